What follows belongs to an exercise in optimizing a design on an open flow for small area, a short achievable clock period and few clock cycles; a production flow would make more cautious choices.
RTL that was checked went through simulation tests only; none was proved equivalent to the original.
The runs stand in the order in which they began. Some may have run side by side, so a run need not build on the results above it, and the first need not be the original design.
Some runs may be left out. An edit can pass the tests and still lose a function that they never use.
No functional check of the RTL was part of runs 2 to 4, 16, 17, 19, 20, 22, 29, 30, 32 to 35, 39, 40, 47 and 48.
No activity file was given, so power comes from the tool's default toggle rates.

==> design/flow/design.v <==
module modular_reduction #(
    parameter DATA_WIDTH = 48,   
    parameter Q_WIDTH    = 23    
) (
    input  wire clk,
    input  wire rst_n,
    input  wire start,
    output reg  done,
    input  wire [DATA_WIDTH-1:0] data_in,
    output reg  [Q_WIDTH-1:0]    data_out
);
  localparam [22:0] Q = 23'd8380417;   
  localparam [5:0] K = 6'd24;   
  localparam IDLE = 2'b00;
  localparam COMPUTE = 2'b01;
  localparam FINISH = 2'b10;
  reg [1:0] state;
  reg [1:0] cycle_count;
  reg [DATA_WIDTH-1:0] x_reg;
  reg [49:0] temp1;   
  reg [47:0] temp2;   
  reg [47:0] result;
  function [49:0] mul_mu;
    input [23:0] x;  
    begin
      mul_mu = (x << 25) + (x << 15) + (x << 4) + (x << 3) + (x << 2);
    end
  endfunction
  function [47:0] mul_q;
    input [25:0] x;   
    begin
      mul_q = (x << 23) - (x << 13) + x;
    end
  endfunction
  always @(posedge clk or negedge rst_n) begin
    if (!rst_n) begin
      state <= IDLE;
      cycle_count <= 0;
      done <= 0;
      data_out <= 0;
      x_reg <= 0;
      temp1 <= 0;
      temp2 <= 0;
      result <= 0;
    end else begin
      case (state)
        IDLE: begin
          done <= 0;
          cycle_count <= 0;
          if (start) begin
            x_reg <= data_in;
            state <= COMPUTE;
          end
        end
        COMPUTE: begin
          case (cycle_count)
            2'b00: begin
              temp1 <= mul_mu(x_reg >> K);
              cycle_count <= 2'b01;
            end
            2'b01: begin
              temp2 <= mul_q(temp1 >> K);
              cycle_count <= 2'b10;
            end
            2'b10: begin
              result <= x_reg - temp2;
              cycle_count <= 2'b11;
            end
            2'b11: begin
              if (result >= Q) begin
                result <= result - Q;
              end else begin
                data_out <= result;
                state <= FINISH;
              end
            end
          endcase
        end
        FINISH: begin
          done  <= 1;
          state <= IDLE;
        end
      endcase
    end
  end
endmodule
==> design/flow/run.sh <==
#!/bin/bash
# synth_recipe.tcl (not shown) runs the flow's synth.tcl, then flattens the netlist and writes it again
# the make line also repeats each setting of config.mk as NAME=value (left out here)
make -C /OpenROAD-flow-scripts/flow DESIGN_CONFIG=/design/flow/config.mk WORK_HOME=/design/flow/orfs CLKGATE_MAP_FILE= SYNTH_SCRIPT=/design/flow/synth_recipe.tcl finish
==> design/flow/constraint.sdc <==
create_clock -name core_clock -period 5.0 [get_ports {clk}]
set_input_delay 1.0000 -clock core_clock [delete_from_list [all_inputs] [get_ports {clk}]]
set_output_delay 1.0000 -clock core_clock [all_outputs]
set_load 0.01 [all_outputs]
==> design/flow/config.mk <==
export PLATFORM = sky130hd
export DESIGN_NAME = modular_reduction
export DESIGN_NICKNAME = modular_reduction
export VERILOG_FILES = /design/flow/design.v
export SDC_FILE = /design/flow/constraint.sdc
export NUM_CORES = 4
export LEC_CHECK = 0
export CAP_MARGIN = 20
export CORE_MARGIN = 2
export CORE_UTILIZATION = 40
export SLEW_MARGIN = 20
==> impl_metrics.prom, run 1 <==
# TYPE chip_impl_metric gauge
chip_impl_metric{name="worst_slew_margin_rel",unit="%"} 37.8
chip_impl_metric{name="detailedPlacementHpwl",unit="um"} 40400
chip_impl_metric{name="clock_tree.buffer_depth",unit=""} 2
chip_impl_metric{name="ys_ff_latch",unit=""} 198
chip_impl_metric{name="cts_hold_buffers",unit=""} 0
chip_impl_metric{name="slew_viol_final",unit=""} 0
chip_impl_metric{name="core",unit="um2"} 43100
chip_impl_metric{name="clock_sinks",unit=""} 198
chip_impl_metric{name="yosysWarnings",unit=""} 1
chip_impl_metric{name="period_share",unit="%"} 91.7
chip_impl_metric{name="die_w",unit="um"} 213
chip_impl_metric{name="detail_route.wirelength",unit="um"} 50100
chip_impl_metric{name="n_diodes",unit=""} 0
chip_impl_metric{name="rows",unit=""} 76
chip_impl_metric{name="fillCellCount",unit=""} 4109
chip_impl_metric{name="synthDistinctLibCells",unit=""} 80
chip_impl_metric{name="tightest_slew",unit="ns"} 0.921
chip_impl_metric{name="worst-r2r-cell-count",unit=""} 14
chip_impl_metric{name="async_flop_share",unit="%"} 100
chip_impl_metric{name="clkSlewWorstSetupHoldPaths",unit="ns"} 0.07
chip_impl_metric{name="drc_errors",unit=""} 0
chip_impl_metric{name="initialDrtViolationCount",unit=""} 1091
chip_impl_info{name="crit_path_start_kind",value="register"} 1
chip_impl_metric{name="fmax",unit="GHz"} 0.218
chip_impl_metric{name="vias",unit=""} 14600
chip_impl_info{name="ys.flop_type",value="sky130_fd_sc_hd__dfrtp_1"} 1
chip_impl_metric{name="postSynthCellCount",unit=""} 1992
chip_impl_metric{name="starting_density_of_the_core",unit="%"} 40.5
chip_impl_metric{name="fin_nets",unit=""} 2355
chip_impl_metric{name="cts_resized",unit=""} 0
chip_impl_info{name="clock-root-buffer",value="sky130_fd_sc_hd__clkbuf_16"} 1
chip_impl_metric{name="portbufs",unit=""} 74
chip_impl_metric{name="cts_post_setup_buffers_inserted",unit=""} 0
chip_impl_metric{name="overall_die_height",unit="um"} 213
chip_impl_info{name="hold_path_class",value="register to register"} 1
chip_impl_metric{name="timing_hold_violations_final",unit=""} 0
chip_impl_metric{name="crit_fanout",unit=""} 8
chip_impl_metric{name="grt_pass1_vias",unit=""} 14000
chip_impl_metric{name="max_cap_viols",unit=""} 0
chip_impl_metric{name="critPathArrivalTime",unit="ns"} 4.89
chip_impl_info{name="post-synth-top-area-cell",value="sky130_fd_sc_hd__dfrtp_1"} 1
chip_impl_metric{name="inserted_clock_buffers",unit=""} 17
chip_impl_metric{name="drt-vias-per-instance",unit=""} 5.56
chip_impl_metric{name="clock_tree.htree_level_count",unit=""} 4
chip_impl_info{name="post-synth-top-count-cell",value="sky130_fd_sc_hd__ha_1"} 1
chip_impl_metric{name="wire_per_inst",unit="um"} 19.0
chip_impl_metric{name="grt_max_degree",unit=""} 98
chip_impl_metric{name="setup_viol",unit=""} 0
chip_impl_metric{name="insertion_delay",unit="ns"} 0.46
chip_impl_metric{name="synthToLayoutAreaGrowth",unit="%"} 11.0
chip_impl_metric{name="antenna_found_initial",unit=""} 0
chip_impl_metric{name="cp.required",unit="ns"} 5.30
chip_impl_metric{name="hold-path-cell-count",unit=""} 2
chip_impl_metric{name="synth_edf_count",unit=""} 0
chip_impl_metric{name="post_synth.cell_area_avg",unit="um2"} 8.75
chip_impl_metric{name="die_area",unit="um2"} 45200
chip_impl_metric{name="synth.yosys.seq_area_share",unit="%"} 28.4
chip_impl_metric{name="synth.cell_area",unit="um2"} 17400
chip_impl_metric{name="tns",unit="ns"} 0
chip_impl_metric{name="place.gp.congestion",unit=""} 0.927
chip_impl_metric{name="final.min_clock_period",unit="ns"} 4.58
chip_impl_info{name="worst-setup-path-type",value="register to register"} 1
chip_impl_metric{name="floorplan.io_pins",unit=""} 75
chip_impl_info{name="crit_path_end_kind",value="register"} 1
chip_impl_metric{name="grt_pass1_wl",unit="um"} 79100
chip_impl_metric{name="yosys.area.top_type_share",unit="%"} 28.4
chip_impl_info{name="synthTopCellsByCount",value="sky130_fd_sc_hd__ha_1 (230), sky130_fd_sc_hd__dfrtp_1 (198), sky130_fd_sc_hd__nand2_1 (198), sky130_fd_sc_hd__a21oi_1 (167), sky130_fd_sc_hd__inv_1 (167)"} 1
chip_impl_info{name="run_status",value="complete, no violations"} 1
chip_impl_info{name="synth.top_cells.by_area",value="sky130_fd_sc_hd__dfrtp_1 (28%), sky130_fd_sc_hd__ha_1 (17%), sky130_fd_sc_hd__a21oi_1 (4.8%), sky130_fd_sc_hd__o21ai_0 (4.7%), sky130_fd_sc_hd__fa_1 (4.7%)"} 1
chip_impl_metric{name="final_layout_size_suffix_gt1_share",unit="%"} 7.23
chip_impl_metric{name="first_pass_iters",unit=""} 5
chip_impl_info{name="tritoncts",value="built"} 1
chip_impl_metric{name="clock-skew-final",unit="ns"} 0.00967
chip_impl_metric{name="grt_overflow_total",unit=""} 0
chip_impl_info{name="rsz0062_at_grt",value="false"} 1
chip_impl_metric{name="ant_nets",unit=""} 0
chip_impl_metric{name="globalRouteTotalUtil",unit="%"} 22.7
[worst max-delay path, cell delays in order (launching register included)]
cell and delay (ns):
sky130_fd_sc_hd__dfrtp_1 0.56, sky130_fd_sc_hd__fa_1 0.48, sky130_fd_sc_hd__ha_1 0.31, sky130_fd_sc_hd__ha_1 0.31, sky130_fd_sc_hd__ha_1 0.30, sky130_fd_sc_hd__and4_1 0.18
sky130_fd_sc_hd__a31oi_1 0.11, sky130_fd_sc_hd__nor3_1 0.21, sky130_fd_sc_hd__o221ai_1 0.19, sky130_fd_sc_hd__o211ai_1 0.63, sky130_fd_sc_hd__a21oi_1 0.23, sky130_fd_sc_hd__a211o_1 0.37
sky130_fd_sc_hd__nor3_1 0.31, sky130_fd_sc_hd__xnor2_1 0.15, sky130_fd_sc_hd__o21ai_0 0.08
[placed cells by master (no fill, tap or decap), drive strengths merged, types with 39 or more instances in the layout]
| master | netlist | final |
|---|---|---|
| ha | 230 | 230 |
| nand2 | 201 | 201 |
| dfrtp | 198 | 198 |
| inv | 167 | 171 |
| o21ai | 171 | 171 |
| a21oi | 167 | 167 |
| nor2 | 107 | 107 |
| clkdlybuf4s50 | 0 | 73 |
| mux2 | 68 | 68 |
| xnor2 | 65 | 65 |
| a21o | 63 | 63 |
| fa | 41 | 41 |
| xor2 | 39 | 39 |
[final timing paths]
kind,start,endpoint,slack [ns]
setup / recovery,x_reg[29],temp1[48],0.42
hold reg to reg,data_out[1],data_out[1],0.48
max in group asynchronous,rst_n,temp1[40],3.33
hold / removal,data_out[1],data_out[1],0.48
setup reg to reg,x_reg[29],temp1[48],0.42
min in group asynchronous,rst_n,result[42],0.59
[cell type report]
type,instances,area [um2],share of cell area (%)
sequential,198,4950,25.6
clock inverter,12,118,0.608
clock buffer,20,467,2.41
inverter,168,631,3.26
timing repair buffer,97,917,4.74
tap,585,732,3.78
multi-input combinational,1551,11500,59.6
[through the flow]
step	worst slack, ns	util, %	cell area (um2)	std cells	hold slack [ns]
detailed placement	0.437	43.6	18800	2599	0.472
global route	0.0442	44.9	19300	2631	0.500
global placement	0.543	43.6	18800	2599	0.464
finish	0.416	44.9	19300	2631	0.480
CTS	0.422	44.9	19300	2631	0.489
floorplan	0.928	-	17400	1992	0.450
[cell families (layout without fill, tap and decap cells)]
logic type | Yosys count | count (layout) | share of synthesized area [%]
compound gates | 585 | 585 | 20.8
xor+xnor | 104 | 104 | 5.23
fa+ha+maj | 271 | 271 | 21.2
buf+inv | 243 | 297 | 5.44
flops | 198 | 198 | 28.4
mux | 73 | 73 | 4.68
simple gates | 518 | 518 | 14.2
[per-layer routing]
layer	vias up	routed length [um]	track usage (%)
li1	7189	-	-
met1	7047	23900	32.0
met2	339	22600	35.5
met3	63	2130	3.69
met4	0	1470	7.50
met5	-	0	0
Testbench counts, summed over its fixed seeds: cycles 111,948.
Power of run 1 is left out: the tool's default activity adds up to more than one toggle a clock period on the data nets, which glitch-free logic cannot reach.
==> run 2, diff against run 1 <==
==> design/flow/design.v (replaced) <==
module modular_reduction #(
    parameter DATA_WIDTH = 48,
    parameter Q_WIDTH    = 23
) (
    input  wire clk,
    input  wire rst_n,
    input  wire start,
    output reg  done,
    input  wire [DATA_WIDTH-1:0] data_in,
    output wire [Q_WIDTH-1:0]    data_out
);
  localparam [22:0] Q = 23'd8380417;
  wire [22:0] x0 = data_in[22:0];
  wire [9:0]  A  = data_in[32:23];   
  wire [9:0]  B  = data_in[42:33];   
  wire [2:0]  C  = data_in[45:43];   
  wire [1:0]  D  = data_in[47:46];   
  wire [19:0] M  = data_in[42:23];   
  localparam [25:0] KC = 26'd8314853;
  wire [25:0] y_next = {3'd0, x0} + {3'd0, A, 13'd0} + {3'd0, B, 13'd0}
                     + {10'd0, C, 13'd0} + {8'd0, D, 16'd0} + {24'd0, D}
                     + {6'd0, ~M} + {16'd0, ~B} + {23'd0, ~C}
                     + {13'd0, ~C, 10'd0} + {3'd0, ~C, 20'd0}
                     + {21'd0, ~D, 3'd0} + {10'd0, ~D, 14'd0}
                     + KC;
  reg [25:0] y;
  always @(posedge clk) begin
    y <= y_next;
  end
  always @(posedge clk or negedge rst_n) begin
    if (!rst_n) done <= 1'b0;
    else        done <= start;
  end
  wire [2:0]  yh = y[25:23];
  wire [22:0] yl = y[22:0];
  wire [15:0] c0 = yh * 16'd8191;
  wire [16:0] c1 = c0 + 17'd8191;
  wire [23:0] s0 = {1'b0, yl} + {8'd0, c0};
  wire [23:0] s1 = {1'b0, yl} + {7'd0, c1};   
  assign data_out = s1[23] ? s1[22:0] : s0[22:0];
endmodule
==> run 2 against run 1 <==
  * Now fails the layout checks on negative setup slack
  * Utilization rose by 15 points
  * Via count shrank 61%
  * Cell area decreased by 53%
  * Critical endpoint is now data_out[22]
  * Clock-buffer cell count is 17 lower
  * Sequential share of layout area is 19 points lower
  * Area after synthesis is 65% lower
  * Die area fell by 64%
  * Flip-flop and latch count shrank 171
  * Final cell count fell by 56%
  * Critical path depth grew 5
  * First-iteration DRC count fell by 79%
==> impl_metrics.prom, run 2 <==
# TYPE chip_impl_metric gauge
chip_impl_metric{name="inserted_clock_buffers",unit=""} 3
chip_impl_info{name="ordered_list_of_cells_on_the_worst_path",value="fa_2, ha_4, fa_2, fa_2, fa_1, inv_2, ha_4, inv_2, ha_4, a21o_1, a221oi_2, o2bb2ai_2, a2111oi_4, buf_4, nor2_4, buf_6, a211o_4, o221a_4, buf_6"} 1
chip_impl_metric{name="grt_max_degree",unit=""} 16
chip_impl_info{name="clock-root-buffer",value="sky130_fd_sc_hd__clkbuf_16"} 1
chip_impl_info{name="critical_path.slowest_cell",value="sky130_fd_sc_hd__fa_1"} 1
chip_impl_metric{name="vias",unit=""} 5659
chip_impl_metric{name="cts_hold_buffers",unit=""} 0
chip_impl_metric{name="setup_viol",unit=""} 23
chip_impl_metric{name="detail_route.wirelength",unit="um"} 16400
chip_impl_metric{name="clkSlewWorstSetupHoldPaths",unit="ns"} 0.06
chip_impl_info{name="synthTopCellsByCount",value="sky130_fd_sc_hd__inv_1 (171), sky130_fd_sc_hd__ha_1 (131), sky130_fd_sc_hd__fa_1 (57), sky130_fd_sc_hd__a21oi_1 (39), sky130_fd_sc_hd__nor2_1 (34)"} 1
chip_impl_metric{name="synth_edf_count",unit=""} 0
chip_impl_metric{name="post-route-worst-setup-slack",unit="ns"} -0.964
chip_impl_metric{name="post_synth.cell_area_avg",unit="um2"} 8.58
chip_impl_metric{name="initialDrtViolationCount",unit=""} 233
chip_impl_info{name="crit_path_end_kind",value="output pin"} 1
chip_impl_info{name="run_status",value="failed layout checks"} 1
chip_impl_metric{name="rows",unit=""} 45
chip_impl_metric{name="yosysWarnings",unit=""} 1
chip_impl_metric{name="postSynthCellCount",unit=""} 716
chip_impl_metric{name="drc_errors",unit=""} 0
chip_impl_metric{name="synth.cell_area",unit="um2"} 6150
chip_impl_metric{name="clock_tree.htree_level_count",unit=""} 1
chip_impl_info{name="synth.top_cells.by_area",value="sky130_fd_sc_hd__ha_1 (27%), sky130_fd_sc_hd__fa_1 (19%), sky130_fd_sc_hd__inv_1 (10%), sky130_fd_sc_hd__dfxtp_1 (8.5%), sky130_fd_sc_hd__xnor2_1 (3.7%)"} 1
chip_impl_metric{name="globalRouteTotalUtil",unit="%"} 19.9
chip_impl_info{name="post-synth-top-count-cell",value="sky130_fd_sc_hd__inv_1"} 1
chip_impl_metric{name="wire_per_inst",unit="um"} 14.3
chip_impl_info{name="check.faults",value="negative setup slack"} 1
chip_impl_metric{name="crit_cells",unit=""} 19
chip_impl_info{name="ys.flop_type",value="sky130_fd_sc_hd__dfxtp_1"} 1
chip_impl_metric{name="worst_path_largest_cell_delay",unit="ns"} 0.56
chip_impl_metric{name="pre_cts_ws",unit="ns"} -1.11
chip_impl_metric{name="critPathArrivalTime",unit="ns"} 4.96
chip_impl_metric{name="dp.cells",unit=""} 1126
chip_impl_metric{name="portbufs",unit=""} 74
chip_impl_metric{name="die_area",unit="um2"} 16400
chip_impl_info{name="mostFrequentLayoutCell",value="sky130_fd_sc_hd__buf_4"} 1
chip_impl_metric{name="grt_pass1_vias",unit=""} 6051
chip_impl_metric{name="clock_tree.buffer_depth",unit=""} 2
chip_impl_metric{name="detailedPlacementHpwl",unit="um"} 14300
chip_impl_metric{name="synthDistinctLibCells",unit=""} 67
chip_impl_metric{name="synthToLayoutAreaGrowth",unit="%"} 46.5
chip_impl_metric{name="worst-path-buf-inv",unit=""} 5
chip_impl_metric{name="ant_nets",unit=""} 0
chip_impl_metric{name="async_flop_share",unit="%"} 3.70
chip_impl_metric{name="core",unit="um2"} 15100
chip_impl_metric{name="grt_pass1_wl",unit="um"} 26700
chip_impl_metric{name="die_w",unit="um"} 128
chip_impl_metric{name="fin_nets",unit=""} 1201
-- run 2: changes by cell type after synthesis, sizes merged, moves of 38 or more --
cell / before / now
a21o: 63 / 14
nor2: 107 / 34
ha: 230 / 131
xnor2: 65 / 27
nand2: 201 / 29
mux2: 68 / 1
a21oi: 167 / 41
dfrtp: 198 / 1
o21ai: 171 / 33
clkbuf: 60 / 3
-- run 2: per-layer routing --
layer / share of wire [%] / global-route usage, % / vias to the layer above
li1: - / - / 2861
met1: 41 / 22.2 / 2649
met2: 52 / 39.2 / 114
met3: 2.5 / 0.876 / 35
met4: 3.7 / 7.95 / 0
met5: 0 / 0 / -
-- run 2: how the worst min path moves through the flow --
stage | endpoint | slack, ns | depth (start not counted) | start
finish | done | 0.89 | 1 | rst_n
global route | done | 0.89 | 1 | rst_n
CTS | done | 0.88 | 1 | rst_n
detailed placement | done | 1.16 | 1 | rst_n
global placement | done | 1.15 | 1 | rst_n
floorplan | done | 0.70 | 0 | rst_n
-- run 2: logic make-up (layout without fill, tap and decap cells) --
kind of cell | Yosys count | count (layout) | share of synthesized area (%)
simple gates | 117 | 117 | 9.24
xor+xnor | 46 | 46 | 6.68
flops | 27 | 27 | 8.88
buf+inv | 179 | 424 | 11.5
fa+ha+maj | 188 | 188 | 45.2
mux | 5 | 5 | 0.835
compound gates | 154 | 154 | 17.6
-- run 2: final cells by class --
| type | instances | area (um2) |
|---|---|---|
| Sequential cell | 27 | 552 |
| Fill cell | 1312 | 6080 |
| Multi-Input combinational cell | 510 | 5430 |
| Inverter | 172 | 646 |
| Timing Repair Buffer | 248 | 2060 |
| Tap cell | 188 | 235 |
| Clock inverter | 1 | 5.00 |
| Clock buffer | 3 | 75.1 |
-- run 2: through the flow --
step | setup TNS [ns] | hold WS, ns
floorplan | -9.97 | 0.704
global placement | -25.83 | 1.15
detailed placement | -28.15 | 1.16
CTS | -22.83 | 0.879
global route | -23.77 | 0.888
finish | -19.68 | 0.886
-- run 2: what timing repair did --
action / in CTS / in global routing
gates resized for setup: 135 / 57
pin swaps: 31 / 36
endpoints found under the setup margin: 34 / 31
buffers inserted: 12 / 7
cloned: 0 / 1
Power of run 2 is left out for the same reason.
==> run 3, diff against run 2 <==
==> design/flow/design.v (replaced) <==
module modular_reduction #(
    parameter DATA_WIDTH = 48,
    parameter Q_WIDTH    = 23
) (
    input  wire clk,
    input  wire rst_n,
    input  wire start,
    output reg  done,
    input  wire [DATA_WIDTH-1:0] data_in,
    output wire [Q_WIDTH-1:0]    data_out
);
  wire [22:0] x0 = data_in[22:0];
  wire [9:0]  A  = data_in[32:23];   
  wire [9:0]  B  = data_in[42:33];   
  wire [2:0]  C  = data_in[45:43];   
  wire [1:0]  D  = data_in[47:46];   
  wire [19:0] M  = data_in[42:23];   
  wire [25:0] p0 = {3'd0, x0};
  wire [25:0] p1 = {3'd0, A, 13'd0};
  wire [25:0] p2 = {3'd0, B, 13'd0};
  wire [25:0] p3 = {8'd0, D, C, 11'd0, D};
  wire [25:0] n0 = {6'd0, M};
  wire [25:0] n1 = {16'd0, B};
  wire [25:0] n2 = {3'd0, C, 4'd0, D, 1'd0, C, 5'd0, D, C};
  function [51:0] csa;
    input [25:0] a, b, c;
    begin
      csa[25:0]  = a ^ b ^ c;
      csa[51:26] = {((a & b) | (a & c) | (b & c)), 1'b0};
    end
  endfunction
  wire [51:0] pa = csa(p0, p1, p2);
  wire [51:0] pb = csa(pa[25:0], pa[51:26], p3);
  wire [51:0] na = csa(n0, n1, n2);
  localparam [25:0] KN = 26'd16760836;
  wire [51:0] nb = csa(~na[25:0], ~na[51:26], KN);
  wire [51:0] ya = csa(pb[25:0], pb[51:26], nb[25:0]);
  wire [51:0] yb = csa(ya[25:0], ya[51:26], nb[51:26]);
  wire [25:0] y_next = yb[25:0] + yb[51:26];
  reg [25:0] y;
  always @(posedge clk) begin
    y <= y_next;
  end
  always @(posedge clk or negedge rst_n) begin
    if (!rst_n) done <= 1'b0;
    else        done <= start;
  end
  wire [2:0]  yh = y[25:23];
  wire [22:0] yl = y[22:0];
  reg  [15:0] thr;
  always @(*) begin
    case (yh)
      3'd0: thr = 16'hE001;   
      3'd1: thr = 16'hC002;
      3'd2: thr = 16'hA003;
      3'd3: thr = 16'h8004;
      3'd4: thr = 16'h6005;
      default: thr = 16'h4006;
    endcase
  end
  wire        up = (&yl[22:16]) & (yl[15:0] >= thr);
  wire [3:0]  k  = {1'b0, yh} + {3'd0, up};
  wire [15:0] kq = k * 16'd8191;
  wire [22:0] r  = yl + {7'd0, kq};
  assign data_out = r;
endmodule
==> run 3 against run 2 <==
  * The layout still fails its checks (negative setup slack)
  * Cell area fell by 7.9%
  * Flip-flop and latch count did not move
  * Final cell count fell by 8.5%
  * Area after synthesis fell by 10%
  * First-iteration DRC count fell by 28%
  * Maximum frequency fell by 18%
  * Critical path type unchanged
  * Largest cell class unchanged
==> impl_metrics.prom, run 3 <==
# TYPE chip_impl_metric gauge
chip_impl_info{name="run_status",value="failed layout checks"} 1
chip_impl_info{name="check.faults",value="negative setup slack"} 1
chip_impl_metric{name="first_pass_iters",unit=""} 4
chip_impl_metric{name="synth_edf_count",unit=""} 0
chip_impl_metric{name="die_area",unit="um2"} 14800
chip_impl_metric{name="synthDistinctLibCells",unit=""} 61
chip_impl_metric{name="setup_viol",unit=""} 20
chip_impl_info{name="synthTopCellsByCount",value="sky130_fd_sc_hd__inv_1 (156), sky130_fd_sc_hd__ha_1 (111), sky130_fd_sc_hd__fa_1 (58), sky130_fd_sc_hd__a21oi_1 (43), sky130_fd_sc_hd__o21ai_0 (29)"} 1
chip_impl_metric{name="globalRouteTotalUtil",unit="%"} 19.5
chip_impl_metric{name="critPathArrivalTime",unit="ns"} 6.29
chip_impl_metric{name="clkSlewWorstSetupHoldPaths",unit="ns"} 0.06
chip_impl_info{name="critical_path.slowest_cell",value="sky130_fd_sc_hd__fa_2"} 1
chip_impl_metric{name="final_layout_size_suffix_gt1_share",unit="%"} 33.5
chip_impl_info{name="ys.flop_type",value="sky130_fd_sc_hd__dfxtp_1"} 1
chip_impl_metric{name="portbufs",unit=""} 74
chip_impl_metric{name="detail_route.wirelength",unit="um"} 14000
chip_impl_metric{name="drc_errors",unit=""} 0
chip_impl_metric{name="async_flop_share",unit="%"} 3.70
chip_impl_metric{name="postSynthCellCount",unit=""} 635
chip_impl_metric{name="grt_max_degree",unit=""} 15
chip_impl_metric{name="fmax",unit="GHz"} 0.137
chip_impl_metric{name="die_w",unit="um"} 122
chip_impl_info{name="synth.top_cells.by_area",value="sky130_fd_sc_hd__ha_1 (25%), sky130_fd_sc_hd__fa_1 (21%), sky130_fd_sc_hd__inv_1 (11%), sky130_fd_sc_hd__dfxtp_1 (9.4%), sky130_fd_sc_hd__xnor2_1 (4.4%)"} 1
chip_impl_metric{name="clock_tree.htree_level_count",unit=""} 1
chip_impl_info{name="mostFrequentLayoutCell",value="sky130_fd_sc_hd__buf_4"} 1
chip_impl_metric{name="yosysWarnings",unit=""} 1
chip_impl_metric{name="grt_pass1_wl",unit="um"} 23400
chip_impl_metric{name="fin_nets",unit=""} 1096
chip_impl_metric{name="inserted_clock_buffers",unit=""} 3
chip_impl_metric{name="worst_path_largest_cell_delay",unit="ns"} 0.57
chip_impl_metric{name="ant_nets",unit=""} 0
chip_impl_metric{name="initialDrtViolationCount",unit=""} 168
chip_impl_info{name="clock-root-buffer",value="sky130_fd_sc_hd__clkbuf_16"} 1
chip_impl_metric{name="ys_ff_latch",unit=""} 27
chip_impl_metric{name="detailedPlacementHpwl",unit="um"} 12300
chip_impl_metric{name="clock_tree.buffer_depth",unit=""} 2
chip_impl_metric{name="wire_per_inst",unit="um"} 13.4
chip_impl_metric{name="cp.required",unit="ns"} 4.00
chip_impl_metric{name="synth.cell_area",unit="um2"} 5530
chip_impl_metric{name="grt_overflow_total",unit=""} 0
chip_impl_metric{name="cts_hold_buffers",unit=""} 0
chip_impl_metric{name="grt_pass1_vias",unit=""} 5336
chip_impl_metric{name="rows",unit=""} 42
chip_impl_metric{name="core",unit="um2"} 13400
chip_impl_info{name="post-synth-top-count-cell",value="sky130_fd_sc_hd__inv_1"} 1
chip_impl_metric{name="vias",unit=""} 4998
chip_impl_metric{name="post-route-worst-setup-slack",unit="ns"} -2.29
chip_impl_metric{name="post_synth.cell_area_avg",unit="um2"} 8.71
chip_impl_metric{name="synthToLayoutAreaGrowth",unit="%"} 49.9
==> run 3: cell count changes after synthesis, moves of 5 or more <==
cell	change
sky130_fd_sc_hd__nor2_1	-21
sky130_fd_sc_hd__ha_1	-20
sky130_fd_sc_hd__inv_1	-15
sky130_fd_sc_hd__nand3_1	-11
sky130_fd_sc_hd__nand4_1	+10
sky130_fd_sc_hd__o21a_1	-8
sky130_fd_sc_hd__o31ai_1	-6
sky130_fd_sc_hd__nand2_1	-5
sky130_fd_sc_hd__o21ai_1	-5
==> run 3: cell type report <==
| type | instances | area (um2) |
|---|---|---|
| inverter | 156 | 586 |
| sequential | 27 | 554 |
| multi-input combinational | 443 | 4900 |
| clock buffer | 4 | 78.8 |
| fill | 1171 | 5110 |
| tap | 176 | 220 |
| timing repair buffer | 245 | 1950 |
==> run 3: cell families after synthesis <==
family,synth area share [%]
compound gates,15.3
flops,9.86
buf+inv,11.7
xor+xnor,6.81
simple gates,10.1
mux,0.204
fa+ha+maj,46.1
==> run 3: worst max-delay path by stage <==
stage / cells past startpoint / slack, ns / end
3_5_place_dp: 27 / -2.49 / data_out[13]
5_1_grt: 27 / -2.55 / data_out[11]
6_report: 26 / -2.29 / data_out[11]
4_1_cts: 26 / -2.39 / data_out[11]
2_1_floorplan: 26 / -1.70 / data_out[13]
3_3_place_gp: 28 / -2.21 / data_out[13]
==> run 3: worst max-delay path: cells and delay by family, from the launching register on <==
family                   cells  cell delay, ns
buffers and inverters        2            0.21
flip-flops                   1            0.35
AO/OA/AOI/OAI               13            2.26
adder cells (fa/ha/maj)      8            2.79
XOR/XNOR                     2            0.27
AND/OR/NAND/NOR              1            0.16
==> run 3: per-layer routing <==
layer	vias to the layer above	wire length (um)	part of all wire (%)	global-route usage, %
met4	0	415	3.0	4.96
met2	91	7240	52	38.3
met3	25	338	2.4	0.796
met5	-	0	0	0
li1	2577	-	-	-
met1	2305	6050	43	23.0
==> run 3: per-stage QoR <==
step	setup TNS, ns	util [%]	setup slack, ns	instances	hold WS (ns)
finish	-38.17	61.9	-2.29	1051	0.881
global route	-43.46	61.9	-2.55	1051	0.874
CTS	-38.77	60.4	-2.39	1046	0.876
detailed placement	-46.00	58.0	-2.49	1030	1.15
global placement	-40.72	58.0	-2.21	1030	1.15
floorplan	-24.99	-	-1.70	635	0.704
==> run 3: what timing repair did <==
action / CTS / global route
gates resized for setup: 138 / 41
setup buffers: 13 / 5
setup endpoints to repair: 29 / 25
pin swaps: 61 / 28
Power of run 3 is left out for the same reason.
==> run 4: too many edits to list; what changed since run 3 <==
design/flow/design.v: 66 -> 405 lines; modules unchanged: 0
  modular_reduction: edited, 66 -> 405 lines, not shown
==> run 4 against run 3 <==
  * Flip-flop and latch count unchanged
  * Area after synthesis down 25%
  * Critical endpoint is now data_out[17]
  * Final cell count down 31%
  * The layout still fails its checks (negative setup slack)
  * Critical path depth down 3
  * Sequential share of layout area up 2.7 points
==> impl_metrics.prom, run 4 <==
# TYPE chip_impl_metric gauge
chip_impl_info{name="run_status",value="failed layout checks"} 1
chip_impl_info{name="check.faults",value="negative setup slack"} 1
chip_impl_metric{name="worst_path_largest_cell_delay",unit="ns"} 0.41
chip_impl_metric{name="worst-path-buf-inv",unit=""} 2
chip_impl_info{name="critical_path.top_delay_family",value="simple AND/OR/NAND/NOR gates"} 1
chip_impl_info{name="clock-root-buffer",value="sky130_fd_sc_hd__clkbuf_8"} 1
chip_impl_metric{name="critPathArrivalTime",unit="ns"} 4.37
chip_impl_metric{name="floorplan.io_pins",unit=""} 75
chip_impl_metric{name="synthToLayoutAreaGrowth",unit="%"} 41.1
chip_impl_info{name="synthTopCellsByCount",value="sky130_fd_sc_hd__inv_1 (114), sky130_fd_sc_hd__fa_1 (75), sky130_fd_sc_hd__ha_1 (49), sky130_fd_sc_hd__dfxtp_1 (26), sky130_fd_sc_hd__a21oi_1 (21)"} 1
chip_impl_metric{name="grt_max_degree",unit=""} 18
chip_impl_metric{name="pre_cts_ws",unit="ns"} -0.590
chip_impl_metric{name="tns",unit="ns"} -2.59
chip_impl_metric{name="yosysWarnings",unit=""} 1
chip_impl_metric{name="first_pass_iters",unit=""} 4
chip_impl_metric{name="dp.cells",unit=""} 717
chip_impl_metric{name="regArea",unit="um2"} 553
chip_impl_metric{name="ant_nets",unit=""} 0
chip_impl_metric{name="final-instance-count-excl-fill",unit=""} 729
chip_impl_metric{name="largest_register_ffs",unit=""} 26
chip_impl_info{name="critical_path.slowest_cell",value="sky130_fd_sc_hd__fa_2"} 1
chip_impl_metric{name="drc_errors",unit=""} 0
chip_impl_metric{name="wire_per_inst",unit="um"} 13.5
chip_impl_metric{name="cts_hold_buffers",unit=""} 0
chip_impl_metric{name="vias",unit=""} 3378
chip_impl_metric{name="grt_pass1_vias",unit=""} 3770
chip_impl_metric{name="inserted_clock_buffers",unit=""} 3
chip_impl_metric{name="slew_viol_final",unit=""} 0
chip_impl_metric{name="post_synth.cell_area_avg",unit="um2"} 9.53
chip_impl_metric{name="fin_nets",unit=""} 769
chip_impl_metric{name="setup_viol",unit=""} 9
chip_impl_metric{name="cp.required",unit="ns"} 4.00
chip_impl_metric{name="clkSlewWorstSetupHoldPaths",unit="ns"} 0.09
chip_impl_metric{name="final_layout_size_suffix_gt1_share",unit="%"} 24.1
chip_impl_metric{name="initialDrtViolationCount",unit=""} 70
chip_impl_metric{name="worst_ir_drop_vdd",unit="mV"} 0.214
chip_impl_info{name="mostFrequentLayoutCell",value="sky130_fd_sc_hd__inv_1"} 1
chip_impl_info{name="ys.flop_type",value="sky130_fd_sc_hd__dfxtp_1"} 1
chip_impl_metric{name="die_area",unit="um2"} 11300
chip_impl_metric{name="synth.cell_area",unit="um2"} 4170
chip_impl_metric{name="ys_ff_latch",unit=""} 27
chip_impl_metric{name="clock_tree.htree_level_count",unit=""} 1
chip_impl_metric{name="crit_cells",unit=""} 23
chip_impl_metric{name="grt_pass1_wl",unit="um"} 17000
chip_impl_info{name="synth.top_cells.by_area",value="sky130_fd_sc_hd__fa_1 (36%), sky130_fd_sc_hd__ha_1 (15%), sky130_fd_sc_hd__dfxtp_1 (12%), sky130_fd_sc_hd__inv_1 (10%), sky130_fd_sc_hd__xor2_1 (3.1%)"} 1
chip_impl_metric{name="powerDensity",unit="nW/um2"} 476
chip_impl_metric{name="rows",unit=""} 37
chip_impl_metric{name="synth_edf_count",unit=""} 0
chip_impl_metric{name="die_w",unit="um"} 106
chip_impl_info{name="worst-setup-path-type",value="register to output pin"} 1
chip_impl_metric{name="grt_overflow_total",unit=""} 0
chip_impl_info{name="post-synth-top-count-cell",value="sky130_fd_sc_hd__inv_1"} 1
chip_impl_metric{name="detailedPlacementHpwl",unit="um"} 9220
chip_impl_metric{name="finalCoreUtilization",unit="%"} 57.6
chip_impl_metric{name="post_dp_cell_area",unit="um2"} 5670
chip_impl_metric{name="async_flop_share",unit="%"} 3.70
chip_impl_metric{name="fmax",unit="GHz"} 0.186
chip_impl_info{name="rsz0062_at_grt",value="true"} 1
chip_impl_metric{name="core",unit="um2"} 10200
chip_impl_metric{name="place.gp.congestion",unit=""} 0.889
chip_impl_metric{name="portbufs",unit=""} 74
chip_impl_metric{name="fillCellCount",unit=""} 902
chip_impl_metric{name="postSynthCellCount",unit=""} 438
chip_impl_metric{name="clock_tree.buffer_depth",unit=""} 2
chip_impl_info{name="post-synth-top-area-cell",value="sky130_fd_sc_hd__fa_1"} 1
chip_impl_metric{name="post-route-worst-setup-slack",unit="ns"} -0.374
chip_impl_metric{name="synthDistinctLibCells",unit=""} 53
chip_impl_metric{name="drt-vias-per-instance",unit=""} 4.63
chip_impl_metric{name="globalRouteTotalUtil",unit="%"} 18.9
chip_impl_metric{name="detail_route.wirelength",unit="um"} 9870
chip_impl_metric{name="max_cap_viols",unit=""} 0
## run 4: cell type report
| type | count | area share (%) |
|---|---|---|
| well taps | 136 | 2.89 |
| flip-flops and latches | 27 | 9.39 |
| inverters | 117 | 7.54 |
| repair buffers | 155 | 22.6 |
| multi-input cells | 290 | 56.7 |
| clock inverters | 1 | 0.149 |
| clock buffers | 3 | 0.701 |
## run 4: through the flow
step / hold slack [ns] / power [mW]
floorplan: 0.704 / 1.65
global placement: 1.15 / 2.61
detailed placement: 1.15 / 2.64
CTS: 0.856 / 2.79
global route: 0.853 / 3.12
finish: 0.859 / 2.80
## run 4: repair_timing
item,4_1_cts,5_1_grt
buffers inserted,6,3
gates cloned,0,0
pin swaps,20,15
setup endpoints to repair,11,24
resized for setup,55,33
## run 4: cell families after synthesis
kind of cell | Yosys count | share of synthesized area [%]
buffers and inverters | 121 | 11.4
xor gates and xnor gates | 26 | 5.46
adders and majority gates | 124 | 50.7
AOI/OAI and AO/OA | 62 | 9.35
and+or+nand+nor | 78 | 10.1
DFF | 27 | 13.1
## run 4: power breakdown
part	total (mW)	switching (mW)	internal [mW]
Combinational	2.25	1.11	1.14
Clock	0.124	0.0661	0.0583
Sequential	0.431	0.0835	0.348
## run 4: path summary, 6_finish.rpt
check                       from            to  slack, ns
worst max-delay path       y[23]  data_out[17]      -0.37
worst min-delay path       rst_n          done       0.86
max in group asynchronous  rst_n          done       4.04
min in group core_clock    start          done       1.16
## run 4: metal layers
metal	vias up	global-route usage, %	wire [um]
li1	1675	-	-
met1	1630	22.6	4140
met2	63	36.7	5340
met3	10	0.920	215
met4	0	4.42	177
met5	-	0	0
==> run 5: too many edits to list; what changed since run 4 <==
design/flow/design.v: 405 -> 479 lines; modules unchanged: 0
  modular_reduction: edited, 405 -> 479 lines, not shown
==> run 5 against run 4 <==
  * Sequential power increased by 17%
  * Largest power group unchanged
  * Largest cell class unchanged
  * Global-route usage increased by 0.14 points
  * Wire length up 11%
  * Area after synthesis is 7.8% higher
  * Die area is 7.5% higher
  * First-iteration DRC count up 80%
  * Clock power grew 4%
  * The run now finishes clean
==> impl_metrics.prom, run 5 <==
# TYPE chip_impl_metric gauge
chip_impl_metric{name="critPathArrivalTime",unit="ns"} 4.95
chip_impl_metric{name="clock_tree.buffer_depth",unit=""} 2
chip_impl_metric{name="post-route-worst-setup-slack",unit="ns"} 0.209
chip_impl_metric{name="postSynthCellCount",unit=""} 507
chip_impl_metric{name="cp.required",unit="ns"} 5.16
chip_impl_metric{name="die_w",unit="um"} 110
chip_impl_info{name="ys.flop_type",value="sky130_fd_sc_hd__dfxtp_1"} 1
chip_impl_info{name="synthTopCellsByCount",value="sky130_fd_sc_hd__inv_1 (119), sky130_fd_sc_hd__fa_1 (66), sky130_fd_sc_hd__ha_1 (50), sky130_fd_sc_hd__nor2_1 (30)"} 1
chip_impl_metric{name="detailedPlacementHpwl",unit="um"} 9550
chip_impl_metric{name="ant_nets",unit=""} 0
chip_impl_info{name="post-synth-top-area-cell",value="sky130_fd_sc_hd__fa_1"} 1
chip_impl_info{name="run_status",value="complete, no violations"} 1
chip_impl_metric{name="synthDistinctLibCells",unit=""} 63
chip_impl_metric{name="post_synth.cell_area_avg",unit="um2"} 8.88
chip_impl_metric{name="drc_errors",unit=""} 0
chip_impl_metric{name="drt-vias-per-instance",unit=""} 4.94
chip_impl_metric{name="setup_viol",unit=""} 0
chip_impl_metric{name="final_layout_size_suffix_gt1_share",unit="%"} 9.67
chip_impl_metric{name="globalRouteTotalUtil",unit="%"} 19.0
chip_impl_info{name="critical_path.slowest_cell",value="sky130_fd_sc_hd__clkdlybuf4s50_1"} 1
chip_impl_metric{name="die_area",unit="um2"} 12100
chip_impl_metric{name="finalCoreUtilization",unit="%"} 52.6
chip_impl_metric{name="clock_tree.htree_level_count",unit=""} 1
chip_impl_metric{name="grt_pass1_vias",unit=""} 3821
chip_impl_metric{name="floorplan.io_pins",unit=""} 75
chip_impl_metric{name="fillCellCount",unit=""} 1013
chip_impl_metric{name="grt_max_degree",unit=""} 23
chip_impl_metric{name="worst_path_largest_cell_delay",unit="ns"} 0.50
chip_impl_info{name="synth.top_cells.by_area",value="sky130_fd_sc_hd__fa_1 (29%), sky130_fd_sc_hd__ha_1 (14%), sky130_fd_sc_hd__dfxtp_1 (12%), sky130_fd_sc_hd__inv_1 (9.9%), sky130_fd_sc_hd__xor2_1 (3.7%)"} 1
chip_impl_metric{name="place.gp.congestion",unit=""} 0.830
chip_impl_metric{name="async_flop_share",unit="%"} 3.70
chip_impl_info{name="clock-root-buffer",value="sky130_fd_sc_hd__clkbuf_8"} 1
chip_impl_metric{name="core",unit="um2"} 10900
chip_impl_metric{name="vias",unit=""} 3703
chip_impl_metric{name="clkSlewWorstSetupHoldPaths",unit="ns"} 0.10
chip_impl_metric{name="inserted_clock_buffers",unit=""} 3
chip_impl_metric{name="first_pass_iters",unit=""} 4
chip_impl_metric{name="grt_pass1_wl",unit="um"} 17900
chip_impl_metric{name="post_dp_cell_area",unit="um2"} 5620
chip_impl_metric{name="portbufs",unit=""} 74
chip_impl_metric{name="yosysWarnings",unit=""} 1
chip_impl_metric{name="fin_nets",unit=""} 778
chip_impl_metric{name="initialDrtViolationCount",unit=""} 126
chip_impl_metric{name="worst_ir_drop_vdd",unit="mV"} 0.210
chip_impl_metric{name="slew_viol_final",unit=""} 0
chip_impl_metric{name="powerDensity",unit="nW/um2"} 525
chip_impl_metric{name="largest_register_ffs",unit=""} 26
chip_impl_metric{name="wire_per_inst",unit="um"} 14.5
chip_impl_info{name="mostFrequentLayoutCell",value="sky130_fd_sc_hd__inv_1"} 1
[run 5: timing repair]
action,4_1_cts,5_1_grt
gates resized for setup,0,8
hold buffers,0,0
setup buffers,0,1
endpoints found under the setup margin,0,9
[run 5: worst max-delay path: cells and delay by family]
family	cells	cell delay [ns]
adders and majority gates	4	1.66
and+or+nand+nor	2	0.60
AOI/OAI and AO/OA	6	1.07
buffers and inverters	3	0.61
[run 5: logic make-up after synthesis]
| kind of cell | synth area share [%] |
|---|---|
| xor+xnor | 6.98 |
| fa+ha+maj | 43.5 |
| simple gates | 11.0 |
| compound gates | 14.2 |
| buf+inv | 11.1 |
| mux | 1.20 |
| flops | 12.1 |
[run 5: area by class of cell]
cell class	count	area (um2)	share of cell area, %
Multi-Input combinational cell	350	3500	61.1
Timing Repair Buffer	109	1000	17.5
Inverter	120	450	7.87
Clock inverter	1	7.51	0.131
Clock buffer	3	41.3	0.722
Sequential cell	27	546	9.53
Tap cell	140	175	3.06
[run 5: metal layers]
layer / vias up / global-route usage [%] / wire length (um)
met4: 0 / 3.35 / 78
met1: 1791 / 27.6 / 4940
met2: 76 / 31.6 / 5300
li1: 1832 / - / -
met5: - / 0 / 0
met3: 4 / 1.23 / 595
[run 5: power by group]
group	switching, mW	total, mW	leakage, nW	internal (mW)
logic	1.17	2.37	2.50	1.20
clock network	0.0727	0.129	0.0217	0.0567
registers	0.163	0.506	0.231	0.343
total	1.40	3.00	2.76	1.60
[run 5: worst max-delay path by stage]
stage,from,endpoint,slack (ns)
floorplan,data_in[34],y[23],0.44
finish,data_in[24],y[23],0.21
CTS,data_in[24],y[23],0.07
global placement,data_in[24],y[23],-0.16
detailed placement,data_in[24],y[23],-0.22
global route,y[23],data_out[21],-0.02
[run 5: stage by stage]
stage	cells	setup TNS, ns	hold WS, ns	total power, mW
2_1_floorplan	507	0	0.704	1.96
3_3_place_gp	745	-0.204	1.15	2.77
3_5_place_dp	745	-0.573	1.15	2.82
4_1_cts	749	0	0.842	2.97
5_1_grt	750	-0.0229	0.837	3.32
6_report	750	0	0.849	3.00
Testbench counts for the RTL of run 5, summed over its fixed seeds: cycles 16,000.
==> run 6, diff against run 5 <==
==> design/flow/flow/run.sh (new file) <==
#!/bin/bash
# Own layout flow: the standard flow (standard synthesis included), with
# plain sky130_fd_sc_hd__buf_1 cells as the port buffers instead of the
# buffer that buffer_ports picks by itself (a 0.5 ns clkdlybuf4s50_1).
set -euo pipefail
bash standard.sh "BUFFER_PORTS_ARGS=-buffer_cell sky130_fd_sc_hd__buf_1" finish > standard.log 2>&1
==> design/flow/standard.sh (new file) <==
#!/bin/bash
# synth_recipe.tcl (not shown) runs the flow's synth.tcl, then flattens the netlist and writes it again
# the make line also repeats each setting of config.mk as NAME=value (left out here)
make -C /OpenROAD-flow-scripts/flow DESIGN_CONFIG=/design/flow/config.mk WORK_HOME=/design/flow/orfs CLKGATE_MAP_FILE= SYNTH_SCRIPT=/design/flow/synth_recipe.tcl "${@:-finish}"
removed: design/flow/run.sh
==> run 6 against run 5 <==
  * Setup slack improved by 0.14 ns
  * Via count fell by 3.4%
  * Area after synthesis did not move
  * Sequential power rose by 1%
  * Final cell count fell by 3.2%
  * Synthesized cell count did not move
  * Combinational power fell by 16%
  * Critical path type unchanged
==> impl_metrics.prom, run 6 <==
# TYPE chip_impl_metric gauge
chip_impl_info{name="post-synth-top-area-cell",value="sky130_fd_sc_hd__fa_1"} 1
chip_impl_metric{name="clkSlewWorstSetupHoldPaths",unit="ns"} 0.09
chip_impl_metric{name="clock_tree.htree_level_count",unit=""} 1
chip_impl_metric{name="grt_pass1_wl",unit="um"} 16500
chip_impl_info{name="post-synth-top-count-cell",value="sky130_fd_sc_hd__inv_1"} 1
chip_impl_metric{name="cp.required",unit="ns"} 5.16
chip_impl_metric{name="core",unit="um2"} 10900
chip_impl_metric{name="critPathArrivalTime",unit="ns"} 4.81
chip_impl_metric{name="cts_hold_buffers",unit=""} 0
chip_impl_metric{name="postSynthCellCount",unit=""} 507
chip_impl_metric{name="final_layout_size_suffix_gt1_share",unit="%"} 4.78
chip_impl_metric{name="cts_resized",unit=""} 0
chip_impl_metric{name="die_area",unit="um2"} 12100
chip_impl_metric{name="async_flop_share",unit="%"} 3.70
chip_impl_info{name="most-common-layout-cells",value="sky130_fd_sc_hd__inv_1 (119), sky130_fd_sc_hd__buf_1 (74), sky130_fd_sc_hd__fa_1 (66)"} 1
chip_impl_metric{name="first_pass_iters",unit=""} 4
chip_impl_metric{name="synth.cell_area",unit="um2"} 4500
chip_impl_info{name="ys.flop_type",value="sky130_fd_sc_hd__dfxtp_1"} 1
chip_impl_metric{name="synthToLayoutAreaGrowth",unit="%"} 11.9
chip_impl_metric{name="final-instance-count-excl-fill",unit=""} 726
chip_impl_metric{name="worst_path_largest_cell_delay",unit="ns"} 0.49
chip_impl_metric{name="powerDensity",unit="nW/um2"} 520
chip_impl_metric{name="clock_sinks",unit=""} 27
chip_impl_info{name="tritoncts",value="built"} 1
chip_impl_metric{name="fillCellCount",unit=""} 1106
chip_impl_info{name="crit_path_end_kind",value="register"} 1
chip_impl_metric{name="grt_max_degree",unit=""} 17
chip_impl_metric{name="drt-vias-per-instance",unit=""} 4.93
chip_impl_metric{name="detailedPlacementHpwl",unit="um"} 9080
chip_impl_info{name="clock-root-buffer",value="sky130_fd_sc_hd__clkbuf_8"} 1
chip_impl_metric{name="slew_viol_final",unit=""} 0
chip_impl_metric{name="place.gp.congestion",unit=""} 0.927
chip_impl_metric{name="floorplan.io_pins",unit=""} 75
chip_impl_metric{name="setup_viol",unit=""} 0
chip_impl_metric{name="portbufs",unit=""} 74
chip_impl_metric{name="synthDistinctLibCells",unit=""} 63
chip_impl_metric{name="tns",unit="ns"} 0
chip_impl_metric{name="starting_density_of_the_core",unit="%"} 41.3
chip_impl_metric{name="p_leak",unit="nW"} 2.43
chip_impl_metric{name="grt_pass1_vias",unit=""} 3585
chip_impl_metric{name="ys_ff_latch",unit=""} 27
chip_impl_info{name="largest_register",value="y"} 1
chip_impl_metric{name="wire_per_inst",unit="um"} 14.0
chip_impl_metric{name="clock_tree.buffer_depth",unit=""} 2
chip_impl_metric{name="worst-path-buf-inv",unit=""} 3
chip_impl_info{name="critical_path.top_delay_family",value="adder cells"} 1
chip_impl_metric{name="initialDrtViolationCount",unit=""} 159
chip_impl_metric{name="drc_errors",unit=""} 0
chip_impl_metric{name="post_synth.cell_area_avg",unit="um2"} 8.88
chip_impl_info{name="synthTopCellsByCount",value="sky130_fd_sc_hd__inv_1 (119), sky130_fd_sc_hd__fa_1 (66), sky130_fd_sc_hd__ha_1 (50), sky130_fd_sc_hd__nor2_1 (30)"} 1
chip_impl_info{name="critical_path.slowest_cell",value="sky130_fd_sc_hd__fa_1"} 1
chip_impl_metric{name="overall_die_height",unit="um"} 110
chip_impl_metric{name="crit_fanout",unit=""} 4
chip_impl_metric{name="n_diodes",unit=""} 0
chip_impl_metric{name="pre_cts_ws",unit="ns"} 0.0624
chip_impl_metric{name="vias",unit=""} 3577
chip_impl_metric{name="largest_register_ffs",unit=""} 26
chip_impl_metric{name="worst_ir_drop_vdd",unit="mV"} 0.229
chip_impl_metric{name="globalRouteTotalUtil",unit="%"} 17.4
chip_impl_metric{name="inserted_clock_buffers",unit=""} 3
chip_impl_info{name="run_status",value="complete, no violations"} 1
chip_impl_metric{name="post-route-worst-setup-slack",unit="ns"} 0.348
chip_impl_metric{name="fin_nets",unit=""} 754
chip_impl_metric{name="die_w",unit="um"} 110
chip_impl_metric{name="yosysWarnings",unit=""} 1
chip_impl_metric{name="cts_post_setup_buffers_inserted",unit=""} 0
chip_impl_info{name="synth.top_cells.by_area",value="sky130_fd_sc_hd__fa_1 (29%), sky130_fd_sc_hd__ha_1 (14%), sky130_fd_sc_hd__dfxtp_1 (12%), sky130_fd_sc_hd__inv_1 (9.9%), sky130_fd_sc_hd__xor2_1 (3.7%)"} 1
chip_impl_info{name="mostFrequentLayoutCell",value="sky130_fd_sc_hd__inv_1"} 1
chip_impl_metric{name="ant_nets",unit=""} 0
chip_impl_metric{name="detail_route.wirelength",unit="um"} 10100
chip_impl_metric{name="dp.cells",unit=""} 722
## run 6: worst paths after layout
kind,startpoint,cells past startpoint,slack (ns),to
setup / recovery,data_in[24],15,0.35,y[23]
hold / removal,rst_n,1,0.47,done
max in group asynchronous,rst_n,1,4.44,done
min in group core_clock,start,1,0.82,done
## run 6: through the flow
| stage | hold slack [ns] | utilization [%] | cell area, um2 | total power, mW |
|---|---|---|---|---|
| 4_1_cts | 0.458 | 46.3 | 5040 | 2.64 |
| 2_1_floorplan | 0.704 | - | 4500 | 1.96 |
| 6_report | 0.468 | 46.3 | 5040 | 2.62 |
| 3_5_place_dp | 0.765 | 45.8 | 4990 | 2.50 |
| 3_3_place_gp | 0.762 | 45.8 | 4990 | 2.47 |
| 5_1_grt | 0.459 | 46.3 | 5040 | 2.93 |
## run 6: cell families after synthesis
| kind of cell | after synthesis | share of synthesized area, % |
|---|---|---|
| buffers and inverters | 130 | 11.1 |
| adders and majority gates | 117 | 43.5 |
| and+or+nand+nor | 98 | 11.0 |
| AOI/OAI and AO/OA | 96 | 14.2 |
| xor gates and xnor gates | 35 | 6.98 |
| DFF | 27 | 12.1 |
| muxes | 4 | 1.20 |
## run 6: cell type report
class	instances	area, um2	area share, %
clock buffer	3	41.3	0.820
sequential	27	546	10.8
inverter	120	450	8.94
clock inverter	1	7.51	0.149
tap	140	175	3.48
multi-input combinational	350	3460	68.6
timing repair buffer	85	360	7.15
## run 6: metal layers
layer / vias to the layer above / part of all wire (%) / global-route usage [%]
met5: - / 0 / 0
met4: 0 / 1.0 / 3.44
met3: 10 / 5.7 / 1.59
met2: 89 / 47 / 28.9
met1: 1694 / 46 / 24.8
li1: 1784 / - / -
## run 6: power breakdown
part	internal, mW	switching [mW]
clock network	0.0566	0.0682
registers	0.343	0.167
logic	0.879	1.10
==> run 7, diff against run 6 <==
--- a/design/flow/config.mk
+++ b/design/flow/config.mk
@@ -5,6 +5,7 @@
 export SDC_FILE = /design/flow/constraint.sdc
 export NUM_CORES = 4
 export LEC_CHECK = 0
+export ABC_CLOCK_PERIOD_IN_PS = 2500
 export CAP_MARGIN = 20
 export CORE_MARGIN = 2
 export CORE_UTILIZATION = 40
==> run 7 against run 6 <==
  * Setup slack did not move
  * Non-clock buffer count did not move
  * Final cell count did not move
  * Clock power barely moved
  * Global-route usage did not move
  * Die area did not move
  * Synthesized cell count did not move
  * Area after synthesis did not move
  * Worst hold slack did not move
  * Largest cell class unchanged
  * Critical path type unchanged
==> impl_metrics.prom, run 7 <==
# TYPE chip_impl_metric gauge
chip_impl_metric{name="inserted_clock_buffers",unit=""} 3
chip_impl_metric{name="setup_viol",unit=""} 0
chip_impl_metric{name="powerDensity",unit="nW/um2"} 520
chip_impl_metric{name="fillCellCount",unit=""} 1106
chip_impl_metric{name="cp.required",unit="ns"} 5.16
chip_impl_metric{name="cts_hold_buffers",unit=""} 0
chip_impl_info{name="tritoncts",value="built"} 1
chip_impl_metric{name="async_flop_share",unit="%"} 3.70
chip_impl_metric{name="tns",unit="ns"} 0
chip_impl_metric{name="initialDrtViolationCount",unit=""} 159
chip_impl_metric{name="drc_errors",unit=""} 0
chip_impl_metric{name="met3WireLength",unit="um"} 581
chip_impl_metric{name="clock_tree.buffer_depth",unit=""} 2
chip_impl_metric{name="cts_post_setup_buffers_inserted",unit=""} 0
chip_impl_metric{name="worst_ir_drop_vdd",unit="mV"} 0.229
chip_impl_metric{name="synth.cell_area",unit="um2"} 4500
chip_impl_metric{name="postSynthCellCount",unit=""} 507
chip_impl_metric{name="ant_nets",unit=""} 0
chip_impl_metric{name="clkSlewWorstSetupHoldPaths",unit="ns"} 0.09
chip_impl_metric{name="floorplan.io_pins",unit=""} 75
chip_impl_metric{name="synthToLayoutAreaGrowth",unit="%"} 11.9
chip_impl_info{name="synth.top_cells.by_area",value="sky130_fd_sc_hd__fa_1 (29%), sky130_fd_sc_hd__ha_1 (14%), sky130_fd_sc_hd__dfxtp_1 (12%), sky130_fd_sc_hd__inv_1 (9.9%), sky130_fd_sc_hd__xor2_1 (3.7%)"} 1
chip_impl_metric{name="met2_length",unit="um"} 4790
chip_impl_metric{name="wire_per_inst",unit="um"} 14.0
chip_impl_metric{name="die_w",unit="um"} 110
chip_impl_metric{name="pre_cts_ws",unit="ns"} 0.0624
chip_impl_metric{name="globalRouteTotalUtil",unit="%"} 17.4
chip_impl_metric{name="detail_route.wirelength",unit="um"} 10100
chip_impl_metric{name="core",unit="um2"} 10900
chip_impl_info{name="highest_layer",value="met4"} 1
chip_impl_metric{name="detailedPlacementHpwl",unit="um"} 9080
chip_impl_metric{name="yosysWarnings",unit=""} 1
chip_impl_metric{name="final_layout_size_suffix_gt1_share",unit="%"} 4.78
chip_impl_info{name="ys.flop_type",value="sky130_fd_sc_hd__dfxtp_1"} 1
chip_impl_info{name="mostFrequentLayoutCell",value="sky130_fd_sc_hd__inv_1"} 1
chip_impl_metric{name="cts_resized",unit=""} 0
chip_impl_info{name="post-synth-top-count-cell",value="sky130_fd_sc_hd__inv_1"} 1
chip_impl_info{name="post-synth-top-area-cell",value="sky130_fd_sc_hd__fa_1"} 1
chip_impl_metric{name="detail_route.wirelength.met1",unit="um"} 4660
chip_impl_info{name="synthTopCellsByCount",value="sky130_fd_sc_hd__inv_1 (119), sky130_fd_sc_hd__fa_1 (66), sky130_fd_sc_hd__ha_1 (50), sky130_fd_sc_hd__nor2_1 (30)"} 1
chip_impl_metric{name="largest_register_ffs",unit=""} 26
chip_impl_metric{name="starting_density_of_the_core",unit="%"} 41.3
chip_impl_metric{name="fin_nets",unit=""} 754
chip_impl_info{name="largest_register",value="y"} 1
chip_impl_metric{name="grt_pass1_vias",unit=""} 3585
chip_impl_metric{name="grt_max_degree",unit=""} 17
chip_impl_metric{name="portbufs",unit=""} 74
chip_impl_info{name="run_status",value="complete, no violations"} 1
chip_impl_metric{name="slew_viol_final",unit=""} 0
run 7: per-layer routing:
layer  up-vias  track usage [%]
met5         -                0
met3        10             1.59
met4         0             3.44
met2        89             28.9
li1       1784                -
met1      1694             24.8
run 7: kinds of logic after synthesis:
family | synth area share (%)
DFF | 12.1
xor gates and xnor gates | 6.98
muxes | 1.20
AOI/OAI and AO/OA | 14.2
buffers and inverters | 11.1
and+or+nand+nor | 11.0
adders and majority gates | 43.5
run 7: metrics by stage:
stage,instances,util (%),cell area (um2)
after floorplan,507,-,4500
after global routing,726,46.3,5040
after CTS,726,46.3,5040
after detailed placement,722,45.8,4990
final,726,46.3,5040
after global placement,722,45.8,4990
run 7: worst max-delay path by stage:
stage | startpoint | to | slack, ns | cells past startpoint
finish | data_in[24] | y[23] | 0.35 | 15
global route | data_in[47] | y[23] | 0.007 | 15
CTS | data_in[24] | y[23] | 0.36 | 15
detailed placement | data_in[24] | y[23] | 0.06 | 15
global placement | data_in[24] | y[23] | 0.17 | 15
floorplan | data_in[34] | y[23] | 0.44 | 14
run 7: critical path, cell delays in order:
cell and delay (ns):
sky130_fd_sc_hd__buf_1 0.13, sky130_fd_sc_hd__inv_1 0.06, sky130_fd_sc_hd__ha_1 0.30, sky130_fd_sc_hd__fa_1 0.45, sky130_fd_sc_hd__fa_1 0.49, sky130_fd_sc_hd__inv_1 0.05, sky130_fd_sc_hd__fa_1 0.43, sky130_fd_sc_hd__nor2b_1 0.18
sky130_fd_sc_hd__o2111ai_1 0.15, sky130_fd_sc_hd__a31oi_1 0.28, sky130_fd_sc_hd__a21bo_2 0.23, sky130_fd_sc_hd__a41oi_1 0.16, sky130_fd_sc_hd__a21oi_1 0.33, sky130_fd_sc_hd__a211oi_1 0.12, sky130_fd_sc_hd__or3b_2 0.44
run 7: power breakdown:
| part | total [mW] | switching (mW) | internal, mW | leakage [nW] |
|---|---|---|---|---|
| Sequential | 0.511 | 0.167 | 0.343 | 0.231 |
| Clock | 0.125 | 0.0682 | 0.0566 | 0.0217 |
| Combinational | 1.98 | 1.10 | 0.879 | 2.18 |
run 7: area by class of cell:
cell class                      instances  area (um2)  area share [%]
Multi-Input combinational cell        350        3460            68.6
Sequential cell                        27         546            10.8
Inverter                              120         450            8.94
Timing Repair Buffer                   85         360            7.15
Tap cell                              140         175            3.48
Clock buffer                            3        41.3           0.820
Clock inverter                          1        7.51           0.149
==> run 8, diff against run 7 <==
--- a/design/flow/config.mk
+++ b/design/flow/config.mk
@@ -5,8 +5,8 @@
 export SDC_FILE = /design/flow/constraint.sdc
 export NUM_CORES = 4
 export LEC_CHECK = 0
-export ABC_CLOCK_PERIOD_IN_PS = 2500
 export CAP_MARGIN = 20
 export CORE_MARGIN = 2
 export CORE_UTILIZATION = 40
+export SETUP_SLACK_MARGIN = 0.6
 export SLEW_MARGIN = 20
==> run 8 against run 7 <==
  * Cell area is 5.2% higher
  * Critical endpoint is now data_out[22]
  * Worst hold slack worse by 0.015 ns
  * Highest routed layer unchanged
  * Total power is 9.4% higher
  * Area after synthesis stayed put
  * Critical path type is now register to output pin
  * Sequential power is 2% higher
  * Die area stayed put
  * Maximum frequency is 7.6% higher
  * Clock-buffer cell count stayed put
  * Combinational power is 12% higher
  * Via count is 2.5% higher
==> impl_metrics.prom, run 8 <==
# TYPE chip_impl_metric gauge
chip_impl_metric{name="slew_viol_final",unit=""} 0
chip_impl_metric{name="portbufs",unit=""} 74
chip_impl_info{name="mostFrequentLayoutCell",value="sky130_fd_sc_hd__inv_1"} 1
chip_impl_metric{name="postSynthCellCount",unit=""} 507
chip_impl_metric{name="cp.required",unit="ns"} 4.00
chip_impl_metric{name="inserted_clock_buffers",unit=""} 3
chip_impl_metric{name="detail_route.wirelength",unit="um"} 10900
chip_impl_metric{name="post_dp_cell_area",unit="um2"} 4980
chip_impl_metric{name="fillCellCount",unit=""} 1061
chip_impl_metric{name="async_flop_share",unit="%"} 3.70
chip_impl_info{name="critical_path.slowest_cell",value="sky130_fd_sc_hd__or4_4"} 1
chip_impl_metric{name="largest_register_ffs",unit=""} 26
chip_impl_metric{name="clkSlewWorstSetupHoldPaths",unit="ns"} 0.10
chip_impl_metric{name="worst_path_largest_cell_delay",unit="ns"} 0.57
chip_impl_metric{name="setup_viol",unit=""} 0
chip_impl_metric{name="initialDrtViolationCount",unit=""} 75
chip_impl_metric{name="tns",unit="ns"} 0
chip_impl_metric{name="starting_density_of_the_core",unit="%"} 41.3
chip_impl_metric{name="finish.instance_area",unit="um2"} 5300
chip_impl_metric{name="worst-path-buf-inv",unit=""} 1
chip_impl_metric{name="clock_sinks",unit=""} 27
chip_impl_metric{name="worst_ir_drop_vdd",unit="mV"} 0.204
chip_impl_metric{name="fin_nets",unit=""} 764
chip_impl_metric{name="globalRouteTotalUtil",unit="%"} 18.5
chip_impl_metric{name="clock_tree.buffer_depth",unit=""} 2
chip_impl_metric{name="floorplan.io_pins",unit=""} 75
chip_impl_metric{name="final_layout_size_suffix_gt1_share",unit="%"} 14.8
chip_impl_info{name="largest_register",value="y"} 1
chip_impl_info{name="ys.flop_type",value="sky130_fd_sc_hd__dfxtp_1"} 1
chip_impl_info{name="synth.top_cells.by_area",value="sky130_fd_sc_hd__fa_1 (29%), sky130_fd_sc_hd__ha_1 (14%), sky130_fd_sc_hd__dfxtp_1 (12%), sky130_fd_sc_hd__inv_1 (9.9%), sky130_fd_sc_hd__xor2_1 (3.7%)"} 1
chip_impl_metric{name="grt_pass1_vias",unit=""} 3733
chip_impl_metric{name="drc_errors",unit=""} 0
chip_impl_metric{name="grt_max_degree",unit=""} 17
chip_impl_info{name="ordered_list_of_cells_on_the_worst_path",value="or4_4, nor4_4, nand2_1, fa_2, ha_4, nor2_2, nor2_1, nand2_1, o21ai_2, mux2i_4, nor2_1, xnor2_1, buf_2"} 1
chip_impl_metric{name="yosysWarnings",unit=""} 1
chip_impl_metric{name="core",unit="um2"} 10900
chip_impl_info{name="post-synth-top-area-cell",value="sky130_fd_sc_hd__fa_1"} 1
chip_impl_info{name="critical_path.top_delay_family",value="simple AND/OR/NAND/NOR gates"} 1
chip_impl_info{name="synthTopCellsByCount",value="sky130_fd_sc_hd__inv_1 (119), sky130_fd_sc_hd__fa_1 (66), sky130_fd_sc_hd__ha_1 (50), sky130_fd_sc_hd__nor2_1 (30)"} 1
chip_impl_metric{name="wire_per_inst",unit="um"} 14.8
chip_impl_metric{name="die_w",unit="um"} 110
chip_impl_metric{name="n_diodes",unit=""} 0
chip_impl_info{name="tritoncts",value="built"} 1
chip_impl_metric{name="synthToLayoutAreaGrowth",unit="%"} 17.8
chip_impl_info{name="run_status",value="complete, no violations"} 1
chip_impl_metric{name="ant_nets",unit=""} 0
chip_impl_info{name="post-synth-top-count-cell",value="sky130_fd_sc_hd__inv_1"} 1
chip_impl_metric{name="drt-vias-per-instance",unit=""} 4.98
chip_impl_metric{name="pre_cts_ws",unit="ns"} 0.106
## run 8: cell counts after synthesis
Identical to the previous run, type by type.
## run 8: timing repair
action	CTS	global route
endpoints found under the setup margin	17	17
hold buffers	0	0
setup buffers	3	10
cloned	0	0
pin swaps	4	18
gates resized for setup	16	44
## run 8: metrics by stage
| stage | power [mW] | cells | utilization [%] |
|---|---|---|---|
| 4_1_cts | 2.72 | 726 | 46.9 |
| 6_report | 2.86 | 736 | 48.7 |
| 3_5_place_dp | 2.50 | 719 | 45.7 |
| 5_1_grt | 3.17 | 736 | 48.7 |
| 2_1_floorplan | 1.98 | 507 | - |
| 3_3_place_gp | 2.46 | 719 | 45.7 |
## run 8: cell type report
class                   count  area (um2)  area share [%]
flip-flops and latches     27         552            10.4
well taps                 140         175            3.30
inverters                 120         453            8.54
clock buffers               3        41.3           0.779
repair buffers             95         454            8.57
clock inverters             1        7.51           0.142
multi-input cells         350        3620            68.3
## run 8: path summary, 6_finish.rpt
check | start | endpoint | slack (ns) | depth (start not counted)
worst max-delay path | y[6] | data_out[22] | 0.68 | 13
max in group asynchronous | rst_n | done | 4.45 | 1
min in group core_clock | start | done | 0.81 | 1
worst min-delay path | rst_n | done | 0.45 | 1
## run 8: cell families after synthesis
| group | Yosys count | share of synthesized area [%] |
|---|---|---|
| buffers and inverters | 130 | 11.1 |
| adders and majority gates | 117 | 43.5 |
| and+or+nand+nor | 98 | 11.0 |
| AOI/OAI and AO/OA | 96 | 14.2 |
| xor gates and xnor gates | 35 | 6.98 |
| DFF | 27 | 12.1 |
| muxes | 4 | 1.20 |
## run 8: power breakdown
part / total (mW) / switching [mW] / internal [mW]
clock: 0.130 / 0.0733 / 0.0567
combinational: 2.21 / 1.21 / 1.00
sequential: 0.522 / 0.174 / 0.348
total: 2.86 / 1.46 / 1.41
## run 8: per-layer routing
metal  up-vias  global-route usage (%)  part of all wire [%]  wire length, um
met5         -                       0                     0                0
met4         0                    3.25                  0.73               80
met3         6                    1.29                   3.3              356
met2        61                    31.3                    49             5360
met1      1795                    26.2                    47             5090
li1       1804                       -                     -                -
==> run 9, diff against run 8 <==
--- a/design/flow/config.mk
+++ b/design/flow/config.mk
@@ -8,5 +8,5 @@
 export CAP_MARGIN = 20
 export CORE_MARGIN = 2
 export CORE_UTILIZATION = 40
-export SETUP_SLACK_MARGIN = 0.6
+export SETUP_SLACK_MARGIN = 1.0
 export SLEW_MARGIN = 20
==> run 9 against run 8 <==
  * Total power is 8.8% higher
  * Non-clock buffer count is 16 higher
  * Sequential share of layout area is 0.42 points lower
  * Combinational power is about 10% higher
  * Largest cell class unchanged
  * Utilization is 3.1 points higher
==> impl_metrics.prom, run 9 <==
# TYPE chip_impl_metric gauge
chip_impl_info{name="run_status",value="complete, no violations"} 1
chip_impl_info{name="rsz0062_at_grt",value="true"} 1
chip_impl_metric{name="grt_pass1_vias",unit=""} 3607
chip_impl_metric{name="die_w",unit="um"} 110
chip_impl_metric{name="fillCellCount",unit=""} 1029
chip_impl_metric{name="initialDrtViolationCount",unit=""} 119
chip_impl_metric{name="async_flop_share",unit="%"} 3.70
chip_impl_metric{name="slew_viol_final",unit=""} 0
chip_impl_info{name="synthTopCellsByCount",value="sky130_fd_sc_hd__inv_1 (119), sky130_fd_sc_hd__fa_1 (66), sky130_fd_sc_hd__ha_1 (50), sky130_fd_sc_hd__nor2_1 (30)"} 1
chip_impl_metric{name="totalPowerFinal",unit="mW"} 3.12
chip_impl_metric{name="post_synth_xor_area_fraction",unit="%"} 6.98
chip_impl_metric{name="yosysWarnings",unit=""} 1
chip_impl_metric{name="cts_hold_buffers",unit=""} 0
chip_impl_metric{name="globalRouteTotalUtil",unit="%"} 18.0
chip_impl_info{name="largest_register",value="y"} 1
chip_impl_metric{name="drc_errors",unit=""} 0
chip_impl_metric{name="grt_max_degree",unit=""} 17
chip_impl_metric{name="floorplan.io_pins",unit=""} 75
chip_impl_metric{name="wire_per_inst",unit="um"} 14.4
chip_impl_metric{name="worst-path-buf-inv",unit=""} 2
chip_impl_metric{name="cp.required",unit="ns"} 4.00
chip_impl_metric{name="n_diodes",unit=""} 0
chip_impl_metric{name="post_synth_fa_ha_maj_area_fraction",unit="%"} 43.5
chip_impl_metric{name="postSynthCellCount",unit=""} 507
chip_impl_metric{name="clock_tree.htree_level_count",unit=""} 1
chip_impl_info{name="ordered_list_of_cells_on_the_worst_path",value="or4_4, nor4_4, nand2_1, fa_2, ha_4, nor2_4, nor2_2, nand2_1, o21ai_2, mux2i_4, buf_12, nor2_1, xor2_1, buf_2"} 1
chip_impl_info{name="post-synth-top-count-cell",value="sky130_fd_sc_hd__inv_1"} 1
chip_impl_metric{name="inserted_clock_buffers",unit=""} 3
chip_impl_info{name="tritoncts",value="built"} 1
chip_impl_metric{name="synthMuxAreaShare",unit="%"} 1.20
chip_impl_metric{name="tns",unit="ns"} 0
chip_impl_metric{name="clock_tree.buffer_depth",unit=""} 2
chip_impl_metric{name="setup_viol",unit=""} 0
chip_impl_metric{name="clock_sinks",unit=""} 27
chip_impl_metric{name="yosys.area.top_type_share",unit="%"} 29.4
chip_impl_metric{name="finish.instance_area",unit="um2"} 5640
chip_impl_metric{name="synthToLayoutAreaGrowth",unit="%"} 25.3
chip_impl_metric{name="clkSlewWorstSetupHoldPaths",unit="ns"} 0.10
chip_impl_metric{name="grt_overflow_total",unit=""} 0
chip_impl_metric{name="post_dp_cell_area",unit="um2"} 5000
chip_impl_metric{name="fin_nets",unit=""} 781
chip_impl_metric{name="post_synth_and_or_nand_nor_area_fraction",unit="%"} 11.0
chip_impl_info{name="ys.flop_type",value="sky130_fd_sc_hd__dfxtp_1"} 1
chip_impl_metric{name="core",unit="um2"} 10900
chip_impl_metric{name="drt-vias-per-instance",unit=""} 4.99
chip_impl_metric{name="worst_ir_drop_vdd",unit="mV"} 0.244
chip_impl_info{name="synth.top_cells.by_area",value="sky130_fd_sc_hd__fa_1 (29%), sky130_fd_sc_hd__ha_1 (14%), sky130_fd_sc_hd__dfxtp_1 (12%), sky130_fd_sc_hd__inv_1 (9.9%), sky130_fd_sc_hd__xor2_1 (3.7%)"} 1
chip_impl_metric{name="detail_route.wirelength",unit="um"} 10800
chip_impl_info{name="post-synth-top-area-cell",value="sky130_fd_sc_hd__fa_1"} 1
==> run 9: cell types whose count changed in the layout (fill, tap and decap cells not counted), sizes merged <==
cell	delta
nand2b	+1
clkbuf	-4
clkinvlp	+1
buf	+20
inv	-1
==> run 9: timing repair <==
action                                  in CTS  in global routing
buffers inserted                            16                 14
cloned                                       0                  1
gates resized for setup                     65                 49
pin swaps                                   27                 30
endpoints found under the setup margin      34                 31
==> run 9: final cells by class <==
type / instances / area (um2) / area share (%)
inverters: 120 / 459 / 8.14
clock buffers: 3 / 41.3 / 0.732
clock inverters: 1 / 7.51 / 0.133
flip-flops and latches: 27 / 563 / 9.98
repair buffers: 111 / 642 / 11.4
multi-input cells: 351 / 3750 / 66.5
well taps: 140 / 175 / 3.11
==> run 9: logic make-up (layout without fill, tap and decap cells) <==
kind of cell | after synthesis | count (layout)
buf+inv | 130 | 235
simple gates | 98 | 99
compound gates | 96 | 96
fa+ha+maj | 117 | 117
flops | 27 | 27
mux | 4 | 4
xor+xnor | 35 | 35
==> run 9: metrics by stage <==
stage	util [%]	hold WS, ns	std cells	worst slack [ns]
global placement	46.0	0.764	718	0.108
global route	51.8	0.449	753	0.673
detailed placement	46.0	0.766	718	0.0185
finish	51.8	0.455	753	0.791
floorplan	-	0.704	507	0.636
CTS	49.3	0.456	738	0.799
==> run 9: how the worst max path moves through the flow <==
stage,slack (ns),startpoint,depth (start not counted),end
finish,0.79,y[6],14,data_out[21]
global route,0.67,y[6],14,data_out[21]
CTS,0.80,data_in[35],15,y[23]
detailed placement,0.02,data_in[47],15,y[23]
global placement,0.11,data_in[47],15,y[23]
floorplan,0.64,data_in[47],14,y[23]
==> run 9: per-layer routing <==
layer	wire length [um]	vias up	track usage [%]	share of wire [%]
met5	0	-	0	0
met4	53	0	2.17	0.49
met3	466	4	1.12	4.3
met2	5190	94	29.0	48
met1	5140	1822	27.5	47
li1	-	1836	-	-
==> run 9: where the power goes <==
group	internal [mW]	total [mW]	leakage, nW	switching [mW]
combinational	1.16	2.44	2.42	1.28
sequential	0.357	0.546	0.232	0.188
clock	0.0567	0.132	0.0217	0.0750
total	1.57	3.12	2.67	1.54
==> run 10, diff against run 9 <==
--- a/design/flow/config.mk
+++ b/design/flow/config.mk
@@ -8,5 +8,5 @@
 export CAP_MARGIN = 20
 export CORE_MARGIN = 2
 export CORE_UTILIZATION = 40
-export SETUP_SLACK_MARGIN = 1.0
+export SETUP_SLACK_MARGIN = 1.5
 export SLEW_MARGIN = 20
==> run 10 against run 9 <==
  * Still clean
  * Die area unchanged
  * Area after synthesis unchanged
  * Clock-buffer cell count unchanged
  * Cell area increased by 5.6%
  * Critical path depth increased by 1
  * Clock power decreased by 5%
  * Critical endpoint is now y[23]
==> impl_metrics.prom, run 10 <==
# TYPE chip_impl_metric gauge
chip_impl_info{name="area_dominant_class",value="multi-input combinational cells"} 1
chip_impl_metric{name="clock_tree.htree_level_count",unit=""} 1
chip_impl_metric{name="async_flop_share",unit="%"} 3.70
chip_impl_info{name="post-synth-top-area-cell",value="sky130_fd_sc_hd__fa_1"} 1
chip_impl_metric{name="clock_power_share",unit="%"} 3.7
chip_impl_metric{name="fin_nets",unit=""} 791
chip_impl_metric{name="multi_input_comb_cells",unit=""} 350
chip_impl_metric{name="cts_hold_buffers",unit=""} 0
chip_impl_metric{name="clock_tree.buffer_depth",unit=""} 2
chip_impl_metric{name="slew_viol_final",unit=""} 0
chip_impl_metric{name="intPower",unit="mW"} 1.73
chip_impl_metric{name="worst_ir_drop_vdd",unit="mV"} 0.284
chip_impl_metric{name="area_share_nonclk_buffers",unit="%"} 13.4
chip_impl_metric{name="clkSlewWorstSetupHoldPaths",unit="ns"} 0.10
chip_impl_metric{name="power.share.sequential",unit="%"} 16.6
chip_impl_info{name="rsz0062_at_grt",value="true"} 1
chip_impl_metric{name="n_diodes",unit=""} 0
chip_impl_info{name="synth.top_cells.by_area",value="sky130_fd_sc_hd__fa_1 (29%), sky130_fd_sc_hd__ha_1 (14%), sky130_fd_sc_hd__dfxtp_1 (12%), sky130_fd_sc_hd__inv_1 (9.9%), sky130_fd_sc_hd__xor2_1 (3.7%)"} 1
chip_impl_metric{name="regArea",unit="um2"} 557
chip_impl_metric{name="postSynthCellCount",unit=""} 507
chip_impl_info{name="run_status",value="complete, no violations"} 1
chip_impl_metric{name="grt_overflow_total",unit=""} 0
chip_impl_metric{name="initialDrtViolationCount",unit=""} 227
chip_impl_metric{name="post_synth_and_or_nand_nor_area_fraction",unit="%"} 11.0
chip_impl_metric{name="yosysWarnings",unit=""} 1
chip_impl_info{name="post-synth-top-count-cell",value="sky130_fd_sc_hd__inv_1"} 1
chip_impl_metric{name="finish.instance_area",unit="um2"} 5960
chip_impl_metric{name="fillCellCount",unit=""} 992
chip_impl_metric{name="globalRouteTotalUtil",unit="%"} 18.4
chip_impl_metric{name="cp.required",unit="ns"} 5.16
chip_impl_metric{name="multi_input_gate_share_of_the_layout_cell_area",unit="%"} 65.8
chip_impl_metric{name="totalPowerFinal",unit="mW"} 3.38
chip_impl_metric{name="power.sequential.total",unit="uW"} 559
chip_impl_metric{name="setup_viol",unit=""} 0
chip_impl_metric{name="swShare",unit="%"} 48.9
chip_impl_metric{name="seq-cell-share",unit="%"} 9.35
chip_impl_metric{name="wire_per_inst",unit="um"} 15.1
chip_impl_metric{name="dp.cells",unit=""} 718
chip_impl_info{name="largestPowerGroup",value="combinational logic"} 1
chip_impl_metric{name="post_dp_cell_area",unit="um2"} 5040
chip_impl_metric{name="synthToLayoutAreaGrowth",unit="%"} 32.3
chip_impl_metric{name="clock_sinks",unit=""} 27
chip_impl_metric{name="inserted_clock_buffers",unit=""} 3
chip_impl_info{name="largest_register",value="y"} 1
chip_impl_metric{name="die_w",unit="um"} 110
chip_impl_info{name="tritoncts",value="built"} 1
chip_impl_metric{name="grt_pass1_vias",unit=""} 3756
chip_impl_metric{name="drt-vias-per-instance",unit=""} 5.06
chip_impl_metric{name="post_synth_xor_area_fraction",unit="%"} 6.98
## run 10: cell count changes in the layout (fill, tap and decap cells not counted), moves of 3 or more
cell                      before  now
sky130_fd_sc_hd__o21ai_0      12    9
sky130_fd_sc_hd__buf_6         8   20
sky130_fd_sc_hd__xnor2_1      15   12
sky130_fd_sc_hd__dfxtp_1      16   19
sky130_fd_sc_hd__nor3_4        0    3
sky130_fd_sc_hd__buf_1        53   41
sky130_fd_sc_hd__o21ai_1       5    8
sky130_fd_sc_hd__nor2_4        1    4
sky130_fd_sc_hd__nor3_1        7    4
sky130_fd_sc_hd__nor2_1       26   21
sky130_fd_sc_hd__buf_2        14   24
sky130_fd_sc_hd__xnor2_2       1    4
## run 10: worst max-delay path, stage by stage
cell                         delay [ns]
sky130_fd_sc_hd__buf_8             0.08
sky130_fd_sc_hd__clkinvlp_4        0.10
sky130_fd_sc_hd__fa_2              0.37
sky130_fd_sc_hd__inv_2             0.06
sky130_fd_sc_hd__fa_1              0.42
sky130_fd_sc_hd__fa_1              0.47
sky130_fd_sc_hd__ha_1              0.30
sky130_fd_sc_hd__nor2b_4           0.18
sky130_fd_sc_hd__o2111ai_4         0.15
sky130_fd_sc_hd__a31oi_4           0.22
sky130_fd_sc_hd__a21bo_2           0.20
sky130_fd_sc_hd__a41oi_4           0.12
sky130_fd_sc_hd__a21oi_4           0.27
sky130_fd_sc_hd__a211oi_2          0.11
sky130_fd_sc_hd__or3b_4            0.37
## run 10: path summary, 6_finish.rpt
kind	start	endpoint	slack [ns]	cells after the start
max	data_in[47]	y[23]	0.73	15
min	rst_n	done	0.47	1
max in group asynchronous	rst_n	done	4.44	1
min in group core_clock	start	done	0.82	1
## run 10: layer usage
layer,vias to the layer above,GRT usage [%],part of all wire [%]
li1,1860,-,-
met1,1893,26.5,46
met2,96,30.6,48
met3,10,1.59,4.4
met4,0,2.80,0.97
met5,-,0,0
## run 10: metrics by stage
| step | util [%] | worst slack, ns | hold WS (ns) |
|---|---|---|---|
| 2_1_floorplan | - | 0.650 | 0.704 |
| 3_3_place_gp | 46.3 | 0.117 | 0.762 |
| 3_5_place_dp | 46.3 | 0.00852 | 0.765 |
| 4_1_cts | 51.1 | 0.774 | 0.465 |
| 5_1_grt | 54.7 | 0.608 | 0.469 |
| 6_report | 54.7 | 0.732 | 0.467 |
## run 10: timing repair
item / CTS / global route
buffers inserted: 22 / 18
endpoints found under the setup margin: 45 / 44
pin swaps: 36 / 43
gates resized for setup: 98 / 62
cloned: 0 / 1
## run 10: logic make-up after synthesis
kind of cell,count (synthesis)
buf+inv,130
flops,27
compound gates,96
fa+ha+maj,117
simple gates,98
mux,4
xor+xnor,35
==> run 11, diff against run 10 <==
--- a/design/flow/config.mk
+++ b/design/flow/config.mk
@@ -5,8 +5,9 @@
 export SDC_FILE = /design/flow/constraint.sdc
 export NUM_CORES = 4
 export LEC_CHECK = 0
+export ABC_AREA = 1
 export CAP_MARGIN = 20
 export CORE_MARGIN = 2
 export CORE_UTILIZATION = 40
-export SETUP_SLACK_MARGIN = 1.5
+export SETUP_SLACK_MARGIN = 0.6
 export SLEW_MARGIN = 20
==> run 11 against run 10 <==
  * Setup slack improved by 0.063 ns
  * Utilization fell by 9.1 points
  * Still clean
  * Combinational power is 26% lower
  * Area after synthesis rose by 4.3%
  * Non-clock buffer count shrank 47
  * Critical path depth grew 2
  * Sequential power is 14% lower
  * Critical path type unchanged
  * Synthesized cell count increased by 21%
  * Clock-buffer cell count increased by 1
==> impl_metrics.prom, run 11 <==
# TYPE chip_impl_metric gauge
chip_impl_metric{name="n_diodes",unit=""} 0
chip_impl_info{name="synth.top_cells.by_area",value="sky130_fd_sc_hd__fa_1 (28%), sky130_fd_sc_hd__ha_1 (13%), sky130_fd_sc_hd__inv_1 (13%), sky130_fd_sc_hd__dfxtp_1 (11%), sky130_fd_sc_hd__nand2_1 (8.8%)"} 1
chip_impl_metric{name="synthToLayoutAreaGrowth",unit="%"} 10.9
chip_impl_metric{name="grt_pass1_vias",unit=""} 4038
chip_impl_metric{name="groute.layer.met1.usage",unit="%"} 23.4
chip_impl_info{name="largest_register",value="y"} 1
chip_impl_metric{name="inserted_clock_buffers",unit=""} 3
chip_impl_info{name="globalRoute.busiestLayer",value="met2"} 1
chip_impl_metric{name="first_pass_iters",unit=""} 5
chip_impl_metric{name="floorplan.io_pins",unit=""} 75
chip_impl_metric{name="vias",unit=""} 3968
chip_impl_metric{name="synth_edf_count",unit=""} 0
chip_impl_metric{name="globalRouteMet3Util",unit="%"} 2.92
chip_impl_metric{name="p_leak",unit="nW"} 2.80
chip_impl_metric{name="detail_route.wirelength",unit="um"} 10500
chip_impl_metric{name="regArea",unit="um2"} 547
chip_impl_metric{name="worst_ir_drop_vdd",unit="mV"} 0.307
chip_impl_metric{name="initialDrtViolationCount",unit=""} 241
chip_impl_metric{name="grt_max_degree",unit=""} 15
chip_impl_metric{name="powerDensity",unit="nW/um2"} 506
chip_impl_metric{name="slew_viol_final",unit=""} 0
chip_impl_metric{name="drc_errors",unit=""} 0
chip_impl_info{name="critical_path.slowest_cell",value="sky130_fd_sc_hd__fa_1"} 1
chip_impl_metric{name="fillCellCount",unit=""} 1172
chip_impl_metric{name="largest_register_ffs",unit=""} 26
chip_impl_metric{name="yosysWarnings",unit=""} 1
chip_impl_metric{name="timing_hold_violations_final",unit=""} 0
chip_impl_metric{name="multiInputGateArea",unit="um2"} 3470
chip_impl_info{name="post-synth-top-area-cell",value="sky130_fd_sc_hd__fa_1"} 1
chip_impl_metric{name="drt-vias-per-instance",unit=""} 4.77
chip_impl_metric{name="finalCoreUtilization",unit="%"} 45.6
chip_impl_info{name="post-synth-top-count-cell",value="sky130_fd_sc_hd__inv_1"} 1
chip_impl_metric{name="clkSlewWorstSetupHoldPaths",unit="ns"} 0.06
chip_impl_info{name="cp-startpoint",value="data_in[34]"} 1
chip_impl_metric{name="global_route.usage.met2",unit="%"} 30.2
chip_impl_metric{name="period_share",unit="%"} 84.1
chip_impl_metric{name="grt_overflow_total",unit=""} 0
chip_impl_metric{name="cp.required",unit="ns"} 5.14
chip_impl_metric{name="final-instance-count-excl-fill",unit=""} 832
chip_impl_metric{name="clock_tree.htree_level_count",unit=""} 1
chip_impl_metric{name="grt_pass1_wl",unit="um"} 18400
chip_impl_metric{name="globalRouteTotalUtil",unit="%"} 17.6
chip_impl_metric{name="yosys.area.top_type_share",unit="%"} 28.2
chip_impl_metric{name="die_w",unit="um"} 112
chip_impl_metric{name="max_cap_viols",unit=""} 0
chip_impl_metric{name="die_area",unit="um2"} 12600
chip_impl_metric{name="ys_ff_latch",unit=""} 27
chip_impl_info{name="run_status",value="complete, no violations"} 1
chip_impl_info{name="hold_path_class",value="input port to asynchronous set/reset pin"} 1
chip_impl_metric{name="fin_nets",unit=""} 857
chip_impl_metric{name="synth.cell_area",unit="um2"} 4690
chip_impl_info{name="critical_path.top_delay_family",value="adder cells"} 1
chip_impl_metric{name="setup_viol",unit=""} 0
chip_impl_metric{name="worst-path-buf-inv",unit=""} 4
chip_impl_info{name="rsz0062_at_grt",value="true"} 1
chip_impl_metric{name="dp.cells",unit=""} 827
chip_impl_info{name="tritoncts",value="built"} 1
chip_impl_metric{name="synthDistinctLibCells",unit=""} 36
chip_impl_metric{name="crit_fanout",unit=""} 9
chip_impl_info{name="synthTopCellsByCount",value="sky130_fd_sc_hd__inv_1 (166), sky130_fd_sc_hd__nand2_1 (110), sky130_fd_sc_hd__fa_1 (66), sky130_fd_sc_hd__ha_1 (50), sky130_fd_sc_hd__nor2_1 (44)"} 1
chip_impl_metric{name="wire_per_inst",unit="um"} 12.6
chip_impl_info{name="ordered_list_of_cells_on_the_worst_path",value="buf_1, inv_1, ha_1, fa_1, fa_1, inv_1, fa_1, inv_1, nand3_1, o211ai_1, nand2_1, o211ai_1, nand3_1, nand3_4, nand2_1, o21ai_0, nor2_1"} 1
chip_impl_info{name="ys.flop_type",value="sky130_fd_sc_hd__dfxtp_1"} 1
chip_impl_info{name="clock-root-buffer",value="sky130_fd_sc_hd__clkbuf_16"} 1
chip_impl_metric{name="worst_path_largest_cell_delay",unit="ns"} 0.49
chip_impl_metric{name="async_flop_share",unit="%"} 3.70
chip_impl_metric{name="worst_slew_margin_rel",unit="%"} 69.6
chip_impl_metric{name="clock_tree.buffer_depth",unit=""} 2
chip_impl_metric{name="clock_sinks",unit=""} 27
chip_impl_metric{name="synth.yosys.seq_area_share",unit="%"} 11.6
chip_impl_metric{name="postSynthCellCount",unit=""} 615
[run 11: changes by cell type after synthesis, sizes merged, moves of 6 or more]
cell and delta:
nand2 +91, inv +50, nand3 +36, nor2 +20
nand4 +14, xnor2 -11, xor2 -11, nand2b -9
o21a -8, clkbuf -7, o21ai -6
[run 11: path summary, 6_finish.rpt]
path                       endpoint  slack [ns]  depth (start not counted)
min in group core_clock        done        0.85                          1
worst max-delay path          y[17]        0.80                         17
worst min-delay path           done        0.50                          1
max in group asynchronous      done        4.40                          1
[run 11: cell families after synthesis]
group | synth area share [%]
compound gates | 6.64
xor+xnor | 2.43
buf+inv | 14.7
fa+ha+maj | 41.5
simple gates | 23.1
flops | 11.6
[run 11: area by class of cell]
type | count | area share [%]
sequential | 27 | 10.5
timing repair buffer | 75 | 5.51
multi-input combinational | 413 | 66.7
inverter | 170 | 12.3
clock buffer | 4 | 1.51
tap | 143 | 3.44
[run 11: timing repair]
item,CTS,global route
resized for setup,0,6
setup endpoints to repair,0,12
hold buffers,0,0
setup buffers,0,1
[run 11: per-stage QoR]
stage               power, mW  hold WS [ns]  setup slack (ns)  area, um2
floorplan                1.95         0.704             0.966       4690
global placement         2.43         0.762             0.606       5100
detailed placement       2.44         0.764             0.531       5100
CTS                      2.63         0.495             0.601       5180
global route             2.99         0.497             0.574       5200
finish                   2.63         0.500             0.796       5200
[run 11: power breakdown]
part	leakage, nW	internal [mW]	switching (mW)
clock	0.0382	0.109	0.0636
combinational	2.53	0.748	1.23
sequential	0.231	0.342	0.137
total	2.80	1.20	1.44
[run 11: routing by layer]
metal  up-vias  routed length, um
li1       2014                  -
met1      1851               4690
met2        95               5040
met3         8                594
met4         0                140
met5         -                  0
==> run 12, diff against run 11 <==
--- a/design/flow/config.mk
+++ b/design/flow/config.mk
@@ -9,5 +9,4 @@
 export CAP_MARGIN = 20
 export CORE_MARGIN = 2
 export CORE_UTILIZATION = 40
-export SETUP_SLACK_MARGIN = 0.6
 export SLEW_MARGIN = 20
==> run 12 against run 11 <==
  * Still clean on timing, DRC and antenna
  * Clock power about the same
  * Setup slack worse by 0.19 ns
  * Die area unchanged
  * Largest cell class unchanged
  * Largest power group unchanged
  * Highest routed layer unchanged
==> impl_metrics.prom, run 12 <==
# TYPE chip_impl_metric gauge
chip_impl_info{name="run_status",value="complete, no violations"} 1
chip_impl_metric{name="initialDrtViolationCount",unit=""} 233
chip_impl_metric{name="synthToLayoutAreaGrowth",unit="%"} 10.3
chip_impl_metric{name="vias",unit=""} 3965
chip_impl_metric{name="post_synth_and_or_nand_nor_area_fraction",unit="%"} 23.1
chip_impl_info{name="main_combinational_cell_family_by_area_after_synthesis",value="adder cells"} 1
chip_impl_metric{name="drt-vias-per-instance",unit=""} 4.77
chip_impl_info{name="cp-startpoint",value="y[23]"} 1
chip_impl_info{name="hold_path_class",value="input port to asynchronous set/reset pin"} 1
chip_impl_metric{name="clock_sinks",unit=""} 27
chip_impl_metric{name="clkSlewWorstSetupHoldPaths",unit="ns"} 0.06
chip_impl_metric{name="cts_post_setup_buffers_inserted",unit=""} 0
chip_impl_info{name="synthTopCellsByCount",value="sky130_fd_sc_hd__inv_1 (166), sky130_fd_sc_hd__nand2_1 (110), sky130_fd_sc_hd__fa_1 (66), sky130_fd_sc_hd__ha_1 (50), sky130_fd_sc_hd__nor2_1 (44)"} 1
chip_impl_metric{name="timing_hold_violations_final",unit=""} 0
chip_impl_info{name="ys.flop_type",value="sky130_fd_sc_hd__dfxtp_1"} 1
chip_impl_metric{name="synth.cell_area",unit="um2"} 4690
chip_impl_info{name="post-synth-top-count-cell",value="sky130_fd_sc_hd__inv_1"} 1
chip_impl_metric{name="yosysWarnings",unit=""} 1
chip_impl_metric{name="postSynthCellCount",unit=""} 615
chip_impl_metric{name="worst_ir_drop_vdd",unit="mV"} 0.305
chip_impl_metric{name="grt_pass1_wl",unit="um"} 18400
chip_impl_metric{name="inserted_clock_buffers",unit=""} 3
chip_impl_metric{name="power.share.sequential",unit="%"} 18.3
chip_impl_info{name="rsz0062_at_grt",value="false"} 1
chip_impl_metric{name="clock_tree.htree_level_count",unit=""} 1
chip_impl_metric{name="grt_max_degree",unit=""} 15
chip_impl_metric{name="n_diodes",unit=""} 0
chip_impl_metric{name="cts_hold_buffers",unit=""} 0
chip_impl_metric{name="fillCellCount",unit=""} 1174
chip_impl_metric{name="powerDensity",unit="nW/um2"} 504
chip_impl_metric{name="slew_viol_final",unit=""} 0
chip_impl_metric{name="ys_ff_latch",unit=""} 27
chip_impl_metric{name="clock_tree.buffer_depth",unit=""} 2
chip_impl_metric{name="yosys.area.top_type_share",unit="%"} 28.2
chip_impl_metric{name="totalPowerFinal",unit="mW"} 2.61
chip_impl_metric{name="setup_viol",unit=""} 0
chip_impl_metric{name="crit_fanout",unit=""} 14
chip_impl_metric{name="p_switching",unit="mW"} 1.42
chip_impl_metric{name="power_frac_comb",unit="%"} 75.1
chip_impl_metric{name="cp.required",unit="ns"} 4.00
chip_impl_info{name="largest_register",value="y"} 1
chip_impl_metric{name="floorplan.io_pins",unit=""} 75
chip_impl_metric{name="detail_route.wirelength",unit="um"} 10400
chip_impl_metric{name="max_cap_viols",unit=""} 0
chip_impl_metric{name="die_w",unit="um"} 112
chip_impl_metric{name="clock_power_share",unit="%"} 6.6
chip_impl_metric{name="fin_nets",unit=""} 856
chip_impl_metric{name="synthDistinctLibCells",unit=""} 36
chip_impl_metric{name="post_synthesis_compound_gate_area_fraction",unit="%"} 6.64
-- run 12: cell counts after synthesis --
Identical to the previous run, type by type.
-- run 12: kinds of logic (layout without fill, tap and decap cells) --
family / Yosys count / count (layout)
and+or+nand+nor: 232 / 232
buffers and inverters: 175 / 248
adders and majority gates: 116 / 116
AOI/OAI and AO/OA: 52 / 52
DFF: 27 / 27
xor gates and xnor gates: 13 / 13
-- run 12: power groups by stage --
stage	Sequential (mW)	Combinational, mW	Clock (mW)
final	0.478	1.96	0.172
after CTS	0.479	1.97	0.176
after global placement	0.482	1.95	0
after floorplan	0.427	1.52	0
after global routing	0.496	2.28	0.188
after detailed placement	0.484	1.96	0
-- run 12: critical path, stage by stage (launching register included) --
cell                      delay (ns)
sky130_fd_sc_hd__dfxtp_1        0.47
sky130_fd_sc_hd__inv_1          0.08
sky130_fd_sc_hd__ha_1           0.20
sky130_fd_sc_hd__inv_1          0.06
sky130_fd_sc_hd__ha_1           0.15
sky130_fd_sc_hd__nor2_1         0.05
sky130_fd_sc_hd__o21ai_0        0.28
sky130_fd_sc_hd__nand3_1        0.15
sky130_fd_sc_hd__fa_1           0.40
sky130_fd_sc_hd__ha_1           0.22
sky130_fd_sc_hd__inv_1          0.08
sky130_fd_sc_hd__nand2_1        0.07
sky130_fd_sc_hd__nand3_1        0.08
sky130_fd_sc_hd__nand2_1        0.07
sky130_fd_sc_hd__inv_1          0.07
sky130_fd_sc_hd__nand3_2        0.25
sky130_fd_sc_hd__nand3_1        0.18
sky130_fd_sc_hd__nand2_1        0.06
sky130_fd_sc_hd__nand2_1        0.06
sky130_fd_sc_hd__buf_1          0.15
-- run 12: path summary, 6_finish.rpt --
kind / endpoint / cells past startpoint
min: done / 1
max: data_out[18] / 19
max in group asynchronous: done / 1
min in group core_clock: done / 1
-- run 12: through the flow --
stage / worst slack, ns / instances / cell area [um2] / util [%]
floorplan: 0.966 / 615 / 4690 / -
global placement: 0.606 / 827 / 5100 / 44.6
detailed placement: 0.531 / 827 / 5100 / 44.6
CTS: 0.601 / 831 / 5180 / 45.3
global route: 0.258 / 831 / 5180 / 45.3
finish: 0.604 / 831 / 5180 / 45.3
-- run 12: area by class of cell --
class	count	area, um2	area share, %
timing repair buffer	74	278	5.37
inverter	170	639	12.4
tap	143	179	3.46
sequential	27	546	10.5
clock buffer	4	78.8	1.52
multi-input combinational	413	3460	66.8
-- run 12: per-layer routing --
metal / global-route usage, % / share of wire, %
met1: 23.4 / 44
met2: 30.2 / 48
met3: 2.92 / 6.6
met4: 3.98 / 1.3
met5: 0 / 0
==> run 13, diff against run 12 <==
--- a/design/flow/config.mk
+++ b/design/flow/config.mk
@@ -9,4 +9,5 @@
 export CAP_MARGIN = 20
 export CORE_MARGIN = 2
 export CORE_UTILIZATION = 40
+export SETUP_SLACK_MARGIN = 0.8
 export SLEW_MARGIN = 20
==> run 13 against run 12 <==
  * Area after synthesis unchanged
  * Highest routed layer unchanged
  * Global-route usage grew 0.069 points
  * Worst hold slack about the same
  * Largest cell class unchanged
  * Cell area is 2.6% higher
  * Synthesized cell count unchanged
  * Clock power hardly changed
  * Still clean
  * Critical path depth fell by 3
  * Non-clock buffer count rose by 6
  * Clock-buffer cell count unchanged
  * Critical path type is now input port to register
==> impl_metrics.prom, run 13 <==
# TYPE chip_impl_metric gauge
chip_impl_metric{name="synthDistinctLibCells",unit=""} 36
chip_impl_metric{name="floorplan.io_pins",unit=""} 75
chip_impl_metric{name="initialDrtViolationCount",unit=""} 252
chip_impl_metric{name="powerDensity",unit="nW/um2"} 515
chip_impl_info{name="synthTopCellsByCount",value="sky130_fd_sc_hd__inv_1 (166), sky130_fd_sc_hd__nand2_1 (110), sky130_fd_sc_hd__fa_1 (66), sky130_fd_sc_hd__ha_1 (50), sky130_fd_sc_hd__nor2_1 (44)"} 1
chip_impl_info{name="cp-startpoint",value="data_in[34]"} 1
chip_impl_info{name="rsz0062_at_grt",value="true"} 1
chip_impl_info{name="highest_layer",value="met4"} 1
chip_impl_metric{name="detail_route.wirelength.met1",unit="um"} 4890
chip_impl_metric{name="yosys.area.top_type_share",unit="%"} 28.2
chip_impl_metric{name="clock_sinks",unit=""} 27
chip_impl_metric{name="pre_cts_ws",unit="ns"} 0.531
chip_impl_metric{name="ys_ff_latch",unit=""} 27
chip_impl_info{name="largest_register",value="y"} 1
chip_impl_metric{name="power.share.sequential",unit="%"} 17.6
chip_impl_info{name="timing.critical_path.to",value="y[9]"} 1
chip_impl_metric{name="drt-vias-per-instance",unit=""} 4.81
chip_impl_metric{name="met2_length",unit="um"} 5270
chip_impl_metric{name="postSynthCellCount",unit=""} 615
chip_impl_metric{name="grt_pass1_wl",unit="um"} 18500
chip_impl_metric{name="slew_viol_final",unit=""} 0
chip_impl_metric{name="synth.cell_area",unit="um2"} 4690
chip_impl_metric{name="cp.required",unit="ns"} 5.17
chip_impl_metric{name="timing_hold_violations_final",unit=""} 0
chip_impl_info{name="hold_path_class",value="input port to asynchronous set/reset pin"} 1
chip_impl_metric{name="post-route-worst-setup-slack",unit="ns"} 0.952
chip_impl_metric{name="worst_ir_drop_vdd",unit="mV"} 0.296
chip_impl_info{name="run_status",value="complete, no violations"} 1
chip_impl_metric{name="p_switching",unit="mW"} 1.49
chip_impl_metric{name="max_cap_viols",unit=""} 0
chip_impl_metric{name="power_frac_comb",unit="%"} 76.1
chip_impl_metric{name="crit_fanout",unit=""} 3
chip_impl_metric{name="global_route.usage.met2",unit="%"} 30.4
chip_impl_metric{name="cts_post_setup_buffers_inserted",unit=""} 0
chip_impl_info{name="synth.top_cells.by_area",value="sky130_fd_sc_hd__fa_1 (28%), sky130_fd_sc_hd__ha_1 (13%), sky130_fd_sc_hd__inv_1 (13%), sky130_fd_sc_hd__dfxtp_1 (11%), sky130_fd_sc_hd__nand2_1 (8.8%)"} 1
chip_impl_metric{name="setup_viol",unit=""} 0
chip_impl_metric{name="critPathArrivalTime",unit="ns"} 4.22
chip_impl_metric{name="vias",unit=""} 4028
chip_impl_info{name="post-synth-top-count-cell",value="sky130_fd_sc_hd__inv_1"} 1
chip_impl_metric{name="met3WireLength",unit="um"} 588
chip_impl_metric{name="clkSlewWorstSetupHoldPaths",unit="ns"} 0.06
chip_impl_metric{name="fillCellCount",unit=""} 1161
chip_impl_metric{name="clock_tree.buffer_depth",unit=""} 2
chip_impl_metric{name="clock_power_share",unit="%"} 6.3
chip_impl_metric{name="grt_max_degree",unit=""} 15
chip_impl_metric{name="globalRouteMet3Util",unit="%"} 2.92
chip_impl_metric{name="cts_hold_buffers",unit=""} 0
chip_impl_metric{name="detail_route.wirelength",unit="um"} 10900
chip_impl_metric{name="inserted_clock_buffers",unit=""} 3
[run 13: worst min path at each step]
stage          startpoint  endpoint  slack [ns]  cells past startpoint
6_report            rst_n      done        0.50                      1
5_1_grt             rst_n      done        0.50                      1
4_1_cts             rst_n      done        0.50                      1
3_5_place_dp        rst_n      done        0.76                      1
3_3_place_gp        rst_n      done        0.76                      1
2_1_floorplan       rst_n      done        0.70                      0
[run 13: power groups by stage]
| stage | combinational (mW) | sequential [mW] | clock [mW] |
|---|---|---|---|
| final | 2.08 | 0.482 | 0.172 |
| after CTS | 1.98 | 0.480 | 0.176 |
| after detailed placement | 1.96 | 0.484 | 0 |
| after floorplan | 1.52 | 0.427 | 0 |
| after global placement | 1.95 | 0.482 | 0 |
| after global routing | 2.41 | 0.500 | 0.188 |
[run 13: critical path, cell delays in order]
cell and delay (ns):
sky130_fd_sc_hd__clkbuf_2 0.14, sky130_fd_sc_hd__inv_1 0.08, sky130_fd_sc_hd__ha_1 0.29, sky130_fd_sc_hd__fa_1 0.46, sky130_fd_sc_hd__fa_1 0.49, sky130_fd_sc_hd__inv_1 0.06, sky130_fd_sc_hd__fa_2 0.37, sky130_fd_sc_hd__inv_1 0.08
sky130_fd_sc_hd__nand3_1 0.07, sky130_fd_sc_hd__o211ai_1 0.13, sky130_fd_sc_hd__nand2_1 0.09, sky130_fd_sc_hd__o211ai_1 0.17, sky130_fd_sc_hd__buf_4 0.18, sky130_fd_sc_hd__inv_1 0.04, sky130_fd_sc_hd__fa_1 0.38, sky130_fd_sc_hd__xnor2_1 0.19
[run 13: area by class of cell]
cell class	count	area (um2)	share of cell area (%)
multi-input cells	414	3540	66.6
inverters	170	639	12.0
flip-flops and latches	27	549	10.3
repair buffers	80	329	6.20
well taps	143	179	3.37
clock buffers	4	78.8	1.48
[run 13: cells by family (layout without fill, tap and decap cells)]
group	Yosys count	in the layout	share of synthesized area, %
AO/OA/AOI/OAI	52	52	6.64
XOR/XNOR	13	13	2.43
adder cells (fa/ha/maj)	116	116	41.5
buffers and inverters	175	254	14.7
flip-flops	27	27	11.6
AND/OR/NAND/NOR	232	233	23.1
[run 13: metrics by stage]
| stage | total power, mW | util, % | instances | instance area [um2] |
|---|---|---|---|---|
| 2_1_floorplan | 1.95 | - | 615 | 4690 |
| 3_5_place_dp | 2.44 | 44.6 | 827 | 5100 |
| 3_3_place_gp | 2.43 | 44.6 | 827 | 5100 |
| 6_report | 2.74 | 46.5 | 838 | 5310 |
| 5_1_grt | 3.09 | 46.5 | 838 | 5310 |
| 4_1_cts | 2.64 | 45.5 | 831 | 5190 |
--- run 14: outline of the changes from run 13 ---
design/flow/design.v: 479 -> 428 lines; modules unchanged: 0
  modular_reduction: edited, 479 -> 418 lines, shown in part
  fa3: new, 10 lines
==> module modular_reduction, changes in run 14, first 5 of 236 lines <==
@@ -18,152 +18,91 @@
   assign hc1 = x[16] & x[26];
   assign hs2 = x[0] ^ x[23];
   assign hc2 = x[0] & x[23];
-  assign fs0 = x[1] ^ x[47] ^ nx[23];
==> module fa3 as of run 14 <==
module fa3 (
    input  wire a,
    input  wire b,
    input  wire c,
    output wire s,
    output wire co
);
  assign s  = a ^ b ^ c;
  assign co = (a & b) | (a & c) | (b & c);
endmodule
==> design/flow/flow/run.sh (replaced) <==
#!/bin/bash
# Own layout flow: the standard flow with two changes.
#  - Synthesis: the standard flow's synthesis script, except that Yosys's extract_fa runs
#    only inside module fa3 (the RTL's full adder), which is kept as its own
#    module until the final flatten, so every fa3 becomes one
#    sky130_fd_sc_hd__fa_1 and all other logic is left to abc (no half adders
#    and no inverters forced around extracted adders). Everything else,
#    including the final flatten and renaming, is synth_recipe.tcl as given.
#  - Port buffers: plain sky130_fd_sc_hd__buf_1 instead of the buffer that
#    buffer_ports picks by itself (a 0.5 ns clkdlybuf4s50_1).
set -euo pipefail
W=$PWD
grep -q 'extract_fa {\*}\[dont_use_extract_fa_args\]' "$FLOW_HOME/scripts/synth.tcl"
sed 's/extract_fa {\*}\[dont_use_extract_fa_args\]/extract_fa -fa fa3/' \
  "$FLOW_HOME/scripts/synth.tcl" > "$W/own_synth_body.tcl"
sed "s#source \$::env(SCRIPTS_DIR)/synth.tcl#source $W/own_synth_body.tcl#" \
  "$W/synth_recipe.tcl" > "$W/own_synth.tcl"
grep -q "own_synth_body.tcl" "$W/own_synth.tcl"
bash standard.sh "SYNTH_SCRIPT=$W/own_synth.tcl" "SYNTH_KEEP_MODULES=fa3" \
  "BUFFER_PORTS_ARGS=-buffer_cell sky130_fd_sc_hd__buf_1" finish > standard.log 2>&1
--- a/design/flow/config.mk
+++ b/design/flow/config.mk
@@ -9,5 +9,5 @@
 export CAP_MARGIN = 20
 export CORE_MARGIN = 2
 export CORE_UTILIZATION = 40
-export SETUP_SLACK_MARGIN = 0.8
+export SETUP_SLACK_MARGIN = 0.6
 export SLEW_MARGIN = 20
==> run 14 against run 13 <==
  * Still clean on timing, DRC and antenna
  * Cell area decreased by 9.4%
  * Setup slack got worse by 0.081 ns
  * Wire length fell by 2.8%
  * Area after synthesis shrank 7.0%
  * Clock power is 27% lower
==> impl_metrics.prom, run 14 <==
# TYPE chip_impl_metric gauge
chip_impl_info{name="largest_register",value="y"} 1
chip_impl_metric{name="grt_overflow_total",unit=""} 0
chip_impl_metric{name="grt_max_degree",unit=""} 16
chip_impl_info{name="post-synth-top-count-cell",value="sky130_fd_sc_hd__nand2_1"} 1
chip_impl_metric{name="drt-vias-per-instance",unit=""} 4.77
chip_impl_metric{name="slew_viol_final",unit=""} 0
chip_impl_metric{name="clock_power_share",unit="%"} 5.3
chip_impl_info{name="ys.flop_type",value="sky130_fd_sc_hd__dfxtp_1"} 1
chip_impl_metric{name="worst_slew_margin_rel",unit="%"} 57.8
chip_impl_metric{name="synthDistinctLibCells",unit=""} 32
chip_impl_metric{name="vias",unit=""} 4161
chip_impl_metric{name="floorplan.io_pins",unit=""} 75
chip_impl_metric{name="power_frac_comb",unit="%"} 75.4
chip_impl_metric{name="worst_path_largest_cell_delay",unit="ns"} 0.56
chip_impl_info{name="synthTopCellsByCount",value="sky130_fd_sc_hd__nand2_1 (195), sky130_fd_sc_hd__inv_1 (118), sky130_fd_sc_hd__nor2_1 (88), sky130_fd_sc_hd__fa_1 (61), sky130_fd_sc_hd__nand3_1 (42)"} 1
chip_impl_info{name="ordered_list_of_cells_on_the_worst_path",value="buf_1, fa_1, fa_1, fa_1, nand2_1, inv_1, nor2_1, a21oi_1, o21ai_0, inv_1, o21ai_0, a21boi_0, nand3_1, nand2_1"} 1
chip_impl_metric{name="postSynthCellCount",unit=""} 662
chip_impl_info{name="hold_path_class",value="input port to asynchronous set/reset pin"} 1
chip_impl_info{name="rsz0062_at_grt",value="false"} 1
chip_impl_metric{name="intPower",unit="mW"} 1.03
chip_impl_metric{name="ys_ff_latch",unit=""} 27
chip_impl_metric{name="cts_hold_buffers",unit=""} 0
chip_impl_metric{name="crit_fanout",unit=""} 6
chip_impl_metric{name="clkSlewWorstSetupHoldPaths",unit="ns"} 0.10
chip_impl_info{name="run_status",value="complete, no violations"} 1
chip_impl_metric{name="cp.required",unit="ns"} 5.19
chip_impl_metric{name="detail_route.wirelength",unit="um"} 10600
chip_impl_metric{name="detail_route.wirelength.met1",unit="um"} 5100
chip_impl_metric{name="totalPowerFinal",unit="mW"} 2.38
chip_impl_metric{name="clock_sinks",unit=""} 27
chip_impl_metric{name="powerDensity",unit="nW/um2"} 495
chip_impl_metric{name="synthToLayoutAreaGrowth",unit="%"} 10.3
chip_impl_info{name="synth.top_cells.by_area",value="sky130_fd_sc_hd__fa_1 (28%), sky130_fd_sc_hd__nand2_1 (17%), sky130_fd_sc_hd__dfxtp_1 (12%), sky130_fd_sc_hd__inv_1 (10%), sky130_fd_sc_hd__nor2_1 (7.6%)"} 1
chip_impl_info{name="critical_path.slowest_cell",value="sky130_fd_sc_hd__fa_1"} 1
chip_impl_metric{name="p_switching",unit="mW"} 1.35
chip_impl_metric{name="worst-path-buf-inv",unit=""} 3
chip_impl_metric{name="cts_post_setup_buffers_inserted",unit=""} 0
chip_impl_metric{name="critPathArrivalTime",unit="ns"} 4.32
chip_impl_metric{name="max_cap_viols",unit=""} 0
chip_impl_metric{name="timing_hold_violations_final",unit=""} 0
chip_impl_metric{name="worst_ir_drop_vdd",unit="mV"} 0.165
chip_impl_metric{name="synth.cell_area",unit="um2"} 4360
chip_impl_metric{name="grt_pass1_wl",unit="um"} 18500
chip_impl_metric{name="yosys.area.top_type_share",unit="%"} 28.0
chip_impl_metric{name="n_diodes",unit=""} 0
chip_impl_info{name="path_common_cell",value="sky130_fd_sc_hd__fa_1"} 1
chip_impl_metric{name="clock_tree.buffer_depth",unit=""} 2
chip_impl_metric{name="inserted_clock_buffers",unit=""} 3
chip_impl_metric{name="fillCellCount",unit=""} 1163
==> run 14: layer usage <==
| metal | GRT usage, % | vias to the layer above |
|---|---|---|
| met5 | 0 | - |
| met4 | 4.12 | 0 |
| met3 | 1.69 | 11 |
| met2 | 34.4 | 80 |
| met1 | 26.6 | 1908 |
| li1 | - | 2162 |
==> run 14: cell type report <==
| cell class | instances | area (um2) | share of cell area (%) |
|---|---|---|---|
| Timing Repair Buffer | 74 | 278 | 5.77 |
| Clock inverter | 1 | 5.00 | 0.104 |
| Tap cell | 140 | 175 | 3.64 |
| Sequential cell | 27 | 546 | 11.3 |
| Clock buffer | 3 | 41.3 | 0.858 |
| Inverter | 120 | 450 | 9.36 |
| Multi-Input combinational cell | 508 | 3320 | 68.9 |
==> run 14: final timing paths <==
kind                             start  endpoint  slack, ns  cells after the start
setup / recovery           data_in[37]     y[22]       0.87                     14
hold / removal                   rst_n      done       0.46                      1
max in group asynchronous        rst_n      done       4.44                      1
min in group core_clock          start      done       0.82                      1
==> run 14: power groups by stage <==
stage / Sequential (mW) / Clock (mW) / Combinational [mW]
finish: 0.460 / 0.126 / 1.80
global route: 0.480 / 0.140 / 2.10
CTS: 0.460 / 0.130 / 1.81
detailed placement: 0.465 / 0 / 1.81
global placement: 0.466 / 0 / 1.77
floorplan: 0.406 / 0 / 1.44
==> run 14: logic make-up (layout without fill, tap and decap cells) <==
group | Yosys count | after routing | synth area share, %
AO/OA/AOI/OAI | 48 | 48 | 5.99
buffers and inverters | 127 | 198 | 11.5
adder cells (fa/ha/maj) | 61 | 61 | 28.0
flip-flops | 27 | 27 | 12.5
XOR/XNOR | 26 | 26 | 5.22
AND/OR/NAND/NOR | 373 | 373 | 36.8
==> run 14: per-module statistics from Yosys (local to each module, per instance) <==
| module | cell area [um2] | flip-flops and latches |
|---|---|---|
| modular_reduction | 3140 | 27 |
| fa3 | 20.0 | 0 |
==> run 14: metrics by stage <==
step / worst slack [ns] / instances / hold slack, ns / utilization, % / cell area (um2)
finish: 0.870 / 873 / 0.461 / 44.8 / 4810
global placement: 0.627 / 869 / 0.763 / 44.4 / 4770
CTS: 0.844 / 873 / 0.460 / 44.8 / 4810
detailed placement: 0.530 / 869 / 0.774 / 44.4 / 4770
global route: 0.601 / 873 / 0.456 / 44.8 / 4810
floorplan: 1.17 / 662 / 0.704 / - / 4360
Testbench counts for the RTL of run 14, summed over its fixed seeds: cycles 16,000.
==> run 15, diff against run 14 <==
--- a/design/flow/flow/run.sh
+++ b/design/flow/flow/run.sh
@@ -6,13 +6,17 @@
 #    sky130_fd_sc_hd__fa_1 and all other logic is left to abc (no half adders
 #    and no inverters forced around extracted adders). Everything else,
 #    including the final flatten and renaming, is synth_recipe.tcl as given.
+#  - abc runs flow/abc.script instead of ORFS's abc_area/abc_speed script.
 #  - Port buffers: plain sky130_fd_sc_hd__buf_1 instead of the buffer that
 #    buffer_ports picks by itself (a 0.5 ns clkdlybuf4s50_1).
 set -euo pipefail
 W=$PWD
 grep -q 'extract_fa {\*}\[dont_use_extract_fa_args\]' "$FLOW_HOME/scripts/synth.tcl"
-sed 's/extract_fa {\*}\[dont_use_extract_fa_args\]/extract_fa -fa fa3/' \
+grep -q '^  log_cmd abc {\*}$abc_args$' "$FLOW_HOME/scripts/synth.tcl"
+sed -e 's/extract_fa {\*}\[dont_use_extract_fa_args\]/extract_fa -fa fa3/' \
+  -e "s#^  log_cmd abc {\*}\$abc_args\$#  lset abc_args 1 $W/flow/abc.script\n  log_cmd abc {*}\$abc_args#" \
   "$FLOW_HOME/scripts/synth.tcl" > "$W/own_synth_body.tcl"
+grep -q "flow/abc.script" "$W/own_synth_body.tcl"
 sed "s#source \$::env(SCRIPTS_DIR)/synth.tcl#source $W/own_synth_body.tcl#" \
   "$W/synth_recipe.tcl" > "$W/own_synth.tcl"
 grep -q "own_synth_body.tcl" "$W/own_synth.tcl"
==> design/flow/flow/abc.script (new file) <==
&get -n
&st
&dch
&nf -R 1000
&put
topo
stime -c
buffer -c
upsize -c
dnsize -c
==> run 15 against run 14 <==
  * Combinational power rose by 4%
  * Clock power barely moved
  * Still clean
  * Highest routed layer unchanged
  * First-iteration DRC count fell by 39%
  * Flip-flop and latch count did not move
==> impl_metrics.prom, run 15 <==
# TYPE chip_impl_metric gauge
chip_impl_info{name="synthTopCellsByCount",value="sky130_fd_sc_hd__fa_1 (61), sky130_fd_sc_hd__nand2_1 (43), sky130_fd_sc_hd__xnor2_1 (40), sky130_fd_sc_hd__nor2_1 (39), sky130_fd_sc_hd__inv_1 (33)"} 1
chip_impl_metric{name="synth.cell_area",unit="um2"} 3890
chip_impl_metric{name="vias",unit=""} 3143
chip_impl_metric{name="powerDensity",unit="nW/um2"} 541
chip_impl_info{name="rsz0062_at_grt",value="true"} 1
chip_impl_metric{name="final-instance-count-excl-fill",unit=""} 649
chip_impl_metric{name="postSynthCellCount",unit=""} 429
chip_impl_info{name="run_status",value="complete, no violations"} 1
chip_impl_metric{name="inserted_clock_buffers",unit=""} 3
chip_impl_metric{name="cp.required",unit="ns"} 4.00
chip_impl_metric{name="cts_hold_buffers",unit=""} 0
chip_impl_metric{name="ys_ff_latch",unit=""} 27
chip_impl_metric{name="worst_path_largest_cell_delay",unit="ns"} 0.37
chip_impl_metric{name="critPathArrivalTime",unit="ns"} 3.35
chip_impl_metric{name="slew_viol_final",unit=""} 0
chip_impl_info{name="post-synth-top-count-cell",value="sky130_fd_sc_hd__fa_1"} 1
chip_impl_metric{name="clock_tree.buffer_depth",unit=""} 2
chip_impl_metric{name="yosys.area.top_type_share",unit="%"} 31.4
chip_impl_metric{name="max_cap_viols",unit=""} 0
chip_impl_metric{name="clkSlewWorstSetupHoldPaths",unit="ns"} 0.09
chip_impl_metric{name="synth.yosys.seq_area_share",unit="%"} 14.0
chip_impl_info{name="critical_path.slowest_cell",value="sky130_fd_sc_hd__nor4_4"} 1
chip_impl_metric{name="detail_route.wirelength",unit="um"} 8900
chip_impl_info{name="ys.flop_type",value="sky130_fd_sc_hd__dfxtp_1"} 1
chip_impl_info{name="cp-startpoint",value="y[6]"} 1
chip_impl_metric{name="n_diodes",unit=""} 0
chip_impl_metric{name="overall_die_height",unit="um"} 103
chip_impl_info{name="worst-setup-path-type",value="register to output pin"} 1
chip_impl_metric{name="worst_ir_drop_vdd",unit="mV"} 0.163
chip_impl_metric{name="grt_overflow_total",unit=""} 0
chip_impl_metric{name="drt-vias-per-instance",unit=""} 4.84
chip_impl_metric{name="dp.cells",unit=""} 634
chip_impl_metric{name="synthToLayoutAreaGrowth",unit="%"} 18.2
chip_impl_metric{name="floorplan.io_pins",unit=""} 75
chip_impl_metric{name="final_layout_size_suffix_gt1_share",unit="%"} 16.5
chip_impl_metric{name="post_dp_cell_area",unit="um2"} 4350
chip_impl_info{name="ordered_list_of_cells_on_the_worst_path",value="nor4_4, nand2_1, nor3_4, nand2_2, or2_4, a21oi_2, nor2_2, and2_4, nor2_4, nor2_4, a21oi_2, or3_4, mux2_4, o41ai_4, nand2_1, buf_1"} 1
chip_impl_metric{name="grt_max_degree",unit=""} 17
chip_impl_info{name="hold_path_class",value="input port to asynchronous set/reset pin"} 1
chip_impl_metric{name="synthDistinctLibCells",unit=""} 59
chip_impl_metric{name="worst_slew_margin_rel",unit="%"} 68.3
chip_impl_metric{name="finish.instance_area",unit="um2"} 4600
chip_impl_info{name="synth.top_cells.by_area",value="sky130_fd_sc_hd__fa_1 (31%), sky130_fd_sc_hd__dfxtp_1 (13%), sky130_fd_sc_hd__xnor2_1 (9.0%), sky130_fd_sc_hd__xor2_1 (7.2%), sky130_fd_sc_hd__nand2_1 (4.1%)"} 1
chip_impl_metric{name="grt_pass1_wl",unit="um"} 13900
chip_impl_metric{name="totalPowerFinal",unit="mW"} 2.49
chip_impl_metric{name="timing_hold_violations_final",unit=""} 0
chip_impl_metric{name="clock_sinks",unit=""} 27
chip_impl_metric{name="async_flop_share",unit="%"} 3.70
chip_impl_metric{name="crit_fanout",unit=""} 5
==> run 15: where the power goes <==
part	switching (mW)	internal, mW	leakage, nW	total, mW
logic	1.03	0.837	1.58	1.87
clock network	0.0656	0.0570	0.0228	0.123
registers	0.156	0.349	0.232	0.505
total	1.25	1.24	1.83	2.49
==> run 15: cell families after synthesis <==
family                   share of synthesized area (%)
AO/OA/AOI/OAI                                     10.2
XOR/XNOR                                          16.6
adder cells (fa/ha/maj)                           33.8
buffers and inverters                             4.24
flip-flops                                        14.0
multiplexers                                      1.54
AND/OR/NAND/NOR                                   19.6
==> run 15: per-module statistics from Yosys (local to each module, per instance) <==
| module | cells inside | flip-flops and latches |
|---|---|---|
| fa3 | 1 | 0 |
| modular_reduction | 368 | 27 |
==> run 15: worst max-delay path: cells and delay by family, from the launching register on <==
family	cells	cell delay, ns
simple gates	11	1.74
compound gates	3	0.50
buf+inv	1	0.13
mux	1	0.36
flops	1	0.35
==> run 15: cell type report <==
class,instances,area [um2]
inverter,33,124
timing repair buffer,92,428
multi-input combinational,360,3290
fill,955,4990
tap,133,166
clock buffer,4,45.0
sequential,27,554
==> run 15: what timing repair did <==
action | CTS | global route
pin swaps | 3 | 6
setup buffers | 2 | 9
endpoints found under the hold margin | 0 | 0
setup endpoints to repair | 23 | 28
resized for setup | 10 | 29
==> run 15: layer usage <==
layer / share of wire [%] / global-route usage [%] / vias up
met1: 43 / 20.9 / 1507
met3: 3.3 / 1.56 / 4
met2: 53 / 32.4 / 67
li1: - / - / 1565
met4: 0.66 / 2.77 / 0
met5: 0 / 0 / -
==> run 15: path summary, 6_finish.rpt <==
check | slack, ns | to
max | 0.65 | data_out[6]
min | 0.47 | done
min in group core_clock | 0.83 | done
max in group asynchronous | 4.43 | done
==> run 15: stage by stage <==
step                      setup WS [ns]  hold slack, ns  util (%)
after global placement            0.277           0.763      45.3
after floorplan                   0.658           0.704         -
after CTS                         0.591           0.469      46.4
after detailed placement          0.191           0.767      45.3
after global routing              0.482           0.462      48.0
final                             0.651           0.474      48.0
==> run 16: too many edits to list; what changed since run 15 <==
design/flow/design.v: 428 -> 412 lines; modules unchanged: 1
  modular_reduction: edited, 418 -> 402 lines, shown in part
==> module modular_reduction as of run 16, first 13 of 402 lines <==
module modular_reduction #(
    parameter DATA_WIDTH = 48,
    parameter Q_WIDTH    = 23
) (
    input  wire clk,
    input  wire rst_n,
    input  wire start,
    output reg  done,
    input  wire [DATA_WIDTH-1:0] data_in,
    output wire [Q_WIDTH-1:0]    data_out
);
  wire [47:0] x = data_in;
  wire [47:0] nx = ~data_in;
==> design/flow/flow/run.sh (replaced) <==
#!/bin/bash
# Own layout flow: the standard flow with these changes.
#  - Synthesis: the standard flow's synthesis script, except that Yosys's extract_fa runs
#    only inside module fa3 (the RTL's full adder), which is kept as its own
#    module until the final flatten, so every fa3 becomes one
#    sky130_fd_sc_hd__fa_1 and all other logic is left to abc (no half adders
#    and no inverters forced around extracted adders). Everything else,
#    including the final flatten and renaming, is synth_recipe.tcl as given.
#  - If flow/abc.script exists, abc runs it instead of ORFS's abc script.
#  - Port buffers: plain sky130_fd_sc_hd__buf_1 instead of the buffer that
#    buffer_ports picks by itself (a 0.5 ns clkdlybuf4s50_1).
# Each tool's output goes to standard.log (make) and ORFS's own logs.
set -euo pipefail
W=$PWD
S="$FLOW_HOME/scripts/synth.tcl"
grep -q 'extract_fa {\*}\[dont_use_extract_fa_args\]' "$S"
grep -q '^  log_cmd abc {\*}$abc_args$' "$S"
ABC_SED=()
if [[ -f "$W/flow/abc.script" ]]; then
  ABC_SED=(-e "s#^  log_cmd abc {\*}\$abc_args\$#  lset abc_args 1 $W/flow/abc.script\n  log_cmd abc {*}\$abc_args#")
fi
sed -e 's/extract_fa {\*}\[dont_use_extract_fa_args\]/extract_fa -fa fa3/' "${ABC_SED[@]}" \
  "$S" > "$W/own_synth_body.tcl"
sed "s#source \$::env(SCRIPTS_DIR)/synth.tcl#source $W/own_synth_body.tcl#" \
  "$W/synth_recipe.tcl" > "$W/own_synth.tcl"
grep -q "own_synth_body.tcl" "$W/own_synth.tcl"
bash standard.sh "SYNTH_SCRIPT=$W/own_synth.tcl" "SYNTH_KEEP_MODULES=fa3" \
  "BUFFER_PORTS_ARGS=-buffer_cell sky130_fd_sc_hd__buf_1" finish > standard.log 2>&1
==> run 16 against run 15 <==
  * Now fails the layout checks on negative setup slack
  * Wire length rose by 11%
  * Global-route usage rose by 3.3 points
  * Worst hold slack got worse by 0.013 ns
  * Via count rose by 9.1%
  * Setup slack got worse by 1.3 ns
  * Die area fell by 5.1%
  * Critical path depth rose by 13
  * Sequential share of layout area fell by 2.1 points
  * First-iteration DRC count rose by 13%
  * Combinational power rose by 45%
==> impl_metrics.prom, run 16 <==
# TYPE chip_impl_metric gauge
chip_impl_metric{name="cts_hold_buffers",unit=""} 0
chip_impl_metric{name="power.share.sequential",unit="%"} 13.1
chip_impl_info{name="ys.flop_type",value="sky130_fd_sc_hd__dfxtp_1"} 1
chip_impl_metric{name="worst_ir_drop_vdd",unit="mV"} 0.314
chip_impl_info{name="check.faults",value="negative setup slack"} 1
chip_impl_info{name="timing.critical_path.to",value="data_out[17]"} 1
chip_impl_metric{name="vias",unit=""} 3430
chip_impl_metric{name="fin_worst_hold_slack",unit="ns"} 0.461
chip_impl_metric{name="pre_cts_ws",unit="ns"} -0.718
chip_impl_metric{name="cp.required",unit="ns"} 4.00
chip_impl_info{name="critical_path.slowest_cell",value="sky130_fd_sc_hd__a311o_1"} 1
chip_impl_metric{name="final_layout_size_suffix_gt1_share",unit="%"} 37.8
chip_impl_metric{name="floorplan.io_pins",unit=""} 75
chip_impl_info{name="cp-startpoint",value="y[8]"} 1
chip_impl_metric{name="overall_die_height",unit="um"} 100
chip_impl_metric{name="die_w",unit="um"} 100
chip_impl_metric{name="grt_overflow_total",unit=""} 0
chip_impl_metric{name="timing_hold_violations_final",unit=""} 0
chip_impl_metric{name="post-route-worst-setup-slack",unit="ns"} -0.642
chip_impl_info{name="run_status",value="failed layout checks"} 1
chip_impl_metric{name="worst-path-buf-inv",unit=""} 5
chip_impl_metric{name="synthToLayoutAreaGrowth",unit="%"} 49.9
chip_impl_metric{name="worst_path_largest_cell_delay",unit="ns"} 0.35
chip_impl_metric{name="clock_tree.buffer_depth",unit=""} 2
chip_impl_metric{name="setup_viol",unit=""} 26
chip_impl_info{name="hold_path_class",value="input port to asynchronous set/reset pin"} 1
chip_impl_metric{name="drt-vias-per-instance",unit=""} 4.87
chip_impl_metric{name="intPower",unit="mW"} 1.80
chip_impl_info{name="rsz0062_at_grt",value="true"} 1
chip_impl_metric{name="n_diodes",unit=""} 0
chip_impl_info{name="synth.top_cells.by_area",value="sky130_fd_sc_hd__fa_1 (33%), sky130_fd_sc_hd__dfxtp_1 (14%), sky130_fd_sc_hd__xnor2_1 (10%), sky130_fd_sc_hd__xor2_1 (6.6%), sky130_fd_sc_hd__nor2_1 (4.7%)"} 1
chip_impl_metric{name="crit_fanout",unit=""} 7
chip_impl_metric{name="async_flop_share",unit="%"} 3.70
chip_impl_metric{name="yosys.area.top_type_share",unit="%"} 33.1
chip_impl_metric{name="inserted_clock_buffers",unit=""} 3
chip_impl_metric{name="synth.cell_area",unit="um2"} 3690
chip_impl_metric{name="worst_slew_margin_rel",unit="%"} 63.7
chip_impl_metric{name="critPathArrivalTime",unit="ns"} 4.64
chip_impl_info{name="post-synth-top-count-cell",value="sky130_fd_sc_hd__fa_1"} 1
chip_impl_info{name="synthTopCellsByCount",value="sky130_fd_sc_hd__fa_1 (61), sky130_fd_sc_hd__nor2_1 (46), sky130_fd_sc_hd__xnor2_1 (44), sky130_fd_sc_hd__inv_1 (38), sky130_fd_sc_hd__nand2_1 (38)"} 1
chip_impl_metric{name="grt_max_degree",unit=""} 17
chip_impl_metric{name="ys_ff_latch",unit=""} 27
chip_impl_metric{name="detail_route.wirelength",unit="um"} 9880
chip_impl_metric{name="slew_viol_final",unit=""} 0
chip_impl_metric{name="clock_power_share",unit="%"} 4.0
chip_impl_metric{name="synth.yosys.seq_area_share",unit="%"} 14.8
chip_impl_metric{name="grt_pass1_wl",unit="um"} 16000
chip_impl_metric{name="power_frac_comb",unit="%"} 82.9
chip_impl_metric{name="powerDensity",unit="nW/um2"} 591
-- run 16: what timing repair did --
action                     in CTS  in global routing
pin swaps                      28                 32
buffers inserted               17                 16
gates cloned                    0                  0
setup endpoints to repair      32                 38
gates resized for setup        65                 49
-- run 16: cells by family (layout without fill, tap and decap cells) --
| group | after synthesis | after routing | share of synthesized area, % |
|---|---|---|---|
| and+or+nand+nor | 129 | 129 | 17.2 |
| xor gates and xnor gates | 72 | 72 | 17.1 |
| adders and majority gates | 70 | 70 | 35.6 |
| AOI/OAI and AO/OA | 62 | 62 | 10.5 |
| buffers and inverters | 44 | 232 | 4.55 |
| DFF | 27 | 27 | 14.8 |
| muxes | 1 | 1 | 0.271 |
-- run 16: metrics by stage --
step	std cells	instance area (um2)	power (mW)
after floorplan	405	3830	1.85
final	704	5530	3.27
after global placement	667	4830	2.58
after CTS	688	5240	3.03
after detailed placement	667	4830	2.62
after global routing	704	5530	3.56
-- run 16: per-module statistics from Yosys (local to each module, per instance) --
module / copies in the design / flops+latches / cells inside / cell area, um2
fa3: 61 / 0 / 1 / 20.0
modular_reduction: 1 / 27 / 344 / 2470
-- run 16: layer usage --
layer	routed length (um)	track usage, %
met4	181	5.37
met3	390	2.02
met5	0	0
met1	4390	27.9
met2	4920	34.2
-- run 16: worst min-delay path by stage --
stage	to	start	depth (start not counted)	slack, ns
floorplan	done	rst_n	0	0.70
global placement	done	rst_n	1	0.76
detailed placement	done	rst_n	1	0.76
CTS	done	rst_n	1	0.46
global route	done	rst_n	1	0.47
finish	done	rst_n	1	0.46
-- run 16: final cells by class --
class | count | area, um2
clock buffers | 3 | 41.3
clock inverters | 1 | 7.51
fillers | 753 | 3580
inverters | 40 | 153
multi-input cells | 334 | 3360
flip-flops and latches | 27 | 552
well taps | 111 | 139
repair buffers | 188 | 1270
-- run 16: power groups by stage --
| stage | clock [mW] | combinational, mW | sequential [mW] |
|---|---|---|---|
| 6_report | 0.130 | 2.71 | 0.428 |
| 5_1_grt | 0.144 | 2.97 | 0.442 |
| 4_1_cts | 0.134 | 2.47 | 0.426 |
| 3_5_place_dp | 0 | 2.20 | 0.423 |
| 3_3_place_gp | 0 | 2.16 | 0.421 |
| 2_1_floorplan | 0 | 1.40 | 0.451 |
==> run 17, diff against run 16 <==
==> design/flow/flow/abc.script (replaced) <==
strash
dch
map -a
topo
stime -c
buffer -c
upsize -c
dnsize -c
==> run 17 against run 16 <==
  * The layout still fails its checks (negative setup slack)
  * Worst hold slack better by 0.011 ns
  * Sequential power grew 4.9%
  * Largest cell class unchanged
  * Global-route usage down 0.32 points
  * Sequential share of layout area rose by 0.88 points
  * Flip-flop and latch count is the same
==> impl_metrics.prom, run 17 <==
# TYPE chip_impl_metric gauge
chip_impl_metric{name="synth.cell_area",unit="um2"} 3860
chip_impl_metric{name="global_route.usage.met2",unit="%"} 35.6
chip_impl_metric{name="n_diodes",unit=""} 0
chip_impl_metric{name="post_dp_cell_area",unit="um2"} 4340
chip_impl_metric{name="finish.instance_area",unit="um2"} 5060
chip_impl_metric{name="yosys.area.top_type_share",unit="%"} 31.7
chip_impl_metric{name="timing_hold_violations_final",unit=""} 0
chip_impl_metric{name="cp.required",unit="ns"} 4.00
chip_impl_metric{name="grt_pass1_wl",unit="um"} 16300
chip_impl_metric{name="post-route-worst-setup-slack",unit="ns"} -0.00348
chip_impl_metric{name="worst_path_largest_cell_delay",unit="ns"} 0.34
chip_impl_metric{name="grt_max_degree",unit=""} 16
chip_impl_metric{name="totalPowerFinal",unit="mW"} 2.82
chip_impl_metric{name="fillCellCount",unit=""} 911
chip_impl_info{name="timing.critical_path.to",value="data_out[18]"} 1
chip_impl_metric{name="portbufs",unit=""} 74
chip_impl_info{name="globalRoute.busiestLayer",value="met2"} 1
chip_impl_metric{name="ys_ff_latch",unit=""} 27
chip_impl_info{name="rsz0062_at_grt",value="true"} 1
chip_impl_metric{name="worst_ir_drop_vdd",unit="mV"} 0.199
chip_impl_metric{name="crit_fanout",unit=""} 6
chip_impl_info{name="critical_path.slowest_cell",value="sky130_fd_sc_hd__dfxtp_2"} 1
chip_impl_metric{name="synth.yosys.seq_area_share",unit="%"} 14.1
chip_impl_metric{name="critPathArrivalTime",unit="ns"} 4.00
chip_impl_metric{name="detail_route.wirelength",unit="um"} 9860
chip_impl_metric{name="final_layout_size_suffix_gt1_share",unit="%"} 24.8
chip_impl_metric{name="die_w",unit="um"} 102
chip_impl_metric{name="globalRouteMet3Util",unit="%"} 2.94
chip_impl_metric{name="final-instance-count-excl-fill",unit=""} 761
chip_impl_info{name="cp-startpoint",value="y[6]"} 1
chip_impl_metric{name="grt_overflow_total",unit=""} 0
chip_impl_metric{name="cts_hold_buffers",unit=""} 0
chip_impl_info{name="hold_path_class",value="input port to asynchronous set/reset pin"} 1
chip_impl_info{name="run_status",value="failed layout checks"} 1
chip_impl_info{name="check.faults",value="negative setup slack"} 1
chip_impl_info{name="highest_layer",value="met4"} 1
chip_impl_metric{name="detail_route.wirelength.met1",unit="um"} 4260
chip_impl_metric{name="inserted_clock_buffers",unit=""} 3
chip_impl_metric{name="setup_viol",unit=""} 1
chip_impl_metric{name="worst-path-buf-inv",unit=""} 8
chip_impl_metric{name="groute.layer.met1.usage",unit="%"} 25.0
chip_impl_info{name="synth.top_cells.by_area",value="sky130_fd_sc_hd__fa_1 (32%), sky130_fd_sc_hd__dfxtp_1 (13%), sky130_fd_sc_hd__nor2_1 (11%), sky130_fd_sc_hd__inv_1 (8.4%), sky130_fd_sc_hd__nand2_1 (5.9%)"} 1
chip_impl_metric{name="worst_slew_margin_rel",unit="%"} 72.1
chip_impl_info{name="post-synth-top-count-cell",value="sky130_fd_sc_hd__nor2_1"} 1
chip_impl_info{name="ys.flop_type",value="sky130_fd_sc_hd__dfxtp_1"} 1
chip_impl_metric{name="dp.cells",unit=""} 719
chip_impl_metric{name="fin_worst_hold_slack",unit="ns"} 0.472
chip_impl_metric{name="met2_length",unit="um"} 5020
chip_impl_metric{name="met3WireLength",unit="um"} 362
[run 17: cell types whose count changed in the layout (fill, tap and decap cells not counted), moves of 8 or more]
| cell | previous run | this run |
|---|---|---|
| sky130_fd_sc_hd__buf_4 | 94 | 28 |
| sky130_fd_sc_hd__nor2_1 | 40 | 101 |
| sky130_fd_sc_hd__inv_1 | 37 | 84 |
| sky130_fd_sc_hd__nand2_1 | 35 | 57 |
| sky130_fd_sc_hd__xnor2_1 | 36 | 14 |
| sky130_fd_sc_hd__nor2_2 | 2 | 14 |
| sky130_fd_sc_hd__nor2_4 | 5 | 16 |
| sky130_fd_sc_hd__buf_6 | 24 | 15 |
| sky130_fd_sc_hd__a21oi_2 | 5 | 13 |
| sky130_fd_sc_hd__inv_2 | 2 | 10 |
| sky130_fd_sc_hd__xnor2_2 | 8 | 0 |
[run 17: repair_timing]
| item | in CTS | in global routing |
|---|---|---|
| setup buffers | 19 | 19 |
| pin swaps | 21 | 32 |
| setup endpoints to repair | 23 | 32 |
| gates resized for setup | 55 | 54 |
[run 17: how the worst min path moves through the flow]
stage,cells past startpoint,to,startpoint
after floorplan,0,done,rst_n
after global routing,1,done,rst_n
after detailed placement,1,done,rst_n
after global placement,1,done,rst_n
final,1,done,rst_n
after CTS,1,done,rst_n
[run 17: modules after synthesis (local to each module, per instance)]
| module | flops+latches | cells | copies in the design | area, um2 |
|---|---|---|---|---|
| modular_reduction | 27 | 451 | 1 | 2640 |
| fa3 | 0 | 1 | 61 | 20.0 |
[run 17: logic make-up (layout without fill, tap and decap cells)]
kind of cell	after synthesis	count (layout)	share of synthesized area [%]
AO/OA/AOI/OAI	61	61	9.51
buffers and inverters	98	218	9.67
adder cells (fa/ha/maj)	62	62	31.9
flip-flops	27	27	14.1
XOR/XNOR	35	35	7.95
AND/OR/NAND/NOR	229	229	26.8
[run 17: per-stage QoR]
stage,setup slack (ns),setup TNS (ns)
5_1_grt,-0.360,-2.99
6_report,-0.00348,-0.00348
3_3_place_gp,0.227,0
4_1_cts,0.0372,0
3_5_place_dp,0.0611,0
2_1_floorplan,0.584,0
[run 17: layout make-up]
cell class | count | area [um2] | share of cell area [%]
clock buffer | 3 | 41.3 | 0.816
multi-input combinational | 387 | 3210 | 63.4
clock inverter | 1 | 5.00 | 0.0990
timing repair buffer | 116 | 714 | 14.1
inverter | 98 | 380 | 7.52
sequential | 27 | 549 | 10.9
tap | 129 | 161 | 3.19
[run 17: power breakdown]
part	switching, mW	total, mW	internal, mW
registers	0.107	0.449	0.342
logic	1.25	2.25	1.00
clock network	0.0641	0.120	0.0558
total	1.42	2.82	1.40
==> run 18, diff against run 17 <==
==> design/flow/design.v: back to that of run 14 <==
==> design/flow/flow/run.sh (replaced) <==
#!/bin/bash
# Own layout flow: the standard flow with two changes.
#  - Synthesis: the standard flow's synthesis script, except that Yosys's extract_fa runs
#    only inside module fa3 (the RTL's full adder), which is kept as its own
#    module until the final flatten, so every fa3 becomes one
#    sky130_fd_sc_hd__fa_1 and all other logic is left to abc (no half adders
#    and no inverters forced around extracted adders). Everything else,
#    including the final flatten and renaming, is synth_recipe.tcl as given.
#  - abc runs flow/abc.script instead of ORFS's abc_area/abc_speed script.
#  - Port buffers: plain sky130_fd_sc_hd__buf_1 instead of the buffer that
#    buffer_ports picks by itself (a 0.5 ns clkdlybuf4s50_1).
set -euo pipefail
W=$PWD
grep -q 'extract_fa {\*}\[dont_use_extract_fa_args\]' "$FLOW_HOME/scripts/synth.tcl"
grep -q '^  log_cmd abc {\*}$abc_args$' "$FLOW_HOME/scripts/synth.tcl"
sed -e 's/extract_fa {\*}\[dont_use_extract_fa_args\]/extract_fa -fa fa3/' \
  -e "s#^  log_cmd abc {\*}\$abc_args\$#  lset abc_args 1 $W/flow/abc.script\n  log_cmd abc {*}\$abc_args#" \
  "$FLOW_HOME/scripts/synth.tcl" > "$W/own_synth_body.tcl"
grep -q "flow/abc.script" "$W/own_synth_body.tcl"
sed "s#source \$::env(SCRIPTS_DIR)/synth.tcl#source $W/own_synth_body.tcl#" \
  "$W/synth_recipe.tcl" > "$W/own_synth.tcl"
grep -q "own_synth_body.tcl" "$W/own_synth.tcl"
bash standard.sh "SYNTH_SCRIPT=$W/own_synth.tcl" "SYNTH_KEEP_MODULES=fa3" \
  "BUFFER_PORTS_ARGS=-buffer_cell sky130_fd_sc_hd__buf_1" finish > standard.log 2>&1
==> run 18 against run 17 <==
  * Final cell count down 3.9%
  * Global-route usage is 0.84 points lower
  * Total power down 20%
  * The run now finishes clean
==> impl_metrics.prom, run 18 <==
# TYPE chip_impl_metric gauge
chip_impl_metric{name="postSynthCellCount",unit=""} 521
chip_impl_info{name="cp-startpoint",value="data_in[26]"} 1
chip_impl_info{name="ys.flop_type",value="sky130_fd_sc_hd__dfxtp_1"} 1
chip_impl_metric{name="finish.instance_area",unit="um2"} 4510
chip_impl_metric{name="post_synth_xor_area_fraction",unit="%"} 8.44
chip_impl_metric{name="die_w",unit="um"} 103
chip_impl_metric{name="vias",unit=""} 3515
chip_impl_info{name="hold_path_class",value="input port to asynchronous set/reset pin"} 1
chip_impl_metric{name="setup_viol",unit=""} 0
chip_impl_metric{name="timing_hold_violations_final",unit=""} 0
chip_impl_metric{name="post_synth_fa_ha_maj_area_fraction",unit="%"} 31.5
chip_impl_info{name="rsz0062_at_grt",value="true"} 1
chip_impl_info{name="run_status",value="complete, no violations"} 1
chip_impl_metric{name="fin_worst_hold_slack",unit="ns"} 0.463
chip_impl_metric{name="pre_cts_ws",unit="ns"} 0.282
chip_impl_metric{name="post_synth_and_or_nand_nor_area_fraction",unit="%"} 24.1
chip_impl_metric{name="critPathArrivalTime",unit="ns"} 4.33
chip_impl_metric{name="synthToLayoutAreaGrowth",unit="%"} 14.4
chip_impl_metric{name="tns",unit="ns"} 0
chip_impl_metric{name="worst_ir_drop_vdd",unit="mV"} 0.157
chip_impl_metric{name="post-route-worst-setup-slack",unit="ns"} 0.843
chip_impl_metric{name="inserted_clock_buffers",unit=""} 3
chip_impl_metric{name="fillCellCount",unit=""} 1040
chip_impl_metric{name="synth.yosys.seq_area_share",unit="%"} 13.8
chip_impl_metric{name="totalPowerFinal",unit="mW"} 2.26
chip_impl_info{name="main_combinational_cell_family_by_area_after_synthesis",value="adder cells"} 1
chip_impl_metric{name="synthMuxAreaShare",unit="%"} 0
chip_impl_metric{name="ys_ff_latch",unit=""} 27
chip_impl_metric{name="slew_viol_final",unit=""} 0
chip_impl_metric{name="antenna_found_initial",unit=""} 0
chip_impl_metric{name="worst_slew_margin_rel",unit="%"} 71.7
chip_impl_metric{name="post_dp_cell_area",unit="um2"} 4380
chip_impl_info{name="post-synth-top-count-cell",value="sky130_fd_sc_hd__nor2_1"} 1
chip_impl_metric{name="synth.cell_area",unit="um2"} 3940
chip_impl_metric{name="rows",unit=""} 36
chip_impl_metric{name="grt_max_degree",unit=""} 17
chip_impl_info{name="synth.top_cells.by_area",value="sky130_fd_sc_hd__fa_1 (31%), sky130_fd_sc_hd__dfxtp_1 (13%), sky130_fd_sc_hd__nor2_1 (11%), sky130_fd_sc_hd__inv_1 (8.4%), sky130_fd_sc_hd__xor2_1 (4.9%)"} 1
chip_impl_info{name="critical_path.slowest_cell",value="sky130_fd_sc_hd__fa_1"} 1
chip_impl_metric{name="grt_overflow_total",unit=""} 0
chip_impl_metric{name="yosys.area.top_type_share",unit="%"} 31.0
chip_impl_metric{name="post_synthesis_compound_gate_area_fraction",unit="%"} 12.8
chip_impl_metric{name="clkSlewWorstSetupHoldPaths",unit="ns"} 0.09
chip_impl_metric{name="worst_path_largest_cell_delay",unit="ns"} 0.51
chip_impl_info{name="worst-setup-path-type",value="input port to register"} 1
chip_impl_metric{name="detail_route.wirelength",unit="um"} 9270
chip_impl_metric{name="final.min_clock_period",unit="ns"} 4.16
chip_impl_metric{name="crit_fanout",unit=""} 4
chip_impl_metric{name="grt_pass1_wl",unit="um"} 15900
chip_impl_metric{name="portbufs",unit=""} 74
## run 18: cell types whose count changed in the layout (fill, tap and decap cells not counted), moves of 7 or more
cell,previous run,this run
sky130_fd_sc_hd__o21ai_0,16,23
sky130_fd_sc_hd__buf_1,52,68
sky130_fd_sc_hd__nor2_1,101,113
sky130_fd_sc_hd__nor2_4,16,1
sky130_fd_sc_hd__a21oi_2,13,5
sky130_fd_sc_hd__buf_2,16,0
sky130_fd_sc_hd__a21oi_1,11,20
sky130_fd_sc_hd__and2_1,7,14
sky130_fd_sc_hd__buf_4,28,2
sky130_fd_sc_hd__buf_6,15,0
## run 18: kinds of logic (layout without fill, tap and decap cells)
logic type | after synthesis | after routing
flops | 27 | 27
simple gates | 218 | 218
xor+xnor | 38 | 38
fa+ha+maj | 63 | 63
buf+inv | 97 | 174
compound gates | 78 | 78
## run 18: worst max-delay path: cells and delay by family
kind | cells | cell delay, ns
adders and majority gates | 4 | 1.73
buffers and inverters | 1 | 0.12
and+or+nand+nor | 7 | 0.75
AOI/OAI and AO/OA | 4 | 0.75
## run 18: metal layers
metal | wire length, um | global-route usage [%] | up-vias
li1 | - | - | 1777
met1 | 4110 | 25.7 | 1642
met2 | 4490 | 33.5 | 91
met3 | 612 | 2.42 | 5
met4 | 66 | 3.24 | 0
met5 | 0 | 0 | -
## run 18: modules after synthesis, one instance, submodules excluded
module | flops+latches | cell area [um2] | times used
modular_reduction | 27 | 2720 | 1
fa3 | 0 | 20.0 | 61
## run 18: area by class of cell
type	count	area, um2	share of cell area [%]
Inverter	94	357	7.91
Sequential cell	27	547	12.1
Tap cell	133	166	3.69
Multi-Input combinational cell	397	3090	68.5
Clock inverter	1	7.51	0.166
Timing Repair Buffer	76	300	6.66
Clock buffer	3	41.3	0.915
## run 18: through the flow
| stage | instances | utilization, % |
|---|---|---|
| 4_1_cts | 730 | 45.9 |
| 3_5_place_dp | 726 | 45.2 |
| 6_report | 731 | 46.6 |
| 3_3_place_gp | 726 | 45.2 |
| 5_1_grt | 731 | 46.6 |
| 2_1_floorplan | 521 | - |
## run 18: final timing paths
check	slack [ns]	cells after the start	endpoint
worst min-delay path	0.46	1	done
worst max-delay path	0.84	16	y[25]
max in group asynchronous	4.44	1	done
min in group core_clock	0.82	1	done
## run 18: power breakdown
part	total (mW)	switching [mW]	internal, mW
Sequential	0.459	0.119	0.340
Combinational	1.67	1.03	0.647
Clock	0.128	0.0713	0.0568
Total	2.26	1.22	1.04
## run 18: what timing repair did
action	in CTS	in global routing
resized for setup	3	22
hold endpoints to repair	0	0
endpoints found under the setup margin	6	15
buffers inserted	0	1
hold buffers	0	0
pin swaps	0	3
Testbench counts for the RTL of run 18, summed over its fixed seeds: cycles 16,000.
==> run 19, diff against run 18 <==
--- a/design/flow/design.v
+++ b/design/flow/design.v
@@ -103,6 +103,23 @@
   fa3 u_fs60 (.a(~x[45]), .b(hs12), .c(fc37), .s(fs60), .co(fc60));
   wire [25:0] ra = {1'b0, fc60, fc59, fc58, fc57, fc56, fc55, fc54, fc53, fc52, ~fc51, fc50, fc49, fc48, ~fc47, ~fc46, ~fc45, ~fc44, fc43, fc42, fc41, ~fc40, fc39, fc38, hc13, hs13};
   wire [25:0] rb = {1'b0, hc12, fs60, fs59, fs58, fs57, fs56, fs55, fs54, fs53, fs52, ~fs51, fs50, fs49, fs48, ~fs47, ~fs46, ~fs45, ~fs44, fs43, fs42, fs41, ~fs40, fs39, fs38, hs11};
+  wire [25:0] y_next;
+  cpa u_cpa (.ra(ra), .rb(rb), .y_next(y_next));
+  reg [25:0] y;
+  always @(posedge clk) begin
+    y <= y_next;
+  end
+  always @(posedge clk or negedge rst_n) begin
+    if (!rst_n) done <= 1'b0;
+    else        done <= start;
+  end
+  outside u_out (.y(y), .data_out(data_out));
+endmodule
+module cpa (
+    input  wire [25:0] ra,
+    input  wire [25:0] rb,
+    output wire [25:0] y_next
+);
   wire [25:0] g0 = ra & rb;
   wire [25:0] p0 = ra ^ rb;
   wire G0_1 = g0[1] | (p0[1] & g0[0]);
@@ -195,15 +212,12 @@
   wire G4_24 = G3_24 | (P3_24 & G3_15);
   wire G4_25 = G3_25 | (P3_25 & G3_15);
   wire [25:0] cy = {G4_24, G4_23, G4_22, G4_21, G4_20, G4_19, G4_18, G4_17, G4_16, G3_15, G3_14, G3_13, G3_12, G3_11, G3_10, G3_9, G3_8, G2_7, G2_6, G2_5, G2_4, G1_3, G1_2, G0_1, g0[0], 1'b0};
-  wire [25:0] y_next = p0 ^ cy;
-  reg [25:0] y;
-  always @(posedge clk) begin
-    y <= y_next;
-  end
-  always @(posedge clk or negedge rst_n) begin
-    if (!rst_n) done <= 1'b0;
-    else        done <= start;
-  end
+  assign y_next = p0 ^ cy;
+endmodule
+module outside (
+    input  wire [25:0] y,
+    output wire [22:0]   data_out
+);
   wire [2:0]  yh = y[25:23];
   wire [9:0]  H  = y[22:13];
   wire [12:0] L  = y[12:0];
@@ -392,24 +406,38 @@
   assign c16 = up ? c16_1 : c16_0;
   assign h3 = up ? h3_1 : h3_0;
   wire [9:0]  fl;
+  wire [9:0]  zl;                        
   genvar gi;
+  assign zl[0] = 1'b1;
+  generate
+    for (gi = 1; gi < 10; gi = gi + 1) begin : g_zl
+      assign zl[gi] = zl[gi-1] & ~L[gi+2];
+    end
+  endgenerate
   generate
     for (gi = 0; gi < 10; gi = gi + 1) begin : g_dec
       if (gi == 0) begin : g0
         assign fl[gi] = b3;
       end else begin : gn
-        assign fl[gi] = b3 & ~|L[gi+2:3];
+        assign fl[gi] = b3 & zl[gi];
       end
     end
   endgenerate
   wire [9:0]  mid = L[12:3] ^ fl;
   wire [6:0]  fh;
+  wire [6:0]  ah;                        
+  assign ah[0] = 1'b1;
+  generate
+    for (gi = 1; gi < 7; gi = gi + 1) begin : g_ah
+      assign ah[gi] = ah[gi-1] & H[gi+2];
+    end
+  endgenerate
   generate
     for (gi = 0; gi < 7; gi = gi + 1) begin : g_inc
       if (gi == 0) begin : g0
         assign fh[gi] = c16;
       end else begin : gn
-        assign fh[gi] = c16 & (&H[gi+2:3]);
+        assign fh[gi] = c16 & ah[gi];
       end
     end
   endgenerate
==> design/flow/flow/run.sh (replaced) <==
#!/bin/bash
# Own layout flow: the standard flow with these changes.
#  - Synthesis: the standard flow's synthesis script, except that
#    * Yosys's extract_fa runs only inside module fa3 (the RTL's full adder),
#      so every fa3 becomes one sky130_fd_sc_hd__fa_1 and all other logic is
#      left to abc (no half adders or inverters forced around adders);
#    * the modules named in flow/abc_mods.txt are kept as their own modules
#      until the final flatten, and abc maps each of them with the script
#      named beside it (scripts in flow/).
#    Everything else, including the final flatten and renaming, is
#    synth_recipe.tcl as given.
#  - Port buffers: plain sky130_fd_sc_hd__buf_1 instead of the buffer that
#    buffer_ports picks by itself (a 0.5 ns clkdlybuf4s50_1).
# make's output goes to standard.log; each ORFS step keeps its own log.
set -euo pipefail
W=$PWD
S="$FLOW_HOME/scripts/synth.tcl"
grep -q 'extract_fa {\*}\[dont_use_extract_fa_args\]' "$S"
grep -q '^  log_cmd abc {\*}$abc_args$' "$S"
MODS=""
KEEP="fa3"
ABC_TCL=""
while read -r m s; do
  [[ -z "$m" ]] && continue
  [[ -f "$W/flow/$s" ]]
  ABC_TCL+="  set a \$abc_args\\n  lset a 1 $W/flow/$s\\n  log_cmd abc {*}\$a $m\\n"
  [[ "$m" != "$FLOW_TOP" ]] && KEEP+=" $m"
done < "$W/flow/abc_mods.txt"
sed -e 's/extract_fa {\*}\[dont_use_extract_fa_args\]/extract_fa -fa fa3/' \
  -e "s#^  log_cmd abc {\*}\$abc_args\$#$ABC_TCL#" \
  "$S" > "$W/own_synth_body.tcl"
sed "s#source \$::env(SCRIPTS_DIR)/synth.tcl#source $W/own_synth_body.tcl#" \
  "$W/synth_recipe.tcl" > "$W/own_synth.tcl"
grep -q "own_synth_body.tcl" "$W/own_synth.tcl"
bash standard.sh "SYNTH_SCRIPT=$W/own_synth.tcl" "SYNTH_KEEP_MODULES=$KEEP" \
  "BUFFER_PORTS_ARGS=-buffer_cell sky130_fd_sc_hd__buf_1" finish > standard.log 2>&1
==> design/flow/flow/abc3.script (new file) <==
strash
dch
map -a
topo
stime -c
buffer -c
upsize -c
dnsize -c
==> design/flow/flow/abc8.script (new file) <==
strash
dch
map
topo
stime -c
buffer -c
upsize -c
dnsize -c
==> design/flow/flow/abc_mods.txt (new file) <==
cpa abc8.script
outside abc3.script
modular_reduction abc3.script
--- a/design/flow/config.mk
+++ b/design/flow/config.mk
@@ -5,7 +5,6 @@
 export SDC_FILE = /design/flow/constraint.sdc
 export NUM_CORES = 4
 export LEC_CHECK = 0
-export ABC_AREA = 1
 export CAP_MARGIN = 20
 export CORE_MARGIN = 2
 export CORE_UTILIZATION = 40
removed: design/flow/flow/abc.script
==> run 19 against run 18 <==
  * Still clean on timing, DRC and antenna
  * Worst hold slack improved by 0.010 ns
  * Utilization decreased by 0.90 points
  * Cell area increased by 9.3%
  * Synthesized cell count increased by 18%
  * Non-clock buffer count unchanged
  * Via count increased by 21%
  * First-iteration DRC count increased by 120%
  * Die area increased by 11%
  * Total power increased by 9.4%
  * Flip-flop and latch count unchanged
  * Critical path type unchanged
==> impl_metrics.prom, run 19 <==
# TYPE chip_impl_metric gauge
chip_impl_info{name="run_status",value="complete, no violations"} 1
chip_impl_metric{name="dp.cells",unit=""} 832
chip_impl_metric{name="wire_per_inst",unit="um"} 13.4
chip_impl_metric{name="synthToLayoutAreaGrowth",unit="%"} 11.8
chip_impl_metric{name="final.min_clock_period",unit="ns"} 3.97
chip_impl_metric{name="worst-path-buf-inv",unit=""} 4
chip_impl_metric{name="synth_edf_count",unit=""} 0
chip_impl_metric{name="fmax",unit="GHz"} 0.252
chip_impl_metric{name="postSynthCellCount",unit=""} 616
chip_impl_metric{name="die_area",unit="um2"} 11900
chip_impl_metric{name="swShare",unit="%"} 56.2
chip_impl_metric{name="final-instance-count-excl-fill",unit=""} 836
chip_impl_metric{name="vias",unit=""} 4237
chip_impl_metric{name="yosys.area.top_type_share",unit="%"} 27.7
chip_impl_metric{name="powerDensity",unit="nW/um2"} 502
chip_impl_metric{name="first_pass_iters",unit=""} 5
chip_impl_metric{name="post_synth.cell_area_avg",unit="um2"} 7.16
chip_impl_metric{name="timing_hold_violations_final",unit=""} 0
chip_impl_metric{name="synth.cell_area",unit="um2"} 4410
chip_impl_info{name="critical_path.top_delay_family",value="adder cells"} 1
chip_impl_metric{name="synth.yosys.seq_area_share",unit="%"} 12.4
chip_impl_metric{name="portbufs",unit=""} 74
chip_impl_metric{name="worst_path_largest_cell_delay",unit="ns"} 0.49
chip_impl_metric{name="grt_pass1_vias",unit=""} 4150
chip_impl_info{name="crit_path_start_kind",value="input port"} 1
chip_impl_metric{name="detailedPlacementHpwl",unit="um"} 9910
chip_impl_metric{name="clock_power_share",unit="%"} 4.9
chip_impl_metric{name="power_frac_comb",unit="%"} 77.2
chip_impl_info{name="cp-startpoint",value="data_in[35]"} 1
chip_impl_metric{name="n_diodes",unit=""} 0
chip_impl_info{name="synthTopCellsByCount",value="sky130_fd_sc_hd__inv_1 (108), sky130_fd_sc_hd__nor2_1 (108), sky130_fd_sc_hd__nand2_1 (92), sky130_fd_sc_hd__fa_1 (61), sky130_fd_sc_hd__a21oi_1 (34)"} 1
chip_impl_metric{name="globalRouteTotalUtil",unit="%"} 20.3
chip_impl_info{name="timing.critical_path.to",value="y[18]"} 1
chip_impl_info{name="ys.flop_type",value="sky130_fd_sc_hd__dfxtp_1"} 1
chip_impl_metric{name="ant_nets",unit=""} 0
chip_impl_metric{name="critPathArrivalTime",unit="ns"} 4.13
chip_impl_metric{name="intPower",unit="mW"} 1.08
chip_impl_metric{name="rows",unit=""} 38
chip_impl_metric{name="p_switching",unit="mW"} 1.39
chip_impl_metric{name="yosysWarnings",unit=""} 1
chip_impl_metric{name="grt_overflow_total",unit=""} 0
chip_impl_metric{name="grt_max_degree",unit=""} 15
chip_impl_metric{name="setup_viol",unit=""} 0
chip_impl_metric{name="inserted_clock_buffers",unit=""} 3
chip_impl_metric{name="crit_cells",unit=""} 14
chip_impl_metric{name="overall_die_height",unit="um"} 109
chip_impl_metric{name="tns",unit="ns"} 0
chip_impl_metric{name="clock_tree.htree_level_count",unit=""} 1
chip_impl_metric{name="worst_ir_drop_vdd",unit="mV"} 0.198
chip_impl_metric{name="die_w",unit="um"} 109
chip_impl_metric{name="drc_errors",unit=""} 0
chip_impl_metric{name="clkSlewWorstSetupHoldPaths",unit="ns"} 0.09
chip_impl_info{name="hold_path_class",value="input port to asynchronous set/reset pin"} 1
chip_impl_metric{name="antenna_found_initial",unit=""} 0
chip_impl_metric{name="power.share.sequential",unit="%"} 17.9
chip_impl_info{name="worst-setup-path-type",value="input port to register"} 1
chip_impl_metric{name="crit_fanout",unit=""} 10
chip_impl_metric{name="cp.required",unit="ns"} 5.16
chip_impl_metric{name="slew_viol_final",unit=""} 0
chip_impl_info{name="synth.top_cells.by_area",value="sky130_fd_sc_hd__fa_1 (28%), sky130_fd_sc_hd__dfxtp_1 (12%), sky130_fd_sc_hd__inv_1 (9.2%), sky130_fd_sc_hd__nor2_1 (9.2%), sky130_fd_sc_hd__nand2_1 (7.8%)"} 1
chip_impl_info{name="mostFrequentLayoutCell",value="sky130_fd_sc_hd__inv_1"} 1
chip_impl_metric{name="detail_route.wirelength",unit="um"} 11200
chip_impl_metric{name="cts_post_setup_buffers_inserted",unit=""} 0
chip_impl_metric{name="initialDrtViolationCount",unit=""} 222
chip_impl_metric{name="synthDistinctLibCells",unit=""} 46
chip_impl_info{name="rsz0062_at_grt",value="false"} 1
chip_impl_metric{name="period_share",unit="%"} 79.4
chip_impl_metric{name="grt_pass1_wl",unit="um"} 19100
chip_impl_info{name="critical_path.slowest_cell",value="sky130_fd_sc_hd__fa_1"} 1
chip_impl_info{name="clock-root-buffer",value="sky130_fd_sc_hd__clkbuf_8"} 1
chip_impl_metric{name="ys_ff_latch",unit=""} 27
[run 19: worst min-delay path by stage]
stage	end	slack, ns
after floorplan	done	0.70
after global placement	done	0.76
after detailed placement	done	0.77
after CTS	done	0.46
after global routing	done	0.46
final	done	0.47
[run 19: layer usage]
metal	vias up	share of wire, %	GRT usage (%)
met1	1981	46	28.0
met5	-	0	0
met2	131	48	35.0
met4	0	1.0	4.40
met3	10	4.8	1.49
li1	2115	-	-
[run 19: repair_timing]
item | in CTS | in global routing
hold endpoints to repair | 0 | 0
hold buffers | 0 | 0
gates resized for setup | 0 | 3
endpoints found under the setup margin | 0 | 3
[run 19: Yosys stat by module, one instance, submodules excluded]
module	copies in the design	area [um2]
modular_reduction	1	915
cpa	1	1350
outside	1	921
fa3	61	20.0
[run 19: area by class of cell]
class,instances,area (um2)
repair buffers,76,294
fillers,1104,5860
multi-input cells,474,3440
clock buffers,4,45.0
inverters,115,432
flip-flops and latches,27,546
well taps,140,175
[run 19: kinds of logic after synthesis]
logic type | synth area share (%)
other | 0.0850
DFF | 12.4
AOI/OAI and AO/OA | 17.8
adders and majority gates | 27.7
xor gates and xnor gates | 6.50
buffers and inverters | 10.1
and+or+nand+nor | 25.5
[run 19: metrics by stage]
stage	hold slack, ns	util (%)	cell area, um2	setup WS [ns]	power, mW
detailed placement	0.767	45.2	4880	0.740	2.35
global placement	0.763	45.2	4880	0.809	2.31
finish	0.473	45.7	4930	1.03	2.47
CTS	0.461	45.6	4920	0.937	2.48
floorplan	0.704	-	4420	1.32	1.87
global route	0.457	45.7	4930	0.622	2.79
[run 19: power groups by stage]
stage	logic [mW]	registers (mW)	clock network [mW]
3_3_place_gp	1.86	0.446	0
3_5_place_dp	1.90	0.445	0
4_1_cts	1.91	0.440	0.130
6_report	1.91	0.442	0.122
5_1_grt	2.19	0.460	0.137
2_1_floorplan	1.46	0.413	0
==> run 20, diff against run 19 <==
==> design/flow/flow/abc_mods.txt (replaced) <==
cpa abc8.script
outside abc8.script
modular_reduction abc3.script
==> run 20 against run 19 <==
  * Area after synthesis is 7.0% higher
  * Setup slack worse by 0.012 ns
  * Via count is 6.1% higher
  * Still clean
  * Non-clock buffer count stayed put
  * Sequential power is 8.1% higher
  * Die area is 6.7% higher
  * Total power is 7.6% higher
  * Critical path depth is 4 lower
  * Cell area is 6.0% higher
  * First-iteration DRC count is 38% higher
  * Maximum frequency is 0.31% lower
  * Clock-buffer cell count is 1 lower
==> impl_metrics.prom, run 20 <==
# TYPE chip_impl_metric gauge
chip_impl_metric{name="ys_ff_latch",unit=""} 27
chip_impl_metric{name="die_area",unit="um2"} 12700
chip_impl_metric{name="cp.required",unit="ns"} 4.00
chip_impl_metric{name="dp.cells",unit=""} 864
chip_impl_metric{name="final-instance-count-excl-fill",unit=""} 868
chip_impl_info{name="critical_path.slowest_cell",value="sky130_fd_sc_hd__o22ai_2"} 1
chip_impl_metric{name="critPathArrivalTime",unit="ns"} 2.98
chip_impl_metric{name="timing_hold_violations_final",unit=""} 0
chip_impl_metric{name="first_pass_iters",unit=""} 5
chip_impl_metric{name="grt_overflow_total",unit=""} 0
chip_impl_metric{name="yosysWarnings",unit=""} 1
chip_impl_metric{name="fmax",unit="GHz"} 0.251
chip_impl_metric{name="setup_viol",unit=""} 0
chip_impl_metric{name="slew_viol_final",unit=""} 0
chip_impl_metric{name="synth.yosys.seq_area_share",unit="%"} 11.6
chip_impl_metric{name="vias",unit=""} 4494
chip_impl_metric{name="cts_hold_buffers",unit=""} 0
chip_impl_metric{name="totalPowerFinal",unit="mW"} 2.66
chip_impl_metric{name="drc_errors",unit=""} 0
chip_impl_metric{name="worst_ir_drop_vdd",unit="mV"} 0.281
chip_impl_metric{name="powerDensity",unit="nW/um2"} 509
chip_impl_metric{name="synthToLayoutAreaGrowth",unit="%"} 10.8
chip_impl_metric{name="overall_die_height",unit="um"} 113
chip_impl_metric{name="rows",unit=""} 39
chip_impl_metric{name="tns",unit="ns"} 0
chip_impl_metric{name="antenna_found_initial",unit=""} 0
chip_impl_info{name="ys.flop_type",value="sky130_fd_sc_hd__dfxtp_1"} 1
chip_impl_metric{name="cts_post_setup_buffers_inserted",unit=""} 0
chip_impl_metric{name="p_switching",unit="mW"} 1.50
chip_impl_metric{name="period_share",unit="%"} 79.7
chip_impl_metric{name="wire_per_inst",unit="um"} 14.2
chip_impl_info{name="run_status",value="complete, no violations"} 1
chip_impl_info{name="crit_path_start_kind",value="register"} 1
chip_impl_metric{name="crit_fanout",unit=""} 13
chip_impl_metric{name="cts_resized",unit=""} 0
chip_impl_metric{name="grt_max_degree",unit=""} 24
chip_impl_metric{name="pre_cts_ws",unit="ns"} 0.747
chip_impl_info{name="worst-setup-path-type",value="register to output pin"} 1
chip_impl_metric{name="ant_nets",unit=""} 0
chip_impl_metric{name="detail_route.wirelength",unit="um"} 12300
chip_impl_metric{name="synth.cell_area",unit="um2"} 4720
chip_impl_metric{name="inserted_clock_buffers",unit=""} 3
chip_impl_metric{name="die_w",unit="um"} 113
chip_impl_metric{name="post-route-worst-setup-slack",unit="ns"} 1.02
chip_impl_info{name="hold_path_class",value="input port to asynchronous set/reset pin"} 1
chip_impl_info{name="mostFrequentLayoutCell",value="sky130_fd_sc_hd__nand2_1"} 1
chip_impl_metric{name="yosys.area.top_type_share",unit="%"} 25.9
chip_impl_metric{name="final.min_clock_period",unit="ns"} 3.98
chip_impl_metric{name="n_diodes",unit=""} 0
-- run 20: cell types whose count changed in the layout (fill, tap and decap cells not counted), sizes merged, moves of 4 or more --
| cell | previous run | this run |
|---|---|---|
| nand3 | 14 | 24 |
| nor2 | 120 | 92 |
| nand4 | 7 | 14 |
| nand2 | 92 | 116 |
| inv | 115 | 109 |
| o21bai | 3 | 7 |
| o21ai | 30 | 37 |
| o211ai | 15 | 25 |
-- run 20: per-layer routing --
metal | GRT usage, % | wire (um) | vias to the layer above
met3 | 1.08 | 405 | 15
met1 | 27.4 | 5850 | 2089
met4 | 3.41 | 148 | 0
li1 | - | - | 2276
met5 | 0 | 0 | -
met2 | 35.9 | 5900 | 114
-- run 20: modules after synthesis, one instance, submodules excluded --
| module | flops+latches | times used |
|---|---|---|
| outside | 0 | 1 |
| modular_reduction | 27 | 1 |
| fa3 | 0 | 61 |
| cpa | 0 | 1 |
-- run 20: logic make-up after synthesis --
kind of cell               after synthesis  synth area share, %
AOI/OAI and AO/OA                      146                 21.4
other                                    1               0.0795
buffers and inverters                  117                 9.79
and+or+nand+nor                        273                 26.3
DFF                                     27                 11.6
adders and majority gates               61                 25.9
xor gates and xnor gates                25                 4.96
-- run 20: area by class of cell --
class,instances,area (um2)
inverters,109,409
flip-flops and latches,27,546
multi-input cells,509,3720
clock inverters,1,5.00
fillers,1202,6240
well taps,143,179
repair buffers,76,293
clock buffers,3,75.1
-- run 20: worst max-delay path by stage --
stage	to	cells after the start	slack [ns]	startpoint
final	data_out[17]	10	1.02	y[24]
after global placement	y[25]	13	0.79	data_in[25]
after detailed placement	y[25]	13	0.75	data_in[25]
after global routing	y[25]	13	0.74	data_in[25]
after CTS	y[25]	13	1.01	data_in[25]
after floorplan	y[25]	12	1.32	data_in[15]
-- run 20: per-stage QoR --
| step | hold WS (ns) | cell area, um2 |
|---|---|---|
| 3_3_place_gp | 0.762 | 5150 |
| 4_1_cts | 0.493 | 5230 |
| 6_report | 0.494 | 5230 |
| 3_5_place_dp | 0.767 | 5150 |
| 5_1_grt | 0.490 | 5230 |
| 2_1_floorplan | 0.704 | 4730 |
-- run 20: power by group through the flow --
stage | logic, mW | clock network [mW] | registers, mW
3_5_place_dp | 2.01 | 0 | 0.478
4_1_cts | 2.02 | 0.182 | 0.473
2_1_floorplan | 1.57 | 0 | 0.413
6_report | 2.01 | 0.177 | 0.478
3_3_place_gp | 1.98 | 0 | 0.478
5_1_grt | 2.30 | 0.193 | 0.492
==> run 21, diff against run 20 <==
==> design/flow/design.v: back to that of run 14 <==
==> design/flow/flow/run.sh (replaced) <==
#!/bin/bash
# Own layout flow: the standard flow with two changes.
#  - Synthesis: the standard flow's synthesis script, except that Yosys's extract_fa runs
#    only inside module fa3 (the RTL's full adder), which is kept as its own
#    module until the final flatten, so every fa3 becomes one
#    sky130_fd_sc_hd__fa_1 and all other logic is left to abc (no half adders
#    and no inverters forced around extracted adders). Everything else,
#    including the final flatten and renaming, is synth_recipe.tcl as given.
#  - abc runs flow/abc.script instead of ORFS's abc_area/abc_speed script.
#  - Port buffers: plain sky130_fd_sc_hd__buf_1 instead of the buffer that
#    buffer_ports picks by itself (a 0.5 ns clkdlybuf4s50_1).
set -euo pipefail
W=$PWD
grep -q 'extract_fa {\*}\[dont_use_extract_fa_args\]' "$FLOW_HOME/scripts/synth.tcl"
grep -q '^  log_cmd abc {\*}$abc_args$' "$FLOW_HOME/scripts/synth.tcl"
sed -e 's/extract_fa {\*}\[dont_use_extract_fa_args\]/extract_fa -fa fa3/' \
  -e "s#^  log_cmd abc {\*}\$abc_args\$#  lset abc_args 1 $W/flow/abc.script\n  log_cmd abc {*}\$abc_args#" \
  "$FLOW_HOME/scripts/synth.tcl" > "$W/own_synth_body.tcl"
grep -q "flow/abc.script" "$W/own_synth_body.tcl"
sed "s#source \$::env(SCRIPTS_DIR)/synth.tcl#source $W/own_synth_body.tcl#" \
  "$W/synth_recipe.tcl" > "$W/own_synth.tcl"
grep -q "own_synth_body.tcl" "$W/own_synth.tcl"
bash standard.sh "SYNTH_SCRIPT=$W/own_synth.tcl" "SYNTH_KEEP_MODULES=fa3" \
  "BUFFER_PORTS_ARGS=-buffer_cell sky130_fd_sc_hd__buf_1" finish > standard.log 2>&1
==> design/flow/flow/abc.script (new file) <==
strash
dch
map -a
topo
stime -c
buffer -c
upsize -c
dnsize -c
--- a/design/flow/config.mk
+++ b/design/flow/config.mk
@@ -5,8 +5,9 @@
 export SDC_FILE = /design/flow/constraint.sdc
 export NUM_CORES = 4
 export LEC_CHECK = 0
+export ABC_AREA = 1
 export CAP_MARGIN = 20
 export CORE_MARGIN = 2
 export CORE_UTILIZATION = 40
-export SETUP_SLACK_MARGIN = 0.6
+export SETUP_SLACK_MARGIN = 0.3
 export SLEW_MARGIN = 20
removed: design/flow/flow/abc3.script
removed: design/flow/flow/abc8.script
removed: design/flow/flow/abc_mods.txt
==> run 21 against run 20 <==
  * Sequential power shrank 6.5%
  * Critical path depth grew 8
  * Cell area shrank 15%
  * Flip-flop and latch count is the same
  * Non-clock buffer count shrank 1
  * Global-route usage shrank 1.1 points
  * Synthesized cell count shrank 20%
==> impl_metrics.prom, run 21 <==
# TYPE chip_impl_metric gauge
chip_impl_info{name="run_status",value="complete, no violations"} 1
chip_impl_metric{name="dp.cells",unit=""} 726
chip_impl_metric{name="ys_ff_latch",unit=""} 27
chip_impl_metric{name="tns",unit="ns"} 0
chip_impl_info{name="worst-setup-path-type",value="register to output pin"} 1
chip_impl_info{name="rsz0062_at_grt",value="true"} 1
chip_impl_metric{name="p_switching",unit="mW"} 1.19
chip_impl_metric{name="first_pass_iters",unit=""} 4
chip_impl_metric{name="grt_max_degree",unit=""} 17
chip_impl_info{name="clock-root-buffer",value="sky130_fd_sc_hd__clkbuf_8"} 1
chip_impl_metric{name="overall_die_height",unit="um"} 103
chip_impl_metric{name="detail_route.wirelength",unit="um"} 9230
chip_impl_metric{name="timing_hold_violations_final",unit=""} 0
chip_impl_metric{name="core",unit="um2"} 9680
chip_impl_metric{name="die_area",unit="um2"} 10700
chip_impl_metric{name="n_diodes",unit=""} 0
chip_impl_info{name="hold_path_class",value="input port to asynchronous set/reset pin"} 1
chip_impl_metric{name="powerDensity",unit="nW/um2"} 501
chip_impl_metric{name="rows",unit=""} 36
chip_impl_metric{name="largest_register_ffs",unit=""} 26
chip_impl_info{name="ys.flop_type",value="sky130_fd_sc_hd__dfxtp_1"} 1
chip_impl_metric{name="yosysWarnings",unit=""} 1
chip_impl_info{name="mostFrequentLayoutCell",value="sky130_fd_sc_hd__nor2_1"} 1
chip_impl_metric{name="crit_fanout",unit=""} 7
chip_impl_metric{name="antenna_found_initial",unit=""} 0
chip_impl_metric{name="vias",unit=""} 3517
chip_impl_metric{name="synthToLayoutAreaGrowth",unit="%"} 12.7
chip_impl_metric{name="wire_per_inst",unit="um"} 12.6
chip_impl_metric{name="drc_errors",unit=""} 0
chip_impl_info{name="crit_path_start_kind",value="register"} 1
chip_impl_metric{name="grt_overflow_total",unit=""} 0
chip_impl_metric{name="yosys.area.top_type_share",unit="%"} 31.0
chip_impl_info{name="synth.top_cells.by_area",value="sky130_fd_sc_hd__fa_1 (31%), sky130_fd_sc_hd__dfxtp_1 (13%), sky130_fd_sc_hd__nor2_1 (11%), sky130_fd_sc_hd__inv_1 (8.4%), sky130_fd_sc_hd__xor2_1 (4.9%)"} 1
chip_impl_metric{name="die_w",unit="um"} 103
chip_impl_metric{name="cts_post_setup_buffers_inserted",unit=""} 0
chip_impl_metric{name="final-instance-count-excl-fill",unit=""} 730
chip_impl_metric{name="inserted_clock_buffers",unit=""} 3
chip_impl_metric{name="final.min_clock_period",unit="ns"} 4.37
chip_impl_metric{name="critPathArrivalTime",unit="ns"} 3.37
chip_impl_metric{name="period_share",unit="%"} 87.4
chip_impl_metric{name="synth.cell_area",unit="um2"} 3940
chip_impl_metric{name="worst_path_largest_cell_delay",unit="ns"} 0.34
chip_impl_metric{name="swShare",unit="%"} 53.6
chip_impl_metric{name="slew_viol_final",unit=""} 0
chip_impl_metric{name="ant_nets",unit=""} 0
chip_impl_metric{name="synth.yosys.seq_area_share",unit="%"} 13.8
chip_impl_info{name="critical_path.slowest_cell",value="sky130_fd_sc_hd__dfxtp_1"} 1
chip_impl_metric{name="cp.required",unit="ns"} 4.00
chip_impl_metric{name="setup_viol",unit=""} 0
==> run 21: cell families (layout without fill, tap and decap cells) <==
kind of cell               after synthesis  count (layout)  share of synthesized area, %
xor gates and xnor gates                38              38                          8.44
and+or+nand+nor                        218             218                          24.1
DFF                                     27              27                          13.8
AOI/OAI and AO/OA                       78              78                          12.8
buffers and inverters                   97             173                          9.33
adders and majority gates               63              63                          31.5
==> run 21: path summary, 6_finish.rpt <==
path | start | end | slack [ns] | depth (start not counted)
min | rst_n | done | 0.47 | 1
max in group asynchronous | rst_n | done | 4.44 | 1
min in group core_clock | start | done | 0.82 | 1
max | y[3] | data_out[6] | 0.63 | 18
==> run 21: routing by layer <==
| metal | routed length [um] | track usage [%] | up-vias |
|---|---|---|---|
| met1 | 4160 | 25.7 | 1654 |
| met4 | 65 | 3.24 | 0 |
| met5 | 0 | 0 | - |
| met2 | 4450 | 33.3 | 88 |
| li1 | - | - | 1770 |
| met3 | 554 | 2.42 | 5 |
==> run 21: repair_timing <==
item	4_1_cts	5_1_grt
setup endpoints to repair	0	9
hold buffers	0	0
hold endpoints to repair	0	0
gates resized for setup	0	3
==> run 21: per-module statistics from Yosys, one instance, submodules excluded <==
module / copies in the design / flip-flops and latches
fa3: 61 / 0
modular_reduction: 1 / 27
==> run 21: through the flow <==
step           hold slack, ns  setup slack [ns]  area [um2]  power (mW)
6_report                0.466             0.628        4440        2.22
5_1_grt                 0.457             0.249        4440        2.51
4_1_cts                 0.458             0.482        4430        2.23
3_5_place_dp            0.767             0.282        4380        2.10
3_3_place_gp            0.767             0.387        4380        2.08
2_1_floorplan           0.704             0.761        3940        1.69
==> run 21: final cells by class <==
| cell class | count | area (um2) |
|---|---|---|
| fill | 1042 | 5240 |
| multi-input combinational | 397 | 3040 |
| sequential | 27 | 546 |
| inverter | 94 | 353 |
| timing repair buffer | 75 | 285 |
| tap | 133 | 166 |
| clock buffer | 3 | 41.3 |
| clock inverter | 1 | 7.51 |
==> run 21: power groups by stage <==
stage	registers (mW)	logic, mW	clock network (mW)
2_1_floorplan	0.409	1.28	0
3_3_place_gp	0.447	1.63	0
3_5_place_dp	0.449	1.65	0
4_1_cts	0.443	1.66	0.133
5_1_grt	0.465	1.90	0.140
6_report	0.447	1.65	0.126
Testbench counts for the RTL of run 21, summed over its fixed seeds: cycles 16,000.
## Run 22: large edit since run 21, in outline
design/flow/design.v: 428 -> 283 lines; modules unchanged: 1
  modular_reduction: edited, 418 -> 273 lines, not shown
==> design/flow/flow/run.sh (replaced) <==
#!/bin/bash
# Own layout flow: the standard flow with these changes.
#  - Synthesis: the standard flow's synthesis script, except that Yosys's extract_fa runs
#    only inside module fa3 (the RTL's full adder), which is kept as its own
#    module until the final flatten, so every fa3 becomes one
#    sky130_fd_sc_hd__fa_1 and all other logic is left to abc (no half adders
#    and no inverters forced around extracted adders). Everything else,
#    including the final flatten and renaming, is synth_recipe.tcl as given.
#  - If flow/abc.script exists, abc runs it instead of ORFS's abc script.
#  - Port buffers: plain sky130_fd_sc_hd__buf_1 instead of the buffer that
#    buffer_ports picks by itself (a 0.5 ns clkdlybuf4s50_1).
# Each tool's output goes to standard.log (make) and ORFS's own logs.
set -euo pipefail
W=$PWD
S="$FLOW_HOME/scripts/synth.tcl"
grep -q 'extract_fa {\*}\[dont_use_extract_fa_args\]' "$S"
grep -q '^  log_cmd abc {\*}$abc_args$' "$S"
ABC_SED=()
if [[ -f "$W/flow/abc.script" ]]; then
  ABC_SED=(-e "s#^  log_cmd abc {\*}\$abc_args\$#  lset abc_args 1 $W/flow/abc.script\n  log_cmd abc {*}\$abc_args#")
fi
sed -e 's/extract_fa {\*}\[dont_use_extract_fa_args\]/extract_fa -fa fa3/' "${ABC_SED[@]}" \
  "$S" > "$W/own_synth_body.tcl"
sed "s#source \$::env(SCRIPTS_DIR)/synth.tcl#source $W/own_synth_body.tcl#" \
  "$W/synth_recipe.tcl" > "$W/own_synth.tcl"
grep -q "own_synth_body.tcl" "$W/own_synth.tcl"
bash standard.sh "SYNTH_SCRIPT=$W/own_synth.tcl" "SYNTH_KEEP_MODULES=fa3" \
  "BUFFER_PORTS_ARGS=-buffer_cell sky130_fd_sc_hd__buf_1" finish > standard.log 2>&1
--- a/design/flow/config.mk
+++ b/design/flow/config.mk
@@ -9,5 +9,5 @@
 export CAP_MARGIN = 20
 export CORE_MARGIN = 2
 export CORE_UTILIZATION = 40
-export SETUP_SLACK_MARGIN = 0.3
+export SETUP_SLACK_MARGIN = 0.6
 export SLEW_MARGIN = 20
==> run 22 against run 21 <==
  * Sequential share of layout area rose by 0.33 points
  * Clock power barely moved
  * Critical path type is now input port to register
  * Flip-flop and latch count is the same
  * Via count fell by 13%
  * Utilization is 1.5 points higher
  * Combinational power about the same
  * Area after synthesis is 5.5% lower
  * Final cell count shrank 8.1%
  * Global-route usage shrank 1.8 points
  * Non-clock buffer count is 9 higher
  * Critical endpoint is now y[22]
  * Clock-buffer cell count increased by 1
  * Wire length fell by 11%
==> impl_metrics.prom, run 22 <==
# TYPE chip_impl_metric gauge
chip_impl_info{name="run_status",value="complete, no violations"} 1
chip_impl_metric{name="fillCellCount",unit=""} 906
chip_impl_metric{name="synthToLayoutAreaGrowth",unit="%"} 16.5
chip_impl_metric{name="die_area",unit="um2"} 10100
chip_impl_metric{name="tns",unit="ns"} 0
chip_impl_metric{name="synth.yosys.seq_area_share",unit="%"} 14.6
chip_impl_metric{name="multiInputGateArea",unit="um2"} 2890
chip_impl_metric{name="detail_route.wirelength",unit="um"} 8220
chip_impl_metric{name="yosysWarnings",unit=""} 1
chip_impl_info{name="synth.top_cells.by_area",value="sky130_fd_sc_hd__fa_1 (33%), sky130_fd_sc_hd__dfxtp_1 (14%), sky130_fd_sc_hd__nor2_1 (11%), sky130_fd_sc_hd__inv_1 (9.1%), sky130_fd_sc_hd__xor2_1 (7.3%)"} 1
chip_impl_metric{name="yosys.area.top_type_share",unit="%"} 32.8
chip_impl_metric{name="drt-vias-per-instance",unit=""} 4.58
chip_impl_metric{name="finish.instance_area",unit="um2"} 4340
chip_impl_metric{name="critPathArrivalTime",unit="ns"} 4.40
chip_impl_info{name="crit_path_start_kind",value="input port"} 1
chip_impl_info{name="main_combinational_cell_family_by_area_after_synthesis",value="adder cells"} 1
chip_impl_metric{name="powerDensity",unit="nW/um2"} 510
chip_impl_metric{name="post_dp_cell_area",unit="um2"} 4140
chip_impl_metric{name="rows",unit=""} 35
chip_impl_metric{name="vias",unit=""} 3072
chip_impl_metric{name="timing_hold_violations_final",unit=""} 0
chip_impl_info{name="rsz0062_at_grt",value="true"} 1
chip_impl_metric{name="setup_viol",unit=""} 0
chip_impl_metric{name="slew_viol_final",unit=""} 0
chip_impl_metric{name="grt_max_degree",unit=""} 15
chip_impl_metric{name="n_diodes",unit=""} 0
chip_impl_metric{name="ys_ff_latch",unit=""} 27
chip_impl_metric{name="ant_nets",unit=""} 0
chip_impl_metric{name="post_synthesis_compound_gate_area_fraction",unit="%"} 9.10
chip_impl_metric{name="first_pass_iters",unit=""} 4
chip_impl_metric{name="inserted_clock_buffers",unit=""} 3
chip_impl_metric{name="post_synth_fa_ha_maj_area_fraction",unit="%"} 33.4
chip_impl_metric{name="crit_fanout",unit=""} 8
chip_impl_metric{name="period_share",unit="%"} 84.8
chip_impl_metric{name="die_w",unit="um"} 101
chip_impl_metric{name="final.min_clock_period",unit="ns"} 4.24
chip_impl_metric{name="worst_path_largest_cell_delay",unit="ns"} 0.50
chip_impl_metric{name="post_synth_xor_area_fraction",unit="%"} 10.8
chip_impl_metric{name="antenna_found_initial",unit=""} 0
chip_impl_metric{name="drc_errors",unit=""} 0
chip_impl_metric{name="cp.required",unit="ns"} 5.16
chip_impl_metric{name="core",unit="um2"} 9150
chip_impl_info{name="mostFrequentLayoutCell",value="sky130_fd_sc_hd__nor2_1"} 1
chip_impl_info{name="hold_path_class",value="input port to asynchronous set/reset pin"} 1
chip_impl_metric{name="wire_per_inst",unit="um"} 12.3
chip_impl_metric{name="grt_overflow_total",unit=""} 0
chip_impl_info{name="critical_path.slowest_cell",value="sky130_fd_sc_hd__fa_1"} 1
chip_impl_metric{name="post_synth_and_or_nand_nor_area_fraction",unit="%"} 22.7
chip_impl_metric{name="largest_register_ffs",unit=""} 26
==> run 22: changes by cell type in the layout (fill, tap and decap cells not counted), moves of 3 or more <==
cell	change
sky130_fd_sc_hd__buf_1	-7
sky130_fd_sc_hd__nand3_1	-3
sky130_fd_sc_hd__xor2_1	+9
sky130_fd_sc_hd__nor3_1	-7
sky130_fd_sc_hd__buf_4	+8
sky130_fd_sc_hd__o311ai_0	-3
sky130_fd_sc_hd__o22ai_1	-3
sky130_fd_sc_hd__nand2_1	-6
sky130_fd_sc_hd__nor2_1	-13
sky130_fd_sc_hd__clkbuf_2	+7
sky130_fd_sc_hd__nor2_4	+4
sky130_fd_sc_hd__o21ai_0	-12
==> run 22: modules after synthesis, one instance, submodules excluded <==
module	flops+latches	times used	area, um2
fa3	0	61	20.0
modular_reduction	27	1	2500
==> run 22: what timing repair did <==
action	in CTS	in global routing
hold buffers	0	0
pin swaps	1	9
buffers inserted	1	9
setup endpoints to repair	1	27
resized for setup	0	30
==> run 22: worst max-delay path by stage <==
stage,from,slack (ns),endpoint,depth (start not counted)
3_3_place_gp,data_in[35],0.43,y[22],17
3_5_place_dp,data_in[23],0.33,y[22],17
5_1_grt,y[23],0.54,data_out[10],21
6_report,data_in[35],0.76,y[22],17
2_1_floorplan,data_in[23],0.80,y[20],15
4_1_cts,y[3],0.60,data_out[19],13
==> run 22: cell type report <==
cell class / instances / area share [%]
Sequential cell: 27 / 12.6
Inverter: 93 / 8.05
Clock buffer: 4 / 1.04
Timing Repair Buffer: 84 / 8.42
Tap cell: 111 / 3.20
Multi-Input combinational cell: 352 / 66.7
==> run 22: cell families (layout without fill, tap and decap cells) <==
family                   after synthesis  in the layout
AO/OA/AOI/OAI                         51             51
XOR/XNOR                              46             46
adder cells (fa/ha/maj)               63             63
buffers and inverters                 93            181
flip-flops                            27             27
AND/OR/NAND/NOR                      192            192
==> run 22: through the flow <==
step / hold WS (ns) / cells / setup WS [ns]
6_report: 0.466 / 671 / 0.758
5_1_grt: 0.464 / 671 / 0.537
4_1_cts: 0.462 / 662 / 0.601
3_5_place_dp: 0.765 / 657 / 0.331
3_3_place_gp: 0.766 / 657 / 0.433
2_1_floorplan: 0.704 / 472 / 0.796
==> run 22: power breakdown <==
part / switching, mW / internal [mW] / total, mW
sequential: 0.0739 / 0.339 / 0.413
clock: 0.0678 / 0.0572 / 0.125
combinational: 1.00 / 0.667 / 1.67
total: 1.15 / 1.06 / 2.21
==> run 22: layer usage <==
metal / GRT usage, % / share of wire (%)
met1: 23.2 / 46
met2: 31.1 / 50
met3: 1.32 / 3.1
met4: 2.53 / 0.72
met5: 0 / 0
==> run 23, diff against run 22 <==
--- a/design/flow/design.v
+++ b/design/flow/design.v
@@ -131,71 +131,45 @@
   wire P0_23 = p0[23] & p0[22];
   wire G0_25 = g0[25] | (p0[25] & g0[24]);
   wire P0_25 = p0[25] & p0[24];
-  wire G1_2 = g0[2] | (p0[2] & G0_1);
   wire G1_3 = G0_3 | (P0_3 & G0_1);
-  wire G1_6 = g0[6] | (p0[6] & G0_5);
-  wire P1_6 = p0[6] & P0_5;
   wire G1_7 = G0_7 | (P0_7 & G0_5);
   wire P1_7 = P0_7 & P0_5;
-  wire G1_10 = g0[10] | (p0[10] & G0_9);
-  wire P1_10 = p0[10] & P0_9;
   wire G1_11 = G0_11 | (P0_11 & G0_9);
   wire P1_11 = P0_11 & P0_9;
-  wire G1_14 = g0[14] | (p0[14] & G0_13);
-  wire P1_14 = p0[14] & P0_13;
   wire G1_15 = G0_15 | (P0_15 & G0_13);
   wire P1_15 = P0_15 & P0_13;
-  wire G1_18 = g0[18] | (p0[18] & G0_17);
-  wire P1_18 = p0[18] & P0_17;
   wire G1_19 = G0_19 | (P0_19 & G0_17);
   wire P1_19 = P0_19 & P0_17;
-  wire G1_22 = g0[22] | (p0[22] & G0_21);
-  wire P1_22 = p0[22] & P0_21;
   wire G1_23 = G0_23 | (P0_23 & G0_21);
   wire P1_23 = P0_23 & P0_21;
-  wire G2_4 = g0[4] | (p0[4] & G1_3);
-  wire G2_5 = G0_5 | (P0_5 & G1_3);
-  wire G2_6 = G1_6 | (P1_6 & G1_3);
   wire G2_7 = G1_7 | (P1_7 & G1_3);
-  wire G2_12 = g0[12] | (p0[12] & G1_11);
-  wire P2_12 = p0[12] & P1_11;
-  wire G2_13 = G0_13 | (P0_13 & G1_11);
-  wire P2_13 = P0_13 & P1_11;
-  wire G2_14 = G1_14 | (P1_14 & G1_11);
-  wire P2_14 = P1_14 & P1_11;
   wire G2_15 = G1_15 | (P1_15 & G1_11);
   wire P2_15 = P1_15 & P1_11;
-  wire G2_20 = g0[20] | (p0[20] & G1_19);
-  wire P2_20 = p0[20] & P1_19;
-  wire G2_21 = G0_21 | (P0_21 & G1_19);
-  wire P2_21 = P0_21 & P1_19;
-  wire G2_22 = G1_22 | (P1_22 & G1_19);
-  wire P2_22 = P1_22 & P1_19;
   wire G2_23 = G1_23 | (P1_23 & G1_19);
   wire P2_23 = P1_23 & P1_19;
-  wire G3_8 = g0[8] | (p0[8] & G2_7);
-  wire G3_9 = G0_9 | (P0_9 & G2_7);
-  wire G3_10 = G1_10 | (P1_10 & G2_7);
-  wire G3_11 = G1_11 | (P1_11 & G2_7);
-  wire G3_12 = G2_12 | (P2_12 & G2_7);
-  wire G3_13 = G2_13 | (P2_13 & G2_7);
-  wire G3_14 = G2_14 | (P2_14 & G2_7);
   wire G3_15 = G2_15 | (P2_15 & G2_7);
-  wire G3_24 = g0[24] | (p0[24] & G2_23);
-  wire P3_24 = p0[24] & P2_23;
-  wire G3_25 = G0_25 | (P0_25 & G2_23);
-  wire P3_25 = P0_25 & P2_23;
-  wire G4_16 = g0[16] | (p0[16] & G3_15);
-  wire G4_17 = G0_17 | (P0_17 & G3_15);
-  wire G4_18 = G1_18 | (P1_18 & G3_15);
-  wire G4_19 = G1_19 | (P1_19 & G3_15);
-  wire G4_20 = G2_20 | (P2_20 & G3_15);
-  wire G4_21 = G2_21 | (P2_21 & G3_15);
-  wire G4_22 = G2_22 | (P2_22 & G3_15);
-  wire G4_23 = G2_23 | (P2_23 & G3_15);
-  wire G4_24 = G3_24 | (P3_24 & G3_15);
-  wire G4_25 = G3_25 | (P3_25 & G3_15);
-  wire [25:0] cy = {G4_24, G4_23, G4_22, G4_21, G4_20, G4_19, G4_18, G4_17, G4_16, G3_15, G3_14, G3_13, G3_12, G3_11, G3_10, G3_9, G3_8, G2_7, G2_6, G2_5, G2_4, G1_3, G1_2, G0_1, g0[0], 1'b0};
+  wire G6_23 = G2_23 | (P2_23 & G3_15);
+  wire G7_11 = G1_11 | (P1_11 & G2_7);
+  wire G7_19 = G1_19 | (P1_19 & G3_15);
+  wire G8_5 = G0_5 | (P0_5 & G1_3);
+  wire G8_9 = G0_9 | (P0_9 & G2_7);
+  wire G8_13 = G0_13 | (P0_13 & G7_11);
+  wire G8_17 = G0_17 | (P0_17 & G3_15);
+  wire G8_21 = G0_21 | (P0_21 & G7_19);
+  wire G8_25 = G0_25 | (P0_25 & G6_23);
+  wire G9_2 = g0[2] | (p0[2] & G0_1);
+  wire G9_4 = g0[4] | (p0[4] & G1_3);
+  wire G9_6 = g0[6] | (p0[6] & G8_5);
+  wire G9_8 = g0[8] | (p0[8] & G2_7);
+  wire G9_10 = g0[10] | (p0[10] & G8_9);
+  wire G9_12 = g0[12] | (p0[12] & G7_11);
+  wire G9_14 = g0[14] | (p0[14] & G8_13);
+  wire G9_16 = g0[16] | (p0[16] & G3_15);
+  wire G9_18 = g0[18] | (p0[18] & G8_17);
+  wire G9_20 = g0[20] | (p0[20] & G7_19);
+  wire G9_22 = g0[22] | (p0[22] & G8_21);
+  wire G9_24 = g0[24] | (p0[24] & G6_23);
+  wire [25:0] cy = {G9_24, G6_23, G9_22, G8_21, G9_20, G7_19, G9_18, G8_17, G9_16, G3_15, G9_14, G8_13, G9_12, G7_11, G9_10, G8_9, G9_8, G2_7, G9_6, G8_5, G9_4, G1_3, G9_2, G0_1, g0[0], 1'b0};
   assign y_next = p0 ^ cy;
   reg [25:0] y;
   always @(posedge clk) begin
==> run 23 against run 22 <==
  * Cell area down 2.7%
  * First-iteration DRC count fell by 1.2%
  * Maximum frequency fell by 0.46%
  * Clock power is essentially flat
  * Flip-flop and latch count did not move
  * Synthesized cell count is 2.5% lower
  * Global-route usage about the same
  * Wire length down 1.4%
  * Via count shrank 0.75%
  * Critical endpoint is now y[19]
  * Highest routed layer unchanged
==> impl_metrics.prom, run 23 <==
# TYPE chip_impl_metric gauge
chip_impl_metric{name="setup_viol",unit=""} 0
chip_impl_metric{name="wire_per_inst",unit="um"} 12.4
chip_impl_metric{name="drc_errors",unit=""} 0
chip_impl_metric{name="cp.required",unit="ns"} 5.16
chip_impl_metric{name="ant_nets",unit=""} 0
chip_impl_metric{name="met2_length",unit="um"} 4030
chip_impl_metric{name="synth.yosys.seq_area_share",unit="%"} 15.0
chip_impl_metric{name="cts_hold_buffers",unit=""} 0
chip_impl_info{name="crit_path_start_kind",value="input port"} 1
chip_impl_metric{name="drt-vias-per-instance",unit=""} 4.68
chip_impl_metric{name="first_pass_iters",unit=""} 5
chip_impl_metric{name="die_area",unit="um2"} 9850
chip_impl_info{name="mostFrequentLayoutCell",value="sky130_fd_sc_hd__nor2_1"} 1
chip_impl_metric{name="starting_density_of_the_core",unit="%"} 41.4
chip_impl_metric{name="detail_route.wirelength.met1",unit="um"} 3620
chip_impl_info{name="tritoncts",value="built"} 1
chip_impl_metric{name="postSynthCellCount",unit=""} 460
chip_impl_metric{name="yosysWarnings",unit=""} 1
chip_impl_metric{name="initialDrtViolationCount",unit=""} 80
chip_impl_metric{name="regArea",unit="um2"} 546
chip_impl_metric{name="yosys.area.top_type_share",unit="%"} 33.7
chip_impl_info{name="run_status",value="complete, no violations"} 1
chip_impl_metric{name="powerDensity",unit="nW/um2"} 491
chip_impl_metric{name="final.min_clock_period",unit="ns"} 4.26
chip_impl_info{name="hold_path_class",value="input port to asynchronous set/reset pin"} 1
chip_impl_metric{name="grt_pass1_vias",unit=""} 3013
chip_impl_info{name="critical_path.slowest_cell",value="sky130_fd_sc_hd__fa_1"} 1
chip_impl_metric{name="pre_cts_ws",unit="ns"} 0.243
chip_impl_metric{name="crit_fanout",unit=""} 5
chip_impl_metric{name="met3WireLength",unit="um"} 292
chip_impl_metric{name="critPathArrivalTime",unit="ns"} 4.43
chip_impl_metric{name="fin_worst_hold_slack",unit="ns"} 0.469
chip_impl_info{name="rsz0062_at_grt",value="true"} 1
chip_impl_metric{name="largest_register_ffs",unit=""} 26
chip_impl_metric{name="worst_path_largest_cell_delay",unit="ns"} 0.51
chip_impl_metric{name="fillCellCount",unit=""} 893
chip_impl_info{name="synth.top_cells.by_area",value="sky130_fd_sc_hd__fa_1 (34%), sky130_fd_sc_hd__dfxtp_1 (14%), sky130_fd_sc_hd__nor2_1 (10%), sky130_fd_sc_hd__inv_1 (8.4%), sky130_fd_sc_hd__xor2_1 (7.0%)"} 1
chip_impl_metric{name="tns",unit="ns"} 0
chip_impl_metric{name="die_w",unit="um"} 99.2
chip_impl_metric{name="n_diodes",unit=""} 0
chip_impl_metric{name="post-route-worst-setup-slack",unit="ns"} 0.739
chip_impl_metric{name="post_dp_cell_area",unit="um2"} 4060
chip_impl_metric{name="synthToLayoutAreaGrowth",unit="%"} 16.4
chip_impl_metric{name="timing_hold_violations_final",unit=""} 0
chip_impl_info{name="highest_layer",value="met4"} 1
chip_impl_metric{name="core",unit="um2"} 8760
chip_impl_metric{name="antenna_found_initial",unit=""} 0
chip_impl_metric{name="grt_max_degree",unit=""} 15
chip_impl_info{name="post-synth-top-count-cell",value="sky130_fd_sc_hd__nor2_1"} 1
-- run 23: changes by cell type after synthesis, sizes merged, moves of 3 or more --
cell and change:
nor2 -11, nor3 +3, nand2 +5, a21oi -3
inv -6, xnor2 +3
-- run 23: where the power goes --
part | internal, mW | switching, mW
clock | 0.0571 | 0.0645
sequential | 0.338 | 0.0680
combinational | 0.616 | 0.928
total | 1.01 | 1.06
-- run 23: metrics by stage --
stage / util [%] / total power, mW / cells
2_1_floorplan: - / 1.52 / 460
3_3_place_gp: 46.3 / 1.85 / 644
3_5_place_dp: 46.3 / 1.87 / 644
4_1_cts: 46.9 / 2.00 / 648
5_1_grt: 48.2 / 2.33 / 652
6_report: 48.2 / 2.07 / 652
-- run 23: cells by family after synthesis --
kind of cell    synth area share (%)
compound gates                  7.76
xor+xnor                        11.3
fa+ha+maj                       34.0
buf+inv                         9.07
flops                           15.0
simple gates                    22.8
-- run 23: cell type report --
class | instances | area share (%)
Timing Repair Buffer | 80 | 7.82
Multi-Input combinational cell | 346 | 67.2
Clock buffer | 4 | 1.07
Tap cell | 108 | 3.20
Sequential cell | 27 | 12.9
Inverter | 87 | 7.79
-- run 23: worst max path at each step --
stage,depth (start not counted),to,start
floorplan,17,y[24],data_in[23]
global route,20,data_out[10],y[24]
finish,17,y[19],data_in[29]
global placement,19,y[24],data_in[38]
detailed placement,19,y[24],data_in[38]
CTS,19,y[24],data_in[35]
-- run 23: what timing repair did --
action	CTS	global route
endpoints found under the setup margin	3	10
pin swaps	0	5
gates resized for setup	1	24
cloned	0	0
buffers inserted	0	4
-- run 23: per-module statistics from Yosys, one instance, submodules excluded --
module / times used / cells / cell area, um2
modular_reduction: 1 / 399 / 2410
fa3: 61 / 1 / 20.0
-- run 23: per-layer routing --
layer | track usage, % | vias to the layer above
met5 | 0 | -
met4 | 5.48 | 0
met3 | 1.26 | 13
met2 | 30.2 | 64
met1 | 22.9 | 1415
li1 | - | 1557
Testbench counts for the RTL of run 23, summed over its fixed seeds: cycles 16,000.
==> run 24, diff against run 23 <==
--- a/design/flow/config.mk
+++ b/design/flow/config.mk
@@ -9,5 +9,5 @@
 export CAP_MARGIN = 20
 export CORE_MARGIN = 2
 export CORE_UTILIZATION = 40
-export SETUP_SLACK_MARGIN = 0.6
+export SETUP_SLACK_MARGIN = 0.9
 export SLEW_MARGIN = 20
==> run 24 against run 23 <==
  * Still clean
  * Via count grew 0.72%
  * Setup slack gained 0.16 ns
  * Critical path depth is 2 higher
  * Utilization increased by 2.9 points
  * Clock-buffer cell count unchanged
  * Worst hold slack improved by 0.0014 ns
  * Sequential share of layout area decreased by 0.62 points
==> impl_metrics.prom, run 24 <==
# TYPE chip_impl_metric gauge
chip_impl_info{name="synth.top_cells.by_area",value="sky130_fd_sc_hd__fa_1 (34%), sky130_fd_sc_hd__dfxtp_1 (14%), sky130_fd_sc_hd__nor2_1 (10%), sky130_fd_sc_hd__inv_1 (8.4%), sky130_fd_sc_hd__xor2_1 (7.0%)"} 1
chip_impl_metric{name="clock_tree.buffer_depth",unit=""} 2
chip_impl_metric{name="ant_nets",unit=""} 0
chip_impl_metric{name="die_w",unit="um"} 99.2
chip_impl_metric{name="grt_pass1_vias",unit=""} 3081
chip_impl_metric{name="critPathArrivalTime",unit="ns"} 4.30
chip_impl_metric{name="post_dp_cell_area",unit="um2"} 4080
chip_impl_metric{name="synth.yosys.seq_area_share",unit="%"} 15.0
chip_impl_metric{name="die_area",unit="um2"} 9850
chip_impl_metric{name="powerDensity",unit="nW/um2"} 501
chip_impl_info{name="post-synth-top-count-cell",value="sky130_fd_sc_hd__nor2_1"} 1
chip_impl_metric{name="setup_viol",unit=""} 0
chip_impl_metric{name="starting_density_of_the_core",unit="%"} 41.4
chip_impl_metric{name="synthToLayoutAreaGrowth",unit="%"} 23.4
chip_impl_metric{name="globalRouteTotalUtil",unit="%"} 17.2
chip_impl_info{name="critical_path.slowest_cell",value="sky130_fd_sc_hd__fa_1"} 1
chip_impl_metric{name="inserted_clock_buffers",unit=""} 3
chip_impl_metric{name="fillCellCount",unit=""} 843
chip_impl_metric{name="postSynthCellCount",unit=""} 460
chip_impl_info{name="main_combinational_cell_family_by_area_after_synthesis",value="adder cells"} 1
chip_impl_info{name="hold_path_class",value="input port to asynchronous set/reset pin"} 1
chip_impl_metric{name="crit_fanout",unit=""} 3
chip_impl_metric{name="core",unit="um2"} 8760
chip_impl_metric{name="drc_errors",unit=""} 0
chip_impl_metric{name="synthDistinctLibCells",unit=""} 38
chip_impl_metric{name="post_synth_and_or_nand_nor_area_fraction",unit="%"} 22.8
chip_impl_metric{name="tns",unit="ns"} 0
chip_impl_metric{name="post_synth_xor_area_fraction",unit="%"} 11.3
chip_impl_metric{name="worst_path_largest_cell_delay",unit="ns"} 0.56
chip_impl_metric{name="largest_register_ffs",unit=""} 26
chip_impl_info{name="run_status",value="complete, no violations"} 1
chip_impl_metric{name="cts_hold_buffers",unit=""} 0
chip_impl_info{name="mostFrequentLayoutCell",value="sky130_fd_sc_hd__nor2_1"} 1
chip_impl_metric{name="antenna_found_initial",unit=""} 0
chip_impl_info{name="cp-startpoint",value="data_in[45]"} 1
chip_impl_metric{name="wire_per_inst",unit="um"} 12.5
chip_impl_metric{name="n_diodes",unit=""} 0
chip_impl_metric{name="post_synthesis_compound_gate_area_fraction",unit="%"} 7.76
chip_impl_metric{name="yosys.area.top_type_share",unit="%"} 33.7
chip_impl_metric{name="initialDrtViolationCount",unit=""} 115
chip_impl_metric{name="totalPowerFinal",unit="mW"} 2.24
chip_impl_metric{name="grt_max_degree",unit=""} 15
chip_impl_metric{name="drt-vias-per-instance",unit=""} 4.63
chip_impl_metric{name="yosysWarnings",unit=""} 1
chip_impl_metric{name="synthMuxAreaShare",unit="%"} 0
chip_impl_metric{name="cp.required",unit="ns"} 5.20
chip_impl_info{name="rsz0062_at_grt",value="true"} 1
chip_impl_info{name="tritoncts",value="built"} 1
chip_impl_info{name="crit_path_start_kind",value="input port"} 1
run 24: report_power, final:
group          internal (mW)  switching, mW
logic                  0.700           1.00
clock network         0.0570         0.0651
registers              0.342         0.0745
run 24: logic make-up (layout without fill, tap and decap cells):
kind of cell | after synthesis | in the layout
adder cells (fa/ha/maj) | 62 | 62
flip-flops | 27 | 27
XOR/XNOR | 47 | 47
AO/OA/AOI/OAI | 44 | 44
buffers and inverters | 87 | 182
AND/OR/NAND/NOR | 193 | 193
run 24: path summary, 6_finish.rpt:
kind / end / slack (ns) / cells past startpoint
min in group core_clock: done / 0.82 / 1
max: y[24] / 0.90 / 19
min: done / 0.47 / 1
max in group asynchronous: done / 4.43 / 1
run 24: repair_timing:
item | CTS | global route
pin swaps | 6 | 19
endpoints found under the hold margin | 0 | 0
gates resized for setup | 18 | 75
setup buffers | 4 | 11
endpoints found under the setup margin | 16 | 27
run 24: final cells by class:
class                   instances  area, um2  area share (%)
inverters                      87        332            7.40
clock buffers                   4       45.0            1.01
multi-input cells             346       2970            66.2
well taps                     108        135            3.02
repair buffers                 91        449            10.0
flip-flops and latches         27        551            12.3
run 24: stage by stage:
| step | util, % | setup WS (ns) | instances | hold slack [ns] |
|---|---|---|---|---|
| 2_1_floorplan | - | 0.901 | 460 | 0.704 |
| 3_3_place_gp | 46.6 | 0.419 | 644 | 0.763 |
| 3_5_place_dp | 46.6 | 0.330 | 644 | 0.765 |
| 4_1_cts | 48.1 | 0.867 | 652 | 0.467 |
| 5_1_grt | 51.1 | 0.731 | 663 | 0.464 |
| 6_report | 51.1 | 0.900 | 663 | 0.471 |
run 24: per-module statistics from Yosys (local to each module, per instance):
module | area [um2] | times used | flip-flops and latches | cells inside
fa3 | 20.0 | 61 | 0 | 1
modular_reduction | 2410 | 1 | 27 | 399
run 24: routing by layer:
| layer | up-vias | wire length (um) | track usage, % | part of all wire (%) |
|---|---|---|---|---|
| met1 | 1424 | 3640 | 22.4 | 44 |
| met4 | 0 | 61 | 3.16 | 0.74 |
| met5 | - | 0 | 0 | 0 |
| li1 | 1580 | - | - | - |
| met2 | 62 | 4220 | 31.5 | 51 |
| met3 | 5 | 349 | 1.26 | 4.2 |
## Run 25: large edit since run 24, in outline
design/flow/design.v: 257 -> 283 lines; modules unchanged: 1
  modular_reduction: edited, 247 -> 273 lines, shown in part
==> module modular_reduction as of run 25, first 16 of 273 lines <==
module modular_reduction #(
    parameter DATA_WIDTH = 48,
    parameter Q_WIDTH    = 23
) (
    input  wire clk,
    input  wire rst_n,
    input  wire start,
    output reg  done,
    input  wire [DATA_WIDTH-1:0] data_in,
    output wire [Q_WIDTH-1:0]    data_out
);
  wire [47:0] x = data_in;
  wire [47:0] nx = ~data_in;
  wire ks0, kc0, ks1, kc1, ks2, kc2, ks3, kc3, ks4, kc4, ks5, kc5, ks6, kc6, ks7, kc7, ks8, kc8, ks9, kc9, ks10, kc10, ks11, kc11, ks12, kc12, ks13, kc13, ks14, kc14, ks15, kc15, ks16, kc16, fs0, fc0, hs0, hc0, hs1, hc1, fs1, fc1, fs2, fc2, fs3, fc3, hs2, hc2, fs4, fc4, fs5, fc5, fs6, fc6, hs3, hc3, fs7, fc7, hs4, hc4, hs5, hc5, hs6, hc6, hs7, hc7, hs8, hc8, fs8, fc8, fs9, fc9, fs10, fc10, fs11, fc11, hs9, hc9, hs10, hc10, hs11, hc11, hs12, hc12, hs13, hc13, hs14, hc14, hs15, hc15, hs16, hc16, fs12, fc12, fs13, fc13, fs14, fc14, fs15, fc15, fs16, fc16, fs17, fc17, fs18, fc18, fs19, fc19, fs20, fc20, fs21, fc21, hs17, hc17, fs22, fc22, fs23, fc23, fs24, fc24, fs25, fc25, fs26, fc26, fs27, fc27, fs28, fc28, fs29, fc29, fs30, fc30, fs31, fc31, fs32, fc32, fs33, fc33, fs34, fc34, fs35, fc35, fs36, fc36, fs37, fc37, fs38, fc38, fs39, fc39, fs40, fc40, fs41, fc41, fs42, fc42, fs43, fc43, fs44, fc44;
  assign ks0 = x[23] ^ x[33];
  assign kc0 = x[23] & x[33];
==> design/flow/flow/abc.script (replaced) <==
&get -n
&st
&dch
&nf -a
&put
topo
stime -c
buffer -c
upsize -c
dnsize -c
--- a/design/flow/config.mk
+++ b/design/flow/config.mk
@@ -9,5 +9,5 @@
 export CAP_MARGIN = 20
 export CORE_MARGIN = 2
 export CORE_UTILIZATION = 40
-export SETUP_SLACK_MARGIN = 0.9
+export SETUP_SLACK_MARGIN = 0.6
 export SLEW_MARGIN = 20
==> run 25 against run 24 <==
  * Critical path depth fell by 5
  * Clock power barely moved
  * Still clean on timing, DRC and antenna
  * Area after synthesis fell by 1.6%
  * Largest cell class unchanged
  * Sequential share of layout area rose by 1.3 points
==> impl_metrics.prom, run 25 <==
# TYPE chip_impl_metric gauge
chip_impl_info{name="run_status",value="complete, no violations"} 1
chip_impl_metric{name="fillCellCount",unit=""} 877
chip_impl_metric{name="multiInputGateArea",unit="um2"} 2930
chip_impl_metric{name="starting_density_of_the_core",unit="%"} 41.1
chip_impl_metric{name="initialDrtViolationCount",unit=""} 150
chip_impl_metric{name="regArea",unit="um2"} 546
chip_impl_metric{name="groute.layer.met1.usage",unit="%"} 22.5
chip_impl_metric{name="finalCoreUtilization",unit="%"} 46.3
chip_impl_metric{name="met2_length",unit="um"} 3950
chip_impl_metric{name="core",unit="um2"} 8680
chip_impl_metric{name="post_synth_and_or_nand_nor_area_fraction",unit="%"} 21.4
chip_impl_info{name="clock-root-buffer",value="sky130_fd_sc_hd__clkbuf_8"} 1
chip_impl_info{name="crit_path_start_kind",value="input port"} 1
chip_impl_metric{name="globalRouteTotalUtil",unit="%"} 17.1
chip_impl_metric{name="synthToLayoutAreaGrowth",unit="%"} 12.4
chip_impl_metric{name="detail_route.wirelength.met1",unit="um"} 3560
chip_impl_metric{name="postSynthCellCount",unit=""} 400
chip_impl_metric{name="met3WireLength",unit="um"} 333
chip_impl_metric{name="n_diodes",unit=""} 0
chip_impl_metric{name="powerDensity",unit="nW/um2"} 528
chip_impl_metric{name="inserted_clock_buffers",unit=""} 3
chip_impl_metric{name="cp.required",unit="ns"} 5.20
chip_impl_metric{name="critPathArrivalTime",unit="ns"} 4.33
chip_impl_metric{name="post_dp_cell_area",unit="um2"} 3970
chip_impl_metric{name="wire_per_inst",unit="um"} 13.6
chip_impl_metric{name="die_area",unit="um2"} 9700
chip_impl_metric{name="synthDistinctLibCells",unit=""} 50
chip_impl_info{name="rsz0062_at_grt",value="false"} 1
chip_impl_metric{name="die_w",unit="um"} 98.5
chip_impl_info{name="highest_layer",value="met4"} 1
chip_impl_metric{name="globalRouteMet3Util",unit="%"} 1.63
chip_impl_info{name="post-synth-top-count-cell",value="sky130_fd_sc_hd__nor2_1"} 1
chip_impl_metric{name="grt_pass1_vias",unit=""} 2906
chip_impl_metric{name="drt-vias-per-instance",unit=""} 4.83
chip_impl_metric{name="clock_power_share",unit="%"} 5.8
chip_impl_metric{name="antenna_found_initial",unit=""} 0
chip_impl_metric{name="drc_errors",unit=""} 0
chip_impl_info{name="tritoncts",value="built"} 1
chip_impl_metric{name="detail_route.wirelength",unit="um"} 7930
chip_impl_metric{name="crit_fanout",unit=""} 4
chip_impl_metric{name="clock_tree.buffer_depth",unit=""} 2
chip_impl_info{name="synth.top_cells.by_area",value="sky130_fd_sc_hd__fa_1 (25%), sky130_fd_sc_hd__dfxtp_1 (15%), sky130_fd_sc_hd__xnor2_1 (13%), sky130_fd_sc_hd__xor2_1 (8.8%), sky130_fd_sc_hd__nor2_1 (5.8%)"} 1
chip_impl_metric{name="setup_viol",unit=""} 0
chip_impl_info{name="hold_path_class",value="input port to asynchronous set/reset pin"} 1
chip_impl_metric{name="post_synthesis_compound_gate_area_fraction",unit="%"} 10.3
chip_impl_info{name="mostFrequentLayoutCell",value="sky130_fd_sc_hd__buf_1"} 1
chip_impl_info{name="main_combinational_cell_family_by_area_after_synthesis",value="adder cells"} 1
chip_impl_metric{name="global_route.usage.met2",unit="%"} 31.0
chip_impl_metric{name="ant_nets",unit=""} 0
[run 25: changes by cell type in the layout (fill, tap and decap cells not counted), moves of 8 or more]
cell	before	now
sky130_fd_sc_hd__inv_1	77	17
sky130_fd_sc_hd__nor2_1	90	55
sky130_fd_sc_hd__o21ai_0	5	17
sky130_fd_sc_hd__inv_2	8	0
sky130_fd_sc_hd__buf_2	8	0
sky130_fd_sc_hd__and2_1	13	23
sky130_fd_sc_hd__buf_1	52	74
sky130_fd_sc_hd__xnor2_1	18	54
sky130_fd_sc_hd__clkbuf_2	12	0
sky130_fd_sc_hd__buf_4	17	3
sky130_fd_sc_hd__fa_1	60	45
[run 25: per-stage QoR]
stage          power [mW]  hold slack (ns)  instances  setup slack (ns)
2_1_floorplan        1.66            0.704        400             0.963
3_3_place_gp         1.99            0.763        579             0.708
3_5_place_dp         2.02            0.767        579             0.582
6_report             2.12            0.473        583             0.867
4_1_cts              2.14            0.471        583             0.871
5_1_grt              2.34            0.466        583             0.613
[run 25: layout make-up]
cell class	count	area share (%)
Tap cell	108	3.37
Clock buffer	4	1.12
Sequential cell	27	13.6
Inverter	17	1.59
Timing Repair Buffer	77	7.48
Multi-Input combinational cell	350	72.9
[run 25: worst max path at each step]
stage,start,to,slack [ns],cells past startpoint
floorplan,data_in[24],y[21],0.96,12
global placement,data_in[24],y[21],0.71,13
detailed placement,data_in[34],y[21],0.58,13
CTS,data_in[34],y[21],0.87,13
global route,data_in[34],y[24],0.61,14
finish,data_in[34],y[24],0.87,14
[run 25: critical path, stage by stage]
cell	delay, ns
sky130_fd_sc_hd__buf_1	0.15
sky130_fd_sc_hd__fa_1	0.43
sky130_fd_sc_hd__fa_1	0.49
sky130_fd_sc_hd__inv_1	0.05
sky130_fd_sc_hd__fa_1	0.54
sky130_fd_sc_hd__nand2_1	0.06
sky130_fd_sc_hd__o21ai_0	0.30
sky130_fd_sc_hd__a21oi_2	0.11
sky130_fd_sc_hd__o31ai_4	0.33
sky130_fd_sc_hd__a21oi_2	0.13
sky130_fd_sc_hd__o21ai_2	0.24
sky130_fd_sc_hd__a21oi_2	0.12
sky130_fd_sc_hd__o21ai_1	0.20
sky130_fd_sc_hd__xor2_1	0.17
[run 25: power groups by stage]
stage | logic, mW | registers (mW) | clock network [mW]
after detailed placement | 1.57 | 0.454 | 0
after floorplan | 1.23 | 0.427 | 0
after global routing | 1.75 | 0.464 | 0.133
after CTS | 1.57 | 0.448 | 0.126
final | 1.55 | 0.446 | 0.123
after global placement | 1.54 | 0.448 | 0
[run 25: Yosys stat by module (local to each module, per instance)]
module             cells  area [um2]
modular_reduction    355        2670
fa3                    1        20.0
Testbench counts for the RTL of run 25, summed over its fixed seeds: cycles 16,000.
==> run 26, diff against run 25 <==
--- a/design/flow/config.mk
+++ b/design/flow/config.mk
@@ -9,5 +9,5 @@
 export CAP_MARGIN = 20
 export CORE_MARGIN = 2
 export CORE_UTILIZATION = 40
-export SETUP_SLACK_MARGIN = 0.6
+export SETUP_SLACK_MARGIN = 0.4
 export SLEW_MARGIN = 20
==> run 26 against run 25 <==
  * Still clean
  * Critical path depth unchanged
  * Setup slack unchanged
  * Non-clock buffer count unchanged
  * Critical endpoint unchanged
  * Largest power group unchanged
  * Highest routed layer unchanged
==> impl_metrics.prom, run 26 <==
# TYPE chip_impl_metric gauge
chip_impl_info{name="critical_path.slowest_cell",value="sky130_fd_sc_hd__fa_1"} 1
chip_impl_metric{name="drc_errors",unit=""} 0
chip_impl_info{name="tritoncts",value="built"} 1
chip_impl_metric{name="inserted_clock_buffers",unit=""} 3
chip_impl_metric{name="setup_viol",unit=""} 0
chip_impl_metric{name="portbufs",unit=""} 74
chip_impl_info{name="synthTopCellsByCount",value="sky130_fd_sc_hd__nor2_1 (55), sky130_fd_sc_hd__xnor2_1 (54), sky130_fd_sc_hd__fa_1 (45), sky130_fd_sc_hd__nand2_1 (41), sky130_fd_sc_hd__xor2_1 (36)"} 1
chip_impl_info{name="post-synth-top-count-cell",value="sky130_fd_sc_hd__nor2_1"} 1
chip_impl_metric{name="postSynthCellCount",unit=""} 400
chip_impl_metric{name="cp.required",unit="ns"} 5.20
chip_impl_metric{name="grt_overflow_total",unit=""} 0
chip_impl_metric{name="die_w",unit="um"} 98.5
chip_impl_metric{name="detail_route.wirelength",unit="um"} 7930
chip_impl_metric{name="synthToLayoutAreaGrowth",unit="%"} 12.4
chip_impl_info{name="largest_register",value="y"} 1
chip_impl_metric{name="floorplan.io_pins",unit=""} 75
chip_impl_metric{name="core",unit="um2"} 8680
chip_impl_info{name="rsz0062_at_grt",value="false"} 1
chip_impl_metric{name="drt-vias-per-instance",unit=""} 4.83
chip_impl_info{name="mostFrequentLayoutCell",value="sky130_fd_sc_hd__buf_1"} 1
chip_impl_info{name="hold_path_class",value="input port to asynchronous set/reset pin"} 1
chip_impl_metric{name="synth_edf_count",unit=""} 0
chip_impl_metric{name="fillCellCount",unit=""} 877
chip_impl_info{name="run_status",value="complete, no violations"} 1
chip_impl_info{name="clock-root-buffer",value="sky130_fd_sc_hd__clkbuf_8"} 1
chip_impl_metric{name="yosysWarnings",unit=""} 1
chip_impl_info{name="post-synth-top-area-cell",value="sky130_fd_sc_hd__fa_1"} 1
chip_impl_metric{name="clock_sinks",unit=""} 27
chip_impl_metric{name="globalRouteTotalUtil",unit="%"} 17.1
chip_impl_metric{name="wire_per_inst",unit="um"} 13.6
chip_impl_metric{name="die_area",unit="um2"} 9700
chip_impl_metric{name="ant_nets",unit=""} 0
chip_impl_metric{name="worst_path_largest_cell_delay",unit="ns"} 0.54
chip_impl_metric{name="clock_tree.buffer_depth",unit=""} 2
chip_impl_metric{name="n_diodes",unit=""} 0
chip_impl_info{name="crit_path_start_kind",value="input port"} 1
chip_impl_metric{name="detailedPlacementHpwl",unit="um"} 7240
chip_impl_metric{name="starting_density_of_the_core",unit="%"} 41.1
chip_impl_metric{name="antenna_found_initial",unit=""} 0
chip_impl_metric{name="crit_fanout",unit=""} 4
chip_impl_info{name="synth.top_cells.by_area",value="sky130_fd_sc_hd__fa_1 (25%), sky130_fd_sc_hd__dfxtp_1 (15%), sky130_fd_sc_hd__xnor2_1 (13%), sky130_fd_sc_hd__xor2_1 (8.8%), sky130_fd_sc_hd__nor2_1 (5.8%)"} 1
chip_impl_metric{name="totalPowerFinal",unit="mW"} 2.12
chip_impl_metric{name="clock_power_share",unit="%"} 5.8
chip_impl_metric{name="powerDensity",unit="nW/um2"} 528
chip_impl_metric{name="initialDrtViolationCount",unit=""} 150
chip_impl_info{name="ordered_list_of_cells_on_the_worst_path",value="buf_1, fa_1, fa_1, inv_1, fa_1, nand2_1, o21ai_0, a21oi_2, o31ai_4, a21oi_2, o21ai_2, a21oi_2, o21ai_1, xor2_1"} 1
chip_impl_metric{name="synthDistinctLibCells",unit=""} 50
chip_impl_metric{name="critPathArrivalTime",unit="ns"} 4.33
chip_impl_metric{name="grt_pass1_vias",unit=""} 2906
==> run 26: worst max-delay path: cells and delay by family <==
kind | cells | cell delay [ns]
AO/OA/AOI/OAI | 7 | 1.43
XOR/XNOR | 1 | 0.17
adder cells (fa/ha/maj) | 3 | 1.46
buffers and inverters | 2 | 0.20
AND/OR/NAND/NOR | 1 | 0.06
==> run 26: layout make-up <==
cell class / count / area [um2] / area share, %
multi-input combinational: 350 / 2930 / 72.9
clock buffer: 4 / 45.0 / 1.12
timing repair buffer: 77 / 300 / 7.48
inverter: 17 / 63.8 / 1.59
sequential: 27 / 546 / 13.6
tap: 108 / 135 / 3.37
==> run 26: Yosys stat by module, one instance, submodules excluded <==
module             copies in the design  cells  flops+latches
fa3                                  45      1              0
modular_reduction                     1    355             27
==> run 26: power groups by stage <==
stage | clock, mW | combinational [mW] | sequential [mW]
6_report | 0.123 | 1.55 | 0.446
4_1_cts | 0.126 | 1.57 | 0.448
2_1_floorplan | 0 | 1.23 | 0.427
5_1_grt | 0.133 | 1.75 | 0.464
3_3_place_gp | 0 | 1.54 | 0.448
3_5_place_dp | 0 | 1.57 | 0.454
==> run 26: path summary, 6_finish.rpt <==
path	startpoint	endpoint	slack, ns	cells after the start
min in group core_clock	start	done	0.82	1
max	data_in[34]	y[24]	0.87	14
min	rst_n	done	0.47	1
max in group asynchronous	rst_n	done	4.43	1
==> run 26: cell families after synthesis <==
| group | count (synthesis) | synth area share (%) |
|---|---|---|
| flops | 27 | 15.3 |
| buf+inv | 23 | 2.80 |
| simple gates | 155 | 21.4 |
| fa+ha+maj | 52 | 27.2 |
| xor+xnor | 91 | 22.7 |
| mux | 1 | 0.280 |
| compound gates | 51 | 10.3 |
==> run 26: metal layers <==
metal	routed length [um]	vias up	share of wire (%)	global-route usage, %
met5	0	-	0	0
met4	84	0	1.1	3.16
met3	333	6	4.2	1.63
met2	3950	70	50	31.0
met1	3560	1297	45	22.5
li1	-	1442	-	-
==> run 26: through the flow <==
step           worst slack [ns]  cell area, um2  cells  utilization [%]  hold slack, ns
2_1_floorplan             0.963            3570    400                -           0.704
3_3_place_gp              0.708            3970    579             45.7           0.763
3_5_place_dp              0.582            3970    579             45.7           0.767
4_1_cts                   0.871            4020    583             46.3           0.471
5_1_grt                   0.613            4020    583             46.3           0.466
6_report                  0.867            4020    583             46.3           0.473
==> run 27, diff against run 26 <==
==> design/flow/flow/abc.script (replaced) <==
&get -n
&st
&dch
&nf -a
&put
topo
stime -c
buffer -c
upsize -c
dnsize -c
strash
dch
map
topo
stime -c
buffer -c
upsize -c
dnsize -c
--- a/design/flow/config.mk
+++ b/design/flow/config.mk
@@ -9,5 +9,5 @@
 export CAP_MARGIN = 20
 export CORE_MARGIN = 2
 export CORE_UTILIZATION = 40
-export SETUP_SLACK_MARGIN = 0.4
+export SETUP_SLACK_MARGIN = 0.6
 export SLEW_MARGIN = 20
==> run 27 against run 26 <==
  * Final cell count rose by 29%
  * Critical path type unchanged
  * Worst hold slack improved by 0.0058 ns
  * Clock-buffer cell count decreased by 1
  * Clock power about the same
  * Critical path depth is 2 higher
  * Still clean
  * Setup slack improved by 0.14 ns
  * Cell area rose by 7.0%
  * Sequential share of layout area is 0.89 points lower
  * Via count grew 24%
  * Die area increased by 6.5%
==> impl_metrics.prom, run 27 <==
# TYPE chip_impl_metric gauge
chip_impl_metric{name="wire_per_inst",unit="um"} 11.9
chip_impl_metric{name="post-route-worst-setup-slack",unit="ns"} 1.01
chip_impl_metric{name="setup_viol",unit=""} 0
chip_impl_metric{name="ant_nets",unit=""} 0
chip_impl_metric{name="fin_worst_hold_slack",unit="ns"} 0.479
chip_impl_metric{name="crit_fanout",unit=""} 5
chip_impl_metric{name="drt-vias-per-instance",unit=""} 4.65
chip_impl_metric{name="clock_power_share",unit="%"} 5.9
chip_impl_metric{name="yosysWarnings",unit=""} 1
chip_impl_metric{name="postSynthCellCount",unit=""} 547
chip_impl_metric{name="worst_path_largest_cell_delay",unit="ns"} 0.51
chip_impl_metric{name="overall_die_height",unit="um"} 102
chip_impl_info{name="crit_path_start_kind",value="input port"} 1
chip_impl_metric{name="clock_tree.buffer_depth",unit=""} 2
chip_impl_metric{name="globalRouteTotalUtil",unit="%"} 18.5
chip_impl_metric{name="cp.required",unit="ns"} 5.17
chip_impl_metric{name="portbufs",unit=""} 74
chip_impl_info{name="mostFrequentLayoutCell",value="sky130_fd_sc_hd__nand2_1"} 1
chip_impl_metric{name="die_area",unit="um2"} 10300
chip_impl_metric{name="detailedPlacementHpwl",unit="um"} 8080
chip_impl_metric{name="starting_density_of_the_core",unit="%"} 41.3
chip_impl_info{name="cp-startpoint",value="data_in[34]"} 1
chip_impl_metric{name="synthToLayoutAreaGrowth",unit="%"} 12.7
chip_impl_info{name="synthTopCellsByCount",value="sky130_fd_sc_hd__nand2_1 (133), sky130_fd_sc_hd__nor2_1 (107), sky130_fd_sc_hd__inv_1 (73), sky130_fd_sc_hd__fa_1 (45), sky130_fd_sc_hd__dfxtp_1 (26)"} 1
chip_impl_info{name="hold_path_class",value="input port to asynchronous set/reset pin"} 1
chip_impl_info{name="clock-root-buffer",value="sky130_fd_sc_hd__clkbuf_8"} 1
chip_impl_info{name="post-synth-top-count-cell",value="sky130_fd_sc_hd__nand2_1"} 1
chip_impl_metric{name="n_diodes",unit=""} 0
chip_impl_metric{name="final-instance-count-excl-fill",unit=""} 753
chip_impl_info{name="rsz0062_at_grt",value="false"} 1
chip_impl_metric{name="fillCellCount",unit=""} 967
chip_impl_metric{name="clock_sinks",unit=""} 27
chip_impl_metric{name="synthDistinctLibCells",unit=""} 47
chip_impl_metric{name="grt_pass1_vias",unit=""} 3324
chip_impl_metric{name="antenna_found_initial",unit=""} 0
chip_impl_metric{name="core",unit="um2"} 9240
chip_impl_info{name="ordered_list_of_cells_on_the_worst_path",value="buf_1, fa_1, fa_1, inv_1, fa_1, inv_1, nand2_1, nand4_1, inv_1, nand3_1, o21bai_1, a31oi_4, o21ai_2, a21boi_2, o211ai_2, nand2_1"} 1
chip_impl_metric{name="dp.cells",unit=""} 749
chip_impl_info{name="critical_path.top_delay_family",value="adder cells"} 1
chip_impl_metric{name="powerDensity",unit="nW/um2"} 475
chip_impl_metric{name="grt_overflow_total",unit=""} 0
chip_impl_metric{name="inserted_clock_buffers",unit=""} 3
chip_impl_metric{name="initialDrtViolationCount",unit=""} 160
chip_impl_info{name="largest_register",value="y"} 1
chip_impl_metric{name="worst-path-buf-inv",unit=""} 4
chip_impl_info{name="synth.top_cells.by_area",value="sky130_fd_sc_hd__fa_1 (24%), sky130_fd_sc_hd__dfxtp_1 (14%), sky130_fd_sc_hd__nand2_1 (13%), sky130_fd_sc_hd__nor2_1 (11%), sky130_fd_sc_hd__inv_1 (7.2%)"} 1
chip_impl_metric{name="pre_cts_ws",unit="ns"} 0.735
chip_impl_metric{name="totalPowerFinal",unit="mW"} 2.04
chip_impl_info{name="run_status",value="complete, no violations"} 1
-- run 27: changes by cell type after synthesis, sizes merged, moves of 11 or more --
cell	change
inv	+58
nand2	+95
xnor2	-35
and2	-11
o21ai	-12
nand3	+18
nor2	+55
xor2	-17
-- run 27: through the flow --
step | cell area, um2 | util (%)
5_1_grt | 4300 | 46.5
6_report | 4300 | 46.5
3_3_place_gp | 4250 | 46.0
2_1_floorplan | 3810 | -
3_5_place_dp | 4250 | 46.0
4_1_cts | 4300 | 46.5
-- run 27: cell families after synthesis --
group	share of synthesized area, %
flip-flops	14.3
adder cells (fa/ha/maj)	23.6
XOR/XNOR	8.92
AO/OA/AOI/OAI	11.9
buffers and inverters	7.68
AND/OR/NAND/NOR	33.6
-- run 27: cell type report --
class                           instances  area (um2)  area share (%)
Timing Repair Buffer                   75         285            6.64
Inverter                               75         282            6.55
Clock buffer                            3        41.3           0.961
Sequential cell                        27         546            12.7
Multi-Input combinational cell        443        2980            69.2
Tap cell                              129         161            3.76
Clock inverter                          1        7.51           0.175
-- run 27: power groups by stage --
stage	sequential (mW)	combinational, mW	clock [mW]
after detailed placement	0.417	1.51	0
after CTS	0.411	1.52	0.123
final	0.408	1.51	0.121
after global routing	0.425	1.71	0.130
after floorplan	0.395	1.15	0
after global placement	0.412	1.49	0
-- run 27: final timing paths --
check | to | slack (ns) | cells after the start
worst max-delay path | y[24] | 1.01 | 16
worst min-delay path | done | 0.48 | 1
max in group asynchronous | done | 4.43 | 1
min in group core_clock | done | 0.83 | 1
-- run 27: per-layer routing --
metal / vias to the layer above / wire [um] / global-route usage [%]
met5: - / 0 / 0
met4: 0 / 170 / 4.57
met3: 14 / 291 / 0.966
met2: 83 / 4200 / 32.5
met1: 1549 / 4300 / 24.9
li1: 1852 / - / -
-- run 27: Yosys stat by module, one instance, submodules excluded --
module | cells inside | times used | flip-flops and latches
modular_reduction | 502 | 1 | 27
fa3 | 1 | 45 | 0
==> run 28, diff against run 27 <==
==> design/flow/flow/abc.script (replaced) <==
strash
dch
map -a
topo
stime -c
buffer -c
upsize -c
dnsize -c
strash
dch
map
topo
stime -c
buffer -c
upsize -c
dnsize -c
==> run 28 against run 27 <==
  * Clock-buffer cell count is the same
  * Synthesized cell count shrank 10%
  * Setup slack lost 0.16 ns
  * Largest power group unchanged
  * Sequential power is essentially flat
  * Final cell count shrank 10%
  * Die area shrank 3.9%
  * Utilization grew 0.32 points
  * Critical path type unchanged
  * Sequential share of layout area grew 0.54 points
==> impl_metrics.prom, run 28 <==
# TYPE chip_impl_metric gauge
chip_impl_metric{name="grt_pass1_wl",unit="um"} 14000
chip_impl_metric{name="p_leak",unit="nW"} 1.89
chip_impl_metric{name="synth.yosys.seq_area_share",unit="%"} 14.9
chip_impl_metric{name="globalRouteTotalUtil",unit="%"} 17.5
chip_impl_metric{name="slew_viol_final",unit=""} 0
chip_impl_metric{name="post-route-worst-setup-slack",unit="ns"} 0.848
chip_impl_metric{name="totalPowerFinal",unit="mW"} 2.01
chip_impl_metric{name="clock_tree.buffer_depth",unit=""} 2
chip_impl_metric{name="powerDensity",unit="nW/um2"} 488
chip_impl_metric{name="p_switching",unit="mW"} 1.04
chip_impl_metric{name="yosysWarnings",unit=""} 1
chip_impl_info{name="synthTopCellsByCount",value="sky130_fd_sc_hd__nor2_1 (99), sky130_fd_sc_hd__nand2_1 (88), sky130_fd_sc_hd__inv_1 (71), sky130_fd_sc_hd__fa_1 (45), sky130_fd_sc_hd__xnor2_1 (28)"} 1
chip_impl_info{name="critical_path.top_delay_family",value="adder cells"} 1
chip_impl_info{name="run_status",value="complete, no violations"} 1
chip_impl_metric{name="core",unit="um2"} 8810
chip_impl_metric{name="clock_sinks",unit=""} 27
chip_impl_metric{name="clock_power_share",unit="%"} 6.0
chip_impl_metric{name="pre_cts_ws",unit="ns"} 0.506
chip_impl_info{name="cp-startpoint",value="data_in[35]"} 1
chip_impl_metric{name="setup_viol",unit=""} 0
chip_impl_info{name="clock-root-buffer",value="sky130_fd_sc_hd__clkbuf_8"} 1
chip_impl_metric{name="detailedPlacementHpwl",unit="um"} 7460
chip_impl_metric{name="ant_nets",unit=""} 0
chip_impl_metric{name="wire_per_inst",unit="um"} 11.9
chip_impl_info{name="crit_path_start_kind",value="input port"} 1
chip_impl_metric{name="overall_die_height",unit="um"} 99.6
chip_impl_metric{name="worst-path-buf-inv",unit=""} 2
chip_impl_metric{name="grt_overflow_total",unit=""} 0
chip_impl_info{name="hold_path_class",value="input port to asynchronous set/reset pin"} 1
chip_impl_metric{name="synth_edf_count",unit=""} 0
chip_impl_metric{name="synthDistinctLibCells",unit=""} 46
chip_impl_metric{name="initialDrtViolationCount",unit=""} 128
chip_impl_metric{name="n_diodes",unit=""} 0
chip_impl_metric{name="drt-vias-per-instance",unit=""} 4.69
chip_impl_metric{name="cp.required",unit="ns"} 5.17
chip_impl_metric{name="postSynthCellCount",unit=""} 491
chip_impl_metric{name="grt_pass1_vias",unit=""} 3159
chip_impl_metric{name="vias",unit=""} 3170
chip_impl_metric{name="portbufs",unit=""} 74
chip_impl_info{name="mostFrequentLayoutCell",value="sky130_fd_sc_hd__nor2_1"} 1
chip_impl_metric{name="starting_density_of_the_core",unit="%"} 41.5
chip_impl_metric{name="antenna_found_initial",unit=""} 0
chip_impl_info{name="synth.top_cells.by_area",value="sky130_fd_sc_hd__fa_1 (25%), sky130_fd_sc_hd__dfxtp_1 (14%), sky130_fd_sc_hd__nor2_1 (10%), sky130_fd_sc_hd__nand2_1 (9.0%), sky130_fd_sc_hd__inv_1 (7.3%)"} 1
chip_impl_metric{name="synthToLayoutAreaGrowth",unit="%"} 12.7
chip_impl_metric{name="critPathArrivalTime",unit="ns"} 4.32
chip_impl_metric{name="worst_path_largest_cell_delay",unit="ns"} 0.52
chip_impl_info{name="largest_register",value="y"} 1
chip_impl_info{name="ordered_list_of_cells_on_the_worst_path",value="buf_1, fa_1, fa_1, fa_1, inv_1, nand2_1, nand2_1, nor3_1, and3_1, nand3b_1, o21bai_4, a31oi_4, o21bai_4, nand4_1, a21oi_1, nor2_1"} 1
chip_impl_info{name="rsz0062_at_grt",value="true"} 1
## run 28: metrics by stage
stage	hold WS, ns	utilization, %	instance area, um2	std cells
final	0.473	46.8	4120	676
after global routing	0.464	46.8	4120	676
after CTS	0.468	46.8	4120	676
after detailed placement	0.764	46.2	4070	672
after global placement	0.763	46.2	4070	672
after floorplan	0.704	-	3660	491
## run 28: kinds of logic after synthesis
| group | after synthesis | synth area share (%) |
|---|---|---|
| xor gates and xnor gates | 54 | 12.9 |
| and+or+nand+nor | 237 | 28.5 |
| adders and majority gates | 45 | 24.6 |
| buffers and inverters | 73 | 7.52 |
| AOI/OAI and AO/OA | 55 | 11.6 |
| DFF | 27 | 14.9 |
## run 28: cell type report
| type | count | area, um2 |
|---|---|---|
| clock buffers | 3 | 41.3 |
| repair buffers | 75 | 287 |
| clock inverters | 1 | 7.51 |
| fillers | 893 | 4680 |
| well taps | 108 | 135 |
| inverters | 71 | 267 |
| multi-input cells | 391 | 2840 |
| flip-flops and latches | 27 | 546 |
## run 28: power groups by stage
stage / logic [mW] / clock network (mW) / registers, mW
2_1_floorplan: 1.16 / 0 / 0.395
3_3_place_gp: 1.48 / 0 / 0.413
3_5_place_dp: 1.50 / 0 / 0.416
4_1_cts: 1.50 / 0.126 / 0.410
5_1_grt: 1.70 / 0.135 / 0.424
6_report: 1.48 / 0.121 / 0.408
## run 28: per-module statistics from Yosys (local to each module, per instance)
| module | flip-flops and latches | copies in the design | area [um2] | cells |
|---|---|---|---|---|
| modular_reduction | 27 | 1 | 2760 | 446 |
| fa3 | 0 | 45 | 20.0 | 1 |
## run 28: metal layers
layer	wire (um)	vias up	global-route usage (%)
met5	0	-	0
met4	113	0	3.90
met3	251	8	1.19
met2	3890	62	31.4
met1	3800	1427	23.0
li1	-	1673	-
## run 28: final timing paths
| check | to | cells after the start | slack, ns |
|---|---|---|---|
| max | y[24] | 16 | 0.85 |
| min | done | 1 | 0.47 |
| max in group asynchronous | done | 1 | 4.43 |
| min in group core_clock | done | 1 | 0.83 |
==> run 29, diff against run 28 <==
--- a/design/flow/design.v
+++ b/design/flow/design.v
@@ -11,7 +11,7 @@
 );
   wire [47:0] x = data_in;
   wire [47:0] nx = ~data_in;
-  wire ks0, kc0, ks1, kc1, ks2, kc2, ks3, kc3, ks4, kc4, ks5, kc5, ks6, kc6, ks7, kc7, ks8, kc8, ks9, kc9, ks10, kc10, ks11, kc11, ks12, kc12, ks13, kc13, ks14, kc14, ks15, kc15, ks16, kc16, fs0, fc0, hs0, hc0, hs1, hc1, fs1, fc1, fs2, fc2, fs3, fc3, hs2, hc2, fs4, fc4, fs5, fc5, fs6, fc6, hs3, hc3, fs7, fc7, hs4, hc4, hs5, hc5, hs6, hc6, hs7, hc7, hs8, hc8, fs8, fc8, fs9, fc9, fs10, fc10, fs11, fc11, hs9, hc9, hs10, hc10, hs11, hc11, hs12, hc12, hs13, hc13, hs14, hc14, hs15, hc15, hs16, hc16, fs12, fc12, fs13, fc13, fs14, fc14, fs15, fc15, fs16, fc16, fs17, fc17, fs18, fc18, fs19, fc19, fs20, fc20, fs21, fc21, hs17, hc17, fs22, fc22, fs23, fc23, fs24, fc24, fs25, fc25, fs26, fc26, fs27, fc27, fs28, fc28, fs29, fc29, fs30, fc30, fs31, fc31, fs32, fc32, fs33, fc33, fs34, fc34, fs35, fc35, fs36, fc36, fs37, fc37, fs38, fc38, fs39, fc39, fs40, fc40, fs41, fc41, fs42, fc42, fs43, fc43, fs44, fc44;
+  wire ks0, kc0, ks1, kc1, ks2, kc2, ks3, kc3, ks4, kc4, ks5, kc5, ks6, kc6, ks7, kc7, ks8, kc8, ks9, kc9, ks10, kc10, ks11, kc11, ks12, kc12, ks13, kc13, ks14, kc14, fs0, fc0, hs0, hc0, hs1, hc1, fs1, fc1, fs2, fc2, fs3, fc3, hs2, hc2, fs4, fc4, fs5, fc5, fs6, fc6, hs3, hc3, fs7, fc7, fs8, fc8, hs4, hc4, fs9, fc9, hs5, hc5, hs6, hc6, fs10, fc10, fs11, fc11, fs12, fc12, fs13, fc13, hs7, hc7, hs8, hc8, hs9, hc9, hs10, hc10, hs11, hc11, hs12, hc12, hs13, hc13, hs14, hc14, fs14, fc14, fs15, fc15, fs16, fc16, fs17, fc17, fs18, fc18, fs19, fc19, fs20, fc20, fs21, fc21, fs22, fc22, fs23, fc23, hs15, hc15, fs24, fc24, fs25, fc25, fs26, fc26, fs27, fc27, fs28, fc28, fs29, fc29, fs30, fc30, fs31, fc31, fs32, fc32, fs33, fc33, fs34, fc34, fs35, fc35, fs36, fc36, fs37, fc37, fs38, fc38, fs39, fc39, fs40, fc40, fs41, fc41, fs42, fc42, fs43, fc43, fs44, fc44, fs45, fc45, fs46, fc46;
   assign ks0 = x[23] ^ x[33];
   assign kc0 = x[23] & x[33];
   assign ks1 = x[25] ^ x[35];
@@ -36,16 +36,12 @@
   assign kc10 = x[37] & x[46];
   assign ks11 = x[38] ^ x[47];
   assign kc11 = x[38] & x[47];
-  assign ks12 = x[41] ^ x[40];
-  assign kc12 = x[41] & x[40];
-  assign ks13 = x[42] ^ kc12;
-  assign kc13 = x[42] & kc12;
-  assign ks14 = x[43] ^ kc13;
-  assign kc14 = x[43] & kc13;
-  assign ks15 = x[44] ^ kc14;
-  assign kc15 = x[44] & kc14;
-  assign ks16 = x[45] ^ kc15;
-  assign kc16 = x[45] & kc15;
+  assign ks12 = x[40] ^ x[41];
+  assign kc12 = x[40] & x[41];
+  assign ks13 = x[42] ^ x[43];
+  assign kc13 = x[42] & x[43];
+  assign ks14 = x[44] ^ x[45];
+  assign kc14 = x[44] & x[45];
   fa3 u_fs0 (.a(x[24]), .b(x[34]), .c(x[44]), .s(fs0), .co(fc0));
   assign hs0 = ~x[26] ^ ~x[36];
   assign hc0 = ~x[26] & ~x[36];
@@ -62,73 +58,71 @@
   assign hs3 = x[40] ^ x[47];
   assign hc3 = x[40] & x[47];
   fa3 u_fs7 (.a(x[18]), .b(x[28]), .c(x[38]), .s(fs7), .co(fc7));
-  assign hs4 = x[19] ^ x[29];
-  assign hc4 = x[19] & x[29];
-  assign hs5 = x[20] ^ x[30];
-  assign hc5 = x[20] & x[30];
-  assign hs6 = x[21] ^ x[31];
-  assign hc6 = x[21] & x[31];
-  assign hs7 = x[22] ^ x[32];
-  assign hc7 = x[22] & x[32];
-  assign hs8 = x[0] ^ x[46];
-  assign hc8 = x[0] & x[46];
-  fa3 u_fs8 (.a(x[1]), .b(x[47]), .c(~kc0), .s(fs8), .co(fc8));
-  fa3 u_fs9 (.a(x[45]), .b(ks1), .c(fc0), .s(fs9), .co(fc9));
-  fa3 u_fs10 (.a(~x[3]), .b(x[46]), .c(kc1), .s(fs10), .co(fc10));
-  fa3 u_fs11 (.a(x[4]), .b(hc0), .c(hs1), .s(fs11), .co(fc11));
-  assign hs9 = x[5] ^ hc1;
-  assign hc9 = x[5] & hc1;
-  assign hs10 = x[6] ^ ~kc2;
-  assign hc10 = x[6] & ~kc2;
-  assign hs11 = x[7] ^ ~kc3;
-  assign hc11 = x[7] & ~kc3;
-  assign hs12 = x[8] ^ ~kc4;
-  assign hc12 = x[8] & ~kc4;
-  assign hs13 = x[9] ^ ~kc5;
-  assign hc13 = x[9] & ~kc5;
-  assign hs14 = x[10] ^ ~kc6;
-  assign hc14 = x[10] & ~kc6;
-  assign hs15 = x[11] ^ ~kc7;
-  assign hc15 = x[11] & ~kc7;
-  assign hs16 = x[12] ^ ~kc8;
-  assign hc16 = x[12] & ~kc8;
-  fa3 u_fs12 (.a(x[36]), .b(~x[43]), .c(kc9), .s(fs12), .co(fc12));
-  fa3 u_fs13 (.a(x[44]), .b(fc1), .c(fs2), .s(fs13), .co(fc13));
-  fa3 u_fs14 (.a(fc2), .b(fs3), .c(hs2), .s(fs14), .co(fc14));
-  fa3 u_fs15 (.a(fc3), .b(hc2), .c(fs4), .s(fs15), .co(fc15));
-  fa3 u_fs16 (.a(hs3), .b(fc4), .c(fs6), .s(fs16), .co(fc16));
-  fa3 u_fs17 (.a(hc3), .b(fc6), .c(fs7), .s(fs17), .co(fc17));
-  fa3 u_fs18 (.a(x[39]), .b(hs4), .c(fc7), .s(fs18), .co(fc18));
-  fa3 u_fs19 (.a(x[40]), .b(hc4), .c(hs5), .s(fs19), .co(fc19));
-  fa3 u_fs20 (.a(x[41]), .b(hc5), .c(hs6), .s(fs20), .co(fc20));
-  fa3 u_fs21 (.a(x[42]), .b(hc6), .c(hs7), .s(fs21), .co(fc21));
-  assign hs17 = ~x[43] ^ hs8;
-  assign hc17 = ~x[43] & hs8;
-  fa3 u_fs22 (.a(hc8), .b(~fs0), .c(fs8), .s(fs22), .co(fc22));
-  fa3 u_fs23 (.a(x[2]), .b(fc8), .c(~fs9), .s(fs23), .co(fc23));
-  fa3 u_fs24 (.a(~hs0), .b(fs10), .c(fc9), .s(fs24), .co(fc24));
-  fa3 u_fs25 (.a(x[47]), .b(fc10), .c(~fs11), .s(fs25), .co(fc25));
-  fa3 u_fs26 (.a(~ks2), .b(hs9), .c(fc11), .s(fs26), .co(fc26));
-  fa3 u_fs27 (.a(~ks3), .b(hc9), .c(hs10), .s(fs27), .co(fc27));
-  fa3 u_fs28 (.a(~ks4), .b(hc10), .c(hs11), .s(fs28), .co(fc28));
-  fa3 u_fs29 (.a(~ks5), .b(hc11), .c(hs12), .s(fs29), .co(fc29));
-  fa3 u_fs30 (.a(~ks6), .b(hc12), .c(hs13), .s(fs30), .co(fc30));
-  fa3 u_fs31 (.a(~ks7), .b(hc13), .c(hs14), .s(fs31), .co(fc31));
-  fa3 u_fs32 (.a(~ks8), .b(hc14), .c(hs15), .s(fs32), .co(fc32));
-  fa3 u_fs33 (.a(~ks9), .b(hc15), .c(hs16), .s(fs33), .co(fc33));
-  fa3 u_fs34 (.a(hc16), .b(fs1), .c(~fs12), .s(fs34), .co(fc34));
-  fa3 u_fs35 (.a(ks10), .b(fc12), .c(~fs13), .s(fs35), .co(fc35));
-  fa3 u_fs36 (.a(~ks11), .b(fc13), .c(fs14), .s(fs36), .co(fc36));
-  fa3 u_fs37 (.a(~fs5), .b(fc14), .c(fs15), .s(fs37), .co(fc37));
-  fa3 u_fs38 (.a(~fc5), .b(fc15), .c(fs16), .s(fs38), .co(fc38));
-  fa3 u_fs39 (.a(~ks12), .b(fc16), .c(fs17), .s(fs39), .co(fc39));
-  fa3 u_fs40 (.a(~ks13), .b(fc17), .c(fs18), .s(fs40), .co(fc40));
-  fa3 u_fs41 (.a(~ks14), .b(fs19), .c(fc18), .s(fs41), .co(fc41));
-  fa3 u_fs42 (.a(fc19), .b(fs20), .c(~ks15), .s(fs42), .co(fc42));
-  fa3 u_fs43 (.a(fc20), .b(fs21), .c(~ks16), .s(fs43), .co(fc43));
-  fa3 u_fs44 (.a(hc7), .b(fc21), .c(~kc16), .s(fs44), .co(fc44));
-  wire [25:0] ra = {1'b0, fc44, fc43, fc42, fc41, fc40, fc39, fc38, fc37, fc36, ~fc35, fc34, fc33, fc32, fc31, fc30, fc29, fc28, fc27, fc26, ~fc25, ~fc24, fc23, fc22, hc17, hs17};
-  wire [25:0] rb = {1'b0, 1'b0, fs44, fs43, fs42, fs41, fs40, fs39, fs38, fs37, fs36, ~fs35, fs34, fs33, fs32, fs31, fs30, fs29, fs28, fs27, fs26, ~fs25, ~fs24, fs23, fs22, ~ks0};
+  fa3 u_fs8 (.a(x[19]), .b(x[29]), .c(x[39]), .s(fs8), .co(fc8));
+  assign hs4 = x[20] ^ x[30];
+  assign hc4 = x[20] & x[30];
+  fa3 u_fs9 (.a(x[21]), .b(x[31]), .c(x[41]), .s(fs9), .co(fc9));
+  assign hs5 = x[22] ^ x[32];
+  assign hc5 = x[22] & x[32];
+  assign hs6 = x[0] ^ x[46];
+  assign hc6 = x[0] & x[46];
+  fa3 u_fs10 (.a(x[1]), .b(x[47]), .c(~kc0), .s(fs10), .co(fc10));
+  fa3 u_fs11 (.a(x[45]), .b(ks1), .c(fc0), .s(fs11), .co(fc11));
+  fa3 u_fs12 (.a(~x[3]), .b(x[46]), .c(kc1), .s(fs12), .co(fc12));
+  fa3 u_fs13 (.a(x[4]), .b(hc0), .c(hs1), .s(fs13), .co(fc13));
+  assign hs7 = x[5] ^ hc1;
+  assign hc7 = x[5] & hc1;
+  assign hs8 = x[6] ^ ~kc2;
+  assign hc8 = x[6] & ~kc2;
+  assign hs9 = x[7] ^ ~kc3;
+  assign hc9 = x[7] & ~kc3;
+  assign hs10 = x[8] ^ ~kc4;
+  assign hc10 = x[8] & ~kc4;
+  assign hs11 = x[9] ^ ~kc5;
+  assign hc11 = x[9] & ~kc5;
+  assign hs12 = x[10] ^ ~kc6;
+  assign hc12 = x[10] & ~kc6;
+  assign hs13 = x[11] ^ ~kc7;
+  assign hc13 = x[11] & ~kc7;
+  assign hs14 = x[12] ^ ~kc8;
+  assign hc14 = x[12] & ~kc8;
+  fa3 u_fs14 (.a(x[36]), .b(~x[43]), .c(kc9), .s(fs14), .co(fc14));
+  fa3 u_fs15 (.a(x[44]), .b(fc1), .c(fs2), .s(fs15), .co(fc15));
+  fa3 u_fs16 (.a(fc2), .b(fs3), .c(hs2), .s(fs16), .co(fc16));
+  fa3 u_fs17 (.a(fc3), .b(hc2), .c(fs4), .s(fs17), .co(fc17));
+  fa3 u_fs18 (.a(hs3), .b(fc4), .c(fs6), .s(fs18), .co(fc18));
+  fa3 u_fs19 (.a(hc3), .b(fc6), .c(fs7), .s(fs19), .co(fc19));
+  fa3 u_fs20 (.a(x[42]), .b(fc7), .c(fs8), .s(fs20), .co(fc20));
+  fa3 u_fs21 (.a(x[40]), .b(hs4), .c(fc8), .s(fs21), .co(fc21));
+  fa3 u_fs22 (.a(x[44]), .b(hc4), .c(fs9), .s(fs22), .co(fc22));
+  fa3 u_fs23 (.a(x[42]), .b(hs5), .c(fc9), .s(fs23), .co(fc23));
+  assign hs15 = ~x[43] ^ hs6;
+  assign hc15 = ~x[43] & hs6;
+  fa3 u_fs24 (.a(hc6), .b(~fs0), .c(fs10), .s(fs24), .co(fc24));
+  fa3 u_fs25 (.a(x[2]), .b(fc10), .c(~fs11), .s(fs25), .co(fc25));
+  fa3 u_fs26 (.a(~hs0), .b(fs12), .c(fc11), .s(fs26), .co(fc26));
+  fa3 u_fs27 (.a(x[47]), .b(fc12), .c(~fs13), .s(fs27), .co(fc27));
+  fa3 u_fs28 (.a(~ks2), .b(hs7), .c(fc13), .s(fs28), .co(fc28));
+  fa3 u_fs29 (.a(~ks3), .b(hc7), .c(hs8), .s(fs29), .co(fc29));
+  fa3 u_fs30 (.a(~ks4), .b(hc8), .c(hs9), .s(fs30), .co(fc30));
+  fa3 u_fs31 (.a(~ks5), .b(hc9), .c(hs10), .s(fs31), .co(fc31));
+  fa3 u_fs32 (.a(~ks6), .b(hc10), .c(hs11), .s(fs32), .co(fc32));
+  fa3 u_fs33 (.a(~ks7), .b(hc11), .c(hs12), .s(fs33), .co(fc33));
+  fa3 u_fs34 (.a(~ks8), .b(hc12), .c(hs13), .s(fs34), .co(fc34));
+  fa3 u_fs35 (.a(~ks9), .b(hc13), .c(hs14), .s(fs35), .co(fc35));
+  fa3 u_fs36 (.a(hc14), .b(fs1), .c(~fs14), .s(fs36), .co(fc36));
+  fa3 u_fs37 (.a(ks10), .b(fc14), .c(~fs15), .s(fs37), .co(fc37));
+  fa3 u_fs38 (.a(~ks11), .b(fc15), .c(fs16), .s(fs38), .co(fc38));
+  fa3 u_fs39 (.a(~fs5), .b(fc16), .c(fs17), .s(fs39), .co(fc39));
+  fa3 u_fs40 (.a(~fc5), .b(fc17), .c(fs18), .s(fs40), .co(fc40));
+  fa3 u_fs41 (.a(~ks12), .b(fc18), .c(fs19), .s(fs41), .co(fc41));
+  fa3 u_fs42 (.a(~kc12), .b(fc19), .c(fs20), .s(fs42), .co(fc42));
+  fa3 u_fs43 (.a(~ks13), .b(fc20), .c(fs21), .s(fs43), .co(fc43));
+  fa3 u_fs44 (.a(~kc13), .b(fc21), .c(fs22), .s(fs44), .co(fc44));
+  fa3 u_fs45 (.a(~ks14), .b(fc22), .c(fs23), .s(fs45), .co(fc45));
+  fa3 u_fs46 (.a(hc5), .b(~kc14), .c(fc23), .s(fs46), .co(fc46));
+  wire [25:0] ra = {1'b0, fc46, fc45, fc44, fc43, fc42, fc41, fc40, fc39, fc38, ~fc37, fc36, fc35, fc34, fc33, fc32, fc31, fc30, fc29, fc28, ~fc27, ~fc26, fc25, fc24, hc15, hs15};
+  wire [25:0] rb = {1'b0, 1'b0, fs46, fs45, fs44, fs43, fs42, fs41, fs40, fs39, fs38, ~fs37, fs36, fs35, fs34, fs33, fs32, fs31, fs30, fs29, fs28, ~fs27, ~fs26, fs25, fs24, ~ks0};
   wire [25:0] y_next;
   wire [25:0] g0 = ra & rb;
   wire [25:0] p0 = ra ^ rb;
==> design/flow/flow/abc.script (replaced) <==
&get -n
&st
&dch
&nf -a
&put
topo
stime -c
buffer -c
upsize -c
dnsize -c
==> run 29 against run 28 <==
  * Area after synthesis down 4.8%
  * Combinational power up 11%
  * Die area down 4.6%
  * Still clean on timing, DRC and antenna
  * Final cell count is 14% lower
  * Setup slack lost 0.018 ns
  * Via count down 13%
==> impl_metrics.prom, run 29 <==
# TYPE chip_impl_metric gauge
chip_impl_metric{name="vias",unit=""} 2752
chip_impl_metric{name="finish.instance_area",unit="um2"} 4060
chip_impl_info{name="rsz0062_at_grt",value="false"} 1
chip_impl_metric{name="core",unit="um2"} 8590
chip_impl_metric{name="drt-vias-per-instance",unit=""} 4.73
chip_impl_metric{name="power.sequential.total",unit="uW"} 434
chip_impl_metric{name="clock_power_share",unit="%"} 5.6
chip_impl_info{name="synthTopCellsByCount",value="sky130_fd_sc_hd__xnor2_1 (67), sky130_fd_sc_hd__nor2_1 (55), sky130_fd_sc_hd__fa_1 (47), sky130_fd_sc_hd__nand2_1 (45), sky130_fd_sc_hd__xor2_1 (30)"} 1
chip_impl_metric{name="p_switching",unit="mW"} 1.06
chip_impl_metric{name="finalCoreUtilization",unit="%"} 47.2
chip_impl_metric{name="post_synth_xor_area_fraction",unit="%"} 25.0
chip_impl_metric{name="powerDensity",unit="nW/um2"} 544
chip_impl_metric{name="fin_worst_hold_slack",unit="ns"} 0.462
chip_impl_info{name="hold_path_class",value="input port to asynchronous set/reset pin"} 1
chip_impl_info{name="timing.critical_path.to",value="y[25]"} 1
chip_impl_metric{name="overall_die_height",unit="um"} 97.3
chip_impl_info{name="largest_register",value="y"} 1
chip_impl_info{name="run_status",value="complete, no violations"} 1
chip_impl_metric{name="post_synth_fa_ha_maj_area_fraction",unit="%"} 28.8
chip_impl_metric{name="post_dp_cell_area",unit="um2"} 3920
chip_impl_metric{name="setup_viol",unit=""} 0
chip_impl_metric{name="synthToLayoutAreaGrowth",unit="%"} 16.4
chip_impl_metric{name="grt_pass1_vias",unit=""} 2778
chip_impl_metric{name="detailedPlacementHpwl",unit="um"} 6810
chip_impl_metric{name="starting_density_of_the_core",unit="%"} 40.6
chip_impl_metric{name="post_synthesis_compound_gate_area_fraction",unit="%"} 8.08
chip_impl_info{name="cp-startpoint",value="data_in[34]"} 1
chip_impl_metric{name="p_clk",unit="uW"} 124
chip_impl_metric{name="period_share",unit="%"} 83.4
chip_impl_metric{name="postSynthCellCount",unit=""} 392
chip_impl_metric{name="slew_viol_final",unit=""} 0
chip_impl_metric{name="synth_edf_count",unit=""} 0
chip_impl_metric{name="clock_tree.buffer_depth",unit=""} 2
chip_impl_metric{name="synthDistinctLibCells",unit=""} 39
chip_impl_metric{name="post_synth_and_or_nand_nor_area_fraction",unit="%"} 20.1
chip_impl_metric{name="clock_sinks",unit=""} 27
chip_impl_metric{name="wire_per_inst",unit="um"} 12.8
chip_impl_metric{name="yosysWarnings",unit=""} 1
chip_impl_info{name="synth.top_cells.by_area",value="sky130_fd_sc_hd__fa_1 (27%), sky130_fd_sc_hd__xnor2_1 (17%), sky130_fd_sc_hd__dfxtp_1 (15%), sky130_fd_sc_hd__xor2_1 (7.5%), sky130_fd_sc_hd__nor2_1 (5.9%)"} 1
chip_impl_metric{name="globalRouteTotalUtil",unit="%"} 16.6
chip_impl_metric{name="antenna_found_initial",unit=""} 0
chip_impl_metric{name="initialDrtViolationCount",unit=""} 75
chip_impl_metric{name="grt_overflow_total",unit=""} 0
chip_impl_metric{name="p_leak",unit="nW"} 1.53
chip_impl_metric{name="comb_power",unit="mW"} 1.65
chip_impl_metric{name="worst_slew_margin_rel",unit="%"} 72.8
chip_impl_metric{name="n_diodes",unit=""} 0
chip_impl_metric{name="cp.required",unit="ns"} 5.18
chip_impl_info{name="crit_path_start_kind",value="input port"} 1
run 29: final cells by class:
| class | count | area, um2 |
|---|---|---|
| clock buffers | 3 | 41.3 |
| flip-flops and latches | 27 | 546 |
| inverters | 18 | 67.6 |
| fillers | 860 | 4540 |
| repair buffers | 81 | 344 |
| clock inverters | 1 | 5.00 |
| multi-input cells | 344 | 2920 |
| well taps | 108 | 135 |
run 29: cells by family (layout without fill, tap and decap cells):
| family | after synthesis | count (layout) |
|---|---|---|
| AOI/OAI and AO/OA | 42 | 42 |
| xor gates and xnor gates | 98 | 98 |
| adders and majority gates | 53 | 53 |
| buffers and inverters | 21 | 103 |
| DFF | 27 | 27 |
| and+or+nand+nor | 151 | 151 |
run 29: how the worst min path moves through the flow:
stage,depth (start not counted),slack (ns),from,to
after floorplan,0,0.70,rst_n,done
after detailed placement,1,0.77,rst_n,done
after global placement,1,0.76,rst_n,done
final,1,0.46,rst_n,done
after CTS,1,0.46,rst_n,done
after global routing,1,0.44,rst_n,done
run 29: timing repair:
action	in CTS	in global routing
gates resized for setup	1	11
pin swaps	1	1
setup buffers	1	1
endpoints found under the setup margin	3	23
run 29: routing by layer:
| metal | global-route usage, % | routed length, um | vias up |
|---|---|---|---|
| li1 | - | - | 1416 |
| met1 | 21.5 | 3310 | 1261 |
| met2 | 29.7 | 3690 | 69 |
| met3 | 1.73 | 351 | 6 |
| met4 | 4.38 | 113 | 0 |
| met5 | 0 | 0 | - |
run 29: worst max-delay path, stage by stage:
cell and delay, ns:
sky130_fd_sc_hd__buf_1 0.23, sky130_fd_sc_hd__fa_1 0.48, sky130_fd_sc_hd__fa_1 0.49, sky130_fd_sc_hd__inv_1 0.05, sky130_fd_sc_hd__fa_1 0.55, sky130_fd_sc_hd__xor2_2 0.24, sky130_fd_sc_hd__nor4_2 0.10, sky130_fd_sc_hd__nand2b_1 0.09
sky130_fd_sc_hd__nand3_1 0.08, sky130_fd_sc_hd__a41oi_2 0.27, sky130_fd_sc_hd__o21ai_2 0.14, sky130_fd_sc_hd__a221oi_2 0.32, sky130_fd_sc_hd__o21ai_1 0.15, sky130_fd_sc_hd__and2_1 0.18
run 29: through the flow:
step | setup slack, ns | power, mW | instances
floorplan | 0.811 | 1.66 | 392
global placement | 0.480 | 2.00 | 576
detailed placement | 0.296 | 2.03 | 576
CTS | 0.624 | 2.17 | 581
global route | 0.599 | 2.44 | 582
finish | 0.830 | 2.21 | 582
run 29: per-module statistics from Yosys, one instance, submodules excluded:
module             flip-flops and latches  copies in the design  cell area [um2]
modular_reduction                      27                     1             2540
fa3                                     0                    47             20.0
==> run 30, diff against run 29 <==
--- a/design/flow/config.mk
+++ b/design/flow/config.mk
@@ -9,5 +9,5 @@
 export CAP_MARGIN = 20
 export CORE_MARGIN = 2
 export CORE_UTILIZATION = 40
-export SETUP_SLACK_MARGIN = 0.6
+export SETUP_SLACK_MARGIN = 0.8
 export SLEW_MARGIN = 20
==> run 30 against run 29 <==
  * Still clean on timing, DRC and antenna
  * Worst hold slack better by 0.0015 ns
  * Critical path depth unchanged
  * Combinational power is 6% higher
  * Clock power about the same
  * Synthesized cell count is the same
  * Sequential power is 0.9% higher
  * Total power is 4.6% higher
  * First-iteration DRC count rose by 27%
  * Critical path type unchanged
==> impl_metrics.prom, run 30 <==
# TYPE chip_impl_metric gauge
chip_impl_metric{name="initialDrtViolationCount",unit=""} 95
chip_impl_metric{name="starting_density_of_the_core",unit="%"} 40.6
chip_impl_metric{name="synthDistinctLibCells",unit=""} 39
chip_impl_metric{name="max_cap_viols",unit=""} 0
chip_impl_info{name="synthTopCellsByCount",value="sky130_fd_sc_hd__xnor2_1 (67), sky130_fd_sc_hd__nor2_1 (55), sky130_fd_sc_hd__fa_1 (47), sky130_fd_sc_hd__nand2_1 (45), sky130_fd_sc_hd__xor2_1 (30)"} 1
chip_impl_metric{name="clock_sinks",unit=""} 27
chip_impl_metric{name="grt_pass1_vias",unit=""} 2778
chip_impl_metric{name="slew_viol_final",unit=""} 0
chip_impl_metric{name="drc_errors",unit=""} 0
chip_impl_metric{name="period_share",unit="%"} 80.5
chip_impl_metric{name="cp.required",unit="ns"} 5.18
chip_impl_metric{name="vias",unit=""} 2788
chip_impl_metric{name="die_w",unit="um"} 97.3
chip_impl_metric{name="grt_pass1_wl",unit="um"} 12700
chip_impl_info{name="run_status",value="complete, no violations"} 1
chip_impl_metric{name="floorplan.io_pins",unit=""} 75
chip_impl_metric{name="antenna_found_initial",unit=""} 0
chip_impl_metric{name="detailedPlacementHpwl",unit="um"} 6810
chip_impl_info{name="worst-setup-path-type",value="input port to register"} 1
chip_impl_metric{name="place.gp.congestion",unit=""} 0.855
chip_impl_info{name="largest_register",value="y"} 1
chip_impl_info{name="synth.top_cells.by_area",value="sky130_fd_sc_hd__fa_1 (27%), sky130_fd_sc_hd__xnor2_1 (17%), sky130_fd_sc_hd__dfxtp_1 (15%), sky130_fd_sc_hd__xor2_1 (7.5%), sky130_fd_sc_hd__nor2_1 (5.9%)"} 1
chip_impl_metric{name="synthToLayoutAreaGrowth",unit="%"} 20.1
chip_impl_metric{name="fin_worst_hold_slack",unit="ns"} 0.463
chip_impl_metric{name="powerDensity",unit="nW/um2"} 552
chip_impl_metric{name="post_synth.cell_area_avg",unit="um2"} 8.89
chip_impl_metric{name="wire_per_inst",unit="um"} 13.0
chip_impl_metric{name="worst_ir_drop_vdd",unit="mV"} 0.174
chip_impl_metric{name="final_layout_size_suffix_gt1_share",unit="%"} 10.7
chip_impl_info{name="timing.critical_path.to",value="y[25]"} 1
chip_impl_info{name="cp-startpoint",value="data_in[34]"} 1
chip_impl_metric{name="overall_die_height",unit="um"} 97.3
chip_impl_metric{name="core",unit="um2"} 8590
chip_impl_metric{name="grt_overflow_total",unit=""} 0
chip_impl_metric{name="ys_ff_latch",unit=""} 27
chip_impl_metric{name="synth_edf_count",unit=""} 0
chip_impl_metric{name="worst_slew_margin_rel",unit="%"} 69.3
chip_impl_info{name="rsz0062_at_grt",value="false"} 1
chip_impl_info{name="hold_path_class",value="input port to asynchronous set/reset pin"} 1
chip_impl_info{name="crit_path_start_kind",value="input port"} 1
chip_impl_metric{name="setup_viol",unit=""} 0
chip_impl_metric{name="drt-vias-per-instance",unit=""} 4.77
chip_impl_metric{name="clock_tree.buffer_depth",unit=""} 2
chip_impl_metric{name="tightest_slew",unit="ns"} 0.457
chip_impl_metric{name="n_diodes",unit=""} 0
chip_impl_metric{name="yosysWarnings",unit=""} 1
chip_impl_metric{name="postSynthCellCount",unit=""} 392
chip_impl_metric{name="globalRouteTotalUtil",unit="%"} 16.7
chip_impl_metric{name="p_leak",unit="nW"} 1.59
==> run 30: timing repair <==
action                     4_1_cts  5_1_grt
setup endpoints to repair       21       25
resized for setup                6       29
hold buffers                     0        0
pin swaps                        1       10
buffers inserted                 1        4
==> run 30: area by class of cell <==
cell class                 instances  area [um2]
clock buffer                       3        41.3
timing repair buffer              84         377
tap                              108         135
inverter                          18        67.6
multi-input combinational        344        3010
sequential                        27         547
clock inverter                     1        5.00
fill                             847        4410
==> run 30: modules after synthesis (local to each module, per instance) <==
module	area [um2]	times used	cells	flip-flops and latches
modular_reduction	2540	1	345	27
fa3	20.0	47	1	0
==> run 30: kinds of logic (layout without fill, tap and decap cells) <==
family | count (synthesis) | after routing | share of synthesized area [%]
compound gates | 42 | 42 | 8.08
xor+xnor | 98 | 98 | 25.0
fa+ha+maj | 53 | 53 | 28.8
buf+inv | 21 | 106 | 2.33
flops | 27 | 27 | 15.7
simple gates | 151 | 151 | 20.1
==> run 30: critical path, cell delays in order <==
cell and delay (ns):
sky130_fd_sc_hd__clkbuf_2 0.14, sky130_fd_sc_hd__fa_1 0.48, sky130_fd_sc_hd__fa_1 0.49, sky130_fd_sc_hd__inv_1 0.05
sky130_fd_sc_hd__fa_2 0.60, sky130_fd_sc_hd__xor2_4 0.23, sky130_fd_sc_hd__nor4_4 0.07, sky130_fd_sc_hd__nand2b_1 0.09
sky130_fd_sc_hd__nand3_1 0.10, sky130_fd_sc_hd__a41oi_4 0.26, sky130_fd_sc_hd__o21ai_4 0.10, sky130_fd_sc_hd__a221oi_4 0.30
sky130_fd_sc_hd__o21ai_2 0.12, sky130_fd_sc_hd__and2_1 0.16
==> run 30: per-layer routing <==
metal | up-vias | part of all wire [%] | global-route usage, %
li1 | 1421 | - | -
met1 | 1280 | 44 | 21.6
met2 | 80 | 49 | 29.7
met3 | 7 | 5.0 | 1.73
met4 | 0 | 1.7 | 4.38
met5 | - | 0 | 0
==> run 30: per-stage QoR <==
step	utilization (%)	power, mW	setup WS (ns)	cells	area (um2)
after detailed placement	45.6	2.03	0.296	576	3920
after global placement	45.6	2.00	0.480	576	3920
final	48.7	2.31	0.975	585	4180
after floorplan	-	1.66	0.811	392	3480
after global routing	48.7	2.54	0.800	585	4180
after CTS	46.7	2.19	0.802	581	4010
==> run 30: where the power goes <==
part	internal [mW]	leakage (nW)	switching, mW
sequential	0.341	0.231	0.0968
combinational	0.799	1.33	0.951
clock	0.0559	0.0255	0.0675
total	1.20	1.59	1.12
==> run 31, diff against run 30 <==
==> design/flow/design.v: back to that of run 25 <==
--- a/design/flow/config.mk
+++ b/design/flow/config.mk
@@ -9,5 +9,6 @@
 export CAP_MARGIN = 20
 export CORE_MARGIN = 2
 export CORE_UTILIZATION = 40
+export PLACE_DENSITY = 0.8
 export SETUP_SLACK_MARGIN = 0.8
 export SLEW_MARGIN = 20
==> run 31 against run 30 <==
  * Area after synthesis is 2.5% higher
  * Sequential power is 2% higher
  * Utilization is 1.8 points lower
  * Wire length is 6.1% higher
  * Critical path depth stayed put
  * Worst hold slack better by 0.0042 ns
  * Global-route usage is 0.33 points higher
  * Die area is 2.4% higher
  * First-iteration DRC count is 5.3% higher
  * Flip-flop and latch count stayed put
  * Cell area is 2.8% lower
  * Critical path type unchanged
  * Critical endpoint is now y[24]
==> impl_metrics.prom, run 31 <==
# TYPE chip_impl_metric gauge
chip_impl_info{name="run_status",value="complete, no violations"} 1
chip_impl_metric{name="drt-vias-per-instance",unit=""} 4.97
chip_impl_metric{name="clock_tree.buffer_depth",unit=""} 2
chip_impl_metric{name="vias",unit=""} 2904
chip_impl_metric{name="synthToLayoutAreaGrowth",unit="%"} 13.9
chip_impl_metric{name="period_share",unit="%"} 81.1
chip_impl_metric{name="pre_cts_ws",unit="ns"} 0.487
chip_impl_metric{name="yosysWarnings",unit=""} 1
chip_impl_metric{name="dp.cells",unit=""} 578
chip_impl_metric{name="floorplan.io_pins",unit=""} 75
chip_impl_metric{name="initialDrtViolationCount",unit=""} 100
chip_impl_metric{name="antenna_found_initial",unit=""} 0
chip_impl_metric{name="overall_die_height",unit="um"} 98.5
chip_impl_metric{name="clock_sinks",unit=""} 27
chip_impl_metric{name="worst_ir_drop_vdd",unit="mV"} 0.185
chip_impl_info{name="crit_path_start_kind",value="input port"} 1
chip_impl_metric{name="synthMuxAreaShare",unit="%"} 0.280
chip_impl_info{name="largest_register",value="y"} 1
chip_impl_info{name="main_combinational_cell_family_by_area_after_synthesis",value="adder cells"} 1
chip_impl_info{name="rsz0062_at_grt",value="true"} 1
chip_impl_metric{name="ys_ff_latch",unit=""} 27
chip_impl_metric{name="die_w",unit="um"} 98.5
chip_impl_metric{name="cp.required",unit="ns"} 5.20
chip_impl_metric{name="totalPowerFinal",unit="mW"} 2.20
chip_impl_metric{name="cts_hold_buffers",unit=""} 0
chip_impl_metric{name="final-instance-count-excl-fill",unit=""} 584
chip_impl_metric{name="grt_pass1_vias",unit=""} 2967
chip_impl_metric{name="final_layout_size_suffix_gt1_share",unit="%"} 8.61
chip_impl_metric{name="grt_overflow_total",unit=""} 0
chip_impl_metric{name="tightest_slew",unit="ns"} 0.472
chip_impl_metric{name="p_leak",unit="nW"} 1.56
chip_impl_metric{name="slew_viol_final",unit=""} 0
chip_impl_metric{name="place.gp.congestion",unit=""} 0.845
chip_impl_info{name="synthTopCellsByCount",value="sky130_fd_sc_hd__nor2_1 (55), sky130_fd_sc_hd__xnor2_1 (54), sky130_fd_sc_hd__fa_1 (45), sky130_fd_sc_hd__nand2_1 (41), sky130_fd_sc_hd__xor2_1 (36)"} 1
chip_impl_metric{name="postSynthCellCount",unit=""} 400
chip_impl_metric{name="worst_slew_margin_rel",unit="%"} 68.3
chip_impl_metric{name="post_synthesis_compound_gate_area_fraction",unit="%"} 10.3
chip_impl_metric{name="post-route-worst-setup-slack",unit="ns"} 0.946
chip_impl_metric{name="finalCoreUtilization",unit="%"} 46.9
chip_impl_metric{name="finish.instance_area",unit="um2"} 4070
chip_impl_metric{name="starting_density_of_the_core",unit="%"} 41.1
chip_impl_metric{name="n_diodes",unit=""} 0
chip_impl_metric{name="post_synth_fa_ha_maj_area_fraction",unit="%"} 27.2
chip_impl_info{name="hold_path_class",value="input port to asynchronous set/reset pin"} 1
chip_impl_metric{name="fin_worst_hold_slack",unit="ns"} 0.468
chip_impl_metric{name="grt_pass1_wl",unit="um"} 13400
chip_impl_metric{name="setup_viol",unit=""} 0
chip_impl_metric{name="detailedPlacementHpwl",unit="um"} 7210
chip_impl_metric{name="post_synth_and_or_nand_nor_area_fraction",unit="%"} 21.4
## run 31: cell count changes after synthesis, moves of 4 or more
cell	previous run	this run
sky130_fd_sc_hd__o21ai_0	12	17
sky130_fd_sc_hd__xnor2_1	67	54
sky130_fd_sc_hd__and2_1	18	23
sky130_fd_sc_hd__xor2_1	30	36
sky130_fd_sc_hd__nand2_1	45	41
## run 31: repair_timing
item,4_1_cts,5_1_grt
setup endpoints to repair,3,16
pin swaps,2,4
buffers inserted,1,1
gates resized for setup,1,12
## run 31: final cells by class
| class | count | area [um2] |
|---|---|---|
| Clock buffer | 4 | 45.0 |
| Timing Repair Buffer | 78 | 313 |
| Fill cell | 866 | 4610 |
| Sequential cell | 27 | 546 |
| Inverter | 17 | 63.8 |
| Tap cell | 108 | 135 |
| Multi-Input combinational cell | 350 | 2970 |
## run 31: final timing paths
path / start / to
max in group asynchronous: rst_n / done
min in group core_clock: start / done
worst max-delay path: data_in[44] / y[24]
worst min-delay path: rst_n / done
## run 31: cell families after synthesis
logic type	Yosys count
flip-flops	27
AO/OA/AOI/OAI	51
AND/OR/NAND/NOR	155
buffers and inverters	23
multiplexers	1
XOR/XNOR	91
adder cells (fa/ha/maj)	52
## run 31: power by group
group / internal, mW / switching, mW / total, mW
Clock: 0.0571 / 0.0658 / 0.123
Sequential: 0.338 / 0.109 / 0.448
Combinational: 0.697 / 0.933 / 1.63
## run 31: layer usage
metal	track usage (%)	part of all wire (%)
met4	6.11	2.9
met3	1.99	4.4
met1	20.0	41
met2	31.7	51
met5	0	0
## run 31: critical path, stage by stage
cell                       delay [ns]
sky130_fd_sc_hd__clkbuf_2        0.18
sky130_fd_sc_hd__fa_1            0.41
sky130_fd_sc_hd__fa_1            0.49
sky130_fd_sc_hd__inv_1           0.05
sky130_fd_sc_hd__fa_1            0.53
sky130_fd_sc_hd__xnor2_2         0.20
sky130_fd_sc_hd__nor2_2          0.14
sky130_fd_sc_hd__a21oi_2         0.10
sky130_fd_sc_hd__o31ai_4         0.32
sky130_fd_sc_hd__a21oi_2         0.14
sky130_fd_sc_hd__o21ai_2         0.22
sky130_fd_sc_hd__a21oi_2         0.11
sky130_fd_sc_hd__o21ai_1         0.20
sky130_fd_sc_hd__xor2_1          0.16
## run 31: per-module statistics from Yosys (local to each module, per instance)
module             cells  flip-flops and latches  times used  cell area [um2]
modular_reduction    355                      27           1             2670
fa3                    1                       0          45             20.0
Testbench counts for the RTL of run 31, summed over its fixed seeds: cycles 16,000.
--- run 32: outline of the changes from run 31 ---
design/flow/design.v: 283 -> 284 lines; modules unchanged: 1
  modular_reduction: edited, 273 -> 274 lines, not shown
--- a/design/flow/config.mk
+++ b/design/flow/config.mk
@@ -9,6 +9,5 @@
 export CAP_MARGIN = 20
 export CORE_MARGIN = 2
 export CORE_UTILIZATION = 40
-export PLACE_DENSITY = 0.8
-export SETUP_SLACK_MARGIN = 0.8
+export SETUP_SLACK_MARGIN = 0.6
 export SLEW_MARGIN = 20
==> run 32 against run 31 <==
  * Still clean on timing, DRC and antenna
  * Area after synthesis shrank 3.2%
  * Total power shrank 2.8%
  * Largest power group unchanged
  * Combinational power is 2% lower
==> impl_metrics.prom, run 32 <==
# TYPE chip_impl_metric gauge
chip_impl_metric{name="n_diodes",unit=""} 0
chip_impl_metric{name="finalCoreUtilization",unit="%"} 49.5
chip_impl_metric{name="wire_per_inst",unit="um"} 13.9
chip_impl_metric{name="grt_pass1_wl",unit="um"} 13400
chip_impl_metric{name="post_synth.cell_area_avg",unit="um2"} 8.93
chip_impl_metric{name="yosysWarnings",unit=""} 1
chip_impl_info{name="synthTopCellsByCount",value="sky130_fd_sc_hd__nor2_1 (61), sky130_fd_sc_hd__xnor2_1 (57), sky130_fd_sc_hd__fa_1 (45), sky130_fd_sc_hd__nand2_1 (37), sky130_fd_sc_hd__dfxtp_1 (25)"} 1
chip_impl_metric{name="drt-vias-per-instance",unit=""} 4.94
chip_impl_metric{name="die_w",unit="um"} 97.0
chip_impl_info{name="largest_register",value="y"} 1
chip_impl_info{name="run_status",value="complete, no violations"} 1
chip_impl_metric{name="clock_power_share",unit="%"} 6.3
chip_impl_metric{name="grt_overflow_total",unit=""} 0
chip_impl_metric{name="starting_density_of_the_core",unit="%"} 41.6
chip_impl_metric{name="floorplan.io_pins",unit=""} 75
chip_impl_metric{name="swShare",unit="%"} 47.0
chip_impl_metric{name="power_frac_comb",unit="%"} 74.3
chip_impl_metric{name="slew_viol_final",unit=""} 0
chip_impl_info{name="crit_path_start_kind",value="input port"} 1
chip_impl_metric{name="setup_viol",unit=""} 0
chip_impl_metric{name="synthToLayoutAreaGrowth",unit="%"} 18.9
chip_impl_info{name="critical_path.slowest_cell",value="sky130_fd_sc_hd__fa_1"} 1
chip_impl_metric{name="ys_ff_latch",unit=""} 26
chip_impl_metric{name="initialDrtViolationCount",unit=""} 62
chip_impl_info{name="post-synth-top-area-cell",value="sky130_fd_sc_hd__fa_1"} 1
chip_impl_metric{name="clock_tree.buffer_depth",unit=""} 2
chip_impl_metric{name="tightest_slew",unit="ns"} 0.944
chip_impl_metric{name="fillCellCount",unit=""} 808
chip_impl_metric{name="worst_ir_drop_vdd",unit="mV"} 0.170
chip_impl_metric{name="cp.required",unit="ns"} 5.16
chip_impl_info{name="path_common_cell",value="sky130_fd_sc_hd__fa_1"} 1
chip_impl_metric{name="p_leak",unit="nW"} 1.57
chip_impl_metric{name="vias",unit=""} 2872
chip_impl_metric{name="worst_path_largest_cell_delay",unit="ns"} 0.51
chip_impl_info{name="hold_path_class",value="input port to asynchronous set/reset pin"} 1
chip_impl_metric{name="overall_die_height",unit="um"} 97.0
chip_impl_metric{name="grt_pass1_vias",unit=""} 2897
chip_impl_metric{name="totalPowerFinal",unit="mW"} 2.14
chip_impl_metric{name="fin_worst_hold_slack",unit="ns"} 0.473
chip_impl_metric{name="p_switching",unit="mW"} 1.01
chip_impl_metric{name="intPower",unit="mW"} 1.13
chip_impl_metric{name="critPathArrivalTime",unit="ns"} 4.47
chip_impl_metric{name="period_share",unit="%"} 86.2
chip_impl_metric{name="postSynthCellCount",unit=""} 387
chip_impl_info{name="rsz0062_at_grt",value="false"} 1
chip_impl_info{name="cp-startpoint",value="data_in[34]"} 1
chip_impl_info{name="ordered_list_of_cells_on_the_worst_path",value="buf_8, fa_2, fa_1, inv_1, fa_1, xor2_1, and3b_2, a211oi_4, o31ai_4, buf_6, a31oi_4, nor3_2, or2_4, maj3_2, xnor2_1"} 1
chip_impl_metric{name="final_layout_size_suffix_gt1_share",unit="%"} 10.3
chip_impl_metric{name="place.gp.congestion",unit=""} 0.876
## run 32: cell count changes after synthesis, moves of 4 or more
cell	before	now
sky130_fd_sc_hd__nor2_1	55	61
sky130_fd_sc_hd__inv_1	17	10
sky130_fd_sc_hd__or2_2	2	6
sky130_fd_sc_hd__maj3_1	7	3
sky130_fd_sc_hd__xor2_1	36	24
sky130_fd_sc_hd__nand2_1	41	37
sky130_fd_sc_hd__nand3_1	3	7
## run 32: worst min-delay path by stage
stage | startpoint | endpoint | slack (ns) | cells after the start
after floorplan | rst_n | done | 0.70 | 0
after global placement | rst_n | done | 0.76 | 1
after detailed placement | rst_n | done | 0.76 | 1
after CTS | rst_n | done | 0.47 | 1
after global routing | rst_n | done | 0.48 | 1
final | rst_n | done | 0.47 | 1
## run 32: worst max-delay path, delay by kind of cell
family	cells	cell delay, ns
AND/OR/NAND/NOR	3	0.58
AO/OA/AOI/OAI	3	0.59
XOR/XNOR	2	0.32
buffers and inverters	3	0.29
adder cells (fa/ha/maj)	4	1.69
## run 32: routing by layer
metal  GRT usage, %  up-vias  share of wire [%]
met4           4.66        0                2.1
li1               -     1461                  -
met3           1.73       10                3.9
met5              0        -                  0
met2           31.2       68                 49
met1           22.2     1333                 45
## run 32: logic make-up (layout without fill, tap and decap cells)
| family | count (synthesis) | after routing | share of synthesized area (%) |
|---|---|---|---|
| compound gates | 54 | 54 | 11.9 |
| xor+xnor | 82 | 82 | 21.2 |
| flops | 26 | 26 | 15.2 |
| buf+inv | 13 | 102 | 1.45 |
| fa+ha+maj | 49 | 49 | 27.3 |
| simple gates | 163 | 163 | 23.0 |
## run 32: area by class of cell
class | count | area, um2 | area share (%)
sequential | 26 | 526 | 12.8
inverter | 10 | 37.5 | 0.914
multi-input combinational | 348 | 2940 | 71.7
tap | 105 | 131 | 3.20
clock buffer | 4 | 55.1 | 1.34
timing repair buffer | 88 | 414 | 10.1
## run 32: per-stage QoR
step                      setup WS (ns)  std cells
final                             0.692        581
after detailed placement          0.235        568
after global routing              0.580        581
after CTS                         0.657        575
after global placement            0.292        568
after floorplan                   0.651        387
## run 32: power groups by stage
| stage | Clock [mW] | Combinational, mW | Sequential, mW |
|---|---|---|---|
| after floorplan | 0 | 1.17 | 0.396 |
| after global placement | 0 | 1.46 | 0.414 |
| after detailed placement | 0 | 1.48 | 0.418 |
| after CTS | 0.140 | 1.51 | 0.412 |
| after global routing | 0.146 | 1.78 | 0.431 |
| final | 0.134 | 1.59 | 0.417 |
## run 32: repair_timing
item	4_1_cts	5_1_grt
setup buffers	3	6
setup endpoints to repair	4	8
pin swaps	3	13
hold buffers	0	0
hold endpoints to repair	0	0
gates resized for setup	1	25
==> run 33, diff against run 32 <==
--- a/design/flow/config.mk
+++ b/design/flow/config.mk
@@ -9,5 +9,5 @@
 export CAP_MARGIN = 20
 export CORE_MARGIN = 2
 export CORE_UTILIZATION = 40
-export SETUP_SLACK_MARGIN = 0.6
+export SETUP_SLACK_MARGIN = 0.8
 export SLEW_MARGIN = 20
==> run 33 against run 32 <==
  * Flip-flop and latch count unchanged
  * Sequential share of layout area decreased by 0.10 points
  * Critical path type unchanged
  * Sequential power increased by 2%
  * Final cell count decreased by 0.17%
==> impl_metrics.prom, run 33 <==
# TYPE chip_impl_metric gauge
chip_impl_info{name="crit_path_start_kind",value="input port"} 1
chip_impl_info{name="critical_path.top_delay_family",value="adder cells"} 1
chip_impl_metric{name="final_layout_size_suffix_gt1_share",unit="%"} 12.8
chip_impl_metric{name="clkSlewWorstSetupHoldPaths",unit="ns"} 0.09
chip_impl_metric{name="setup_viol",unit=""} 0
chip_impl_info{name="hold_path_class",value="input port to asynchronous set/reset pin"} 1
chip_impl_metric{name="finalCoreUtilization",unit="%"} 50.1
chip_impl_info{name="clock-root-buffer",value="sky130_fd_sc_hd__clkbuf_8"} 1
chip_impl_metric{name="grt_pass1_wl",unit="um"} 13700
chip_impl_metric{name="grt_overflow_total",unit=""} 0
chip_impl_metric{name="totalPowerFinal",unit="mW"} 2.17
chip_impl_metric{name="place.gp.congestion",unit=""} 0.906
chip_impl_metric{name="power_frac_comb",unit="%"} 74.7
chip_impl_metric{name="portbufs",unit=""} 74
chip_impl_metric{name="pre_cts_ws",unit="ns"} 0.230
chip_impl_metric{name="fin_worst_hold_slack",unit="ns"} 0.480
chip_impl_metric{name="tns",unit="ns"} 0
chip_impl_metric{name="fmax",unit="GHz"} 0.241
chip_impl_metric{name="cp.required",unit="ns"} 5.15
chip_impl_metric{name="tightest_slew",unit="ns"} 0.673
chip_impl_metric{name="p_leak",unit="nW"} 1.60
chip_impl_info{name="largest_register",value="y"} 1
chip_impl_info{name="post-synth-top-count-cell",value="sky130_fd_sc_hd__nor2_1"} 1
chip_impl_metric{name="clock_sinks",unit=""} 26
chip_impl_metric{name="postSynthCellCount",unit=""} 387
chip_impl_info{name="worst-setup-path-type",value="input port to register"} 1
chip_impl_metric{name="ys_ff_latch",unit=""} 26
chip_impl_info{name="path_common_cell",value="sky130_fd_sc_hd__fa_2"} 1
chip_impl_info{name="rsz0062_at_grt",value="true"} 1
chip_impl_metric{name="starting_density_of_the_core",unit="%"} 41.6
chip_impl_metric{name="overall_die_height",unit="um"} 97.0
chip_impl_metric{name="synth.yosys.seq_area_share",unit="%"} 15.2
chip_impl_info{name="critical_path.slowest_cell",value="sky130_fd_sc_hd__fa_2"} 1
chip_impl_metric{name="worst_ir_drop_vdd",unit="mV"} 0.159
chip_impl_metric{name="grt_pass1_vias",unit=""} 2940
chip_impl_metric{name="first_pass_iters",unit=""} 4
chip_impl_info{name="ordered_list_of_cells_on_the_worst_path",value="buf_8, fa_2, fa_1, inv_1, fa_2, xor2_2, and3b_2, a211oi_4, o31ai_4, a31oi_4, nor3_2, or2_4, maj3_2, xnor2_1"} 1
chip_impl_metric{name="clock_tree.htree_level_count",unit=""} 1
chip_impl_metric{name="clock_power_share",unit="%"} 5.6
chip_impl_metric{name="dp.cells",unit=""} 569
chip_impl_metric{name="inserted_clock_buffers",unit=""} 3
chip_impl_metric{name="worst_path_largest_cell_delay",unit="ns"} 0.55
chip_impl_metric{name="max_cap_viols",unit=""} 0
chip_impl_metric{name="wire_per_inst",unit="um"} 14.5
chip_impl_metric{name="n_diodes",unit=""} 0
chip_impl_info{name="ys.flop_type",value="sky130_fd_sc_hd__dfxtp_1"} 1
chip_impl_metric{name="intPower",unit="mW"} 1.14
chip_impl_metric{name="vias",unit=""} 2899
chip_impl_metric{name="cts_hold_buffers",unit=""} 0
chip_impl_metric{name="slew_viol_final",unit=""} 0
chip_impl_metric{name="swShare",unit="%"} 47.4
chip_impl_metric{name="post_synth.cell_area_avg",unit="um2"} 8.93
chip_impl_metric{name="final-instance-count-excl-fill",unit=""} 580
chip_impl_metric{name="critPathArrivalTime",unit="ns"} 4.30
chip_impl_metric{name="period_share",unit="%"} 82.9
chip_impl_metric{name="synthToLayoutAreaGrowth",unit="%"} 20.4
chip_impl_metric{name="clock_tree.buffer_depth",unit=""} 2
chip_impl_metric{name="initialDrtViolationCount",unit=""} 129
chip_impl_metric{name="fillCellCount",unit=""} 828
chip_impl_info{name="run_status",value="complete, no violations"} 1
chip_impl_metric{name="p_switching",unit="mW"} 1.03
chip_impl_info{name="mostFrequentLayoutCell",value="sky130_fd_sc_hd__buf_1"} 1
chip_impl_metric{name="drt-vias-per-instance",unit=""} 5.00
chip_impl_metric{name="yosysWarnings",unit=""} 1
chip_impl_metric{name="floorplan.io_pins",unit=""} 75
chip_impl_metric{name="grt_max_degree",unit=""} 15
chip_impl_metric{name="worst-path-buf-inv",unit=""} 2
chip_impl_metric{name="post-route-worst-setup-slack",unit="ns"} 0.856
chip_impl_info{name="synthTopCellsByCount",value="sky130_fd_sc_hd__nor2_1 (61), sky130_fd_sc_hd__xnor2_1 (57), sky130_fd_sc_hd__fa_1 (45), sky130_fd_sc_hd__nand2_1 (37), sky130_fd_sc_hd__dfxtp_1 (25)"} 1
chip_impl_info{name="post-synth-top-area-cell",value="sky130_fd_sc_hd__fa_1"} 1
chip_impl_metric{name="die_w",unit="um"} 97.0
==> run 33: cell counts after synthesis <==
No cell type changed its count.
==> run 33: Yosys stat by module (local to each module, per instance) <==
module | cell area [um2] | copies in the design | flip-flops and latches
fa3 | 20.0 | 45 | 0
modular_reduction | 2550 | 1 | 26
==> run 33: layout make-up <==
cell class,count,area [um2],share of cell area [%]
timing repair buffer,87,407,9.77
multi-input combinational,348,3010,72.4
tap,105,131,3.16
clock buffer,4,45.0,1.08
inverter,10,37.5,0.902
sequential,26,528,12.7
==> run 33: timing repair <==
item | CTS | global route
hold endpoints to repair | 0 | 0
setup endpoints to repair | 9 | 10
pin swaps | 4 | 2
gates resized for setup | 6 | 33
gates cloned | 0 | 0
buffers inserted | 3 | 4
==> run 33: logic make-up (layout without fill, tap and decap cells) <==
kind of cell             after synthesis  in the layout  share of synthesized area, %
AO/OA/AOI/OAI                         54             54                          11.9
XOR/XNOR                              82             82                          21.2
buffers and inverters                 13            101                          1.45
flip-flops                            26             26                          15.2
AND/OR/NAND/NOR                      163            163                          23.0
adder cells (fa/ha/maj)               49             49                          27.3
==> run 33: per-layer routing <==
layer  vias to the layer above  routed length, um  part of all wire, %  track usage, %
met1                      1376               3570                   42            22.1
met3                         8                320                  3.8            1.88
met4                         0                170                  2.0            5.09
met2                        66               4370                   52            32.9
li1                       1449                  -                    -               -
met5                         -                  0                    0               0
==> run 33: path summary, 6_finish.rpt <==
| path | depth (start not counted) | endpoint | startpoint |
|---|---|---|---|
| setup / recovery | 14 | y[19] | data_in[24] |
| hold / removal | 1 | done | rst_n |
| max in group asynchronous | 1 | done | rst_n |
| min in group core_clock | 1 | done | start |
==> run 33: power groups by stage <==
stage / combinational [mW] / sequential (mW) / clock (mW)
final: 1.62 / 0.427 / 0.122
after detailed placement: 1.48 / 0.420 / 0
after global placement: 1.46 / 0.415 / 0
after floorplan: 1.16 / 0.396 / 0
after global routing: 1.80 / 0.448 / 0.136
after CTS: 1.51 / 0.418 / 0.125
==> run 34, diff against run 33 <==
==> design/flow/flow/abc.script (replaced) <==
&get -n
&st
&dch
&nf -a
&put
topo
stime -c
buffer -c
upsize -c
dnsize -c
strash
dch
map
topo
stime -c
buffer -c
upsize -c
dnsize -c
==> run 34 against run 33 <==
  * First-iteration DRC count fell by 9.3%
  * Combinational power fell by 9.9%
  * Critical path type unchanged
  * Non-clock buffer count is 13 lower
  * Global-route usage is 1.2 points higher
  * Via count rose by 16%
  * Total power decreased by 7.0%
  * Maximum frequency rose by 4.6%
  * Wire length up 7.6%
  * Still clean
==> impl_metrics.prom, run 34 <==
# TYPE chip_impl_metric gauge
chip_impl_info{name="rsz0062_at_grt",value="false"} 1
chip_impl_metric{name="floorplan.io_pins",unit=""} 75
chip_impl_info{name="mostFrequentLayoutCell",value="sky130_fd_sc_hd__nor2_1"} 1
chip_impl_metric{name="period_share",unit="%"} 79.2
chip_impl_info{name="ordered_list_of_cells_on_the_worst_path",value="buf_1, fa_1, fa_1, fa_1, and2_1, nor2_2, inv_1, nor4_4, nand4_2, o21bai_1, a21oi_1, o21bai_1, nand3_1, nand2_1, nand2_1, nand2_1"} 1
chip_impl_info{name="critical_path.slowest_cell",value="sky130_fd_sc_hd__fa_1"} 1
chip_impl_metric{name="fillCellCount",unit=""} 938
chip_impl_metric{name="clock_power_share",unit="%"} 8.4
chip_impl_metric{name="cp.required",unit="ns"} 5.17
chip_impl_metric{name="clock_tree.buffer_depth",unit=""} 2
chip_impl_metric{name="n_diodes",unit=""} 0
chip_impl_metric{name="first_pass_iters",unit=""} 4
chip_impl_metric{name="die_w",unit="um"} 102
chip_impl_metric{name="tns",unit="ns"} 0
chip_impl_metric{name="final_layout_size_suffix_gt1_share",unit="%"} 10.9
chip_impl_metric{name="finalCoreUtilization",unit="%"} 47.1
chip_impl_metric{name="postSynthCellCount",unit=""} 518
chip_impl_metric{name="overall_die_height",unit="um"} 102
chip_impl_metric{name="portbufs",unit=""} 74
chip_impl_info{name="crit_path_start_kind",value="input port"} 1
chip_impl_metric{name="clock_tree.htree_level_count",unit=""} 1
chip_impl_metric{name="starting_density_of_the_core",unit="%"} 41.3
chip_impl_metric{name="slew_viol_final",unit=""} 0
chip_impl_metric{name="post_synth.cell_area_avg",unit="um2"} 7.36
chip_impl_metric{name="fmax",unit="GHz"} 0.252
chip_impl_metric{name="clock_sinks",unit=""} 26
chip_impl_metric{name="cts_hold_buffers",unit=""} 0
chip_impl_metric{name="worst_ir_drop_vdd",unit="mV"} 0.145
chip_impl_metric{name="max_cap_viols",unit=""} 0
chip_impl_metric{name="worst_path_largest_cell_delay",unit="ns"} 0.54
chip_impl_metric{name="inserted_clock_buffers",unit=""} 3
chip_impl_metric{name="post-route-worst-setup-slack",unit="ns"} 1.04
chip_impl_metric{name="pre_cts_ws",unit="ns"} 0.538
chip_impl_metric{name="initialDrtViolationCount",unit=""} 117
chip_impl_info{name="run_status",value="complete, no violations"} 1
chip_impl_info{name="clock-root-buffer",value="sky130_fd_sc_hd__clkbuf_8"} 1
chip_impl_metric{name="grt_pass1_vias",unit=""} 3381
chip_impl_info{name="synthTopCellsByCount",value="sky130_fd_sc_hd__nor2_1 (125), sky130_fd_sc_hd__nand2_1 (89), sky130_fd_sc_hd__inv_1 (70), sky130_fd_sc_hd__fa_1 (45), sky130_fd_sc_hd__dfxtp_1 (25)"} 1
chip_impl_metric{name="intPower",unit="uW"} 987
chip_impl_info{name="largest_register",value="y"} 1
chip_impl_metric{name="synth.yosys.seq_area_share",unit="%"} 13.8
chip_impl_info{name="critical_path.top_delay_family",value="adder cells"} 1
chip_impl_metric{name="power_frac_comb",unit="%"} 72.3
chip_impl_metric{name="ys_ff_latch",unit=""} 26
chip_impl_info{name="ys.flop_type",value="sky130_fd_sc_hd__dfxtp_1"} 1
chip_impl_metric{name="worst-path-buf-inv",unit=""} 2
chip_impl_metric{name="swShare",unit="%"} 51.1
chip_impl_metric{name="critPathArrivalTime",unit="ns"} 4.13
chip_impl_metric{name="p_leak",unit="nW"} 2.01
==> run 34: cell types whose count changed after synthesis, sizes merged, moves of 4 or more <==
cell and delta:
a21boi +7, a21oi +6, and2 -12, inv +63
maj3 -4, nand2 +58, nand2b -5, nand3 +4
nand4 +6, nor2 +76, o21bai +4, or2 -5
xnor2 -37
==> run 34: power groups by stage <==
stage,registers (mW),logic [mW],clock network (mW)
2_1_floorplan,0.378,1.13,0
3_3_place_gp,0.397,1.43,0
5_1_grt,0.409,1.66,0.185
4_1_cts,0.393,1.47,0.176
6_report,0.391,1.46,0.169
3_5_place_dp,0.398,1.46,0
==> run 34: cell families (layout without fill, tap and decap cells) <==
logic type                 count (synthesis)  in the layout  synth area share, %
AOI/OAI and AO/OA                         62             62                 12.7
xor gates and xnor gates                  42             42                 10.0
adders and majority gates                 45             45                 23.6
buffers and inverters                     73            151                 7.19
DFF                                       26             26                 13.8
and+or+nand+nor                          270            270                 32.7
==> run 34: final cells by class <==
type / instances / area (um2) / area share, %
clock inverters: 1 / 30.0 / 0.691
clock buffers: 3 / 41.3 / 0.950
inverters: 73 / 274 / 6.30
repair buffers: 74 / 285 / 6.56
multi-input cells: 419 / 3030 / 69.7
well taps: 129 / 161 / 3.71
flip-flops and latches: 26 / 526 / 12.1
==> run 34: stage by stage <==
step                      hold WS, ns  total power [mW]
after floorplan                 0.704              1.50
after global placement          0.762              1.82
after detailed placement        0.764              1.86
after CTS                       0.463              2.03
after global routing            0.462              2.25
final                           0.474              2.02
==> run 34: routing by layer <==
metal / GRT usage [%] / share of wire [%] / vias to the layer above
met5: 0 / 0 / -
met4: 3.43 / 0.73 / 0
met3: 1.17 / 3.1 / 4
met2: 33.9 / 48 / 65
met1: 26.1 / 48 / 1541
li1: - / - / 1763
==> run 34: worst paths after layout <==
kind	to	slack, ns	startpoint	cells after the start
setup / recovery	y[23]	1.04	data_in[25]	16
hold / removal	done	0.47	rst_n	1
max in group asynchronous	done	4.43	rst_n	1
min in group core_clock	done	0.82	start	1
==> run 34: Yosys stat by module, one instance, submodules excluded <==
module / flip-flops and latches / times used
modular_reduction: 26 / 1
fa3: 0 / 45
==> run 34: what timing repair did <==
action / CTS / global route
buffers inserted: 0 / 0
resized for setup: 0 / 12
endpoints found under the setup margin: 0 / 9
endpoints found under the hold margin: 0 / 0
==> run 35, diff against run 34 <==
==> design/flow/flow/abc.script (replaced) <==
strash
dch
map -a
topo
stime -c
buffer -c
upsize -c
dnsize -c
==> run 35 against run 34 <==
  * Sequential power increased by 3%
  * Flip-flop and latch count unchanged
  * Total power fell by 6.7%
  * Clock-buffer cell count is the same
  * Synthesized cell count up 0.58%
  * Setup slack got worse by 0.15 ns
  * Combinational power down about 10%
  * Global-route usage decreased by 1.1 points
  * Die area down 5.5%
  * Via count decreased by 1.8%
  * Maximum frequency shrank 3.5%
  * Sequential share of layout area is 0.45 points higher
  * Still clean
==> impl_metrics.prom, run 35 <==
# TYPE chip_impl_metric gauge
chip_impl_info{name="run_status",value="complete, no violations"} 1
chip_impl_metric{name="initialDrtViolationCount",unit=""} 106
chip_impl_metric{name="worst_ir_drop_vdd",unit="mV"} 0.159
chip_impl_metric{name="synth.yosys.seq_area_share",unit="%"} 14.6
chip_impl_metric{name="ys_ff_latch",unit=""} 26
chip_impl_metric{name="cp.required",unit="ns"} 5.21
chip_impl_metric{name="floorplan.io_pins",unit=""} 75
chip_impl_metric{name="p_leak",unit="nW"} 2.02
chip_impl_metric{name="clock_tree.buffer_depth",unit=""} 2
chip_impl_metric{name="detail_route.wirelength.met1",unit="um"} 3760
chip_impl_metric{name="setup_viol",unit=""} 0
chip_impl_metric{name="overall_die_height",unit="um"} 98.8
chip_impl_metric{name="drt-vias-per-instance",unit=""} 4.63
chip_impl_metric{name="grt_pass1_vias",unit=""} 3199
chip_impl_metric{name="period_share",unit="%"} 82.1
chip_impl_info{name="ordered_list_of_cells_on_the_worst_path",value="buf_1, inv_1, nor2_1, nor2_1, fa_1, inv_1, fa_1, fa_1, and2_1, a21oi_1, nor2_1, a211oi_2, o31ai_4, nand3_2, nand2_2, a221oi_2, xor2_1"} 1
chip_impl_info{name="crit_path_start_kind",value="input port"} 1
chip_impl_info{name="synthTopCellsByCount",value="sky130_fd_sc_hd__nor2_1 (149), sky130_fd_sc_hd__inv_1 (92), sky130_fd_sc_hd__nand2_1 (78), sky130_fd_sc_hd__fa_1 (45), sky130_fd_sc_hd__dfxtp_1 (25)"} 1
chip_impl_metric{name="met2_length",unit="um"} 4060
chip_impl_metric{name="critPathArrivalTime",unit="ns"} 4.32
chip_impl_metric{name="n_diodes",unit=""} 0
chip_impl_info{name="ys.flop_type",value="sky130_fd_sc_hd__dfxtp_1"} 1
chip_impl_info{name="rsz0062_at_grt",value="true"} 1
chip_impl_metric{name="fillCellCount",unit=""} 928
chip_impl_info{name="highest_layer",value="met4"} 1
chip_impl_metric{name="fmax",unit="GHz"} 0.243
chip_impl_metric{name="inserted_clock_buffers",unit=""} 3
chip_impl_metric{name="clock_sinks",unit=""} 26
chip_impl_metric{name="post-route-worst-setup-slack",unit="ns"} 0.893
chip_impl_metric{name="worst_path_largest_cell_delay",unit="ns"} 0.46
chip_impl_metric{name="clkSlewWorstSetupHoldPaths",unit="ns"} 0.10
chip_impl_metric{name="met3WireLength",unit="um"} 482
chip_impl_info{name="globalRoute.busiestLayer",value="met2"} 1
chip_impl_metric{name="globalRouteMet3Util",unit="%"} 1.84
chip_impl_metric{name="post_synth.cell_area_avg",unit="um2"} 6.90
chip_impl_metric{name="finalCoreUtilization",unit="%"} 48.2
chip_impl_info{name="mostFrequentLayoutCell",value="sky130_fd_sc_hd__nor2_1"} 1
chip_impl_metric{name="powerDensity",unit="nW/um2"} 448
chip_impl_metric{name="final_layout_size_suffix_gt1_share",unit="%"} 9.06
chip_impl_metric{name="clock_tree.htree_level_count",unit=""} 1
chip_impl_metric{name="postSynthCellCount",unit=""} 521
chip_impl_metric{name="pre_cts_ws",unit="ns"} 0.418
chip_impl_metric{name="portbufs",unit=""} 74
chip_impl_metric{name="max_cap_viols",unit=""} 0
chip_impl_info{name="clock-root-buffer",value="sky130_fd_sc_hd__clkbuf_8"} 1
chip_impl_metric{name="slew_viol_final",unit=""} 0
chip_impl_metric{name="tns",unit="ns"} 0
chip_impl_metric{name="die_w",unit="um"} 98.8
chip_impl_metric{name="global_route.usage.met2",unit="%"} 32.3
run 35: cell count changes after synthesis, moves of 4 or more:
cell / previous run / this run
sky130_fd_sc_hd__nor2_1: 125 / 149
sky130_fd_sc_hd__inv_1: 70 / 92
sky130_fd_sc_hd__a21oi_1: 9 / 21
sky130_fd_sc_hd__nand2_1: 89 / 78
sky130_fd_sc_hd__a21boi_0: 7 / 0
sky130_fd_sc_hd__nor2_2: 10 / 3
sky130_fd_sc_hd__o21ai_1: 8 / 1
sky130_fd_sc_hd__and2_1: 9 / 13
sky130_fd_sc_hd__nand3_1: 9 / 5
run 35: final cells by class:
cell class	instances	area, um2	area share, %
Clock inverter	1	30.0	0.715
Sequential cell	26	527	12.5
Multi-Input combinational cell	399	2760	65.7
Tap cell	108	135	3.22
Inverter	96	360	8.58
Timing Repair Buffer	82	345	8.22
Clock buffer	3	41.3	0.983
run 35: path summary, 6_finish.rpt:
| check | from | to | slack, ns | cells past startpoint |
|---|---|---|---|---|
| worst max-delay path | data_in[38] | y[24] | 0.89 | 17 |
| worst min-delay path | rst_n | done | 0.47 | 1 |
| min in group core_clock | start | done | 0.83 | 1 |
| max in group asynchronous | rst_n | done | 4.43 | 1 |
run 35: metrics by stage:
| step | hold WS (ns) | total power [mW] | cells |
|---|---|---|---|
| 2_1_floorplan | 0.704 | 1.35 | 521 |
| 3_3_place_gp | 0.763 | 1.63 | 704 |
| 3_5_place_dp | 0.765 | 1.65 | 704 |
| 4_1_cts | 0.470 | 1.87 | 713 |
| 5_1_grt | 0.477 | 2.08 | 715 |
| 6_report | 0.474 | 1.88 | 715 |
run 35: cell families (layout without fill, tap and decap cells):
kind of cell    Yosys count  after routing  share of synthesized area, %
simple gates            271            271                          32.6
buf+inv                  96            182                          10.0
fa+ha+maj                45             45                          25.1
compound gates           44             44                          8.22
xor+xnor                 39             39                          9.51
flops                    26             26                          14.6
run 35: critical path: cells and delay by family:
family	cells	cell delay [ns]
adders and majority gates	3	1.24
AOI/OAI and AO/OA	4	0.85
xor gates and xnor gates	1	0.18
and+or+nand+nor	6	0.69
buffers and inverters	3	0.36
run 35: Yosys stat by module (local to each module, per instance):
module	copies in the design	area (um2)
modular_reduction	1	2690
fa3	45	20.0
run 35: power breakdown:
group	switching, mW	total, mW	internal (mW)
clock network	0.0673	0.174	0.107
registers	0.0801	0.403	0.323
logic	0.780	1.31	0.526
run 35: timing repair:
item / 4_1_cts / 5_1_grt
resized for setup: 6 / 17
pin swaps: 6 / 7
setup endpoints to repair: 2 / 21
setup buffers: 5 / 2
hold buffers: 0 / 0
==> run 36, diff against run 35 <==
==> design/flow/design.v: back to that of run 25 <==
==> design/flow/flow/abc.script (replaced) <==
&get -n
&st
&dch
&nf -a
&put
topo
stime -c
buffer -c
upsize -c
dnsize -c
--- a/design/flow/config.mk
+++ b/design/flow/config.mk
@@ -9,5 +9,5 @@
 export CAP_MARGIN = 20
 export CORE_MARGIN = 2
 export CORE_UTILIZATION = 40
-export SETUP_SLACK_MARGIN = 0.8
+export SETUP_SLACK_MARGIN = 1.0
 export SLEW_MARGIN = 20
==> run 36 against run 35 <==
  * Via count fell by 13%
  * Highest routed layer unchanged
  * Largest power group unchanged
  * Flip-flop and latch count is 1 higher
  * Clock-buffer cell count unchanged
  * Setup slack better by 0.19 ns
  * Synthesized cell count fell by 23%
  * Global-route usage shrank 1.3 points
==> impl_metrics.prom, run 36 <==
# TYPE chip_impl_metric gauge
chip_impl_metric{name="pre_cts_ws",unit="ns"} 0.565
chip_impl_metric{name="setup_viol",unit=""} 0
chip_impl_metric{name="clock_power_share",unit="%"} 5.3
chip_impl_info{name="rsz0062_at_grt",value="true"} 1
chip_impl_metric{name="slew_viol_final",unit=""} 0
chip_impl_metric{name="intPower",unit="mW"} 1.18
chip_impl_metric{name="totalPowerFinal",unit="mW"} 2.32
chip_impl_metric{name="p_switching",unit="mW"} 1.13
chip_impl_metric{name="clock_sinks",unit=""} 27
chip_impl_metric{name="critPathArrivalTime",unit="ns"} 4.07
chip_impl_metric{name="finalCoreUtilization",unit="%"} 49.0
chip_impl_metric{name="period_share",unit="%"} 78.3
chip_impl_info{name="synthTopCellsByCount",value="sky130_fd_sc_hd__nor2_1 (55), sky130_fd_sc_hd__xnor2_1 (54), sky130_fd_sc_hd__fa_1 (45), sky130_fd_sc_hd__nand2_1 (41), sky130_fd_sc_hd__xor2_1 (36)"} 1
chip_impl_metric{name="overall_die_height",unit="um"} 98.5
chip_impl_metric{name="post_synth.cell_area_avg",unit="um2"} 8.93
chip_impl_metric{name="powerDensity",unit="nW/um2"} 545
chip_impl_metric{name="final-instance-count-excl-fill",unit=""} 590
chip_impl_metric{name="fin_worst_hold_slack",unit="ns"} 0.475
chip_impl_metric{name="postSynthCellCount",unit=""} 400
chip_impl_metric{name="worst_path_largest_cell_delay",unit="ns"} 0.58
chip_impl_info{name="ys.flop_type",value="sky130_fd_sc_hd__dfxtp_1"} 1
chip_impl_metric{name="global_route.usage.met2",unit="%"} 30.0
chip_impl_metric{name="swShare",unit="%"} 48.9
chip_impl_metric{name="multiInputGateArea",unit="um2"} 3070
chip_impl_metric{name="ys_ff_latch",unit=""} 27
chip_impl_info{name="mostFrequentLayoutCell",value="sky130_fd_sc_hd__buf_1"} 1
chip_impl_metric{name="cp.required",unit="ns"} 5.16
chip_impl_metric{name="dp.cells",unit=""} 579
chip_impl_metric{name="drt-vias-per-instance",unit=""} 4.86
chip_impl_metric{name="synth.yosys.seq_area_share",unit="%"} 15.3
chip_impl_metric{name="initialDrtViolationCount",unit=""} 85
chip_impl_info{name="crit_path_start_kind",value="input port"} 1
chip_impl_info{name="run_status",value="complete, no violations"} 1
chip_impl_metric{name="portbufs",unit=""} 74
chip_impl_info{name="critical_path.top_delay_family",value="adder cells"} 1
chip_impl_metric{name="cts_hold_buffers",unit=""} 0
chip_impl_metric{name="power.share.sequential",unit="%"} 19.7
chip_impl_info{name="globalRoute.busiestLayer",value="met2"} 1
chip_impl_metric{name="clock_tree.buffer_depth",unit=""} 2
chip_impl_metric{name="die_w",unit="um"} 98.5
chip_impl_metric{name="worst_ir_drop_vdd",unit="mV"} 0.143
chip_impl_metric{name="fillCellCount",unit=""} 874
chip_impl_metric{name="final_layout_size_suffix_gt1_share",unit="%"} 16.6
chip_impl_metric{name="max_cap_viols",unit=""} 0
chip_impl_metric{name="fmax",unit="GHz"} 0.255
chip_impl_metric{name="regArea",unit="um2"} 552
chip_impl_metric{name="clock_tree.htree_level_count",unit=""} 1
chip_impl_info{name="clock-root-buffer",value="sky130_fd_sc_hd__clkbuf_8"} 1
chip_impl_metric{name="clkSlewWorstSetupHoldPaths",unit="ns"} 0.09
run 36: cell count changes in the layout (fill, tap and decap cells not counted), moves of 6 or more:
| cell | before | now |
|---|---|---|
| sky130_fd_sc_hd__nor2_4 | 6 | 0 |
| sky130_fd_sc_hd__xnor2_1 | 18 | 52 |
| sky130_fd_sc_hd__buf_1 | 68 | 58 |
| sky130_fd_sc_hd__nor2_1 | 140 | 54 |
| sky130_fd_sc_hd__nor2_2 | 10 | 2 |
| sky130_fd_sc_hd__nand2_1 | 78 | 41 |
| sky130_fd_sc_hd__a21oi_1 | 20 | 8 |
| sky130_fd_sc_hd__o21ai_0 | 8 | 15 |
| sky130_fd_sc_hd__inv_1 | 92 | 17 |
| sky130_fd_sc_hd__xor2_1 | 21 | 33 |
| sky130_fd_sc_hd__and2_1 | 13 | 22 |
run 36: routing by layer:
metal | share of wire [%] | vias to the layer above | wire, um
met5 | 0 | - | 0
met4 | 1.7 | 0 | 137
met3 | 3.4 | 10 | 273
met2 | 51 | 61 | 4070
met1 | 44 | 1353 | 3570
li1 | - | 1446 | -
run 36: kinds of logic after synthesis:
logic type / count (synthesis) / synth area share (%)
buf+inv: 23 / 2.80
fa+ha+maj: 52 / 27.2
compound gates: 51 / 10.3
xor+xnor: 91 / 22.7
simple gates: 155 / 21.4
flops: 27 / 15.3
mux: 1 / 0.280
run 36: power by group through the flow:
| stage | logic [mW] | clock network, mW | registers, mW |
|---|---|---|---|
| 2_1_floorplan | 1.24 | 0 | 0.427 |
| 3_3_place_gp | 1.54 | 0 | 0.448 |
| 3_5_place_dp | 1.58 | 0 | 0.451 |
| 4_1_cts | 1.60 | 0.128 | 0.445 |
| 5_1_grt | 1.93 | 0.136 | 0.472 |
| 6_report | 1.74 | 0.122 | 0.455 |
run 36: final cells by class:
| type | instances | area share [%] |
|---|---|---|
| repair buffers | 84 | 9.07 |
| multi-input cells | 350 | 72.2 |
| well taps | 108 | 3.18 |
| clock inverters | 1 | 0.118 |
| inverters | 17 | 1.50 |
| flip-flops and latches | 27 | 13.0 |
| clock buffers | 3 | 0.971 |
run 36: path summary, 6_finish.rpt:
kind,depth (start not counted),from,end
setup / recovery,14,data_in[34],y[23]
hold / removal,1,rst_n,done
max in group asynchronous,1,rst_n,done
min in group core_clock,1,start,done
run 36: what timing repair did:
action	CTS	global route
gates cloned	0	1
setup endpoints to repair	16	29
pin swaps	3	8
gates resized for setup	10	54
setup buffers	2	4
hold endpoints to repair	0	0
run 36: modules after synthesis (local to each module, per instance):
module,copies in the design,cells,area [um2]
fa3,45,1,20.0
modular_reduction,1,355,2670
Testbench counts for the RTL of run 36, summed over its fixed seeds: cycles 16,000.
==> run 37, diff against run 36 <==
--- a/design/flow/config.mk
+++ b/design/flow/config.mk
@@ -9,5 +9,5 @@
 export CAP_MARGIN = 20
 export CORE_MARGIN = 2
 export CORE_UTILIZATION = 40
-export SETUP_SLACK_MARGIN = 1.0
+export SETUP_SLACK_MARGIN = 0.7
 export SLEW_MARGIN = 20
==> run 37 against run 36 <==
  * Area after synthesis unchanged
  * Total power down 8.2%
  * Via count down 2.2%
  * Die area unchanged
  * Flip-flop and latch count unchanged
  * Clock power about the same
  * Worst hold slack better by 0.00068 ns
  * Sequential share of layout area up 0.58 points
  * Critical path depth unchanged
  * Synthesized cell count unchanged
  * Still clean
  * Setup slack worse by 0.17 ns
==> impl_metrics.prom, run 37 <==
# TYPE chip_impl_metric gauge
chip_impl_info{name="cp-startpoint",value="data_in[24]"} 1
chip_impl_info{name="mostFrequentLayoutCell",value="sky130_fd_sc_hd__buf_1"} 1
chip_impl_metric{name="ys_ff_latch",unit=""} 27
chip_impl_metric{name="final_layout_size_suffix_gt1_share",unit="%"} 6.53
chip_impl_info{name="synthTopCellsByCount",value="sky130_fd_sc_hd__nor2_1 (55), sky130_fd_sc_hd__xnor2_1 (54), sky130_fd_sc_hd__fa_1 (45), sky130_fd_sc_hd__nand2_1 (41), sky130_fd_sc_hd__xor2_1 (36)"} 1
chip_impl_metric{name="ant_nets",unit=""} 0
chip_impl_metric{name="worst_ir_drop_vdd",unit="mV"} 0.167
chip_impl_metric{name="overall_die_height",unit="um"} 98.5
chip_impl_metric{name="yosysWarnings",unit=""} 1
chip_impl_metric{name="starting_density_of_the_core",unit="%"} 41.1
chip_impl_metric{name="global_route.usage.met2",unit="%"} 31.0
chip_impl_metric{name="clock_tree.htree_level_count",unit=""} 1
chip_impl_info{name="globalRoute.busiestLayer",value="met2"} 1
chip_impl_metric{name="cp.required",unit="ns"} 5.20
chip_impl_metric{name="final-instance-count-excl-fill",unit=""} 583
chip_impl_metric{name="clock_sinks",unit=""} 27
chip_impl_metric{name="critPathArrivalTime",unit="ns"} 4.28
chip_impl_metric{name="dp.cells",unit=""} 579
chip_impl_metric{name="setup_viol",unit=""} 0
chip_impl_metric{name="powerDensity",unit="nW/um2"} 528
chip_impl_metric{name="postSynthCellCount",unit=""} 400
chip_impl_info{name="run_status",value="complete, no violations"} 1
chip_impl_metric{name="clkSlewWorstSetupHoldPaths",unit="ns"} 0.09
chip_impl_metric{name="die_w",unit="um"} 98.5
chip_impl_metric{name="grt_max_degree",unit=""} 15
chip_impl_metric{name="synth.cell_area",unit="um2"} 3570
chip_impl_metric{name="inserted_clock_buffers",unit=""} 3
chip_impl_metric{name="grt_overflow_total",unit=""} 0
chip_impl_metric{name="p_leak",unit="nW"} 1.54
chip_impl_info{name="clock-root-buffer",value="sky130_fd_sc_hd__clkbuf_8"} 1
chip_impl_metric{name="post_synth.cell_area_avg",unit="um2"} 8.93
chip_impl_info{name="timing.critical_path.to",value="y[24]"} 1
chip_impl_metric{name="pre_cts_ws",unit="ns"} 0.582
chip_impl_metric{name="max_cap_viols",unit=""} 0
chip_impl_metric{name="synth.yosys.seq_area_share",unit="%"} 15.3
chip_impl_metric{name="drt-vias-per-instance",unit=""} 4.82
chip_impl_metric{name="synthDistinctLibCells",unit=""} 50
chip_impl_info{name="rsz0062_at_grt",value="true"} 1
chip_impl_metric{name="initialDrtViolationCount",unit=""} 96
chip_impl_metric{name="fmax",unit="GHz"} 0.245
chip_impl_metric{name="clock_tree.buffer_depth",unit=""} 2
chip_impl_metric{name="period_share",unit="%"} 81.6
chip_impl_metric{name="cts_hold_buffers",unit=""} 0
chip_impl_metric{name="slew_viol_final",unit=""} 0
chip_impl_metric{name="portbufs",unit=""} 74
chip_impl_metric{name="yosys.area.top_type_share",unit="%"} 25.2
chip_impl_info{name="ys.flop_type",value="sky130_fd_sc_hd__dfxtp_1"} 1
chip_impl_metric{name="fin_worst_hold_slack",unit="ns"} 0.476
chip_impl_info{name="crit_path_start_kind",value="input port"} 1
==> run 37: modules after synthesis (local to each module, per instance) <==
module / cell area [um2] / flops+latches / cells
fa3: 20.0 / 0 / 1
modular_reduction: 2670 / 27 / 355
==> run 37: report_power, final <==
part	internal [mW]	switching [mW]
registers	0.338	0.108
logic	0.676	0.881
clock network	0.0570	0.0647
==> run 37: kinds of logic (layout without fill, tap and decap cells) <==
kind of cell / after synthesis / count (layout) / synth area share (%)
and+or+nand+nor: 155 / 155 / 21.4
xor gates and xnor gates: 91 / 91 / 22.7
adders and majority gates: 52 / 52 / 27.2
AOI/OAI and AO/OA: 51 / 51 / 10.3
DFF: 27 / 27 / 15.3
buffers and inverters: 23 / 98 / 2.80
muxes: 1 / 1 / 0.280
==> run 37: worst min path at each step <==
| stage | startpoint | cells after the start | endpoint |
|---|---|---|---|
| 5_1_grt | rst_n | 1 | done |
| 2_1_floorplan | rst_n | 0 | done |
| 3_3_place_gp | rst_n | 1 | done |
| 4_1_cts | rst_n | 1 | done |
| 6_report | rst_n | 1 | done |
| 3_5_place_dp | rst_n | 1 | done |
==> run 37: routing by layer <==
layer | wire (um) | part of all wire (%)
met5 | 0 | 0
met4 | 85 | 1.1
met3 | 321 | 4.1
met2 | 3950 | 50
met1 | 3550 | 45
==> run 37: area by class of cell <==
| type | count | area [um2] |
|---|---|---|
| Tap cell | 108 | 135 |
| Timing Repair Buffer | 77 | 302 |
| Fill cell | 877 | 4650 |
| Sequential cell | 27 | 546 |
| Clock buffer | 4 | 45.0 |
| Multi-Input combinational cell | 350 | 2930 |
| Inverter | 17 | 63.8 |
==> run 37: stage by stage <==
step	util [%]	power, mW
floorplan	-	1.66
global placement	45.7	1.99
detailed placement	45.7	2.02
CTS	46.3	2.14
global route	46.4	2.35
finish	46.4	2.12
==> run 37: what timing repair did <==
item,in CTS,in global routing
setup buffers,0,0
gates resized for setup,0,3
endpoints found under the hold margin,0,0
endpoints found under the setup margin,0,5
==> run 37: critical path: stages <==
cell,delay [ns]
sky130_fd_sc_hd__buf_1,0.13
sky130_fd_sc_hd__fa_1,0.45
sky130_fd_sc_hd__fa_1,0.49
sky130_fd_sc_hd__inv_1,0.05
sky130_fd_sc_hd__fa_1,0.52
sky130_fd_sc_hd__xnor2_2,0.19
sky130_fd_sc_hd__nor2_1,0.18
sky130_fd_sc_hd__a21oi_2,0.12
sky130_fd_sc_hd__o31ai_4,0.33
sky130_fd_sc_hd__a21oi_2,0.13
sky130_fd_sc_hd__o21ai_2,0.22
sky130_fd_sc_hd__a21oi_2,0.12
sky130_fd_sc_hd__o21ai_1,0.20
sky130_fd_sc_hd__xor2_1,0.17
==> run 38, diff against run 37 <==
--- a/design/flow/config.mk
+++ b/design/flow/config.mk
@@ -9,5 +9,5 @@
 export CAP_MARGIN = 20
 export CORE_MARGIN = 2
 export CORE_UTILIZATION = 40
-export SETUP_SLACK_MARGIN = 0.7
+export SETUP_SLACK_MARGIN = 0.8
 export SLEW_MARGIN = 20
==> run 38 against run 37 <==
  * Wire length up 0.87%
  * Sequential power hardly changed
  * Clock power about the same
  * First-iteration DRC count grew 21%
  * Sequential share of layout area is 0.16 points lower
  * Worst hold slack about the same
  * Clock-buffer cell count unchanged
  * Highest routed layer unchanged
==> impl_metrics.prom, run 38 <==
# TYPE chip_impl_metric gauge
chip_impl_metric{name="max_cap_viols",unit=""} 0
chip_impl_metric{name="fmax",unit="GHz"} 0.249
chip_impl_metric{name="p_leak",unit="nW"} 1.56
chip_impl_metric{name="clock_sinks",unit=""} 27
chip_impl_metric{name="fillCellCount",unit=""} 879
chip_impl_metric{name="drt-vias-per-instance",unit=""} 4.84
chip_impl_metric{name="inserted_clock_buffers",unit=""} 3
chip_impl_metric{name="worst-path-buf-inv",unit=""} 2
chip_impl_metric{name="worst_path_largest_cell_delay",unit="ns"} 0.52
chip_impl_metric{name="synth.cell_area",unit="um2"} 3570
chip_impl_info{name="ys.flop_type",value="sky130_fd_sc_hd__dfxtp_1"} 1
chip_impl_metric{name="synthDistinctLibCells",unit=""} 50
chip_impl_metric{name="powerDensity",unit="nW/um2"} 535
chip_impl_info{name="critical_path.slowest_cell",value="sky130_fd_sc_hd__fa_1"} 1
chip_impl_metric{name="intPower",unit="mW"} 1.09
chip_impl_metric{name="synth.yosys.seq_area_share",unit="%"} 15.3
chip_impl_metric{name="p_switching",unit="mW"} 1.09
chip_impl_metric{name="worst_ir_drop_vdd",unit="mV"} 0.165
chip_impl_info{name="mostFrequentLayoutCell",value="sky130_fd_sc_hd__buf_1"} 1
chip_impl_metric{name="finalCoreUtilization",unit="%"} 46.9
chip_impl_info{name="run_status",value="complete, no violations"} 1
chip_impl_metric{name="final_layout_size_suffix_gt1_share",unit="%"} 7.98
chip_impl_metric{name="postSynthCellCount",unit=""} 400
chip_impl_metric{name="clock_power_share",unit="%"} 5.6
chip_impl_metric{name="clkSlewWorstSetupHoldPaths",unit="ns"} 0.09
chip_impl_metric{name="critPathArrivalTime",unit="ns"} 4.17
chip_impl_metric{name="ys_ff_latch",unit=""} 27
chip_impl_metric{name="setup_viol",unit=""} 0
chip_impl_metric{name="power.share.sequential",unit="%"} 20.5
chip_impl_metric{name="portbufs",unit=""} 74
chip_impl_metric{name="power_frac_comb",unit="%"} 73.9
chip_impl_metric{name="ant_nets",unit=""} 0
chip_impl_info{name="crit_path_start_kind",value="input port"} 1
chip_impl_info{name="critical_path.top_delay_family",value="adder cells"} 1
chip_impl_metric{name="clock_tree.buffer_depth",unit=""} 2
chip_impl_metric{name="swShare",unit="%"} 49.8
chip_impl_metric{name="period_share",unit="%"} 80.3
chip_impl_metric{name="clock_tree.htree_level_count",unit=""} 1
chip_impl_info{name="clock-root-buffer",value="sky130_fd_sc_hd__clkbuf_8"} 1
chip_impl_info{name="path_common_cell",value="sky130_fd_sc_hd__fa_1"} 1
chip_impl_info{name="ordered_list_of_cells_on_the_worst_path",value="buf_1, fa_1, fa_1, inv_1, fa_1, xnor2_2, nor2_1, a21oi_2, o31ai_4, a21oi_2, o21ai_4, maj3_1, xnor2_1"} 1
chip_impl_metric{name="cts_hold_buffers",unit=""} 0
chip_impl_metric{name="multiInputGateArea",unit="um2"} 2970
chip_impl_metric{name="initialDrtViolationCount",unit=""} 116
chip_impl_metric{name="starting_density_of_the_core",unit="%"} 41.1
chip_impl_metric{name="post_synth.cell_area_avg",unit="um2"} 8.93
chip_impl_metric{name="grt_overflow_total",unit=""} 0
chip_impl_metric{name="yosysWarnings",unit=""} 1
chip_impl_metric{name="die_w",unit="um"} 98.5
## run 38: cell counts after synthesis
No cell type changed its count.
## run 38: cells by family after synthesis
group	synth area share (%)
AND/OR/NAND/NOR	21.4
XOR/XNOR	22.7
adder cells (fa/ha/maj)	27.2
AO/OA/AOI/OAI	10.3
flip-flops	15.3
buffers and inverters	2.80
multiplexers	0.280
## run 38: worst paths after layout
| path | start | endpoint | cells after the start |
|---|---|---|---|
| worst max-delay path | data_in[44] | y[21] | 13 |
| min in group core_clock | start | done | 1 |
| worst min-delay path | rst_n | done | 1 |
| max in group asynchronous | rst_n | done | 1 |
## run 38: area by class of cell
cell class | instances | area share, %
Inverter | 17 | 1.57
Multi-Input combinational cell | 350 | 73.0
Tap cell | 108 | 3.32
Timing Repair Buffer | 78 | 7.65
Clock buffer | 4 | 1.11
Sequential cell | 27 | 13.4
## run 38: timing repair
| action | in CTS | in global routing |
|---|---|---|
| buffers inserted | 0 | 1 |
| setup endpoints to repair | 0 | 17 |
| resized for setup | 0 | 12 |
## run 38: layer usage
metal | global-route usage (%) | up-vias | part of all wire (%)
met3 | 1.63 | 6 | 4.0
met5 | 0 | - | 0
li1 | - | 1441 | -
met1 | 22.5 | 1318 | 44
met4 | 3.16 | 0 | 1.1
met2 | 31.0 | 60 | 50
## run 38: modules after synthesis (local to each module, per instance)
module | cells inside | area, um2 | times used
fa3 | 1 | 20.0 | 45
modular_reduction | 355 | 2670 | 1
## run 38: through the flow
step / instance area [um2] / setup WS (ns) / total power, mW / instances / hold slack, ns
2_1_floorplan: 3570 / 0.963 / 1.66 / 400 / 0.704
3_3_place_gp: 3970 / 0.708 / 1.99 / 579 / 0.763
3_5_place_dp: 3970 / 0.582 / 2.02 / 579 / 0.767
4_1_cts: 4020 / 0.871 / 2.14 / 583 / 0.471
5_1_grt: 4070 / 0.790 / 2.41 / 584 / 0.466
6_report: 4070 / 0.985 / 2.18 / 584 / 0.476
## run 38: power groups by stage
stage               combinational (mW)  clock [mW]  sequential [mW]
detailed placement                1.57           0            0.454
global route                      1.81       0.133            0.464
CTS                               1.57       0.126            0.448
floorplan                         1.23           0            0.427
finish                            1.61       0.122            0.447
global placement                  1.54           0            0.448
==> run 39, diff against run 38 <==
--- a/design/flow/design.v
+++ b/design/flow/design.v
@@ -36,8 +36,8 @@
   assign kc10 = x[37] & x[46];
   assign ks11 = x[38] ^ x[47];
   assign kc11 = x[38] & x[47];
-  assign ks12 = x[41] ^ x[40];
-  assign kc12 = x[41] & x[40];
+  assign ks12 = x[40] ^ x[41];
+  assign kc12 = x[40] & x[41];
   assign ks13 = x[42] ^ kc12;
   assign kc13 = x[42] & kc12;
   assign ks14 = x[43] ^ kc13;
@@ -201,6 +201,10 @@
   always @(posedge clk) begin
     y <= y_next;
   end
+  reg lnz;   
+  always @(posedge clk) begin
+    lnz <= |y_next[12:3];
+  end
   always @(posedge clk or negedge rst_n) begin
     if (!rst_n) done <= 1'b0;
     else        done <= start;
@@ -209,7 +213,7 @@
   wire [9:0]  H  = y[22:13];
   wire [12:0] L  = y[12:0];
   wire        allH = &H[9:3];
-  wire        Lnz  = |L[12:3];
+  wire        Lnz  = lnz;
   wire upc, up, b3, c16, b3_0, b3_1, b13_0, b13_1, c16_0, c16_1;
   wire [2:0] l3, h3, l3_0, l3_1, h3_0, h3_1;
   wire [3:0] dl0 = {1'b0, L[2:0]} - {1'b0, yh};           
==> run 39 against run 38 <==
  * Non-clock buffer count increased by 10
  * Setup slack worse by 0.10 ns
  * First-iteration DRC count rose by 35%
  * Sequential share of layout area is essentially flat
  * Global-route usage about the same
  * Combinational power rose by 6%
  * Die area fell by 0.97%
  * Flip-flop and latch count grew 1
  * Utilization grew 2.0 points
  * Worst hold slack got worse by 0.0080 ns
  * Clock-buffer cell count is the same
  * Area after synthesis shrank 1.0%
==> impl_metrics.prom, run 39 <==
# TYPE chip_impl_metric gauge
chip_impl_metric{name="synth.yosys.seq_area_share",unit="%"} 16.0
chip_impl_metric{name="postSynthCellCount",unit=""} 401
chip_impl_info{name="largest_register",value="y"} 1
chip_impl_metric{name="drt-vias-per-instance",unit=""} 4.72
chip_impl_metric{name="clock_tree.htree_level_count",unit=""} 1
chip_impl_info{name="rsz0062_at_grt",value="false"} 1
chip_impl_metric{name="worst_path_largest_cell_delay",unit="ns"} 0.56
chip_impl_metric{name="starting_density_of_the_core",unit="%"} 40.9
chip_impl_info{name="ordered_list_of_cells_on_the_worst_path",value="clkbuf_2, fa_2, fa_1, inv_2, fa_2, xnor2_2, nand2b_4, o21a_4, o31ai_4, buf_4, a31oi_4, nor3_2, or2_4, maj3_2, xnor2_2"} 1
chip_impl_metric{name="yosysWarnings",unit=""} 1
chip_impl_metric{name="setup_viol",unit=""} 0
chip_impl_metric{name="post_synth_and_or_nand_nor_area_fraction",unit="%"} 23.0
chip_impl_metric{name="synthDistinctLibCells",unit=""} 49
chip_impl_metric{name="worst_ir_drop_vdd",unit="mV"} 0.198
chip_impl_metric{name="p_leak",unit="nW"} 1.66
chip_impl_info{name="timing.critical_path.to",value="y[19]"} 1
chip_impl_metric{name="powerDensity",unit="nW/um2"} 538
chip_impl_info{name="critical_path.top_delay_family",value="adder cells"} 1
chip_impl_metric{name="post_synth_xor_area_fraction",unit="%"} 22.2
chip_impl_metric{name="pre_cts_ws",unit="ns"} 0.403
chip_impl_metric{name="clock_sinks",unit=""} 28
chip_impl_metric{name="post_synthesis_compound_gate_area_fraction",unit="%"} 9.17
chip_impl_metric{name="inserted_clock_buffers",unit=""} 3
chip_impl_metric{name="fmax",unit="GHz"} 0.243
chip_impl_info{name="run_status",value="complete, no violations"} 1
chip_impl_metric{name="clkSlewWorstSetupHoldPaths",unit="ns"} 0.09
chip_impl_info{name="crit_path_start_kind",value="input port"} 1
chip_impl_metric{name="clock_tree.buffer_depth",unit=""} 2
chip_impl_info{name="main_combinational_cell_family_by_area_after_synthesis",value="adder cells"} 1
chip_impl_metric{name="initialDrtViolationCount",unit=""} 157
chip_impl_metric{name="period_share",unit="%"} 82.4
chip_impl_info{name="mostFrequentLayoutCell",value="sky130_fd_sc_hd__buf_1"} 1
chip_impl_metric{name="worst-path-buf-inv",unit=""} 3
chip_impl_metric{name="ys_ff_latch",unit=""} 28
chip_impl_metric{name="portbufs",unit=""} 74
chip_impl_metric{name="final_layout_size_suffix_gt1_share",unit="%"} 14.1
chip_impl_info{name="ys.flop_type",value="sky130_fd_sc_hd__dfxtp_1"} 1
chip_impl_info{name="clock-root-buffer",value="sky130_fd_sc_hd__clkbuf_8"} 1
chip_impl_metric{name="critPathArrivalTime",unit="ns"} 4.28
chip_impl_metric{name="grt_overflow_total",unit=""} 0
chip_impl_info{name="critical_path.slowest_cell",value="sky130_fd_sc_hd__fa_2"} 1
chip_impl_metric{name="crit_cells",unit=""} 15
chip_impl_metric{name="synthMuxAreaShare",unit="%"} 0.283
chip_impl_metric{name="totalPowerFinal",unit="mW"} 2.28
chip_impl_metric{name="post_synth.cell_area_avg",unit="um2"} 8.81
chip_impl_metric{name="synth.cell_area",unit="um2"} 3530
chip_impl_info{name="cp-startpoint",value="data_in[24]"} 1
chip_impl_metric{name="post_synth_fa_ha_maj_area_fraction",unit="%"} 26.9
chip_impl_metric{name="ant_nets",unit=""} 0
## run 39: cell count changes in the layout (fill, tap and decap cells not counted), moves of 4 or more
| cell | change |
|---|---|
| sky130_fd_sc_hd__fa_1 | -4 |
| sky130_fd_sc_hd__or2_2 | +5 |
| sky130_fd_sc_hd__fa_2 | +4 |
| sky130_fd_sc_hd__xnor2_1 | -5 |
| sky130_fd_sc_hd__a21oi_1 | -5 |
| sky130_fd_sc_hd__buf_4 | +10 |
| sky130_fd_sc_hd__nor2_1 | +5 |
| sky130_fd_sc_hd__buf_1 | -4 |
| sky130_fd_sc_hd__nand2_1 | +6 |
## run 39: report_power, final
part | switching [mW] | total (mW) | leakage [nW] | internal [mW]
Combinational | 0.934 | 1.71 | 1.39 | 0.774
Clock | 0.0670 | 0.138 | 0.0288 | 0.0705
Sequential | 0.0853 | 0.432 | 0.239 | 0.346
## run 39: through the flow
stage | hold slack [ns] | cell area (um2) | cells | util (%)
6_report | 0.468 | 4230 | 597 | 49.0
3_5_place_dp | 0.767 | 3940 | 581 | 45.6
5_1_grt | 0.467 | 4230 | 597 | 49.0
4_1_cts | 0.462 | 4010 | 586 | 46.5
3_3_place_gp | 0.763 | 3940 | 581 | 45.6
2_1_floorplan | 0.704 | 3530 | 401 | -
## run 39: area by class of cell
cell class              count  area (um2)
well taps                 108         135
multi-input cells         353        3020
clock buffers               4        55.1
inverters                  16        60.1
fillers                   859        4410
repair buffers             88         398
flip-flops and latches     28         566
## run 39: kinds of logic after synthesis
logic type      Yosys count
flops                    28
mux                       1
fa+ha+maj                50
buf+inv                  20
simple gates            171
compound gates           43
xor+xnor                 88
## run 39: routing by layer
metal	track usage (%)	part of all wire, %	vias up
li1	-	-	1453
met1	24.2	46	1290
met2	28.2	48	64
met3	1.72	4.6	9
met4	4.70	1.5	0
met5	0	0	-
## run 39: per-module statistics from Yosys, one instance, submodules excluded
module,flops+latches,copies in the design,cells,cell area [um2]
modular_reduction,28,1,356,2630
fa3,0,45,1,20.0
## run 39: worst min-delay path by stage
stage	startpoint	endpoint	slack, ns	depth (start not counted)
after floorplan	rst_n	done	0.70	0
after detailed placement	rst_n	done	0.77	1
after global routing	rst_n	done	0.47	1
after global placement	rst_n	done	0.76	1
after CTS	rst_n	done	0.46	1
final	rst_n	done	0.47	1
## run 39: timing repair
| action | in CTS | in global routing |
|---|---|---|
| gates cloned | 0 | 0 |
| resized for setup | 2 | 33 |
| endpoints found under the setup margin | 6 | 20 |
| hold endpoints to repair | 0 | 0 |
| buffers inserted | 1 | 11 |
| hold buffers | 0 | 0 |
| pin swaps | 2 | 19 |
==> run 40, diff against run 39 <==
--- a/design/flow/design.v
+++ b/design/flow/design.v
@@ -130,73 +130,64 @@
   wire [25:0] ra = {1'b0, fc44, fc43, fc42, fc41, fc40, fc39, fc38, fc37, fc36, ~fc35, fc34, fc33, fc32, fc31, fc30, fc29, fc28, fc27, fc26, ~fc25, ~fc24, fc23, fc22, hc17, hs17};
   wire [25:0] rb = {1'b0, 1'b0, fs44, fs43, fs42, fs41, fs40, fs39, fs38, fs37, fs36, ~fs35, fs34, fs33, fs32, fs31, fs30, fs29, fs28, fs27, fs26, ~fs25, ~fs24, fs23, fs22, ~ks0};
   wire [25:0] y_next;
+  wire cs_next;
   wire [25:0] g0 = ra & rb;
   wire [25:0] p0 = ra ^ rb;
-  wire G0_1 = g0[1] | (p0[1] & g0[0]);
-  wire G0_3 = g0[3] | (p0[3] & g0[2]);
-  wire P0_3 = p0[3] & p0[2];
-  wire G0_5 = g0[5] | (p0[5] & g0[4]);
-  wire P0_5 = p0[5] & p0[4];
-  wire G0_7 = g0[7] | (p0[7] & g0[6]);
-  wire P0_7 = p0[7] & p0[6];
-  wire G0_9 = g0[9] | (p0[9] & g0[8]);
-  wire P0_9 = p0[9] & p0[8];
-  wire G0_11 = g0[11] | (p0[11] & g0[10]);
-  wire P0_11 = p0[11] & p0[10];
-  wire G0_13 = g0[13] | (p0[13] & g0[12]);
-  wire P0_13 = p0[13] & p0[12];
-  wire G0_15 = g0[15] | (p0[15] & g0[14]);
-  wire P0_15 = p0[15] & p0[14];
-  wire G0_17 = g0[17] | (p0[17] & g0[16]);
-  wire P0_17 = p0[17] & p0[16];
-  wire G0_19 = g0[19] | (p0[19] & g0[18]);
-  wire P0_19 = p0[19] & p0[18];
-  wire G0_21 = g0[21] | (p0[21] & g0[20]);
-  wire P0_21 = p0[21] & p0[20];
-  wire G0_23 = g0[23] | (p0[23] & g0[22]);
-  wire P0_23 = p0[23] & p0[22];
-  wire G0_25 = g0[25] | (p0[25] & g0[24]);
-  wire P0_25 = p0[25] & p0[24];
-  wire G1_3 = G0_3 | (P0_3 & G0_1);
-  wire G1_7 = G0_7 | (P0_7 & G0_5);
-  wire P1_7 = P0_7 & P0_5;
-  wire G1_11 = G0_11 | (P0_11 & G0_9);
-  wire P1_11 = P0_11 & P0_9;
-  wire G1_15 = G0_15 | (P0_15 & G0_13);
-  wire P1_15 = P0_15 & P0_13;
-  wire G1_19 = G0_19 | (P0_19 & G0_17);
-  wire P1_19 = P0_19 & P0_17;
-  wire G1_23 = G0_23 | (P0_23 & G0_21);
-  wire P1_23 = P0_23 & P0_21;
-  wire G2_7 = G1_7 | (P1_7 & G1_3);
-  wire G2_15 = G1_15 | (P1_15 & G1_11);
-  wire P2_15 = P1_15 & P1_11;
-  wire G2_23 = G1_23 | (P1_23 & G1_19);
-  wire P2_23 = P1_23 & P1_19;
-  wire G3_15 = G2_15 | (P2_15 & G2_7);
-  wire G6_23 = G2_23 | (P2_23 & G3_15);
-  wire G7_11 = G1_11 | (P1_11 & G2_7);
-  wire G7_19 = G1_19 | (P1_19 & G3_15);
-  wire G8_5 = G0_5 | (P0_5 & G1_3);
-  wire G8_9 = G0_9 | (P0_9 & G2_7);
-  wire G8_13 = G0_13 | (P0_13 & G7_11);
-  wire G8_17 = G0_17 | (P0_17 & G3_15);
-  wire G8_21 = G0_21 | (P0_21 & G7_19);
-  wire G8_25 = G0_25 | (P0_25 & G6_23);
-  wire G9_2 = g0[2] | (p0[2] & G0_1);
-  wire G9_4 = g0[4] | (p0[4] & G1_3);
-  wire G9_6 = g0[6] | (p0[6] & G8_5);
-  wire G9_8 = g0[8] | (p0[8] & G2_7);
-  wire G9_10 = g0[10] | (p0[10] & G8_9);
-  wire G9_12 = g0[12] | (p0[12] & G7_11);
-  wire G9_14 = g0[14] | (p0[14] & G8_13);
-  wire G9_16 = g0[16] | (p0[16] & G3_15);
-  wire G9_18 = g0[18] | (p0[18] & G8_17);
-  wire G9_20 = g0[20] | (p0[20] & G7_19);
-  wire G9_22 = g0[22] | (p0[22] & G8_21);
-  wire G9_24 = g0[24] | (p0[24] & G6_23);
-  wire [25:0] cy = {G9_24, G6_23, G9_22, G8_21, G9_20, G7_19, G9_18, G8_17, G9_16, G3_15, G9_14, G8_13, G9_12, G7_11, G9_10, G8_9, G9_8, G2_7, G9_6, G8_5, G9_4, G1_3, G9_2, G0_1, g0[0], 1'b0};
-  assign y_next = p0 ^ cy;
+  wire Gl0_1 = g0[1] | (p0[1] & g0[0]);
+  wire Gl0_3 = g0[3] | (p0[3] & g0[2]);
+  wire Pl0_3 = p0[3] & p0[2];
+  wire Gl0_5 = g0[5] | (p0[5] & g0[4]);
+  wire Pl0_5 = p0[5] & p0[4];
+  wire Gl0_7 = g0[7] | (p0[7] & g0[6]);
+  wire Pl0_7 = p0[7] & p0[6];
+  wire Gl0_9 = g0[9] | (p0[9] & g0[8]);
+  wire Pl0_9 = p0[9] & p0[8];
+  wire Gl0_11 = g0[11] | (p0[11] & g0[10]);
+  wire Pl0_11 = p0[11] & p0[10];
+  wire Gl1_3 = Gl0_3 | (Pl0_3 & Gl0_1);
+  wire Gl1_7 = Gl0_7 | (Pl0_7 & Gl0_5);
+  wire Pl1_7 = Pl0_7 & Pl0_5;
+  wire Gl1_11 = Gl0_11 | (Pl0_11 & Gl0_9);
+  wire Pl1_11 = Pl0_11 & Pl0_9;
+  wire Gl2_7 = Gl1_7 | (Pl1_7 & Gl1_3);
+  wire Gl5_11 = Gl1_11 | (Pl1_11 & Gl2_7);
+  wire Gl6_5 = Gl0_5 | (Pl0_5 & Gl1_3);
+  wire Gl6_9 = Gl0_9 | (Pl0_9 & Gl2_7);
+  wire Gl7_2 = g0[2] | (p0[2] & Gl0_1);
+  wire Gl7_4 = g0[4] | (p0[4] & Gl1_3);
+  wire Gl7_6 = g0[6] | (p0[6] & Gl6_5);
+  wire Gl7_8 = g0[8] | (p0[8] & Gl2_7);
+  wire Gl7_10 = g0[10] | (p0[10] & Gl6_9);
+  wire Gl7_12 = g0[12] | (p0[12] & Gl5_11);
+  wire Gh0_1 = g0[14] | (p0[14] & g0[13]);
+  wire Gh0_3 = g0[16] | (p0[16] & g0[15]);
+  wire Ph0_3 = p0[16] & p0[15];
+  wire Gh0_5 = g0[18] | (p0[18] & g0[17]);
+  wire Ph0_5 = p0[18] & p0[17];
+  wire Gh0_7 = g0[20] | (p0[20] & g0[19]);
+  wire Ph0_7 = p0[20] & p0[19];
+  wire Gh0_9 = g0[22] | (p0[22] & g0[21]);
+  wire Ph0_9 = p0[22] & p0[21];
+  wire Gh0_11 = g0[24] | (p0[24] & g0[23]);
+  wire Ph0_11 = p0[24] & p0[23];
+  wire Gh1_3 = Gh0_3 | (Ph0_3 & Gh0_1);
+  wire Gh1_7 = Gh0_7 | (Ph0_7 & Gh0_5);
+  wire Ph1_7 = Ph0_7 & Ph0_5;
+  wire Gh1_11 = Gh0_11 | (Ph0_11 & Gh0_9);
+  wire Ph1_11 = Ph0_11 & Ph0_9;
+  wire Gh2_7 = Gh1_7 | (Ph1_7 & Gh1_3);
+  wire Gh5_11 = Gh1_11 | (Ph1_11 & Gh2_7);
+  wire Gh6_5 = Gh0_5 | (Ph0_5 & Gh1_3);
+  wire Gh6_9 = Gh0_9 | (Ph0_9 & Gh2_7);
+  wire Gh7_2 = g0[15] | (p0[15] & Gh0_1);
+  wire Gh7_4 = g0[17] | (p0[17] & Gh1_3);
+  wire Gh7_6 = g0[19] | (p0[19] & Gh6_5);
+  wire Gh7_8 = g0[21] | (p0[21] & Gh2_7);
+  wire Gh7_10 = g0[23] | (p0[23] & Gh6_9);
+  wire Gh7_12 = g0[25] | (p0[25] & Gh5_11);
+  wire [25:0] cy = {Gh5_11, Gh7_10, Gh6_9, Gh7_8, Gh2_7, Gh7_6, Gh6_5, Gh7_4, Gh1_3, Gh7_2, Gh0_1, g0[13], 1'b0, Gl5_11, Gl7_10, Gl6_9, Gl7_8, Gl2_7, Gl7_6, Gl6_5, Gl7_4, Gl1_3, Gl7_2, Gl0_1, g0[0], 1'b0};
+  assign y_next = p0 ^ cy;    
+  assign cs_next = Gl7_12;     
   reg [25:0] y;
   always @(posedge clk) begin
     y <= y_next;
@@ -205,12 +196,26 @@
   always @(posedge clk) begin
     lnz <= |y_next[12:3];
   end
+  reg cs;   
+  always @(posedge clk) begin
+    cs <= cs_next;
+  end
   always @(posedge clk or negedge rst_n) begin
     if (!rst_n) done <= 1'b0;
     else        done <= start;
   end
-  wire [2:0]  yh = y[25:23];
-  wire [9:0]  H  = y[22:13];
+  wire [12:0] ys = y[25:13];
+  wire [12:0] ai;                
+  assign ai[0] = cs;
+  genvar gj;
+  generate
+    for (gj = 1; gj < 13; gj = gj + 1) begin : g_ai
+      assign ai[gj] = cs & (&ys[gj-1:0]);
+    end
+  endgenerate
+  wire [12:0] yt = ys ^ ai;
+  wire [2:0]  yh = yt[12:10];
+  wire [9:0]  H  = yt[9:0];
   wire [12:0] L  = y[12:0];
   wire        allH = &H[9:3];
   wire        Lnz  = lnz;
==> run 40 against run 39 <==
  * Non-clock buffer count increased by 31
  * Area after synthesis rose by 3.6%
  * Setup slack worse by 0.37 ns
  * Combinational power increased by 38%
  * Critical endpoint is now y[24]
  * Largest cell class unchanged
==> impl_metrics.prom, run 40 <==
# TYPE chip_impl_metric gauge
chip_impl_metric{name="grt_pass1_vias",unit=""} 3308
chip_impl_metric{name="synth.cell_area",unit="um2"} 3660
chip_impl_metric{name="fmax",unit="GHz"} 0.223
chip_impl_metric{name="detailedPlacementHpwl",unit="um"} 7020
chip_impl_info{name="crit_path_start_kind",value="input port"} 1
chip_impl_metric{name="worst_ir_drop_vdd",unit="mV"} 0.226
chip_impl_metric{name="final-instance-count-excl-fill",unit=""} 633
chip_impl_metric{name="drt-vias-per-instance",unit=""} 4.92
chip_impl_info{name="mostFrequentLayoutCell",value="sky130_fd_sc_hd__xnor2_1"} 1
chip_impl_info{name="rsz0062_at_grt",value="true"} 1
chip_impl_metric{name="post_synth.cell_area_avg",unit="um2"} 9.11
chip_impl_metric{name="clkSlewWorstSetupHoldPaths",unit="ns"} 0.06
chip_impl_metric{name="clock_sinks",unit=""} 29
chip_impl_metric{name="slew_viol_final",unit=""} 0
chip_impl_metric{name="powerDensity",unit="nW/um2"} 620
chip_impl_metric{name="period_share",unit="%"} 89.8
chip_impl_metric{name="rows",unit=""} 34
chip_impl_metric{name="finalCoreUtilization",unit="%"} 56.3
chip_impl_metric{name="final_layout_size_suffix_gt1_share",unit="%"} 31.6
chip_impl_metric{name="grt_overflow_total",unit=""} 0
chip_impl_metric{name="critPathArrivalTime",unit="ns"} 4.65
chip_impl_info{name="ys.flop_type",value="sky130_fd_sc_hd__dfxtp_1"} 1
chip_impl_metric{name="worst_path_largest_cell_delay",unit="ns"} 0.51
chip_impl_metric{name="ys_ff_latch",unit=""} 29
chip_impl_info{name="ordered_list_of_cells_on_the_worst_path",value="buf_8, fa_1, fa_1, inv_2, fa_1, xnor2_2, a31oi_4, o31ai_4, a31oi_2, o21ai_2, maj3_2, maj3_2, a21o_1, o21ai_2, o21ai_2, xor2_1"} 1
chip_impl_metric{name="cts_hold_buffers",unit=""} 0
chip_impl_metric{name="clock_tree.buffer_depth",unit=""} 2
chip_impl_info{name="run_status",value="complete, no violations"} 1
chip_impl_info{name="most-common-layout-cells",value="sky130_fd_sc_hd__xnor2_1 (50), sky130_fd_sc_hd__buf_1 (46), sky130_fd_sc_hd__nor2_1 (45)"} 1
chip_impl_info{name="critical_path.slowest_cell",value="sky130_fd_sc_hd__fa_1"} 1
chip_impl_metric{name="ant_nets",unit=""} 0
chip_impl_info{name="largest_register",value="y"} 1
chip_impl_metric{name="synth.yosys.seq_area_share",unit="%"} 16.0
chip_impl_metric{name="clock_tree.htree_level_count",unit=""} 2
chip_impl_metric{name="yosysWarnings",unit=""} 1
chip_impl_metric{name="cp.required",unit="ns"} 5.16
chip_impl_metric{name="setup_viol",unit=""} 0
chip_impl_info{name="tritoncts",value="built"} 1
chip_impl_metric{name="portbufs",unit=""} 74
chip_impl_metric{name="synthDistinctLibCells",unit=""} 51
chip_impl_metric{name="wire_per_inst",unit="um"} 14.2
chip_impl_metric{name="dp.cells",unit=""} 589
chip_impl_info{name="clock-root-buffer",value="sky130_fd_sc_hd__clkbuf_8"} 1
chip_impl_metric{name="postSynthCellCount",unit=""} 402
chip_impl_metric{name="vias",unit=""} 3113
chip_impl_metric{name="starting_density_of_the_core",unit="%"} 41.6
chip_impl_metric{name="inserted_clock_buffers",unit=""} 5
chip_impl_metric{name="p_leak",unit="nW"} 2.00
chip_impl_metric{name="initialDrtViolationCount",unit=""} 93
## run 40: cell count changes in the layout (fill, tap and decap cells not counted), sizes merged, moves of 3 or more
| cell | previous run | this run |
|---|---|---|
| and2 | 21 | 24 |
| nand3 | 4 | 9 |
| maj3 | 5 | 11 |
| buf | 82 | 115 |
| xnor2 | 52 | 59 |
| o21ai | 21 | 12 |
| nand2 | 47 | 36 |
| nor2 | 60 | 47 |
| or2 | 8 | 4 |
| o41ai | 0 | 3 |
## run 40: stage by stage
| stage | area (um2) | hold slack, ns | setup slack [ns] | power, mW |
|---|---|---|---|---|
| finish | 4950 | 0.472 | 0.508 | 3.07 |
| global route | 4950 | 0.469 | 0.369 | 3.31 |
| CTS | 4700 | 0.468 | 0.628 | 2.79 |
| detailed placement | 4180 | 0.770 | 0.110 | 2.17 |
| global placement | 4180 | 0.762 | 0.200 | 2.13 |
| floorplan | 3720 | 0.704 | 0.411 | 1.79 |
## run 40: worst max-delay path: cells and delay by family
family                     cells  cell delay, ns
AOI/OAI and AO/OA              7            1.02
xor gates and xnor gates       2            0.31
adders and majority gates      5            2.16
buffers and inverters          2            0.14
## run 40: repair_timing
item	4_1_cts	5_1_grt
gates resized for setup	65	44
setup buffers	25	10
setup endpoints to repair	28	28
cloned	1	0
pin swaps	43	35
## run 40: area by class of cell
cell class | count | area [um2]
Clock buffer | 7 | 96.3
Sequential cell | 29 | 608
Fill cell | 783 | 3850
Clock inverter | 1 | 5.00
Inverter | 18 | 67.6
Tap cell | 108 | 135
Timing Repair Buffer | 119 | 687
Multi-Input combinational cell | 351 | 3350
## run 40: power by group
group	leakage (nW)	switching (mW)	internal, mW
clock	0.0542	0.0857	0.124
sequential	0.249	0.126	0.373
combinational	1.70	1.16	1.20
## run 40: routing by layer
layer	share of wire, %	wire length [um]	vias up	GRT usage (%)
met3	3.2	283	18	1.55
met1	42	3780	1447	22.9
met2	52	4680	83	34.6
li1	-	-	1565	-
met5	0	0	-	0
met4	2.6	229	0	6.74
## run 40: final timing paths
kind / startpoint / end / slack [ns] / cells past startpoint
worst max-delay path: data_in[34] / y[24] / 0.51 / 16
worst min-delay path: rst_n / done / 0.47 / 1
max in group asynchronous: rst_n / done / 4.43 / 1
min in group core_clock: start / done / 0.82 / 1
## run 40: logic make-up (layout without fill, tap and decap cells)
group	count (synthesis)	after routing	share of synthesized area, %
buffers and inverters	23	145	2.63
XOR/XNOR	94	94	23.7
multiplexers	2	2	0.547
flip-flops	29	29	16.0
adder cells (fa/ha/maj)	56	56	27.7
AND/OR/NAND/NOR	155	155	21.4
AO/OA/AOI/OAI	43	44	8.07
==> run 41, diff against run 40 <==
==> design/flow/design.v: back to that of run 25 <==
==> design/flow/flow/abc.script (replaced) <==
&get -n
&st
&dch
&nf -R 1000
&put
topo
stime -c
buffer -c
upsize -c
dnsize -c
==> run 41 against run 40 <==
  * Still clean on timing, DRC and antenna
  * Die area down 5.4%
  * Final cell count down 6.8%
  * Worst hold slack worse by 0.00067 ns
  * Total power down 25%
  * Sequential share of layout area up 0.65 points
  * Critical path depth up 3
  * Largest power group unchanged
==> impl_metrics.prom, run 41 <==
# TYPE chip_impl_metric gauge
chip_impl_metric{name="clock_tree.buffer_depth",unit=""} 2
chip_impl_info{name="cp-startpoint",value="data_in[24]"} 1
chip_impl_metric{name="worst_ir_drop_vdd",unit="mV"} 0.145
chip_impl_metric{name="totalPowerFinal",unit="mW"} 2.30
chip_impl_metric{name="final-instance-count-excl-fill",unit=""} 590
chip_impl_metric{name="portbufs",unit=""} 74
chip_impl_metric{name="fin_worst_hold_slack",unit="ns"} 0.471
chip_impl_metric{name="grt_pass1_vias",unit=""} 2811
chip_impl_metric{name="synthDistinctLibCells",unit=""} 47
chip_impl_metric{name="regArea",unit="um2"} 552
chip_impl_metric{name="ant_nets",unit=""} 0
chip_impl_metric{name="period_share",unit="%"} 82.4
chip_impl_info{name="ys.flop_type",value="sky130_fd_sc_hd__dfxtp_1"} 1
chip_impl_metric{name="cp.required",unit="ns"} 5.17
chip_impl_metric{name="p_leak",unit="nW"} 1.68
chip_impl_metric{name="ys_ff_latch",unit=""} 27
chip_impl_info{name="post-synth-top-area-cell",value="sky130_fd_sc_hd__fa_1"} 1
chip_impl_info{name="tritoncts",value="built"} 1
chip_impl_metric{name="first_pass_iters",unit=""} 6
chip_impl_metric{name="dp.cells",unit=""} 573
chip_impl_metric{name="drt-vias-per-instance",unit=""} 4.84
chip_impl_metric{name="finish.instance_area",unit="um2"} 4270
chip_impl_metric{name="place.gp.congestion",unit=""} 0.853
chip_impl_metric{name="clkSlewWorstSetupHoldPaths",unit="ns"} 0.09
chip_impl_metric{name="synth_edf_count",unit=""} 0
chip_impl_metric{name="post-route-worst-setup-slack",unit="ns"} 0.882
chip_impl_metric{name="max_cap_viols",unit=""} 0
chip_impl_metric{name="post_synth.cell_area_avg",unit="um2"} 8.80
chip_impl_metric{name="setup_viol",unit=""} 0
chip_impl_metric{name="synth.yosys.seq_area_share",unit="%"} 15.8
chip_impl_metric{name="globalRouteTotalUtil",unit="%"} 17.4
chip_impl_metric{name="cts_hold_buffers",unit=""} 0
chip_impl_info{name="most-common-layout-cells",value="sky130_fd_sc_hd__buf_1 (62), sky130_fd_sc_hd__nor2_1 (58), sky130_fd_sc_hd__xnor2_1 (48)"} 1
chip_impl_metric{name="clock_tree.htree_level_count",unit=""} 1
chip_impl_metric{name="inserted_clock_buffers",unit=""} 3
chip_impl_metric{name="final_layout_size_suffix_gt1_share",unit="%"} 16.7
chip_impl_info{name="clock-root-buffer",value="sky130_fd_sc_hd__clkbuf_8"} 1
chip_impl_metric{name="clock_sinks",unit=""} 27
chip_impl_info{name="rsz0062_at_grt",value="true"} 1
chip_impl_metric{name="antenna_found_initial",unit=""} 0
chip_impl_info{name="timing.critical_path.to",value="y[24]"} 1
chip_impl_info{name="post-synth-top-count-cell",value="sky130_fd_sc_hd__nor2_1"} 1
chip_impl_metric{name="critPathArrivalTime",unit="ns"} 4.29
chip_impl_metric{name="initialDrtViolationCount",unit=""} 92
chip_impl_metric{name="vias",unit=""} 2853
chip_impl_metric{name="wire_per_inst",unit="um"} 14.0
chip_impl_metric{name="pre_cts_ws",unit="ns"} 0.306
chip_impl_metric{name="async_flop_share",unit="%"} 3.70
chip_impl_metric{name="detailedPlacementHpwl",unit="um"} 7100
chip_impl_metric{name="fmax",unit="GHz"} 0.243
chip_impl_metric{name="fillCellCount",unit=""} 777
chip_impl_metric{name="postSynthCellCount",unit=""} 393
chip_impl_metric{name="detail_route.wirelength",unit="um"} 8260
chip_impl_metric{name="tns",unit="ns"} 0
chip_impl_metric{name="finalCoreUtilization",unit="%"} 51.4
chip_impl_metric{name="multiInputGateArea",unit="um2"} 3030
chip_impl_metric{name="slew_viol_final",unit=""} 0
chip_impl_metric{name="powerDensity",unit="nW/um2"} 539
chip_impl_metric{name="grt_overflow_total",unit=""} 0
chip_impl_metric{name="synth.cell_area",unit="um2"} 3460
chip_impl_info{name="crit_path_start_kind",value="input port"} 1
chip_impl_info{name="mostFrequentLayoutCell",value="sky130_fd_sc_hd__buf_1"} 1
chip_impl_info{name="run_status",value="complete, no violations"} 1
chip_impl_metric{name="yosysWarnings",unit=""} 1
chip_impl_metric{name="rows",unit=""} 33
chip_impl_info{name="largest_register",value="y"} 1
chip_impl_metric{name="post_dp_cell_area",unit="um2"} 3910
chip_impl_metric{name="crit_fanout",unit=""} 4
chip_impl_metric{name="worst_slew_margin_rel",unit="%"} 67.2
chip_impl_metric{name="starting_density_of_the_core",unit="%"} 41.7
chip_impl_info{name="hold_path_class",value="input port to asynchronous set/reset pin"} 1
[run 41: kinds of logic after synthesis]
family | Yosys count | synth area share, %
multiplexers | 1 | 0.290
flip-flops | 27 | 15.8
AO/OA/AOI/OAI | 39 | 7.27
AND/OR/NAND/NOR | 166 | 24.1
adder cells (fa/ha/maj) | 51 | 27.8
XOR/XNOR | 89 | 22.5
buffers and inverters | 20 | 2.24
[run 41: modules after synthesis, one instance, submodules excluded]
module	cell area (um2)	flip-flops and latches	cells inside	copies in the design
fa3	20.0	0	1	45
modular_reduction	2560	27	348	1
[run 41: critical path: stages]
cell and delay (ns):
sky130_fd_sc_hd__buf_8 0.10, sky130_fd_sc_hd__fa_2 0.37, sky130_fd_sc_hd__fa_1 0.48, sky130_fd_sc_hd__inv_1 0.05
sky130_fd_sc_hd__fa_1 0.54, sky130_fd_sc_hd__xor2_2 0.20, sky130_fd_sc_hd__nand2_2 0.09, sky130_fd_sc_hd__nand3_2 0.10
sky130_fd_sc_hd__o21ai_4 0.06, sky130_fd_sc_hd__or3_4 0.34, sky130_fd_sc_hd__o2111ai_4 0.10, sky130_fd_sc_hd__nand4_4 0.13
sky130_fd_sc_hd__nand3_4 0.10, sky130_fd_sc_hd__nand4_4 0.08, sky130_fd_sc_hd__nand4_4 0.12, sky130_fd_sc_hd__a21oi_4 0.08
sky130_fd_sc_hd__o21ai_2 0.14, sky130_fd_sc_hd__and2_4 0.16, sky130_fd_sc_hd__nor2_2 0.03
[run 41: layer usage]
metal | share of wire (%) | vias up | wire length [um] | global-route usage [%]
li1 | - | 1445 | - | -
met4 | 0.19 | 0 | 16 | 3.03
met1 | 44 | 1337 | 3600 | 23.5
met3 | 5.2 | 2 | 427 | 1.73
met5 | 0 | - | 0 | 0
met2 | 51 | 69 | 4220 | 30.6
[run 41: cell type report]
cell class                      instances  share of cell area (%)
Tap cell                              105                    3.08
Inverter                               16                    1.47
Multi-Input combinational cell        346                    71.1
Sequential cell                        27                    12.9
Clock buffer                            4                    1.06
Timing Repair Buffer                   92                    10.4
[run 41: timing repair]
action	CTS	global route
endpoints found under the hold margin	0	0
resized for setup	12	42
pin swaps	5	5
setup buffers	3	10
endpoints found under the setup margin	20	22
[run 41: power by group]
part	internal (mW)	switching, mW	total, mW	leakage (nW)
clock	0.0569	0.0628	0.120	0.0228
combinational	0.796	0.933	1.73	1.43
sequential	0.342	0.111	0.453	0.231
Testbench counts for the RTL of run 41, summed over its fixed seeds: cycles 16,000.
==> run 42, diff against run 41 <==
==> design/flow/flow/abc.script (replaced) <==
strash
dch
map -a
topo
stime -c
buffer -c
upsize -c
dnsize -c
==> run 42 against run 41 <==
  * Clock power barely moved
  * Combinational power shrank 19%
  * Total power down 16%
  * Maximum frequency up 0.32%
  * Flip-flop and latch count stayed put
  * Sequential power shrank 9.3%
  * Area after synthesis up 4.2%
  * Setup slack gained 0.013 ns
  * Wire length fell by 0.54%
  * Non-clock buffer count decreased by 12
  * Critical endpoint unchanged
  * Highest routed layer unchanged
==> impl_metrics.prom, run 42 <==
# TYPE chip_impl_metric gauge
chip_impl_info{name="highest_layer",value="met4"} 1
chip_impl_metric{name="regArea",unit="um2"} 546
chip_impl_metric{name="groute.layer.met1.usage",unit="%"} 22.0
chip_impl_metric{name="max_cap_viols",unit=""} 0
chip_impl_metric{name="vias",unit=""} 3224
chip_impl_metric{name="yosysWarnings",unit=""} 1
chip_impl_metric{name="finalCoreUtilization",unit="%"} 48.0
chip_impl_metric{name="antenna_found_initial",unit=""} 0
chip_impl_info{name="ys.flop_type",value="sky130_fd_sc_hd__dfxtp_1"} 1
chip_impl_metric{name="worst_slew_margin_rel",unit="%"} 70.6
chip_impl_metric{name="post_synth.cell_area_avg",unit="um2"} 6.90
chip_impl_metric{name="cts_hold_buffers",unit=""} 0
chip_impl_metric{name="cp.required",unit="ns"} 5.17
chip_impl_metric{name="pre_cts_ws",unit="ns"} 0.427
chip_impl_metric{name="first_pass_iters",unit=""} 4
chip_impl_metric{name="synthDistinctLibCells",unit=""} 35
chip_impl_metric{name="clock_sinks",unit=""} 27
chip_impl_metric{name="setup_viol",unit=""} 0
chip_impl_metric{name="slew_viol_final",unit=""} 0
chip_impl_metric{name="globalRouteTotalUtil",unit="%"} 16.9
chip_impl_metric{name="ant_nets",unit=""} 0
chip_impl_metric{name="fin_worst_hold_slack",unit="ns"} 0.466
chip_impl_metric{name="final-instance-count-excl-fill",unit=""} 714
chip_impl_metric{name="fmax",unit="GHz"} 0.244
chip_impl_metric{name="detail_route.wirelength.met1",unit="um"} 3830
chip_impl_metric{name="postSynthCellCount",unit=""} 522
chip_impl_info{name="run_status",value="complete, no violations"} 1
chip_impl_info{name="rsz0062_at_grt",value="true"} 1
chip_impl_metric{name="detailedPlacementHpwl",unit="um"} 7450
chip_impl_metric{name="period_share",unit="%"} 82.1
chip_impl_metric{name="finish.instance_area",unit="um2"} 4190
chip_impl_metric{name="p_leak",unit="nW"} 2.04
chip_impl_metric{name="multiInputGateArea",unit="um2"} 2750
chip_impl_metric{name="met2_length",unit="um"} 4120
chip_impl_info{name="tritoncts",value="built"} 1
chip_impl_info{name="clock-root-buffer",value="sky130_fd_sc_hd__clkbuf_8"} 1
chip_impl_metric{name="grt_pass1_vias",unit=""} 3152
chip_impl_metric{name="starting_density_of_the_core",unit="%"} 41.3
chip_impl_metric{name="ys_ff_latch",unit=""} 27
chip_impl_metric{name="clock_tree.htree_level_count",unit=""} 1
chip_impl_metric{name="detail_route.wirelength",unit="um"} 8220
chip_impl_metric{name="post_dp_cell_area",unit="um2"} 4010
chip_impl_metric{name="grt_overflow_total",unit=""} 0
chip_impl_metric{name="rows",unit=""} 34
chip_impl_metric{name="initialDrtViolationCount",unit=""} 120
chip_impl_metric{name="crit_fanout",unit=""} 3
chip_impl_metric{name="async_flop_share",unit="%"} 3.70
chip_impl_metric{name="synth_edf_count",unit=""} 0
chip_impl_info{name="post-synth-top-count-cell",value="sky130_fd_sc_hd__nor2_1"} 1
[run 42: worst max-delay path by stage]
stage                     depth (start not counted)    end   startpoint
after global routing                             20  y[24]  data_in[24]
final                                            19  y[24]  data_in[15]
after CTS                                        20  y[24]  data_in[44]
after floorplan                                  20  y[24]  data_in[24]
after detailed placement                         21  y[24]  data_in[44]
after global placement                           21  y[24]  data_in[44]
[run 42: cells by family (layout without fill, tap and decap cells)]
logic type | count (synthesis) | count (layout) | synth area share (%)
adders and majority gates | 46 | 46 | 25.3
AOI/OAI and AO/OA | 43 | 43 | 7.57
and+or+nand+nor | 263 | 263 | 30.8
xor gates and xnor gates | 45 | 45 | 10.9
DFF | 27 | 27 | 15.1
buffers and inverters | 98 | 182 | 10.2
[run 42: where the power goes]
group | switching (mW) | internal, mW
Sequential | 0.0772 | 0.334
Clock | 0.0667 | 0.0559
Combinational | 0.847 | 0.551
[run 42: final cells by class]
cell class | instances | area share (%)
Clock inverter | 1 | 0.120
Tap cell | 108 | 3.23
Multi-Input combinational cell | 397 | 65.7
Sequential cell | 27 | 13.0
Inverter | 98 | 8.79
Timing Repair Buffer | 80 | 8.13
Clock buffer | 3 | 0.986
[run 42: repair_timing]
| action | in CTS | in global routing |
|---|---|---|
| gates resized for setup | 4 | 33 |
| setup endpoints to repair | 4 | 15 |
| pin swaps | 1 | 8 |
| setup buffers | 1 | 5 |
[run 42: worst max-delay path, cell delays in order]
cell and delay [ns]:
sky130_fd_sc_hd__buf_1 0.09, sky130_fd_sc_hd__fa_1 0.56, sky130_fd_sc_hd__fa_1 0.44, sky130_fd_sc_hd__fa_1 0.49, sky130_fd_sc_hd__inv_1 0.05, sky130_fd_sc_hd__nand2_1 0.07, sky130_fd_sc_hd__inv_1 0.05, sky130_fd_sc_hd__nor2_2 0.13
sky130_fd_sc_hd__nand2_2 0.10, sky130_fd_sc_hd__nor2_4 0.12, sky130_fd_sc_hd__inv_2 0.05, sky130_fd_sc_hd__nor4_4 0.33, sky130_fd_sc_hd__nor2_4 0.07, sky130_fd_sc_hd__o31ai_4 0.23, sky130_fd_sc_hd__nand3_2 0.10, sky130_fd_sc_hd__nand2_2 0.10
sky130_fd_sc_hd__nand3_2 0.09, sky130_fd_sc_hd__a21boi_2 0.14, sky130_fd_sc_hd__nor2_1 0.05
[run 42: modules after synthesis (local to each module, per instance)]
module,cells,flops+latches,times used
fa3,1,0,45
modular_reduction,477,27,1
==> run 43, diff against run 42 <==
==> design/flow/flow/abc.script (replaced) <==
&get -n
&st
&dch
&nf -a
&put
--- a/design/flow/config.mk
+++ b/design/flow/config.mk
@@ -9,5 +9,5 @@
 export CAP_MARGIN = 20
 export CORE_MARGIN = 2
 export CORE_UTILIZATION = 40
-export SETUP_SLACK_MARGIN = 0.8
+export SETUP_SLACK_MARGIN = 1.2
 export SLEW_MARGIN = 20
==> run 43 against run 42 <==
  * Clock-buffer cell count grew 1
  * Maximum frequency grew 4.9%
  * Final cell count shrank 15%
  * Critical path type is now register to output pin
  * Critical endpoint is now data_out[14]
==> impl_metrics.prom, run 43 <==
# TYPE chip_impl_metric gauge
chip_impl_metric{name="grt_pass1_vias",unit=""} 2980
chip_impl_metric{name="detailedPlacementHpwl",unit="um"} 6870
chip_impl_metric{name="finish.instance_area",unit="um2"} 4630
chip_impl_metric{name="rows",unit=""} 33
chip_impl_info{name="critical_path.slowest_cell",value="sky130_fd_sc_hd__or4_4"} 1
chip_impl_metric{name="fmax",unit="GHz"} 0.255
chip_impl_metric{name="initialDrtViolationCount",unit=""} 97
chip_impl_metric{name="postSynthCellCount",unit=""} 394
chip_impl_info{name="rsz0062_at_grt",value="true"} 1
chip_impl_info{name="clock-root-buffer",value="sky130_fd_sc_hd__clkbuf_8"} 1
chip_impl_metric{name="worst_slew_margin_rel",unit="%"} 70.4
chip_impl_metric{name="globalRouteTotalUtil",unit="%"} 19.1
chip_impl_metric{name="multiInputGateArea",unit="um2"} 3220
chip_impl_metric{name="ant_nets",unit=""} 0
chip_impl_info{name="critical_path.top_delay_family",value="simple AND/OR/NAND/NOR gates"} 1
chip_impl_metric{name="synth_edf_count",unit=""} 0
chip_impl_metric{name="finalCoreUtilization",unit="%"} 56.1
chip_impl_metric{name="synthDistinctLibCells",unit=""} 31
chip_impl_metric{name="yosysWarnings",unit=""} 1
chip_impl_metric{name="max_cap_viols",unit=""} 0
chip_impl_metric{name="async_flop_share",unit="%"} 3.70
chip_impl_metric{name="worst-path-buf-inv",unit=""} 3
chip_impl_info{name="post-synth-top-count-cell",value="sky130_fd_sc_hd__nor2_1"} 1
chip_impl_metric{name="final-instance-count-excl-fill",unit=""} 609
chip_impl_metric{name="first_pass_iters",unit=""} 4
chip_impl_info{name="ys.flop_type",value="sky130_fd_sc_hd__dfxtp_1"} 1
chip_impl_info{name="path_common_cell",value="sky130_fd_sc_hd__buf_4"} 1
chip_impl_metric{name="cp.required",unit="ns"} 4.00
chip_impl_metric{name="ys_ff_latch",unit=""} 27
chip_impl_metric{name="post_synth.cell_area_avg",unit="um2"} 8.65
chip_impl_metric{name="setup_viol",unit=""} 0
chip_impl_metric{name="pre_cts_ws",unit="ns"} 0.598
chip_impl_metric{name="post_dp_cell_area",unit="um2"} 3900
chip_impl_metric{name="crit_fanout",unit=""} 6
chip_impl_metric{name="detail_route.wirelength",unit="um"} 8400
chip_impl_metric{name="starting_density_of_the_core",unit="%"} 41.3
chip_impl_metric{name="p_leak",unit="nW"} 1.82
chip_impl_metric{name="clock_sinks",unit=""} 27
chip_impl_metric{name="core",unit="um2"} 8260
chip_impl_metric{name="period_share",unit="%"} 78.3
chip_impl_metric{name="grt_overflow_total",unit=""} 0
chip_impl_metric{name="cts_hold_buffers",unit=""} 0
chip_impl_metric{name="regArea",unit="um2"} 548
chip_impl_metric{name="clock_tree.htree_level_count",unit=""} 1
chip_impl_metric{name="post-route-worst-setup-slack",unit="ns"} 1.09
chip_impl_info{name="run_status",value="complete, no violations"} 1
chip_impl_metric{name="fin_worst_hold_slack",unit="ns"} 0.467
chip_impl_info{name="ordered_list_of_cells_on_the_worst_path",value="or4_4, nor4_4, nand2b_1, o41ai_4, nor2_1, o211ai_1, buf_4, buf_4, mux2i_1, xnor2_1, buf_2"} 1
chip_impl_metric{name="slew_viol_final",unit=""} 0
## run 43: changes by cell type in the layout (fill, tap and decap cells not counted), moves of 13 or more
cell and delta:
sky130_fd_sc_hd__inv_1 -89, sky130_fd_sc_hd__nor2_1 -81, sky130_fd_sc_hd__nand2_1 -38, sky130_fd_sc_hd__xnor2_1 +35
sky130_fd_sc_hd__buf_1 -26, sky130_fd_sc_hd__buf_2 +24, sky130_fd_sc_hd__and2_0 +19, sky130_fd_sc_hd__buf_4 +17
sky130_fd_sc_hd__a21oi_1 -13, sky130_fd_sc_hd__clkinv_1 +13
## run 43: what timing repair did
action,4_1_cts,5_1_grt
setup buffers,18,11
pin swaps,29,21
resized for setup,80,55
endpoints found under the setup margin,36,36
cloned,1,0
## run 43: final timing paths
path                       start            to  slack [ns]  cells after the start
min                        rst_n          done        0.47                      1
max                         y[6]  data_out[14]        1.09                     11
max in group asynchronous  rst_n          done        4.44                      1
min in group core_clock    start          done        0.82                      1
## run 43: kinds of logic (layout without fill, tap and decap cells)
group | after synthesis | count (layout) | share of synthesized area [%]
AOI/OAI and AO/OA | 51 | 52 | 8.62
xor gates and xnor gates | 91 | 91 | 23.8
adders and majority gates | 52 | 52 | 28.5
buffers and inverters | 17 | 126 | 1.87
DFF | 27 | 27 | 16.0
muxes | 1 | 1 | 0.294
and+or+nand+nor | 155 | 155 | 21.0
## run 43: cell type report
class	instances	share of cell area, %
Timing Repair Buffer	105	13.4
Inverter	17	1.48
Sequential cell	27	11.8
Clock buffer	4	0.972
Tap cell	105	2.83
Multi-Input combinational cell	351	69.5
## run 43: Yosys stat by module, one instance, submodules excluded
module | cells | flops+latches | area, um2
fa3 | 1 | 0 | 20.0
modular_reduction | 349 | 27 | 2510
## run 43: routing by layer
metal	vias to the layer above	part of all wire, %	GRT usage, %
li1	1493	-	-
met4	0	0.98	4.58
met5	-	0	0
met2	62	51	34.6
met1	1381	44	25.0
met3	5	3.3	1.17
## run 43: power breakdown
group | switching (mW) | internal (mW) | leakage [nW]
logic | 1.05 | 0.990 | 1.57
clock network | 0.0649 | 0.0571 | 0.0228
registers | 0.116 | 0.340 | 0.231
total | 1.23 | 1.39 | 1.82
==> run 44, diff against run 43 <==
--- a/design/flow/config.mk
+++ b/design/flow/config.mk
@@ -9,5 +9,5 @@
 export CAP_MARGIN = 20
 export CORE_MARGIN = 2
 export CORE_UTILIZATION = 40
-export SETUP_SLACK_MARGIN = 1.2
+export SETUP_SLACK_MARGIN = 0.8
 export SLEW_MARGIN = 20
==> run 44 against run 43 <==
  * Global-route usage decreased by 1.4 points
  * Non-clock buffer count decreased by 18
  * Utilization decreased by 6.5 points
  * Critical endpoint is now y[21]
  * Wire length decreased by 7.1%
  * Critical path depth increased by 2
  * Flip-flop and latch count unchanged
  * Cell area decreased by 12%
  * Worst hold slack improved by 0.0083 ns
  * Sequential power decreased by 3%
==> impl_metrics.prom, run 44 <==
# TYPE chip_impl_metric gauge
chip_impl_info{name="run_status",value="complete, no violations"} 1
chip_impl_metric{name="globalRouteTotalUtil",unit="%"} 17.8
chip_impl_metric{name="period_share",unit="%"} 81.2
chip_impl_metric{name="yosysWarnings",unit=""} 1
chip_impl_info{name="ys.flop_type",value="sky130_fd_sc_hd__dfxtp_1"} 1
chip_impl_metric{name="swShare",unit="%"} 48.9
chip_impl_metric{name="power_frac_comb",unit="%"} 74.3
chip_impl_info{name="most-common-layout-cells",value="sky130_fd_sc_hd__buf_1 (68), sky130_fd_sc_hd__nor2_1 (56), sky130_fd_sc_hd__xnor2_1 (53)"} 1
chip_impl_metric{name="final-instance-count-excl-fill",unit=""} 590
chip_impl_metric{name="initialDrtViolationCount",unit=""} 85
chip_impl_metric{name="comb_power",unit="mW"} 1.62
chip_impl_metric{name="p_switching",unit="mW"} 1.07
chip_impl_metric{name="postSynthCellCount",unit=""} 394
chip_impl_metric{name="detail_route.wirelength",unit="um"} 7800
chip_impl_info{name="cp-startpoint",value="data_in[24]"} 1
chip_impl_info{name="timing.critical_path.to",value="y[21]"} 1
chip_impl_info{name="largestPowerGroup",value="combinational logic"} 1
chip_impl_metric{name="powerDensity",unit="nW/um2"} 533
chip_impl_metric{name="max_cap_viols",unit=""} 0
chip_impl_metric{name="async_flop_share",unit="%"} 3.70
chip_impl_metric{name="slew_viol_final",unit=""} 0
chip_impl_metric{name="fmax",unit="GHz"} 0.246
chip_impl_metric{name="grt_overflow_total",unit=""} 0
chip_impl_metric{name="post_synth.cell_area_avg",unit="um2"} 8.65
chip_impl_info{name="post-synth-top-count-cell",value="sky130_fd_sc_hd__nor2_1"} 1
chip_impl_metric{name="drc_errors",unit=""} 0
chip_impl_metric{name="synth_edf_count",unit=""} 0
chip_impl_info{name="clock-root-buffer",value="sky130_fd_sc_hd__clkbuf_8"} 1
chip_impl_metric{name="p_leak",unit="nW"} 1.52
chip_impl_metric{name="clock_tree.htree_level_count",unit=""} 1
chip_impl_metric{name="cp.required",unit="ns"} 5.15
chip_impl_metric{name="power.share.sequential",unit="%"} 20.2
chip_impl_metric{name="grt_pass1_vias",unit=""} 2770
chip_impl_metric{name="worst_slew_margin_rel",unit="%"} 67.0
chip_impl_metric{name="starting_density_of_the_core",unit="%"} 41.3
chip_impl_metric{name="clock_sinks",unit=""} 27
chip_impl_metric{name="synth.yosys.seq_area_share",unit="%"} 16.0
chip_impl_info{name="synthTopCellsByCount",value="sky130_fd_sc_hd__nor2_1 (56), sky130_fd_sc_hd__xnor2_1 (54), sky130_fd_sc_hd__fa_1 (45), sky130_fd_sc_hd__nand2_1 (43), sky130_fd_sc_hd__xor2_1 (36)"} 1
chip_impl_metric{name="ys_ff_latch",unit=""} 27
chip_impl_metric{name="p_clk",unit="uW"} 120
chip_impl_metric{name="first_pass_iters",unit=""} 4
chip_impl_metric{name="crit_fanout",unit=""} 3
chip_impl_metric{name="intPower",unit="mW"} 1.12
chip_impl_metric{name="core",unit="um2"} 8260
chip_impl_metric{name="ant_nets",unit=""} 0
chip_impl_metric{name="detailedPlacementHpwl",unit="um"} 6860
chip_impl_info{name="rsz0062_at_grt",value="true"} 1
chip_impl_metric{name="synthDistinctLibCells",unit=""} 31
chip_impl_metric{name="clock_power_share",unit="%"} 5.5
-- run 44: cell counts after synthesis --
No cell type changed its count.
-- run 44: per-stage QoR --
| step | hold WS, ns | utilization, % | power, mW | instance area (um2) | worst slack (ns) |
|---|---|---|---|---|---|
| 2_1_floorplan | 0.704 | - | 1.55 | 3420 | 0.841 |
| 3_3_place_gp | 0.767 | 46.8 | 1.89 | 3870 | 0.454 |
| 3_5_place_dp | 0.768 | 46.8 | 1.91 | 3870 | 0.289 |
| 4_1_cts | 0.472 | 48.5 | 2.10 | 4000 | 0.835 |
| 5_1_grt | 0.463 | 49.7 | 2.41 | 4100 | 0.797 |
| 6_report | 0.475 | 49.7 | 2.18 | 4100 | 0.940 |
-- run 44: final cells by class --
| type | count | area, um2 | area share [%] |
|---|---|---|---|
| Timing Repair Buffer | 87 | 383 | 9.33 |
| Inverter | 17 | 63.8 | 1.56 |
| Sequential cell | 27 | 546 | 13.3 |
| Tap cell | 105 | 131 | 3.20 |
| Clock buffer | 4 | 45.0 | 1.10 |
| Multi-Input combinational cell | 350 | 2930 | 71.5 |
-- run 44: routing by layer --
layer | vias to the layer above | GRT usage [%] | share of wire (%)
met5 | - | 0 | 0
met4 | 0 | 3.52 | 0.73
met3 | 4 | 1.33 | 3.5
met2 | 59 | 31.8 | 51
met1 | 1308 | 23.5 | 45
li1 | 1463 | - | -
-- run 44: worst max-delay path: stages --
cell                       delay [ns]
sky130_fd_sc_hd__clkbuf_2        0.12
sky130_fd_sc_hd__fa_1            0.43
sky130_fd_sc_hd__fa_1            0.49
sky130_fd_sc_hd__clkinv_1        0.07
sky130_fd_sc_hd__fa_1            0.52
sky130_fd_sc_hd__xnor2_2         0.23
sky130_fd_sc_hd__nor2_1          0.09
sky130_fd_sc_hd__a21oi_2         0.24
sky130_fd_sc_hd__o31ai_4         0.11
sky130_fd_sc_hd__a21oi_2         0.28
sky130_fd_sc_hd__o21ai_2         0.12
sky130_fd_sc_hd__maj3_1          0.37
sky130_fd_sc_hd__xnor2_1         0.14
-- run 44: timing repair --
action / CTS / global route
setup endpoints to repair: 28 / 27
gates resized for setup: 14 / 21
gates cloned: 0 / 0
hold buffers: 0 / 0
buffers inserted: 3 / 5
pin swaps: 4 / 7
-- run 44: cell families (layout without fill, tap and decap cells) --
group	after synthesis	count (layout)	share of synthesized area, %
xor gates and xnor gates	91	91	23.8
muxes	1	1	0.294
buffers and inverters	17	108	1.87
DFF	27	27	16.0
adders and majority gates	52	52	28.5
and+or+nand+nor	155	155	21.0
AOI/OAI and AO/OA	51	51	8.62
==> run 45, diff against run 44 <==
==> design/flow/flow/abc.script (replaced) <==
&get -n
&st
&dch
&nf -a
&put
topo
stime -c
buffer -c
upsize -c
dnsize -c
--- a/design/flow/config.mk
+++ b/design/flow/config.mk
@@ -9,5 +9,6 @@
 export CAP_MARGIN = 20
 export CORE_MARGIN = 2
 export CORE_UTILIZATION = 40
+export GPL_TIMING_DRIVEN = 0
 export SETUP_SLACK_MARGIN = 0.8
 export SLEW_MARGIN = 20
==> run 45 against run 44 <==
  * Utilization decreased by 2.3 points
  * Still clean on timing, DRC and antenna
  * Synthesized cell count rose by 1.5%
  * First-iteration DRC count fell by 15%
  * Die area rose by 4.5%
  * Combinational power is essentially flat
  * Wire length decreased by 1.3%
  * Non-clock buffer count decreased by 7
==> impl_metrics.prom, run 45 <==
# TYPE chip_impl_metric gauge
chip_impl_metric{name="synthDistinctLibCells",unit=""} 50
chip_impl_metric{name="async_flop_share",unit="%"} 3.70
chip_impl_metric{name="period_share",unit="%"} 81.3
chip_impl_metric{name="globalRouteTotalUtil",unit="%"} 16.6
chip_impl_info{name="post-synth-top-count-cell",value="sky130_fd_sc_hd__nor2_1"} 1
chip_impl_metric{name="slew_viol_final",unit=""} 0
chip_impl_metric{name="clock_tree.htree_level_count",unit=""} 1
chip_impl_metric{name="finish.instance_area",unit="um2"} 4110
chip_impl_metric{name="worst_slew_margin_rel",unit="%"} 70.3
chip_impl_metric{name="powerDensity",unit="nW/um2"} 533
chip_impl_metric{name="first_pass_iters",unit=""} 4
chip_impl_info{name="run_status",value="complete, no violations"} 1
chip_impl_metric{name="ant_nets",unit=""} 0
chip_impl_metric{name="cp.required",unit="ns"} 5.17
chip_impl_metric{name="post_synth_xor_area_fraction",unit="%"} 22.7
chip_impl_metric{name="detail_route.wirelength",unit="um"} 7700
chip_impl_metric{name="fmax",unit="GHz"} 0.246
chip_impl_metric{name="core",unit="um2"} 8680
chip_impl_info{name="main_combinational_cell_family_by_area_after_synthesis",value="adder cells"} 1
chip_impl_info{name="rsz0062_at_grt",value="true"} 1
chip_impl_metric{name="clock_sinks",unit=""} 27
chip_impl_metric{name="fin_worst_hold_slack",unit="ns"} 0.470
chip_impl_metric{name="pre_cts_ws",unit="ns"} 0.335
chip_impl_metric{name="detailedPlacementHpwl",unit="um"} 6960
chip_impl_metric{name="synth.yosys.seq_area_share",unit="%"} 15.3
chip_impl_metric{name="synth.cell_area",unit="um2"} 3570
chip_impl_metric{name="post-route-worst-setup-slack",unit="ns"} 0.937
chip_impl_info{name="synthTopCellsByCount",value="sky130_fd_sc_hd__nor2_1 (55), sky130_fd_sc_hd__xnor2_1 (54), sky130_fd_sc_hd__fa_1 (45), sky130_fd_sc_hd__nand2_1 (41), sky130_fd_sc_hd__xor2_1 (36)"} 1
chip_impl_metric{name="post_synth.cell_area_avg",unit="um2"} 8.93
chip_impl_metric{name="finalCoreUtilization",unit="%"} 47.3
chip_impl_info{name="most-common-layout-cells",value="sky130_fd_sc_hd__buf_1 (70), sky130_fd_sc_hd__nor2_1 (55), sky130_fd_sc_hd__xnor2_1 (53)"} 1
chip_impl_metric{name="synth_edf_count",unit=""} 0
chip_impl_metric{name="grt_pass1_vias",unit=""} 2860
chip_impl_metric{name="synthMuxAreaShare",unit="%"} 0.280
chip_impl_metric{name="starting_density_of_the_core",unit="%"} 41.1
chip_impl_metric{name="post_dp_cell_area",unit="um2"} 3980
chip_impl_metric{name="p_leak",unit="nW"} 1.58
chip_impl_metric{name="initialDrtViolationCount",unit=""} 72
chip_impl_metric{name="totalPowerFinal",unit="mW"} 2.19
chip_impl_metric{name="post_synthesis_compound_gate_area_fraction",unit="%"} 10.3
chip_impl_metric{name="cts_hold_buffers",unit=""} 0
chip_impl_metric{name="postSynthCellCount",unit=""} 400
chip_impl_metric{name="yosysWarnings",unit=""} 1
chip_impl_metric{name="post_synth_and_or_nand_nor_area_fraction",unit="%"} 21.4
chip_impl_metric{name="post_synth_fa_ha_maj_area_fraction",unit="%"} 27.2
chip_impl_metric{name="ys_ff_latch",unit=""} 27
chip_impl_info{name="hold_path_class",value="input port to asynchronous set/reset pin"} 1
chip_impl_info{name="clock-root-buffer",value="sky130_fd_sc_hd__clkbuf_8"} 1
chip_impl_metric{name="final-instance-count-excl-fill",unit=""} 586
-- run 45: cell count changes in the layout (fill, tap and decap cells not counted), moves of 3 or more --
cell | before | now
sky130_fd_sc_hd__a21oi_2 | 5 | 2
sky130_fd_sc_hd__clkinv_1 | 17 | 0
sky130_fd_sc_hd__and2_1 | 0 | 23
sky130_fd_sc_hd__clkbuf_2 | 6 | 3
sky130_fd_sc_hd__inv_1 | 0 | 17
sky130_fd_sc_hd__o21ai_0 | 18 | 15
sky130_fd_sc_hd__and2_0 | 22 | 0
sky130_fd_sc_hd__buf_4 | 13 | 2
-- run 45: worst max-delay path by stage --
stage / start / to / slack [ns] / depth (start not counted)
after floorplan: data_in[24] / y[21] / 0.96 / 12
after global placement: data_in[44] / y[21] / 0.43 / 13
after detailed placement: data_in[44] / y[21] / 0.34 / 13
after CTS: data_in[34] / y[21] / 0.80 / 13
after global routing: y[23] / data_out[5] / 0.80 / 12
final: data_in[35] / y[21] / 0.94 / 11
-- run 45: timing repair --
action,in CTS,in global routing
cloned,0,0
buffers inserted,0,1
setup endpoints to repair,5,13
gates resized for setup,3,16
pin swaps,0,5
-- run 45: report_power, final --
part / internal [mW] / leakage, nW / switching [mW]
clock: 0.0559 / 0.0255 / 0.0708
sequential: 0.338 / 0.231 / 0.108
combinational: 0.707 / 1.32 / 0.907
-- run 45: final cells by class --
class | count | area [um2] | share of cell area [%]
buffer | 6 | 40.0 | 0.975
clock buffer | 3 | 41.3 | 1.01
clock inverter | 1 | 5.00 | 0.122
inverter | 17 | 63.8 | 1.55
multi-input combinational | 350 | 2990 | 72.8
sequential | 27 | 546 | 13.3
tap | 108 | 135 | 3.29
timing repair buffer | 74 | 285 | 6.95
-- run 45: per-layer routing --
metal,share of wire (%),track usage [%],vias to the layer above
met3,3.9,1.42,11
met1,44,20.5,1348
met5,0,0,-
met2,50,30.5,57
li1,-,-,1447
met4,2.1,5.27,0
-- run 45: critical path: stages --
cell	delay, ns
sky130_fd_sc_hd__buf_1	0.24
sky130_fd_sc_hd__fa_1	0.49
sky130_fd_sc_hd__fa_1	0.54
sky130_fd_sc_hd__fa_1	0.48
sky130_fd_sc_hd__maj3_1	0.36
sky130_fd_sc_hd__a21oi_1	0.13
sky130_fd_sc_hd__o21ai_1	0.12
sky130_fd_sc_hd__a21oi_4	0.23
sky130_fd_sc_hd__o21ai_4	0.12
sky130_fd_sc_hd__maj3_1	0.38
sky130_fd_sc_hd__xnor2_1	0.14
-- run 45: modules after synthesis, one instance, submodules excluded --
module             area [um2]  copies in the design
fa3                      20.0                    45
modular_reduction        2670                     1
==> run 46, diff against run 45 <==
--- a/design/flow/config.mk
+++ b/design/flow/config.mk
@@ -9,6 +9,6 @@
 export CAP_MARGIN = 20
 export CORE_MARGIN = 2
 export CORE_UTILIZATION = 40
-export GPL_TIMING_DRIVEN = 0
+export GPL_ROUTABILITY_DRIVEN = 0
 export SETUP_SLACK_MARGIN = 0.8
 export SLEW_MARGIN = 20
==> run 46 against run 45 <==
  * Still clean
  * Sequential power about the same
  * Maximum frequency up 1.2%
  * Critical path depth increased by 2
  * Cell area shrank 0.82%
  * Flip-flop and latch count unchanged
  * Utilization is 0.39 points lower
  * Sequential share of layout area increased by 0.11 points
  * Clock-buffer cell count is 1 higher
  * Final cell count down 0.34%
  * Largest cell class unchanged
==> impl_metrics.prom, run 46 <==
# TYPE chip_impl_metric gauge
chip_impl_info{name="run_status",value="complete, no violations"} 1
chip_impl_info{name="ordered_list_of_cells_on_the_worst_path",value="buf_1, fa_1, fa_1, inv_1, fa_1, xnor2_2, nor2_1, a21oi_2, o31ai_4, a21oi_2, o21ai_4, maj3_1, xnor2_1"} 1
chip_impl_metric{name="postSynthCellCount",unit=""} 400
chip_impl_metric{name="cts_hold_buffers",unit=""} 0
chip_impl_info{name="most-common-layout-cells",value="sky130_fd_sc_hd__buf_1 (71), sky130_fd_sc_hd__nor2_1 (55), sky130_fd_sc_hd__xnor2_1 (53)"} 1
chip_impl_metric{name="synth.cell_area",unit="um2"} 3570
chip_impl_metric{name="regArea",unit="um2"} 546
chip_impl_info{name="rsz0062_at_grt",value="true"} 1
chip_impl_metric{name="power_frac_comb",unit="%"} 73.9
chip_impl_info{name="clock-root-buffer",value="sky130_fd_sc_hd__clkbuf_8"} 1
chip_impl_metric{name="finish.instance_area",unit="um2"} 4070
chip_impl_metric{name="synth.yosys.seq_area_share",unit="%"} 15.3
chip_impl_metric{name="first_pass_iters",unit=""} 4
chip_impl_info{name="critical_path.top_delay_family",value="adder cells"} 1
chip_impl_metric{name="synthDistinctLibCells",unit=""} 50
chip_impl_metric{name="cp.required",unit="ns"} 5.16
chip_impl_info{name="synthTopCellsByCount",value="sky130_fd_sc_hd__nor2_1 (55), sky130_fd_sc_hd__xnor2_1 (54), sky130_fd_sc_hd__fa_1 (45), sky130_fd_sc_hd__nand2_1 (41), sky130_fd_sc_hd__xor2_1 (36)"} 1
chip_impl_metric{name="slew_viol_final",unit=""} 0
chip_impl_metric{name="power.share.sequential",unit="%"} 20.5
chip_impl_metric{name="clock_sinks",unit=""} 27
chip_impl_metric{name="async_flop_share",unit="%"} 3.70
chip_impl_metric{name="antenna_found_initial",unit=""} 0
chip_impl_metric{name="post_synth.cell_area_avg",unit="um2"} 8.93
chip_impl_metric{name="final-instance-count-excl-fill",unit=""} 584
chip_impl_metric{name="p_switching",unit="mW"} 1.09
chip_impl_info{name="ys.flop_type",value="sky130_fd_sc_hd__dfxtp_1"} 1
chip_impl_metric{name="finalCoreUtilization",unit="%"} 46.9
chip_impl_metric{name="globalRouteTotalUtil",unit="%"} 17.1
chip_impl_metric{name="worst-path-buf-inv",unit=""} 2
chip_impl_metric{name="post-route-worst-setup-slack",unit="ns"} 0.985
chip_impl_metric{name="ys_ff_latch",unit=""} 27
chip_impl_metric{name="yosysWarnings",unit=""} 1
chip_impl_metric{name="fmax",unit="GHz"} 0.249
chip_impl_metric{name="intPower",unit="mW"} 1.09
chip_impl_metric{name="period_share",unit="%"} 80.3
chip_impl_metric{name="ant_nets",unit=""} 0
chip_impl_info{name="path_common_cell",value="sky130_fd_sc_hd__fa_1"} 1
chip_impl_metric{name="post_dp_cell_area",unit="um2"} 3970
chip_impl_metric{name="clock_power_share",unit="%"} 5.6
chip_impl_metric{name="synth_edf_count",unit=""} 0
chip_impl_metric{name="grt_pass1_vias",unit=""} 2906
chip_impl_metric{name="starting_density_of_the_core",unit="%"} 41.1
chip_impl_metric{name="p_leak",unit="nW"} 1.56
chip_impl_info{name="post-synth-top-count-cell",value="sky130_fd_sc_hd__nor2_1"} 1
chip_impl_metric{name="detailedPlacementHpwl",unit="um"} 7240
chip_impl_metric{name="worst_path_largest_cell_delay",unit="ns"} 0.52
chip_impl_metric{name="clock_tree.htree_level_count",unit=""} 1
chip_impl_metric{name="core",unit="um2"} 8680
chip_impl_metric{name="powerDensity",unit="nW/um2"} 535
## run 46: cell counts after synthesis
Identical to the previous run, type by type.
## run 46: layer usage
metal / share of wire (%) / vias up / track usage, %
met5: 0 / - / 0
li1: - / 1441 / -
met4: 1.1 / 0 / 3.16
met3: 4.0 / 6 / 1.63
met2: 50 / 60 / 31.0
met1: 44 / 1318 / 22.5
## run 46: cells by family (layout without fill, tap and decap cells)
group / count (synthesis) / count (layout) / share of synthesized area, %
flops: 27 / 27 / 15.3
compound gates: 51 / 51 / 10.3
xor+xnor: 91 / 91 / 22.7
buf+inv: 23 / 99 / 2.80
mux: 1 / 1 / 0.280
fa+ha+maj: 52 / 52 / 27.2
simple gates: 155 / 155 / 21.4
## run 46: layout make-up
| class | count | share of cell area (%) |
|---|---|---|
| Multi-Input combinational cell | 350 | 73.0 |
| Timing Repair Buffer | 78 | 7.65 |
| Tap cell | 108 | 3.32 |
| Sequential cell | 27 | 13.4 |
| Inverter | 17 | 1.57 |
| Clock buffer | 4 | 1.11 |
## run 46: repair_timing
item                                    CTS  global route
buffers inserted                          0             1
gates resized for setup                   0            12
endpoints found under the setup margin    0            17
## run 46: modules after synthesis (local to each module, per instance)
module	flops+latches	copies in the design	area [um2]	cells
fa3	0	45	20.0	1
modular_reduction	27	1	2670	355
## run 46: power groups by stage
stage	registers, mW	clock network (mW)	logic, mW
final	0.447	0.122	1.61
after global routing	0.464	0.133	1.81
after detailed placement	0.454	0	1.57
after CTS	0.448	0.126	1.57
after global placement	0.448	0	1.54
after floorplan	0.427	0	1.23
## run 46: per-stage QoR
stage | hold slack, ns | power (mW)
floorplan | 0.704 | 1.66
global placement | 0.763 | 1.99
detailed placement | 0.767 | 2.02
CTS | 0.471 | 2.14
global route | 0.466 | 2.41
finish | 0.476 | 2.18
## run 46: path summary, 6_finish.rpt
kind	to	slack [ns]	cells past startpoint
max	y[21]	0.98	13
min	done	0.48	1
max in group asynchronous	done	4.43	1
min in group core_clock	done	0.83	1
==> run 47, diff against run 46 <==
--- a/design/flow/design.v
+++ b/design/flow/design.v
@@ -157,45 +157,71 @@
   wire P0_23 = p0[23] & p0[22];
   wire G0_25 = g0[25] | (p0[25] & g0[24]);
   wire P0_25 = p0[25] & p0[24];
+  wire G1_2 = g0[2] | (p0[2] & G0_1);
   wire G1_3 = G0_3 | (P0_3 & G0_1);
+  wire G1_6 = g0[6] | (p0[6] & G0_5);
+  wire P1_6 = p0[6] & P0_5;
   wire G1_7 = G0_7 | (P0_7 & G0_5);
   wire P1_7 = P0_7 & P0_5;
+  wire G1_10 = g0[10] | (p0[10] & G0_9);
+  wire P1_10 = p0[10] & P0_9;
   wire G1_11 = G0_11 | (P0_11 & G0_9);
   wire P1_11 = P0_11 & P0_9;
+  wire G1_14 = g0[14] | (p0[14] & G0_13);
+  wire P1_14 = p0[14] & P0_13;
   wire G1_15 = G0_15 | (P0_15 & G0_13);
   wire P1_15 = P0_15 & P0_13;
+  wire G1_18 = g0[18] | (p0[18] & G0_17);
+  wire P1_18 = p0[18] & P0_17;
   wire G1_19 = G0_19 | (P0_19 & G0_17);
   wire P1_19 = P0_19 & P0_17;
+  wire G1_22 = g0[22] | (p0[22] & G0_21);
+  wire P1_22 = p0[22] & P0_21;
   wire G1_23 = G0_23 | (P0_23 & G0_21);
   wire P1_23 = P0_23 & P0_21;
+  wire G2_4 = g0[4] | (p0[4] & G1_3);
+  wire G2_5 = G0_5 | (P0_5 & G1_3);
+  wire G2_6 = G1_6 | (P1_6 & G1_3);
   wire G2_7 = G1_7 | (P1_7 & G1_3);
+  wire G2_12 = g0[12] | (p0[12] & G1_11);
+  wire P2_12 = p0[12] & P1_11;
+  wire G2_13 = G0_13 | (P0_13 & G1_11);
+  wire P2_13 = P0_13 & P1_11;
+  wire G2_14 = G1_14 | (P1_14 & G1_11);
+  wire P2_14 = P1_14 & P1_11;
   wire G2_15 = G1_15 | (P1_15 & G1_11);
   wire P2_15 = P1_15 & P1_11;
+  wire G2_20 = g0[20] | (p0[20] & G1_19);
+  wire P2_20 = p0[20] & P1_19;
+  wire G2_21 = G0_21 | (P0_21 & G1_19);
+  wire P2_21 = P0_21 & P1_19;
+  wire G2_22 = G1_22 | (P1_22 & G1_19);
+  wire P2_22 = P1_22 & P1_19;
   wire G2_23 = G1_23 | (P1_23 & G1_19);
   wire P2_23 = P1_23 & P1_19;
+  wire G3_8 = g0[8] | (p0[8] & G2_7);
+  wire G3_9 = G0_9 | (P0_9 & G2_7);
+  wire G3_10 = G1_10 | (P1_10 & G2_7);
+  wire G3_11 = G1_11 | (P1_11 & G2_7);
+  wire G3_12 = G2_12 | (P2_12 & G2_7);
+  wire G3_13 = G2_13 | (P2_13 & G2_7);
+  wire G3_14 = G2_14 | (P2_14 & G2_7);
   wire G3_15 = G2_15 | (P2_15 & G2_7);
-  wire G6_23 = G2_23 | (P2_23 & G3_15);
-  wire G7_11 = G1_11 | (P1_11 & G2_7);
-  wire G7_19 = G1_19 | (P1_19 & G3_15);
-  wire G8_5 = G0_5 | (P0_5 & G1_3);
-  wire G8_9 = G0_9 | (P0_9 & G2_7);
-  wire G8_13 = G0_13 | (P0_13 & G7_11);
-  wire G8_17 = G0_17 | (P0_17 & G3_15);
-  wire G8_21 = G0_21 | (P0_21 & G7_19);
-  wire G8_25 = G0_25 | (P0_25 & G6_23);
-  wire G9_2 = g0[2] | (p0[2] & G0_1);
-  wire G9_4 = g0[4] | (p0[4] & G1_3);
-  wire G9_6 = g0[6] | (p0[6] & G8_5);
-  wire G9_8 = g0[8] | (p0[8] & G2_7);
-  wire G9_10 = g0[10] | (p0[10] & G8_9);
-  wire G9_12 = g0[12] | (p0[12] & G7_11);
-  wire G9_14 = g0[14] | (p0[14] & G8_13);
-  wire G9_16 = g0[16] | (p0[16] & G3_15);
-  wire G9_18 = g0[18] | (p0[18] & G8_17);
-  wire G9_20 = g0[20] | (p0[20] & G7_19);
-  wire G9_22 = g0[22] | (p0[22] & G8_21);
-  wire G9_24 = g0[24] | (p0[24] & G6_23);
-  wire [25:0] cy = {G9_24, G6_23, G9_22, G8_21, G9_20, G7_19, G9_18, G8_17, G9_16, G3_15, G9_14, G8_13, G9_12, G7_11, G9_10, G8_9, G9_8, G2_7, G9_6, G8_5, G9_4, G1_3, G9_2, G0_1, g0[0], 1'b0};
+  wire G3_24 = g0[24] | (p0[24] & G2_23);
+  wire P3_24 = p0[24] & P2_23;
+  wire G3_25 = G0_25 | (P0_25 & G2_23);
+  wire P3_25 = P0_25 & P2_23;
+  wire G4_16 = g0[16] | (p0[16] & G3_15);
+  wire G4_17 = G0_17 | (P0_17 & G3_15);
+  wire G4_18 = G1_18 | (P1_18 & G3_15);
+  wire G4_19 = G1_19 | (P1_19 & G3_15);
+  wire G4_20 = G2_20 | (P2_20 & G3_15);
+  wire G4_21 = G2_21 | (P2_21 & G3_15);
+  wire G4_22 = G2_22 | (P2_22 & G3_15);
+  wire G4_23 = G2_23 | (P2_23 & G3_15);
+  wire G4_24 = G3_24 | (P3_24 & G3_15);
+  wire G4_25 = G3_25 | (P3_25 & G3_15);
+  wire [25:0] cy = {G4_24, G4_23, G4_22, G4_21, G4_20, G4_19, G4_18, G4_17, G4_16, G3_15, G3_14, G3_13, G3_12, G3_11, G3_10, G3_9, G3_8, G2_7, G2_6, G2_5, G2_4, G1_3, G1_2, G0_1, g0[0], 1'b0};
   assign y_next = p0 ^ cy;
   reg [25:0] y;
   always @(posedge clk) begin
--- a/design/flow/config.mk
+++ b/design/flow/config.mk
@@ -9,6 +9,5 @@
 export CAP_MARGIN = 20
 export CORE_MARGIN = 2
 export CORE_UTILIZATION = 40
-export GPL_ROUTABILITY_DRIVEN = 0
 export SETUP_SLACK_MARGIN = 0.8
 export SLEW_MARGIN = 20
==> run 47 against run 46 <==
  * Die area grew 0.88%
  * Sequential power is essentially flat
  * Total power shrank 0.47%
  * Setup slack lost 0.091 ns
  * Sequential share of layout area shrank 0.11 points
  * Area after synthesis grew 0.91%
  * Maximum frequency shrank 2.2%
  * Combinational power is essentially flat
  * Non-clock buffer count is the same
==> impl_metrics.prom, run 47 <==
# TYPE chip_impl_metric gauge
chip_impl_metric{name="p_leak",unit="nW"} 1.55
chip_impl_metric{name="synth_edf_count",unit=""} 0
chip_impl_info{name="most-common-layout-cells",value="sky130_fd_sc_hd__buf_1 (65), sky130_fd_sc_hd__nor2_1 (52), sky130_fd_sc_hd__xnor2_1 (51)"} 1
chip_impl_metric{name="post_synthesis_compound_gate_area_fraction",unit="%"} 11.9
chip_impl_metric{name="globalRouteTotalUtil",unit="%"} 16.7
chip_impl_metric{name="antenna_found_initial",unit=""} 0
chip_impl_metric{name="synth.yosys.seq_area_share",unit="%"} 15.1
chip_impl_metric{name="post_synth_and_or_nand_nor_area_fraction",unit="%"} 21.5
chip_impl_metric{name="slew_viol_final",unit=""} 0
chip_impl_metric{name="synthMuxAreaShare",unit="%"} 0
chip_impl_metric{name="tightest_slew",unit="ns"} 0.499
chip_impl_metric{name="cp.required",unit="ns"} 5.21
chip_impl_metric{name="ant_nets",unit=""} 0
chip_impl_metric{name="ys_ff_latch",unit=""} 27
chip_impl_info{name="post-synth-top-count-cell",value="sky130_fd_sc_hd__nor2_1"} 1
chip_impl_metric{name="cts_hold_buffers",unit=""} 0
chip_impl_metric{name="power_frac_comb",unit="%"} 73.6
chip_impl_metric{name="synthDistinctLibCells",unit=""} 55
chip_impl_metric{name="fillCellCount",unit=""} 864
chip_impl_info{name="ys.flop_type",value="sky130_fd_sc_hd__dfxtp_1"} 1
chip_impl_metric{name="drt-vias-per-instance",unit=""} 4.98
chip_impl_metric{name="synth.cell_area",unit="um2"} 3600
chip_impl_metric{name="yosysWarnings",unit=""} 1
chip_impl_metric{name="worst_path_largest_cell_delay",unit="ns"} 0.52
chip_impl_metric{name="grt_pass1_vias",unit=""} 2878
chip_impl_info{name="timing.critical_path.to",value="y[21]"} 1
chip_impl_metric{name="detailedPlacementHpwl",unit="um"} 7260
chip_impl_info{name="run_status",value="complete, no violations"} 1
chip_impl_info{name="synthTopCellsByCount",value="sky130_fd_sc_hd__nor2_1 (53), sky130_fd_sc_hd__xnor2_1 (51), sky130_fd_sc_hd__fa_1 (45), sky130_fd_sc_hd__xor2_1 (35), sky130_fd_sc_hd__nand2_1 (33)"} 1
chip_impl_metric{name="postSynthCellCount",unit=""} 402
chip_impl_metric{name="post-route-worst-setup-slack",unit="ns"} 0.893
chip_impl_metric{name="totalPowerFinal",unit="mW"} 2.17
chip_impl_metric{name="first_pass_iters",unit=""} 4
chip_impl_metric{name="power.share.sequential",unit="%"} 20.5
chip_impl_metric{name="crit_cells",unit=""} 11
chip_impl_info{name="clock-root-buffer",value="sky130_fd_sc_hd__clkbuf_8"} 1
chip_impl_metric{name="intPower",unit="mW"} 1.11
chip_impl_metric{name="async_flop_share",unit="%"} 3.70
chip_impl_metric{name="p_switching",unit="mW"} 1.06
chip_impl_metric{name="worst-path-buf-inv",unit=""} 1
chip_impl_info{name="rsz0062_at_grt",value="true"} 1
chip_impl_metric{name="fin_worst_hold_slack",unit="ns"} 0.467
chip_impl_metric{name="post_synth_fa_ha_maj_area_fraction",unit="%"} 26.7
chip_impl_info{name="ordered_list_of_cells_on_the_worst_path",value="buf_2, fa_1, fa_1, fa_2, a22oi_2, nor2_1, maj3_1, maj3_1, maj3_1, a31oi_1, xor2_1"} 1
chip_impl_metric{name="final-instance-count-excl-fill",unit=""} 588
chip_impl_metric{name="period_share",unit="%"} 82.1
chip_impl_metric{name="fmax",unit="GHz"} 0.244
chip_impl_metric{name="powerDensity",unit="nW/um2"} 528
chip_impl_metric{name="starting_density_of_the_core",unit="%"} 41.3
run 47: how the worst min path moves through the flow:
stage / from / end / slack [ns] / cells after the start
floorplan: rst_n / done / 0.70 / 0
global placement: rst_n / done / 0.76 / 1
detailed placement: rst_n / done / 0.77 / 1
CTS: rst_n / done / 0.46 / 1
global route: rst_n / done / 0.46 / 1
finish: rst_n / done / 0.47 / 1
run 47: area by class of cell:
cell class	instances	area [um2]	share of cell area, %
tap	108	135	3.29
multi-input combinational	353	2990	72.8
timing repair buffer	78	319	7.77
inverter	18	67.6	1.64
sequential	27	546	13.3
clock buffer	3	41.3	1.01
clock inverter	1	7.51	0.183
run 47: routing by layer:
metal	vias up	GRT usage [%]	share of wire (%)
li1	1473	-	-
met1	1383	21.8	46
met2	63	29.6	49
met3	8	1.49	3.2
met4	0	4.74	1.5
met5	-	0	0
run 47: Yosys stat by module, one instance, submodules excluded:
module,copies in the design,flops+latches
fa3,45,0
modular_reduction,1,27
run 47: stage by stage:
stage / util (%) / instance area [um2]
global placement: 45.8 / 4000
floorplan: - / 3600
CTS: 46.5 / 4060
detailed placement: 45.8 / 4000
finish: 47.1 / 4110
global route: 47.1 / 4110
run 47: what timing repair did:
action / 4_1_cts / 5_1_grt
gates cloned: 0 / 1
resized for setup: 4 / 14
endpoints found under the hold margin: 0 / 0
buffers inserted: 0 / 2
pin swaps: 0 / 3
endpoints found under the setup margin: 11 / 9
run 47: kinds of logic (layout without fill, tap and decap cells):
family          count (synthesis)  count (layout)
xor+xnor                       88              88
simple gates                  153             153
buf+inv                        23             100
flops                          27              27
fa+ha+maj                      51              51
compound gates                 60              61
run 47: power groups by stage:
stage               clock, mW  sequential [mW]  combinational [mW]
global route            0.140            0.464                1.77
CTS                     0.133            0.446                1.57
floorplan                   0            0.424                1.23
global placement            0            0.443                1.53
detailed placement          0            0.449                1.56
finish                  0.129            0.445                1.60
==> run 48, diff against run 47 <==
--- a/design/flow/design.v
+++ b/design/flow/design.v
@@ -133,94 +133,178 @@
   wire [25:0] g0 = ra & rb;
   wire [25:0] p0 = ra ^ rb;
   wire G0_1 = g0[1] | (p0[1] & g0[0]);
+  wire G0_2 = g0[2] | (p0[2] & g0[1]);
+  wire P0_2 = p0[2] & p0[1];
   wire G0_3 = g0[3] | (p0[3] & g0[2]);
   wire P0_3 = p0[3] & p0[2];
+  wire G0_4 = g0[4] | (p0[4] & g0[3]);
+  wire P0_4 = p0[4] & p0[3];
   wire G0_5 = g0[5] | (p0[5] & g0[4]);
   wire P0_5 = p0[5] & p0[4];
+  wire G0_6 = g0[6] | (p0[6] & g0[5]);
+  wire P0_6 = p0[6] & p0[5];
   wire G0_7 = g0[7] | (p0[7] & g0[6]);
   wire P0_7 = p0[7] & p0[6];
+  wire G0_8 = g0[8] | (p0[8] & g0[7]);
+  wire P0_8 = p0[8] & p0[7];
   wire G0_9 = g0[9] | (p0[9] & g0[8]);
   wire P0_9 = p0[9] & p0[8];
+  wire G0_10 = g0[10] | (p0[10] & g0[9]);
+  wire P0_10 = p0[10] & p0[9];
   wire G0_11 = g0[11] | (p0[11] & g0[10]);
   wire P0_11 = p0[11] & p0[10];
+  wire G0_12 = g0[12] | (p0[12] & g0[11]);
+  wire P0_12 = p0[12] & p0[11];
   wire G0_13 = g0[13] | (p0[13] & g0[12]);
   wire P0_13 = p0[13] & p0[12];
+  wire G0_14 = g0[14] | (p0[14] & g0[13]);
+  wire P0_14 = p0[14] & p0[13];
   wire G0_15 = g0[15] | (p0[15] & g0[14]);
   wire P0_15 = p0[15] & p0[14];
+  wire G0_16 = g0[16] | (p0[16] & g0[15]);
+  wire P0_16 = p0[16] & p0[15];
   wire G0_17 = g0[17] | (p0[17] & g0[16]);
   wire P0_17 = p0[17] & p0[16];
+  wire G0_18 = g0[18] | (p0[18] & g0[17]);
+  wire P0_18 = p0[18] & p0[17];
   wire G0_19 = g0[19] | (p0[19] & g0[18]);
   wire P0_19 = p0[19] & p0[18];
+  wire G0_20 = g0[20] | (p0[20] & g0[19]);
+  wire P0_20 = p0[20] & p0[19];
   wire G0_21 = g0[21] | (p0[21] & g0[20]);
   wire P0_21 = p0[21] & p0[20];
+  wire G0_22 = g0[22] | (p0[22] & g0[21]);
+  wire P0_22 = p0[22] & p0[21];
   wire G0_23 = g0[23] | (p0[23] & g0[22]);
   wire P0_23 = p0[23] & p0[22];
+  wire G0_24 = g0[24] | (p0[24] & g0[23]);
+  wire P0_24 = p0[24] & p0[23];
   wire G0_25 = g0[25] | (p0[25] & g0[24]);
   wire P0_25 = p0[25] & p0[24];
-  wire G1_2 = g0[2] | (p0[2] & G0_1);
+  wire G1_2 = G0_2 | (P0_2 & g0[0]);
   wire G1_3 = G0_3 | (P0_3 & G0_1);
-  wire G1_6 = g0[6] | (p0[6] & G0_5);
-  wire P1_6 = p0[6] & P0_5;
+  wire G1_4 = G0_4 | (P0_4 & G0_2);
+  wire P1_4 = P0_4 & P0_2;
+  wire G1_5 = G0_5 | (P0_5 & G0_3);
+  wire P1_5 = P0_5 & P0_3;
+  wire G1_6 = G0_6 | (P0_6 & G0_4);
+  wire P1_6 = P0_6 & P0_4;
   wire G1_7 = G0_7 | (P0_7 & G0_5);
   wire P1_7 = P0_7 & P0_5;
-  wire G1_10 = g0[10] | (p0[10] & G0_9);
-  wire P1_10 = p0[10] & P0_9;
+  wire G1_8 = G0_8 | (P0_8 & G0_6);
+  wire P1_8 = P0_8 & P0_6;
+  wire G1_9 = G0_9 | (P0_9 & G0_7);
+  wire P1_9 = P0_9 & P0_7;
+  wire G1_10 = G0_10 | (P0_10 & G0_8);
+  wire P1_10 = P0_10 & P0_8;
   wire G1_11 = G0_11 | (P0_11 & G0_9);
   wire P1_11 = P0_11 & P0_9;
-  wire G1_14 = g0[14] | (p0[14] & G0_13);
-  wire P1_14 = p0[14] & P0_13;
+  wire G1_12 = G0_12 | (P0_12 & G0_10);
+  wire P1_12 = P0_12 & P0_10;
+  wire G1_13 = G0_13 | (P0_13 & G0_11);
+  wire P1_13 = P0_13 & P0_11;
+  wire G1_14 = G0_14 | (P0_14 & G0_12);
+  wire P1_14 = P0_14 & P0_12;
   wire G1_15 = G0_15 | (P0_15 & G0_13);
   wire P1_15 = P0_15 & P0_13;
-  wire G1_18 = g0[18] | (p0[18] & G0_17);
-  wire P1_18 = p0[18] & P0_17;
+  wire G1_16 = G0_16 | (P0_16 & G0_14);
+  wire P1_16 = P0_16 & P0_14;
+  wire G1_17 = G0_17 | (P0_17 & G0_15);
+  wire P1_17 = P0_17 & P0_15;
+  wire G1_18 = G0_18 | (P0_18 & G0_16);
+  wire P1_18 = P0_18 & P0_16;
   wire G1_19 = G0_19 | (P0_19 & G0_17);
   wire P1_19 = P0_19 & P0_17;
-  wire G1_22 = g0[22] | (p0[22] & G0_21);
-  wire P1_22 = p0[22] & P0_21;
+  wire G1_20 = G0_20 | (P0_20 & G0_18);
+  wire P1_20 = P0_20 & P0_18;
+  wire G1_21 = G0_21 | (P0_21 & G0_19);
+  wire P1_21 = P0_21 & P0_19;
+  wire G1_22 = G0_22 | (P0_22 & G0_20);
+  wire P1_22 = P0_22 & P0_20;
   wire G1_23 = G0_23 | (P0_23 & G0_21);
   wire P1_23 = P0_23 & P0_21;
-  wire G2_4 = g0[4] | (p0[4] & G1_3);
-  wire G2_5 = G0_5 | (P0_5 & G1_3);
-  wire G2_6 = G1_6 | (P1_6 & G1_3);
+  wire G1_24 = G0_24 | (P0_24 & G0_22);
+  wire P1_24 = P0_24 & P0_22;
+  wire G1_25 = G0_25 | (P0_25 & G0_23);
+  wire P1_25 = P0_25 & P0_23;
+  wire G2_4 = G1_4 | (P1_4 & g0[0]);
+  wire G2_5 = G1_5 | (P1_5 & G0_1);
+  wire G2_6 = G1_6 | (P1_6 & G1_2);
   wire G2_7 = G1_7 | (P1_7 & G1_3);
-  wire G2_12 = g0[12] | (p0[12] & G1_11);
-  wire P2_12 = p0[12] & P1_11;
-  wire G2_13 = G0_13 | (P0_13 & G1_11);
-  wire P2_13 = P0_13 & P1_11;
-  wire G2_14 = G1_14 | (P1_14 & G1_11);
-  wire P2_14 = P1_14 & P1_11;
+  wire G2_8 = G1_8 | (P1_8 & G1_4);
+  wire P2_8 = P1_8 & P1_4;
+  wire G2_9 = G1_9 | (P1_9 & G1_5);
+  wire P2_9 = P1_9 & P1_5;
+  wire G2_10 = G1_10 | (P1_10 & G1_6);
+  wire P2_10 = P1_10 & P1_6;
+  wire G2_11 = G1_11 | (P1_11 & G1_7);
+  wire P2_11 = P1_11 & P1_7;
+  wire G2_12 = G1_12 | (P1_12 & G1_8);
+  wire P2_12 = P1_12 & P1_8;
+  wire G2_13 = G1_13 | (P1_13 & G1_9);
+  wire P2_13 = P1_13 & P1_9;
+  wire G2_14 = G1_14 | (P1_14 & G1_10);
+  wire P2_14 = P1_14 & P1_10;
   wire G2_15 = G1_15 | (P1_15 & G1_11);
   wire P2_15 = P1_15 & P1_11;
-  wire G2_20 = g0[20] | (p0[20] & G1_19);
-  wire P2_20 = p0[20] & P1_19;
-  wire G2_21 = G0_21 | (P0_21 & G1_19);
-  wire P2_21 = P0_21 & P1_19;
-  wire G2_22 = G1_22 | (P1_22 & G1_19);
-  wire P2_22 = P1_22 & P1_19;
+  wire G2_16 = G1_16 | (P1_16 & G1_12);
+  wire P2_16 = P1_16 & P1_12;
+  wire G2_17 = G1_17 | (P1_17 & G1_13);
+  wire P2_17 = P1_17 & P1_13;
+  wire G2_18 = G1_18 | (P1_18 & G1_14);
+  wire P2_18 = P1_18 & P1_14;
+  wire G2_19 = G1_19 | (P1_19 & G1_15);
+  wire P2_19 = P1_19 & P1_15;
+  wire G2_20 = G1_20 | (P1_20 & G1_16);
+  wire P2_20 = P1_20 & P1_16;
+  wire G2_21 = G1_21 | (P1_21 & G1_17);
+  wire P2_21 = P1_21 & P1_17;
+  wire G2_22 = G1_22 | (P1_22 & G1_18);
+  wire P2_22 = P1_22 & P1_18;
   wire G2_23 = G1_23 | (P1_23 & G1_19);
   wire P2_23 = P1_23 & P1_19;
-  wire G3_8 = g0[8] | (p0[8] & G2_7);
-  wire G3_9 = G0_9 | (P0_9 & G2_7);
-  wire G3_10 = G1_10 | (P1_10 & G2_7);
-  wire G3_11 = G1_11 | (P1_11 & G2_7);
-  wire G3_12 = G2_12 | (P2_12 & G2_7);
-  wire G3_13 = G2_13 | (P2_13 & G2_7);
-  wire G3_14 = G2_14 | (P2_14 & G2_7);
+  wire G2_24 = G1_24 | (P1_24 & G1_20);
+  wire P2_24 = P1_24 & P1_20;
+  wire G2_25 = G1_25 | (P1_25 & G1_21);
+  wire P2_25 = P1_25 & P1_21;
+  wire G3_8 = G2_8 | (P2_8 & g0[0]);
+  wire G3_9 = G2_9 | (P2_9 & G0_1);
+  wire G3_10 = G2_10 | (P2_10 & G1_2);
+  wire G3_11 = G2_11 | (P2_11 & G1_3);
+  wire G3_12 = G2_12 | (P2_12 & G2_4);
+  wire G3_13 = G2_13 | (P2_13 & G2_5);
+  wire G3_14 = G2_14 | (P2_14 & G2_6);
   wire G3_15 = G2_15 | (P2_15 & G2_7);
-  wire G3_24 = g0[24] | (p0[24] & G2_23);
-  wire P3_24 = p0[24] & P2_23;
-  wire G3_25 = G0_25 | (P0_25 & G2_23);
-  wire P3_25 = P0_25 & P2_23;
-  wire G4_16 = g0[16] | (p0[16] & G3_15);
-  wire G4_17 = G0_17 | (P0_17 & G3_15);
-  wire G4_18 = G1_18 | (P1_18 & G3_15);
-  wire G4_19 = G1_19 | (P1_19 & G3_15);
-  wire G4_20 = G2_20 | (P2_20 & G3_15);
-  wire G4_21 = G2_21 | (P2_21 & G3_15);
-  wire G4_22 = G2_22 | (P2_22 & G3_15);
-  wire G4_23 = G2_23 | (P2_23 & G3_15);
-  wire G4_24 = G3_24 | (P3_24 & G3_15);
-  wire G4_25 = G3_25 | (P3_25 & G3_15);
+  wire G3_16 = G2_16 | (P2_16 & G2_8);
+  wire P3_16 = P2_16 & P2_8;
+  wire G3_17 = G2_17 | (P2_17 & G2_9);
+  wire P3_17 = P2_17 & P2_9;
+  wire G3_18 = G2_18 | (P2_18 & G2_10);
+  wire P3_18 = P2_18 & P2_10;
+  wire G3_19 = G2_19 | (P2_19 & G2_11);
+  wire P3_19 = P2_19 & P2_11;
+  wire G3_20 = G2_20 | (P2_20 & G2_12);
+  wire P3_20 = P2_20 & P2_12;
+  wire G3_21 = G2_21 | (P2_21 & G2_13);
+  wire P3_21 = P2_21 & P2_13;
+  wire G3_22 = G2_22 | (P2_22 & G2_14);
+  wire P3_22 = P2_22 & P2_14;
+  wire G3_23 = G2_23 | (P2_23 & G2_15);
+  wire P3_23 = P2_23 & P2_15;
+  wire G3_24 = G2_24 | (P2_24 & G2_16);
+  wire P3_24 = P2_24 & P2_16;
+  wire G3_25 = G2_25 | (P2_25 & G2_17);
+  wire P3_25 = P2_25 & P2_17;
+  wire G4_16 = G3_16 | (P3_16 & g0[0]);
+  wire G4_17 = G3_17 | (P3_17 & G0_1);
+  wire G4_18 = G3_18 | (P3_18 & G1_2);
+  wire G4_19 = G3_19 | (P3_19 & G1_3);
+  wire G4_20 = G3_20 | (P3_20 & G2_4);
+  wire G4_21 = G3_21 | (P3_21 & G2_5);
+  wire G4_22 = G3_22 | (P3_22 & G2_6);
+  wire G4_23 = G3_23 | (P3_23 & G2_7);
+  wire G4_24 = G3_24 | (P3_24 & G3_8);
+  wire G4_25 = G3_25 | (P3_25 & G3_9);
   wire [25:0] cy = {G4_24, G4_23, G4_22, G4_21, G4_20, G4_19, G4_18, G4_17, G4_16, G3_15, G3_14, G3_13, G3_12, G3_11, G3_10, G3_9, G3_8, G2_7, G2_6, G2_5, G2_4, G1_3, G1_2, G0_1, g0[0], 1'b0};
   assign y_next = p0 ^ cy;
   reg [25:0] y;
==> run 48 against run 47 <==
  * Still clean
  * Flip-flop and latch count unchanged
  * Via count increased by 19%
  * Area after synthesis increased by 8.9%
  * Total power increased by 15%
  * Synthesized cell count increased by 21%
  * Sequential power about the same
  * Utilization decreased by 0.78 points
  * Worst hold slack improved by 0.017 ns
  * Wire length increased by 23%
  * Clock power decreased by about 10%
  * Maximum frequency increased by 0.72%
  * Critical endpoint is now y[25]
==> impl_metrics.prom, run 48 <==
# TYPE chip_impl_metric gauge
chip_impl_metric{name="vias",unit=""} 3479
chip_impl_metric{name="floorplan.io_pins",unit=""} 75
chip_impl_metric{name="post-route-worst-setup-slack",unit="ns"} 0.923
chip_impl_metric{name="globalRouteTotalUtil",unit="%"} 19.7
chip_impl_metric{name="antenna_found_initial",unit=""} 0
chip_impl_metric{name="fmax",unit="GHz"} 0.245
chip_impl_metric{name="place.gp.congestion",unit=""} 0.901
chip_impl_metric{name="synth_edf_count",unit=""} 0
chip_impl_metric{name="starting_density_of_the_core",unit="%"} 40.7
chip_impl_metric{name="yosysWarnings",unit=""} 1
chip_impl_metric{name="tightest_slew",unit="ns"} 0.653
chip_impl_metric{name="drt-vias-per-instance",unit=""} 5.00
chip_impl_info{name="critical_path.slowest_cell",value="sky130_fd_sc_hd__fa_1"} 1
chip_impl_metric{name="ys_ff_latch",unit=""} 27
chip_impl_metric{name="totalPowerFinal",unit="mW"} 2.49
chip_impl_metric{name="fin_worst_hold_slack",unit="ns"} 0.483
chip_impl_metric{name="grt_pass1_vias",unit=""} 3457
chip_impl_info{name="synthTopCellsByCount",value="sky130_fd_sc_hd__nor2_1 (80), sky130_fd_sc_hd__xnor2_1 (73), sky130_fd_sc_hd__nand2_1 (53), sky130_fd_sc_hd__fa_1 (45), sky130_fd_sc_hd__o21ai_0 (35)"} 1
chip_impl_info{name="clock-root-buffer",value="sky130_fd_sc_hd__clkbuf_8"} 1
chip_impl_metric{name="finalCoreUtilization",unit="%"} 46.3
chip_impl_info{name="ys.flop_type",value="sky130_fd_sc_hd__dfxtp_1"} 1
chip_impl_info{name="post-synth-top-count-cell",value="sky130_fd_sc_hd__nor2_1"} 1
chip_impl_info{name="most-common-layout-cells",value="sky130_fd_sc_hd__nor2_1 (80), sky130_fd_sc_hd__buf_1 (72), sky130_fd_sc_hd__xnor2_1 (69)"} 1
chip_impl_metric{name="timing_hold_violations_final",unit=""} 0
chip_impl_info{name="mostFrequentLayoutCell",value="sky130_fd_sc_hd__nor2_1"} 1
chip_impl_metric{name="first_pass_iters",unit=""} 5
chip_impl_metric{name="post_dp_cell_area",unit="um2"} 4370
chip_impl_metric{name="powerDensity",unit="nW/um2"} 558
chip_impl_metric{name="postSynthCellCount",unit=""} 486
chip_impl_metric{name="ant_nets",unit=""} 0
chip_impl_metric{name="synth.yosys.seq_area_share",unit="%"} 13.9
chip_impl_metric{name="clock_sinks",unit=""} 27
chip_impl_info{name="crit_path_end_kind",value="register"} 1
chip_impl_info{name="ordered_list_of_cells_on_the_worst_path",value="buf_1, fa_1, fa_1, fa_1, xor2_2, o21ai_0, a21oi_1, o21ai_0, a221o_1, a31o_2, and2_1"} 1
chip_impl_metric{name="final-instance-count-excl-fill",unit=""} 696
chip_impl_metric{name="async_flop_share",unit="%"} 3.70
chip_impl_metric{name="detailedPlacementHpwl",unit="um"} 9150
chip_impl_metric{name="p_leak",unit="nW"} 1.63
chip_impl_metric{name="max_cap_viols",unit=""} 0
chip_impl_metric{name="slew_viol_final",unit=""} 0
chip_impl_metric{name="synthDistinctLibCells",unit=""} 44
chip_impl_metric{name="finish.instance_area",unit="um2"} 4470
chip_impl_metric{name="cp.required",unit="ns"} 5.16
chip_impl_info{name="run_status",value="complete, no violations"} 1
chip_impl_metric{name="fillCellCount",unit=""} 1020
chip_impl_metric{name="period_share",unit="%"} 81.5
chip_impl_info{name="rsz0062_at_grt",value="false"} 1
chip_impl_metric{name="worst_path_largest_cell_delay",unit="ns"} 0.59
chip_impl_metric{name="synth.cell_area",unit="um2"} 3920
==> run 48: worst max-delay path, delay by kind of cell <==
kind                     cells  cell delay (ns)
AND/OR/NAND/NOR              1             0.15
AO/OA/AOI/OAI                5             1.08
adder cells (fa/ha/maj)      3             1.55
XOR/XNOR                     1             0.25
buffers and inverters        1             0.20
==> run 48: cells by family after synthesis <==
family / after synthesis / synth area share, %
and+or+nand+nor: 195 / 22.6
AOI/OAI and AO/OA: 97 / 15.4
DFF: 27 / 13.9
buffers and inverters: 22 / 2.30
xor gates and xnor gates: 97 / 22.0
adders and majority gates: 48 / 23.8
==> run 48: area by class of cell <==
type | count | area, um2 | area share (%)
tap | 133 | 166 | 3.73
sequential | 27 | 546 | 12.2
clock buffer | 4 | 45.0 | 1.01
timing repair buffer | 77 | 303 | 6.78
multi-input combinational | 437 | 3340 | 74.8
inverter | 18 | 67.6 | 1.51
==> run 48: layer usage <==
layer	part of all wire (%)	global-route usage, %	routed length [um]	up-vias
li1	-	-	-	1779
met1	46	26.3	4650	1577
met2	48	34.7	4870	111
met3	3.4	1.15	343	12
met4	2.1	5.16	210	0
met5	0	0	0	-
==> run 48: worst paths after layout <==
path	from	to	slack (ns)	cells past startpoint
min	rst_n	done	0.48	1
max in group asynchronous	rst_n	done	4.42	1
max	data_in[35]	y[25]	0.92	11
min in group core_clock	start	done	0.84	1
==> run 48: per-module statistics from Yosys (local to each module, per instance) <==
module	area, um2	times used	flip-flops and latches	cells
fa3	20.0	45	0	1
modular_reduction	3020	1	27	441
==> run 48: what timing repair did <==
| action | 4_1_cts | 5_1_grt |
|---|---|---|
| endpoints found under the setup margin | 0 | 7 |
| resized for setup | 0 | 9 |
| hold buffers | 0 | 0 |
| setup buffers | 0 | 0 |
==> run 48: where the power goes <==
group          internal, mW  switching (mW)  total (mW)  leakage (nW)
registers             0.339           0.105       0.444         0.231
logic                 0.786            1.15        1.93          1.37
clock network        0.0568          0.0588       0.116        0.0228
==> run 49, diff against run 48 <==
==> design/flow/design.v: back to that of run 25 <==
--- a/design/flow/config.mk
+++ b/design/flow/config.mk
@@ -9,5 +9,5 @@
 export CAP_MARGIN = 20
 export CORE_MARGIN = 2
 export CORE_UTILIZATION = 40
-export SETUP_SLACK_MARGIN = 0.8
+export SETUP_SLACK_MARGIN = 0.85
 export SLEW_MARGIN = 20
==> run 49 against run 48 <==
  * Global-route usage decreased by 2.6 points
  * Largest power group unchanged
  * Wire length fell by 21%
  * Setup slack better by 0.081 ns
  * Highest routed layer unchanged
  * Non-clock buffer count rose by 1
==> impl_metrics.prom, run 49 <==
# TYPE chip_impl_metric gauge
chip_impl_info{name="run_status",value="complete, no violations"} 1
chip_impl_metric{name="fin_worst_hold_slack",unit="ns"} 0.475
chip_impl_metric{name="first_pass_iters",unit=""} 4
chip_impl_metric{name="p_leak",unit="nW"} 1.57
chip_impl_metric{name="synth.yosys.seq_area_share",unit="%"} 15.3
chip_impl_metric{name="timing_hold_violations_final",unit=""} 0
chip_impl_metric{name="cp.required",unit="ns"} 5.16
chip_impl_metric{name="ys_ff_latch",unit=""} 27
chip_impl_metric{name="grt_pass1_vias",unit=""} 2906
chip_impl_metric{name="starting_density_of_the_core",unit="%"} 41.1
chip_impl_metric{name="fillCellCount",unit=""} 872
chip_impl_metric{name="powerDensity",unit="nW/um2"} 536
chip_impl_metric{name="worst_path_largest_cell_delay",unit="ns"} 0.51
chip_impl_metric{name="place.gp.congestion",unit=""} 0.865
chip_impl_metric{name="cts_hold_buffers",unit=""} 0
chip_impl_metric{name="period_share",unit="%"} 79.9
chip_impl_info{name="post-synth-top-area-cell",value="sky130_fd_sc_hd__fa_1"} 1
chip_impl_metric{name="tightest_slew",unit="ns"} 0.456
chip_impl_metric{name="crit_cells",unit=""} 13
chip_impl_metric{name="initialDrtViolationCount",unit=""} 138
chip_impl_metric{name="postSynthCellCount",unit=""} 400
chip_impl_metric{name="synth_edf_count",unit=""} 0
chip_impl_info{name="synthTopCellsByCount",value="sky130_fd_sc_hd__nor2_1 (55), sky130_fd_sc_hd__xnor2_1 (54), sky130_fd_sc_hd__fa_1 (45), sky130_fd_sc_hd__nand2_1 (41), sky130_fd_sc_hd__xor2_1 (36)"} 1
chip_impl_metric{name="max_cap_viols",unit=""} 0
chip_impl_metric{name="globalRouteTotalUtil",unit="%"} 17.1
chip_impl_info{name="critical_path.slowest_cell",value="sky130_fd_sc_hd__fa_1"} 1
chip_impl_metric{name="tns",unit="ns"} 0
chip_impl_info{name="mostFrequentLayoutCell",value="sky130_fd_sc_hd__buf_1"} 1
chip_impl_metric{name="n_diodes",unit=""} 0
chip_impl_metric{name="fmax",unit="GHz"} 0.250
chip_impl_metric{name="yosysWarnings",unit=""} 1
chip_impl_info{name="ys.flop_type",value="sky130_fd_sc_hd__dfxtp_1"} 1
chip_impl_metric{name="synth.cell_area",unit="um2"} 3570
chip_impl_metric{name="detailedPlacementHpwl",unit="um"} 7240
chip_impl_metric{name="synthDistinctLibCells",unit=""} 50
chip_impl_info{name="crit_path_end_kind",value="register"} 1
chip_impl_metric{name="multiInputGateArea",unit="um2"} 3000
chip_impl_metric{name="regArea",unit="um2"} 546
chip_impl_metric{name="ant_nets",unit=""} 0
chip_impl_metric{name="worst-path-buf-inv",unit=""} 2
chip_impl_info{name="post-synth-top-count-cell",value="sky130_fd_sc_hd__nor2_1"} 1
chip_impl_metric{name="clock_sinks",unit=""} 27
chip_impl_info{name="rsz0062_at_grt",value="true"} 1
chip_impl_info{name="most-common-layout-cells",value="sky130_fd_sc_hd__buf_1 (71), sky130_fd_sc_hd__nor2_1 (54), sky130_fd_sc_hd__xnor2_1 (53)"} 1
chip_impl_info{name="ordered_list_of_cells_on_the_worst_path",value="clkbuf_2, fa_1, fa_1, inv_1, fa_1, nor2b_1, maj3_1, a21oi_1, o21ai_1, a21oi_4, o21ai_4, maj3_1, xnor2_1"} 1
chip_impl_metric{name="floorplan.io_pins",unit=""} 75
chip_impl_info{name="clock-root-buffer",value="sky130_fd_sc_hd__clkbuf_8"} 1
chip_impl_metric{name="vias",unit=""} 2837
chip_impl_metric{name="slew_viol_final",unit=""} 0
## run 49: per-stage QoR
stage / instance area [um2] / setup slack [ns] / util, % / total power [mW] / cells
final: 4100 / 1.00 / 47.2 / 2.20 / 584
after global routing: 4100 / 0.847 / 47.2 / 2.43 / 584
after CTS: 4020 / 0.871 / 46.3 / 2.14 / 583
after detailed placement: 3970 / 0.582 / 45.7 / 2.02 / 579
after global placement: 3970 / 0.708 / 45.7 / 1.99 / 579
after floorplan: 3570 / 0.963 / - / 1.66 / 400
## run 49: cells by family (layout without fill, tap and decap cells)
logic type / Yosys count / count (layout) / share of synthesized area, %
buffers and inverters: 23 / 99 / 2.80
AOI/OAI and AO/OA: 51 / 51 / 10.3
DFF: 27 / 27 / 15.3
adders and majority gates: 52 / 52 / 27.2
xor gates and xnor gates: 91 / 91 / 22.7
and+or+nand+nor: 155 / 155 / 21.4
muxes: 1 / 1 / 0.280
## run 49: final timing paths
check / startpoint / slack [ns] / end
max: data_in[34] / 1.00 / y[21]
min: rst_n / 0.47 / done
max in group asynchronous: rst_n / 4.43 / done
min in group core_clock: start / 0.83 / done
## run 49: report_power, final
group / leakage, nW / internal, mW / switching (mW) / total, mW
logic: 1.31 / 0.704 / 0.921 / 1.63
clock network: 0.0228 / 0.0570 / 0.0654 / 0.122
registers: 0.231 / 0.338 / 0.111 / 0.450
total: 1.57 / 1.10 / 1.10 / 2.20
## run 49: repair_timing
item,in CTS,in global routing
resized for setup,0,18
endpoints found under the setup margin,0,22
setup buffers,0,1
## run 49: per-module statistics from Yosys (local to each module, per instance)
module / flip-flops and latches / cell area [um2] / cells inside / copies in the design
modular_reduction: 27 / 2670 / 355 / 1
fa3: 0 / 20.0 / 1 / 45
## run 49: layout make-up
type,count,share of cell area [%]
Clock buffer,4,1.10
Inverter,17,1.56
Tap cell,108,3.30
Timing Repair Buffer,78,7.61
Multi-Input combinational cell,350,73.1
Sequential cell,27,13.3
## run 49: layer usage
metal | up-vias | share of wire (%) | GRT usage (%)
met5 | - | 0 | 0
met4 | 0 | 1.1 | 3.16
met3 | 6 | 4.1 | 1.63
met2 | 62 | 51 | 31.0
met1 | 1330 | 44 | 22.5
li1 | 1439 | - | -
Testbench counts for the RTL of run 49, summed over its fixed seeds: cycles 16,000.
==> run 50, diff against run 49 <==
--- a/design/flow/config.mk
+++ b/design/flow/config.mk
@@ -9,5 +9,5 @@
 export CAP_MARGIN = 20
 export CORE_MARGIN = 2
 export CORE_UTILIZATION = 40
-export SETUP_SLACK_MARGIN = 0.85
+export SETUP_SLACK_MARGIN = 0.9
 export SLEW_MARGIN = 20
==> run 50 against run 49 <==
  * Clock power about the same
  * Cell area is 0.98% higher
  * Sequential share of layout area decreased by 0.13 points
  * Largest cell class unchanged
  * Non-clock buffer count unchanged
  * Via count is 0.32% lower
  * Critical endpoint unchanged
  * Wire length is 0.64% higher
  * Critical path type unchanged
  * Highest routed layer unchanged
  * Die area did not move
  * Flip-flop and latch count unchanged
  * Maximum frequency is 0.62% higher
  * Worst hold slack about the same
==> impl_metrics.prom, run 50 <==
# TYPE chip_impl_metric gauge
chip_impl_info{name="run_status",value="complete, no violations"} 1
chip_impl_metric{name="fmax",unit="GHz"} 0.252
chip_impl_metric{name="globalRouteTotalUtil",unit="%"} 17.1
chip_impl_metric{name="starting_density_of_the_core",unit="%"} 41.1
chip_impl_metric{name="pre_cts_ws",unit="ns"} 0.582
chip_impl_metric{name="place.gp.congestion",unit=""} 0.865
chip_impl_metric{name="timing_hold_violations_final",unit=""} 0
chip_impl_metric{name="p_switching",unit="mW"} 1.11
chip_impl_metric{name="synthDistinctLibCells",unit=""} 50
chip_impl_metric{name="post_dp_cell_area",unit="um2"} 3970
chip_impl_metric{name="setup_viol",unit=""} 0
chip_impl_info{name="crit_path_start_kind",value="input port"} 1
chip_impl_info{name="crit_path_end_kind",value="register"} 1
chip_impl_info{name="ys.flop_type",value="sky130_fd_sc_hd__dfxtp_1"} 1
chip_impl_metric{name="max_cap_viols",unit=""} 0
chip_impl_info{name="post-synth-top-count-cell",value="sky130_fd_sc_hd__nor2_1"} 1
chip_impl_metric{name="grt_pass1_vias",unit=""} 2900
chip_impl_metric{name="intPower",unit="mW"} 1.11
chip_impl_metric{name="initialDrtViolationCount",unit=""} 135
chip_impl_metric{name="fillCellCount",unit=""} 867
chip_impl_metric{name="synth.yosys.seq_area_share",unit="%"} 15.3
chip_impl_metric{name="ys_ff_latch",unit=""} 27
chip_impl_metric{name="synth_edf_count",unit=""} 0
chip_impl_metric{name="totalPowerFinal",unit="mW"} 2.22
chip_impl_metric{name="clock_power_share",unit="%"} 5.5
chip_impl_metric{name="swShare",unit="%"} 50.0
chip_impl_metric{name="detailedPlacementHpwl",unit="um"} 7240
chip_impl_metric{name="tns",unit="ns"} 0
chip_impl_info{name="synthTopCellsByCount",value="sky130_fd_sc_hd__nor2_1 (55), sky130_fd_sc_hd__xnor2_1 (54), sky130_fd_sc_hd__fa_1 (45), sky130_fd_sc_hd__nand2_1 (41), sky130_fd_sc_hd__xor2_1 (36)"} 1
chip_impl_metric{name="vias",unit=""} 2828
chip_impl_metric{name="cp.required",unit="ns"} 5.16
chip_impl_info{name="mostFrequentLayoutCell",value="sky130_fd_sc_hd__buf_1"} 1
chip_impl_metric{name="worst_path_largest_cell_delay",unit="ns"} 0.52
chip_impl_metric{name="first_pass_iters",unit=""} 4
chip_impl_metric{name="worst-path-buf-inv",unit=""} 2
chip_impl_info{name="post-synth-top-area-cell",value="sky130_fd_sc_hd__fa_1"} 1
chip_impl_info{name="most-common-layout-cells",value="sky130_fd_sc_hd__buf_1 (67), sky130_fd_sc_hd__nor2_1 (54), sky130_fd_sc_hd__xnor2_1 (53)"} 1
chip_impl_metric{name="power_frac_comb",unit="%"} 74.2
chip_impl_metric{name="finalCoreUtilization",unit="%"} 47.7
chip_impl_metric{name="finish.instance_area",unit="um2"} 4140
chip_impl_metric{name="p_leak",unit="nW"} 1.59
chip_impl_metric{name="period_share",unit="%"} 79.4
chip_impl_metric{name="synth.cell_area",unit="um2"} 3570
chip_impl_metric{name="n_diodes",unit=""} 0
chip_impl_metric{name="postSynthCellCount",unit=""} 400
chip_impl_info{name="ordered_list_of_cells_on_the_worst_path",value="clkbuf_2, fa_1, fa_1, inv_1, fa_1, nor2b_1, maj3_1, a21oi_1, o21ai_2, a21oi_4, o21ai_4, maj3_1, xnor2_1"} 1
chip_impl_metric{name="powerDensity",unit="nW/um2"} 537
chip_impl_metric{name="regArea",unit="um2"} 546
chip_impl_metric{name="ant_nets",unit=""} 0
## run 50: cell counts after synthesis
Identical to the previous run, type by type.
## run 50: layout make-up
type | instances | area share [%]
well taps | 108 | 3.27
clock buffers | 4 | 1.09
repair buffers | 78 | 7.74
inverters | 17 | 1.54
flip-flops and latches | 27 | 13.2
multi-input cells | 350 | 73.2
## run 50: per-module statistics from Yosys, one instance, submodules excluded
module,cells inside,cell area (um2)
modular_reduction,355,2670
fa3,1,20.0
## run 50: worst paths after layout
| kind | start | end | slack, ns | depth (start not counted) |
|---|---|---|---|---|
| max in group asynchronous | rst_n | done | 4.43 | 1 |
| worst max-delay path | data_in[24] | y[21] | 1.03 | 13 |
| min in group core_clock | start | done | 0.83 | 1 |
| worst min-delay path | rst_n | done | 0.47 | 1 |
## run 50: through the flow
step / std cells / hold slack [ns]
finish: 584 / 0.475
CTS: 583 / 0.471
global route: 584 / 0.466
global placement: 579 / 0.763
floorplan: 400 / 0.704
detailed placement: 579 / 0.767
## run 50: routing by layer
layer  wire length, um  GRT usage (%)  up-vias
met4                85           3.16        0
met2              4080           31.0       64
li1                  -              -     1439
met5                 0              0        -
met3               338           1.63        6
met1              3520           22.4     1319
## run 50: logic make-up after synthesis
logic type,count (synthesis),share of synthesized area [%]
adders and majority gates,52,27.2
xor gates and xnor gates,91,22.7
AOI/OAI and AO/OA,51,10.3
DFF,27,15.3
and+or+nand+nor,155,21.4
buffers and inverters,23,2.80
muxes,1,0.280
## run 50: power groups by stage
stage	combinational, mW	clock, mW	sequential, mW
global route	1.85	0.133	0.467
floorplan	1.23	0	0.427
CTS	1.57	0.126	0.448
detailed placement	1.57	0	0.454
finish	1.65	0.123	0.450
global placement	1.54	0	0.448
## run 50: repair_timing
action	in CTS	in global routing
gates resized for setup	2	27
pin swaps	0	5
endpoints found under the setup margin	4	29
setup buffers	0	1

## afterwards: timing with drivers on the ports
How much do the figures lean on ideal ports? The routed layouts below were timed once more, with nothing changed but the port constraints.
Step 1: set_driving_cell puts a clkbuf_16 on clk and a buf_2 on each other input, an assumption about the parent block.
Step 2 adds t to the input delays and takes it off the output delays; t is the mean of the earliest and latest rising clock arrival at the registers after step 1. Input paths then give back, and output paths get back, about the clock's delay inside the block.
Three values: ideal, step 1, step 2; two values: the first two.
run	shift t [ns]	setup slack, ns	worst hold slack (ns)	worst data-port slew with drivers (ns)
run 1	0.512	0.416 / 0.416 / 0.416	0.480 / 0.480 / 0.480	0.04
run 2	0.290	-0.964 / -0.998 / -0.708	0.886 / 0.875 / 1.165	0.03
run 3	0.289	-2.293 / -2.328 / -2.039	0.881 / 0.869 / 1.158	0.05
run 4	0.297	-0.374 / -0.404 / -0.107	0.859 / 0.858 / 1.155	0.04
run 5	0.309	0.209 / 0.190 / -0.096	0.849 / 0.840 / 1.149	0.05
run 6	0.300	0.348 / 0.350 / 0.050	0.468 / 0.464 / 0.764	0.04
run 7	0.300	0.348 / 0.350 / 0.050	0.468 / 0.464 / 0.764	0.04
run 8	0.309	0.679 / 0.648 / 0.396	0.453 / 0.445 / 0.754	0.04
run 9	0.305	0.791 / 0.764 / 0.498	0.455 / 0.451 / 0.756	0.05
run 10	0.296	0.732 / 0.711 / 0.415	0.467 / 0.464 / 0.760	0.05
run 11	0.289	0.796 / 0.813 / 0.524	0.500 / 0.485 / 0.774	0.04
run 12	0.289	0.604 / 0.565 / 0.511	0.500 / 0.485 / 0.774	0.04
run 13	0.289	0.952 / 0.967 / 0.680	0.499 / 0.484 / 0.773	0.04
run 14	0.309	0.870 / 0.883 / 0.573	0.461 / 0.450 / 0.760	0.04
run 15	0.294	0.651 / 0.621 / 0.437	0.474 / 0.468 / 0.762	0.04
run 16	0.306	-0.642 / -0.671 / -0.724	0.461 / 0.461 / 0.767	0.06
run 17	0.297	-0.003 / -0.033 / 0.168	0.472 / 0.465 / 0.762	0.05
run 18	0.307	0.843 / 0.848 / 0.541	0.463 / 0.458 / 0.765	0.04
run 19	0.296	1.029 / 1.022 / 0.728	0.473 / 0.466 / 0.762	0.04
run 20	0.286	1.017 / 0.985 / 0.734	0.494 / 0.487 / 0.773	0.04
run 21	0.303	0.628 / 0.599 / 0.404	0.466 / 0.461 / 0.764	0.04
run 22	0.300	0.758 / 0.763 / 0.463	0.466 / 0.464 / 0.764	0.03
run 23	0.297	0.739 / 0.747 / 0.450	0.469 / 0.464 / 0.762	0.05
run 24	0.296	0.900 / 0.890 / 0.593	0.471 / 0.466 / 0.763	0.05
run 25	0.296	0.867 / 0.869 / 0.573	0.473 / 0.466 / 0.762	0.04
run 26	0.296	0.867 / 0.869 / 0.573	0.473 / 0.466 / 0.762	0.04
run 27	0.294	1.007 / 1.015 / 0.721	0.479 / 0.472 / 0.766	0.03
run 28	0.295	0.848 / 0.841 / 0.545	0.473 / 0.471 / 0.767	0.04
run 29	0.303	0.830 / 0.835 / 0.532	0.462 / 0.453 / 0.756	0.04
run 30	0.304	0.975 / 0.960 / 0.679	0.463 / 0.454 / 0.758	0.04
run 31	0.296	0.946 / 0.950 / 0.654	0.468 / 0.460 / 0.757	0.04
run 32	0.298	0.692 / 0.677 / 0.379	0.473 / 0.465 / 0.763	0.06
run 33	0.296	0.856 / 0.841 / 0.545	0.480 / 0.480 / 0.776	0.06
run 34	0.296	1.038 / 1.047 / 0.751	0.474 / 0.466 / 0.762	0.04
run 35	0.300	0.893 / 0.904 / 0.604	0.474 / 0.467 / 0.767	0.04
run 36	0.296	1.085 / 1.074 / 0.787	0.475 / 0.467 / 0.763	0.05
run 37	0.294	0.918 / 0.924 / 0.630	0.476 / 0.468 / 0.762	0.04
run 38	0.294	0.985 / 0.967 / 0.687	0.476 / 0.468 / 0.763	0.04
run 39	0.301	0.880 / 0.868 / 0.566	0.468 / 0.460 / 0.762	0.05
run 40	0.307	0.508 / 0.497 / 0.190	0.472 / 0.463 / 0.770	0.05
run 41	0.289	0.882 / 0.868 / 0.579	0.471 / 0.467 / 0.757	0.05
run 42	0.299	0.895 / 0.884 / 0.604	0.466 / 0.461 / 0.761	0.04
run 43	0.301	1.085 / 1.054 / 0.840	0.467 / 0.461 / 0.762	0.05
run 44	0.295	0.940 / 0.948 / 0.652	0.475 / 0.468 / 0.764	0.05
run 45	0.302	0.937 / 0.943 / 0.641	0.470 / 0.464 / 0.766	0.04
run 46	0.294	0.985 / 0.967 / 0.687	0.476 / 0.468 / 0.763	0.04
run 47	0.302	0.893 / 0.905 / 0.602	0.467 / 0.460 / 0.762	0.04
run 48	0.285	0.923 / 0.923 / 0.638	0.483 / 0.481 / 0.767	0.04
run 49	0.295	1.004 / 1.004 / 0.709	0.475 / 0.467 / 0.762	0.04
run 50	0.295	1.029 / 1.034 / 0.738	0.475 / 0.467 / 0.762	0.04
With both steps, setup timing fails in run 5, where it was met with ideal ports. The setup slack of run 40, which loses most, moves by -0.011 ns with the drivers and by -0.318 ns with both steps.
